Source: an optimization exercise on an open RTL-to-GDS flow (aim: a short achievable clock period and few clock cycles). Production flows keep margins and buffers that such runs may drop.
At most, simulation tests tie the RTL to the original design; equivalence was not proved.
The runs stand in the order in which they began. Some may have run side by side, so a run need not build on the results above it, and the first need not be the original design.
Some runs may be left out. An edit can pass the tests and still lose a function that they never use.
No functional check of the RTL was part of runs 1 to 3.

### design/flow/config.mk
export PLATFORM = sky130hd
export DESIGN_NAME = JAM
export DESIGN_NICKNAME = JAM
export VERILOG_FILES = /design/flow/design.v
export SDC_FILE = /design/flow/constraint.sdc
export NUM_CORES = 4
export LEC_CHECK = 0
export CAP_MARGIN = 20
export CORE_MARGIN = 2
export CORE_UTILIZATION = 40
export SLEW_MARGIN = 20
### design/flow/constraint.sdc
create_clock -name core_clock -period 5.5 [get_ports {CLK}]
set_input_delay 1.1000 -clock core_clock [delete_from_list [all_inputs] [get_ports {CLK}]]
set_output_delay 1.1000 -clock core_clock [all_outputs]
set_load 0.01 [all_outputs]
### design/flow/design.v
module JAM (
input CLK,
input RST,
output reg [2:0] W,
output reg [2:0] J,
input [6:0] Cost,
output [3:0] MatchCount,
output [9:0] MinCost,
output reg Valid );
reg [2:0] pos;       
reg [2:0] wd, jd;    
reg vd;              
reg last;            
wire lastrd = (W == 3'd7) && (pos == 3'd7);
always @(posedge CLK or posedge RST) begin
  if (RST) begin
    W <= 3'd0; J <= 3'd0; pos <= 3'd0; wd <= 3'd0; jd <= 3'd0; vd <= 1'b0; last <= 1'b0; Valid <= 1'b0;
  end else begin
    pos <= pos + 3'd1;
    if (pos == 3'd7) W <= W + 3'd1; else J <= J + 3'd1;
    wd <= W; jd <= J; vd <= 1'b1;
    last <= lastrd;
    Valid <= last;
  end
end
wire [7:0] jt = 8'd1 << J;    
wire [7:0] jdt = 8'd1 << jd;  
wire [7:0] wdt = vd ? (8'd1 << wd) : 8'd0;
reg [6:0] m_01; wire [3:0] c_01 = 4'd1;
always @(posedge CLK) if (W == 3'd0 && J == 3'd0) m_01 <= Cost;
reg [6:0] m_02; wire [3:0] c_02 = 4'd1;
always @(posedge CLK) if (W == 3'd0 && J == 3'd1) m_02 <= Cost;
reg [6:0] m_04; wire [3:0] c_04 = 4'd1;
always @(posedge CLK) if (W == 3'd0 && J == 3'd2) m_04 <= Cost;
reg [6:0] m_08; wire [3:0] c_08 = 4'd1;
always @(posedge CLK) if (W == 3'd0 && J == 3'd3) m_08 <= Cost;
reg [6:0] m_10; wire [3:0] c_10 = 4'd1;
always @(posedge CLK) if (W == 3'd0 && J == 3'd4) m_10 <= Cost;
reg [6:0] m_20; wire [3:0] c_20 = 4'd1;
always @(posedge CLK) if (W == 3'd0 && J == 3'd5) m_20 <= Cost;
reg [6:0] m_40; wire [3:0] c_40 = 4'd1;
always @(posedge CLK) if (W == 3'd0 && J == 3'd6) m_40 <= Cost;
reg [6:0] m_80; wire [3:0] c_80 = 4'd1;
always @(posedge CLK) if (W == 3'd0 && J == 3'd7) m_80 <= Cost;
reg [7:0] m_03; reg [3:0] c_03;
reg [7:0] dm_03; reg [3:0] dc_03;
wire [6:0] pm_03 = ({7{jt[0]}} & m_02) | ({7{jt[1]}} & m_01);
wire [3:0] pc_03 = ({4{jt[0]}} & c_02) | ({4{jt[1]}} & c_01);
always @(posedge CLK) begin dm_03 <= pm_03 + Cost; dc_03 <= pc_03; end
wire f_03 = wdt[1] & jdt[0];
wire u_03 = wdt[1] & (jdt[1]);
always @(posedge CLK) begin
  if (f_03 || (u_03 && dm_03 < m_03)) begin m_03 <= dm_03; c_03 <= dc_03; end
  else if (u_03 && dm_03 == m_03) c_03 <= c_03 + dc_03;
end
reg [7:0] m_05; reg [3:0] c_05;
reg [7:0] dm_05; reg [3:0] dc_05;
wire [6:0] pm_05 = ({7{jt[0]}} & m_04) | ({7{jt[2]}} & m_01);
wire [3:0] pc_05 = ({4{jt[0]}} & c_04) | ({4{jt[2]}} & c_01);
always @(posedge CLK) begin dm_05 <= pm_05 + Cost; dc_05 <= pc_05; end
wire f_05 = wdt[1] & jdt[0];
wire u_05 = wdt[1] & (jdt[2]);
always @(posedge CLK) begin
  if (f_05 || (u_05 && dm_05 < m_05)) begin m_05 <= dm_05; c_05 <= dc_05; end
  else if (u_05 && dm_05 == m_05) c_05 <= c_05 + dc_05;
end
reg [7:0] m_09; reg [3:0] c_09;
reg [7:0] dm_09; reg [3:0] dc_09;
wire [6:0] pm_09 = ({7{jt[0]}} & m_08) | ({7{jt[3]}} & m_01);
wire [3:0] pc_09 = ({4{jt[0]}} & c_08) | ({4{jt[3]}} & c_01);
always @(posedge CLK) begin dm_09 <= pm_09 + Cost; dc_09 <= pc_09; end
wire f_09 = wdt[1] & jdt[0];
wire u_09 = wdt[1] & (jdt[3]);
always @(posedge CLK) begin
  if (f_09 || (u_09 && dm_09 < m_09)) begin m_09 <= dm_09; c_09 <= dc_09; end
  else if (u_09 && dm_09 == m_09) c_09 <= c_09 + dc_09;
end
reg [7:0] m_11; reg [3:0] c_11;
reg [7:0] dm_11; reg [3:0] dc_11;
wire [6:0] pm_11 = ({7{jt[0]}} & m_10) | ({7{jt[4]}} & m_01);
wire [3:0] pc_11 = ({4{jt[0]}} & c_10) | ({4{jt[4]}} & c_01);
always @(posedge CLK) begin dm_11 <= pm_11 + Cost; dc_11 <= pc_11; end
wire f_11 = wdt[1] & jdt[0];
wire u_11 = wdt[1] & (jdt[4]);
always @(posedge CLK) begin
  if (f_11 || (u_11 && dm_11 < m_11)) begin m_11 <= dm_11; c_11 <= dc_11; end
  else if (u_11 && dm_11 == m_11) c_11 <= c_11 + dc_11;
end
reg [7:0] m_21; reg [3:0] c_21;
reg [7:0] dm_21; reg [3:0] dc_21;
wire [6:0] pm_21 = ({7{jt[0]}} & m_20) | ({7{jt[5]}} & m_01);
wire [3:0] pc_21 = ({4{jt[0]}} & c_20) | ({4{jt[5]}} & c_01);
always @(posedge CLK) begin dm_21 <= pm_21 + Cost; dc_21 <= pc_21; end
wire f_21 = wdt[1] & jdt[0];
wire u_21 = wdt[1] & (jdt[5]);
always @(posedge CLK) begin
  if (f_21 || (u_21 && dm_21 < m_21)) begin m_21 <= dm_21; c_21 <= dc_21; end
  else if (u_21 && dm_21 == m_21) c_21 <= c_21 + dc_21;
end
reg [7:0] m_41; reg [3:0] c_41;
reg [7:0] dm_41; reg [3:0] dc_41;
wire [6:0] pm_41 = ({7{jt[0]}} & m_40) | ({7{jt[6]}} & m_01);
wire [3:0] pc_41 = ({4{jt[0]}} & c_40) | ({4{jt[6]}} & c_01);
always @(posedge CLK) begin dm_41 <= pm_41 + Cost; dc_41 <= pc_41; end
wire f_41 = wdt[1] & jdt[0];
wire u_41 = wdt[1] & (jdt[6]);
always @(posedge CLK) begin
  if (f_41 || (u_41 && dm_41 < m_41)) begin m_41 <= dm_41; c_41 <= dc_41; end
  else if (u_41 && dm_41 == m_41) c_41 <= c_41 + dc_41;
end
reg [7:0] m_81; reg [3:0] c_81;
reg [7:0] dm_81; reg [3:0] dc_81;
wire [6:0] pm_81 = ({7{jt[0]}} & m_80) | ({7{jt[7]}} & m_01);
wire [3:0] pc_81 = ({4{jt[0]}} & c_80) | ({4{jt[7]}} & c_01);
always @(posedge CLK) begin dm_81 <= pm_81 + Cost; dc_81 <= pc_81; end
wire f_81 = wdt[1] & jdt[7];
wire u_81 = wdt[1] & (jdt[0]);
always @(posedge CLK) begin
  if (f_81 || (u_81 && dm_81 < m_81)) begin m_81 <= dm_81; c_81 <= dc_81; end
  else if (u_81 && dm_81 == m_81) c_81 <= c_81 + dc_81;
end
reg [7:0] m_06; reg [3:0] c_06;
reg [7:0] dm_06; reg [3:0] dc_06;
wire [6:0] pm_06 = ({7{jt[1]}} & m_04) | ({7{jt[2]}} & m_02);
wire [3:0] pc_06 = ({4{jt[1]}} & c_04) | ({4{jt[2]}} & c_02);
always @(posedge CLK) begin dm_06 <= pm_06 + Cost; dc_06 <= pc_06; end
wire f_06 = wdt[1] & jdt[1];
wire u_06 = wdt[1] & (jdt[2]);
always @(posedge CLK) begin
  if (f_06 || (u_06 && dm_06 < m_06)) begin m_06 <= dm_06; c_06 <= dc_06; end
  else if (u_06 && dm_06 == m_06) c_06 <= c_06 + dc_06;
end
reg [7:0] m_0a; reg [3:0] c_0a;
reg [7:0] dm_0a; reg [3:0] dc_0a;
wire [6:0] pm_0a = ({7{jt[1]}} & m_08) | ({7{jt[3]}} & m_02);
wire [3:0] pc_0a = ({4{jt[1]}} & c_08) | ({4{jt[3]}} & c_02);
always @(posedge CLK) begin dm_0a <= pm_0a + Cost; dc_0a <= pc_0a; end
wire f_0a = wdt[1] & jdt[1];
wire u_0a = wdt[1] & (jdt[3]);
always @(posedge CLK) begin
  if (f_0a || (u_0a && dm_0a < m_0a)) begin m_0a <= dm_0a; c_0a <= dc_0a; end
  else if (u_0a && dm_0a == m_0a) c_0a <= c_0a + dc_0a;
end
reg [7:0] m_12; reg [3:0] c_12;
reg [7:0] dm_12; reg [3:0] dc_12;
wire [6:0] pm_12 = ({7{jt[1]}} & m_10) | ({7{jt[4]}} & m_02);
wire [3:0] pc_12 = ({4{jt[1]}} & c_10) | ({4{jt[4]}} & c_02);
always @(posedge CLK) begin dm_12 <= pm_12 + Cost; dc_12 <= pc_12; end
wire f_12 = wdt[1] & jdt[1];
wire u_12 = wdt[1] & (jdt[4]);
always @(posedge CLK) begin
  if (f_12 || (u_12 && dm_12 < m_12)) begin m_12 <= dm_12; c_12 <= dc_12; end
  else if (u_12 && dm_12 == m_12) c_12 <= c_12 + dc_12;
end
reg [7:0] m_22; reg [3:0] c_22;
reg [7:0] dm_22; reg [3:0] dc_22;
wire [6:0] pm_22 = ({7{jt[1]}} & m_20) | ({7{jt[5]}} & m_02);
wire [3:0] pc_22 = ({4{jt[1]}} & c_20) | ({4{jt[5]}} & c_02);
always @(posedge CLK) begin dm_22 <= pm_22 + Cost; dc_22 <= pc_22; end
wire f_22 = wdt[1] & jdt[1];
wire u_22 = wdt[1] & (jdt[5]);
always @(posedge CLK) begin
  if (f_22 || (u_22 && dm_22 < m_22)) begin m_22 <= dm_22; c_22 <= dc_22; end
  else if (u_22 && dm_22 == m_22) c_22 <= c_22 + dc_22;
end
reg [7:0] m_42; reg [3:0] c_42;
reg [7:0] dm_42; reg [3:0] dc_42;
wire [6:0] pm_42 = ({7{jt[1]}} & m_40) | ({7{jt[6]}} & m_02);
wire [3:0] pc_42 = ({4{jt[1]}} & c_40) | ({4{jt[6]}} & c_02);
always @(posedge CLK) begin dm_42 <= pm_42 + Cost; dc_42 <= pc_42; end
wire f_42 = wdt[1] & jdt[1];
wire u_42 = wdt[1] & (jdt[6]);
always @(posedge CLK) begin
  if (f_42 || (u_42 && dm_42 < m_42)) begin m_42 <= dm_42; c_42 <= dc_42; end
  else if (u_42 && dm_42 == m_42) c_42 <= c_42 + dc_42;
end
reg [7:0] m_82; reg [3:0] c_82;
reg [7:0] dm_82; reg [3:0] dc_82;
wire [6:0] pm_82 = ({7{jt[1]}} & m_80) | ({7{jt[7]}} & m_02);
wire [3:0] pc_82 = ({4{jt[1]}} & c_80) | ({4{jt[7]}} & c_02);
always @(posedge CLK) begin dm_82 <= pm_82 + Cost; dc_82 <= pc_82; end
wire f_82 = wdt[1] & jdt[7];
wire u_82 = wdt[1] & (jdt[1]);
always @(posedge CLK) begin
  if (f_82 || (u_82 && dm_82 < m_82)) begin m_82 <= dm_82; c_82 <= dc_82; end
  else if (u_82 && dm_82 == m_82) c_82 <= c_82 + dc_82;
end
reg [7:0] m_0c; reg [3:0] c_0c;
reg [7:0] dm_0c; reg [3:0] dc_0c;
wire [6:0] pm_0c = ({7{jt[2]}} & m_08) | ({7{jt[3]}} & m_04);
wire [3:0] pc_0c = ({4{jt[2]}} & c_08) | ({4{jt[3]}} & c_04);
always @(posedge CLK) begin dm_0c <= pm_0c + Cost; dc_0c <= pc_0c; end
wire f_0c = wdt[1] & jdt[2];
wire u_0c = wdt[1] & (jdt[3]);
always @(posedge CLK) begin
  if (f_0c || (u_0c && dm_0c < m_0c)) begin m_0c <= dm_0c; c_0c <= dc_0c; end
  else if (u_0c && dm_0c == m_0c) c_0c <= c_0c + dc_0c;
end
reg [7:0] m_14; reg [3:0] c_14;
reg [7:0] dm_14; reg [3:0] dc_14;
wire [6:0] pm_14 = ({7{jt[2]}} & m_10) | ({7{jt[4]}} & m_04);
wire [3:0] pc_14 = ({4{jt[2]}} & c_10) | ({4{jt[4]}} & c_04);
always @(posedge CLK) begin dm_14 <= pm_14 + Cost; dc_14 <= pc_14; end
wire f_14 = wdt[1] & jdt[2];
wire u_14 = wdt[1] & (jdt[4]);
always @(posedge CLK) begin
  if (f_14 || (u_14 && dm_14 < m_14)) begin m_14 <= dm_14; c_14 <= dc_14; end
  else if (u_14 && dm_14 == m_14) c_14 <= c_14 + dc_14;
end
reg [7:0] m_24; reg [3:0] c_24;
reg [7:0] dm_24; reg [3:0] dc_24;
wire [6:0] pm_24 = ({7{jt[2]}} & m_20) | ({7{jt[5]}} & m_04);
wire [3:0] pc_24 = ({4{jt[2]}} & c_20) | ({4{jt[5]}} & c_04);
always @(posedge CLK) begin dm_24 <= pm_24 + Cost; dc_24 <= pc_24; end
wire f_24 = wdt[1] & jdt[2];
wire u_24 = wdt[1] & (jdt[5]);
always @(posedge CLK) begin
  if (f_24 || (u_24 && dm_24 < m_24)) begin m_24 <= dm_24; c_24 <= dc_24; end
  else if (u_24 && dm_24 == m_24) c_24 <= c_24 + dc_24;
end
reg [7:0] m_44; reg [3:0] c_44;
reg [7:0] dm_44; reg [3:0] dc_44;
wire [6:0] pm_44 = ({7{jt[2]}} & m_40) | ({7{jt[6]}} & m_04);
wire [3:0] pc_44 = ({4{jt[2]}} & c_40) | ({4{jt[6]}} & c_04);
always @(posedge CLK) begin dm_44 <= pm_44 + Cost; dc_44 <= pc_44; end
wire f_44 = wdt[1] & jdt[2];
wire u_44 = wdt[1] & (jdt[6]);
always @(posedge CLK) begin
  if (f_44 || (u_44 && dm_44 < m_44)) begin m_44 <= dm_44; c_44 <= dc_44; end
  else if (u_44 && dm_44 == m_44) c_44 <= c_44 + dc_44;
end
reg [7:0] m_84; reg [3:0] c_84;
reg [7:0] dm_84; reg [3:0] dc_84;
wire [6:0] pm_84 = ({7{jt[2]}} & m_80) | ({7{jt[7]}} & m_04);
wire [3:0] pc_84 = ({4{jt[2]}} & c_80) | ({4{jt[7]}} & c_04);
always @(posedge CLK) begin dm_84 <= pm_84 + Cost; dc_84 <= pc_84; end
wire f_84 = wdt[1] & jdt[7];
wire u_84 = wdt[1] & (jdt[2]);
always @(posedge CLK) begin
  if (f_84 || (u_84 && dm_84 < m_84)) begin m_84 <= dm_84; c_84 <= dc_84; end
  else if (u_84 && dm_84 == m_84) c_84 <= c_84 + dc_84;
end
reg [7:0] m_18; reg [3:0] c_18;
reg [7:0] dm_18; reg [3:0] dc_18;
wire [6:0] pm_18 = ({7{jt[3]}} & m_10) | ({7{jt[4]}} & m_08);
wire [3:0] pc_18 = ({4{jt[3]}} & c_10) | ({4{jt[4]}} & c_08);
always @(posedge CLK) begin dm_18 <= pm_18 + Cost; dc_18 <= pc_18; end
wire f_18 = wdt[1] & jdt[3];
wire u_18 = wdt[1] & (jdt[4]);
always @(posedge CLK) begin
  if (f_18 || (u_18 && dm_18 < m_18)) begin m_18 <= dm_18; c_18 <= dc_18; end
  else if (u_18 && dm_18 == m_18) c_18 <= c_18 + dc_18;
end
reg [7:0] m_28; reg [3:0] c_28;
reg [7:0] dm_28; reg [3:0] dc_28;
wire [6:0] pm_28 = ({7{jt[3]}} & m_20) | ({7{jt[5]}} & m_08);
wire [3:0] pc_28 = ({4{jt[3]}} & c_20) | ({4{jt[5]}} & c_08);
always @(posedge CLK) begin dm_28 <= pm_28 + Cost; dc_28 <= pc_28; end
wire f_28 = wdt[1] & jdt[3];
wire u_28 = wdt[1] & (jdt[5]);
always @(posedge CLK) begin
  if (f_28 || (u_28 && dm_28 < m_28)) begin m_28 <= dm_28; c_28 <= dc_28; end
  else if (u_28 && dm_28 == m_28) c_28 <= c_28 + dc_28;
end
reg [7:0] m_48; reg [3:0] c_48;
reg [7:0] dm_48; reg [3:0] dc_48;
wire [6:0] pm_48 = ({7{jt[3]}} & m_40) | ({7{jt[6]}} & m_08);
wire [3:0] pc_48 = ({4{jt[3]}} & c_40) | ({4{jt[6]}} & c_08);
always @(posedge CLK) begin dm_48 <= pm_48 + Cost; dc_48 <= pc_48; end
wire f_48 = wdt[1] & jdt[3];
wire u_48 = wdt[1] & (jdt[6]);
always @(posedge CLK) begin
  if (f_48 || (u_48 && dm_48 < m_48)) begin m_48 <= dm_48; c_48 <= dc_48; end
  else if (u_48 && dm_48 == m_48) c_48 <= c_48 + dc_48;
end
reg [7:0] m_88; reg [3:0] c_88;
reg [7:0] dm_88; reg [3:0] dc_88;
wire [6:0] pm_88 = ({7{jt[3]}} & m_80) | ({7{jt[7]}} & m_08);
wire [3:0] pc_88 = ({4{jt[3]}} & c_80) | ({4{jt[7]}} & c_08);
always @(posedge CLK) begin dm_88 <= pm_88 + Cost; dc_88 <= pc_88; end
wire f_88 = wdt[1] & jdt[7];
wire u_88 = wdt[1] & (jdt[3]);
always @(posedge CLK) begin
  if (f_88 || (u_88 && dm_88 < m_88)) begin m_88 <= dm_88; c_88 <= dc_88; end
  else if (u_88 && dm_88 == m_88) c_88 <= c_88 + dc_88;
end
reg [7:0] m_30; reg [3:0] c_30;
reg [7:0] dm_30; reg [3:0] dc_30;
wire [6:0] pm_30 = ({7{jt[4]}} & m_20) | ({7{jt[5]}} & m_10);
wire [3:0] pc_30 = ({4{jt[4]}} & c_20) | ({4{jt[5]}} & c_10);
always @(posedge CLK) begin dm_30 <= pm_30 + Cost; dc_30 <= pc_30; end
wire f_30 = wdt[1] & jdt[4];
wire u_30 = wdt[1] & (jdt[5]);
always @(posedge CLK) begin
  if (f_30 || (u_30 && dm_30 < m_30)) begin m_30 <= dm_30; c_30 <= dc_30; end
  else if (u_30 && dm_30 == m_30) c_30 <= c_30 + dc_30;
end
reg [7:0] m_50; reg [3:0] c_50;
reg [7:0] dm_50; reg [3:0] dc_50;
wire [6:0] pm_50 = ({7{jt[4]}} & m_40) | ({7{jt[6]}} & m_10);
wire [3:0] pc_50 = ({4{jt[4]}} & c_40) | ({4{jt[6]}} & c_10);
always @(posedge CLK) begin dm_50 <= pm_50 + Cost; dc_50 <= pc_50; end
wire f_50 = wdt[1] & jdt[4];
wire u_50 = wdt[1] & (jdt[6]);
always @(posedge CLK) begin
  if (f_50 || (u_50 && dm_50 < m_50)) begin m_50 <= dm_50; c_50 <= dc_50; end
  else if (u_50 && dm_50 == m_50) c_50 <= c_50 + dc_50;
end
reg [7:0] m_90; reg [3:0] c_90;
reg [7:0] dm_90; reg [3:0] dc_90;
wire [6:0] pm_90 = ({7{jt[4]}} & m_80) | ({7{jt[7]}} & m_10);
wire [3:0] pc_90 = ({4{jt[4]}} & c_80) | ({4{jt[7]}} & c_10);
always @(posedge CLK) begin dm_90 <= pm_90 + Cost; dc_90 <= pc_90; end
wire f_90 = wdt[1] & jdt[7];
wire u_90 = wdt[1] & (jdt[4]);
always @(posedge CLK) begin
  if (f_90 || (u_90 && dm_90 < m_90)) begin m_90 <= dm_90; c_90 <= dc_90; end
  else if (u_90 && dm_90 == m_90) c_90 <= c_90 + dc_90;
end
reg [7:0] m_60; reg [3:0] c_60;
reg [7:0] dm_60; reg [3:0] dc_60;
wire [6:0] pm_60 = ({7{jt[5]}} & m_40) | ({7{jt[6]}} & m_20);
wire [3:0] pc_60 = ({4{jt[5]}} & c_40) | ({4{jt[6]}} & c_20);
always @(posedge CLK) begin dm_60 <= pm_60 + Cost; dc_60 <= pc_60; end
wire f_60 = wdt[1] & jdt[5];
wire u_60 = wdt[1] & (jdt[6]);
always @(posedge CLK) begin
  if (f_60 || (u_60 && dm_60 < m_60)) begin m_60 <= dm_60; c_60 <= dc_60; end
  else if (u_60 && dm_60 == m_60) c_60 <= c_60 + dc_60;
end
reg [7:0] m_a0; reg [3:0] c_a0;
reg [7:0] dm_a0; reg [3:0] dc_a0;
wire [6:0] pm_a0 = ({7{jt[5]}} & m_80) | ({7{jt[7]}} & m_20);
wire [3:0] pc_a0 = ({4{jt[5]}} & c_80) | ({4{jt[7]}} & c_20);
always @(posedge CLK) begin dm_a0 <= pm_a0 + Cost; dc_a0 <= pc_a0; end
wire f_a0 = wdt[1] & jdt[7];
wire u_a0 = wdt[1] & (jdt[5]);
always @(posedge CLK) begin
  if (f_a0 || (u_a0 && dm_a0 < m_a0)) begin m_a0 <= dm_a0; c_a0 <= dc_a0; end
  else if (u_a0 && dm_a0 == m_a0) c_a0 <= c_a0 + dc_a0;
end
reg [7:0] m_c0; reg [3:0] c_c0;
reg [7:0] dm_c0; reg [3:0] dc_c0;
wire [6:0] pm_c0 = ({7{jt[6]}} & m_80) | ({7{jt[7]}} & m_40);
wire [3:0] pc_c0 = ({4{jt[6]}} & c_80) | ({4{jt[7]}} & c_40);
always @(posedge CLK) begin dm_c0 <= pm_c0 + Cost; dc_c0 <= pc_c0; end
wire f_c0 = wdt[1] & jdt[7];
wire u_c0 = wdt[1] & (jdt[6]);
always @(posedge CLK) begin
  if (f_c0 || (u_c0 && dm_c0 < m_c0)) begin m_c0 <= dm_c0; c_c0 <= dc_c0; end
  else if (u_c0 && dm_c0 == m_c0) c_c0 <= c_c0 + dc_c0;
end
reg [8:0] m_07; reg [3:0] c_07;
reg [8:0] dm_07; reg [3:0] dc_07;
wire [7:0] pm_07 = ({8{jt[0]}} & m_06) | ({8{jt[1]}} & m_05) | ({8{jt[2]}} & m_03);
wire [3:0] pc_07 = ({4{jt[0]}} & c_06) | ({4{jt[1]}} & c_05) | ({4{jt[2]}} & c_03);
always @(posedge CLK) begin dm_07 <= pm_07 + Cost; dc_07 <= pc_07; end
wire f_07 = wdt[2] & jdt[0];
wire u_07 = wdt[2] & (jdt[1] | jdt[2]);
always @(posedge CLK) begin
  if (f_07 || (u_07 && dm_07 < m_07)) begin m_07 <= dm_07; c_07 <= dc_07; end
  else if (u_07 && dm_07 == m_07) c_07 <= c_07 + dc_07;
end
reg [8:0] m_0b; reg [3:0] c_0b;
reg [8:0] dm_0b; reg [3:0] dc_0b;
wire [7:0] pm_0b = ({8{jt[0]}} & m_0a) | ({8{jt[1]}} & m_09) | ({8{jt[3]}} & m_03);
wire [3:0] pc_0b = ({4{jt[0]}} & c_0a) | ({4{jt[1]}} & c_09) | ({4{jt[3]}} & c_03);
always @(posedge CLK) begin dm_0b <= pm_0b + Cost; dc_0b <= pc_0b; end
wire f_0b = wdt[2] & jdt[0];
wire u_0b = wdt[2] & (jdt[1] | jdt[3]);
always @(posedge CLK) begin
  if (f_0b || (u_0b && dm_0b < m_0b)) begin m_0b <= dm_0b; c_0b <= dc_0b; end
  else if (u_0b && dm_0b == m_0b) c_0b <= c_0b + dc_0b;
end
reg [8:0] m_13; reg [3:0] c_13;
reg [8:0] dm_13; reg [3:0] dc_13;
wire [7:0] pm_13 = ({8{jt[0]}} & m_12) | ({8{jt[1]}} & m_11) | ({8{jt[4]}} & m_03);
wire [3:0] pc_13 = ({4{jt[0]}} & c_12) | ({4{jt[1]}} & c_11) | ({4{jt[4]}} & c_03);
always @(posedge CLK) begin dm_13 <= pm_13 + Cost; dc_13 <= pc_13; end
wire f_13 = wdt[2] & jdt[0];
wire u_13 = wdt[2] & (jdt[1] | jdt[4]);
always @(posedge CLK) begin
  if (f_13 || (u_13 && dm_13 < m_13)) begin m_13 <= dm_13; c_13 <= dc_13; end
  else if (u_13 && dm_13 == m_13) c_13 <= c_13 + dc_13;
end
reg [8:0] m_23; reg [3:0] c_23;
reg [8:0] dm_23; reg [3:0] dc_23;
wire [7:0] pm_23 = ({8{jt[0]}} & m_22) | ({8{jt[1]}} & m_21) | ({8{jt[5]}} & m_03);
wire [3:0] pc_23 = ({4{jt[0]}} & c_22) | ({4{jt[1]}} & c_21) | ({4{jt[5]}} & c_03);
always @(posedge CLK) begin dm_23 <= pm_23 + Cost; dc_23 <= pc_23; end
wire f_23 = wdt[2] & jdt[0];
wire u_23 = wdt[2] & (jdt[1] | jdt[5]);
always @(posedge CLK) begin
  if (f_23 || (u_23 && dm_23 < m_23)) begin m_23 <= dm_23; c_23 <= dc_23; end
  else if (u_23 && dm_23 == m_23) c_23 <= c_23 + dc_23;
end
reg [8:0] m_43; reg [3:0] c_43;
reg [8:0] dm_43; reg [3:0] dc_43;
wire [7:0] pm_43 = ({8{jt[0]}} & m_42) | ({8{jt[1]}} & m_41) | ({8{jt[6]}} & m_03);
wire [3:0] pc_43 = ({4{jt[0]}} & c_42) | ({4{jt[1]}} & c_41) | ({4{jt[6]}} & c_03);
always @(posedge CLK) begin dm_43 <= pm_43 + Cost; dc_43 <= pc_43; end
wire f_43 = wdt[2] & jdt[6];
wire u_43 = wdt[2] & (jdt[0] | jdt[1]);
always @(posedge CLK) begin
  if (f_43 || (u_43 && dm_43 < m_43)) begin m_43 <= dm_43; c_43 <= dc_43; end
  else if (u_43 && dm_43 == m_43) c_43 <= c_43 + dc_43;
end
reg [8:0] m_83; reg [3:0] c_83;
reg [8:0] dm_83; reg [3:0] dc_83;
wire [7:0] pm_83 = ({8{jt[0]}} & m_82) | ({8{jt[1]}} & m_81) | ({8{jt[7]}} & m_03);
wire [3:0] pc_83 = ({4{jt[0]}} & c_82) | ({4{jt[1]}} & c_81) | ({4{jt[7]}} & c_03);
always @(posedge CLK) begin dm_83 <= pm_83 + Cost; dc_83 <= pc_83; end
wire f_83 = wdt[2] & jdt[7];
wire u_83 = wdt[2] & (jdt[0] | jdt[1]);
always @(posedge CLK) begin
  if (f_83 || (u_83 && dm_83 < m_83)) begin m_83 <= dm_83; c_83 <= dc_83; end
  else if (u_83 && dm_83 == m_83) c_83 <= c_83 + dc_83;
end
reg [8:0] m_0d; reg [3:0] c_0d;
reg [8:0] dm_0d; reg [3:0] dc_0d;
wire [7:0] pm_0d = ({8{jt[0]}} & m_0c) | ({8{jt[2]}} & m_09) | ({8{jt[3]}} & m_05);
wire [3:0] pc_0d = ({4{jt[0]}} & c_0c) | ({4{jt[2]}} & c_09) | ({4{jt[3]}} & c_05);
always @(posedge CLK) begin dm_0d <= pm_0d + Cost; dc_0d <= pc_0d; end
wire f_0d = wdt[2] & jdt[0];
wire u_0d = wdt[2] & (jdt[2] | jdt[3]);
always @(posedge CLK) begin
  if (f_0d || (u_0d && dm_0d < m_0d)) begin m_0d <= dm_0d; c_0d <= dc_0d; end
  else if (u_0d && dm_0d == m_0d) c_0d <= c_0d + dc_0d;
end
reg [8:0] m_15; reg [3:0] c_15;
reg [8:0] dm_15; reg [3:0] dc_15;
wire [7:0] pm_15 = ({8{jt[0]}} & m_14) | ({8{jt[2]}} & m_11) | ({8{jt[4]}} & m_05);
wire [3:0] pc_15 = ({4{jt[0]}} & c_14) | ({4{jt[2]}} & c_11) | ({4{jt[4]}} & c_05);
always @(posedge CLK) begin dm_15 <= pm_15 + Cost; dc_15 <= pc_15; end
wire f_15 = wdt[2] & jdt[0];
wire u_15 = wdt[2] & (jdt[2] | jdt[4]);
always @(posedge CLK) begin
  if (f_15 || (u_15 && dm_15 < m_15)) begin m_15 <= dm_15; c_15 <= dc_15; end
  else if (u_15 && dm_15 == m_15) c_15 <= c_15 + dc_15;
end
reg [8:0] m_25; reg [3:0] c_25;
reg [8:0] dm_25; reg [3:0] dc_25;
wire [7:0] pm_25 = ({8{jt[0]}} & m_24) | ({8{jt[2]}} & m_21) | ({8{jt[5]}} & m_05);
wire [3:0] pc_25 = ({4{jt[0]}} & c_24) | ({4{jt[2]}} & c_21) | ({4{jt[5]}} & c_05);
always @(posedge CLK) begin dm_25 <= pm_25 + Cost; dc_25 <= pc_25; end
wire f_25 = wdt[2] & jdt[0];
wire u_25 = wdt[2] & (jdt[2] | jdt[5]);
always @(posedge CLK) begin
  if (f_25 || (u_25 && dm_25 < m_25)) begin m_25 <= dm_25; c_25 <= dc_25; end
  else if (u_25 && dm_25 == m_25) c_25 <= c_25 + dc_25;
end
reg [8:0] m_45; reg [3:0] c_45;
reg [8:0] dm_45; reg [3:0] dc_45;
wire [7:0] pm_45 = ({8{jt[0]}} & m_44) | ({8{jt[2]}} & m_41) | ({8{jt[6]}} & m_05);
wire [3:0] pc_45 = ({4{jt[0]}} & c_44) | ({4{jt[2]}} & c_41) | ({4{jt[6]}} & c_05);
always @(posedge CLK) begin dm_45 <= pm_45 + Cost; dc_45 <= pc_45; end
wire f_45 = wdt[2] & jdt[6];
wire u_45 = wdt[2] & (jdt[0] | jdt[2]);
always @(posedge CLK) begin
  if (f_45 || (u_45 && dm_45 < m_45)) begin m_45 <= dm_45; c_45 <= dc_45; end
  else if (u_45 && dm_45 == m_45) c_45 <= c_45 + dc_45;
end
reg [8:0] m_85; reg [3:0] c_85;
reg [8:0] dm_85; reg [3:0] dc_85;
wire [7:0] pm_85 = ({8{jt[0]}} & m_84) | ({8{jt[2]}} & m_81) | ({8{jt[7]}} & m_05);
wire [3:0] pc_85 = ({4{jt[0]}} & c_84) | ({4{jt[2]}} & c_81) | ({4{jt[7]}} & c_05);
always @(posedge CLK) begin dm_85 <= pm_85 + Cost; dc_85 <= pc_85; end
wire f_85 = wdt[2] & jdt[7];
wire u_85 = wdt[2] & (jdt[0] | jdt[2]);
always @(posedge CLK) begin
  if (f_85 || (u_85 && dm_85 < m_85)) begin m_85 <= dm_85; c_85 <= dc_85; end
  else if (u_85 && dm_85 == m_85) c_85 <= c_85 + dc_85;
end
reg [8:0] m_19; reg [3:0] c_19;
reg [8:0] dm_19; reg [3:0] dc_19;
wire [7:0] pm_19 = ({8{jt[0]}} & m_18) | ({8{jt[3]}} & m_11) | ({8{jt[4]}} & m_09);
wire [3:0] pc_19 = ({4{jt[0]}} & c_18) | ({4{jt[3]}} & c_11) | ({4{jt[4]}} & c_09);
always @(posedge CLK) begin dm_19 <= pm_19 + Cost; dc_19 <= pc_19; end
wire f_19 = wdt[2] & jdt[0];
wire u_19 = wdt[2] & (jdt[3] | jdt[4]);
always @(posedge CLK) begin
  if (f_19 || (u_19 && dm_19 < m_19)) begin m_19 <= dm_19; c_19 <= dc_19; end
  else if (u_19 && dm_19 == m_19) c_19 <= c_19 + dc_19;
end
reg [8:0] m_29; reg [3:0] c_29;
reg [8:0] dm_29; reg [3:0] dc_29;
wire [7:0] pm_29 = ({8{jt[0]}} & m_28) | ({8{jt[3]}} & m_21) | ({8{jt[5]}} & m_09);
wire [3:0] pc_29 = ({4{jt[0]}} & c_28) | ({4{jt[3]}} & c_21) | ({4{jt[5]}} & c_09);
always @(posedge CLK) begin dm_29 <= pm_29 + Cost; dc_29 <= pc_29; end
wire f_29 = wdt[2] & jdt[0];
wire u_29 = wdt[2] & (jdt[3] | jdt[5]);
always @(posedge CLK) begin
  if (f_29 || (u_29 && dm_29 < m_29)) begin m_29 <= dm_29; c_29 <= dc_29; end
  else if (u_29 && dm_29 == m_29) c_29 <= c_29 + dc_29;
end
reg [8:0] m_49; reg [3:0] c_49;
reg [8:0] dm_49; reg [3:0] dc_49;
wire [7:0] pm_49 = ({8{jt[0]}} & m_48) | ({8{jt[3]}} & m_41) | ({8{jt[6]}} & m_09);
wire [3:0] pc_49 = ({4{jt[0]}} & c_48) | ({4{jt[3]}} & c_41) | ({4{jt[6]}} & c_09);
always @(posedge CLK) begin dm_49 <= pm_49 + Cost; dc_49 <= pc_49; end
wire f_49 = wdt[2] & jdt[6];
wire u_49 = wdt[2] & (jdt[0] | jdt[3]);
always @(posedge CLK) begin
  if (f_49 || (u_49 && dm_49 < m_49)) begin m_49 <= dm_49; c_49 <= dc_49; end
  else if (u_49 && dm_49 == m_49) c_49 <= c_49 + dc_49;
end
reg [8:0] m_89; reg [3:0] c_89;
reg [8:0] dm_89; reg [3:0] dc_89;
wire [7:0] pm_89 = ({8{jt[0]}} & m_88) | ({8{jt[3]}} & m_81) | ({8{jt[7]}} & m_09);
wire [3:0] pc_89 = ({4{jt[0]}} & c_88) | ({4{jt[3]}} & c_81) | ({4{jt[7]}} & c_09);
always @(posedge CLK) begin dm_89 <= pm_89 + Cost; dc_89 <= pc_89; end
wire f_89 = wdt[2] & jdt[7];
wire u_89 = wdt[2] & (jdt[0] | jdt[3]);
always @(posedge CLK) begin
  if (f_89 || (u_89 && dm_89 < m_89)) begin m_89 <= dm_89; c_89 <= dc_89; end
  else if (u_89 && dm_89 == m_89) c_89 <= c_89 + dc_89;
end
reg [8:0] m_31; reg [3:0] c_31;
reg [8:0] dm_31; reg [3:0] dc_31;
wire [7:0] pm_31 = ({8{jt[0]}} & m_30) | ({8{jt[4]}} & m_21) | ({8{jt[5]}} & m_11);
wire [3:0] pc_31 = ({4{jt[0]}} & c_30) | ({4{jt[4]}} & c_21) | ({4{jt[5]}} & c_11);
always @(posedge CLK) begin dm_31 <= pm_31 + Cost; dc_31 <= pc_31; end
wire f_31 = wdt[2] & jdt[0];
wire u_31 = wdt[2] & (jdt[4] | jdt[5]);
always @(posedge CLK) begin
  if (f_31 || (u_31 && dm_31 < m_31)) begin m_31 <= dm_31; c_31 <= dc_31; end
  else if (u_31 && dm_31 == m_31) c_31 <= c_31 + dc_31;
end
reg [8:0] m_51; reg [3:0] c_51;
reg [8:0] dm_51; reg [3:0] dc_51;
wire [7:0] pm_51 = ({8{jt[0]}} & m_50) | ({8{jt[4]}} & m_41) | ({8{jt[6]}} & m_11);
wire [3:0] pc_51 = ({4{jt[0]}} & c_50) | ({4{jt[4]}} & c_41) | ({4{jt[6]}} & c_11);
always @(posedge CLK) begin dm_51 <= pm_51 + Cost; dc_51 <= pc_51; end
wire f_51 = wdt[2] & jdt[6];
wire u_51 = wdt[2] & (jdt[0] | jdt[4]);
always @(posedge CLK) begin
  if (f_51 || (u_51 && dm_51 < m_51)) begin m_51 <= dm_51; c_51 <= dc_51; end
  else if (u_51 && dm_51 == m_51) c_51 <= c_51 + dc_51;
end
reg [8:0] m_91; reg [3:0] c_91;
reg [8:0] dm_91; reg [3:0] dc_91;
wire [7:0] pm_91 = ({8{jt[0]}} & m_90) | ({8{jt[4]}} & m_81) | ({8{jt[7]}} & m_11);
wire [3:0] pc_91 = ({4{jt[0]}} & c_90) | ({4{jt[4]}} & c_81) | ({4{jt[7]}} & c_11);
always @(posedge CLK) begin dm_91 <= pm_91 + Cost; dc_91 <= pc_91; end
wire f_91 = wdt[2] & jdt[7];
wire u_91 = wdt[2] & (jdt[0] | jdt[4]);
always @(posedge CLK) begin
  if (f_91 || (u_91 && dm_91 < m_91)) begin m_91 <= dm_91; c_91 <= dc_91; end
  else if (u_91 && dm_91 == m_91) c_91 <= c_91 + dc_91;
end
reg [8:0] m_61; reg [3:0] c_61;
reg [8:0] dm_61; reg [3:0] dc_61;
wire [7:0] pm_61 = ({8{jt[0]}} & m_60) | ({8{jt[5]}} & m_41) | ({8{jt[6]}} & m_21);
wire [3:0] pc_61 = ({4{jt[0]}} & c_60) | ({4{jt[5]}} & c_41) | ({4{jt[6]}} & c_21);
always @(posedge CLK) begin dm_61 <= pm_61 + Cost; dc_61 <= pc_61; end
wire f_61 = wdt[2] & jdt[6];
wire u_61 = wdt[2] & (jdt[0] | jdt[5]);
always @(posedge CLK) begin
  if (f_61 || (u_61 && dm_61 < m_61)) begin m_61 <= dm_61; c_61 <= dc_61; end
  else if (u_61 && dm_61 == m_61) c_61 <= c_61 + dc_61;
end
reg [8:0] m_a1; reg [3:0] c_a1;
reg [8:0] dm_a1; reg [3:0] dc_a1;
wire [7:0] pm_a1 = ({8{jt[0]}} & m_a0) | ({8{jt[5]}} & m_81) | ({8{jt[7]}} & m_21);
wire [3:0] pc_a1 = ({4{jt[0]}} & c_a0) | ({4{jt[5]}} & c_81) | ({4{jt[7]}} & c_21);
always @(posedge CLK) begin dm_a1 <= pm_a1 + Cost; dc_a1 <= pc_a1; end
wire f_a1 = wdt[2] & jdt[7];
wire u_a1 = wdt[2] & (jdt[0] | jdt[5]);
always @(posedge CLK) begin
  if (f_a1 || (u_a1 && dm_a1 < m_a1)) begin m_a1 <= dm_a1; c_a1 <= dc_a1; end
  else if (u_a1 && dm_a1 == m_a1) c_a1 <= c_a1 + dc_a1;
end
reg [8:0] m_c1; reg [3:0] c_c1;
reg [8:0] dm_c1; reg [3:0] dc_c1;
wire [7:0] pm_c1 = ({8{jt[0]}} & m_c0) | ({8{jt[6]}} & m_81) | ({8{jt[7]}} & m_41);
wire [3:0] pc_c1 = ({4{jt[0]}} & c_c0) | ({4{jt[6]}} & c_81) | ({4{jt[7]}} & c_41);
always @(posedge CLK) begin dm_c1 <= pm_c1 + Cost; dc_c1 <= pc_c1; end
wire f_c1 = wdt[2] & jdt[6];
wire u_c1 = wdt[2] & (jdt[0] | jdt[7]);
always @(posedge CLK) begin
  if (f_c1 || (u_c1 && dm_c1 < m_c1)) begin m_c1 <= dm_c1; c_c1 <= dc_c1; end
  else if (u_c1 && dm_c1 == m_c1) c_c1 <= c_c1 + dc_c1;
end
reg [8:0] m_0e; reg [3:0] c_0e;
reg [8:0] dm_0e; reg [3:0] dc_0e;
wire [7:0] pm_0e = ({8{jt[1]}} & m_0c) | ({8{jt[2]}} & m_0a) | ({8{jt[3]}} & m_06);
wire [3:0] pc_0e = ({4{jt[1]}} & c_0c) | ({4{jt[2]}} & c_0a) | ({4{jt[3]}} & c_06);
always @(posedge CLK) begin dm_0e <= pm_0e + Cost; dc_0e <= pc_0e; end
wire f_0e = wdt[2] & jdt[1];
wire u_0e = wdt[2] & (jdt[2] | jdt[3]);
always @(posedge CLK) begin
  if (f_0e || (u_0e && dm_0e < m_0e)) begin m_0e <= dm_0e; c_0e <= dc_0e; end
  else if (u_0e && dm_0e == m_0e) c_0e <= c_0e + dc_0e;
end
reg [8:0] m_16; reg [3:0] c_16;
reg [8:0] dm_16; reg [3:0] dc_16;
wire [7:0] pm_16 = ({8{jt[1]}} & m_14) | ({8{jt[2]}} & m_12) | ({8{jt[4]}} & m_06);
wire [3:0] pc_16 = ({4{jt[1]}} & c_14) | ({4{jt[2]}} & c_12) | ({4{jt[4]}} & c_06);
always @(posedge CLK) begin dm_16 <= pm_16 + Cost; dc_16 <= pc_16; end
wire f_16 = wdt[2] & jdt[1];
wire u_16 = wdt[2] & (jdt[2] | jdt[4]);
always @(posedge CLK) begin
  if (f_16 || (u_16 && dm_16 < m_16)) begin m_16 <= dm_16; c_16 <= dc_16; end
  else if (u_16 && dm_16 == m_16) c_16 <= c_16 + dc_16;
end
reg [8:0] m_26; reg [3:0] c_26;
reg [8:0] dm_26; reg [3:0] dc_26;
wire [7:0] pm_26 = ({8{jt[1]}} & m_24) | ({8{jt[2]}} & m_22) | ({8{jt[5]}} & m_06);
wire [3:0] pc_26 = ({4{jt[1]}} & c_24) | ({4{jt[2]}} & c_22) | ({4{jt[5]}} & c_06);
always @(posedge CLK) begin dm_26 <= pm_26 + Cost; dc_26 <= pc_26; end
wire f_26 = wdt[2] & jdt[1];
wire u_26 = wdt[2] & (jdt[2] | jdt[5]);
always @(posedge CLK) begin
  if (f_26 || (u_26 && dm_26 < m_26)) begin m_26 <= dm_26; c_26 <= dc_26; end
  else if (u_26 && dm_26 == m_26) c_26 <= c_26 + dc_26;
end
reg [8:0] m_46; reg [3:0] c_46;
reg [8:0] dm_46; reg [3:0] dc_46;
wire [7:0] pm_46 = ({8{jt[1]}} & m_44) | ({8{jt[2]}} & m_42) | ({8{jt[6]}} & m_06);
wire [3:0] pc_46 = ({4{jt[1]}} & c_44) | ({4{jt[2]}} & c_42) | ({4{jt[6]}} & c_06);
always @(posedge CLK) begin dm_46 <= pm_46 + Cost; dc_46 <= pc_46; end
wire f_46 = wdt[2] & jdt[6];
wire u_46 = wdt[2] & (jdt[1] | jdt[2]);
always @(posedge CLK) begin
  if (f_46 || (u_46 && dm_46 < m_46)) begin m_46 <= dm_46; c_46 <= dc_46; end
  else if (u_46 && dm_46 == m_46) c_46 <= c_46 + dc_46;
end
reg [8:0] m_86; reg [3:0] c_86;
reg [8:0] dm_86; reg [3:0] dc_86;
wire [7:0] pm_86 = ({8{jt[1]}} & m_84) | ({8{jt[2]}} & m_82) | ({8{jt[7]}} & m_06);
wire [3:0] pc_86 = ({4{jt[1]}} & c_84) | ({4{jt[2]}} & c_82) | ({4{jt[7]}} & c_06);
always @(posedge CLK) begin dm_86 <= pm_86 + Cost; dc_86 <= pc_86; end
wire f_86 = wdt[2] & jdt[7];
wire u_86 = wdt[2] & (jdt[1] | jdt[2]);
always @(posedge CLK) begin
  if (f_86 || (u_86 && dm_86 < m_86)) begin m_86 <= dm_86; c_86 <= dc_86; end
  else if (u_86 && dm_86 == m_86) c_86 <= c_86 + dc_86;
end
reg [8:0] m_1a; reg [3:0] c_1a;
reg [8:0] dm_1a; reg [3:0] dc_1a;
wire [7:0] pm_1a = ({8{jt[1]}} & m_18) | ({8{jt[3]}} & m_12) | ({8{jt[4]}} & m_0a);
wire [3:0] pc_1a = ({4{jt[1]}} & c_18) | ({4{jt[3]}} & c_12) | ({4{jt[4]}} & c_0a);
always @(posedge CLK) begin dm_1a <= pm_1a + Cost; dc_1a <= pc_1a; end
wire f_1a = wdt[2] & jdt[1];
wire u_1a = wdt[2] & (jdt[3] | jdt[4]);
always @(posedge CLK) begin
  if (f_1a || (u_1a && dm_1a < m_1a)) begin m_1a <= dm_1a; c_1a <= dc_1a; end
  else if (u_1a && dm_1a == m_1a) c_1a <= c_1a + dc_1a;
end
reg [8:0] m_2a; reg [3:0] c_2a;
reg [8:0] dm_2a; reg [3:0] dc_2a;
wire [7:0] pm_2a = ({8{jt[1]}} & m_28) | ({8{jt[3]}} & m_22) | ({8{jt[5]}} & m_0a);
wire [3:0] pc_2a = ({4{jt[1]}} & c_28) | ({4{jt[3]}} & c_22) | ({4{jt[5]}} & c_0a);
always @(posedge CLK) begin dm_2a <= pm_2a + Cost; dc_2a <= pc_2a; end
wire f_2a = wdt[2] & jdt[1];
wire u_2a = wdt[2] & (jdt[3] | jdt[5]);
always @(posedge CLK) begin
  if (f_2a || (u_2a && dm_2a < m_2a)) begin m_2a <= dm_2a; c_2a <= dc_2a; end
  else if (u_2a && dm_2a == m_2a) c_2a <= c_2a + dc_2a;
end
reg [8:0] m_4a; reg [3:0] c_4a;
reg [8:0] dm_4a; reg [3:0] dc_4a;
wire [7:0] pm_4a = ({8{jt[1]}} & m_48) | ({8{jt[3]}} & m_42) | ({8{jt[6]}} & m_0a);
wire [3:0] pc_4a = ({4{jt[1]}} & c_48) | ({4{jt[3]}} & c_42) | ({4{jt[6]}} & c_0a);
always @(posedge CLK) begin dm_4a <= pm_4a + Cost; dc_4a <= pc_4a; end
wire f_4a = wdt[2] & jdt[6];
wire u_4a = wdt[2] & (jdt[1] | jdt[3]);
always @(posedge CLK) begin
  if (f_4a || (u_4a && dm_4a < m_4a)) begin m_4a <= dm_4a; c_4a <= dc_4a; end
  else if (u_4a && dm_4a == m_4a) c_4a <= c_4a + dc_4a;
end
reg [8:0] m_8a; reg [3:0] c_8a;
reg [8:0] dm_8a; reg [3:0] dc_8a;
wire [7:0] pm_8a = ({8{jt[1]}} & m_88) | ({8{jt[3]}} & m_82) | ({8{jt[7]}} & m_0a);
wire [3:0] pc_8a = ({4{jt[1]}} & c_88) | ({4{jt[3]}} & c_82) | ({4{jt[7]}} & c_0a);
always @(posedge CLK) begin dm_8a <= pm_8a + Cost; dc_8a <= pc_8a; end
wire f_8a = wdt[2] & jdt[7];
wire u_8a = wdt[2] & (jdt[1] | jdt[3]);
always @(posedge CLK) begin
  if (f_8a || (u_8a && dm_8a < m_8a)) begin m_8a <= dm_8a; c_8a <= dc_8a; end
  else if (u_8a && dm_8a == m_8a) c_8a <= c_8a + dc_8a;
end
reg [8:0] m_32; reg [3:0] c_32;
reg [8:0] dm_32; reg [3:0] dc_32;
wire [7:0] pm_32 = ({8{jt[1]}} & m_30) | ({8{jt[4]}} & m_22) | ({8{jt[5]}} & m_12);
wire [3:0] pc_32 = ({4{jt[1]}} & c_30) | ({4{jt[4]}} & c_22) | ({4{jt[5]}} & c_12);
always @(posedge CLK) begin dm_32 <= pm_32 + Cost; dc_32 <= pc_32; end
wire f_32 = wdt[2] & jdt[1];
wire u_32 = wdt[2] & (jdt[4] | jdt[5]);
always @(posedge CLK) begin
  if (f_32 || (u_32 && dm_32 < m_32)) begin m_32 <= dm_32; c_32 <= dc_32; end
  else if (u_32 && dm_32 == m_32) c_32 <= c_32 + dc_32;
end
reg [8:0] m_52; reg [3:0] c_52;
reg [8:0] dm_52; reg [3:0] dc_52;
wire [7:0] pm_52 = ({8{jt[1]}} & m_50) | ({8{jt[4]}} & m_42) | ({8{jt[6]}} & m_12);
wire [3:0] pc_52 = ({4{jt[1]}} & c_50) | ({4{jt[4]}} & c_42) | ({4{jt[6]}} & c_12);
always @(posedge CLK) begin dm_52 <= pm_52 + Cost; dc_52 <= pc_52; end
wire f_52 = wdt[2] & jdt[6];
wire u_52 = wdt[2] & (jdt[1] | jdt[4]);
always @(posedge CLK) begin
  if (f_52 || (u_52 && dm_52 < m_52)) begin m_52 <= dm_52; c_52 <= dc_52; end
  else if (u_52 && dm_52 == m_52) c_52 <= c_52 + dc_52;
end
reg [8:0] m_92; reg [3:0] c_92;
reg [8:0] dm_92; reg [3:0] dc_92;
wire [7:0] pm_92 = ({8{jt[1]}} & m_90) | ({8{jt[4]}} & m_82) | ({8{jt[7]}} & m_12);
wire [3:0] pc_92 = ({4{jt[1]}} & c_90) | ({4{jt[4]}} & c_82) | ({4{jt[7]}} & c_12);
always @(posedge CLK) begin dm_92 <= pm_92 + Cost; dc_92 <= pc_92; end
wire f_92 = wdt[2] & jdt[7];
wire u_92 = wdt[2] & (jdt[1] | jdt[4]);
always @(posedge CLK) begin
  if (f_92 || (u_92 && dm_92 < m_92)) begin m_92 <= dm_92; c_92 <= dc_92; end
  else if (u_92 && dm_92 == m_92) c_92 <= c_92 + dc_92;
end
reg [8:0] m_62; reg [3:0] c_62;
reg [8:0] dm_62; reg [3:0] dc_62;
wire [7:0] pm_62 = ({8{jt[1]}} & m_60) | ({8{jt[5]}} & m_42) | ({8{jt[6]}} & m_22);
wire [3:0] pc_62 = ({4{jt[1]}} & c_60) | ({4{jt[5]}} & c_42) | ({4{jt[6]}} & c_22);
always @(posedge CLK) begin dm_62 <= pm_62 + Cost; dc_62 <= pc_62; end
wire f_62 = wdt[2] & jdt[6];
wire u_62 = wdt[2] & (jdt[1] | jdt[5]);
always @(posedge CLK) begin
  if (f_62 || (u_62 && dm_62 < m_62)) begin m_62 <= dm_62; c_62 <= dc_62; end
  else if (u_62 && dm_62 == m_62) c_62 <= c_62 + dc_62;
end
reg [8:0] m_a2; reg [3:0] c_a2;
reg [8:0] dm_a2; reg [3:0] dc_a2;
wire [7:0] pm_a2 = ({8{jt[1]}} & m_a0) | ({8{jt[5]}} & m_82) | ({8{jt[7]}} & m_22);
wire [3:0] pc_a2 = ({4{jt[1]}} & c_a0) | ({4{jt[5]}} & c_82) | ({4{jt[7]}} & c_22);
always @(posedge CLK) begin dm_a2 <= pm_a2 + Cost; dc_a2 <= pc_a2; end
wire f_a2 = wdt[2] & jdt[7];
wire u_a2 = wdt[2] & (jdt[1] | jdt[5]);
always @(posedge CLK) begin
  if (f_a2 || (u_a2 && dm_a2 < m_a2)) begin m_a2 <= dm_a2; c_a2 <= dc_a2; end
  else if (u_a2 && dm_a2 == m_a2) c_a2 <= c_a2 + dc_a2;
end
reg [8:0] m_c2; reg [3:0] c_c2;
reg [8:0] dm_c2; reg [3:0] dc_c2;
wire [7:0] pm_c2 = ({8{jt[1]}} & m_c0) | ({8{jt[6]}} & m_82) | ({8{jt[7]}} & m_42);
wire [3:0] pc_c2 = ({4{jt[1]}} & c_c0) | ({4{jt[6]}} & c_82) | ({4{jt[7]}} & c_42);
always @(posedge CLK) begin dm_c2 <= pm_c2 + Cost; dc_c2 <= pc_c2; end
wire f_c2 = wdt[2] & jdt[6];
wire u_c2 = wdt[2] & (jdt[1] | jdt[7]);
always @(posedge CLK) begin
  if (f_c2 || (u_c2 && dm_c2 < m_c2)) begin m_c2 <= dm_c2; c_c2 <= dc_c2; end
  else if (u_c2 && dm_c2 == m_c2) c_c2 <= c_c2 + dc_c2;
end
reg [8:0] m_1c; reg [3:0] c_1c;
reg [8:0] dm_1c; reg [3:0] dc_1c;
wire [7:0] pm_1c = ({8{jt[2]}} & m_18) | ({8{jt[3]}} & m_14) | ({8{jt[4]}} & m_0c);
wire [3:0] pc_1c = ({4{jt[2]}} & c_18) | ({4{jt[3]}} & c_14) | ({4{jt[4]}} & c_0c);
always @(posedge CLK) begin dm_1c <= pm_1c + Cost; dc_1c <= pc_1c; end
wire f_1c = wdt[2] & jdt[2];
wire u_1c = wdt[2] & (jdt[3] | jdt[4]);
always @(posedge CLK) begin
  if (f_1c || (u_1c && dm_1c < m_1c)) begin m_1c <= dm_1c; c_1c <= dc_1c; end
  else if (u_1c && dm_1c == m_1c) c_1c <= c_1c + dc_1c;
end
reg [8:0] m_2c; reg [3:0] c_2c;
reg [8:0] dm_2c; reg [3:0] dc_2c;
wire [7:0] pm_2c = ({8{jt[2]}} & m_28) | ({8{jt[3]}} & m_24) | ({8{jt[5]}} & m_0c);
wire [3:0] pc_2c = ({4{jt[2]}} & c_28) | ({4{jt[3]}} & c_24) | ({4{jt[5]}} & c_0c);
always @(posedge CLK) begin dm_2c <= pm_2c + Cost; dc_2c <= pc_2c; end
wire f_2c = wdt[2] & jdt[2];
wire u_2c = wdt[2] & (jdt[3] | jdt[5]);
always @(posedge CLK) begin
  if (f_2c || (u_2c && dm_2c < m_2c)) begin m_2c <= dm_2c; c_2c <= dc_2c; end
  else if (u_2c && dm_2c == m_2c) c_2c <= c_2c + dc_2c;
end
reg [8:0] m_4c; reg [3:0] c_4c;
reg [8:0] dm_4c; reg [3:0] dc_4c;
wire [7:0] pm_4c = ({8{jt[2]}} & m_48) | ({8{jt[3]}} & m_44) | ({8{jt[6]}} & m_0c);
wire [3:0] pc_4c = ({4{jt[2]}} & c_48) | ({4{jt[3]}} & c_44) | ({4{jt[6]}} & c_0c);
always @(posedge CLK) begin dm_4c <= pm_4c + Cost; dc_4c <= pc_4c; end
wire f_4c = wdt[2] & jdt[6];
wire u_4c = wdt[2] & (jdt[2] | jdt[3]);
always @(posedge CLK) begin
  if (f_4c || (u_4c && dm_4c < m_4c)) begin m_4c <= dm_4c; c_4c <= dc_4c; end
  else if (u_4c && dm_4c == m_4c) c_4c <= c_4c + dc_4c;
end
reg [8:0] m_8c; reg [3:0] c_8c;
reg [8:0] dm_8c; reg [3:0] dc_8c;
wire [7:0] pm_8c = ({8{jt[2]}} & m_88) | ({8{jt[3]}} & m_84) | ({8{jt[7]}} & m_0c);
wire [3:0] pc_8c = ({4{jt[2]}} & c_88) | ({4{jt[3]}} & c_84) | ({4{jt[7]}} & c_0c);
always @(posedge CLK) begin dm_8c <= pm_8c + Cost; dc_8c <= pc_8c; end
wire f_8c = wdt[2] & jdt[7];
wire u_8c = wdt[2] & (jdt[2] | jdt[3]);
always @(posedge CLK) begin
  if (f_8c || (u_8c && dm_8c < m_8c)) begin m_8c <= dm_8c; c_8c <= dc_8c; end
  else if (u_8c && dm_8c == m_8c) c_8c <= c_8c + dc_8c;
end
reg [8:0] m_34; reg [3:0] c_34;
reg [8:0] dm_34; reg [3:0] dc_34;
wire [7:0] pm_34 = ({8{jt[2]}} & m_30) | ({8{jt[4]}} & m_24) | ({8{jt[5]}} & m_14);
wire [3:0] pc_34 = ({4{jt[2]}} & c_30) | ({4{jt[4]}} & c_24) | ({4{jt[5]}} & c_14);
always @(posedge CLK) begin dm_34 <= pm_34 + Cost; dc_34 <= pc_34; end
wire f_34 = wdt[2] & jdt[2];
wire u_34 = wdt[2] & (jdt[4] | jdt[5]);
always @(posedge CLK) begin
  if (f_34 || (u_34 && dm_34 < m_34)) begin m_34 <= dm_34; c_34 <= dc_34; end
  else if (u_34 && dm_34 == m_34) c_34 <= c_34 + dc_34;
end
reg [8:0] m_54; reg [3:0] c_54;
reg [8:0] dm_54; reg [3:0] dc_54;
wire [7:0] pm_54 = ({8{jt[2]}} & m_50) | ({8{jt[4]}} & m_44) | ({8{jt[6]}} & m_14);
wire [3:0] pc_54 = ({4{jt[2]}} & c_50) | ({4{jt[4]}} & c_44) | ({4{jt[6]}} & c_14);
always @(posedge CLK) begin dm_54 <= pm_54 + Cost; dc_54 <= pc_54; end
wire f_54 = wdt[2] & jdt[6];
wire u_54 = wdt[2] & (jdt[2] | jdt[4]);
always @(posedge CLK) begin
  if (f_54 || (u_54 && dm_54 < m_54)) begin m_54 <= dm_54; c_54 <= dc_54; end
  else if (u_54 && dm_54 == m_54) c_54 <= c_54 + dc_54;
end
reg [8:0] m_94; reg [3:0] c_94;
reg [8:0] dm_94; reg [3:0] dc_94;
wire [7:0] pm_94 = ({8{jt[2]}} & m_90) | ({8{jt[4]}} & m_84) | ({8{jt[7]}} & m_14);
wire [3:0] pc_94 = ({4{jt[2]}} & c_90) | ({4{jt[4]}} & c_84) | ({4{jt[7]}} & c_14);
always @(posedge CLK) begin dm_94 <= pm_94 + Cost; dc_94 <= pc_94; end
wire f_94 = wdt[2] & jdt[7];
wire u_94 = wdt[2] & (jdt[2] | jdt[4]);
always @(posedge CLK) begin
  if (f_94 || (u_94 && dm_94 < m_94)) begin m_94 <= dm_94; c_94 <= dc_94; end
  else if (u_94 && dm_94 == m_94) c_94 <= c_94 + dc_94;
end
reg [8:0] m_64; reg [3:0] c_64;
reg [8:0] dm_64; reg [3:0] dc_64;
wire [7:0] pm_64 = ({8{jt[2]}} & m_60) | ({8{jt[5]}} & m_44) | ({8{jt[6]}} & m_24);
wire [3:0] pc_64 = ({4{jt[2]}} & c_60) | ({4{jt[5]}} & c_44) | ({4{jt[6]}} & c_24);
always @(posedge CLK) begin dm_64 <= pm_64 + Cost; dc_64 <= pc_64; end
wire f_64 = wdt[2] & jdt[6];
wire u_64 = wdt[2] & (jdt[2] | jdt[5]);
always @(posedge CLK) begin
  if (f_64 || (u_64 && dm_64 < m_64)) begin m_64 <= dm_64; c_64 <= dc_64; end
  else if (u_64 && dm_64 == m_64) c_64 <= c_64 + dc_64;
end
reg [8:0] m_a4; reg [3:0] c_a4;
reg [8:0] dm_a4; reg [3:0] dc_a4;
wire [7:0] pm_a4 = ({8{jt[2]}} & m_a0) | ({8{jt[5]}} & m_84) | ({8{jt[7]}} & m_24);
wire [3:0] pc_a4 = ({4{jt[2]}} & c_a0) | ({4{jt[5]}} & c_84) | ({4{jt[7]}} & c_24);
always @(posedge CLK) begin dm_a4 <= pm_a4 + Cost; dc_a4 <= pc_a4; end
wire f_a4 = wdt[2] & jdt[7];
wire u_a4 = wdt[2] & (jdt[2] | jdt[5]);
always @(posedge CLK) begin
  if (f_a4 || (u_a4 && dm_a4 < m_a4)) begin m_a4 <= dm_a4; c_a4 <= dc_a4; end
  else if (u_a4 && dm_a4 == m_a4) c_a4 <= c_a4 + dc_a4;
end
reg [8:0] m_c4; reg [3:0] c_c4;
reg [8:0] dm_c4; reg [3:0] dc_c4;
wire [7:0] pm_c4 = ({8{jt[2]}} & m_c0) | ({8{jt[6]}} & m_84) | ({8{jt[7]}} & m_44);
wire [3:0] pc_c4 = ({4{jt[2]}} & c_c0) | ({4{jt[6]}} & c_84) | ({4{jt[7]}} & c_44);
always @(posedge CLK) begin dm_c4 <= pm_c4 + Cost; dc_c4 <= pc_c4; end
wire f_c4 = wdt[2] & jdt[6];
wire u_c4 = wdt[2] & (jdt[2] | jdt[7]);
always @(posedge CLK) begin
  if (f_c4 || (u_c4 && dm_c4 < m_c4)) begin m_c4 <= dm_c4; c_c4 <= dc_c4; end
  else if (u_c4 && dm_c4 == m_c4) c_c4 <= c_c4 + dc_c4;
end
reg [8:0] m_38; reg [3:0] c_38;
reg [8:0] dm_38; reg [3:0] dc_38;
wire [7:0] pm_38 = ({8{jt[3]}} & m_30) | ({8{jt[4]}} & m_28) | ({8{jt[5]}} & m_18);
wire [3:0] pc_38 = ({4{jt[3]}} & c_30) | ({4{jt[4]}} & c_28) | ({4{jt[5]}} & c_18);
always @(posedge CLK) begin dm_38 <= pm_38 + Cost; dc_38 <= pc_38; end
wire f_38 = wdt[2] & jdt[3];
wire u_38 = wdt[2] & (jdt[4] | jdt[5]);
always @(posedge CLK) begin
  if (f_38 || (u_38 && dm_38 < m_38)) begin m_38 <= dm_38; c_38 <= dc_38; end
  else if (u_38 && dm_38 == m_38) c_38 <= c_38 + dc_38;
end
reg [8:0] m_58; reg [3:0] c_58;
reg [8:0] dm_58; reg [3:0] dc_58;
wire [7:0] pm_58 = ({8{jt[3]}} & m_50) | ({8{jt[4]}} & m_48) | ({8{jt[6]}} & m_18);
wire [3:0] pc_58 = ({4{jt[3]}} & c_50) | ({4{jt[4]}} & c_48) | ({4{jt[6]}} & c_18);
always @(posedge CLK) begin dm_58 <= pm_58 + Cost; dc_58 <= pc_58; end
wire f_58 = wdt[2] & jdt[6];
wire u_58 = wdt[2] & (jdt[3] | jdt[4]);
always @(posedge CLK) begin
  if (f_58 || (u_58 && dm_58 < m_58)) begin m_58 <= dm_58; c_58 <= dc_58; end
  else if (u_58 && dm_58 == m_58) c_58 <= c_58 + dc_58;
end
reg [8:0] m_98; reg [3:0] c_98;
reg [8:0] dm_98; reg [3:0] dc_98;
wire [7:0] pm_98 = ({8{jt[3]}} & m_90) | ({8{jt[4]}} & m_88) | ({8{jt[7]}} & m_18);
wire [3:0] pc_98 = ({4{jt[3]}} & c_90) | ({4{jt[4]}} & c_88) | ({4{jt[7]}} & c_18);
always @(posedge CLK) begin dm_98 <= pm_98 + Cost; dc_98 <= pc_98; end
wire f_98 = wdt[2] & jdt[7];
wire u_98 = wdt[2] & (jdt[3] | jdt[4]);
always @(posedge CLK) begin
  if (f_98 || (u_98 && dm_98 < m_98)) begin m_98 <= dm_98; c_98 <= dc_98; end
  else if (u_98 && dm_98 == m_98) c_98 <= c_98 + dc_98;
end
reg [8:0] m_68; reg [3:0] c_68;
reg [8:0] dm_68; reg [3:0] dc_68;
wire [7:0] pm_68 = ({8{jt[3]}} & m_60) | ({8{jt[5]}} & m_48) | ({8{jt[6]}} & m_28);
wire [3:0] pc_68 = ({4{jt[3]}} & c_60) | ({4{jt[5]}} & c_48) | ({4{jt[6]}} & c_28);
always @(posedge CLK) begin dm_68 <= pm_68 + Cost; dc_68 <= pc_68; end
wire f_68 = wdt[2] & jdt[6];
wire u_68 = wdt[2] & (jdt[3] | jdt[5]);
always @(posedge CLK) begin
  if (f_68 || (u_68 && dm_68 < m_68)) begin m_68 <= dm_68; c_68 <= dc_68; end
  else if (u_68 && dm_68 == m_68) c_68 <= c_68 + dc_68;
end
reg [8:0] m_a8; reg [3:0] c_a8;
reg [8:0] dm_a8; reg [3:0] dc_a8;
wire [7:0] pm_a8 = ({8{jt[3]}} & m_a0) | ({8{jt[5]}} & m_88) | ({8{jt[7]}} & m_28);
wire [3:0] pc_a8 = ({4{jt[3]}} & c_a0) | ({4{jt[5]}} & c_88) | ({4{jt[7]}} & c_28);
always @(posedge CLK) begin dm_a8 <= pm_a8 + Cost; dc_a8 <= pc_a8; end
wire f_a8 = wdt[2] & jdt[7];
wire u_a8 = wdt[2] & (jdt[3] | jdt[5]);
always @(posedge CLK) begin
  if (f_a8 || (u_a8 && dm_a8 < m_a8)) begin m_a8 <= dm_a8; c_a8 <= dc_a8; end
  else if (u_a8 && dm_a8 == m_a8) c_a8 <= c_a8 + dc_a8;
end
reg [8:0] m_c8; reg [3:0] c_c8;
reg [8:0] dm_c8; reg [3:0] dc_c8;
wire [7:0] pm_c8 = ({8{jt[3]}} & m_c0) | ({8{jt[6]}} & m_88) | ({8{jt[7]}} & m_48);
wire [3:0] pc_c8 = ({4{jt[3]}} & c_c0) | ({4{jt[6]}} & c_88) | ({4{jt[7]}} & c_48);
always @(posedge CLK) begin dm_c8 <= pm_c8 + Cost; dc_c8 <= pc_c8; end
wire f_c8 = wdt[2] & jdt[6];
wire u_c8 = wdt[2] & (jdt[3] | jdt[7]);
always @(posedge CLK) begin
  if (f_c8 || (u_c8 && dm_c8 < m_c8)) begin m_c8 <= dm_c8; c_c8 <= dc_c8; end
  else if (u_c8 && dm_c8 == m_c8) c_c8 <= c_c8 + dc_c8;
end
reg [8:0] m_70; reg [3:0] c_70;
reg [8:0] dm_70; reg [3:0] dc_70;
wire [7:0] pm_70 = ({8{jt[4]}} & m_60) | ({8{jt[5]}} & m_50) | ({8{jt[6]}} & m_30);
wire [3:0] pc_70 = ({4{jt[4]}} & c_60) | ({4{jt[5]}} & c_50) | ({4{jt[6]}} & c_30);
always @(posedge CLK) begin dm_70 <= pm_70 + Cost; dc_70 <= pc_70; end
wire f_70 = wdt[2] & jdt[6];
wire u_70 = wdt[2] & (jdt[4] | jdt[5]);
always @(posedge CLK) begin
  if (f_70 || (u_70 && dm_70 < m_70)) begin m_70 <= dm_70; c_70 <= dc_70; end
  else if (u_70 && dm_70 == m_70) c_70 <= c_70 + dc_70;
end
reg [8:0] m_b0; reg [3:0] c_b0;
reg [8:0] dm_b0; reg [3:0] dc_b0;
wire [7:0] pm_b0 = ({8{jt[4]}} & m_a0) | ({8{jt[5]}} & m_90) | ({8{jt[7]}} & m_30);
wire [3:0] pc_b0 = ({4{jt[4]}} & c_a0) | ({4{jt[5]}} & c_90) | ({4{jt[7]}} & c_30);
always @(posedge CLK) begin dm_b0 <= pm_b0 + Cost; dc_b0 <= pc_b0; end
wire f_b0 = wdt[2] & jdt[7];
wire u_b0 = wdt[2] & (jdt[4] | jdt[5]);
always @(posedge CLK) begin
  if (f_b0 || (u_b0 && dm_b0 < m_b0)) begin m_b0 <= dm_b0; c_b0 <= dc_b0; end
  else if (u_b0 && dm_b0 == m_b0) c_b0 <= c_b0 + dc_b0;
end
reg [8:0] m_d0; reg [3:0] c_d0;
reg [8:0] dm_d0; reg [3:0] dc_d0;
wire [7:0] pm_d0 = ({8{jt[4]}} & m_c0) | ({8{jt[6]}} & m_90) | ({8{jt[7]}} & m_50);
wire [3:0] pc_d0 = ({4{jt[4]}} & c_c0) | ({4{jt[6]}} & c_90) | ({4{jt[7]}} & c_50);
always @(posedge CLK) begin dm_d0 <= pm_d0 + Cost; dc_d0 <= pc_d0; end
wire f_d0 = wdt[2] & jdt[6];
wire u_d0 = wdt[2] & (jdt[4] | jdt[7]);
always @(posedge CLK) begin
  if (f_d0 || (u_d0 && dm_d0 < m_d0)) begin m_d0 <= dm_d0; c_d0 <= dc_d0; end
  else if (u_d0 && dm_d0 == m_d0) c_d0 <= c_d0 + dc_d0;
end
reg [8:0] m_e0; reg [3:0] c_e0;
reg [8:0] dm_e0; reg [3:0] dc_e0;
wire [7:0] pm_e0 = ({8{jt[5]}} & m_c0) | ({8{jt[6]}} & m_a0) | ({8{jt[7]}} & m_60);
wire [3:0] pc_e0 = ({4{jt[5]}} & c_c0) | ({4{jt[6]}} & c_a0) | ({4{jt[7]}} & c_60);
always @(posedge CLK) begin dm_e0 <= pm_e0 + Cost; dc_e0 <= pc_e0; end
wire f_e0 = wdt[2] & jdt[6];
wire u_e0 = wdt[2] & (jdt[5] | jdt[7]);
always @(posedge CLK) begin
  if (f_e0 || (u_e0 && dm_e0 < m_e0)) begin m_e0 <= dm_e0; c_e0 <= dc_e0; end
  else if (u_e0 && dm_e0 == m_e0) c_e0 <= c_e0 + dc_e0;
end
reg [8:0] m_0f; reg [3:0] c_0f;
reg [8:0] dm_0f; reg [3:0] dc_0f;
wire [8:0] pm_0f = ({9{jt[0]}} & m_0e) | ({9{jt[1]}} & m_0d) | ({9{jt[2]}} & m_0b) | ({9{jt[3]}} & m_07);
wire [3:0] pc_0f = ({4{jt[0]}} & c_0e) | ({4{jt[1]}} & c_0d) | ({4{jt[2]}} & c_0b) | ({4{jt[3]}} & c_07);
always @(posedge CLK) begin dm_0f <= pm_0f + Cost; dc_0f <= pc_0f; end
wire f_0f = wdt[3] & jdt[0];
wire u_0f = wdt[3] & (jdt[1] | jdt[2] | jdt[3]);
always @(posedge CLK) begin
  if (f_0f || (u_0f && dm_0f < m_0f)) begin m_0f <= dm_0f; c_0f <= dc_0f; end
  else if (u_0f && dm_0f == m_0f) c_0f <= c_0f + dc_0f;
end
reg [8:0] m_17; reg [3:0] c_17;
reg [8:0] dm_17; reg [3:0] dc_17;
wire [8:0] pm_17 = ({9{jt[0]}} & m_16) | ({9{jt[1]}} & m_15) | ({9{jt[2]}} & m_13) | ({9{jt[4]}} & m_07);
wire [3:0] pc_17 = ({4{jt[0]}} & c_16) | ({4{jt[1]}} & c_15) | ({4{jt[2]}} & c_13) | ({4{jt[4]}} & c_07);
always @(posedge CLK) begin dm_17 <= pm_17 + Cost; dc_17 <= pc_17; end
wire f_17 = wdt[3] & jdt[0];
wire u_17 = wdt[3] & (jdt[1] | jdt[2] | jdt[4]);
always @(posedge CLK) begin
  if (f_17 || (u_17 && dm_17 < m_17)) begin m_17 <= dm_17; c_17 <= dc_17; end
  else if (u_17 && dm_17 == m_17) c_17 <= c_17 + dc_17;
end
reg [8:0] m_27; reg [3:0] c_27;
reg [8:0] dm_27; reg [3:0] dc_27;
wire [8:0] pm_27 = ({9{jt[0]}} & m_26) | ({9{jt[1]}} & m_25) | ({9{jt[2]}} & m_23) | ({9{jt[5]}} & m_07);
wire [3:0] pc_27 = ({4{jt[0]}} & c_26) | ({4{jt[1]}} & c_25) | ({4{jt[2]}} & c_23) | ({4{jt[5]}} & c_07);
always @(posedge CLK) begin dm_27 <= pm_27 + Cost; dc_27 <= pc_27; end
wire f_27 = wdt[3] & jdt[5];
wire u_27 = wdt[3] & (jdt[0] | jdt[1] | jdt[2]);
always @(posedge CLK) begin
  if (f_27 || (u_27 && dm_27 < m_27)) begin m_27 <= dm_27; c_27 <= dc_27; end
  else if (u_27 && dm_27 == m_27) c_27 <= c_27 + dc_27;
end
reg [8:0] m_47; reg [3:0] c_47;
reg [8:0] dm_47; reg [3:0] dc_47;
wire [8:0] pm_47 = ({9{jt[0]}} & m_46) | ({9{jt[1]}} & m_45) | ({9{jt[2]}} & m_43) | ({9{jt[6]}} & m_07);
wire [3:0] pc_47 = ({4{jt[0]}} & c_46) | ({4{jt[1]}} & c_45) | ({4{jt[2]}} & c_43) | ({4{jt[6]}} & c_07);
always @(posedge CLK) begin dm_47 <= pm_47 + Cost; dc_47 <= pc_47; end
wire f_47 = wdt[3] & jdt[6];
wire u_47 = wdt[3] & (jdt[0] | jdt[1] | jdt[2]);
always @(posedge CLK) begin
  if (f_47 || (u_47 && dm_47 < m_47)) begin m_47 <= dm_47; c_47 <= dc_47; end
  else if (u_47 && dm_47 == m_47) c_47 <= c_47 + dc_47;
end
reg [8:0] m_87; reg [3:0] c_87;
reg [8:0] dm_87; reg [3:0] dc_87;
wire [8:0] pm_87 = ({9{jt[0]}} & m_86) | ({9{jt[1]}} & m_85) | ({9{jt[2]}} & m_83) | ({9{jt[7]}} & m_07);
wire [3:0] pc_87 = ({4{jt[0]}} & c_86) | ({4{jt[1]}} & c_85) | ({4{jt[2]}} & c_83) | ({4{jt[7]}} & c_07);
always @(posedge CLK) begin dm_87 <= pm_87 + Cost; dc_87 <= pc_87; end
wire f_87 = wdt[3] & jdt[7];
wire u_87 = wdt[3] & (jdt[0] | jdt[1] | jdt[2]);
always @(posedge CLK) begin
  if (f_87 || (u_87 && dm_87 < m_87)) begin m_87 <= dm_87; c_87 <= dc_87; end
  else if (u_87 && dm_87 == m_87) c_87 <= c_87 + dc_87;
end
reg [8:0] m_1b; reg [3:0] c_1b;
reg [8:0] dm_1b; reg [3:0] dc_1b;
wire [8:0] pm_1b = ({9{jt[0]}} & m_1a) | ({9{jt[1]}} & m_19) | ({9{jt[3]}} & m_13) | ({9{jt[4]}} & m_0b);
wire [3:0] pc_1b = ({4{jt[0]}} & c_1a) | ({4{jt[1]}} & c_19) | ({4{jt[3]}} & c_13) | ({4{jt[4]}} & c_0b);
always @(posedge CLK) begin dm_1b <= pm_1b + Cost; dc_1b <= pc_1b; end
wire f_1b = wdt[3] & jdt[0];
wire u_1b = wdt[3] & (jdt[1] | jdt[3] | jdt[4]);
always @(posedge CLK) begin
  if (f_1b || (u_1b && dm_1b < m_1b)) begin m_1b <= dm_1b; c_1b <= dc_1b; end
  else if (u_1b && dm_1b == m_1b) c_1b <= c_1b + dc_1b;
end
reg [8:0] m_2b; reg [3:0] c_2b;
reg [8:0] dm_2b; reg [3:0] dc_2b;
wire [8:0] pm_2b = ({9{jt[0]}} & m_2a) | ({9{jt[1]}} & m_29) | ({9{jt[3]}} & m_23) | ({9{jt[5]}} & m_0b);
wire [3:0] pc_2b = ({4{jt[0]}} & c_2a) | ({4{jt[1]}} & c_29) | ({4{jt[3]}} & c_23) | ({4{jt[5]}} & c_0b);
always @(posedge CLK) begin dm_2b <= pm_2b + Cost; dc_2b <= pc_2b; end
wire f_2b = wdt[3] & jdt[5];
wire u_2b = wdt[3] & (jdt[0] | jdt[1] | jdt[3]);
always @(posedge CLK) begin
  if (f_2b || (u_2b && dm_2b < m_2b)) begin m_2b <= dm_2b; c_2b <= dc_2b; end
  else if (u_2b && dm_2b == m_2b) c_2b <= c_2b + dc_2b;
end
reg [8:0] m_4b; reg [3:0] c_4b;
reg [8:0] dm_4b; reg [3:0] dc_4b;
wire [8:0] pm_4b = ({9{jt[0]}} & m_4a) | ({9{jt[1]}} & m_49) | ({9{jt[3]}} & m_43) | ({9{jt[6]}} & m_0b);
wire [3:0] pc_4b = ({4{jt[0]}} & c_4a) | ({4{jt[1]}} & c_49) | ({4{jt[3]}} & c_43) | ({4{jt[6]}} & c_0b);
always @(posedge CLK) begin dm_4b <= pm_4b + Cost; dc_4b <= pc_4b; end
wire f_4b = wdt[3] & jdt[6];
wire u_4b = wdt[3] & (jdt[0] | jdt[1] | jdt[3]);
always @(posedge CLK) begin
  if (f_4b || (u_4b && dm_4b < m_4b)) begin m_4b <= dm_4b; c_4b <= dc_4b; end
  else if (u_4b && dm_4b == m_4b) c_4b <= c_4b + dc_4b;
end
reg [8:0] m_8b; reg [3:0] c_8b;
reg [8:0] dm_8b; reg [3:0] dc_8b;
wire [8:0] pm_8b = ({9{jt[0]}} & m_8a) | ({9{jt[1]}} & m_89) | ({9{jt[3]}} & m_83) | ({9{jt[7]}} & m_0b);
wire [3:0] pc_8b = ({4{jt[0]}} & c_8a) | ({4{jt[1]}} & c_89) | ({4{jt[3]}} & c_83) | ({4{jt[7]}} & c_0b);
always @(posedge CLK) begin dm_8b <= pm_8b + Cost; dc_8b <= pc_8b; end
wire f_8b = wdt[3] & jdt[7];
wire u_8b = wdt[3] & (jdt[0] | jdt[1] | jdt[3]);
always @(posedge CLK) begin
  if (f_8b || (u_8b && dm_8b < m_8b)) begin m_8b <= dm_8b; c_8b <= dc_8b; end
  else if (u_8b && dm_8b == m_8b) c_8b <= c_8b + dc_8b;
end
reg [8:0] m_33; reg [3:0] c_33;
reg [8:0] dm_33; reg [3:0] dc_33;
wire [8:0] pm_33 = ({9{jt[0]}} & m_32) | ({9{jt[1]}} & m_31) | ({9{jt[4]}} & m_23) | ({9{jt[5]}} & m_13);
wire [3:0] pc_33 = ({4{jt[0]}} & c_32) | ({4{jt[1]}} & c_31) | ({4{jt[4]}} & c_23) | ({4{jt[5]}} & c_13);
always @(posedge CLK) begin dm_33 <= pm_33 + Cost; dc_33 <= pc_33; end
wire f_33 = wdt[3] & jdt[5];
wire u_33 = wdt[3] & (jdt[0] | jdt[1] | jdt[4]);
always @(posedge CLK) begin
  if (f_33 || (u_33 && dm_33 < m_33)) begin m_33 <= dm_33; c_33 <= dc_33; end
  else if (u_33 && dm_33 == m_33) c_33 <= c_33 + dc_33;
end
reg [8:0] m_53; reg [3:0] c_53;
reg [8:0] dm_53; reg [3:0] dc_53;
wire [8:0] pm_53 = ({9{jt[0]}} & m_52) | ({9{jt[1]}} & m_51) | ({9{jt[4]}} & m_43) | ({9{jt[6]}} & m_13);
wire [3:0] pc_53 = ({4{jt[0]}} & c_52) | ({4{jt[1]}} & c_51) | ({4{jt[4]}} & c_43) | ({4{jt[6]}} & c_13);
always @(posedge CLK) begin dm_53 <= pm_53 + Cost; dc_53 <= pc_53; end
wire f_53 = wdt[3] & jdt[6];
wire u_53 = wdt[3] & (jdt[0] | jdt[1] | jdt[4]);
always @(posedge CLK) begin
  if (f_53 || (u_53 && dm_53 < m_53)) begin m_53 <= dm_53; c_53 <= dc_53; end
  else if (u_53 && dm_53 == m_53) c_53 <= c_53 + dc_53;
end
reg [8:0] m_93; reg [3:0] c_93;
reg [8:0] dm_93; reg [3:0] dc_93;
wire [8:0] pm_93 = ({9{jt[0]}} & m_92) | ({9{jt[1]}} & m_91) | ({9{jt[4]}} & m_83) | ({9{jt[7]}} & m_13);
wire [3:0] pc_93 = ({4{jt[0]}} & c_92) | ({4{jt[1]}} & c_91) | ({4{jt[4]}} & c_83) | ({4{jt[7]}} & c_13);
always @(posedge CLK) begin dm_93 <= pm_93 + Cost; dc_93 <= pc_93; end
wire f_93 = wdt[3] & jdt[7];
wire u_93 = wdt[3] & (jdt[0] | jdt[1] | jdt[4]);
always @(posedge CLK) begin
  if (f_93 || (u_93 && dm_93 < m_93)) begin m_93 <= dm_93; c_93 <= dc_93; end
  else if (u_93 && dm_93 == m_93) c_93 <= c_93 + dc_93;
end
reg [8:0] m_63; reg [3:0] c_63;
reg [8:0] dm_63; reg [3:0] dc_63;
wire [8:0] pm_63 = ({9{jt[0]}} & m_62) | ({9{jt[1]}} & m_61) | ({9{jt[5]}} & m_43) | ({9{jt[6]}} & m_23);
wire [3:0] pc_63 = ({4{jt[0]}} & c_62) | ({4{jt[1]}} & c_61) | ({4{jt[5]}} & c_43) | ({4{jt[6]}} & c_23);
always @(posedge CLK) begin dm_63 <= pm_63 + Cost; dc_63 <= pc_63; end
wire f_63 = wdt[3] & jdt[5];
wire u_63 = wdt[3] & (jdt[0] | jdt[1] | jdt[6]);
always @(posedge CLK) begin
  if (f_63 || (u_63 && dm_63 < m_63)) begin m_63 <= dm_63; c_63 <= dc_63; end
  else if (u_63 && dm_63 == m_63) c_63 <= c_63 + dc_63;
end
reg [8:0] m_a3; reg [3:0] c_a3;
reg [8:0] dm_a3; reg [3:0] dc_a3;
wire [8:0] pm_a3 = ({9{jt[0]}} & m_a2) | ({9{jt[1]}} & m_a1) | ({9{jt[5]}} & m_83) | ({9{jt[7]}} & m_23);
wire [3:0] pc_a3 = ({4{jt[0]}} & c_a2) | ({4{jt[1]}} & c_a1) | ({4{jt[5]}} & c_83) | ({4{jt[7]}} & c_23);
always @(posedge CLK) begin dm_a3 <= pm_a3 + Cost; dc_a3 <= pc_a3; end
wire f_a3 = wdt[3] & jdt[5];
wire u_a3 = wdt[3] & (jdt[0] | jdt[1] | jdt[7]);
always @(posedge CLK) begin
  if (f_a3 || (u_a3 && dm_a3 < m_a3)) begin m_a3 <= dm_a3; c_a3 <= dc_a3; end
  else if (u_a3 && dm_a3 == m_a3) c_a3 <= c_a3 + dc_a3;
end
reg [8:0] m_c3; reg [3:0] c_c3;
reg [8:0] dm_c3; reg [3:0] dc_c3;
wire [8:0] pm_c3 = ({9{jt[0]}} & m_c2) | ({9{jt[1]}} & m_c1) | ({9{jt[6]}} & m_83) | ({9{jt[7]}} & m_43);
wire [3:0] pc_c3 = ({4{jt[0]}} & c_c2) | ({4{jt[1]}} & c_c1) | ({4{jt[6]}} & c_83) | ({4{jt[7]}} & c_43);
always @(posedge CLK) begin dm_c3 <= pm_c3 + Cost; dc_c3 <= pc_c3; end
wire f_c3 = wdt[3] & jdt[6];
wire u_c3 = wdt[3] & (jdt[0] | jdt[1] | jdt[7]);
always @(posedge CLK) begin
  if (f_c3 || (u_c3 && dm_c3 < m_c3)) begin m_c3 <= dm_c3; c_c3 <= dc_c3; end
  else if (u_c3 && dm_c3 == m_c3) c_c3 <= c_c3 + dc_c3;
end
reg [8:0] m_1d; reg [3:0] c_1d;
reg [8:0] dm_1d; reg [3:0] dc_1d;
wire [8:0] pm_1d = ({9{jt[0]}} & m_1c) | ({9{jt[2]}} & m_19) | ({9{jt[3]}} & m_15) | ({9{jt[4]}} & m_0d);
wire [3:0] pc_1d = ({4{jt[0]}} & c_1c) | ({4{jt[2]}} & c_19) | ({4{jt[3]}} & c_15) | ({4{jt[4]}} & c_0d);
always @(posedge CLK) begin dm_1d <= pm_1d + Cost; dc_1d <= pc_1d; end
wire f_1d = wdt[3] & jdt[0];
wire u_1d = wdt[3] & (jdt[2] | jdt[3] | jdt[4]);
always @(posedge CLK) begin
  if (f_1d || (u_1d && dm_1d < m_1d)) begin m_1d <= dm_1d; c_1d <= dc_1d; end
  else if (u_1d && dm_1d == m_1d) c_1d <= c_1d + dc_1d;
end
reg [8:0] m_2d; reg [3:0] c_2d;
reg [8:0] dm_2d; reg [3:0] dc_2d;
wire [8:0] pm_2d = ({9{jt[0]}} & m_2c) | ({9{jt[2]}} & m_29) | ({9{jt[3]}} & m_25) | ({9{jt[5]}} & m_0d);
wire [3:0] pc_2d = ({4{jt[0]}} & c_2c) | ({4{jt[2]}} & c_29) | ({4{jt[3]}} & c_25) | ({4{jt[5]}} & c_0d);
always @(posedge CLK) begin dm_2d <= pm_2d + Cost; dc_2d <= pc_2d; end
wire f_2d = wdt[3] & jdt[5];
wire u_2d = wdt[3] & (jdt[0] | jdt[2] | jdt[3]);
always @(posedge CLK) begin
  if (f_2d || (u_2d && dm_2d < m_2d)) begin m_2d <= dm_2d; c_2d <= dc_2d; end
  else if (u_2d && dm_2d == m_2d) c_2d <= c_2d + dc_2d;
end
reg [8:0] m_4d; reg [3:0] c_4d;
reg [8:0] dm_4d; reg [3:0] dc_4d;
wire [8:0] pm_4d = ({9{jt[0]}} & m_4c) | ({9{jt[2]}} & m_49) | ({9{jt[3]}} & m_45) | ({9{jt[6]}} & m_0d);
wire [3:0] pc_4d = ({4{jt[0]}} & c_4c) | ({4{jt[2]}} & c_49) | ({4{jt[3]}} & c_45) | ({4{jt[6]}} & c_0d);
always @(posedge CLK) begin dm_4d <= pm_4d + Cost; dc_4d <= pc_4d; end
wire f_4d = wdt[3] & jdt[6];
wire u_4d = wdt[3] & (jdt[0] | jdt[2] | jdt[3]);
always @(posedge CLK) begin
  if (f_4d || (u_4d && dm_4d < m_4d)) begin m_4d <= dm_4d; c_4d <= dc_4d; end
  else if (u_4d && dm_4d == m_4d) c_4d <= c_4d + dc_4d;
end
reg [8:0] m_8d; reg [3:0] c_8d;
reg [8:0] dm_8d; reg [3:0] dc_8d;
wire [8:0] pm_8d = ({9{jt[0]}} & m_8c) | ({9{jt[2]}} & m_89) | ({9{jt[3]}} & m_85) | ({9{jt[7]}} & m_0d);
wire [3:0] pc_8d = ({4{jt[0]}} & c_8c) | ({4{jt[2]}} & c_89) | ({4{jt[3]}} & c_85) | ({4{jt[7]}} & c_0d);
always @(posedge CLK) begin dm_8d <= pm_8d + Cost; dc_8d <= pc_8d; end
wire f_8d = wdt[3] & jdt[7];
wire u_8d = wdt[3] & (jdt[0] | jdt[2] | jdt[3]);
always @(posedge CLK) begin
  if (f_8d || (u_8d && dm_8d < m_8d)) begin m_8d <= dm_8d; c_8d <= dc_8d; end
  else if (u_8d && dm_8d == m_8d) c_8d <= c_8d + dc_8d;
end
reg [8:0] m_35; reg [3:0] c_35;
reg [8:0] dm_35; reg [3:0] dc_35;
wire [8:0] pm_35 = ({9{jt[0]}} & m_34) | ({9{jt[2]}} & m_31) | ({9{jt[4]}} & m_25) | ({9{jt[5]}} & m_15);
wire [3:0] pc_35 = ({4{jt[0]}} & c_34) | ({4{jt[2]}} & c_31) | ({4{jt[4]}} & c_25) | ({4{jt[5]}} & c_15);
always @(posedge CLK) begin dm_35 <= pm_35 + Cost; dc_35 <= pc_35; end
wire f_35 = wdt[3] & jdt[5];
wire u_35 = wdt[3] & (jdt[0] | jdt[2] | jdt[4]);
always @(posedge CLK) begin
  if (f_35 || (u_35 && dm_35 < m_35)) begin m_35 <= dm_35; c_35 <= dc_35; end
  else if (u_35 && dm_35 == m_35) c_35 <= c_35 + dc_35;
end
reg [8:0] m_55; reg [3:0] c_55;
reg [8:0] dm_55; reg [3:0] dc_55;
wire [8:0] pm_55 = ({9{jt[0]}} & m_54) | ({9{jt[2]}} & m_51) | ({9{jt[4]}} & m_45) | ({9{jt[6]}} & m_15);
wire [3:0] pc_55 = ({4{jt[0]}} & c_54) | ({4{jt[2]}} & c_51) | ({4{jt[4]}} & c_45) | ({4{jt[6]}} & c_15);
always @(posedge CLK) begin dm_55 <= pm_55 + Cost; dc_55 <= pc_55; end
wire f_55 = wdt[3] & jdt[6];
wire u_55 = wdt[3] & (jdt[0] | jdt[2] | jdt[4]);
always @(posedge CLK) begin
  if (f_55 || (u_55 && dm_55 < m_55)) begin m_55 <= dm_55; c_55 <= dc_55; end
  else if (u_55 && dm_55 == m_55) c_55 <= c_55 + dc_55;
end
reg [8:0] m_95; reg [3:0] c_95;
reg [8:0] dm_95; reg [3:0] dc_95;
wire [8:0] pm_95 = ({9{jt[0]}} & m_94) | ({9{jt[2]}} & m_91) | ({9{jt[4]}} & m_85) | ({9{jt[7]}} & m_15);
wire [3:0] pc_95 = ({4{jt[0]}} & c_94) | ({4{jt[2]}} & c_91) | ({4{jt[4]}} & c_85) | ({4{jt[7]}} & c_15);
always @(posedge CLK) begin dm_95 <= pm_95 + Cost; dc_95 <= pc_95; end
wire f_95 = wdt[3] & jdt[7];
wire u_95 = wdt[3] & (jdt[0] | jdt[2] | jdt[4]);
always @(posedge CLK) begin
  if (f_95 || (u_95 && dm_95 < m_95)) begin m_95 <= dm_95; c_95 <= dc_95; end
  else if (u_95 && dm_95 == m_95) c_95 <= c_95 + dc_95;
end
reg [8:0] m_65; reg [3:0] c_65;
reg [8:0] dm_65; reg [3:0] dc_65;
wire [8:0] pm_65 = ({9{jt[0]}} & m_64) | ({9{jt[2]}} & m_61) | ({9{jt[5]}} & m_45) | ({9{jt[6]}} & m_25);
wire [3:0] pc_65 = ({4{jt[0]}} & c_64) | ({4{jt[2]}} & c_61) | ({4{jt[5]}} & c_45) | ({4{jt[6]}} & c_25);
always @(posedge CLK) begin dm_65 <= pm_65 + Cost; dc_65 <= pc_65; end
wire f_65 = wdt[3] & jdt[5];
wire u_65 = wdt[3] & (jdt[0] | jdt[2] | jdt[6]);
always @(posedge CLK) begin
  if (f_65 || (u_65 && dm_65 < m_65)) begin m_65 <= dm_65; c_65 <= dc_65; end
  else if (u_65 && dm_65 == m_65) c_65 <= c_65 + dc_65;
end
reg [8:0] m_a5; reg [3:0] c_a5;
reg [8:0] dm_a5; reg [3:0] dc_a5;
wire [8:0] pm_a5 = ({9{jt[0]}} & m_a4) | ({9{jt[2]}} & m_a1) | ({9{jt[5]}} & m_85) | ({9{jt[7]}} & m_25);
wire [3:0] pc_a5 = ({4{jt[0]}} & c_a4) | ({4{jt[2]}} & c_a1) | ({4{jt[5]}} & c_85) | ({4{jt[7]}} & c_25);
always @(posedge CLK) begin dm_a5 <= pm_a5 + Cost; dc_a5 <= pc_a5; end
wire f_a5 = wdt[3] & jdt[5];
wire u_a5 = wdt[3] & (jdt[0] | jdt[2] | jdt[7]);
always @(posedge CLK) begin
  if (f_a5 || (u_a5 && dm_a5 < m_a5)) begin m_a5 <= dm_a5; c_a5 <= dc_a5; end
  else if (u_a5 && dm_a5 == m_a5) c_a5 <= c_a5 + dc_a5;
end
reg [8:0] m_c5; reg [3:0] c_c5;
reg [8:0] dm_c5; reg [3:0] dc_c5;
wire [8:0] pm_c5 = ({9{jt[0]}} & m_c4) | ({9{jt[2]}} & m_c1) | ({9{jt[6]}} & m_85) | ({9{jt[7]}} & m_45);
wire [3:0] pc_c5 = ({4{jt[0]}} & c_c4) | ({4{jt[2]}} & c_c1) | ({4{jt[6]}} & c_85) | ({4{jt[7]}} & c_45);
always @(posedge CLK) begin dm_c5 <= pm_c5 + Cost; dc_c5 <= pc_c5; end
wire f_c5 = wdt[3] & jdt[6];
wire u_c5 = wdt[3] & (jdt[0] | jdt[2] | jdt[7]);
always @(posedge CLK) begin
  if (f_c5 || (u_c5 && dm_c5 < m_c5)) begin m_c5 <= dm_c5; c_c5 <= dc_c5; end
  else if (u_c5 && dm_c5 == m_c5) c_c5 <= c_c5 + dc_c5;
end
reg [8:0] m_39; reg [3:0] c_39;
reg [8:0] dm_39; reg [3:0] dc_39;
wire [8:0] pm_39 = ({9{jt[0]}} & m_38) | ({9{jt[3]}} & m_31) | ({9{jt[4]}} & m_29) | ({9{jt[5]}} & m_19);
wire [3:0] pc_39 = ({4{jt[0]}} & c_38) | ({4{jt[3]}} & c_31) | ({4{jt[4]}} & c_29) | ({4{jt[5]}} & c_19);
always @(posedge CLK) begin dm_39 <= pm_39 + Cost; dc_39 <= pc_39; end
wire f_39 = wdt[3] & jdt[5];
wire u_39 = wdt[3] & (jdt[0] | jdt[3] | jdt[4]);
always @(posedge CLK) begin
  if (f_39 || (u_39 && dm_39 < m_39)) begin m_39 <= dm_39; c_39 <= dc_39; end
  else if (u_39 && dm_39 == m_39) c_39 <= c_39 + dc_39;
end
reg [8:0] m_59; reg [3:0] c_59;
reg [8:0] dm_59; reg [3:0] dc_59;
wire [8:0] pm_59 = ({9{jt[0]}} & m_58) | ({9{jt[3]}} & m_51) | ({9{jt[4]}} & m_49) | ({9{jt[6]}} & m_19);
wire [3:0] pc_59 = ({4{jt[0]}} & c_58) | ({4{jt[3]}} & c_51) | ({4{jt[4]}} & c_49) | ({4{jt[6]}} & c_19);
always @(posedge CLK) begin dm_59 <= pm_59 + Cost; dc_59 <= pc_59; end
wire f_59 = wdt[3] & jdt[6];
wire u_59 = wdt[3] & (jdt[0] | jdt[3] | jdt[4]);
always @(posedge CLK) begin
  if (f_59 || (u_59 && dm_59 < m_59)) begin m_59 <= dm_59; c_59 <= dc_59; end
  else if (u_59 && dm_59 == m_59) c_59 <= c_59 + dc_59;
end
reg [8:0] m_99; reg [3:0] c_99;
reg [8:0] dm_99; reg [3:0] dc_99;
wire [8:0] pm_99 = ({9{jt[0]}} & m_98) | ({9{jt[3]}} & m_91) | ({9{jt[4]}} & m_89) | ({9{jt[7]}} & m_19);
wire [3:0] pc_99 = ({4{jt[0]}} & c_98) | ({4{jt[3]}} & c_91) | ({4{jt[4]}} & c_89) | ({4{jt[7]}} & c_19);
always @(posedge CLK) begin dm_99 <= pm_99 + Cost; dc_99 <= pc_99; end
wire f_99 = wdt[3] & jdt[7];
wire u_99 = wdt[3] & (jdt[0] | jdt[3] | jdt[4]);
always @(posedge CLK) begin
  if (f_99 || (u_99 && dm_99 < m_99)) begin m_99 <= dm_99; c_99 <= dc_99; end
  else if (u_99 && dm_99 == m_99) c_99 <= c_99 + dc_99;
end
reg [8:0] m_69; reg [3:0] c_69;
reg [8:0] dm_69; reg [3:0] dc_69;
wire [8:0] pm_69 = ({9{jt[0]}} & m_68) | ({9{jt[3]}} & m_61) | ({9{jt[5]}} & m_49) | ({9{jt[6]}} & m_29);
wire [3:0] pc_69 = ({4{jt[0]}} & c_68) | ({4{jt[3]}} & c_61) | ({4{jt[5]}} & c_49) | ({4{jt[6]}} & c_29);
always @(posedge CLK) begin dm_69 <= pm_69 + Cost; dc_69 <= pc_69; end
wire f_69 = wdt[3] & jdt[5];
wire u_69 = wdt[3] & (jdt[0] | jdt[3] | jdt[6]);
always @(posedge CLK) begin
  if (f_69 || (u_69 && dm_69 < m_69)) begin m_69 <= dm_69; c_69 <= dc_69; end
  else if (u_69 && dm_69 == m_69) c_69 <= c_69 + dc_69;
end
reg [8:0] m_a9; reg [3:0] c_a9;
reg [8:0] dm_a9; reg [3:0] dc_a9;
wire [8:0] pm_a9 = ({9{jt[0]}} & m_a8) | ({9{jt[3]}} & m_a1) | ({9{jt[5]}} & m_89) | ({9{jt[7]}} & m_29);
wire [3:0] pc_a9 = ({4{jt[0]}} & c_a8) | ({4{jt[3]}} & c_a1) | ({4{jt[5]}} & c_89) | ({4{jt[7]}} & c_29);
always @(posedge CLK) begin dm_a9 <= pm_a9 + Cost; dc_a9 <= pc_a9; end
wire f_a9 = wdt[3] & jdt[5];
wire u_a9 = wdt[3] & (jdt[0] | jdt[3] | jdt[7]);
always @(posedge CLK) begin
  if (f_a9 || (u_a9 && dm_a9 < m_a9)) begin m_a9 <= dm_a9; c_a9 <= dc_a9; end
  else if (u_a9 && dm_a9 == m_a9) c_a9 <= c_a9 + dc_a9;
end
reg [8:0] m_c9; reg [3:0] c_c9;
reg [8:0] dm_c9; reg [3:0] dc_c9;
wire [8:0] pm_c9 = ({9{jt[0]}} & m_c8) | ({9{jt[3]}} & m_c1) | ({9{jt[6]}} & m_89) | ({9{jt[7]}} & m_49);
wire [3:0] pc_c9 = ({4{jt[0]}} & c_c8) | ({4{jt[3]}} & c_c1) | ({4{jt[6]}} & c_89) | ({4{jt[7]}} & c_49);
always @(posedge CLK) begin dm_c9 <= pm_c9 + Cost; dc_c9 <= pc_c9; end
wire f_c9 = wdt[3] & jdt[6];
wire u_c9 = wdt[3] & (jdt[0] | jdt[3] | jdt[7]);
always @(posedge CLK) begin
  if (f_c9 || (u_c9 && dm_c9 < m_c9)) begin m_c9 <= dm_c9; c_c9 <= dc_c9; end
  else if (u_c9 && dm_c9 == m_c9) c_c9 <= c_c9 + dc_c9;
end
reg [8:0] m_71; reg [3:0] c_71;
reg [8:0] dm_71; reg [3:0] dc_71;
wire [8:0] pm_71 = ({9{jt[0]}} & m_70) | ({9{jt[4]}} & m_61) | ({9{jt[5]}} & m_51) | ({9{jt[6]}} & m_31);
wire [3:0] pc_71 = ({4{jt[0]}} & c_70) | ({4{jt[4]}} & c_61) | ({4{jt[5]}} & c_51) | ({4{jt[6]}} & c_31);
always @(posedge CLK) begin dm_71 <= pm_71 + Cost; dc_71 <= pc_71; end
wire f_71 = wdt[3] & jdt[5];
wire u_71 = wdt[3] & (jdt[0] | jdt[4] | jdt[6]);
always @(posedge CLK) begin
  if (f_71 || (u_71 && dm_71 < m_71)) begin m_71 <= dm_71; c_71 <= dc_71; end
  else if (u_71 && dm_71 == m_71) c_71 <= c_71 + dc_71;
end
reg [8:0] m_b1; reg [3:0] c_b1;
reg [8:0] dm_b1; reg [3:0] dc_b1;
wire [8:0] pm_b1 = ({9{jt[0]}} & m_b0) | ({9{jt[4]}} & m_a1) | ({9{jt[5]}} & m_91) | ({9{jt[7]}} & m_31);
wire [3:0] pc_b1 = ({4{jt[0]}} & c_b0) | ({4{jt[4]}} & c_a1) | ({4{jt[5]}} & c_91) | ({4{jt[7]}} & c_31);
always @(posedge CLK) begin dm_b1 <= pm_b1 + Cost; dc_b1 <= pc_b1; end
wire f_b1 = wdt[3] & jdt[5];
wire u_b1 = wdt[3] & (jdt[0] | jdt[4] | jdt[7]);
always @(posedge CLK) begin
  if (f_b1 || (u_b1 && dm_b1 < m_b1)) begin m_b1 <= dm_b1; c_b1 <= dc_b1; end
  else if (u_b1 && dm_b1 == m_b1) c_b1 <= c_b1 + dc_b1;
end
reg [8:0] m_d1; reg [3:0] c_d1;
reg [8:0] dm_d1; reg [3:0] dc_d1;
wire [8:0] pm_d1 = ({9{jt[0]}} & m_d0) | ({9{jt[4]}} & m_c1) | ({9{jt[6]}} & m_91) | ({9{jt[7]}} & m_51);
wire [3:0] pc_d1 = ({4{jt[0]}} & c_d0) | ({4{jt[4]}} & c_c1) | ({4{jt[6]}} & c_91) | ({4{jt[7]}} & c_51);
always @(posedge CLK) begin dm_d1 <= pm_d1 + Cost; dc_d1 <= pc_d1; end
wire f_d1 = wdt[3] & jdt[6];
wire u_d1 = wdt[3] & (jdt[0] | jdt[4] | jdt[7]);
always @(posedge CLK) begin
  if (f_d1 || (u_d1 && dm_d1 < m_d1)) begin m_d1 <= dm_d1; c_d1 <= dc_d1; end
  else if (u_d1 && dm_d1 == m_d1) c_d1 <= c_d1 + dc_d1;
end
reg [8:0] m_e1; reg [3:0] c_e1;
reg [8:0] dm_e1; reg [3:0] dc_e1;
wire [8:0] pm_e1 = ({9{jt[0]}} & m_e0) | ({9{jt[5]}} & m_c1) | ({9{jt[6]}} & m_a1) | ({9{jt[7]}} & m_61);
wire [3:0] pc_e1 = ({4{jt[0]}} & c_e0) | ({4{jt[5]}} & c_c1) | ({4{jt[6]}} & c_a1) | ({4{jt[7]}} & c_61);
always @(posedge CLK) begin dm_e1 <= pm_e1 + Cost; dc_e1 <= pc_e1; end
wire f_e1 = wdt[3] & jdt[5];
wire u_e1 = wdt[3] & (jdt[0] | jdt[6] | jdt[7]);
always @(posedge CLK) begin
  if (f_e1 || (u_e1 && dm_e1 < m_e1)) begin m_e1 <= dm_e1; c_e1 <= dc_e1; end
  else if (u_e1 && dm_e1 == m_e1) c_e1 <= c_e1 + dc_e1;
end
reg [8:0] m_1e; reg [3:0] c_1e;
reg [8:0] dm_1e; reg [3:0] dc_1e;
wire [8:0] pm_1e = ({9{jt[1]}} & m_1c) | ({9{jt[2]}} & m_1a) | ({9{jt[3]}} & m_16) | ({9{jt[4]}} & m_0e);
wire [3:0] pc_1e = ({4{jt[1]}} & c_1c) | ({4{jt[2]}} & c_1a) | ({4{jt[3]}} & c_16) | ({4{jt[4]}} & c_0e);
always @(posedge CLK) begin dm_1e <= pm_1e + Cost; dc_1e <= pc_1e; end
wire f_1e = wdt[3] & jdt[1];
wire u_1e = wdt[3] & (jdt[2] | jdt[3] | jdt[4]);
always @(posedge CLK) begin
  if (f_1e || (u_1e && dm_1e < m_1e)) begin m_1e <= dm_1e; c_1e <= dc_1e; end
  else if (u_1e && dm_1e == m_1e) c_1e <= c_1e + dc_1e;
end
reg [8:0] m_2e; reg [3:0] c_2e;
reg [8:0] dm_2e; reg [3:0] dc_2e;
wire [8:0] pm_2e = ({9{jt[1]}} & m_2c) | ({9{jt[2]}} & m_2a) | ({9{jt[3]}} & m_26) | ({9{jt[5]}} & m_0e);
wire [3:0] pc_2e = ({4{jt[1]}} & c_2c) | ({4{jt[2]}} & c_2a) | ({4{jt[3]}} & c_26) | ({4{jt[5]}} & c_0e);
always @(posedge CLK) begin dm_2e <= pm_2e + Cost; dc_2e <= pc_2e; end
wire f_2e = wdt[3] & jdt[5];
wire u_2e = wdt[3] & (jdt[1] | jdt[2] | jdt[3]);
always @(posedge CLK) begin
  if (f_2e || (u_2e && dm_2e < m_2e)) begin m_2e <= dm_2e; c_2e <= dc_2e; end
  else if (u_2e && dm_2e == m_2e) c_2e <= c_2e + dc_2e;
end
reg [8:0] m_4e; reg [3:0] c_4e;
reg [8:0] dm_4e; reg [3:0] dc_4e;
wire [8:0] pm_4e = ({9{jt[1]}} & m_4c) | ({9{jt[2]}} & m_4a) | ({9{jt[3]}} & m_46) | ({9{jt[6]}} & m_0e);
wire [3:0] pc_4e = ({4{jt[1]}} & c_4c) | ({4{jt[2]}} & c_4a) | ({4{jt[3]}} & c_46) | ({4{jt[6]}} & c_0e);
always @(posedge CLK) begin dm_4e <= pm_4e + Cost; dc_4e <= pc_4e; end
wire f_4e = wdt[3] & jdt[6];
wire u_4e = wdt[3] & (jdt[1] | jdt[2] | jdt[3]);
always @(posedge CLK) begin
  if (f_4e || (u_4e && dm_4e < m_4e)) begin m_4e <= dm_4e; c_4e <= dc_4e; end
  else if (u_4e && dm_4e == m_4e) c_4e <= c_4e + dc_4e;
end
reg [8:0] m_8e; reg [3:0] c_8e;
reg [8:0] dm_8e; reg [3:0] dc_8e;
wire [8:0] pm_8e = ({9{jt[1]}} & m_8c) | ({9{jt[2]}} & m_8a) | ({9{jt[3]}} & m_86) | ({9{jt[7]}} & m_0e);
wire [3:0] pc_8e = ({4{jt[1]}} & c_8c) | ({4{jt[2]}} & c_8a) | ({4{jt[3]}} & c_86) | ({4{jt[7]}} & c_0e);
always @(posedge CLK) begin dm_8e <= pm_8e + Cost; dc_8e <= pc_8e; end
wire f_8e = wdt[3] & jdt[7];
wire u_8e = wdt[3] & (jdt[1] | jdt[2] | jdt[3]);
always @(posedge CLK) begin
  if (f_8e || (u_8e && dm_8e < m_8e)) begin m_8e <= dm_8e; c_8e <= dc_8e; end
  else if (u_8e && dm_8e == m_8e) c_8e <= c_8e + dc_8e;
end
reg [8:0] m_36; reg [3:0] c_36;
reg [8:0] dm_36; reg [3:0] dc_36;
wire [8:0] pm_36 = ({9{jt[1]}} & m_34) | ({9{jt[2]}} & m_32) | ({9{jt[4]}} & m_26) | ({9{jt[5]}} & m_16);
wire [3:0] pc_36 = ({4{jt[1]}} & c_34) | ({4{jt[2]}} & c_32) | ({4{jt[4]}} & c_26) | ({4{jt[5]}} & c_16);
always @(posedge CLK) begin dm_36 <= pm_36 + Cost; dc_36 <= pc_36; end
wire f_36 = wdt[3] & jdt[5];
wire u_36 = wdt[3] & (jdt[1] | jdt[2] | jdt[4]);
always @(posedge CLK) begin
  if (f_36 || (u_36 && dm_36 < m_36)) begin m_36 <= dm_36; c_36 <= dc_36; end
  else if (u_36 && dm_36 == m_36) c_36 <= c_36 + dc_36;
end
reg [8:0] m_56; reg [3:0] c_56;
reg [8:0] dm_56; reg [3:0] dc_56;
wire [8:0] pm_56 = ({9{jt[1]}} & m_54) | ({9{jt[2]}} & m_52) | ({9{jt[4]}} & m_46) | ({9{jt[6]}} & m_16);
wire [3:0] pc_56 = ({4{jt[1]}} & c_54) | ({4{jt[2]}} & c_52) | ({4{jt[4]}} & c_46) | ({4{jt[6]}} & c_16);
always @(posedge CLK) begin dm_56 <= pm_56 + Cost; dc_56 <= pc_56; end
wire f_56 = wdt[3] & jdt[6];
wire u_56 = wdt[3] & (jdt[1] | jdt[2] | jdt[4]);
always @(posedge CLK) begin
  if (f_56 || (u_56 && dm_56 < m_56)) begin m_56 <= dm_56; c_56 <= dc_56; end
  else if (u_56 && dm_56 == m_56) c_56 <= c_56 + dc_56;
end
reg [8:0] m_96; reg [3:0] c_96;
reg [8:0] dm_96; reg [3:0] dc_96;
wire [8:0] pm_96 = ({9{jt[1]}} & m_94) | ({9{jt[2]}} & m_92) | ({9{jt[4]}} & m_86) | ({9{jt[7]}} & m_16);
wire [3:0] pc_96 = ({4{jt[1]}} & c_94) | ({4{jt[2]}} & c_92) | ({4{jt[4]}} & c_86) | ({4{jt[7]}} & c_16);
always @(posedge CLK) begin dm_96 <= pm_96 + Cost; dc_96 <= pc_96; end
wire f_96 = wdt[3] & jdt[7];
wire u_96 = wdt[3] & (jdt[1] | jdt[2] | jdt[4]);
always @(posedge CLK) begin
  if (f_96 || (u_96 && dm_96 < m_96)) begin m_96 <= dm_96; c_96 <= dc_96; end
  else if (u_96 && dm_96 == m_96) c_96 <= c_96 + dc_96;
end
reg [8:0] m_66; reg [3:0] c_66;
reg [8:0] dm_66; reg [3:0] dc_66;
wire [8:0] pm_66 = ({9{jt[1]}} & m_64) | ({9{jt[2]}} & m_62) | ({9{jt[5]}} & m_46) | ({9{jt[6]}} & m_26);
wire [3:0] pc_66 = ({4{jt[1]}} & c_64) | ({4{jt[2]}} & c_62) | ({4{jt[5]}} & c_46) | ({4{jt[6]}} & c_26);
always @(posedge CLK) begin dm_66 <= pm_66 + Cost; dc_66 <= pc_66; end
wire f_66 = wdt[3] & jdt[5];
wire u_66 = wdt[3] & (jdt[1] | jdt[2] | jdt[6]);
always @(posedge CLK) begin
  if (f_66 || (u_66 && dm_66 < m_66)) begin m_66 <= dm_66; c_66 <= dc_66; end
  else if (u_66 && dm_66 == m_66) c_66 <= c_66 + dc_66;
end
reg [8:0] m_a6; reg [3:0] c_a6;
reg [8:0] dm_a6; reg [3:0] dc_a6;
wire [8:0] pm_a6 = ({9{jt[1]}} & m_a4) | ({9{jt[2]}} & m_a2) | ({9{jt[5]}} & m_86) | ({9{jt[7]}} & m_26);
wire [3:0] pc_a6 = ({4{jt[1]}} & c_a4) | ({4{jt[2]}} & c_a2) | ({4{jt[5]}} & c_86) | ({4{jt[7]}} & c_26);
always @(posedge CLK) begin dm_a6 <= pm_a6 + Cost; dc_a6 <= pc_a6; end
wire f_a6 = wdt[3] & jdt[5];
wire u_a6 = wdt[3] & (jdt[1] | jdt[2] | jdt[7]);
always @(posedge CLK) begin
  if (f_a6 || (u_a6 && dm_a6 < m_a6)) begin m_a6 <= dm_a6; c_a6 <= dc_a6; end
  else if (u_a6 && dm_a6 == m_a6) c_a6 <= c_a6 + dc_a6;
end
reg [8:0] m_c6; reg [3:0] c_c6;
reg [8:0] dm_c6; reg [3:0] dc_c6;
wire [8:0] pm_c6 = ({9{jt[1]}} & m_c4) | ({9{jt[2]}} & m_c2) | ({9{jt[6]}} & m_86) | ({9{jt[7]}} & m_46);
wire [3:0] pc_c6 = ({4{jt[1]}} & c_c4) | ({4{jt[2]}} & c_c2) | ({4{jt[6]}} & c_86) | ({4{jt[7]}} & c_46);
always @(posedge CLK) begin dm_c6 <= pm_c6 + Cost; dc_c6 <= pc_c6; end
wire f_c6 = wdt[3] & jdt[6];
wire u_c6 = wdt[3] & (jdt[1] | jdt[2] | jdt[7]);
always @(posedge CLK) begin
  if (f_c6 || (u_c6 && dm_c6 < m_c6)) begin m_c6 <= dm_c6; c_c6 <= dc_c6; end
  else if (u_c6 && dm_c6 == m_c6) c_c6 <= c_c6 + dc_c6;
end
reg [8:0] m_3a; reg [3:0] c_3a;
reg [8:0] dm_3a; reg [3:0] dc_3a;
wire [8:0] pm_3a = ({9{jt[1]}} & m_38) | ({9{jt[3]}} & m_32) | ({9{jt[4]}} & m_2a) | ({9{jt[5]}} & m_1a);
wire [3:0] pc_3a = ({4{jt[1]}} & c_38) | ({4{jt[3]}} & c_32) | ({4{jt[4]}} & c_2a) | ({4{jt[5]}} & c_1a);
always @(posedge CLK) begin dm_3a <= pm_3a + Cost; dc_3a <= pc_3a; end
wire f_3a = wdt[3] & jdt[5];
wire u_3a = wdt[3] & (jdt[1] | jdt[3] | jdt[4]);
always @(posedge CLK) begin
  if (f_3a || (u_3a && dm_3a < m_3a)) begin m_3a <= dm_3a; c_3a <= dc_3a; end
  else if (u_3a && dm_3a == m_3a) c_3a <= c_3a + dc_3a;
end
reg [8:0] m_5a; reg [3:0] c_5a;
reg [8:0] dm_5a; reg [3:0] dc_5a;
wire [8:0] pm_5a = ({9{jt[1]}} & m_58) | ({9{jt[3]}} & m_52) | ({9{jt[4]}} & m_4a) | ({9{jt[6]}} & m_1a);
wire [3:0] pc_5a = ({4{jt[1]}} & c_58) | ({4{jt[3]}} & c_52) | ({4{jt[4]}} & c_4a) | ({4{jt[6]}} & c_1a);
always @(posedge CLK) begin dm_5a <= pm_5a + Cost; dc_5a <= pc_5a; end
wire f_5a = wdt[3] & jdt[6];
wire u_5a = wdt[3] & (jdt[1] | jdt[3] | jdt[4]);
always @(posedge CLK) begin
  if (f_5a || (u_5a && dm_5a < m_5a)) begin m_5a <= dm_5a; c_5a <= dc_5a; end
  else if (u_5a && dm_5a == m_5a) c_5a <= c_5a + dc_5a;
end
reg [8:0] m_9a; reg [3:0] c_9a;
reg [8:0] dm_9a; reg [3:0] dc_9a;
wire [8:0] pm_9a = ({9{jt[1]}} & m_98) | ({9{jt[3]}} & m_92) | ({9{jt[4]}} & m_8a) | ({9{jt[7]}} & m_1a);
wire [3:0] pc_9a = ({4{jt[1]}} & c_98) | ({4{jt[3]}} & c_92) | ({4{jt[4]}} & c_8a) | ({4{jt[7]}} & c_1a);
always @(posedge CLK) begin dm_9a <= pm_9a + Cost; dc_9a <= pc_9a; end
wire f_9a = wdt[3] & jdt[7];
wire u_9a = wdt[3] & (jdt[1] | jdt[3] | jdt[4]);
always @(posedge CLK) begin
  if (f_9a || (u_9a && dm_9a < m_9a)) begin m_9a <= dm_9a; c_9a <= dc_9a; end
  else if (u_9a && dm_9a == m_9a) c_9a <= c_9a + dc_9a;
end
reg [8:0] m_6a; reg [3:0] c_6a;
reg [8:0] dm_6a; reg [3:0] dc_6a;
wire [8:0] pm_6a = ({9{jt[1]}} & m_68) | ({9{jt[3]}} & m_62) | ({9{jt[5]}} & m_4a) | ({9{jt[6]}} & m_2a);
wire [3:0] pc_6a = ({4{jt[1]}} & c_68) | ({4{jt[3]}} & c_62) | ({4{jt[5]}} & c_4a) | ({4{jt[6]}} & c_2a);
always @(posedge CLK) begin dm_6a <= pm_6a + Cost; dc_6a <= pc_6a; end
wire f_6a = wdt[3] & jdt[5];
wire u_6a = wdt[3] & (jdt[1] | jdt[3] | jdt[6]);
always @(posedge CLK) begin
  if (f_6a || (u_6a && dm_6a < m_6a)) begin m_6a <= dm_6a; c_6a <= dc_6a; end
  else if (u_6a && dm_6a == m_6a) c_6a <= c_6a + dc_6a;
end
reg [8:0] m_aa; reg [3:0] c_aa;
reg [8:0] dm_aa; reg [3:0] dc_aa;
wire [8:0] pm_aa = ({9{jt[1]}} & m_a8) | ({9{jt[3]}} & m_a2) | ({9{jt[5]}} & m_8a) | ({9{jt[7]}} & m_2a);
wire [3:0] pc_aa = ({4{jt[1]}} & c_a8) | ({4{jt[3]}} & c_a2) | ({4{jt[5]}} & c_8a) | ({4{jt[7]}} & c_2a);
always @(posedge CLK) begin dm_aa <= pm_aa + Cost; dc_aa <= pc_aa; end
wire f_aa = wdt[3] & jdt[5];
wire u_aa = wdt[3] & (jdt[1] | jdt[3] | jdt[7]);
always @(posedge CLK) begin
  if (f_aa || (u_aa && dm_aa < m_aa)) begin m_aa <= dm_aa; c_aa <= dc_aa; end
  else if (u_aa && dm_aa == m_aa) c_aa <= c_aa + dc_aa;
end
reg [8:0] m_ca; reg [3:0] c_ca;
reg [8:0] dm_ca; reg [3:0] dc_ca;
wire [8:0] pm_ca = ({9{jt[1]}} & m_c8) | ({9{jt[3]}} & m_c2) | ({9{jt[6]}} & m_8a) | ({9{jt[7]}} & m_4a);
wire [3:0] pc_ca = ({4{jt[1]}} & c_c8) | ({4{jt[3]}} & c_c2) | ({4{jt[6]}} & c_8a) | ({4{jt[7]}} & c_4a);
always @(posedge CLK) begin dm_ca <= pm_ca + Cost; dc_ca <= pc_ca; end
wire f_ca = wdt[3] & jdt[6];
wire u_ca = wdt[3] & (jdt[1] | jdt[3] | jdt[7]);
always @(posedge CLK) begin
  if (f_ca || (u_ca && dm_ca < m_ca)) begin m_ca <= dm_ca; c_ca <= dc_ca; end
  else if (u_ca && dm_ca == m_ca) c_ca <= c_ca + dc_ca;
end
reg [8:0] m_72; reg [3:0] c_72;
reg [8:0] dm_72; reg [3:0] dc_72;
wire [8:0] pm_72 = ({9{jt[1]}} & m_70) | ({9{jt[4]}} & m_62) | ({9{jt[5]}} & m_52) | ({9{jt[6]}} & m_32);
wire [3:0] pc_72 = ({4{jt[1]}} & c_70) | ({4{jt[4]}} & c_62) | ({4{jt[5]}} & c_52) | ({4{jt[6]}} & c_32);
always @(posedge CLK) begin dm_72 <= pm_72 + Cost; dc_72 <= pc_72; end
wire f_72 = wdt[3] & jdt[5];
wire u_72 = wdt[3] & (jdt[1] | jdt[4] | jdt[6]);
always @(posedge CLK) begin
  if (f_72 || (u_72 && dm_72 < m_72)) begin m_72 <= dm_72; c_72 <= dc_72; end
  else if (u_72 && dm_72 == m_72) c_72 <= c_72 + dc_72;
end
reg [8:0] m_b2; reg [3:0] c_b2;
reg [8:0] dm_b2; reg [3:0] dc_b2;
wire [8:0] pm_b2 = ({9{jt[1]}} & m_b0) | ({9{jt[4]}} & m_a2) | ({9{jt[5]}} & m_92) | ({9{jt[7]}} & m_32);
wire [3:0] pc_b2 = ({4{jt[1]}} & c_b0) | ({4{jt[4]}} & c_a2) | ({4{jt[5]}} & c_92) | ({4{jt[7]}} & c_32);
always @(posedge CLK) begin dm_b2 <= pm_b2 + Cost; dc_b2 <= pc_b2; end
wire f_b2 = wdt[3] & jdt[5];
wire u_b2 = wdt[3] & (jdt[1] | jdt[4] | jdt[7]);
always @(posedge CLK) begin
  if (f_b2 || (u_b2 && dm_b2 < m_b2)) begin m_b2 <= dm_b2; c_b2 <= dc_b2; end
  else if (u_b2 && dm_b2 == m_b2) c_b2 <= c_b2 + dc_b2;
end
reg [8:0] m_d2; reg [3:0] c_d2;
reg [8:0] dm_d2; reg [3:0] dc_d2;
wire [8:0] pm_d2 = ({9{jt[1]}} & m_d0) | ({9{jt[4]}} & m_c2) | ({9{jt[6]}} & m_92) | ({9{jt[7]}} & m_52);
wire [3:0] pc_d2 = ({4{jt[1]}} & c_d0) | ({4{jt[4]}} & c_c2) | ({4{jt[6]}} & c_92) | ({4{jt[7]}} & c_52);
always @(posedge CLK) begin dm_d2 <= pm_d2 + Cost; dc_d2 <= pc_d2; end
wire f_d2 = wdt[3] & jdt[6];
wire u_d2 = wdt[3] & (jdt[1] | jdt[4] | jdt[7]);
always @(posedge CLK) begin
  if (f_d2 || (u_d2 && dm_d2 < m_d2)) begin m_d2 <= dm_d2; c_d2 <= dc_d2; end
  else if (u_d2 && dm_d2 == m_d2) c_d2 <= c_d2 + dc_d2;
end
reg [8:0] m_e2; reg [3:0] c_e2;
reg [8:0] dm_e2; reg [3:0] dc_e2;
wire [8:0] pm_e2 = ({9{jt[1]}} & m_e0) | ({9{jt[5]}} & m_c2) | ({9{jt[6]}} & m_a2) | ({9{jt[7]}} & m_62);
wire [3:0] pc_e2 = ({4{jt[1]}} & c_e0) | ({4{jt[5]}} & c_c2) | ({4{jt[6]}} & c_a2) | ({4{jt[7]}} & c_62);
always @(posedge CLK) begin dm_e2 <= pm_e2 + Cost; dc_e2 <= pc_e2; end
wire f_e2 = wdt[3] & jdt[5];
wire u_e2 = wdt[3] & (jdt[1] | jdt[6] | jdt[7]);
always @(posedge CLK) begin
  if (f_e2 || (u_e2 && dm_e2 < m_e2)) begin m_e2 <= dm_e2; c_e2 <= dc_e2; end
  else if (u_e2 && dm_e2 == m_e2) c_e2 <= c_e2 + dc_e2;
end
reg [8:0] m_3c; reg [3:0] c_3c;
reg [8:0] dm_3c; reg [3:0] dc_3c;
wire [8:0] pm_3c = ({9{jt[2]}} & m_38) | ({9{jt[3]}} & m_34) | ({9{jt[4]}} & m_2c) | ({9{jt[5]}} & m_1c);
wire [3:0] pc_3c = ({4{jt[2]}} & c_38) | ({4{jt[3]}} & c_34) | ({4{jt[4]}} & c_2c) | ({4{jt[5]}} & c_1c);
always @(posedge CLK) begin dm_3c <= pm_3c + Cost; dc_3c <= pc_3c; end
wire f_3c = wdt[3] & jdt[5];
wire u_3c = wdt[3] & (jdt[2] | jdt[3] | jdt[4]);
always @(posedge CLK) begin
  if (f_3c || (u_3c && dm_3c < m_3c)) begin m_3c <= dm_3c; c_3c <= dc_3c; end
  else if (u_3c && dm_3c == m_3c) c_3c <= c_3c + dc_3c;
end
reg [8:0] m_5c; reg [3:0] c_5c;
reg [8:0] dm_5c; reg [3:0] dc_5c;
wire [8:0] pm_5c = ({9{jt[2]}} & m_58) | ({9{jt[3]}} & m_54) | ({9{jt[4]}} & m_4c) | ({9{jt[6]}} & m_1c);
wire [3:0] pc_5c = ({4{jt[2]}} & c_58) | ({4{jt[3]}} & c_54) | ({4{jt[4]}} & c_4c) | ({4{jt[6]}} & c_1c);
always @(posedge CLK) begin dm_5c <= pm_5c + Cost; dc_5c <= pc_5c; end
wire f_5c = wdt[3] & jdt[6];
wire u_5c = wdt[3] & (jdt[2] | jdt[3] | jdt[4]);
always @(posedge CLK) begin
  if (f_5c || (u_5c && dm_5c < m_5c)) begin m_5c <= dm_5c; c_5c <= dc_5c; end
  else if (u_5c && dm_5c == m_5c) c_5c <= c_5c + dc_5c;
end
reg [8:0] m_9c; reg [3:0] c_9c;
reg [8:0] dm_9c; reg [3:0] dc_9c;
wire [8:0] pm_9c = ({9{jt[2]}} & m_98) | ({9{jt[3]}} & m_94) | ({9{jt[4]}} & m_8c) | ({9{jt[7]}} & m_1c);
wire [3:0] pc_9c = ({4{jt[2]}} & c_98) | ({4{jt[3]}} & c_94) | ({4{jt[4]}} & c_8c) | ({4{jt[7]}} & c_1c);
always @(posedge CLK) begin dm_9c <= pm_9c + Cost; dc_9c <= pc_9c; end
wire f_9c = wdt[3] & jdt[7];
wire u_9c = wdt[3] & (jdt[2] | jdt[3] | jdt[4]);
always @(posedge CLK) begin
  if (f_9c || (u_9c && dm_9c < m_9c)) begin m_9c <= dm_9c; c_9c <= dc_9c; end
  else if (u_9c && dm_9c == m_9c) c_9c <= c_9c + dc_9c;
end
reg [8:0] m_6c; reg [3:0] c_6c;
reg [8:0] dm_6c; reg [3:0] dc_6c;
wire [8:0] pm_6c = ({9{jt[2]}} & m_68) | ({9{jt[3]}} & m_64) | ({9{jt[5]}} & m_4c) | ({9{jt[6]}} & m_2c);
wire [3:0] pc_6c = ({4{jt[2]}} & c_68) | ({4{jt[3]}} & c_64) | ({4{jt[5]}} & c_4c) | ({4{jt[6]}} & c_2c);
always @(posedge CLK) begin dm_6c <= pm_6c + Cost; dc_6c <= pc_6c; end
wire f_6c = wdt[3] & jdt[5];
wire u_6c = wdt[3] & (jdt[2] | jdt[3] | jdt[6]);
always @(posedge CLK) begin
  if (f_6c || (u_6c && dm_6c < m_6c)) begin m_6c <= dm_6c; c_6c <= dc_6c; end
  else if (u_6c && dm_6c == m_6c) c_6c <= c_6c + dc_6c;
end
reg [8:0] m_ac; reg [3:0] c_ac;
reg [8:0] dm_ac; reg [3:0] dc_ac;
wire [8:0] pm_ac = ({9{jt[2]}} & m_a8) | ({9{jt[3]}} & m_a4) | ({9{jt[5]}} & m_8c) | ({9{jt[7]}} & m_2c);
wire [3:0] pc_ac = ({4{jt[2]}} & c_a8) | ({4{jt[3]}} & c_a4) | ({4{jt[5]}} & c_8c) | ({4{jt[7]}} & c_2c);
always @(posedge CLK) begin dm_ac <= pm_ac + Cost; dc_ac <= pc_ac; end
wire f_ac = wdt[3] & jdt[5];
wire u_ac = wdt[3] & (jdt[2] | jdt[3] | jdt[7]);
always @(posedge CLK) begin
  if (f_ac || (u_ac && dm_ac < m_ac)) begin m_ac <= dm_ac; c_ac <= dc_ac; end
  else if (u_ac && dm_ac == m_ac) c_ac <= c_ac + dc_ac;
end
reg [8:0] m_cc; reg [3:0] c_cc;
reg [8:0] dm_cc; reg [3:0] dc_cc;
wire [8:0] pm_cc = ({9{jt[2]}} & m_c8) | ({9{jt[3]}} & m_c4) | ({9{jt[6]}} & m_8c) | ({9{jt[7]}} & m_4c);
wire [3:0] pc_cc = ({4{jt[2]}} & c_c8) | ({4{jt[3]}} & c_c4) | ({4{jt[6]}} & c_8c) | ({4{jt[7]}} & c_4c);
always @(posedge CLK) begin dm_cc <= pm_cc + Cost; dc_cc <= pc_cc; end
wire f_cc = wdt[3] & jdt[6];
wire u_cc = wdt[3] & (jdt[2] | jdt[3] | jdt[7]);
always @(posedge CLK) begin
  if (f_cc || (u_cc && dm_cc < m_cc)) begin m_cc <= dm_cc; c_cc <= dc_cc; end
  else if (u_cc && dm_cc == m_cc) c_cc <= c_cc + dc_cc;
end
reg [8:0] m_74; reg [3:0] c_74;
reg [8:0] dm_74; reg [3:0] dc_74;
wire [8:0] pm_74 = ({9{jt[2]}} & m_70) | ({9{jt[4]}} & m_64) | ({9{jt[5]}} & m_54) | ({9{jt[6]}} & m_34);
wire [3:0] pc_74 = ({4{jt[2]}} & c_70) | ({4{jt[4]}} & c_64) | ({4{jt[5]}} & c_54) | ({4{jt[6]}} & c_34);
always @(posedge CLK) begin dm_74 <= pm_74 + Cost; dc_74 <= pc_74; end
wire f_74 = wdt[3] & jdt[5];
wire u_74 = wdt[3] & (jdt[2] | jdt[4] | jdt[6]);
always @(posedge CLK) begin
  if (f_74 || (u_74 && dm_74 < m_74)) begin m_74 <= dm_74; c_74 <= dc_74; end
  else if (u_74 && dm_74 == m_74) c_74 <= c_74 + dc_74;
end
reg [8:0] m_b4; reg [3:0] c_b4;
reg [8:0] dm_b4; reg [3:0] dc_b4;
wire [8:0] pm_b4 = ({9{jt[2]}} & m_b0) | ({9{jt[4]}} & m_a4) | ({9{jt[5]}} & m_94) | ({9{jt[7]}} & m_34);
wire [3:0] pc_b4 = ({4{jt[2]}} & c_b0) | ({4{jt[4]}} & c_a4) | ({4{jt[5]}} & c_94) | ({4{jt[7]}} & c_34);
always @(posedge CLK) begin dm_b4 <= pm_b4 + Cost; dc_b4 <= pc_b4; end
wire f_b4 = wdt[3] & jdt[5];
wire u_b4 = wdt[3] & (jdt[2] | jdt[4] | jdt[7]);
always @(posedge CLK) begin
  if (f_b4 || (u_b4 && dm_b4 < m_b4)) begin m_b4 <= dm_b4; c_b4 <= dc_b4; end
  else if (u_b4 && dm_b4 == m_b4) c_b4 <= c_b4 + dc_b4;
end
reg [8:0] m_d4; reg [3:0] c_d4;
reg [8:0] dm_d4; reg [3:0] dc_d4;
wire [8:0] pm_d4 = ({9{jt[2]}} & m_d0) | ({9{jt[4]}} & m_c4) | ({9{jt[6]}} & m_94) | ({9{jt[7]}} & m_54);
wire [3:0] pc_d4 = ({4{jt[2]}} & c_d0) | ({4{jt[4]}} & c_c4) | ({4{jt[6]}} & c_94) | ({4{jt[7]}} & c_54);
always @(posedge CLK) begin dm_d4 <= pm_d4 + Cost; dc_d4 <= pc_d4; end
wire f_d4 = wdt[3] & jdt[6];
wire u_d4 = wdt[3] & (jdt[2] | jdt[4] | jdt[7]);
always @(posedge CLK) begin
  if (f_d4 || (u_d4 && dm_d4 < m_d4)) begin m_d4 <= dm_d4; c_d4 <= dc_d4; end
  else if (u_d4 && dm_d4 == m_d4) c_d4 <= c_d4 + dc_d4;
end
reg [8:0] m_e4; reg [3:0] c_e4;
reg [8:0] dm_e4; reg [3:0] dc_e4;
wire [8:0] pm_e4 = ({9{jt[2]}} & m_e0) | ({9{jt[5]}} & m_c4) | ({9{jt[6]}} & m_a4) | ({9{jt[7]}} & m_64);
wire [3:0] pc_e4 = ({4{jt[2]}} & c_e0) | ({4{jt[5]}} & c_c4) | ({4{jt[6]}} & c_a4) | ({4{jt[7]}} & c_64);
always @(posedge CLK) begin dm_e4 <= pm_e4 + Cost; dc_e4 <= pc_e4; end
wire f_e4 = wdt[3] & jdt[5];
wire u_e4 = wdt[3] & (jdt[2] | jdt[6] | jdt[7]);
always @(posedge CLK) begin
  if (f_e4 || (u_e4 && dm_e4 < m_e4)) begin m_e4 <= dm_e4; c_e4 <= dc_e4; end
  else if (u_e4 && dm_e4 == m_e4) c_e4 <= c_e4 + dc_e4;
end
reg [8:0] m_78; reg [3:0] c_78;
reg [8:0] dm_78; reg [3:0] dc_78;
wire [8:0] pm_78 = ({9{jt[3]}} & m_70) | ({9{jt[4]}} & m_68) | ({9{jt[5]}} & m_58) | ({9{jt[6]}} & m_38);
wire [3:0] pc_78 = ({4{jt[3]}} & c_70) | ({4{jt[4]}} & c_68) | ({4{jt[5]}} & c_58) | ({4{jt[6]}} & c_38);
always @(posedge CLK) begin dm_78 <= pm_78 + Cost; dc_78 <= pc_78; end
wire f_78 = wdt[3] & jdt[5];
wire u_78 = wdt[3] & (jdt[3] | jdt[4] | jdt[6]);
always @(posedge CLK) begin
  if (f_78 || (u_78 && dm_78 < m_78)) begin m_78 <= dm_78; c_78 <= dc_78; end
  else if (u_78 && dm_78 == m_78) c_78 <= c_78 + dc_78;
end
reg [8:0] m_b8; reg [3:0] c_b8;
reg [8:0] dm_b8; reg [3:0] dc_b8;
wire [8:0] pm_b8 = ({9{jt[3]}} & m_b0) | ({9{jt[4]}} & m_a8) | ({9{jt[5]}} & m_98) | ({9{jt[7]}} & m_38);
wire [3:0] pc_b8 = ({4{jt[3]}} & c_b0) | ({4{jt[4]}} & c_a8) | ({4{jt[5]}} & c_98) | ({4{jt[7]}} & c_38);
always @(posedge CLK) begin dm_b8 <= pm_b8 + Cost; dc_b8 <= pc_b8; end
wire f_b8 = wdt[3] & jdt[5];
wire u_b8 = wdt[3] & (jdt[3] | jdt[4] | jdt[7]);
always @(posedge CLK) begin
  if (f_b8 || (u_b8 && dm_b8 < m_b8)) begin m_b8 <= dm_b8; c_b8 <= dc_b8; end
  else if (u_b8 && dm_b8 == m_b8) c_b8 <= c_b8 + dc_b8;
end
reg [8:0] m_d8; reg [3:0] c_d8;
reg [8:0] dm_d8; reg [3:0] dc_d8;
wire [8:0] pm_d8 = ({9{jt[3]}} & m_d0) | ({9{jt[4]}} & m_c8) | ({9{jt[6]}} & m_98) | ({9{jt[7]}} & m_58);
wire [3:0] pc_d8 = ({4{jt[3]}} & c_d0) | ({4{jt[4]}} & c_c8) | ({4{jt[6]}} & c_98) | ({4{jt[7]}} & c_58);
always @(posedge CLK) begin dm_d8 <= pm_d8 + Cost; dc_d8 <= pc_d8; end
wire f_d8 = wdt[3] & jdt[6];
wire u_d8 = wdt[3] & (jdt[3] | jdt[4] | jdt[7]);
always @(posedge CLK) begin
  if (f_d8 || (u_d8 && dm_d8 < m_d8)) begin m_d8 <= dm_d8; c_d8 <= dc_d8; end
  else if (u_d8 && dm_d8 == m_d8) c_d8 <= c_d8 + dc_d8;
end
reg [8:0] m_e8; reg [3:0] c_e8;
reg [8:0] dm_e8; reg [3:0] dc_e8;
wire [8:0] pm_e8 = ({9{jt[3]}} & m_e0) | ({9{jt[5]}} & m_c8) | ({9{jt[6]}} & m_a8) | ({9{jt[7]}} & m_68);
wire [3:0] pc_e8 = ({4{jt[3]}} & c_e0) | ({4{jt[5]}} & c_c8) | ({4{jt[6]}} & c_a8) | ({4{jt[7]}} & c_68);
always @(posedge CLK) begin dm_e8 <= pm_e8 + Cost; dc_e8 <= pc_e8; end
wire f_e8 = wdt[3] & jdt[5];
wire u_e8 = wdt[3] & (jdt[3] | jdt[6] | jdt[7]);
always @(posedge CLK) begin
  if (f_e8 || (u_e8 && dm_e8 < m_e8)) begin m_e8 <= dm_e8; c_e8 <= dc_e8; end
  else if (u_e8 && dm_e8 == m_e8) c_e8 <= c_e8 + dc_e8;
end
reg [8:0] m_f0; reg [3:0] c_f0;
reg [8:0] dm_f0; reg [3:0] dc_f0;
wire [8:0] pm_f0 = ({9{jt[4]}} & m_e0) | ({9{jt[5]}} & m_d0) | ({9{jt[6]}} & m_b0) | ({9{jt[7]}} & m_70);
wire [3:0] pc_f0 = ({4{jt[4]}} & c_e0) | ({4{jt[5]}} & c_d0) | ({4{jt[6]}} & c_b0) | ({4{jt[7]}} & c_70);
always @(posedge CLK) begin dm_f0 <= pm_f0 + Cost; dc_f0 <= pc_f0; end
wire f_f0 = wdt[3] & jdt[5];
wire u_f0 = wdt[3] & (jdt[4] | jdt[6] | jdt[7]);
always @(posedge CLK) begin
  if (f_f0 || (u_f0 && dm_f0 < m_f0)) begin m_f0 <= dm_f0; c_f0 <= dc_f0; end
  else if (u_f0 && dm_f0 == m_f0) c_f0 <= c_f0 + dc_f0;
end
reg [9:0] m_1f; reg [3:0] c_1f;
reg [9:0] dm_1f; reg [3:0] dc_1f;
wire [8:0] pm_1f = ({9{jt[0]}} & m_1e) | ({9{jt[1]}} & m_1d) | ({9{jt[2]}} & m_1b) | ({9{jt[3]}} & m_17) | ({9{jt[4]}} & m_0f);
wire [3:0] pc_1f = ({4{jt[0]}} & c_1e) | ({4{jt[1]}} & c_1d) | ({4{jt[2]}} & c_1b) | ({4{jt[3]}} & c_17) | ({4{jt[4]}} & c_0f);
always @(posedge CLK) begin dm_1f <= pm_1f + Cost; dc_1f <= pc_1f; end
wire f_1f = wdt[4] & jdt[4];
wire u_1f = wdt[4] & (jdt[0] | jdt[1] | jdt[2] | jdt[3]);
always @(posedge CLK) begin
  if (f_1f || (u_1f && dm_1f < m_1f)) begin m_1f <= dm_1f; c_1f <= dc_1f; end
  else if (u_1f && dm_1f == m_1f) c_1f <= c_1f + dc_1f;
end
reg [9:0] m_2f; reg [3:0] c_2f;
reg [9:0] dm_2f; reg [3:0] dc_2f;
wire [8:0] pm_2f = ({9{jt[0]}} & m_2e) | ({9{jt[1]}} & m_2d) | ({9{jt[2]}} & m_2b) | ({9{jt[3]}} & m_27) | ({9{jt[5]}} & m_0f);
wire [3:0] pc_2f = ({4{jt[0]}} & c_2e) | ({4{jt[1]}} & c_2d) | ({4{jt[2]}} & c_2b) | ({4{jt[3]}} & c_27) | ({4{jt[5]}} & c_0f);
always @(posedge CLK) begin dm_2f <= pm_2f + Cost; dc_2f <= pc_2f; end
wire f_2f = wdt[4] & jdt[5];
wire u_2f = wdt[4] & (jdt[0] | jdt[1] | jdt[2] | jdt[3]);
always @(posedge CLK) begin
  if (f_2f || (u_2f && dm_2f < m_2f)) begin m_2f <= dm_2f; c_2f <= dc_2f; end
  else if (u_2f && dm_2f == m_2f) c_2f <= c_2f + dc_2f;
end
reg [9:0] m_4f; reg [3:0] c_4f;
reg [9:0] dm_4f; reg [3:0] dc_4f;
wire [8:0] pm_4f = ({9{jt[0]}} & m_4e) | ({9{jt[1]}} & m_4d) | ({9{jt[2]}} & m_4b) | ({9{jt[3]}} & m_47) | ({9{jt[6]}} & m_0f);
wire [3:0] pc_4f = ({4{jt[0]}} & c_4e) | ({4{jt[1]}} & c_4d) | ({4{jt[2]}} & c_4b) | ({4{jt[3]}} & c_47) | ({4{jt[6]}} & c_0f);
always @(posedge CLK) begin dm_4f <= pm_4f + Cost; dc_4f <= pc_4f; end
wire f_4f = wdt[4] & jdt[6];
wire u_4f = wdt[4] & (jdt[0] | jdt[1] | jdt[2] | jdt[3]);
always @(posedge CLK) begin
  if (f_4f || (u_4f && dm_4f < m_4f)) begin m_4f <= dm_4f; c_4f <= dc_4f; end
  else if (u_4f && dm_4f == m_4f) c_4f <= c_4f + dc_4f;
end
reg [9:0] m_8f; reg [3:0] c_8f;
reg [9:0] dm_8f; reg [3:0] dc_8f;
wire [8:0] pm_8f = ({9{jt[0]}} & m_8e) | ({9{jt[1]}} & m_8d) | ({9{jt[2]}} & m_8b) | ({9{jt[3]}} & m_87) | ({9{jt[7]}} & m_0f);
wire [3:0] pc_8f = ({4{jt[0]}} & c_8e) | ({4{jt[1]}} & c_8d) | ({4{jt[2]}} & c_8b) | ({4{jt[3]}} & c_87) | ({4{jt[7]}} & c_0f);
always @(posedge CLK) begin dm_8f <= pm_8f + Cost; dc_8f <= pc_8f; end
wire f_8f = wdt[4] & jdt[7];
wire u_8f = wdt[4] & (jdt[0] | jdt[1] | jdt[2] | jdt[3]);
always @(posedge CLK) begin
  if (f_8f || (u_8f && dm_8f < m_8f)) begin m_8f <= dm_8f; c_8f <= dc_8f; end
  else if (u_8f && dm_8f == m_8f) c_8f <= c_8f + dc_8f;
end
reg [9:0] m_37; reg [3:0] c_37;
reg [9:0] dm_37; reg [3:0] dc_37;
wire [8:0] pm_37 = ({9{jt[0]}} & m_36) | ({9{jt[1]}} & m_35) | ({9{jt[2]}} & m_33) | ({9{jt[4]}} & m_27) | ({9{jt[5]}} & m_17);
wire [3:0] pc_37 = ({4{jt[0]}} & c_36) | ({4{jt[1]}} & c_35) | ({4{jt[2]}} & c_33) | ({4{jt[4]}} & c_27) | ({4{jt[5]}} & c_17);
always @(posedge CLK) begin dm_37 <= pm_37 + Cost; dc_37 <= pc_37; end
wire f_37 = wdt[4] & jdt[4];
wire u_37 = wdt[4] & (jdt[0] | jdt[1] | jdt[2] | jdt[5]);
always @(posedge CLK) begin
  if (f_37 || (u_37 && dm_37 < m_37)) begin m_37 <= dm_37; c_37 <= dc_37; end
  else if (u_37 && dm_37 == m_37) c_37 <= c_37 + dc_37;
end
reg [9:0] m_57; reg [3:0] c_57;
reg [9:0] dm_57; reg [3:0] dc_57;
wire [8:0] pm_57 = ({9{jt[0]}} & m_56) | ({9{jt[1]}} & m_55) | ({9{jt[2]}} & m_53) | ({9{jt[4]}} & m_47) | ({9{jt[6]}} & m_17);
wire [3:0] pc_57 = ({4{jt[0]}} & c_56) | ({4{jt[1]}} & c_55) | ({4{jt[2]}} & c_53) | ({4{jt[4]}} & c_47) | ({4{jt[6]}} & c_17);
always @(posedge CLK) begin dm_57 <= pm_57 + Cost; dc_57 <= pc_57; end
wire f_57 = wdt[4] & jdt[4];
wire u_57 = wdt[4] & (jdt[0] | jdt[1] | jdt[2] | jdt[6]);
always @(posedge CLK) begin
  if (f_57 || (u_57 && dm_57 < m_57)) begin m_57 <= dm_57; c_57 <= dc_57; end
  else if (u_57 && dm_57 == m_57) c_57 <= c_57 + dc_57;
end
reg [9:0] m_97; reg [3:0] c_97;
reg [9:0] dm_97; reg [3:0] dc_97;
wire [8:0] pm_97 = ({9{jt[0]}} & m_96) | ({9{jt[1]}} & m_95) | ({9{jt[2]}} & m_93) | ({9{jt[4]}} & m_87) | ({9{jt[7]}} & m_17);
wire [3:0] pc_97 = ({4{jt[0]}} & c_96) | ({4{jt[1]}} & c_95) | ({4{jt[2]}} & c_93) | ({4{jt[4]}} & c_87) | ({4{jt[7]}} & c_17);
always @(posedge CLK) begin dm_97 <= pm_97 + Cost; dc_97 <= pc_97; end
wire f_97 = wdt[4] & jdt[4];
wire u_97 = wdt[4] & (jdt[0] | jdt[1] | jdt[2] | jdt[7]);
always @(posedge CLK) begin
  if (f_97 || (u_97 && dm_97 < m_97)) begin m_97 <= dm_97; c_97 <= dc_97; end
  else if (u_97 && dm_97 == m_97) c_97 <= c_97 + dc_97;
end
reg [9:0] m_67; reg [3:0] c_67;
reg [9:0] dm_67; reg [3:0] dc_67;
wire [8:0] pm_67 = ({9{jt[0]}} & m_66) | ({9{jt[1]}} & m_65) | ({9{jt[2]}} & m_63) | ({9{jt[5]}} & m_47) | ({9{jt[6]}} & m_27);
wire [3:0] pc_67 = ({4{jt[0]}} & c_66) | ({4{jt[1]}} & c_65) | ({4{jt[2]}} & c_63) | ({4{jt[5]}} & c_47) | ({4{jt[6]}} & c_27);
always @(posedge CLK) begin dm_67 <= pm_67 + Cost; dc_67 <= pc_67; end
wire f_67 = wdt[4] & jdt[5];
wire u_67 = wdt[4] & (jdt[0] | jdt[1] | jdt[2] | jdt[6]);
always @(posedge CLK) begin
  if (f_67 || (u_67 && dm_67 < m_67)) begin m_67 <= dm_67; c_67 <= dc_67; end
  else if (u_67 && dm_67 == m_67) c_67 <= c_67 + dc_67;
end
reg [9:0] m_a7; reg [3:0] c_a7;
reg [9:0] dm_a7; reg [3:0] dc_a7;
wire [8:0] pm_a7 = ({9{jt[0]}} & m_a6) | ({9{jt[1]}} & m_a5) | ({9{jt[2]}} & m_a3) | ({9{jt[5]}} & m_87) | ({9{jt[7]}} & m_27);
wire [3:0] pc_a7 = ({4{jt[0]}} & c_a6) | ({4{jt[1]}} & c_a5) | ({4{jt[2]}} & c_a3) | ({4{jt[5]}} & c_87) | ({4{jt[7]}} & c_27);
always @(posedge CLK) begin dm_a7 <= pm_a7 + Cost; dc_a7 <= pc_a7; end
wire f_a7 = wdt[4] & jdt[5];
wire u_a7 = wdt[4] & (jdt[0] | jdt[1] | jdt[2] | jdt[7]);
always @(posedge CLK) begin
  if (f_a7 || (u_a7 && dm_a7 < m_a7)) begin m_a7 <= dm_a7; c_a7 <= dc_a7; end
  else if (u_a7 && dm_a7 == m_a7) c_a7 <= c_a7 + dc_a7;
end
reg [9:0] m_c7; reg [3:0] c_c7;
reg [9:0] dm_c7; reg [3:0] dc_c7;
wire [8:0] pm_c7 = ({9{jt[0]}} & m_c6) | ({9{jt[1]}} & m_c5) | ({9{jt[2]}} & m_c3) | ({9{jt[6]}} & m_87) | ({9{jt[7]}} & m_47);
wire [3:0] pc_c7 = ({4{jt[0]}} & c_c6) | ({4{jt[1]}} & c_c5) | ({4{jt[2]}} & c_c3) | ({4{jt[6]}} & c_87) | ({4{jt[7]}} & c_47);
always @(posedge CLK) begin dm_c7 <= pm_c7 + Cost; dc_c7 <= pc_c7; end
wire f_c7 = wdt[4] & jdt[6];
wire u_c7 = wdt[4] & (jdt[0] | jdt[1] | jdt[2] | jdt[7]);
always @(posedge CLK) begin
  if (f_c7 || (u_c7 && dm_c7 < m_c7)) begin m_c7 <= dm_c7; c_c7 <= dc_c7; end
  else if (u_c7 && dm_c7 == m_c7) c_c7 <= c_c7 + dc_c7;
end
reg [9:0] m_3b; reg [3:0] c_3b;
reg [9:0] dm_3b; reg [3:0] dc_3b;
wire [8:0] pm_3b = ({9{jt[0]}} & m_3a) | ({9{jt[1]}} & m_39) | ({9{jt[3]}} & m_33) | ({9{jt[4]}} & m_2b) | ({9{jt[5]}} & m_1b);
wire [3:0] pc_3b = ({4{jt[0]}} & c_3a) | ({4{jt[1]}} & c_39) | ({4{jt[3]}} & c_33) | ({4{jt[4]}} & c_2b) | ({4{jt[5]}} & c_1b);
always @(posedge CLK) begin dm_3b <= pm_3b + Cost; dc_3b <= pc_3b; end
wire f_3b = wdt[4] & jdt[4];
wire u_3b = wdt[4] & (jdt[0] | jdt[1] | jdt[3] | jdt[5]);
always @(posedge CLK) begin
  if (f_3b || (u_3b && dm_3b < m_3b)) begin m_3b <= dm_3b; c_3b <= dc_3b; end
  else if (u_3b && dm_3b == m_3b) c_3b <= c_3b + dc_3b;
end
reg [9:0] m_5b; reg [3:0] c_5b;
reg [9:0] dm_5b; reg [3:0] dc_5b;
wire [8:0] pm_5b = ({9{jt[0]}} & m_5a) | ({9{jt[1]}} & m_59) | ({9{jt[3]}} & m_53) | ({9{jt[4]}} & m_4b) | ({9{jt[6]}} & m_1b);
wire [3:0] pc_5b = ({4{jt[0]}} & c_5a) | ({4{jt[1]}} & c_59) | ({4{jt[3]}} & c_53) | ({4{jt[4]}} & c_4b) | ({4{jt[6]}} & c_1b);
always @(posedge CLK) begin dm_5b <= pm_5b + Cost; dc_5b <= pc_5b; end
wire f_5b = wdt[4] & jdt[4];
wire u_5b = wdt[4] & (jdt[0] | jdt[1] | jdt[3] | jdt[6]);
always @(posedge CLK) begin
  if (f_5b || (u_5b && dm_5b < m_5b)) begin m_5b <= dm_5b; c_5b <= dc_5b; end
  else if (u_5b && dm_5b == m_5b) c_5b <= c_5b + dc_5b;
end
reg [9:0] m_9b; reg [3:0] c_9b;
reg [9:0] dm_9b; reg [3:0] dc_9b;
wire [8:0] pm_9b = ({9{jt[0]}} & m_9a) | ({9{jt[1]}} & m_99) | ({9{jt[3]}} & m_93) | ({9{jt[4]}} & m_8b) | ({9{jt[7]}} & m_1b);
wire [3:0] pc_9b = ({4{jt[0]}} & c_9a) | ({4{jt[1]}} & c_99) | ({4{jt[3]}} & c_93) | ({4{jt[4]}} & c_8b) | ({4{jt[7]}} & c_1b);
always @(posedge CLK) begin dm_9b <= pm_9b + Cost; dc_9b <= pc_9b; end
wire f_9b = wdt[4] & jdt[4];
wire u_9b = wdt[4] & (jdt[0] | jdt[1] | jdt[3] | jdt[7]);
always @(posedge CLK) begin
  if (f_9b || (u_9b && dm_9b < m_9b)) begin m_9b <= dm_9b; c_9b <= dc_9b; end
  else if (u_9b && dm_9b == m_9b) c_9b <= c_9b + dc_9b;
end
reg [9:0] m_6b; reg [3:0] c_6b;
reg [9:0] dm_6b; reg [3:0] dc_6b;
wire [8:0] pm_6b = ({9{jt[0]}} & m_6a) | ({9{jt[1]}} & m_69) | ({9{jt[3]}} & m_63) | ({9{jt[5]}} & m_4b) | ({9{jt[6]}} & m_2b);
wire [3:0] pc_6b = ({4{jt[0]}} & c_6a) | ({4{jt[1]}} & c_69) | ({4{jt[3]}} & c_63) | ({4{jt[5]}} & c_4b) | ({4{jt[6]}} & c_2b);
always @(posedge CLK) begin dm_6b <= pm_6b + Cost; dc_6b <= pc_6b; end
wire f_6b = wdt[4] & jdt[5];
wire u_6b = wdt[4] & (jdt[0] | jdt[1] | jdt[3] | jdt[6]);
always @(posedge CLK) begin
  if (f_6b || (u_6b && dm_6b < m_6b)) begin m_6b <= dm_6b; c_6b <= dc_6b; end
  else if (u_6b && dm_6b == m_6b) c_6b <= c_6b + dc_6b;
end
reg [9:0] m_ab; reg [3:0] c_ab;
reg [9:0] dm_ab; reg [3:0] dc_ab;
wire [8:0] pm_ab = ({9{jt[0]}} & m_aa) | ({9{jt[1]}} & m_a9) | ({9{jt[3]}} & m_a3) | ({9{jt[5]}} & m_8b) | ({9{jt[7]}} & m_2b);
wire [3:0] pc_ab = ({4{jt[0]}} & c_aa) | ({4{jt[1]}} & c_a9) | ({4{jt[3]}} & c_a3) | ({4{jt[5]}} & c_8b) | ({4{jt[7]}} & c_2b);
always @(posedge CLK) begin dm_ab <= pm_ab + Cost; dc_ab <= pc_ab; end
wire f_ab = wdt[4] & jdt[5];
wire u_ab = wdt[4] & (jdt[0] | jdt[1] | jdt[3] | jdt[7]);
always @(posedge CLK) begin
  if (f_ab || (u_ab && dm_ab < m_ab)) begin m_ab <= dm_ab; c_ab <= dc_ab; end
  else if (u_ab && dm_ab == m_ab) c_ab <= c_ab + dc_ab;
end
reg [9:0] m_cb; reg [3:0] c_cb;
reg [9:0] dm_cb; reg [3:0] dc_cb;
wire [8:0] pm_cb = ({9{jt[0]}} & m_ca) | ({9{jt[1]}} & m_c9) | ({9{jt[3]}} & m_c3) | ({9{jt[6]}} & m_8b) | ({9{jt[7]}} & m_4b);
wire [3:0] pc_cb = ({4{jt[0]}} & c_ca) | ({4{jt[1]}} & c_c9) | ({4{jt[3]}} & c_c3) | ({4{jt[6]}} & c_8b) | ({4{jt[7]}} & c_4b);
always @(posedge CLK) begin dm_cb <= pm_cb + Cost; dc_cb <= pc_cb; end
wire f_cb = wdt[4] & jdt[6];
wire u_cb = wdt[4] & (jdt[0] | jdt[1] | jdt[3] | jdt[7]);
always @(posedge CLK) begin
  if (f_cb || (u_cb && dm_cb < m_cb)) begin m_cb <= dm_cb; c_cb <= dc_cb; end
  else if (u_cb && dm_cb == m_cb) c_cb <= c_cb + dc_cb;
end
reg [9:0] m_73; reg [3:0] c_73;
reg [9:0] dm_73; reg [3:0] dc_73;
wire [8:0] pm_73 = ({9{jt[0]}} & m_72) | ({9{jt[1]}} & m_71) | ({9{jt[4]}} & m_63) | ({9{jt[5]}} & m_53) | ({9{jt[6]}} & m_33);
wire [3:0] pc_73 = ({4{jt[0]}} & c_72) | ({4{jt[1]}} & c_71) | ({4{jt[4]}} & c_63) | ({4{jt[5]}} & c_53) | ({4{jt[6]}} & c_33);
always @(posedge CLK) begin dm_73 <= pm_73 + Cost; dc_73 <= pc_73; end
wire f_73 = wdt[4] & jdt[4];
wire u_73 = wdt[4] & (jdt[0] | jdt[1] | jdt[5] | jdt[6]);
always @(posedge CLK) begin
  if (f_73 || (u_73 && dm_73 < m_73)) begin m_73 <= dm_73; c_73 <= dc_73; end
  else if (u_73 && dm_73 == m_73) c_73 <= c_73 + dc_73;
end
reg [9:0] m_b3; reg [3:0] c_b3;
reg [9:0] dm_b3; reg [3:0] dc_b3;
wire [8:0] pm_b3 = ({9{jt[0]}} & m_b2) | ({9{jt[1]}} & m_b1) | ({9{jt[4]}} & m_a3) | ({9{jt[5]}} & m_93) | ({9{jt[7]}} & m_33);
wire [3:0] pc_b3 = ({4{jt[0]}} & c_b2) | ({4{jt[1]}} & c_b1) | ({4{jt[4]}} & c_a3) | ({4{jt[5]}} & c_93) | ({4{jt[7]}} & c_33);
always @(posedge CLK) begin dm_b3 <= pm_b3 + Cost; dc_b3 <= pc_b3; end
wire f_b3 = wdt[4] & jdt[4];
wire u_b3 = wdt[4] & (jdt[0] | jdt[1] | jdt[5] | jdt[7]);
always @(posedge CLK) begin
  if (f_b3 || (u_b3 && dm_b3 < m_b3)) begin m_b3 <= dm_b3; c_b3 <= dc_b3; end
  else if (u_b3 && dm_b3 == m_b3) c_b3 <= c_b3 + dc_b3;
end
reg [9:0] m_d3; reg [3:0] c_d3;
reg [9:0] dm_d3; reg [3:0] dc_d3;
wire [8:0] pm_d3 = ({9{jt[0]}} & m_d2) | ({9{jt[1]}} & m_d1) | ({9{jt[4]}} & m_c3) | ({9{jt[6]}} & m_93) | ({9{jt[7]}} & m_53);
wire [3:0] pc_d3 = ({4{jt[0]}} & c_d2) | ({4{jt[1]}} & c_d1) | ({4{jt[4]}} & c_c3) | ({4{jt[6]}} & c_93) | ({4{jt[7]}} & c_53);
always @(posedge CLK) begin dm_d3 <= pm_d3 + Cost; dc_d3 <= pc_d3; end
wire f_d3 = wdt[4] & jdt[4];
wire u_d3 = wdt[4] & (jdt[0] | jdt[1] | jdt[6] | jdt[7]);
always @(posedge CLK) begin
  if (f_d3 || (u_d3 && dm_d3 < m_d3)) begin m_d3 <= dm_d3; c_d3 <= dc_d3; end
  else if (u_d3 && dm_d3 == m_d3) c_d3 <= c_d3 + dc_d3;
end
reg [9:0] m_e3; reg [3:0] c_e3;
reg [9:0] dm_e3; reg [3:0] dc_e3;
wire [8:0] pm_e3 = ({9{jt[0]}} & m_e2) | ({9{jt[1]}} & m_e1) | ({9{jt[5]}} & m_c3) | ({9{jt[6]}} & m_a3) | ({9{jt[7]}} & m_63);
wire [3:0] pc_e3 = ({4{jt[0]}} & c_e2) | ({4{jt[1]}} & c_e1) | ({4{jt[5]}} & c_c3) | ({4{jt[6]}} & c_a3) | ({4{jt[7]}} & c_63);
always @(posedge CLK) begin dm_e3 <= pm_e3 + Cost; dc_e3 <= pc_e3; end
wire f_e3 = wdt[4] & jdt[5];
wire u_e3 = wdt[4] & (jdt[0] | jdt[1] | jdt[6] | jdt[7]);
always @(posedge CLK) begin
  if (f_e3 || (u_e3 && dm_e3 < m_e3)) begin m_e3 <= dm_e3; c_e3 <= dc_e3; end
  else if (u_e3 && dm_e3 == m_e3) c_e3 <= c_e3 + dc_e3;
end
reg [9:0] m_3d; reg [3:0] c_3d;
reg [9:0] dm_3d; reg [3:0] dc_3d;
wire [8:0] pm_3d = ({9{jt[0]}} & m_3c) | ({9{jt[2]}} & m_39) | ({9{jt[3]}} & m_35) | ({9{jt[4]}} & m_2d) | ({9{jt[5]}} & m_1d);
wire [3:0] pc_3d = ({4{jt[0]}} & c_3c) | ({4{jt[2]}} & c_39) | ({4{jt[3]}} & c_35) | ({4{jt[4]}} & c_2d) | ({4{jt[5]}} & c_1d);
always @(posedge CLK) begin dm_3d <= pm_3d + Cost; dc_3d <= pc_3d; end
wire f_3d = wdt[4] & jdt[4];
wire u_3d = wdt[4] & (jdt[0] | jdt[2] | jdt[3] | jdt[5]);
always @(posedge CLK) begin
  if (f_3d || (u_3d && dm_3d < m_3d)) begin m_3d <= dm_3d; c_3d <= dc_3d; end
  else if (u_3d && dm_3d == m_3d) c_3d <= c_3d + dc_3d;
end
reg [9:0] m_5d; reg [3:0] c_5d;
reg [9:0] dm_5d; reg [3:0] dc_5d;
wire [8:0] pm_5d = ({9{jt[0]}} & m_5c) | ({9{jt[2]}} & m_59) | ({9{jt[3]}} & m_55) | ({9{jt[4]}} & m_4d) | ({9{jt[6]}} & m_1d);
wire [3:0] pc_5d = ({4{jt[0]}} & c_5c) | ({4{jt[2]}} & c_59) | ({4{jt[3]}} & c_55) | ({4{jt[4]}} & c_4d) | ({4{jt[6]}} & c_1d);
always @(posedge CLK) begin dm_5d <= pm_5d + Cost; dc_5d <= pc_5d; end
wire f_5d = wdt[4] & jdt[4];
wire u_5d = wdt[4] & (jdt[0] | jdt[2] | jdt[3] | jdt[6]);
always @(posedge CLK) begin
  if (f_5d || (u_5d && dm_5d < m_5d)) begin m_5d <= dm_5d; c_5d <= dc_5d; end
  else if (u_5d && dm_5d == m_5d) c_5d <= c_5d + dc_5d;
end
reg [9:0] m_9d; reg [3:0] c_9d;
reg [9:0] dm_9d; reg [3:0] dc_9d;
wire [8:0] pm_9d = ({9{jt[0]}} & m_9c) | ({9{jt[2]}} & m_99) | ({9{jt[3]}} & m_95) | ({9{jt[4]}} & m_8d) | ({9{jt[7]}} & m_1d);
wire [3:0] pc_9d = ({4{jt[0]}} & c_9c) | ({4{jt[2]}} & c_99) | ({4{jt[3]}} & c_95) | ({4{jt[4]}} & c_8d) | ({4{jt[7]}} & c_1d);
always @(posedge CLK) begin dm_9d <= pm_9d + Cost; dc_9d <= pc_9d; end
wire f_9d = wdt[4] & jdt[4];
wire u_9d = wdt[4] & (jdt[0] | jdt[2] | jdt[3] | jdt[7]);
always @(posedge CLK) begin
  if (f_9d || (u_9d && dm_9d < m_9d)) begin m_9d <= dm_9d; c_9d <= dc_9d; end
  else if (u_9d && dm_9d == m_9d) c_9d <= c_9d + dc_9d;
end
reg [9:0] m_6d; reg [3:0] c_6d;
reg [9:0] dm_6d; reg [3:0] dc_6d;
wire [8:0] pm_6d = ({9{jt[0]}} & m_6c) | ({9{jt[2]}} & m_69) | ({9{jt[3]}} & m_65) | ({9{jt[5]}} & m_4d) | ({9{jt[6]}} & m_2d);
wire [3:0] pc_6d = ({4{jt[0]}} & c_6c) | ({4{jt[2]}} & c_69) | ({4{jt[3]}} & c_65) | ({4{jt[5]}} & c_4d) | ({4{jt[6]}} & c_2d);
always @(posedge CLK) begin dm_6d <= pm_6d + Cost; dc_6d <= pc_6d; end
wire f_6d = wdt[4] & jdt[5];
wire u_6d = wdt[4] & (jdt[0] | jdt[2] | jdt[3] | jdt[6]);
always @(posedge CLK) begin
  if (f_6d || (u_6d && dm_6d < m_6d)) begin m_6d <= dm_6d; c_6d <= dc_6d; end
  else if (u_6d && dm_6d == m_6d) c_6d <= c_6d + dc_6d;
end
reg [9:0] m_ad; reg [3:0] c_ad;
reg [9:0] dm_ad; reg [3:0] dc_ad;
wire [8:0] pm_ad = ({9{jt[0]}} & m_ac) | ({9{jt[2]}} & m_a9) | ({9{jt[3]}} & m_a5) | ({9{jt[5]}} & m_8d) | ({9{jt[7]}} & m_2d);
wire [3:0] pc_ad = ({4{jt[0]}} & c_ac) | ({4{jt[2]}} & c_a9) | ({4{jt[3]}} & c_a5) | ({4{jt[5]}} & c_8d) | ({4{jt[7]}} & c_2d);
always @(posedge CLK) begin dm_ad <= pm_ad + Cost; dc_ad <= pc_ad; end
wire f_ad = wdt[4] & jdt[5];
wire u_ad = wdt[4] & (jdt[0] | jdt[2] | jdt[3] | jdt[7]);
always @(posedge CLK) begin
  if (f_ad || (u_ad && dm_ad < m_ad)) begin m_ad <= dm_ad; c_ad <= dc_ad; end
  else if (u_ad && dm_ad == m_ad) c_ad <= c_ad + dc_ad;
end
reg [9:0] m_cd; reg [3:0] c_cd;
reg [9:0] dm_cd; reg [3:0] dc_cd;
wire [8:0] pm_cd = ({9{jt[0]}} & m_cc) | ({9{jt[2]}} & m_c9) | ({9{jt[3]}} & m_c5) | ({9{jt[6]}} & m_8d) | ({9{jt[7]}} & m_4d);
wire [3:0] pc_cd = ({4{jt[0]}} & c_cc) | ({4{jt[2]}} & c_c9) | ({4{jt[3]}} & c_c5) | ({4{jt[6]}} & c_8d) | ({4{jt[7]}} & c_4d);
always @(posedge CLK) begin dm_cd <= pm_cd + Cost; dc_cd <= pc_cd; end
wire f_cd = wdt[4] & jdt[6];
wire u_cd = wdt[4] & (jdt[0] | jdt[2] | jdt[3] | jdt[7]);
always @(posedge CLK) begin
  if (f_cd || (u_cd && dm_cd < m_cd)) begin m_cd <= dm_cd; c_cd <= dc_cd; end
  else if (u_cd && dm_cd == m_cd) c_cd <= c_cd + dc_cd;
end
reg [9:0] m_75; reg [3:0] c_75;
reg [9:0] dm_75; reg [3:0] dc_75;
wire [8:0] pm_75 = ({9{jt[0]}} & m_74) | ({9{jt[2]}} & m_71) | ({9{jt[4]}} & m_65) | ({9{jt[5]}} & m_55) | ({9{jt[6]}} & m_35);
wire [3:0] pc_75 = ({4{jt[0]}} & c_74) | ({4{jt[2]}} & c_71) | ({4{jt[4]}} & c_65) | ({4{jt[5]}} & c_55) | ({4{jt[6]}} & c_35);
always @(posedge CLK) begin dm_75 <= pm_75 + Cost; dc_75 <= pc_75; end
wire f_75 = wdt[4] & jdt[4];
wire u_75 = wdt[4] & (jdt[0] | jdt[2] | jdt[5] | jdt[6]);
always @(posedge CLK) begin
  if (f_75 || (u_75 && dm_75 < m_75)) begin m_75 <= dm_75; c_75 <= dc_75; end
  else if (u_75 && dm_75 == m_75) c_75 <= c_75 + dc_75;
end
reg [9:0] m_b5; reg [3:0] c_b5;
reg [9:0] dm_b5; reg [3:0] dc_b5;
wire [8:0] pm_b5 = ({9{jt[0]}} & m_b4) | ({9{jt[2]}} & m_b1) | ({9{jt[4]}} & m_a5) | ({9{jt[5]}} & m_95) | ({9{jt[7]}} & m_35);
wire [3:0] pc_b5 = ({4{jt[0]}} & c_b4) | ({4{jt[2]}} & c_b1) | ({4{jt[4]}} & c_a5) | ({4{jt[5]}} & c_95) | ({4{jt[7]}} & c_35);
always @(posedge CLK) begin dm_b5 <= pm_b5 + Cost; dc_b5 <= pc_b5; end
wire f_b5 = wdt[4] & jdt[4];
wire u_b5 = wdt[4] & (jdt[0] | jdt[2] | jdt[5] | jdt[7]);
always @(posedge CLK) begin
  if (f_b5 || (u_b5 && dm_b5 < m_b5)) begin m_b5 <= dm_b5; c_b5 <= dc_b5; end
  else if (u_b5 && dm_b5 == m_b5) c_b5 <= c_b5 + dc_b5;
end
reg [9:0] m_d5; reg [3:0] c_d5;
reg [9:0] dm_d5; reg [3:0] dc_d5;
wire [8:0] pm_d5 = ({9{jt[0]}} & m_d4) | ({9{jt[2]}} & m_d1) | ({9{jt[4]}} & m_c5) | ({9{jt[6]}} & m_95) | ({9{jt[7]}} & m_55);
wire [3:0] pc_d5 = ({4{jt[0]}} & c_d4) | ({4{jt[2]}} & c_d1) | ({4{jt[4]}} & c_c5) | ({4{jt[6]}} & c_95) | ({4{jt[7]}} & c_55);
always @(posedge CLK) begin dm_d5 <= pm_d5 + Cost; dc_d5 <= pc_d5; end
wire f_d5 = wdt[4] & jdt[4];
wire u_d5 = wdt[4] & (jdt[0] | jdt[2] | jdt[6] | jdt[7]);
always @(posedge CLK) begin
  if (f_d5 || (u_d5 && dm_d5 < m_d5)) begin m_d5 <= dm_d5; c_d5 <= dc_d5; end
  else if (u_d5 && dm_d5 == m_d5) c_d5 <= c_d5 + dc_d5;
end
reg [9:0] m_e5; reg [3:0] c_e5;
reg [9:0] dm_e5; reg [3:0] dc_e5;
wire [8:0] pm_e5 = ({9{jt[0]}} & m_e4) | ({9{jt[2]}} & m_e1) | ({9{jt[5]}} & m_c5) | ({9{jt[6]}} & m_a5) | ({9{jt[7]}} & m_65);
wire [3:0] pc_e5 = ({4{jt[0]}} & c_e4) | ({4{jt[2]}} & c_e1) | ({4{jt[5]}} & c_c5) | ({4{jt[6]}} & c_a5) | ({4{jt[7]}} & c_65);
always @(posedge CLK) begin dm_e5 <= pm_e5 + Cost; dc_e5 <= pc_e5; end
wire f_e5 = wdt[4] & jdt[5];
wire u_e5 = wdt[4] & (jdt[0] | jdt[2] | jdt[6] | jdt[7]);
always @(posedge CLK) begin
  if (f_e5 || (u_e5 && dm_e5 < m_e5)) begin m_e5 <= dm_e5; c_e5 <= dc_e5; end
  else if (u_e5 && dm_e5 == m_e5) c_e5 <= c_e5 + dc_e5;
end
reg [9:0] m_79; reg [3:0] c_79;
reg [9:0] dm_79; reg [3:0] dc_79;
wire [8:0] pm_79 = ({9{jt[0]}} & m_78) | ({9{jt[3]}} & m_71) | ({9{jt[4]}} & m_69) | ({9{jt[5]}} & m_59) | ({9{jt[6]}} & m_39);
wire [3:0] pc_79 = ({4{jt[0]}} & c_78) | ({4{jt[3]}} & c_71) | ({4{jt[4]}} & c_69) | ({4{jt[5]}} & c_59) | ({4{jt[6]}} & c_39);
always @(posedge CLK) begin dm_79 <= pm_79 + Cost; dc_79 <= pc_79; end
wire f_79 = wdt[4] & jdt[4];
wire u_79 = wdt[4] & (jdt[0] | jdt[3] | jdt[5] | jdt[6]);
always @(posedge CLK) begin
  if (f_79 || (u_79 && dm_79 < m_79)) begin m_79 <= dm_79; c_79 <= dc_79; end
  else if (u_79 && dm_79 == m_79) c_79 <= c_79 + dc_79;
end
reg [9:0] m_b9; reg [3:0] c_b9;
reg [9:0] dm_b9; reg [3:0] dc_b9;
wire [8:0] pm_b9 = ({9{jt[0]}} & m_b8) | ({9{jt[3]}} & m_b1) | ({9{jt[4]}} & m_a9) | ({9{jt[5]}} & m_99) | ({9{jt[7]}} & m_39);
wire [3:0] pc_b9 = ({4{jt[0]}} & c_b8) | ({4{jt[3]}} & c_b1) | ({4{jt[4]}} & c_a9) | ({4{jt[5]}} & c_99) | ({4{jt[7]}} & c_39);
always @(posedge CLK) begin dm_b9 <= pm_b9 + Cost; dc_b9 <= pc_b9; end
wire f_b9 = wdt[4] & jdt[4];
wire u_b9 = wdt[4] & (jdt[0] | jdt[3] | jdt[5] | jdt[7]);
always @(posedge CLK) begin
  if (f_b9 || (u_b9 && dm_b9 < m_b9)) begin m_b9 <= dm_b9; c_b9 <= dc_b9; end
  else if (u_b9 && dm_b9 == m_b9) c_b9 <= c_b9 + dc_b9;
end
reg [9:0] m_d9; reg [3:0] c_d9;
reg [9:0] dm_d9; reg [3:0] dc_d9;
wire [8:0] pm_d9 = ({9{jt[0]}} & m_d8) | ({9{jt[3]}} & m_d1) | ({9{jt[4]}} & m_c9) | ({9{jt[6]}} & m_99) | ({9{jt[7]}} & m_59);
wire [3:0] pc_d9 = ({4{jt[0]}} & c_d8) | ({4{jt[3]}} & c_d1) | ({4{jt[4]}} & c_c9) | ({4{jt[6]}} & c_99) | ({4{jt[7]}} & c_59);
always @(posedge CLK) begin dm_d9 <= pm_d9 + Cost; dc_d9 <= pc_d9; end
wire f_d9 = wdt[4] & jdt[4];
wire u_d9 = wdt[4] & (jdt[0] | jdt[3] | jdt[6] | jdt[7]);
always @(posedge CLK) begin
  if (f_d9 || (u_d9 && dm_d9 < m_d9)) begin m_d9 <= dm_d9; c_d9 <= dc_d9; end
  else if (u_d9 && dm_d9 == m_d9) c_d9 <= c_d9 + dc_d9;
end
reg [9:0] m_e9; reg [3:0] c_e9;
reg [9:0] dm_e9; reg [3:0] dc_e9;
wire [8:0] pm_e9 = ({9{jt[0]}} & m_e8) | ({9{jt[3]}} & m_e1) | ({9{jt[5]}} & m_c9) | ({9{jt[6]}} & m_a9) | ({9{jt[7]}} & m_69);
wire [3:0] pc_e9 = ({4{jt[0]}} & c_e8) | ({4{jt[3]}} & c_e1) | ({4{jt[5]}} & c_c9) | ({4{jt[6]}} & c_a9) | ({4{jt[7]}} & c_69);
always @(posedge CLK) begin dm_e9 <= pm_e9 + Cost; dc_e9 <= pc_e9; end
wire f_e9 = wdt[4] & jdt[5];
wire u_e9 = wdt[4] & (jdt[0] | jdt[3] | jdt[6] | jdt[7]);
always @(posedge CLK) begin
  if (f_e9 || (u_e9 && dm_e9 < m_e9)) begin m_e9 <= dm_e9; c_e9 <= dc_e9; end
  else if (u_e9 && dm_e9 == m_e9) c_e9 <= c_e9 + dc_e9;
end
reg [9:0] m_f1; reg [3:0] c_f1;
reg [9:0] dm_f1; reg [3:0] dc_f1;
wire [8:0] pm_f1 = ({9{jt[0]}} & m_f0) | ({9{jt[4]}} & m_e1) | ({9{jt[5]}} & m_d1) | ({9{jt[6]}} & m_b1) | ({9{jt[7]}} & m_71);
wire [3:0] pc_f1 = ({4{jt[0]}} & c_f0) | ({4{jt[4]}} & c_e1) | ({4{jt[5]}} & c_d1) | ({4{jt[6]}} & c_b1) | ({4{jt[7]}} & c_71);
always @(posedge CLK) begin dm_f1 <= pm_f1 + Cost; dc_f1 <= pc_f1; end
wire f_f1 = wdt[4] & jdt[4];
wire u_f1 = wdt[4] & (jdt[0] | jdt[5] | jdt[6] | jdt[7]);
always @(posedge CLK) begin
  if (f_f1 || (u_f1 && dm_f1 < m_f1)) begin m_f1 <= dm_f1; c_f1 <= dc_f1; end
  else if (u_f1 && dm_f1 == m_f1) c_f1 <= c_f1 + dc_f1;
end
reg [9:0] m_3e; reg [3:0] c_3e;
reg [9:0] dm_3e; reg [3:0] dc_3e;
wire [8:0] pm_3e = ({9{jt[1]}} & m_3c) | ({9{jt[2]}} & m_3a) | ({9{jt[3]}} & m_36) | ({9{jt[4]}} & m_2e) | ({9{jt[5]}} & m_1e);
wire [3:0] pc_3e = ({4{jt[1]}} & c_3c) | ({4{jt[2]}} & c_3a) | ({4{jt[3]}} & c_36) | ({4{jt[4]}} & c_2e) | ({4{jt[5]}} & c_1e);
always @(posedge CLK) begin dm_3e <= pm_3e + Cost; dc_3e <= pc_3e; end
wire f_3e = wdt[4] & jdt[4];
wire u_3e = wdt[4] & (jdt[1] | jdt[2] | jdt[3] | jdt[5]);
always @(posedge CLK) begin
  if (f_3e || (u_3e && dm_3e < m_3e)) begin m_3e <= dm_3e; c_3e <= dc_3e; end
  else if (u_3e && dm_3e == m_3e) c_3e <= c_3e + dc_3e;
end
reg [9:0] m_5e; reg [3:0] c_5e;
reg [9:0] dm_5e; reg [3:0] dc_5e;
wire [8:0] pm_5e = ({9{jt[1]}} & m_5c) | ({9{jt[2]}} & m_5a) | ({9{jt[3]}} & m_56) | ({9{jt[4]}} & m_4e) | ({9{jt[6]}} & m_1e);
wire [3:0] pc_5e = ({4{jt[1]}} & c_5c) | ({4{jt[2]}} & c_5a) | ({4{jt[3]}} & c_56) | ({4{jt[4]}} & c_4e) | ({4{jt[6]}} & c_1e);
always @(posedge CLK) begin dm_5e <= pm_5e + Cost; dc_5e <= pc_5e; end
wire f_5e = wdt[4] & jdt[4];
wire u_5e = wdt[4] & (jdt[1] | jdt[2] | jdt[3] | jdt[6]);
always @(posedge CLK) begin
  if (f_5e || (u_5e && dm_5e < m_5e)) begin m_5e <= dm_5e; c_5e <= dc_5e; end
  else if (u_5e && dm_5e == m_5e) c_5e <= c_5e + dc_5e;
end
reg [9:0] m_9e; reg [3:0] c_9e;
reg [9:0] dm_9e; reg [3:0] dc_9e;
wire [8:0] pm_9e = ({9{jt[1]}} & m_9c) | ({9{jt[2]}} & m_9a) | ({9{jt[3]}} & m_96) | ({9{jt[4]}} & m_8e) | ({9{jt[7]}} & m_1e);
wire [3:0] pc_9e = ({4{jt[1]}} & c_9c) | ({4{jt[2]}} & c_9a) | ({4{jt[3]}} & c_96) | ({4{jt[4]}} & c_8e) | ({4{jt[7]}} & c_1e);
always @(posedge CLK) begin dm_9e <= pm_9e + Cost; dc_9e <= pc_9e; end
wire f_9e = wdt[4] & jdt[4];
wire u_9e = wdt[4] & (jdt[1] | jdt[2] | jdt[3] | jdt[7]);
always @(posedge CLK) begin
  if (f_9e || (u_9e && dm_9e < m_9e)) begin m_9e <= dm_9e; c_9e <= dc_9e; end
  else if (u_9e && dm_9e == m_9e) c_9e <= c_9e + dc_9e;
end
reg [9:0] m_6e; reg [3:0] c_6e;
reg [9:0] dm_6e; reg [3:0] dc_6e;
wire [8:0] pm_6e = ({9{jt[1]}} & m_6c) | ({9{jt[2]}} & m_6a) | ({9{jt[3]}} & m_66) | ({9{jt[5]}} & m_4e) | ({9{jt[6]}} & m_2e);
wire [3:0] pc_6e = ({4{jt[1]}} & c_6c) | ({4{jt[2]}} & c_6a) | ({4{jt[3]}} & c_66) | ({4{jt[5]}} & c_4e) | ({4{jt[6]}} & c_2e);
always @(posedge CLK) begin dm_6e <= pm_6e + Cost; dc_6e <= pc_6e; end
wire f_6e = wdt[4] & jdt[5];
wire u_6e = wdt[4] & (jdt[1] | jdt[2] | jdt[3] | jdt[6]);
always @(posedge CLK) begin
  if (f_6e || (u_6e && dm_6e < m_6e)) begin m_6e <= dm_6e; c_6e <= dc_6e; end
  else if (u_6e && dm_6e == m_6e) c_6e <= c_6e + dc_6e;
end
reg [9:0] m_ae; reg [3:0] c_ae;
reg [9:0] dm_ae; reg [3:0] dc_ae;
wire [8:0] pm_ae = ({9{jt[1]}} & m_ac) | ({9{jt[2]}} & m_aa) | ({9{jt[3]}} & m_a6) | ({9{jt[5]}} & m_8e) | ({9{jt[7]}} & m_2e);
wire [3:0] pc_ae = ({4{jt[1]}} & c_ac) | ({4{jt[2]}} & c_aa) | ({4{jt[3]}} & c_a6) | ({4{jt[5]}} & c_8e) | ({4{jt[7]}} & c_2e);
always @(posedge CLK) begin dm_ae <= pm_ae + Cost; dc_ae <= pc_ae; end
wire f_ae = wdt[4] & jdt[5];
wire u_ae = wdt[4] & (jdt[1] | jdt[2] | jdt[3] | jdt[7]);
always @(posedge CLK) begin
  if (f_ae || (u_ae && dm_ae < m_ae)) begin m_ae <= dm_ae; c_ae <= dc_ae; end
  else if (u_ae && dm_ae == m_ae) c_ae <= c_ae + dc_ae;
end
reg [9:0] m_ce; reg [3:0] c_ce;
reg [9:0] dm_ce; reg [3:0] dc_ce;
wire [8:0] pm_ce = ({9{jt[1]}} & m_cc) | ({9{jt[2]}} & m_ca) | ({9{jt[3]}} & m_c6) | ({9{jt[6]}} & m_8e) | ({9{jt[7]}} & m_4e);
wire [3:0] pc_ce = ({4{jt[1]}} & c_cc) | ({4{jt[2]}} & c_ca) | ({4{jt[3]}} & c_c6) | ({4{jt[6]}} & c_8e) | ({4{jt[7]}} & c_4e);
always @(posedge CLK) begin dm_ce <= pm_ce + Cost; dc_ce <= pc_ce; end
wire f_ce = wdt[4] & jdt[6];
wire u_ce = wdt[4] & (jdt[1] | jdt[2] | jdt[3] | jdt[7]);
always @(posedge CLK) begin
  if (f_ce || (u_ce && dm_ce < m_ce)) begin m_ce <= dm_ce; c_ce <= dc_ce; end
  else if (u_ce && dm_ce == m_ce) c_ce <= c_ce + dc_ce;
end
reg [9:0] m_76; reg [3:0] c_76;
reg [9:0] dm_76; reg [3:0] dc_76;
wire [8:0] pm_76 = ({9{jt[1]}} & m_74) | ({9{jt[2]}} & m_72) | ({9{jt[4]}} & m_66) | ({9{jt[5]}} & m_56) | ({9{jt[6]}} & m_36);
wire [3:0] pc_76 = ({4{jt[1]}} & c_74) | ({4{jt[2]}} & c_72) | ({4{jt[4]}} & c_66) | ({4{jt[5]}} & c_56) | ({4{jt[6]}} & c_36);
always @(posedge CLK) begin dm_76 <= pm_76 + Cost; dc_76 <= pc_76; end
wire f_76 = wdt[4] & jdt[4];
wire u_76 = wdt[4] & (jdt[1] | jdt[2] | jdt[5] | jdt[6]);
always @(posedge CLK) begin
  if (f_76 || (u_76 && dm_76 < m_76)) begin m_76 <= dm_76; c_76 <= dc_76; end
  else if (u_76 && dm_76 == m_76) c_76 <= c_76 + dc_76;
end
reg [9:0] m_b6; reg [3:0] c_b6;
reg [9:0] dm_b6; reg [3:0] dc_b6;
wire [8:0] pm_b6 = ({9{jt[1]}} & m_b4) | ({9{jt[2]}} & m_b2) | ({9{jt[4]}} & m_a6) | ({9{jt[5]}} & m_96) | ({9{jt[7]}} & m_36);
wire [3:0] pc_b6 = ({4{jt[1]}} & c_b4) | ({4{jt[2]}} & c_b2) | ({4{jt[4]}} & c_a6) | ({4{jt[5]}} & c_96) | ({4{jt[7]}} & c_36);
always @(posedge CLK) begin dm_b6 <= pm_b6 + Cost; dc_b6 <= pc_b6; end
wire f_b6 = wdt[4] & jdt[4];
wire u_b6 = wdt[4] & (jdt[1] | jdt[2] | jdt[5] | jdt[7]);
always @(posedge CLK) begin
  if (f_b6 || (u_b6 && dm_b6 < m_b6)) begin m_b6 <= dm_b6; c_b6 <= dc_b6; end
  else if (u_b6 && dm_b6 == m_b6) c_b6 <= c_b6 + dc_b6;
end
reg [9:0] m_d6; reg [3:0] c_d6;
reg [9:0] dm_d6; reg [3:0] dc_d6;
wire [8:0] pm_d6 = ({9{jt[1]}} & m_d4) | ({9{jt[2]}} & m_d2) | ({9{jt[4]}} & m_c6) | ({9{jt[6]}} & m_96) | ({9{jt[7]}} & m_56);
wire [3:0] pc_d6 = ({4{jt[1]}} & c_d4) | ({4{jt[2]}} & c_d2) | ({4{jt[4]}} & c_c6) | ({4{jt[6]}} & c_96) | ({4{jt[7]}} & c_56);
always @(posedge CLK) begin dm_d6 <= pm_d6 + Cost; dc_d6 <= pc_d6; end
wire f_d6 = wdt[4] & jdt[4];
wire u_d6 = wdt[4] & (jdt[1] | jdt[2] | jdt[6] | jdt[7]);
always @(posedge CLK) begin
  if (f_d6 || (u_d6 && dm_d6 < m_d6)) begin m_d6 <= dm_d6; c_d6 <= dc_d6; end
  else if (u_d6 && dm_d6 == m_d6) c_d6 <= c_d6 + dc_d6;
end
reg [9:0] m_e6; reg [3:0] c_e6;
reg [9:0] dm_e6; reg [3:0] dc_e6;
wire [8:0] pm_e6 = ({9{jt[1]}} & m_e4) | ({9{jt[2]}} & m_e2) | ({9{jt[5]}} & m_c6) | ({9{jt[6]}} & m_a6) | ({9{jt[7]}} & m_66);
wire [3:0] pc_e6 = ({4{jt[1]}} & c_e4) | ({4{jt[2]}} & c_e2) | ({4{jt[5]}} & c_c6) | ({4{jt[6]}} & c_a6) | ({4{jt[7]}} & c_66);
always @(posedge CLK) begin dm_e6 <= pm_e6 + Cost; dc_e6 <= pc_e6; end
wire f_e6 = wdt[4] & jdt[5];
wire u_e6 = wdt[4] & (jdt[1] | jdt[2] | jdt[6] | jdt[7]);
always @(posedge CLK) begin
  if (f_e6 || (u_e6 && dm_e6 < m_e6)) begin m_e6 <= dm_e6; c_e6 <= dc_e6; end
  else if (u_e6 && dm_e6 == m_e6) c_e6 <= c_e6 + dc_e6;
end
reg [9:0] m_7a; reg [3:0] c_7a;
reg [9:0] dm_7a; reg [3:0] dc_7a;
wire [8:0] pm_7a = ({9{jt[1]}} & m_78) | ({9{jt[3]}} & m_72) | ({9{jt[4]}} & m_6a) | ({9{jt[5]}} & m_5a) | ({9{jt[6]}} & m_3a);
wire [3:0] pc_7a = ({4{jt[1]}} & c_78) | ({4{jt[3]}} & c_72) | ({4{jt[4]}} & c_6a) | ({4{jt[5]}} & c_5a) | ({4{jt[6]}} & c_3a);
always @(posedge CLK) begin dm_7a <= pm_7a + Cost; dc_7a <= pc_7a; end
wire f_7a = wdt[4] & jdt[4];
wire u_7a = wdt[4] & (jdt[1] | jdt[3] | jdt[5] | jdt[6]);
always @(posedge CLK) begin
  if (f_7a || (u_7a && dm_7a < m_7a)) begin m_7a <= dm_7a; c_7a <= dc_7a; end
  else if (u_7a && dm_7a == m_7a) c_7a <= c_7a + dc_7a;
end
reg [9:0] m_ba; reg [3:0] c_ba;
reg [9:0] dm_ba; reg [3:0] dc_ba;
wire [8:0] pm_ba = ({9{jt[1]}} & m_b8) | ({9{jt[3]}} & m_b2) | ({9{jt[4]}} & m_aa) | ({9{jt[5]}} & m_9a) | ({9{jt[7]}} & m_3a);
wire [3:0] pc_ba = ({4{jt[1]}} & c_b8) | ({4{jt[3]}} & c_b2) | ({4{jt[4]}} & c_aa) | ({4{jt[5]}} & c_9a) | ({4{jt[7]}} & c_3a);
always @(posedge CLK) begin dm_ba <= pm_ba + Cost; dc_ba <= pc_ba; end
wire f_ba = wdt[4] & jdt[4];
wire u_ba = wdt[4] & (jdt[1] | jdt[3] | jdt[5] | jdt[7]);
always @(posedge CLK) begin
  if (f_ba || (u_ba && dm_ba < m_ba)) begin m_ba <= dm_ba; c_ba <= dc_ba; end
  else if (u_ba && dm_ba == m_ba) c_ba <= c_ba + dc_ba;
end
reg [9:0] m_da; reg [3:0] c_da;
reg [9:0] dm_da; reg [3:0] dc_da;
wire [8:0] pm_da = ({9{jt[1]}} & m_d8) | ({9{jt[3]}} & m_d2) | ({9{jt[4]}} & m_ca) | ({9{jt[6]}} & m_9a) | ({9{jt[7]}} & m_5a);
wire [3:0] pc_da = ({4{jt[1]}} & c_d8) | ({4{jt[3]}} & c_d2) | ({4{jt[4]}} & c_ca) | ({4{jt[6]}} & c_9a) | ({4{jt[7]}} & c_5a);
always @(posedge CLK) begin dm_da <= pm_da + Cost; dc_da <= pc_da; end
wire f_da = wdt[4] & jdt[4];
wire u_da = wdt[4] & (jdt[1] | jdt[3] | jdt[6] | jdt[7]);
always @(posedge CLK) begin
  if (f_da || (u_da && dm_da < m_da)) begin m_da <= dm_da; c_da <= dc_da; end
  else if (u_da && dm_da == m_da) c_da <= c_da + dc_da;
end
reg [9:0] m_ea; reg [3:0] c_ea;
reg [9:0] dm_ea; reg [3:0] dc_ea;
wire [8:0] pm_ea = ({9{jt[1]}} & m_e8) | ({9{jt[3]}} & m_e2) | ({9{jt[5]}} & m_ca) | ({9{jt[6]}} & m_aa) | ({9{jt[7]}} & m_6a);
wire [3:0] pc_ea = ({4{jt[1]}} & c_e8) | ({4{jt[3]}} & c_e2) | ({4{jt[5]}} & c_ca) | ({4{jt[6]}} & c_aa) | ({4{jt[7]}} & c_6a);
always @(posedge CLK) begin dm_ea <= pm_ea + Cost; dc_ea <= pc_ea; end
wire f_ea = wdt[4] & jdt[5];
wire u_ea = wdt[4] & (jdt[1] | jdt[3] | jdt[6] | jdt[7]);
always @(posedge CLK) begin
  if (f_ea || (u_ea && dm_ea < m_ea)) begin m_ea <= dm_ea; c_ea <= dc_ea; end
  else if (u_ea && dm_ea == m_ea) c_ea <= c_ea + dc_ea;
end
reg [9:0] m_f2; reg [3:0] c_f2;
reg [9:0] dm_f2; reg [3:0] dc_f2;
wire [8:0] pm_f2 = ({9{jt[1]}} & m_f0) | ({9{jt[4]}} & m_e2) | ({9{jt[5]}} & m_d2) | ({9{jt[6]}} & m_b2) | ({9{jt[7]}} & m_72);
wire [3:0] pc_f2 = ({4{jt[1]}} & c_f0) | ({4{jt[4]}} & c_e2) | ({4{jt[5]}} & c_d2) | ({4{jt[6]}} & c_b2) | ({4{jt[7]}} & c_72);
always @(posedge CLK) begin dm_f2 <= pm_f2 + Cost; dc_f2 <= pc_f2; end
wire f_f2 = wdt[4] & jdt[4];
wire u_f2 = wdt[4] & (jdt[1] | jdt[5] | jdt[6] | jdt[7]);
always @(posedge CLK) begin
  if (f_f2 || (u_f2 && dm_f2 < m_f2)) begin m_f2 <= dm_f2; c_f2 <= dc_f2; end
  else if (u_f2 && dm_f2 == m_f2) c_f2 <= c_f2 + dc_f2;
end
reg [9:0] m_7c; reg [3:0] c_7c;
reg [9:0] dm_7c; reg [3:0] dc_7c;
wire [8:0] pm_7c = ({9{jt[2]}} & m_78) | ({9{jt[3]}} & m_74) | ({9{jt[4]}} & m_6c) | ({9{jt[5]}} & m_5c) | ({9{jt[6]}} & m_3c);
wire [3:0] pc_7c = ({4{jt[2]}} & c_78) | ({4{jt[3]}} & c_74) | ({4{jt[4]}} & c_6c) | ({4{jt[5]}} & c_5c) | ({4{jt[6]}} & c_3c);
always @(posedge CLK) begin dm_7c <= pm_7c + Cost; dc_7c <= pc_7c; end
wire f_7c = wdt[4] & jdt[4];
wire u_7c = wdt[4] & (jdt[2] | jdt[3] | jdt[5] | jdt[6]);
always @(posedge CLK) begin
  if (f_7c || (u_7c && dm_7c < m_7c)) begin m_7c <= dm_7c; c_7c <= dc_7c; end
  else if (u_7c && dm_7c == m_7c) c_7c <= c_7c + dc_7c;
end
reg [9:0] m_bc; reg [3:0] c_bc;
reg [9:0] dm_bc; reg [3:0] dc_bc;
wire [8:0] pm_bc = ({9{jt[2]}} & m_b8) | ({9{jt[3]}} & m_b4) | ({9{jt[4]}} & m_ac) | ({9{jt[5]}} & m_9c) | ({9{jt[7]}} & m_3c);
wire [3:0] pc_bc = ({4{jt[2]}} & c_b8) | ({4{jt[3]}} & c_b4) | ({4{jt[4]}} & c_ac) | ({4{jt[5]}} & c_9c) | ({4{jt[7]}} & c_3c);
always @(posedge CLK) begin dm_bc <= pm_bc + Cost; dc_bc <= pc_bc; end
wire f_bc = wdt[4] & jdt[4];
wire u_bc = wdt[4] & (jdt[2] | jdt[3] | jdt[5] | jdt[7]);
always @(posedge CLK) begin
  if (f_bc || (u_bc && dm_bc < m_bc)) begin m_bc <= dm_bc; c_bc <= dc_bc; end
  else if (u_bc && dm_bc == m_bc) c_bc <= c_bc + dc_bc;
end
reg [9:0] m_dc; reg [3:0] c_dc;
reg [9:0] dm_dc; reg [3:0] dc_dc;
wire [8:0] pm_dc = ({9{jt[2]}} & m_d8) | ({9{jt[3]}} & m_d4) | ({9{jt[4]}} & m_cc) | ({9{jt[6]}} & m_9c) | ({9{jt[7]}} & m_5c);
wire [3:0] pc_dc = ({4{jt[2]}} & c_d8) | ({4{jt[3]}} & c_d4) | ({4{jt[4]}} & c_cc) | ({4{jt[6]}} & c_9c) | ({4{jt[7]}} & c_5c);
always @(posedge CLK) begin dm_dc <= pm_dc + Cost; dc_dc <= pc_dc; end
wire f_dc = wdt[4] & jdt[4];
wire u_dc = wdt[4] & (jdt[2] | jdt[3] | jdt[6] | jdt[7]);
always @(posedge CLK) begin
  if (f_dc || (u_dc && dm_dc < m_dc)) begin m_dc <= dm_dc; c_dc <= dc_dc; end
  else if (u_dc && dm_dc == m_dc) c_dc <= c_dc + dc_dc;
end
reg [9:0] m_ec; reg [3:0] c_ec;
reg [9:0] dm_ec; reg [3:0] dc_ec;
wire [8:0] pm_ec = ({9{jt[2]}} & m_e8) | ({9{jt[3]}} & m_e4) | ({9{jt[5]}} & m_cc) | ({9{jt[6]}} & m_ac) | ({9{jt[7]}} & m_6c);
wire [3:0] pc_ec = ({4{jt[2]}} & c_e8) | ({4{jt[3]}} & c_e4) | ({4{jt[5]}} & c_cc) | ({4{jt[6]}} & c_ac) | ({4{jt[7]}} & c_6c);
always @(posedge CLK) begin dm_ec <= pm_ec + Cost; dc_ec <= pc_ec; end
wire f_ec = wdt[4] & jdt[5];
wire u_ec = wdt[4] & (jdt[2] | jdt[3] | jdt[6] | jdt[7]);
always @(posedge CLK) begin
  if (f_ec || (u_ec && dm_ec < m_ec)) begin m_ec <= dm_ec; c_ec <= dc_ec; end
  else if (u_ec && dm_ec == m_ec) c_ec <= c_ec + dc_ec;
end
reg [9:0] m_f4; reg [3:0] c_f4;
reg [9:0] dm_f4; reg [3:0] dc_f4;
wire [8:0] pm_f4 = ({9{jt[2]}} & m_f0) | ({9{jt[4]}} & m_e4) | ({9{jt[5]}} & m_d4) | ({9{jt[6]}} & m_b4) | ({9{jt[7]}} & m_74);
wire [3:0] pc_f4 = ({4{jt[2]}} & c_f0) | ({4{jt[4]}} & c_e4) | ({4{jt[5]}} & c_d4) | ({4{jt[6]}} & c_b4) | ({4{jt[7]}} & c_74);
always @(posedge CLK) begin dm_f4 <= pm_f4 + Cost; dc_f4 <= pc_f4; end
wire f_f4 = wdt[4] & jdt[4];
wire u_f4 = wdt[4] & (jdt[2] | jdt[5] | jdt[6] | jdt[7]);
always @(posedge CLK) begin
  if (f_f4 || (u_f4 && dm_f4 < m_f4)) begin m_f4 <= dm_f4; c_f4 <= dc_f4; end
  else if (u_f4 && dm_f4 == m_f4) c_f4 <= c_f4 + dc_f4;
end
reg [9:0] m_f8; reg [3:0] c_f8;
reg [9:0] dm_f8; reg [3:0] dc_f8;
wire [8:0] pm_f8 = ({9{jt[3]}} & m_f0) | ({9{jt[4]}} & m_e8) | ({9{jt[5]}} & m_d8) | ({9{jt[6]}} & m_b8) | ({9{jt[7]}} & m_78);
wire [3:0] pc_f8 = ({4{jt[3]}} & c_f0) | ({4{jt[4]}} & c_e8) | ({4{jt[5]}} & c_d8) | ({4{jt[6]}} & c_b8) | ({4{jt[7]}} & c_78);
always @(posedge CLK) begin dm_f8 <= pm_f8 + Cost; dc_f8 <= pc_f8; end
wire f_f8 = wdt[4] & jdt[4];
wire u_f8 = wdt[4] & (jdt[3] | jdt[5] | jdt[6] | jdt[7]);
always @(posedge CLK) begin
  if (f_f8 || (u_f8 && dm_f8 < m_f8)) begin m_f8 <= dm_f8; c_f8 <= dc_f8; end
  else if (u_f8 && dm_f8 == m_f8) c_f8 <= c_f8 + dc_f8;
end
reg [9:0] m_3f; reg [3:0] c_3f;
reg [9:0] dm_3f; reg [3:0] dc_3f;
wire [9:0] pm_3f = ({10{jt[0]}} & m_3e) | ({10{jt[1]}} & m_3d) | ({10{jt[2]}} & m_3b) | ({10{jt[3]}} & m_37) | ({10{jt[4]}} & m_2f) | ({10{jt[5]}} & m_1f);
wire [3:0] pc_3f = ({4{jt[0]}} & c_3e) | ({4{jt[1]}} & c_3d) | ({4{jt[2]}} & c_3b) | ({4{jt[3]}} & c_37) | ({4{jt[4]}} & c_2f) | ({4{jt[5]}} & c_1f);
always @(posedge CLK) begin dm_3f <= pm_3f + Cost; dc_3f <= pc_3f; end
wire f_3f = wdt[5] & jdt[3];
wire u_3f = wdt[5] & (jdt[0] | jdt[1] | jdt[2] | jdt[4] | jdt[5]);
always @(posedge CLK) begin
  if (f_3f || (u_3f && dm_3f < m_3f)) begin m_3f <= dm_3f; c_3f <= dc_3f; end
  else if (u_3f && dm_3f == m_3f) c_3f <= c_3f + dc_3f;
end
reg [9:0] m_5f; reg [3:0] c_5f;
reg [9:0] dm_5f; reg [3:0] dc_5f;
wire [9:0] pm_5f = ({10{jt[0]}} & m_5e) | ({10{jt[1]}} & m_5d) | ({10{jt[2]}} & m_5b) | ({10{jt[3]}} & m_57) | ({10{jt[4]}} & m_4f) | ({10{jt[6]}} & m_1f);
wire [3:0] pc_5f = ({4{jt[0]}} & c_5e) | ({4{jt[1]}} & c_5d) | ({4{jt[2]}} & c_5b) | ({4{jt[3]}} & c_57) | ({4{jt[4]}} & c_4f) | ({4{jt[6]}} & c_1f);
always @(posedge CLK) begin dm_5f <= pm_5f + Cost; dc_5f <= pc_5f; end
wire f_5f = wdt[5] & jdt[3];
wire u_5f = wdt[5] & (jdt[0] | jdt[1] | jdt[2] | jdt[4] | jdt[6]);
always @(posedge CLK) begin
  if (f_5f || (u_5f && dm_5f < m_5f)) begin m_5f <= dm_5f; c_5f <= dc_5f; end
  else if (u_5f && dm_5f == m_5f) c_5f <= c_5f + dc_5f;
end
reg [9:0] m_9f; reg [3:0] c_9f;
reg [9:0] dm_9f; reg [3:0] dc_9f;
wire [9:0] pm_9f = ({10{jt[0]}} & m_9e) | ({10{jt[1]}} & m_9d) | ({10{jt[2]}} & m_9b) | ({10{jt[3]}} & m_97) | ({10{jt[4]}} & m_8f) | ({10{jt[7]}} & m_1f);
wire [3:0] pc_9f = ({4{jt[0]}} & c_9e) | ({4{jt[1]}} & c_9d) | ({4{jt[2]}} & c_9b) | ({4{jt[3]}} & c_97) | ({4{jt[4]}} & c_8f) | ({4{jt[7]}} & c_1f);
always @(posedge CLK) begin dm_9f <= pm_9f + Cost; dc_9f <= pc_9f; end
wire f_9f = wdt[5] & jdt[3];
wire u_9f = wdt[5] & (jdt[0] | jdt[1] | jdt[2] | jdt[4] | jdt[7]);
always @(posedge CLK) begin
  if (f_9f || (u_9f && dm_9f < m_9f)) begin m_9f <= dm_9f; c_9f <= dc_9f; end
  else if (u_9f && dm_9f == m_9f) c_9f <= c_9f + dc_9f;
end
reg [9:0] m_6f; reg [3:0] c_6f;
reg [9:0] dm_6f; reg [3:0] dc_6f;
wire [9:0] pm_6f = ({10{jt[0]}} & m_6e) | ({10{jt[1]}} & m_6d) | ({10{jt[2]}} & m_6b) | ({10{jt[3]}} & m_67) | ({10{jt[5]}} & m_4f) | ({10{jt[6]}} & m_2f);
wire [3:0] pc_6f = ({4{jt[0]}} & c_6e) | ({4{jt[1]}} & c_6d) | ({4{jt[2]}} & c_6b) | ({4{jt[3]}} & c_67) | ({4{jt[5]}} & c_4f) | ({4{jt[6]}} & c_2f);
always @(posedge CLK) begin dm_6f <= pm_6f + Cost; dc_6f <= pc_6f; end
wire f_6f = wdt[5] & jdt[3];
wire u_6f = wdt[5] & (jdt[0] | jdt[1] | jdt[2] | jdt[5] | jdt[6]);
always @(posedge CLK) begin
  if (f_6f || (u_6f && dm_6f < m_6f)) begin m_6f <= dm_6f; c_6f <= dc_6f; end
  else if (u_6f && dm_6f == m_6f) c_6f <= c_6f + dc_6f;
end
reg [9:0] m_af; reg [3:0] c_af;
reg [9:0] dm_af; reg [3:0] dc_af;
wire [9:0] pm_af = ({10{jt[0]}} & m_ae) | ({10{jt[1]}} & m_ad) | ({10{jt[2]}} & m_ab) | ({10{jt[3]}} & m_a7) | ({10{jt[5]}} & m_8f) | ({10{jt[7]}} & m_2f);
wire [3:0] pc_af = ({4{jt[0]}} & c_ae) | ({4{jt[1]}} & c_ad) | ({4{jt[2]}} & c_ab) | ({4{jt[3]}} & c_a7) | ({4{jt[5]}} & c_8f) | ({4{jt[7]}} & c_2f);
always @(posedge CLK) begin dm_af <= pm_af + Cost; dc_af <= pc_af; end
wire f_af = wdt[5] & jdt[3];
wire u_af = wdt[5] & (jdt[0] | jdt[1] | jdt[2] | jdt[5] | jdt[7]);
always @(posedge CLK) begin
  if (f_af || (u_af && dm_af < m_af)) begin m_af <= dm_af; c_af <= dc_af; end
  else if (u_af && dm_af == m_af) c_af <= c_af + dc_af;
end
reg [9:0] m_cf; reg [3:0] c_cf;
reg [9:0] dm_cf; reg [3:0] dc_cf;
wire [9:0] pm_cf = ({10{jt[0]}} & m_ce) | ({10{jt[1]}} & m_cd) | ({10{jt[2]}} & m_cb) | ({10{jt[3]}} & m_c7) | ({10{jt[6]}} & m_8f) | ({10{jt[7]}} & m_4f);
wire [3:0] pc_cf = ({4{jt[0]}} & c_ce) | ({4{jt[1]}} & c_cd) | ({4{jt[2]}} & c_cb) | ({4{jt[3]}} & c_c7) | ({4{jt[6]}} & c_8f) | ({4{jt[7]}} & c_4f);
always @(posedge CLK) begin dm_cf <= pm_cf + Cost; dc_cf <= pc_cf; end
wire f_cf = wdt[5] & jdt[3];
wire u_cf = wdt[5] & (jdt[0] | jdt[1] | jdt[2] | jdt[6] | jdt[7]);
always @(posedge CLK) begin
  if (f_cf || (u_cf && dm_cf < m_cf)) begin m_cf <= dm_cf; c_cf <= dc_cf; end
  else if (u_cf && dm_cf == m_cf) c_cf <= c_cf + dc_cf;
end
reg [9:0] m_77; reg [3:0] c_77;
reg [9:0] dm_77; reg [3:0] dc_77;
wire [9:0] pm_77 = ({10{jt[0]}} & m_76) | ({10{jt[1]}} & m_75) | ({10{jt[2]}} & m_73) | ({10{jt[4]}} & m_67) | ({10{jt[5]}} & m_57) | ({10{jt[6]}} & m_37);
wire [3:0] pc_77 = ({4{jt[0]}} & c_76) | ({4{jt[1]}} & c_75) | ({4{jt[2]}} & c_73) | ({4{jt[4]}} & c_67) | ({4{jt[5]}} & c_57) | ({4{jt[6]}} & c_37);
always @(posedge CLK) begin dm_77 <= pm_77 + Cost; dc_77 <= pc_77; end
wire f_77 = wdt[5] & jdt[4];
wire u_77 = wdt[5] & (jdt[0] | jdt[1] | jdt[2] | jdt[5] | jdt[6]);
always @(posedge CLK) begin
  if (f_77 || (u_77 && dm_77 < m_77)) begin m_77 <= dm_77; c_77 <= dc_77; end
  else if (u_77 && dm_77 == m_77) c_77 <= c_77 + dc_77;
end
reg [9:0] m_b7; reg [3:0] c_b7;
reg [9:0] dm_b7; reg [3:0] dc_b7;
wire [9:0] pm_b7 = ({10{jt[0]}} & m_b6) | ({10{jt[1]}} & m_b5) | ({10{jt[2]}} & m_b3) | ({10{jt[4]}} & m_a7) | ({10{jt[5]}} & m_97) | ({10{jt[7]}} & m_37);
wire [3:0] pc_b7 = ({4{jt[0]}} & c_b6) | ({4{jt[1]}} & c_b5) | ({4{jt[2]}} & c_b3) | ({4{jt[4]}} & c_a7) | ({4{jt[5]}} & c_97) | ({4{jt[7]}} & c_37);
always @(posedge CLK) begin dm_b7 <= pm_b7 + Cost; dc_b7 <= pc_b7; end
wire f_b7 = wdt[5] & jdt[4];
wire u_b7 = wdt[5] & (jdt[0] | jdt[1] | jdt[2] | jdt[5] | jdt[7]);
always @(posedge CLK) begin
  if (f_b7 || (u_b7 && dm_b7 < m_b7)) begin m_b7 <= dm_b7; c_b7 <= dc_b7; end
  else if (u_b7 && dm_b7 == m_b7) c_b7 <= c_b7 + dc_b7;
end
reg [9:0] m_d7; reg [3:0] c_d7;
reg [9:0] dm_d7; reg [3:0] dc_d7;
wire [9:0] pm_d7 = ({10{jt[0]}} & m_d6) | ({10{jt[1]}} & m_d5) | ({10{jt[2]}} & m_d3) | ({10{jt[4]}} & m_c7) | ({10{jt[6]}} & m_97) | ({10{jt[7]}} & m_57);
wire [3:0] pc_d7 = ({4{jt[0]}} & c_d6) | ({4{jt[1]}} & c_d5) | ({4{jt[2]}} & c_d3) | ({4{jt[4]}} & c_c7) | ({4{jt[6]}} & c_97) | ({4{jt[7]}} & c_57);
always @(posedge CLK) begin dm_d7 <= pm_d7 + Cost; dc_d7 <= pc_d7; end
wire f_d7 = wdt[5] & jdt[4];
wire u_d7 = wdt[5] & (jdt[0] | jdt[1] | jdt[2] | jdt[6] | jdt[7]);
always @(posedge CLK) begin
  if (f_d7 || (u_d7 && dm_d7 < m_d7)) begin m_d7 <= dm_d7; c_d7 <= dc_d7; end
  else if (u_d7 && dm_d7 == m_d7) c_d7 <= c_d7 + dc_d7;
end
reg [9:0] m_e7; reg [3:0] c_e7;
reg [9:0] dm_e7; reg [3:0] dc_e7;
wire [9:0] pm_e7 = ({10{jt[0]}} & m_e6) | ({10{jt[1]}} & m_e5) | ({10{jt[2]}} & m_e3) | ({10{jt[5]}} & m_c7) | ({10{jt[6]}} & m_a7) | ({10{jt[7]}} & m_67);
wire [3:0] pc_e7 = ({4{jt[0]}} & c_e6) | ({4{jt[1]}} & c_e5) | ({4{jt[2]}} & c_e3) | ({4{jt[5]}} & c_c7) | ({4{jt[6]}} & c_a7) | ({4{jt[7]}} & c_67);
always @(posedge CLK) begin dm_e7 <= pm_e7 + Cost; dc_e7 <= pc_e7; end
wire f_e7 = wdt[5] & jdt[5];
wire u_e7 = wdt[5] & (jdt[0] | jdt[1] | jdt[2] | jdt[6] | jdt[7]);
always @(posedge CLK) begin
  if (f_e7 || (u_e7 && dm_e7 < m_e7)) begin m_e7 <= dm_e7; c_e7 <= dc_e7; end
  else if (u_e7 && dm_e7 == m_e7) c_e7 <= c_e7 + dc_e7;
end
reg [9:0] m_7b; reg [3:0] c_7b;
reg [9:0] dm_7b; reg [3:0] dc_7b;
wire [9:0] pm_7b = ({10{jt[0]}} & m_7a) | ({10{jt[1]}} & m_79) | ({10{jt[3]}} & m_73) | ({10{jt[4]}} & m_6b) | ({10{jt[5]}} & m_5b) | ({10{jt[6]}} & m_3b);
wire [3:0] pc_7b = ({4{jt[0]}} & c_7a) | ({4{jt[1]}} & c_79) | ({4{jt[3]}} & c_73) | ({4{jt[4]}} & c_6b) | ({4{jt[5]}} & c_5b) | ({4{jt[6]}} & c_3b);
always @(posedge CLK) begin dm_7b <= pm_7b + Cost; dc_7b <= pc_7b; end
wire f_7b = wdt[5] & jdt[3];
wire u_7b = wdt[5] & (jdt[0] | jdt[1] | jdt[4] | jdt[5] | jdt[6]);
always @(posedge CLK) begin
  if (f_7b || (u_7b && dm_7b < m_7b)) begin m_7b <= dm_7b; c_7b <= dc_7b; end
  else if (u_7b && dm_7b == m_7b) c_7b <= c_7b + dc_7b;
end
reg [9:0] m_bb; reg [3:0] c_bb;
reg [9:0] dm_bb; reg [3:0] dc_bb;
wire [9:0] pm_bb = ({10{jt[0]}} & m_ba) | ({10{jt[1]}} & m_b9) | ({10{jt[3]}} & m_b3) | ({10{jt[4]}} & m_ab) | ({10{jt[5]}} & m_9b) | ({10{jt[7]}} & m_3b);
wire [3:0] pc_bb = ({4{jt[0]}} & c_ba) | ({4{jt[1]}} & c_b9) | ({4{jt[3]}} & c_b3) | ({4{jt[4]}} & c_ab) | ({4{jt[5]}} & c_9b) | ({4{jt[7]}} & c_3b);
always @(posedge CLK) begin dm_bb <= pm_bb + Cost; dc_bb <= pc_bb; end
wire f_bb = wdt[5] & jdt[3];
wire u_bb = wdt[5] & (jdt[0] | jdt[1] | jdt[4] | jdt[5] | jdt[7]);
always @(posedge CLK) begin
  if (f_bb || (u_bb && dm_bb < m_bb)) begin m_bb <= dm_bb; c_bb <= dc_bb; end
  else if (u_bb && dm_bb == m_bb) c_bb <= c_bb + dc_bb;
end
reg [9:0] m_db; reg [3:0] c_db;
reg [9:0] dm_db; reg [3:0] dc_db;
wire [9:0] pm_db = ({10{jt[0]}} & m_da) | ({10{jt[1]}} & m_d9) | ({10{jt[3]}} & m_d3) | ({10{jt[4]}} & m_cb) | ({10{jt[6]}} & m_9b) | ({10{jt[7]}} & m_5b);
wire [3:0] pc_db = ({4{jt[0]}} & c_da) | ({4{jt[1]}} & c_d9) | ({4{jt[3]}} & c_d3) | ({4{jt[4]}} & c_cb) | ({4{jt[6]}} & c_9b) | ({4{jt[7]}} & c_5b);
always @(posedge CLK) begin dm_db <= pm_db + Cost; dc_db <= pc_db; end
wire f_db = wdt[5] & jdt[3];
wire u_db = wdt[5] & (jdt[0] | jdt[1] | jdt[4] | jdt[6] | jdt[7]);
always @(posedge CLK) begin
  if (f_db || (u_db && dm_db < m_db)) begin m_db <= dm_db; c_db <= dc_db; end
  else if (u_db && dm_db == m_db) c_db <= c_db + dc_db;
end
reg [9:0] m_eb; reg [3:0] c_eb;
reg [9:0] dm_eb; reg [3:0] dc_eb;
wire [9:0] pm_eb = ({10{jt[0]}} & m_ea) | ({10{jt[1]}} & m_e9) | ({10{jt[3]}} & m_e3) | ({10{jt[5]}} & m_cb) | ({10{jt[6]}} & m_ab) | ({10{jt[7]}} & m_6b);
wire [3:0] pc_eb = ({4{jt[0]}} & c_ea) | ({4{jt[1]}} & c_e9) | ({4{jt[3]}} & c_e3) | ({4{jt[5]}} & c_cb) | ({4{jt[6]}} & c_ab) | ({4{jt[7]}} & c_6b);
always @(posedge CLK) begin dm_eb <= pm_eb + Cost; dc_eb <= pc_eb; end
wire f_eb = wdt[5] & jdt[3];
wire u_eb = wdt[5] & (jdt[0] | jdt[1] | jdt[5] | jdt[6] | jdt[7]);
always @(posedge CLK) begin
  if (f_eb || (u_eb && dm_eb < m_eb)) begin m_eb <= dm_eb; c_eb <= dc_eb; end
  else if (u_eb && dm_eb == m_eb) c_eb <= c_eb + dc_eb;
end
reg [9:0] m_f3; reg [3:0] c_f3;
reg [9:0] dm_f3; reg [3:0] dc_f3;
wire [9:0] pm_f3 = ({10{jt[0]}} & m_f2) | ({10{jt[1]}} & m_f1) | ({10{jt[4]}} & m_e3) | ({10{jt[5]}} & m_d3) | ({10{jt[6]}} & m_b3) | ({10{jt[7]}} & m_73);
wire [3:0] pc_f3 = ({4{jt[0]}} & c_f2) | ({4{jt[1]}} & c_f1) | ({4{jt[4]}} & c_e3) | ({4{jt[5]}} & c_d3) | ({4{jt[6]}} & c_b3) | ({4{jt[7]}} & c_73);
always @(posedge CLK) begin dm_f3 <= pm_f3 + Cost; dc_f3 <= pc_f3; end
wire f_f3 = wdt[5] & jdt[4];
wire u_f3 = wdt[5] & (jdt[0] | jdt[1] | jdt[5] | jdt[6] | jdt[7]);
always @(posedge CLK) begin
  if (f_f3 || (u_f3 && dm_f3 < m_f3)) begin m_f3 <= dm_f3; c_f3 <= dc_f3; end
  else if (u_f3 && dm_f3 == m_f3) c_f3 <= c_f3 + dc_f3;
end
reg [9:0] m_7d; reg [3:0] c_7d;
reg [9:0] dm_7d; reg [3:0] dc_7d;
wire [9:0] pm_7d = ({10{jt[0]}} & m_7c) | ({10{jt[2]}} & m_79) | ({10{jt[3]}} & m_75) | ({10{jt[4]}} & m_6d) | ({10{jt[5]}} & m_5d) | ({10{jt[6]}} & m_3d);
wire [3:0] pc_7d = ({4{jt[0]}} & c_7c) | ({4{jt[2]}} & c_79) | ({4{jt[3]}} & c_75) | ({4{jt[4]}} & c_6d) | ({4{jt[5]}} & c_5d) | ({4{jt[6]}} & c_3d);
always @(posedge CLK) begin dm_7d <= pm_7d + Cost; dc_7d <= pc_7d; end
wire f_7d = wdt[5] & jdt[3];
wire u_7d = wdt[5] & (jdt[0] | jdt[2] | jdt[4] | jdt[5] | jdt[6]);
always @(posedge CLK) begin
  if (f_7d || (u_7d && dm_7d < m_7d)) begin m_7d <= dm_7d; c_7d <= dc_7d; end
  else if (u_7d && dm_7d == m_7d) c_7d <= c_7d + dc_7d;
end
reg [9:0] m_bd; reg [3:0] c_bd;
reg [9:0] dm_bd; reg [3:0] dc_bd;
wire [9:0] pm_bd = ({10{jt[0]}} & m_bc) | ({10{jt[2]}} & m_b9) | ({10{jt[3]}} & m_b5) | ({10{jt[4]}} & m_ad) | ({10{jt[5]}} & m_9d) | ({10{jt[7]}} & m_3d);
wire [3:0] pc_bd = ({4{jt[0]}} & c_bc) | ({4{jt[2]}} & c_b9) | ({4{jt[3]}} & c_b5) | ({4{jt[4]}} & c_ad) | ({4{jt[5]}} & c_9d) | ({4{jt[7]}} & c_3d);
always @(posedge CLK) begin dm_bd <= pm_bd + Cost; dc_bd <= pc_bd; end
wire f_bd = wdt[5] & jdt[3];
wire u_bd = wdt[5] & (jdt[0] | jdt[2] | jdt[4] | jdt[5] | jdt[7]);
always @(posedge CLK) begin
  if (f_bd || (u_bd && dm_bd < m_bd)) begin m_bd <= dm_bd; c_bd <= dc_bd; end
  else if (u_bd && dm_bd == m_bd) c_bd <= c_bd + dc_bd;
end
reg [9:0] m_dd; reg [3:0] c_dd;
reg [9:0] dm_dd; reg [3:0] dc_dd;
wire [9:0] pm_dd = ({10{jt[0]}} & m_dc) | ({10{jt[2]}} & m_d9) | ({10{jt[3]}} & m_d5) | ({10{jt[4]}} & m_cd) | ({10{jt[6]}} & m_9d) | ({10{jt[7]}} & m_5d);
wire [3:0] pc_dd = ({4{jt[0]}} & c_dc) | ({4{jt[2]}} & c_d9) | ({4{jt[3]}} & c_d5) | ({4{jt[4]}} & c_cd) | ({4{jt[6]}} & c_9d) | ({4{jt[7]}} & c_5d);
always @(posedge CLK) begin dm_dd <= pm_dd + Cost; dc_dd <= pc_dd; end
wire f_dd = wdt[5] & jdt[3];
wire u_dd = wdt[5] & (jdt[0] | jdt[2] | jdt[4] | jdt[6] | jdt[7]);
always @(posedge CLK) begin
  if (f_dd || (u_dd && dm_dd < m_dd)) begin m_dd <= dm_dd; c_dd <= dc_dd; end
  else if (u_dd && dm_dd == m_dd) c_dd <= c_dd + dc_dd;
end
reg [9:0] m_ed; reg [3:0] c_ed;
reg [9:0] dm_ed; reg [3:0] dc_ed;
wire [9:0] pm_ed = ({10{jt[0]}} & m_ec) | ({10{jt[2]}} & m_e9) | ({10{jt[3]}} & m_e5) | ({10{jt[5]}} & m_cd) | ({10{jt[6]}} & m_ad) | ({10{jt[7]}} & m_6d);
wire [3:0] pc_ed = ({4{jt[0]}} & c_ec) | ({4{jt[2]}} & c_e9) | ({4{jt[3]}} & c_e5) | ({4{jt[5]}} & c_cd) | ({4{jt[6]}} & c_ad) | ({4{jt[7]}} & c_6d);
always @(posedge CLK) begin dm_ed <= pm_ed + Cost; dc_ed <= pc_ed; end
wire f_ed = wdt[5] & jdt[3];
wire u_ed = wdt[5] & (jdt[0] | jdt[2] | jdt[5] | jdt[6] | jdt[7]);
always @(posedge CLK) begin
  if (f_ed || (u_ed && dm_ed < m_ed)) begin m_ed <= dm_ed; c_ed <= dc_ed; end
  else if (u_ed && dm_ed == m_ed) c_ed <= c_ed + dc_ed;
end
reg [9:0] m_f5; reg [3:0] c_f5;
reg [9:0] dm_f5; reg [3:0] dc_f5;
wire [9:0] pm_f5 = ({10{jt[0]}} & m_f4) | ({10{jt[2]}} & m_f1) | ({10{jt[4]}} & m_e5) | ({10{jt[5]}} & m_d5) | ({10{jt[6]}} & m_b5) | ({10{jt[7]}} & m_75);
wire [3:0] pc_f5 = ({4{jt[0]}} & c_f4) | ({4{jt[2]}} & c_f1) | ({4{jt[4]}} & c_e5) | ({4{jt[5]}} & c_d5) | ({4{jt[6]}} & c_b5) | ({4{jt[7]}} & c_75);
always @(posedge CLK) begin dm_f5 <= pm_f5 + Cost; dc_f5 <= pc_f5; end
wire f_f5 = wdt[5] & jdt[4];
wire u_f5 = wdt[5] & (jdt[0] | jdt[2] | jdt[5] | jdt[6] | jdt[7]);
always @(posedge CLK) begin
  if (f_f5 || (u_f5 && dm_f5 < m_f5)) begin m_f5 <= dm_f5; c_f5 <= dc_f5; end
  else if (u_f5 && dm_f5 == m_f5) c_f5 <= c_f5 + dc_f5;
end
reg [9:0] m_f9; reg [3:0] c_f9;
reg [9:0] dm_f9; reg [3:0] dc_f9;
wire [9:0] pm_f9 = ({10{jt[0]}} & m_f8) | ({10{jt[3]}} & m_f1) | ({10{jt[4]}} & m_e9) | ({10{jt[5]}} & m_d9) | ({10{jt[6]}} & m_b9) | ({10{jt[7]}} & m_79);
wire [3:0] pc_f9 = ({4{jt[0]}} & c_f8) | ({4{jt[3]}} & c_f1) | ({4{jt[4]}} & c_e9) | ({4{jt[5]}} & c_d9) | ({4{jt[6]}} & c_b9) | ({4{jt[7]}} & c_79);
always @(posedge CLK) begin dm_f9 <= pm_f9 + Cost; dc_f9 <= pc_f9; end
wire f_f9 = wdt[5] & jdt[3];
wire u_f9 = wdt[5] & (jdt[0] | jdt[4] | jdt[5] | jdt[6] | jdt[7]);
always @(posedge CLK) begin
  if (f_f9 || (u_f9 && dm_f9 < m_f9)) begin m_f9 <= dm_f9; c_f9 <= dc_f9; end
  else if (u_f9 && dm_f9 == m_f9) c_f9 <= c_f9 + dc_f9;
end
reg [9:0] m_7e; reg [3:0] c_7e;
reg [9:0] dm_7e; reg [3:0] dc_7e;
wire [9:0] pm_7e = ({10{jt[1]}} & m_7c) | ({10{jt[2]}} & m_7a) | ({10{jt[3]}} & m_76) | ({10{jt[4]}} & m_6e) | ({10{jt[5]}} & m_5e) | ({10{jt[6]}} & m_3e);
wire [3:0] pc_7e = ({4{jt[1]}} & c_7c) | ({4{jt[2]}} & c_7a) | ({4{jt[3]}} & c_76) | ({4{jt[4]}} & c_6e) | ({4{jt[5]}} & c_5e) | ({4{jt[6]}} & c_3e);
always @(posedge CLK) begin dm_7e <= pm_7e + Cost; dc_7e <= pc_7e; end
wire f_7e = wdt[5] & jdt[3];
wire u_7e = wdt[5] & (jdt[1] | jdt[2] | jdt[4] | jdt[5] | jdt[6]);
always @(posedge CLK) begin
  if (f_7e || (u_7e && dm_7e < m_7e)) begin m_7e <= dm_7e; c_7e <= dc_7e; end
  else if (u_7e && dm_7e == m_7e) c_7e <= c_7e + dc_7e;
end
reg [9:0] m_be; reg [3:0] c_be;
reg [9:0] dm_be; reg [3:0] dc_be;
wire [9:0] pm_be = ({10{jt[1]}} & m_bc) | ({10{jt[2]}} & m_ba) | ({10{jt[3]}} & m_b6) | ({10{jt[4]}} & m_ae) | ({10{jt[5]}} & m_9e) | ({10{jt[7]}} & m_3e);
wire [3:0] pc_be = ({4{jt[1]}} & c_bc) | ({4{jt[2]}} & c_ba) | ({4{jt[3]}} & c_b6) | ({4{jt[4]}} & c_ae) | ({4{jt[5]}} & c_9e) | ({4{jt[7]}} & c_3e);
always @(posedge CLK) begin dm_be <= pm_be + Cost; dc_be <= pc_be; end
wire f_be = wdt[5] & jdt[3];
wire u_be = wdt[5] & (jdt[1] | jdt[2] | jdt[4] | jdt[5] | jdt[7]);
always @(posedge CLK) begin
  if (f_be || (u_be && dm_be < m_be)) begin m_be <= dm_be; c_be <= dc_be; end
  else if (u_be && dm_be == m_be) c_be <= c_be + dc_be;
end
reg [9:0] m_de; reg [3:0] c_de;
reg [9:0] dm_de; reg [3:0] dc_de;
wire [9:0] pm_de = ({10{jt[1]}} & m_dc) | ({10{jt[2]}} & m_da) | ({10{jt[3]}} & m_d6) | ({10{jt[4]}} & m_ce) | ({10{jt[6]}} & m_9e) | ({10{jt[7]}} & m_5e);
wire [3:0] pc_de = ({4{jt[1]}} & c_dc) | ({4{jt[2]}} & c_da) | ({4{jt[3]}} & c_d6) | ({4{jt[4]}} & c_ce) | ({4{jt[6]}} & c_9e) | ({4{jt[7]}} & c_5e);
always @(posedge CLK) begin dm_de <= pm_de + Cost; dc_de <= pc_de; end
wire f_de = wdt[5] & jdt[3];
wire u_de = wdt[5] & (jdt[1] | jdt[2] | jdt[4] | jdt[6] | jdt[7]);
always @(posedge CLK) begin
  if (f_de || (u_de && dm_de < m_de)) begin m_de <= dm_de; c_de <= dc_de; end
  else if (u_de && dm_de == m_de) c_de <= c_de + dc_de;
end
reg [9:0] m_ee; reg [3:0] c_ee;
reg [9:0] dm_ee; reg [3:0] dc_ee;
wire [9:0] pm_ee = ({10{jt[1]}} & m_ec) | ({10{jt[2]}} & m_ea) | ({10{jt[3]}} & m_e6) | ({10{jt[5]}} & m_ce) | ({10{jt[6]}} & m_ae) | ({10{jt[7]}} & m_6e);
wire [3:0] pc_ee = ({4{jt[1]}} & c_ec) | ({4{jt[2]}} & c_ea) | ({4{jt[3]}} & c_e6) | ({4{jt[5]}} & c_ce) | ({4{jt[6]}} & c_ae) | ({4{jt[7]}} & c_6e);
always @(posedge CLK) begin dm_ee <= pm_ee + Cost; dc_ee <= pc_ee; end
wire f_ee = wdt[5] & jdt[3];
wire u_ee = wdt[5] & (jdt[1] | jdt[2] | jdt[5] | jdt[6] | jdt[7]);
always @(posedge CLK) begin
  if (f_ee || (u_ee && dm_ee < m_ee)) begin m_ee <= dm_ee; c_ee <= dc_ee; end
  else if (u_ee && dm_ee == m_ee) c_ee <= c_ee + dc_ee;
end
reg [9:0] m_f6; reg [3:0] c_f6;
reg [9:0] dm_f6; reg [3:0] dc_f6;
wire [9:0] pm_f6 = ({10{jt[1]}} & m_f4) | ({10{jt[2]}} & m_f2) | ({10{jt[4]}} & m_e6) | ({10{jt[5]}} & m_d6) | ({10{jt[6]}} & m_b6) | ({10{jt[7]}} & m_76);
wire [3:0] pc_f6 = ({4{jt[1]}} & c_f4) | ({4{jt[2]}} & c_f2) | ({4{jt[4]}} & c_e6) | ({4{jt[5]}} & c_d6) | ({4{jt[6]}} & c_b6) | ({4{jt[7]}} & c_76);
always @(posedge CLK) begin dm_f6 <= pm_f6 + Cost; dc_f6 <= pc_f6; end
wire f_f6 = wdt[5] & jdt[4];
wire u_f6 = wdt[5] & (jdt[1] | jdt[2] | jdt[5] | jdt[6] | jdt[7]);
always @(posedge CLK) begin
  if (f_f6 || (u_f6 && dm_f6 < m_f6)) begin m_f6 <= dm_f6; c_f6 <= dc_f6; end
  else if (u_f6 && dm_f6 == m_f6) c_f6 <= c_f6 + dc_f6;
end
reg [9:0] m_fa; reg [3:0] c_fa;
reg [9:0] dm_fa; reg [3:0] dc_fa;
wire [9:0] pm_fa = ({10{jt[1]}} & m_f8) | ({10{jt[3]}} & m_f2) | ({10{jt[4]}} & m_ea) | ({10{jt[5]}} & m_da) | ({10{jt[6]}} & m_ba) | ({10{jt[7]}} & m_7a);
wire [3:0] pc_fa = ({4{jt[1]}} & c_f8) | ({4{jt[3]}} & c_f2) | ({4{jt[4]}} & c_ea) | ({4{jt[5]}} & c_da) | ({4{jt[6]}} & c_ba) | ({4{jt[7]}} & c_7a);
always @(posedge CLK) begin dm_fa <= pm_fa + Cost; dc_fa <= pc_fa; end
wire f_fa = wdt[5] & jdt[3];
wire u_fa = wdt[5] & (jdt[1] | jdt[4] | jdt[5] | jdt[6] | jdt[7]);
always @(posedge CLK) begin
  if (f_fa || (u_fa && dm_fa < m_fa)) begin m_fa <= dm_fa; c_fa <= dc_fa; end
  else if (u_fa && dm_fa == m_fa) c_fa <= c_fa + dc_fa;
end
reg [9:0] m_fc; reg [3:0] c_fc;
reg [9:0] dm_fc; reg [3:0] dc_fc;
wire [9:0] pm_fc = ({10{jt[2]}} & m_f8) | ({10{jt[3]}} & m_f4) | ({10{jt[4]}} & m_ec) | ({10{jt[5]}} & m_dc) | ({10{jt[6]}} & m_bc) | ({10{jt[7]}} & m_7c);
wire [3:0] pc_fc = ({4{jt[2]}} & c_f8) | ({4{jt[3]}} & c_f4) | ({4{jt[4]}} & c_ec) | ({4{jt[5]}} & c_dc) | ({4{jt[6]}} & c_bc) | ({4{jt[7]}} & c_7c);
always @(posedge CLK) begin dm_fc <= pm_fc + Cost; dc_fc <= pc_fc; end
wire f_fc = wdt[5] & jdt[3];
wire u_fc = wdt[5] & (jdt[2] | jdt[4] | jdt[5] | jdt[6] | jdt[7]);
always @(posedge CLK) begin
  if (f_fc || (u_fc && dm_fc < m_fc)) begin m_fc <= dm_fc; c_fc <= dc_fc; end
  else if (u_fc && dm_fc == m_fc) c_fc <= c_fc + dc_fc;
end
reg [9:0] m_7f; reg [3:0] c_7f;
reg [9:0] dm_7f; reg [3:0] dc_7f;
wire [9:0] pm_7f = ({10{jt[0]}} & m_7e) | ({10{jt[1]}} & m_7d) | ({10{jt[2]}} & m_7b) | ({10{jt[3]}} & m_77) | ({10{jt[4]}} & m_6f) | ({10{jt[5]}} & m_5f) | ({10{jt[6]}} & m_3f);
wire [3:0] pc_7f = ({4{jt[0]}} & c_7e) | ({4{jt[1]}} & c_7d) | ({4{jt[2]}} & c_7b) | ({4{jt[3]}} & c_77) | ({4{jt[4]}} & c_6f) | ({4{jt[5]}} & c_5f) | ({4{jt[6]}} & c_3f);
always @(posedge CLK) begin dm_7f <= pm_7f + Cost; dc_7f <= pc_7f; end
wire f_7f = wdt[6] & jdt[2];
wire u_7f = wdt[6] & (jdt[0] | jdt[1] | jdt[3] | jdt[4] | jdt[5] | jdt[6]);
always @(posedge CLK) begin
  if (f_7f || (u_7f && dm_7f < m_7f)) begin m_7f <= dm_7f; c_7f <= dc_7f; end
  else if (u_7f && dm_7f == m_7f) c_7f <= c_7f + dc_7f;
end
reg [9:0] m_bf; reg [3:0] c_bf;
reg [9:0] dm_bf; reg [3:0] dc_bf;
wire [9:0] pm_bf = ({10{jt[0]}} & m_be) | ({10{jt[1]}} & m_bd) | ({10{jt[2]}} & m_bb) | ({10{jt[3]}} & m_b7) | ({10{jt[4]}} & m_af) | ({10{jt[5]}} & m_9f) | ({10{jt[7]}} & m_3f);
wire [3:0] pc_bf = ({4{jt[0]}} & c_be) | ({4{jt[1]}} & c_bd) | ({4{jt[2]}} & c_bb) | ({4{jt[3]}} & c_b7) | ({4{jt[4]}} & c_af) | ({4{jt[5]}} & c_9f) | ({4{jt[7]}} & c_3f);
always @(posedge CLK) begin dm_bf <= pm_bf + Cost; dc_bf <= pc_bf; end
wire f_bf = wdt[6] & jdt[2];
wire u_bf = wdt[6] & (jdt[0] | jdt[1] | jdt[3] | jdt[4] | jdt[5] | jdt[7]);
always @(posedge CLK) begin
  if (f_bf || (u_bf && dm_bf < m_bf)) begin m_bf <= dm_bf; c_bf <= dc_bf; end
  else if (u_bf && dm_bf == m_bf) c_bf <= c_bf + dc_bf;
end
reg [9:0] m_df; reg [3:0] c_df;
reg [9:0] dm_df; reg [3:0] dc_df;
wire [9:0] pm_df = ({10{jt[0]}} & m_de) | ({10{jt[1]}} & m_dd) | ({10{jt[2]}} & m_db) | ({10{jt[3]}} & m_d7) | ({10{jt[4]}} & m_cf) | ({10{jt[6]}} & m_9f) | ({10{jt[7]}} & m_5f);
wire [3:0] pc_df = ({4{jt[0]}} & c_de) | ({4{jt[1]}} & c_dd) | ({4{jt[2]}} & c_db) | ({4{jt[3]}} & c_d7) | ({4{jt[4]}} & c_cf) | ({4{jt[6]}} & c_9f) | ({4{jt[7]}} & c_5f);
always @(posedge CLK) begin dm_df <= pm_df + Cost; dc_df <= pc_df; end
wire f_df = wdt[6] & jdt[2];
wire u_df = wdt[6] & (jdt[0] | jdt[1] | jdt[3] | jdt[4] | jdt[6] | jdt[7]);
always @(posedge CLK) begin
  if (f_df || (u_df && dm_df < m_df)) begin m_df <= dm_df; c_df <= dc_df; end
  else if (u_df && dm_df == m_df) c_df <= c_df + dc_df;
end
reg [9:0] m_ef; reg [3:0] c_ef;
reg [9:0] dm_ef; reg [3:0] dc_ef;
wire [9:0] pm_ef = ({10{jt[0]}} & m_ee) | ({10{jt[1]}} & m_ed) | ({10{jt[2]}} & m_eb) | ({10{jt[3]}} & m_e7) | ({10{jt[5]}} & m_cf) | ({10{jt[6]}} & m_af) | ({10{jt[7]}} & m_6f);
wire [3:0] pc_ef = ({4{jt[0]}} & c_ee) | ({4{jt[1]}} & c_ed) | ({4{jt[2]}} & c_eb) | ({4{jt[3]}} & c_e7) | ({4{jt[5]}} & c_cf) | ({4{jt[6]}} & c_af) | ({4{jt[7]}} & c_6f);
always @(posedge CLK) begin dm_ef <= pm_ef + Cost; dc_ef <= pc_ef; end
wire f_ef = wdt[6] & jdt[2];
wire u_ef = wdt[6] & (jdt[0] | jdt[1] | jdt[3] | jdt[5] | jdt[6] | jdt[7]);
always @(posedge CLK) begin
  if (f_ef || (u_ef && dm_ef < m_ef)) begin m_ef <= dm_ef; c_ef <= dc_ef; end
  else if (u_ef && dm_ef == m_ef) c_ef <= c_ef + dc_ef;
end
reg [9:0] m_f7; reg [3:0] c_f7;
reg [9:0] dm_f7; reg [3:0] dc_f7;
wire [9:0] pm_f7 = ({10{jt[0]}} & m_f6) | ({10{jt[1]}} & m_f5) | ({10{jt[2]}} & m_f3) | ({10{jt[4]}} & m_e7) | ({10{jt[5]}} & m_d7) | ({10{jt[6]}} & m_b7) | ({10{jt[7]}} & m_77);
wire [3:0] pc_f7 = ({4{jt[0]}} & c_f6) | ({4{jt[1]}} & c_f5) | ({4{jt[2]}} & c_f3) | ({4{jt[4]}} & c_e7) | ({4{jt[5]}} & c_d7) | ({4{jt[6]}} & c_b7) | ({4{jt[7]}} & c_77);
always @(posedge CLK) begin dm_f7 <= pm_f7 + Cost; dc_f7 <= pc_f7; end
wire f_f7 = wdt[6] & jdt[2];
wire u_f7 = wdt[6] & (jdt[0] | jdt[1] | jdt[4] | jdt[5] | jdt[6] | jdt[7]);
always @(posedge CLK) begin
  if (f_f7 || (u_f7 && dm_f7 < m_f7)) begin m_f7 <= dm_f7; c_f7 <= dc_f7; end
  else if (u_f7 && dm_f7 == m_f7) c_f7 <= c_f7 + dc_f7;
end
reg [9:0] m_fb; reg [3:0] c_fb;
reg [9:0] dm_fb; reg [3:0] dc_fb;
wire [9:0] pm_fb = ({10{jt[0]}} & m_fa) | ({10{jt[1]}} & m_f9) | ({10{jt[3]}} & m_f3) | ({10{jt[4]}} & m_eb) | ({10{jt[5]}} & m_db) | ({10{jt[6]}} & m_bb) | ({10{jt[7]}} & m_7b);
wire [3:0] pc_fb = ({4{jt[0]}} & c_fa) | ({4{jt[1]}} & c_f9) | ({4{jt[3]}} & c_f3) | ({4{jt[4]}} & c_eb) | ({4{jt[5]}} & c_db) | ({4{jt[6]}} & c_bb) | ({4{jt[7]}} & c_7b);
always @(posedge CLK) begin dm_fb <= pm_fb + Cost; dc_fb <= pc_fb; end
wire f_fb = wdt[6] & jdt[3];
wire u_fb = wdt[6] & (jdt[0] | jdt[1] | jdt[4] | jdt[5] | jdt[6] | jdt[7]);
always @(posedge CLK) begin
  if (f_fb || (u_fb && dm_fb < m_fb)) begin m_fb <= dm_fb; c_fb <= dc_fb; end
  else if (u_fb && dm_fb == m_fb) c_fb <= c_fb + dc_fb;
end
reg [9:0] m_fd; reg [3:0] c_fd;
reg [9:0] dm_fd; reg [3:0] dc_fd;
wire [9:0] pm_fd = ({10{jt[0]}} & m_fc) | ({10{jt[2]}} & m_f9) | ({10{jt[3]}} & m_f5) | ({10{jt[4]}} & m_ed) | ({10{jt[5]}} & m_dd) | ({10{jt[6]}} & m_bd) | ({10{jt[7]}} & m_7d);
wire [3:0] pc_fd = ({4{jt[0]}} & c_fc) | ({4{jt[2]}} & c_f9) | ({4{jt[3]}} & c_f5) | ({4{jt[4]}} & c_ed) | ({4{jt[5]}} & c_dd) | ({4{jt[6]}} & c_bd) | ({4{jt[7]}} & c_7d);
always @(posedge CLK) begin dm_fd <= pm_fd + Cost; dc_fd <= pc_fd; end
wire f_fd = wdt[6] & jdt[2];
wire u_fd = wdt[6] & (jdt[0] | jdt[3] | jdt[4] | jdt[5] | jdt[6] | jdt[7]);
always @(posedge CLK) begin
  if (f_fd || (u_fd && dm_fd < m_fd)) begin m_fd <= dm_fd; c_fd <= dc_fd; end
  else if (u_fd && dm_fd == m_fd) c_fd <= c_fd + dc_fd;
end
reg [9:0] m_fe; reg [3:0] c_fe;
reg [9:0] dm_fe; reg [3:0] dc_fe;
wire [9:0] pm_fe = ({10{jt[1]}} & m_fc) | ({10{jt[2]}} & m_fa) | ({10{jt[3]}} & m_f6) | ({10{jt[4]}} & m_ee) | ({10{jt[5]}} & m_de) | ({10{jt[6]}} & m_be) | ({10{jt[7]}} & m_7e);
wire [3:0] pc_fe = ({4{jt[1]}} & c_fc) | ({4{jt[2]}} & c_fa) | ({4{jt[3]}} & c_f6) | ({4{jt[4]}} & c_ee) | ({4{jt[5]}} & c_de) | ({4{jt[6]}} & c_be) | ({4{jt[7]}} & c_7e);
always @(posedge CLK) begin dm_fe <= pm_fe + Cost; dc_fe <= pc_fe; end
wire f_fe = wdt[6] & jdt[2];
wire u_fe = wdt[6] & (jdt[1] | jdt[3] | jdt[4] | jdt[5] | jdt[6] | jdt[7]);
always @(posedge CLK) begin
  if (f_fe || (u_fe && dm_fe < m_fe)) begin m_fe <= dm_fe; c_fe <= dc_fe; end
  else if (u_fe && dm_fe == m_fe) c_fe <= c_fe + dc_fe;
end
reg [9:0] m_ff; reg [3:0] c_ff;
reg [9:0] dm_ff; reg [3:0] dc_ff;
wire [9:0] pm_ff = ({10{jt[0]}} & m_fe) | ({10{jt[1]}} & m_fd) | ({10{jt[2]}} & m_fb) | ({10{jt[3]}} & m_f7) | ({10{jt[4]}} & m_ef) | ({10{jt[5]}} & m_df) | ({10{jt[6]}} & m_bf) | ({10{jt[7]}} & m_7f);
wire [3:0] pc_ff = ({4{jt[0]}} & c_fe) | ({4{jt[1]}} & c_fd) | ({4{jt[2]}} & c_fb) | ({4{jt[3]}} & c_f7) | ({4{jt[4]}} & c_ef) | ({4{jt[5]}} & c_df) | ({4{jt[6]}} & c_bf) | ({4{jt[7]}} & c_7f);
always @(posedge CLK) begin dm_ff <= pm_ff + Cost; dc_ff <= pc_ff; end
wire f_ff = wdt[7] & jdt[1];
wire u_ff = wdt[7] & (jdt[0] | jdt[2] | jdt[3] | jdt[4] | jdt[5] | jdt[6] | jdt[7]);
always @(posedge CLK) begin
  if (f_ff || (u_ff && dm_ff < m_ff)) begin m_ff <= dm_ff; c_ff <= dc_ff; end
  else if (u_ff && dm_ff == m_ff) c_ff <= c_ff + dc_ff;
end
assign MinCost = m_ff;
assign MatchCount = c_ff;
endmodule
### design/flow/run.sh
#!/bin/bash
# synth_recipe.tcl (not shown) runs the flow's synth.tcl, then flattens the netlist and writes it again
# the make line also repeats each setting of config.mk as NAME=value (left out here)
make -C /OpenROAD-flow-scripts/flow DESIGN_CONFIG=/design/flow/config.mk WORK_HOME=/design/flow/orfs CLKGATE_MAP_FILE= SYNTH_SCRIPT=/design/flow/synth_recipe.tcl finish
==> results of run 1 <==
==> cells in the mapped netlist, types with 110 or more instances <==
cell type  instances
o211ai_1         337
nor3_1           268
a22o_1           196
a211oi_1         138
edfxtp_1        3332
nand4_1          311
nand3_1          433
a221oi_1         110
nor2b_1          593
a22oi_1         1678
a211o_1          217
o41ai_1          128
o221ai_1         549
a21oi_1         1867
ha_1            4741
xnor2_1         1683
xor2_1           659
nor2_1          1441
a222oi_1        1755
mux2_2           460
clkbuf_1        1243
dfxtp_1         3192
o22ai_1          367
nand2b_1         240
buf_1            300
nand2_1         1771
o21a_1           498
buf_2            163
fa_1             470
mux2i_1          366
o21ai_0         2125
a21o_1           866
inv_1           4223
o21bai_1         137
==> through the flow <==
step / util [%] / instances
after floorplan: - / 37900
after global placement: 43.3 / 51300
after CTS: 46.1 / 52800
after detailed placement: 43.4 / 51400
==> cells by family after synthesis <==
logic type,Yosys count
flip-flops,6542
buffers and inverters,5956
multiplexers,850
adder cells (fa/ha/maj),5212
other,1
XOR/XNOR,2344
AND/OR/NAND/NOR,5474
AO/OA/AOI/OAI,11600
==> worst min path at each step <==
| stage | to | slack [ns] | depth (start not counted) |
|---|---|---|---|
| 4_1_cts | Valid$_DFF_PP0_ | 0.36 | 0 |
| 3_5_place_dp | Valid$_DFF_PP0_ | 0.35 | 0 |
| 3_3_place_gp | Valid$_DFF_PP0_ | 0.33 | 0 |
| 2_1_floorplan | Valid$_DFF_PP0_ | 0.33 | 0 |
==> flow_metrics.env, run 1 <==
export IMPL_cts_hold_buf=0
export IMPL_muxShareOfSynthArea_pct=2.31
export IMPL_dpl_cell_area_sq_mm=0.427
export IMPL_yosysTopAreaCell="edfxtp_1"
export IMPL_num_rows=364
export IMPL_yosysSeqAreaShare_pct=41.7
export IMPL_postCtsSetupRepairBufs=0
export IMPL_yosys_area_share_simple_pct=6.49
export IMPL_yosys_warnings=1
export IMPL_synth_cells=37900
export IMPL_synth_xor_area_share_pct=5.21
export IMPL_yosysUniqueCellTypes=111
export IMPL_tool_error="[ERROR GRT-0116] Global routing finished with congestion. Check the congestion regions in the DRC Viewer."
export IMPL_dp_slack_ns=0.582
export IMPL_synth_top_area_share_pct=25.4
export IMPL_numPortBuffers=29
export IMPL_netlist_area_sq_mm=0.395
export IMPL_synth_top_cells_by_area="edfxtp_1 25%, dfxtp_1 16%, ha_1 15%"
export IMPL_die_h_microns=997
export IMPL_cts_resized=0
export IMPL_gp_congestion=1.29
export IMPL_h_tree_depth=6
export IMPL_ys_async_sr_fraction_pct=0.275
export IMPL_grt_max_degree=153
export IMPL_synth_main_ff_cell="edfxtp_1"
export IMPL_start_util_pct=40.1
export IMPL_ys_ff_latch=6542
export IMPL_die_w_microns=997
export IMPL_hpwlAfterDp_microns=2730000
export IMPL_clockBufferDepth=5
export IMPL_cts_buffers=763
export IMPL_synth_edff_count=3332
export IMPL_status="stopped before the end"
export IMPL_synth_top_family_by_area="compound AO/OA/AOI/OAI gates"
export IMPL_io_pins=30
export IMPL_syn_nets=43200
export IMPL_stop_stage="5_1_grt"
export IMPL_synthAdderAreaFrac_pct=17.4
export IMPL_clock_root_buffer="clkbuf_16"
export IMPL_avgSynthCellArea_sq_um=10.4
export IMPL_synth_compound_area_share_pct=21.2
export IMPL_cts_sinks=6542
==> run 2, diff against run 1 <==
==> design/flow/design.v (replaced) <==
module JAM (
input CLK,
input RST,
output reg [2:0] W,
output reg [2:0] J,
input [6:0] Cost,
output [3:0] MatchCount,
output [9:0] MinCost,
output reg Valid );
always @(posedge CLK or posedge RST) begin
  if (RST) begin
    W <= 3'd0; J <= 3'd0; Valid <= 1'b0;
  end else begin
    J <= J + 3'd1;
    if (J == 3'd7) W <= W + 3'd1;
    Valid <= (W == 3'd7) && (J == 3'd7);
  end
end
wire [7:0] row = 8'd1 << W;
wire [7:0] pos = 8'd1 << J;
reg [6:0] vm_01; reg [3:0] vc_01;
reg [6:0] vm_02; reg [3:0] vc_02;
reg [7:0] vm_03; reg [3:0] vc_03;
reg [6:0] vm_04; reg [3:0] vc_04;
reg [7:0] vm_05; reg [3:0] vc_05;
reg [7:0] vm_06; reg [3:0] vc_06;
reg [8:0] vm_07; reg [3:0] vc_07;
reg [6:0] vm_08; reg [3:0] vc_08;
reg [7:0] vm_09; reg [3:0] vc_09;
reg [7:0] vm_0a; reg [3:0] vc_0a;
reg [8:0] vm_0b; reg [3:0] vc_0b;
reg [7:0] vm_0c; reg [3:0] vc_0c;
reg [8:0] vm_0d; reg [3:0] vc_0d;
reg [8:0] vm_0e; reg [3:0] vc_0e;
reg [8:0] vm_0f; reg [3:0] vc_0f;
reg [6:0] vm_10; reg [3:0] vc_10;
reg [7:0] vm_11; reg [3:0] vc_11;
reg [7:0] vm_12; reg [3:0] vc_12;
reg [8:0] vm_13; reg [3:0] vc_13;
reg [7:0] vm_14; reg [3:0] vc_14;
reg [8:0] vm_15; reg [3:0] vc_15;
reg [8:0] vm_16; reg [3:0] vc_16;
reg [8:0] vm_17; reg [3:0] vc_17;
reg [7:0] vm_18; reg [3:0] vc_18;
reg [8:0] vm_19; reg [3:0] vc_19;
reg [8:0] vm_1a; reg [3:0] vc_1a;
reg [8:0] vm_1b; reg [3:0] vc_1b;
reg [8:0] vm_1c; reg [3:0] vc_1c;
reg [8:0] vm_1d; reg [3:0] vc_1d;
reg [8:0] vm_1e; reg [3:0] vc_1e;
reg [9:0] vm_1f; reg [3:0] vc_1f;
reg [6:0] vm_20; reg [3:0] vc_20;
reg [7:0] vm_21; reg [3:0] vc_21;
reg [7:0] vm_22; reg [3:0] vc_22;
reg [8:0] vm_23; reg [3:0] vc_23;
reg [7:0] vm_24; reg [3:0] vc_24;
reg [8:0] vm_25; reg [3:0] vc_25;
reg [8:0] vm_26; reg [3:0] vc_26;
reg [8:0] vm_27; reg [3:0] vc_27;
reg [7:0] vm_28; reg [3:0] vc_28;
reg [8:0] vm_29; reg [3:0] vc_29;
reg [8:0] vm_2a; reg [3:0] vc_2a;
reg [8:0] vm_2b; reg [3:0] vc_2b;
reg [8:0] vm_2c; reg [3:0] vc_2c;
reg [8:0] vm_2d; reg [3:0] vc_2d;
reg [8:0] vm_2e; reg [3:0] vc_2e;
reg [9:0] vm_2f; reg [3:0] vc_2f;
reg [7:0] vm_30; reg [3:0] vc_30;
reg [8:0] vm_31; reg [3:0] vc_31;
reg [8:0] vm_32; reg [3:0] vc_32;
reg [8:0] vm_33; reg [3:0] vc_33;
reg [8:0] vm_34; reg [3:0] vc_34;
reg [8:0] vm_35; reg [3:0] vc_35;
reg [8:0] vm_36; reg [3:0] vc_36;
reg [9:0] vm_37; reg [3:0] vc_37;
reg [8:0] vm_38; reg [3:0] vc_38;
reg [8:0] vm_39; reg [3:0] vc_39;
reg [8:0] vm_3a; reg [3:0] vc_3a;
reg [9:0] vm_3b; reg [3:0] vc_3b;
reg [8:0] vm_3c; reg [3:0] vc_3c;
reg [9:0] vm_3d; reg [3:0] vc_3d;
reg [9:0] vm_3e; reg [3:0] vc_3e;
reg [9:0] vm_3f; reg [3:0] vc_3f;
reg [6:0] vm_40; reg [3:0] vc_40;
reg [7:0] vm_41; reg [3:0] vc_41;
reg [7:0] vm_42; reg [3:0] vc_42;
reg [8:0] vm_43; reg [3:0] vc_43;
reg [7:0] vm_44; reg [3:0] vc_44;
reg [8:0] vm_45; reg [3:0] vc_45;
reg [8:0] vm_46; reg [3:0] vc_46;
reg [8:0] vm_47; reg [3:0] vc_47;
reg [7:0] vm_48; reg [3:0] vc_48;
reg [8:0] vm_49; reg [3:0] vc_49;
reg [8:0] vm_4a; reg [3:0] vc_4a;
reg [8:0] vm_4b; reg [3:0] vc_4b;
reg [8:0] vm_4c; reg [3:0] vc_4c;
reg [8:0] vm_4d; reg [3:0] vc_4d;
reg [8:0] vm_4e; reg [3:0] vc_4e;
reg [9:0] vm_4f; reg [3:0] vc_4f;
reg [7:0] vm_50; reg [3:0] vc_50;
reg [8:0] vm_51; reg [3:0] vc_51;
reg [8:0] vm_52; reg [3:0] vc_52;
reg [8:0] vm_53; reg [3:0] vc_53;
reg [8:0] vm_54; reg [3:0] vc_54;
reg [8:0] vm_55; reg [3:0] vc_55;
reg [8:0] vm_56; reg [3:0] vc_56;
reg [9:0] vm_57; reg [3:0] vc_57;
reg [8:0] vm_58; reg [3:0] vc_58;
reg [8:0] vm_59; reg [3:0] vc_59;
reg [8:0] vm_5a; reg [3:0] vc_5a;
reg [9:0] vm_5b; reg [3:0] vc_5b;
reg [8:0] vm_5c; reg [3:0] vc_5c;
reg [9:0] vm_5d; reg [3:0] vc_5d;
reg [9:0] vm_5e; reg [3:0] vc_5e;
reg [9:0] vm_5f; reg [3:0] vc_5f;
reg [7:0] vm_60; reg [3:0] vc_60;
reg [8:0] vm_61; reg [3:0] vc_61;
reg [8:0] vm_62; reg [3:0] vc_62;
reg [8:0] vm_63; reg [3:0] vc_63;
reg [8:0] vm_64; reg [3:0] vc_64;
reg [8:0] vm_65; reg [3:0] vc_65;
reg [8:0] vm_66; reg [3:0] vc_66;
reg [9:0] vm_67; reg [3:0] vc_67;
reg [8:0] vm_68; reg [3:0] vc_68;
reg [8:0] vm_69; reg [3:0] vc_69;
reg [8:0] vm_6a; reg [3:0] vc_6a;
reg [9:0] vm_6b; reg [3:0] vc_6b;
reg [8:0] vm_6c; reg [3:0] vc_6c;
reg [9:0] vm_6d; reg [3:0] vc_6d;
reg [9:0] vm_6e; reg [3:0] vc_6e;
reg [9:0] vm_6f; reg [3:0] vc_6f;
reg [8:0] vm_70; reg [3:0] vc_70;
reg [8:0] vm_71; reg [3:0] vc_71;
reg [8:0] vm_72; reg [3:0] vc_72;
reg [9:0] vm_73; reg [3:0] vc_73;
reg [8:0] vm_74; reg [3:0] vc_74;
reg [9:0] vm_75; reg [3:0] vc_75;
reg [9:0] vm_76; reg [3:0] vc_76;
reg [9:0] vm_77; reg [3:0] vc_77;
reg [8:0] vm_78; reg [3:0] vc_78;
reg [9:0] vm_79; reg [3:0] vc_79;
reg [9:0] vm_7a; reg [3:0] vc_7a;
reg [9:0] vm_7b; reg [3:0] vc_7b;
reg [9:0] vm_7c; reg [3:0] vc_7c;
reg [9:0] vm_7d; reg [3:0] vc_7d;
reg [9:0] vm_7e; reg [3:0] vc_7e;
reg [9:0] vm_7f; reg [3:0] vc_7f;
reg [6:0] vm_80; reg [3:0] vc_80;
reg [7:0] vm_81; reg [3:0] vc_81;
reg [7:0] vm_82; reg [3:0] vc_82;
reg [8:0] vm_83; reg [3:0] vc_83;
reg [7:0] vm_84; reg [3:0] vc_84;
reg [8:0] vm_85; reg [3:0] vc_85;
reg [8:0] vm_86; reg [3:0] vc_86;
reg [8:0] vm_87; reg [3:0] vc_87;
reg [7:0] vm_88; reg [3:0] vc_88;
reg [8:0] vm_89; reg [3:0] vc_89;
reg [8:0] vm_8a; reg [3:0] vc_8a;
reg [8:0] vm_8b; reg [3:0] vc_8b;
reg [8:0] vm_8c; reg [3:0] vc_8c;
reg [8:0] vm_8d; reg [3:0] vc_8d;
reg [8:0] vm_8e; reg [3:0] vc_8e;
reg [9:0] vm_8f; reg [3:0] vc_8f;
reg [7:0] vm_90; reg [3:0] vc_90;
reg [8:0] vm_91; reg [3:0] vc_91;
reg [8:0] vm_92; reg [3:0] vc_92;
reg [8:0] vm_93; reg [3:0] vc_93;
reg [8:0] vm_94; reg [3:0] vc_94;
reg [8:0] vm_95; reg [3:0] vc_95;
reg [8:0] vm_96; reg [3:0] vc_96;
reg [9:0] vm_97; reg [3:0] vc_97;
reg [8:0] vm_98; reg [3:0] vc_98;
reg [8:0] vm_99; reg [3:0] vc_99;
reg [8:0] vm_9a; reg [3:0] vc_9a;
reg [9:0] vm_9b; reg [3:0] vc_9b;
reg [8:0] vm_9c; reg [3:0] vc_9c;
reg [9:0] vm_9d; reg [3:0] vc_9d;
reg [9:0] vm_9e; reg [3:0] vc_9e;
reg [9:0] vm_9f; reg [3:0] vc_9f;
reg [7:0] vm_a0; reg [3:0] vc_a0;
reg [8:0] vm_a1; reg [3:0] vc_a1;
reg [8:0] vm_a2; reg [3:0] vc_a2;
reg [8:0] vm_a3; reg [3:0] vc_a3;
reg [8:0] vm_a4; reg [3:0] vc_a4;
reg [8:0] vm_a5; reg [3:0] vc_a5;
reg [8:0] vm_a6; reg [3:0] vc_a6;
reg [9:0] vm_a7; reg [3:0] vc_a7;
reg [8:0] vm_a8; reg [3:0] vc_a8;
reg [8:0] vm_a9; reg [3:0] vc_a9;
reg [8:0] vm_aa; reg [3:0] vc_aa;
reg [9:0] vm_ab; reg [3:0] vc_ab;
reg [8:0] vm_ac; reg [3:0] vc_ac;
reg [9:0] vm_ad; reg [3:0] vc_ad;
reg [9:0] vm_ae; reg [3:0] vc_ae;
reg [9:0] vm_af; reg [3:0] vc_af;
reg [8:0] vm_b0; reg [3:0] vc_b0;
reg [8:0] vm_b1; reg [3:0] vc_b1;
reg [8:0] vm_b2; reg [3:0] vc_b2;
reg [9:0] vm_b3; reg [3:0] vc_b3;
reg [8:0] vm_b4; reg [3:0] vc_b4;
reg [9:0] vm_b5; reg [3:0] vc_b5;
reg [9:0] vm_b6; reg [3:0] vc_b6;
reg [9:0] vm_b7; reg [3:0] vc_b7;
reg [8:0] vm_b8; reg [3:0] vc_b8;
reg [9:0] vm_b9; reg [3:0] vc_b9;
reg [9:0] vm_ba; reg [3:0] vc_ba;
reg [9:0] vm_bb; reg [3:0] vc_bb;
reg [9:0] vm_bc; reg [3:0] vc_bc;
reg [9:0] vm_bd; reg [3:0] vc_bd;
reg [9:0] vm_be; reg [3:0] vc_be;
reg [9:0] vm_bf; reg [3:0] vc_bf;
reg [7:0] vm_c0; reg [3:0] vc_c0;
reg [8:0] vm_c1; reg [3:0] vc_c1;
reg [8:0] vm_c2; reg [3:0] vc_c2;
reg [8:0] vm_c3; reg [3:0] vc_c3;
reg [8:0] vm_c4; reg [3:0] vc_c4;
reg [8:0] vm_c5; reg [3:0] vc_c5;
reg [8:0] vm_c6; reg [3:0] vc_c6;
reg [9:0] vm_c7; reg [3:0] vc_c7;
reg [8:0] vm_c8; reg [3:0] vc_c8;
reg [8:0] vm_c9; reg [3:0] vc_c9;
reg [8:0] vm_ca; reg [3:0] vc_ca;
reg [9:0] vm_cb; reg [3:0] vc_cb;
reg [8:0] vm_cc; reg [3:0] vc_cc;
reg [9:0] vm_cd; reg [3:0] vc_cd;
reg [9:0] vm_ce; reg [3:0] vc_ce;
reg [9:0] vm_cf; reg [3:0] vc_cf;
reg [8:0] vm_d0; reg [3:0] vc_d0;
reg [8:0] vm_d1; reg [3:0] vc_d1;
reg [8:0] vm_d2; reg [3:0] vc_d2;
reg [9:0] vm_d3; reg [3:0] vc_d3;
reg [8:0] vm_d4; reg [3:0] vc_d4;
reg [9:0] vm_d5; reg [3:0] vc_d5;
reg [9:0] vm_d6; reg [3:0] vc_d6;
reg [9:0] vm_d7; reg [3:0] vc_d7;
reg [8:0] vm_d8; reg [3:0] vc_d8;
reg [9:0] vm_d9; reg [3:0] vc_d9;
reg [9:0] vm_da; reg [3:0] vc_da;
reg [9:0] vm_db; reg [3:0] vc_db;
reg [9:0] vm_dc; reg [3:0] vc_dc;
reg [9:0] vm_dd; reg [3:0] vc_dd;
reg [9:0] vm_de; reg [3:0] vc_de;
reg [9:0] vm_df; reg [3:0] vc_df;
reg [8:0] vm_e0; reg [3:0] vc_e0;
reg [8:0] vm_e1; reg [3:0] vc_e1;
reg [8:0] vm_e2; reg [3:0] vc_e2;
reg [9:0] vm_e3; reg [3:0] vc_e3;
reg [8:0] vm_e4; reg [3:0] vc_e4;
reg [9:0] vm_e5; reg [3:0] vc_e5;
reg [9:0] vm_e6; reg [3:0] vc_e6;
reg [9:0] vm_e7; reg [3:0] vc_e7;
reg [8:0] vm_e8; reg [3:0] vc_e8;
reg [9:0] vm_e9; reg [3:0] vc_e9;
reg [9:0] vm_ea; reg [3:0] vc_ea;
reg [9:0] vm_eb; reg [3:0] vc_eb;
reg [9:0] vm_ec; reg [3:0] vc_ec;
reg [9:0] vm_ed; reg [3:0] vc_ed;
reg [9:0] vm_ee; reg [3:0] vc_ee;
reg [9:0] vm_ef; reg [3:0] vc_ef;
reg [8:0] vm_f0; reg [3:0] vc_f0;
reg [9:0] vm_f1; reg [3:0] vc_f1;
reg [9:0] vm_f2; reg [3:0] vc_f2;
reg [9:0] vm_f3; reg [3:0] vc_f3;
reg [9:0] vm_f4; reg [3:0] vc_f4;
reg [9:0] vm_f5; reg [3:0] vc_f5;
reg [9:0] vm_f6; reg [3:0] vc_f6;
reg [9:0] vm_f7; reg [3:0] vc_f7;
reg [9:0] vm_f8; reg [3:0] vc_f8;
reg [9:0] vm_f9; reg [3:0] vc_f9;
reg [9:0] vm_fa; reg [3:0] vc_fa;
reg [9:0] vm_fb; reg [3:0] vc_fb;
reg [9:0] vm_fc; reg [3:0] vc_fc;
reg [9:0] vm_fd; reg [3:0] vc_fd;
reg [9:0] vm_fe; reg [3:0] vc_fe;
reg [9:0] vm_ff; reg [3:0] vc_ff;
wire [0:0] vm_00 = 1'b0; wire [3:0] vc_00 = 4'd1;
wire [6:0] s_01 = vm_00 + Cost;
wire e_01 = row[0];
wire f_01 = pos[0] | pos[1] | pos[2] | pos[3] | pos[4] | pos[5] | pos[6] | pos[7];
always @(posedge CLK) begin
  if (e_01 && (f_01 || s_01 < vm_01)) begin vm_80 <= s_01; vc_80 <= vc_00; end
  else if (e_01 && s_01 == vm_01) begin vm_80 <= vm_01; vc_80 <= vc_01 + vc_00; end
  else begin vm_80 <= vm_01; vc_80 <= vc_01; end
end
always @(posedge CLK) begin vm_01 <= vm_02; vc_01 <= vc_02; end
wire [7:0] s_03 = vm_02 + Cost;
wire e_03 = row[1];
wire f_03 = pos[0] | pos[1] | pos[2] | pos[3] | pos[4] | pos[5] | pos[6];
always @(posedge CLK) begin
  if (e_03 && (f_03 || s_03 < vm_03)) begin vm_81 <= s_03; vc_81 <= vc_02; end
  else if (e_03 && s_03 == vm_03) begin vm_81 <= vm_03; vc_81 <= vc_03 + vc_02; end
  else begin vm_81 <= vm_03; vc_81 <= vc_03; end
end
always @(posedge CLK) begin vm_02 <= vm_04; vc_02 <= vc_04; end
wire [7:0] s_05 = vm_04 + Cost;
wire e_05 = row[1];
wire f_05 = pos[0] | pos[1] | pos[2] | pos[3] | pos[4] | pos[5];
always @(posedge CLK) begin
  if (e_05 && (f_05 || s_05 < vm_05)) begin vm_82 <= s_05; vc_82 <= vc_04; end
  else if (e_05 && s_05 == vm_05) begin vm_82 <= vm_05; vc_82 <= vc_05 + vc_04; end
  else begin vm_82 <= vm_05; vc_82 <= vc_05; end
end
always @(posedge CLK) begin vm_03 <= vm_06; vc_03 <= vc_06; end
wire [8:0] s_07 = vm_06 + Cost;
wire e_07 = row[2];
wire f_07 = pos[0] | pos[1] | pos[2] | pos[3] | pos[4] | pos[5];
always @(posedge CLK) begin
  if (e_07 && (f_07 || s_07 < vm_07)) begin vm_83 <= s_07; vc_83 <= vc_06; end
  else if (e_07 && s_07 == vm_07) begin vm_83 <= vm_07; vc_83 <= vc_07 + vc_06; end
  else begin vm_83 <= vm_07; vc_83 <= vc_07; end
end
always @(posedge CLK) begin vm_04 <= vm_08; vc_04 <= vc_08; end
wire [7:0] s_09 = vm_08 + Cost;
wire e_09 = row[1];
wire f_09 = pos[0] | pos[1] | pos[2] | pos[3] | pos[4];
always @(posedge CLK) begin
  if (e_09 && (f_09 || s_09 < vm_09)) begin vm_84 <= s_09; vc_84 <= vc_08; end
  else if (e_09 && s_09 == vm_09) begin vm_84 <= vm_09; vc_84 <= vc_09 + vc_08; end
  else begin vm_84 <= vm_09; vc_84 <= vc_09; end
end
always @(posedge CLK) begin vm_05 <= vm_0a; vc_05 <= vc_0a; end
wire [8:0] s_0b = vm_0a + Cost;
wire e_0b = row[2];
wire f_0b = pos[0] | pos[1] | pos[2] | pos[3] | pos[4];
always @(posedge CLK) begin
  if (e_0b && (f_0b || s_0b < vm_0b)) begin vm_85 <= s_0b; vc_85 <= vc_0a; end
  else if (e_0b && s_0b == vm_0b) begin vm_85 <= vm_0b; vc_85 <= vc_0b + vc_0a; end
  else begin vm_85 <= vm_0b; vc_85 <= vc_0b; end
end
always @(posedge CLK) begin vm_06 <= vm_0c; vc_06 <= vc_0c; end
wire [8:0] s_0d = vm_0c + Cost;
wire e_0d = row[2];
wire f_0d = pos[0] | pos[1] | pos[2] | pos[3] | pos[4];
always @(posedge CLK) begin
  if (e_0d && (f_0d || s_0d < vm_0d)) begin vm_86 <= s_0d; vc_86 <= vc_0c; end
  else if (e_0d && s_0d == vm_0d) begin vm_86 <= vm_0d; vc_86 <= vc_0d + vc_0c; end
  else begin vm_86 <= vm_0d; vc_86 <= vc_0d; end
end
always @(posedge CLK) begin vm_07 <= vm_0e; vc_07 <= vc_0e; end
wire [8:0] s_0f = vm_0e + Cost;
wire e_0f = row[3];
wire f_0f = pos[0] | pos[1] | pos[2] | pos[3] | pos[4];
always @(posedge CLK) begin
  if (e_0f && (f_0f || s_0f < vm_0f)) begin vm_87 <= s_0f; vc_87 <= vc_0e; end
  else if (e_0f && s_0f == vm_0f) begin vm_87 <= vm_0f; vc_87 <= vc_0f + vc_0e; end
  else begin vm_87 <= vm_0f; vc_87 <= vc_0f; end
end
always @(posedge CLK) begin vm_08 <= vm_10; vc_08 <= vc_10; end
wire [7:0] s_11 = vm_10 + Cost;
wire e_11 = row[1];
wire f_11 = pos[0] | pos[1] | pos[2] | pos[3];
always @(posedge CLK) begin
  if (e_11 && (f_11 || s_11 < vm_11)) begin vm_88 <= s_11; vc_88 <= vc_10; end
  else if (e_11 && s_11 == vm_11) begin vm_88 <= vm_11; vc_88 <= vc_11 + vc_10; end
  else begin vm_88 <= vm_11; vc_88 <= vc_11; end
end
always @(posedge CLK) begin vm_09 <= vm_12; vc_09 <= vc_12; end
wire [8:0] s_13 = vm_12 + Cost;
wire e_13 = row[2];
wire f_13 = pos[0] | pos[1] | pos[2] | pos[3];
always @(posedge CLK) begin
  if (e_13 && (f_13 || s_13 < vm_13)) begin vm_89 <= s_13; vc_89 <= vc_12; end
  else if (e_13 && s_13 == vm_13) begin vm_89 <= vm_13; vc_89 <= vc_13 + vc_12; end
  else begin vm_89 <= vm_13; vc_89 <= vc_13; end
end
always @(posedge CLK) begin vm_0a <= vm_14; vc_0a <= vc_14; end
wire [8:0] s_15 = vm_14 + Cost;
wire e_15 = row[2];
wire f_15 = pos[0] | pos[1] | pos[2] | pos[3];
always @(posedge CLK) begin
  if (e_15 && (f_15 || s_15 < vm_15)) begin vm_8a <= s_15; vc_8a <= vc_14; end
  else if (e_15 && s_15 == vm_15) begin vm_8a <= vm_15; vc_8a <= vc_15 + vc_14; end
  else begin vm_8a <= vm_15; vc_8a <= vc_15; end
end
always @(posedge CLK) begin vm_0b <= vm_16; vc_0b <= vc_16; end
wire [8:0] s_17 = vm_16 + Cost;
wire e_17 = row[3];
wire f_17 = pos[0] | pos[1] | pos[2] | pos[3];
always @(posedge CLK) begin
  if (e_17 && (f_17 || s_17 < vm_17)) begin vm_8b <= s_17; vc_8b <= vc_16; end
  else if (e_17 && s_17 == vm_17) begin vm_8b <= vm_17; vc_8b <= vc_17 + vc_16; end
  else begin vm_8b <= vm_17; vc_8b <= vc_17; end
end
always @(posedge CLK) begin vm_0c <= vm_18; vc_0c <= vc_18; end
wire [8:0] s_19 = vm_18 + Cost;
wire e_19 = row[2];
wire f_19 = pos[0] | pos[1] | pos[2] | pos[3];
always @(posedge CLK) begin
  if (e_19 && (f_19 || s_19 < vm_19)) begin vm_8c <= s_19; vc_8c <= vc_18; end
  else if (e_19 && s_19 == vm_19) begin vm_8c <= vm_19; vc_8c <= vc_19 + vc_18; end
  else begin vm_8c <= vm_19; vc_8c <= vc_19; end
end
always @(posedge CLK) begin vm_0d <= vm_1a; vc_0d <= vc_1a; end
wire [8:0] s_1b = vm_1a + Cost;
wire e_1b = row[3];
wire f_1b = pos[0] | pos[1] | pos[2] | pos[3];
always @(posedge CLK) begin
  if (e_1b && (f_1b || s_1b < vm_1b)) begin vm_8d <= s_1b; vc_8d <= vc_1a; end
  else if (e_1b && s_1b == vm_1b) begin vm_8d <= vm_1b; vc_8d <= vc_1b + vc_1a; end
  else begin vm_8d <= vm_1b; vc_8d <= vc_1b; end
end
always @(posedge CLK) begin vm_0e <= vm_1c; vc_0e <= vc_1c; end
wire [8:0] s_1d = vm_1c + Cost;
wire e_1d = row[3];
wire f_1d = pos[0] | pos[1] | pos[2] | pos[3];
always @(posedge CLK) begin
  if (e_1d && (f_1d || s_1d < vm_1d)) begin vm_8e <= s_1d; vc_8e <= vc_1c; end
  else if (e_1d && s_1d == vm_1d) begin vm_8e <= vm_1d; vc_8e <= vc_1d + vc_1c; end
  else begin vm_8e <= vm_1d; vc_8e <= vc_1d; end
end
always @(posedge CLK) begin vm_0f <= vm_1e; vc_0f <= vc_1e; end
wire [9:0] s_1f = vm_1e + Cost;
wire e_1f = row[4];
wire f_1f = pos[0] | pos[1] | pos[2] | pos[3];
always @(posedge CLK) begin
  if (e_1f && (f_1f || s_1f < vm_1f)) begin vm_8f <= s_1f; vc_8f <= vc_1e; end
  else if (e_1f && s_1f == vm_1f) begin vm_8f <= vm_1f; vc_8f <= vc_1f + vc_1e; end
  else begin vm_8f <= vm_1f; vc_8f <= vc_1f; end
end
always @(posedge CLK) begin vm_10 <= vm_20; vc_10 <= vc_20; end
wire [7:0] s_21 = vm_20 + Cost;
wire e_21 = row[1];
wire f_21 = pos[0] | pos[1] | pos[2];
always @(posedge CLK) begin
  if (e_21 && (f_21 || s_21 < vm_21)) begin vm_90 <= s_21; vc_90 <= vc_20; end
  else if (e_21 && s_21 == vm_21) begin vm_90 <= vm_21; vc_90 <= vc_21 + vc_20; end
  else begin vm_90 <= vm_21; vc_90 <= vc_21; end
end
always @(posedge CLK) begin vm_11 <= vm_22; vc_11 <= vc_22; end
wire [8:0] s_23 = vm_22 + Cost;
wire e_23 = row[2];
wire f_23 = pos[0] | pos[1] | pos[2];
always @(posedge CLK) begin
  if (e_23 && (f_23 || s_23 < vm_23)) begin vm_91 <= s_23; vc_91 <= vc_22; end
  else if (e_23 && s_23 == vm_23) begin vm_91 <= vm_23; vc_91 <= vc_23 + vc_22; end
  else begin vm_91 <= vm_23; vc_91 <= vc_23; end
end
always @(posedge CLK) begin vm_12 <= vm_24; vc_12 <= vc_24; end
wire [8:0] s_25 = vm_24 + Cost;
wire e_25 = row[2];
wire f_25 = pos[0] | pos[1] | pos[2];
always @(posedge CLK) begin
  if (e_25 && (f_25 || s_25 < vm_25)) begin vm_92 <= s_25; vc_92 <= vc_24; end
  else if (e_25 && s_25 == vm_25) begin vm_92 <= vm_25; vc_92 <= vc_25 + vc_24; end
  else begin vm_92 <= vm_25; vc_92 <= vc_25; end
end
always @(posedge CLK) begin vm_13 <= vm_26; vc_13 <= vc_26; end
wire [8:0] s_27 = vm_26 + Cost;
wire e_27 = row[3];
wire f_27 = pos[0] | pos[1] | pos[2];
always @(posedge CLK) begin
  if (e_27 && (f_27 || s_27 < vm_27)) begin vm_93 <= s_27; vc_93 <= vc_26; end
  else if (e_27 && s_27 == vm_27) begin vm_93 <= vm_27; vc_93 <= vc_27 + vc_26; end
  else begin vm_93 <= vm_27; vc_93 <= vc_27; end
end
always @(posedge CLK) begin vm_14 <= vm_28; vc_14 <= vc_28; end
wire [8:0] s_29 = vm_28 + Cost;
wire e_29 = row[2];
wire f_29 = pos[0] | pos[1] | pos[2];
always @(posedge CLK) begin
  if (e_29 && (f_29 || s_29 < vm_29)) begin vm_94 <= s_29; vc_94 <= vc_28; end
  else if (e_29 && s_29 == vm_29) begin vm_94 <= vm_29; vc_94 <= vc_29 + vc_28; end
  else begin vm_94 <= vm_29; vc_94 <= vc_29; end
end
always @(posedge CLK) begin vm_15 <= vm_2a; vc_15 <= vc_2a; end
wire [8:0] s_2b = vm_2a + Cost;
wire e_2b = row[3];
wire f_2b = pos[0] | pos[1] | pos[2];
always @(posedge CLK) begin
  if (e_2b && (f_2b || s_2b < vm_2b)) begin vm_95 <= s_2b; vc_95 <= vc_2a; end
  else if (e_2b && s_2b == vm_2b) begin vm_95 <= vm_2b; vc_95 <= vc_2b + vc_2a; end
  else begin vm_95 <= vm_2b; vc_95 <= vc_2b; end
end
always @(posedge CLK) begin vm_16 <= vm_2c; vc_16 <= vc_2c; end
wire [8:0] s_2d = vm_2c + Cost;
wire e_2d = row[3];
wire f_2d = pos[0] | pos[1] | pos[2];
always @(posedge CLK) begin
  if (e_2d && (f_2d || s_2d < vm_2d)) begin vm_96 <= s_2d; vc_96 <= vc_2c; end
  else if (e_2d && s_2d == vm_2d) begin vm_96 <= vm_2d; vc_96 <= vc_2d + vc_2c; end
  else begin vm_96 <= vm_2d; vc_96 <= vc_2d; end
end
always @(posedge CLK) begin vm_17 <= vm_2e; vc_17 <= vc_2e; end
wire [9:0] s_2f = vm_2e + Cost;
wire e_2f = row[4];
wire f_2f = pos[0] | pos[1] | pos[2];
always @(posedge CLK) begin
  if (e_2f && (f_2f || s_2f < vm_2f)) begin vm_97 <= s_2f; vc_97 <= vc_2e; end
  else if (e_2f && s_2f == vm_2f) begin vm_97 <= vm_2f; vc_97 <= vc_2f + vc_2e; end
  else begin vm_97 <= vm_2f; vc_97 <= vc_2f; end
end
always @(posedge CLK) begin vm_18 <= vm_30; vc_18 <= vc_30; end
wire [8:0] s_31 = vm_30 + Cost;
wire e_31 = row[2];
wire f_31 = pos[0] | pos[1] | pos[2];
always @(posedge CLK) begin
  if (e_31 && (f_31 || s_31 < vm_31)) begin vm_98 <= s_31; vc_98 <= vc_30; end
  else if (e_31 && s_31 == vm_31) begin vm_98 <= vm_31; vc_98 <= vc_31 + vc_30; end
  else begin vm_98 <= vm_31; vc_98 <= vc_31; end
end
always @(posedge CLK) begin vm_19 <= vm_32; vc_19 <= vc_32; end
wire [8:0] s_33 = vm_32 + Cost;
wire e_33 = row[3];
wire f_33 = pos[0] | pos[1] | pos[2];
always @(posedge CLK) begin
  if (e_33 && (f_33 || s_33 < vm_33)) begin vm_99 <= s_33; vc_99 <= vc_32; end
  else if (e_33 && s_33 == vm_33) begin vm_99 <= vm_33; vc_99 <= vc_33 + vc_32; end
  else begin vm_99 <= vm_33; vc_99 <= vc_33; end
end
always @(posedge CLK) begin vm_1a <= vm_34; vc_1a <= vc_34; end
wire [8:0] s_35 = vm_34 + Cost;
wire e_35 = row[3];
wire f_35 = pos[0] | pos[1] | pos[2];
always @(posedge CLK) begin
  if (e_35 && (f_35 || s_35 < vm_35)) begin vm_9a <= s_35; vc_9a <= vc_34; end
  else if (e_35 && s_35 == vm_35) begin vm_9a <= vm_35; vc_9a <= vc_35 + vc_34; end
  else begin vm_9a <= vm_35; vc_9a <= vc_35; end
end
always @(posedge CLK) begin vm_1b <= vm_36; vc_1b <= vc_36; end
wire [9:0] s_37 = vm_36 + Cost;
wire e_37 = row[4];
wire f_37 = pos[0] | pos[1] | pos[2];
always @(posedge CLK) begin
  if (e_37 && (f_37 || s_37 < vm_37)) begin vm_9b <= s_37; vc_9b <= vc_36; end
  else if (e_37 && s_37 == vm_37) begin vm_9b <= vm_37; vc_9b <= vc_37 + vc_36; end
  else begin vm_9b <= vm_37; vc_9b <= vc_37; end
end
always @(posedge CLK) begin vm_1c <= vm_38; vc_1c <= vc_38; end
wire [8:0] s_39 = vm_38 + Cost;
wire e_39 = row[3];
wire f_39 = pos[0] | pos[1] | pos[2];
always @(posedge CLK) begin
  if (e_39 && (f_39 || s_39 < vm_39)) begin vm_9c <= s_39; vc_9c <= vc_38; end
  else if (e_39 && s_39 == vm_39) begin vm_9c <= vm_39; vc_9c <= vc_39 + vc_38; end
  else begin vm_9c <= vm_39; vc_9c <= vc_39; end
end
always @(posedge CLK) begin vm_1d <= vm_3a; vc_1d <= vc_3a; end
wire [9:0] s_3b = vm_3a + Cost;
wire e_3b = row[4];
wire f_3b = pos[0] | pos[1] | pos[2];
always @(posedge CLK) begin
  if (e_3b && (f_3b || s_3b < vm_3b)) begin vm_9d <= s_3b; vc_9d <= vc_3a; end
  else if (e_3b && s_3b == vm_3b) begin vm_9d <= vm_3b; vc_9d <= vc_3b + vc_3a; end
  else begin vm_9d <= vm_3b; vc_9d <= vc_3b; end
end
always @(posedge CLK) begin vm_1e <= vm_3c; vc_1e <= vc_3c; end
wire [9:0] s_3d = vm_3c + Cost;
wire e_3d = row[4];
wire f_3d = pos[0] | pos[1] | pos[2];
always @(posedge CLK) begin
  if (e_3d && (f_3d || s_3d < vm_3d)) begin vm_9e <= s_3d; vc_9e <= vc_3c; end
  else if (e_3d && s_3d == vm_3d) begin vm_9e <= vm_3d; vc_9e <= vc_3d + vc_3c; end
  else begin vm_9e <= vm_3d; vc_9e <= vc_3d; end
end
always @(posedge CLK) begin vm_1f <= vm_3e; vc_1f <= vc_3e; end
wire [9:0] s_3f = vm_3e + Cost;
wire e_3f = row[5];
wire f_3f = pos[0] | pos[1] | pos[2];
always @(posedge CLK) begin
  if (e_3f && (f_3f || s_3f < vm_3f)) begin vm_9f <= s_3f; vc_9f <= vc_3e; end
  else if (e_3f && s_3f == vm_3f) begin vm_9f <= vm_3f; vc_9f <= vc_3f + vc_3e; end
  else begin vm_9f <= vm_3f; vc_9f <= vc_3f; end
end
always @(posedge CLK) begin vm_20 <= vm_40; vc_20 <= vc_40; end
wire [7:0] s_41 = vm_40 + Cost;
wire e_41 = row[1];
wire f_41 = pos[0] | pos[1];
always @(posedge CLK) begin
  if (e_41 && (f_41 || s_41 < vm_41)) begin vm_a0 <= s_41; vc_a0 <= vc_40; end
  else if (e_41 && s_41 == vm_41) begin vm_a0 <= vm_41; vc_a0 <= vc_41 + vc_40; end
  else begin vm_a0 <= vm_41; vc_a0 <= vc_41; end
end
always @(posedge CLK) begin vm_21 <= vm_42; vc_21 <= vc_42; end
wire [8:0] s_43 = vm_42 + Cost;
wire e_43 = row[2];
wire f_43 = pos[0] | pos[1];
always @(posedge CLK) begin
  if (e_43 && (f_43 || s_43 < vm_43)) begin vm_a1 <= s_43; vc_a1 <= vc_42; end
  else if (e_43 && s_43 == vm_43) begin vm_a1 <= vm_43; vc_a1 <= vc_43 + vc_42; end
  else begin vm_a1 <= vm_43; vc_a1 <= vc_43; end
end
always @(posedge CLK) begin vm_22 <= vm_44; vc_22 <= vc_44; end
wire [8:0] s_45 = vm_44 + Cost;
wire e_45 = row[2];
wire f_45 = pos[0] | pos[1];
always @(posedge CLK) begin
  if (e_45 && (f_45 || s_45 < vm_45)) begin vm_a2 <= s_45; vc_a2 <= vc_44; end
  else if (e_45 && s_45 == vm_45) begin vm_a2 <= vm_45; vc_a2 <= vc_45 + vc_44; end
  else begin vm_a2 <= vm_45; vc_a2 <= vc_45; end
end
always @(posedge CLK) begin vm_23 <= vm_46; vc_23 <= vc_46; end
wire [8:0] s_47 = vm_46 + Cost;
wire e_47 = row[3];
wire f_47 = pos[0] | pos[1];
always @(posedge CLK) begin
  if (e_47 && (f_47 || s_47 < vm_47)) begin vm_a3 <= s_47; vc_a3 <= vc_46; end
  else if (e_47 && s_47 == vm_47) begin vm_a3 <= vm_47; vc_a3 <= vc_47 + vc_46; end
  else begin vm_a3 <= vm_47; vc_a3 <= vc_47; end
end
always @(posedge CLK) begin vm_24 <= vm_48; vc_24 <= vc_48; end
wire [8:0] s_49 = vm_48 + Cost;
wire e_49 = row[2];
wire f_49 = pos[0] | pos[1];
always @(posedge CLK) begin
  if (e_49 && (f_49 || s_49 < vm_49)) begin vm_a4 <= s_49; vc_a4 <= vc_48; end
  else if (e_49 && s_49 == vm_49) begin vm_a4 <= vm_49; vc_a4 <= vc_49 + vc_48; end
  else begin vm_a4 <= vm_49; vc_a4 <= vc_49; end
end
always @(posedge CLK) begin vm_25 <= vm_4a; vc_25 <= vc_4a; end
wire [8:0] s_4b = vm_4a + Cost;
wire e_4b = row[3];
wire f_4b = pos[0] | pos[1];
always @(posedge CLK) begin
  if (e_4b && (f_4b || s_4b < vm_4b)) begin vm_a5 <= s_4b; vc_a5 <= vc_4a; end
  else if (e_4b && s_4b == vm_4b) begin vm_a5 <= vm_4b; vc_a5 <= vc_4b + vc_4a; end
  else begin vm_a5 <= vm_4b; vc_a5 <= vc_4b; end
end
always @(posedge CLK) begin vm_26 <= vm_4c; vc_26 <= vc_4c; end
wire [8:0] s_4d = vm_4c + Cost;
wire e_4d = row[3];
wire f_4d = pos[0] | pos[1];
always @(posedge CLK) begin
  if (e_4d && (f_4d || s_4d < vm_4d)) begin vm_a6 <= s_4d; vc_a6 <= vc_4c; end
  else if (e_4d && s_4d == vm_4d) begin vm_a6 <= vm_4d; vc_a6 <= vc_4d + vc_4c; end
  else begin vm_a6 <= vm_4d; vc_a6 <= vc_4d; end
end
always @(posedge CLK) begin vm_27 <= vm_4e; vc_27 <= vc_4e; end
wire [9:0] s_4f = vm_4e + Cost;
wire e_4f = row[4];
wire f_4f = pos[0] | pos[1];
always @(posedge CLK) begin
  if (e_4f && (f_4f || s_4f < vm_4f)) begin vm_a7 <= s_4f; vc_a7 <= vc_4e; end
  else if (e_4f && s_4f == vm_4f) begin vm_a7 <= vm_4f; vc_a7 <= vc_4f + vc_4e; end
  else begin vm_a7 <= vm_4f; vc_a7 <= vc_4f; end
end
always @(posedge CLK) begin vm_28 <= vm_50; vc_28 <= vc_50; end
wire [8:0] s_51 = vm_50 + Cost;
wire e_51 = row[2];
wire f_51 = pos[0] | pos[1];
always @(posedge CLK) begin
  if (e_51 && (f_51 || s_51 < vm_51)) begin vm_a8 <= s_51; vc_a8 <= vc_50; end
  else if (e_51 && s_51 == vm_51) begin vm_a8 <= vm_51; vc_a8 <= vc_51 + vc_50; end
  else begin vm_a8 <= vm_51; vc_a8 <= vc_51; end
end
always @(posedge CLK) begin vm_29 <= vm_52; vc_29 <= vc_52; end
wire [8:0] s_53 = vm_52 + Cost;
wire e_53 = row[3];
wire f_53 = pos[0] | pos[1];
always @(posedge CLK) begin
  if (e_53 && (f_53 || s_53 < vm_53)) begin vm_a9 <= s_53; vc_a9 <= vc_52; end
  else if (e_53 && s_53 == vm_53) begin vm_a9 <= vm_53; vc_a9 <= vc_53 + vc_52; end
  else begin vm_a9 <= vm_53; vc_a9 <= vc_53; end
end
always @(posedge CLK) begin vm_2a <= vm_54; vc_2a <= vc_54; end
wire [8:0] s_55 = vm_54 + Cost;
wire e_55 = row[3];
wire f_55 = pos[0] | pos[1];
always @(posedge CLK) begin
  if (e_55 && (f_55 || s_55 < vm_55)) begin vm_aa <= s_55; vc_aa <= vc_54; end
  else if (e_55 && s_55 == vm_55) begin vm_aa <= vm_55; vc_aa <= vc_55 + vc_54; end
  else begin vm_aa <= vm_55; vc_aa <= vc_55; end
end
always @(posedge CLK) begin vm_2b <= vm_56; vc_2b <= vc_56; end
wire [9:0] s_57 = vm_56 + Cost;
wire e_57 = row[4];
wire f_57 = pos[0] | pos[1];
always @(posedge CLK) begin
  if (e_57 && (f_57 || s_57 < vm_57)) begin vm_ab <= s_57; vc_ab <= vc_56; end
  else if (e_57 && s_57 == vm_57) begin vm_ab <= vm_57; vc_ab <= vc_57 + vc_56; end
  else begin vm_ab <= vm_57; vc_ab <= vc_57; end
end
always @(posedge CLK) begin vm_2c <= vm_58; vc_2c <= vc_58; end
wire [8:0] s_59 = vm_58 + Cost;
wire e_59 = row[3];
wire f_59 = pos[0] | pos[1];
always @(posedge CLK) begin
  if (e_59 && (f_59 || s_59 < vm_59)) begin vm_ac <= s_59; vc_ac <= vc_58; end
  else if (e_59 && s_59 == vm_59) begin vm_ac <= vm_59; vc_ac <= vc_59 + vc_58; end
  else begin vm_ac <= vm_59; vc_ac <= vc_59; end
end
always @(posedge CLK) begin vm_2d <= vm_5a; vc_2d <= vc_5a; end
wire [9:0] s_5b = vm_5a + Cost;
wire e_5b = row[4];
wire f_5b = pos[0] | pos[1];
always @(posedge CLK) begin
  if (e_5b && (f_5b || s_5b < vm_5b)) begin vm_ad <= s_5b; vc_ad <= vc_5a; end
  else if (e_5b && s_5b == vm_5b) begin vm_ad <= vm_5b; vc_ad <= vc_5b + vc_5a; end
  else begin vm_ad <= vm_5b; vc_ad <= vc_5b; end
end
always @(posedge CLK) begin vm_2e <= vm_5c; vc_2e <= vc_5c; end
wire [9:0] s_5d = vm_5c + Cost;
wire e_5d = row[4];
wire f_5d = pos[0] | pos[1];
always @(posedge CLK) begin
  if (e_5d && (f_5d || s_5d < vm_5d)) begin vm_ae <= s_5d; vc_ae <= vc_5c; end
  else if (e_5d && s_5d == vm_5d) begin vm_ae <= vm_5d; vc_ae <= vc_5d + vc_5c; end
  else begin vm_ae <= vm_5d; vc_ae <= vc_5d; end
end
always @(posedge CLK) begin vm_2f <= vm_5e; vc_2f <= vc_5e; end
wire [9:0] s_5f = vm_5e + Cost;
wire e_5f = row[5];
wire f_5f = pos[0] | pos[1];
always @(posedge CLK) begin
  if (e_5f && (f_5f || s_5f < vm_5f)) begin vm_af <= s_5f; vc_af <= vc_5e; end
  else if (e_5f && s_5f == vm_5f) begin vm_af <= vm_5f; vc_af <= vc_5f + vc_5e; end
  else begin vm_af <= vm_5f; vc_af <= vc_5f; end
end
always @(posedge CLK) begin vm_30 <= vm_60; vc_30 <= vc_60; end
wire [8:0] s_61 = vm_60 + Cost;
wire e_61 = row[2];
wire f_61 = pos[0] | pos[1];
always @(posedge CLK) begin
  if (e_61 && (f_61 || s_61 < vm_61)) begin vm_b0 <= s_61; vc_b0 <= vc_60; end
  else if (e_61 && s_61 == vm_61) begin vm_b0 <= vm_61; vc_b0 <= vc_61 + vc_60; end
  else begin vm_b0 <= vm_61; vc_b0 <= vc_61; end
end
always @(posedge CLK) begin vm_31 <= vm_62; vc_31 <= vc_62; end
wire [8:0] s_63 = vm_62 + Cost;
wire e_63 = row[3];
wire f_63 = pos[0] | pos[1];
always @(posedge CLK) begin
  if (e_63 && (f_63 || s_63 < vm_63)) begin vm_b1 <= s_63; vc_b1 <= vc_62; end
  else if (e_63 && s_63 == vm_63) begin vm_b1 <= vm_63; vc_b1 <= vc_63 + vc_62; end
  else begin vm_b1 <= vm_63; vc_b1 <= vc_63; end
end
always @(posedge CLK) begin vm_32 <= vm_64; vc_32 <= vc_64; end
wire [8:0] s_65 = vm_64 + Cost;
wire e_65 = row[3];
wire f_65 = pos[0] | pos[1];
always @(posedge CLK) begin
  if (e_65 && (f_65 || s_65 < vm_65)) begin vm_b2 <= s_65; vc_b2 <= vc_64; end
  else if (e_65 && s_65 == vm_65) begin vm_b2 <= vm_65; vc_b2 <= vc_65 + vc_64; end
  else begin vm_b2 <= vm_65; vc_b2 <= vc_65; end
end
always @(posedge CLK) begin vm_33 <= vm_66; vc_33 <= vc_66; end
wire [9:0] s_67 = vm_66 + Cost;
wire e_67 = row[4];
wire f_67 = pos[0] | pos[1];
always @(posedge CLK) begin
  if (e_67 && (f_67 || s_67 < vm_67)) begin vm_b3 <= s_67; vc_b3 <= vc_66; end
  else if (e_67 && s_67 == vm_67) begin vm_b3 <= vm_67; vc_b3 <= vc_67 + vc_66; end
  else begin vm_b3 <= vm_67; vc_b3 <= vc_67; end
end
always @(posedge CLK) begin vm_34 <= vm_68; vc_34 <= vc_68; end
wire [8:0] s_69 = vm_68 + Cost;
wire e_69 = row[3];
wire f_69 = pos[0] | pos[1];
always @(posedge CLK) begin
  if (e_69 && (f_69 || s_69 < vm_69)) begin vm_b4 <= s_69; vc_b4 <= vc_68; end
  else if (e_69 && s_69 == vm_69) begin vm_b4 <= vm_69; vc_b4 <= vc_69 + vc_68; end
  else begin vm_b4 <= vm_69; vc_b4 <= vc_69; end
end
always @(posedge CLK) begin vm_35 <= vm_6a; vc_35 <= vc_6a; end
wire [9:0] s_6b = vm_6a + Cost;
wire e_6b = row[4];
wire f_6b = pos[0] | pos[1];
always @(posedge CLK) begin
  if (e_6b && (f_6b || s_6b < vm_6b)) begin vm_b5 <= s_6b; vc_b5 <= vc_6a; end
  else if (e_6b && s_6b == vm_6b) begin vm_b5 <= vm_6b; vc_b5 <= vc_6b + vc_6a; end
  else begin vm_b5 <= vm_6b; vc_b5 <= vc_6b; end
end
always @(posedge CLK) begin vm_36 <= vm_6c; vc_36 <= vc_6c; end
wire [9:0] s_6d = vm_6c + Cost;
wire e_6d = row[4];
wire f_6d = pos[0] | pos[1];
always @(posedge CLK) begin
  if (e_6d && (f_6d || s_6d < vm_6d)) begin vm_b6 <= s_6d; vc_b6 <= vc_6c; end
  else if (e_6d && s_6d == vm_6d) begin vm_b6 <= vm_6d; vc_b6 <= vc_6d + vc_6c; end
  else begin vm_b6 <= vm_6d; vc_b6 <= vc_6d; end
end
always @(posedge CLK) begin vm_37 <= vm_6e; vc_37 <= vc_6e; end
wire [9:0] s_6f = vm_6e + Cost;
wire e_6f = row[5];
wire f_6f = pos[0] | pos[1];
always @(posedge CLK) begin
  if (e_6f && (f_6f || s_6f < vm_6f)) begin vm_b7 <= s_6f; vc_b7 <= vc_6e; end
  else if (e_6f && s_6f == vm_6f) begin vm_b7 <= vm_6f; vc_b7 <= vc_6f + vc_6e; end
  else begin vm_b7 <= vm_6f; vc_b7 <= vc_6f; end
end
always @(posedge CLK) begin vm_38 <= vm_70; vc_38 <= vc_70; end
wire [8:0] s_71 = vm_70 + Cost;
wire e_71 = row[3];
wire f_71 = pos[0] | pos[1];
always @(posedge CLK) begin
  if (e_71 && (f_71 || s_71 < vm_71)) begin vm_b8 <= s_71; vc_b8 <= vc_70; end
  else if (e_71 && s_71 == vm_71) begin vm_b8 <= vm_71; vc_b8 <= vc_71 + vc_70; end
  else begin vm_b8 <= vm_71; vc_b8 <= vc_71; end
end
always @(posedge CLK) begin vm_39 <= vm_72; vc_39 <= vc_72; end
wire [9:0] s_73 = vm_72 + Cost;
wire e_73 = row[4];
wire f_73 = pos[0] | pos[1];
always @(posedge CLK) begin
  if (e_73 && (f_73 || s_73 < vm_73)) begin vm_b9 <= s_73; vc_b9 <= vc_72; end
  else if (e_73 && s_73 == vm_73) begin vm_b9 <= vm_73; vc_b9 <= vc_73 + vc_72; end
  else begin vm_b9 <= vm_73; vc_b9 <= vc_73; end
end
always @(posedge CLK) begin vm_3a <= vm_74; vc_3a <= vc_74; end
wire [9:0] s_75 = vm_74 + Cost;
wire e_75 = row[4];
wire f_75 = pos[0] | pos[1];
always @(posedge CLK) begin
  if (e_75 && (f_75 || s_75 < vm_75)) begin vm_ba <= s_75; vc_ba <= vc_74; end
  else if (e_75 && s_75 == vm_75) begin vm_ba <= vm_75; vc_ba <= vc_75 + vc_74; end
  else begin vm_ba <= vm_75; vc_ba <= vc_75; end
end
always @(posedge CLK) begin vm_3b <= vm_76; vc_3b <= vc_76; end
wire [9:0] s_77 = vm_76 + Cost;
wire e_77 = row[5];
wire f_77 = pos[0] | pos[1];
always @(posedge CLK) begin
  if (e_77 && (f_77 || s_77 < vm_77)) begin vm_bb <= s_77; vc_bb <= vc_76; end
  else if (e_77 && s_77 == vm_77) begin vm_bb <= vm_77; vc_bb <= vc_77 + vc_76; end
  else begin vm_bb <= vm_77; vc_bb <= vc_77; end
end
always @(posedge CLK) begin vm_3c <= vm_78; vc_3c <= vc_78; end
wire [9:0] s_79 = vm_78 + Cost;
wire e_79 = row[4];
wire f_79 = pos[0] | pos[1];
always @(posedge CLK) begin
  if (e_79 && (f_79 || s_79 < vm_79)) begin vm_bc <= s_79; vc_bc <= vc_78; end
  else if (e_79 && s_79 == vm_79) begin vm_bc <= vm_79; vc_bc <= vc_79 + vc_78; end
  else begin vm_bc <= vm_79; vc_bc <= vc_79; end
end
always @(posedge CLK) begin vm_3d <= vm_7a; vc_3d <= vc_7a; end
wire [9:0] s_7b = vm_7a + Cost;
wire e_7b = row[5];
wire f_7b = pos[0] | pos[1];
always @(posedge CLK) begin
  if (e_7b && (f_7b || s_7b < vm_7b)) begin vm_bd <= s_7b; vc_bd <= vc_7a; end
  else if (e_7b && s_7b == vm_7b) begin vm_bd <= vm_7b; vc_bd <= vc_7b + vc_7a; end
  else begin vm_bd <= vm_7b; vc_bd <= vc_7b; end
end
always @(posedge CLK) begin vm_3e <= vm_7c; vc_3e <= vc_7c; end
wire [9:0] s_7d = vm_7c + Cost;
wire e_7d = row[5];
wire f_7d = pos[0] | pos[1];
always @(posedge CLK) begin
  if (e_7d && (f_7d || s_7d < vm_7d)) begin vm_be <= s_7d; vc_be <= vc_7c; end
  else if (e_7d && s_7d == vm_7d) begin vm_be <= vm_7d; vc_be <= vc_7d + vc_7c; end
  else begin vm_be <= vm_7d; vc_be <= vc_7d; end
end
always @(posedge CLK) begin vm_3f <= vm_7e; vc_3f <= vc_7e; end
wire [9:0] s_7f = vm_7e + Cost;
wire e_7f = row[6];
wire f_7f = pos[0] | pos[1];
always @(posedge CLK) begin
  if (e_7f && (f_7f || s_7f < vm_7f)) begin vm_bf <= s_7f; vc_bf <= vc_7e; end
  else if (e_7f && s_7f == vm_7f) begin vm_bf <= vm_7f; vc_bf <= vc_7f + vc_7e; end
  else begin vm_bf <= vm_7f; vc_bf <= vc_7f; end
end
always @(posedge CLK) begin vm_40 <= vm_80; vc_40 <= vc_80; end
wire [7:0] s_81 = vm_80 + Cost;
wire e_81 = row[1];
wire f_81 = pos[0];
always @(posedge CLK) begin
  if (e_81 && (f_81 || s_81 < vm_81)) begin vm_c0 <= s_81; vc_c0 <= vc_80; end
  else if (e_81 && s_81 == vm_81) begin vm_c0 <= vm_81; vc_c0 <= vc_81 + vc_80; end
  else begin vm_c0 <= vm_81; vc_c0 <= vc_81; end
end
always @(posedge CLK) begin vm_41 <= vm_82; vc_41 <= vc_82; end
wire [8:0] s_83 = vm_82 + Cost;
wire e_83 = row[2];
wire f_83 = pos[0];
always @(posedge CLK) begin
  if (e_83 && (f_83 || s_83 < vm_83)) begin vm_c1 <= s_83; vc_c1 <= vc_82; end
  else if (e_83 && s_83 == vm_83) begin vm_c1 <= vm_83; vc_c1 <= vc_83 + vc_82; end
  else begin vm_c1 <= vm_83; vc_c1 <= vc_83; end
end
always @(posedge CLK) begin vm_42 <= vm_84; vc_42 <= vc_84; end
wire [8:0] s_85 = vm_84 + Cost;
wire e_85 = row[2];
wire f_85 = pos[0];
always @(posedge CLK) begin
  if (e_85 && (f_85 || s_85 < vm_85)) begin vm_c2 <= s_85; vc_c2 <= vc_84; end
  else if (e_85 && s_85 == vm_85) begin vm_c2 <= vm_85; vc_c2 <= vc_85 + vc_84; end
  else begin vm_c2 <= vm_85; vc_c2 <= vc_85; end
end
always @(posedge CLK) begin vm_43 <= vm_86; vc_43 <= vc_86; end
wire [8:0] s_87 = vm_86 + Cost;
wire e_87 = row[3];
wire f_87 = pos[0];
always @(posedge CLK) begin
  if (e_87 && (f_87 || s_87 < vm_87)) begin vm_c3 <= s_87; vc_c3 <= vc_86; end
  else if (e_87 && s_87 == vm_87) begin vm_c3 <= vm_87; vc_c3 <= vc_87 + vc_86; end
  else begin vm_c3 <= vm_87; vc_c3 <= vc_87; end
end
always @(posedge CLK) begin vm_44 <= vm_88; vc_44 <= vc_88; end
wire [8:0] s_89 = vm_88 + Cost;
wire e_89 = row[2];
wire f_89 = pos[0];
always @(posedge CLK) begin
  if (e_89 && (f_89 || s_89 < vm_89)) begin vm_c4 <= s_89; vc_c4 <= vc_88; end
  else if (e_89 && s_89 == vm_89) begin vm_c4 <= vm_89; vc_c4 <= vc_89 + vc_88; end
  else begin vm_c4 <= vm_89; vc_c4 <= vc_89; end
end
always @(posedge CLK) begin vm_45 <= vm_8a; vc_45 <= vc_8a; end
wire [8:0] s_8b = vm_8a + Cost;
wire e_8b = row[3];
wire f_8b = pos[0];
always @(posedge CLK) begin
  if (e_8b && (f_8b || s_8b < vm_8b)) begin vm_c5 <= s_8b; vc_c5 <= vc_8a; end
  else if (e_8b && s_8b == vm_8b) begin vm_c5 <= vm_8b; vc_c5 <= vc_8b + vc_8a; end
  else begin vm_c5 <= vm_8b; vc_c5 <= vc_8b; end
end
always @(posedge CLK) begin vm_46 <= vm_8c; vc_46 <= vc_8c; end
wire [8:0] s_8d = vm_8c + Cost;
wire e_8d = row[3];
wire f_8d = pos[0];
always @(posedge CLK) begin
  if (e_8d && (f_8d || s_8d < vm_8d)) begin vm_c6 <= s_8d; vc_c6 <= vc_8c; end
  else if (e_8d && s_8d == vm_8d) begin vm_c6 <= vm_8d; vc_c6 <= vc_8d + vc_8c; end
  else begin vm_c6 <= vm_8d; vc_c6 <= vc_8d; end
end
always @(posedge CLK) begin vm_47 <= vm_8e; vc_47 <= vc_8e; end
wire [9:0] s_8f = vm_8e + Cost;
wire e_8f = row[4];
wire f_8f = pos[0];
always @(posedge CLK) begin
  if (e_8f && (f_8f || s_8f < vm_8f)) begin vm_c7 <= s_8f; vc_c7 <= vc_8e; end
  else if (e_8f && s_8f == vm_8f) begin vm_c7 <= vm_8f; vc_c7 <= vc_8f + vc_8e; end
  else begin vm_c7 <= vm_8f; vc_c7 <= vc_8f; end
end
always @(posedge CLK) begin vm_48 <= vm_90; vc_48 <= vc_90; end
wire [8:0] s_91 = vm_90 + Cost;
wire e_91 = row[2];
wire f_91 = pos[0];
always @(posedge CLK) begin
  if (e_91 && (f_91 || s_91 < vm_91)) begin vm_c8 <= s_91; vc_c8 <= vc_90; end
  else if (e_91 && s_91 == vm_91) begin vm_c8 <= vm_91; vc_c8 <= vc_91 + vc_90; end
  else begin vm_c8 <= vm_91; vc_c8 <= vc_91; end
end
always @(posedge CLK) begin vm_49 <= vm_92; vc_49 <= vc_92; end
wire [8:0] s_93 = vm_92 + Cost;
wire e_93 = row[3];
wire f_93 = pos[0];
always @(posedge CLK) begin
  if (e_93 && (f_93 || s_93 < vm_93)) begin vm_c9 <= s_93; vc_c9 <= vc_92; end
  else if (e_93 && s_93 == vm_93) begin vm_c9 <= vm_93; vc_c9 <= vc_93 + vc_92; end
  else begin vm_c9 <= vm_93; vc_c9 <= vc_93; end
end
always @(posedge CLK) begin vm_4a <= vm_94; vc_4a <= vc_94; end
wire [8:0] s_95 = vm_94 + Cost;
wire e_95 = row[3];
wire f_95 = pos[0];
always @(posedge CLK) begin
  if (e_95 && (f_95 || s_95 < vm_95)) begin vm_ca <= s_95; vc_ca <= vc_94; end
  else if (e_95 && s_95 == vm_95) begin vm_ca <= vm_95; vc_ca <= vc_95 + vc_94; end
  else begin vm_ca <= vm_95; vc_ca <= vc_95; end
end
always @(posedge CLK) begin vm_4b <= vm_96; vc_4b <= vc_96; end
wire [9:0] s_97 = vm_96 + Cost;
wire e_97 = row[4];
wire f_97 = pos[0];
always @(posedge CLK) begin
  if (e_97 && (f_97 || s_97 < vm_97)) begin vm_cb <= s_97; vc_cb <= vc_96; end
  else if (e_97 && s_97 == vm_97) begin vm_cb <= vm_97; vc_cb <= vc_97 + vc_96; end
  else begin vm_cb <= vm_97; vc_cb <= vc_97; end
end
always @(posedge CLK) begin vm_4c <= vm_98; vc_4c <= vc_98; end
wire [8:0] s_99 = vm_98 + Cost;
wire e_99 = row[3];
wire f_99 = pos[0];
always @(posedge CLK) begin
  if (e_99 && (f_99 || s_99 < vm_99)) begin vm_cc <= s_99; vc_cc <= vc_98; end
  else if (e_99 && s_99 == vm_99) begin vm_cc <= vm_99; vc_cc <= vc_99 + vc_98; end
  else begin vm_cc <= vm_99; vc_cc <= vc_99; end
end
always @(posedge CLK) begin vm_4d <= vm_9a; vc_4d <= vc_9a; end
wire [9:0] s_9b = vm_9a + Cost;
wire e_9b = row[4];
wire f_9b = pos[0];
always @(posedge CLK) begin
  if (e_9b && (f_9b || s_9b < vm_9b)) begin vm_cd <= s_9b; vc_cd <= vc_9a; end
  else if (e_9b && s_9b == vm_9b) begin vm_cd <= vm_9b; vc_cd <= vc_9b + vc_9a; end
  else begin vm_cd <= vm_9b; vc_cd <= vc_9b; end
end
always @(posedge CLK) begin vm_4e <= vm_9c; vc_4e <= vc_9c; end
wire [9:0] s_9d = vm_9c + Cost;
wire e_9d = row[4];
wire f_9d = pos[0];
always @(posedge CLK) begin
  if (e_9d && (f_9d || s_9d < vm_9d)) begin vm_ce <= s_9d; vc_ce <= vc_9c; end
  else if (e_9d && s_9d == vm_9d) begin vm_ce <= vm_9d; vc_ce <= vc_9d + vc_9c; end
  else begin vm_ce <= vm_9d; vc_ce <= vc_9d; end
end
always @(posedge CLK) begin vm_4f <= vm_9e; vc_4f <= vc_9e; end
wire [9:0] s_9f = vm_9e + Cost;
wire e_9f = row[5];
wire f_9f = pos[0];
always @(posedge CLK) begin
  if (e_9f && (f_9f || s_9f < vm_9f)) begin vm_cf <= s_9f; vc_cf <= vc_9e; end
  else if (e_9f && s_9f == vm_9f) begin vm_cf <= vm_9f; vc_cf <= vc_9f + vc_9e; end
  else begin vm_cf <= vm_9f; vc_cf <= vc_9f; end
end
always @(posedge CLK) begin vm_50 <= vm_a0; vc_50 <= vc_a0; end
wire [8:0] s_a1 = vm_a0 + Cost;
wire e_a1 = row[2];
wire f_a1 = pos[0];
always @(posedge CLK) begin
  if (e_a1 && (f_a1 || s_a1 < vm_a1)) begin vm_d0 <= s_a1; vc_d0 <= vc_a0; end
  else if (e_a1 && s_a1 == vm_a1) begin vm_d0 <= vm_a1; vc_d0 <= vc_a1 + vc_a0; end
  else begin vm_d0 <= vm_a1; vc_d0 <= vc_a1; end
end
always @(posedge CLK) begin vm_51 <= vm_a2; vc_51 <= vc_a2; end
wire [8:0] s_a3 = vm_a2 + Cost;
wire e_a3 = row[3];
wire f_a3 = pos[0];
always @(posedge CLK) begin
  if (e_a3 && (f_a3 || s_a3 < vm_a3)) begin vm_d1 <= s_a3; vc_d1 <= vc_a2; end
  else if (e_a3 && s_a3 == vm_a3) begin vm_d1 <= vm_a3; vc_d1 <= vc_a3 + vc_a2; end
  else begin vm_d1 <= vm_a3; vc_d1 <= vc_a3; end
end
always @(posedge CLK) begin vm_52 <= vm_a4; vc_52 <= vc_a4; end
wire [8:0] s_a5 = vm_a4 + Cost;
wire e_a5 = row[3];
wire f_a5 = pos[0];
always @(posedge CLK) begin
  if (e_a5 && (f_a5 || s_a5 < vm_a5)) begin vm_d2 <= s_a5; vc_d2 <= vc_a4; end
  else if (e_a5 && s_a5 == vm_a5) begin vm_d2 <= vm_a5; vc_d2 <= vc_a5 + vc_a4; end
  else begin vm_d2 <= vm_a5; vc_d2 <= vc_a5; end
end
always @(posedge CLK) begin vm_53 <= vm_a6; vc_53 <= vc_a6; end
wire [9:0] s_a7 = vm_a6 + Cost;
wire e_a7 = row[4];
wire f_a7 = pos[0];
always @(posedge CLK) begin
  if (e_a7 && (f_a7 || s_a7 < vm_a7)) begin vm_d3 <= s_a7; vc_d3 <= vc_a6; end
  else if (e_a7 && s_a7 == vm_a7) begin vm_d3 <= vm_a7; vc_d3 <= vc_a7 + vc_a6; end
  else begin vm_d3 <= vm_a7; vc_d3 <= vc_a7; end
end
always @(posedge CLK) begin vm_54 <= vm_a8; vc_54 <= vc_a8; end
wire [8:0] s_a9 = vm_a8 + Cost;
wire e_a9 = row[3];
wire f_a9 = pos[0];
always @(posedge CLK) begin
  if (e_a9 && (f_a9 || s_a9 < vm_a9)) begin vm_d4 <= s_a9; vc_d4 <= vc_a8; end
  else if (e_a9 && s_a9 == vm_a9) begin vm_d4 <= vm_a9; vc_d4 <= vc_a9 + vc_a8; end
  else begin vm_d4 <= vm_a9; vc_d4 <= vc_a9; end
end
always @(posedge CLK) begin vm_55 <= vm_aa; vc_55 <= vc_aa; end
wire [9:0] s_ab = vm_aa + Cost;
wire e_ab = row[4];
wire f_ab = pos[0];
always @(posedge CLK) begin
  if (e_ab && (f_ab || s_ab < vm_ab)) begin vm_d5 <= s_ab; vc_d5 <= vc_aa; end
  else if (e_ab && s_ab == vm_ab) begin vm_d5 <= vm_ab; vc_d5 <= vc_ab + vc_aa; end
  else begin vm_d5 <= vm_ab; vc_d5 <= vc_ab; end
end
always @(posedge CLK) begin vm_56 <= vm_ac; vc_56 <= vc_ac; end
wire [9:0] s_ad = vm_ac + Cost;
wire e_ad = row[4];
wire f_ad = pos[0];
always @(posedge CLK) begin
  if (e_ad && (f_ad || s_ad < vm_ad)) begin vm_d6 <= s_ad; vc_d6 <= vc_ac; end
  else if (e_ad && s_ad == vm_ad) begin vm_d6 <= vm_ad; vc_d6 <= vc_ad + vc_ac; end
  else begin vm_d6 <= vm_ad; vc_d6 <= vc_ad; end
end
always @(posedge CLK) begin vm_57 <= vm_ae; vc_57 <= vc_ae; end
wire [9:0] s_af = vm_ae + Cost;
wire e_af = row[5];
wire f_af = pos[0];
always @(posedge CLK) begin
  if (e_af && (f_af || s_af < vm_af)) begin vm_d7 <= s_af; vc_d7 <= vc_ae; end
  else if (e_af && s_af == vm_af) begin vm_d7 <= vm_af; vc_d7 <= vc_af + vc_ae; end
  else begin vm_d7 <= vm_af; vc_d7 <= vc_af; end
end
always @(posedge CLK) begin vm_58 <= vm_b0; vc_58 <= vc_b0; end
wire [8:0] s_b1 = vm_b0 + Cost;
wire e_b1 = row[3];
wire f_b1 = pos[0];
always @(posedge CLK) begin
  if (e_b1 && (f_b1 || s_b1 < vm_b1)) begin vm_d8 <= s_b1; vc_d8 <= vc_b0; end
  else if (e_b1 && s_b1 == vm_b1) begin vm_d8 <= vm_b1; vc_d8 <= vc_b1 + vc_b0; end
  else begin vm_d8 <= vm_b1; vc_d8 <= vc_b1; end
end
always @(posedge CLK) begin vm_59 <= vm_b2; vc_59 <= vc_b2; end
wire [9:0] s_b3 = vm_b2 + Cost;
wire e_b3 = row[4];
wire f_b3 = pos[0];
always @(posedge CLK) begin
  if (e_b3 && (f_b3 || s_b3 < vm_b3)) begin vm_d9 <= s_b3; vc_d9 <= vc_b2; end
  else if (e_b3 && s_b3 == vm_b3) begin vm_d9 <= vm_b3; vc_d9 <= vc_b3 + vc_b2; end
  else begin vm_d9 <= vm_b3; vc_d9 <= vc_b3; end
end
always @(posedge CLK) begin vm_5a <= vm_b4; vc_5a <= vc_b4; end
wire [9:0] s_b5 = vm_b4 + Cost;
wire e_b5 = row[4];
wire f_b5 = pos[0];
always @(posedge CLK) begin
  if (e_b5 && (f_b5 || s_b5 < vm_b5)) begin vm_da <= s_b5; vc_da <= vc_b4; end
  else if (e_b5 && s_b5 == vm_b5) begin vm_da <= vm_b5; vc_da <= vc_b5 + vc_b4; end
  else begin vm_da <= vm_b5; vc_da <= vc_b5; end
end
always @(posedge CLK) begin vm_5b <= vm_b6; vc_5b <= vc_b6; end
wire [9:0] s_b7 = vm_b6 + Cost;
wire e_b7 = row[5];
wire f_b7 = pos[0];
always @(posedge CLK) begin
  if (e_b7 && (f_b7 || s_b7 < vm_b7)) begin vm_db <= s_b7; vc_db <= vc_b6; end
  else if (e_b7 && s_b7 == vm_b7) begin vm_db <= vm_b7; vc_db <= vc_b7 + vc_b6; end
  else begin vm_db <= vm_b7; vc_db <= vc_b7; end
end
always @(posedge CLK) begin vm_5c <= vm_b8; vc_5c <= vc_b8; end
wire [9:0] s_b9 = vm_b8 + Cost;
wire e_b9 = row[4];
wire f_b9 = pos[0];
always @(posedge CLK) begin
  if (e_b9 && (f_b9 || s_b9 < vm_b9)) begin vm_dc <= s_b9; vc_dc <= vc_b8; end
  else if (e_b9 && s_b9 == vm_b9) begin vm_dc <= vm_b9; vc_dc <= vc_b9 + vc_b8; end
  else begin vm_dc <= vm_b9; vc_dc <= vc_b9; end
end
always @(posedge CLK) begin vm_5d <= vm_ba; vc_5d <= vc_ba; end
wire [9:0] s_bb = vm_ba + Cost;
wire e_bb = row[5];
wire f_bb = pos[0];
always @(posedge CLK) begin
  if (e_bb && (f_bb || s_bb < vm_bb)) begin vm_dd <= s_bb; vc_dd <= vc_ba; end
  else if (e_bb && s_bb == vm_bb) begin vm_dd <= vm_bb; vc_dd <= vc_bb + vc_ba; end
  else begin vm_dd <= vm_bb; vc_dd <= vc_bb; end
end
always @(posedge CLK) begin vm_5e <= vm_bc; vc_5e <= vc_bc; end
wire [9:0] s_bd = vm_bc + Cost;
wire e_bd = row[5];
wire f_bd = pos[0];
always @(posedge CLK) begin
  if (e_bd && (f_bd || s_bd < vm_bd)) begin vm_de <= s_bd; vc_de <= vc_bc; end
  else if (e_bd && s_bd == vm_bd) begin vm_de <= vm_bd; vc_de <= vc_bd + vc_bc; end
  else begin vm_de <= vm_bd; vc_de <= vc_bd; end
end
always @(posedge CLK) begin vm_5f <= vm_be; vc_5f <= vc_be; end
wire [9:0] s_bf = vm_be + Cost;
wire e_bf = row[6];
wire f_bf = pos[0];
always @(posedge CLK) begin
  if (e_bf && (f_bf || s_bf < vm_bf)) begin vm_df <= s_bf; vc_df <= vc_be; end
  else if (e_bf && s_bf == vm_bf) begin vm_df <= vm_bf; vc_df <= vc_bf + vc_be; end
  else begin vm_df <= vm_bf; vc_df <= vc_bf; end
end
always @(posedge CLK) begin vm_60 <= vm_c0; vc_60 <= vc_c0; end
wire [8:0] s_c1 = vm_c0 + Cost;
wire e_c1 = row[2];
wire f_c1 = pos[0];
always @(posedge CLK) begin
  if (e_c1 && (f_c1 || s_c1 < vm_c1)) begin vm_e0 <= s_c1; vc_e0 <= vc_c0; end
  else if (e_c1 && s_c1 == vm_c1) begin vm_e0 <= vm_c1; vc_e0 <= vc_c1 + vc_c0; end
  else begin vm_e0 <= vm_c1; vc_e0 <= vc_c1; end
end
always @(posedge CLK) begin vm_61 <= vm_c2; vc_61 <= vc_c2; end
wire [8:0] s_c3 = vm_c2 + Cost;
wire e_c3 = row[3];
wire f_c3 = pos[0];
always @(posedge CLK) begin
  if (e_c3 && (f_c3 || s_c3 < vm_c3)) begin vm_e1 <= s_c3; vc_e1 <= vc_c2; end
  else if (e_c3 && s_c3 == vm_c3) begin vm_e1 <= vm_c3; vc_e1 <= vc_c3 + vc_c2; end
  else begin vm_e1 <= vm_c3; vc_e1 <= vc_c3; end
end
always @(posedge CLK) begin vm_62 <= vm_c4; vc_62 <= vc_c4; end
wire [8:0] s_c5 = vm_c4 + Cost;
wire e_c5 = row[3];
wire f_c5 = pos[0];
always @(posedge CLK) begin
  if (e_c5 && (f_c5 || s_c5 < vm_c5)) begin vm_e2 <= s_c5; vc_e2 <= vc_c4; end
  else if (e_c5 && s_c5 == vm_c5) begin vm_e2 <= vm_c5; vc_e2 <= vc_c5 + vc_c4; end
  else begin vm_e2 <= vm_c5; vc_e2 <= vc_c5; end
end
always @(posedge CLK) begin vm_63 <= vm_c6; vc_63 <= vc_c6; end
wire [9:0] s_c7 = vm_c6 + Cost;
wire e_c7 = row[4];
wire f_c7 = pos[0];
always @(posedge CLK) begin
  if (e_c7 && (f_c7 || s_c7 < vm_c7)) begin vm_e3 <= s_c7; vc_e3 <= vc_c6; end
  else if (e_c7 && s_c7 == vm_c7) begin vm_e3 <= vm_c7; vc_e3 <= vc_c7 + vc_c6; end
  else begin vm_e3 <= vm_c7; vc_e3 <= vc_c7; end
end
always @(posedge CLK) begin vm_64 <= vm_c8; vc_64 <= vc_c8; end
wire [8:0] s_c9 = vm_c8 + Cost;
wire e_c9 = row[3];
wire f_c9 = pos[0];
always @(posedge CLK) begin
  if (e_c9 && (f_c9 || s_c9 < vm_c9)) begin vm_e4 <= s_c9; vc_e4 <= vc_c8; end
  else if (e_c9 && s_c9 == vm_c9) begin vm_e4 <= vm_c9; vc_e4 <= vc_c9 + vc_c8; end
  else begin vm_e4 <= vm_c9; vc_e4 <= vc_c9; end
end
always @(posedge CLK) begin vm_65 <= vm_ca; vc_65 <= vc_ca; end
wire [9:0] s_cb = vm_ca + Cost;
wire e_cb = row[4];
wire f_cb = pos[0];
always @(posedge CLK) begin
  if (e_cb && (f_cb || s_cb < vm_cb)) begin vm_e5 <= s_cb; vc_e5 <= vc_ca; end
  else if (e_cb && s_cb == vm_cb) begin vm_e5 <= vm_cb; vc_e5 <= vc_cb + vc_ca; end
  else begin vm_e5 <= vm_cb; vc_e5 <= vc_cb; end
end
always @(posedge CLK) begin vm_66 <= vm_cc; vc_66 <= vc_cc; end
wire [9:0] s_cd = vm_cc + Cost;
wire e_cd = row[4];
wire f_cd = pos[0];
always @(posedge CLK) begin
  if (e_cd && (f_cd || s_cd < vm_cd)) begin vm_e6 <= s_cd; vc_e6 <= vc_cc; end
  else if (e_cd && s_cd == vm_cd) begin vm_e6 <= vm_cd; vc_e6 <= vc_cd + vc_cc; end
  else begin vm_e6 <= vm_cd; vc_e6 <= vc_cd; end
end
always @(posedge CLK) begin vm_67 <= vm_ce; vc_67 <= vc_ce; end
wire [9:0] s_cf = vm_ce + Cost;
wire e_cf = row[5];
wire f_cf = pos[0];
always @(posedge CLK) begin
  if (e_cf && (f_cf || s_cf < vm_cf)) begin vm_e7 <= s_cf; vc_e7 <= vc_ce; end
  else if (e_cf && s_cf == vm_cf) begin vm_e7 <= vm_cf; vc_e7 <= vc_cf + vc_ce; end
  else begin vm_e7 <= vm_cf; vc_e7 <= vc_cf; end
end
always @(posedge CLK) begin vm_68 <= vm_d0; vc_68 <= vc_d0; end
wire [8:0] s_d1 = vm_d0 + Cost;
wire e_d1 = row[3];
wire f_d1 = pos[0];
always @(posedge CLK) begin
  if (e_d1 && (f_d1 || s_d1 < vm_d1)) begin vm_e8 <= s_d1; vc_e8 <= vc_d0; end
  else if (e_d1 && s_d1 == vm_d1) begin vm_e8 <= vm_d1; vc_e8 <= vc_d1 + vc_d0; end
  else begin vm_e8 <= vm_d1; vc_e8 <= vc_d1; end
end
always @(posedge CLK) begin vm_69 <= vm_d2; vc_69 <= vc_d2; end
wire [9:0] s_d3 = vm_d2 + Cost;
wire e_d3 = row[4];
wire f_d3 = pos[0];
always @(posedge CLK) begin
  if (e_d3 && (f_d3 || s_d3 < vm_d3)) begin vm_e9 <= s_d3; vc_e9 <= vc_d2; end
  else if (e_d3 && s_d3 == vm_d3) begin vm_e9 <= vm_d3; vc_e9 <= vc_d3 + vc_d2; end
  else begin vm_e9 <= vm_d3; vc_e9 <= vc_d3; end
end
always @(posedge CLK) begin vm_6a <= vm_d4; vc_6a <= vc_d4; end
wire [9:0] s_d5 = vm_d4 + Cost;
wire e_d5 = row[4];
wire f_d5 = pos[0];
always @(posedge CLK) begin
  if (e_d5 && (f_d5 || s_d5 < vm_d5)) begin vm_ea <= s_d5; vc_ea <= vc_d4; end
  else if (e_d5 && s_d5 == vm_d5) begin vm_ea <= vm_d5; vc_ea <= vc_d5 + vc_d4; end
  else begin vm_ea <= vm_d5; vc_ea <= vc_d5; end
end
always @(posedge CLK) begin vm_6b <= vm_d6; vc_6b <= vc_d6; end
wire [9:0] s_d7 = vm_d6 + Cost;
wire e_d7 = row[5];
wire f_d7 = pos[0];
always @(posedge CLK) begin
  if (e_d7 && (f_d7 || s_d7 < vm_d7)) begin vm_eb <= s_d7; vc_eb <= vc_d6; end
  else if (e_d7 && s_d7 == vm_d7) begin vm_eb <= vm_d7; vc_eb <= vc_d7 + vc_d6; end
  else begin vm_eb <= vm_d7; vc_eb <= vc_d7; end
end
always @(posedge CLK) begin vm_6c <= vm_d8; vc_6c <= vc_d8; end
wire [9:0] s_d9 = vm_d8 + Cost;
wire e_d9 = row[4];
wire f_d9 = pos[0];
always @(posedge CLK) begin
  if (e_d9 && (f_d9 || s_d9 < vm_d9)) begin vm_ec <= s_d9; vc_ec <= vc_d8; end
  else if (e_d9 && s_d9 == vm_d9) begin vm_ec <= vm_d9; vc_ec <= vc_d9 + vc_d8; end
  else begin vm_ec <= vm_d9; vc_ec <= vc_d9; end
end
always @(posedge CLK) begin vm_6d <= vm_da; vc_6d <= vc_da; end
wire [9:0] s_db = vm_da + Cost;
wire e_db = row[5];
wire f_db = pos[0];
always @(posedge CLK) begin
  if (e_db && (f_db || s_db < vm_db)) begin vm_ed <= s_db; vc_ed <= vc_da; end
  else if (e_db && s_db == vm_db) begin vm_ed <= vm_db; vc_ed <= vc_db + vc_da; end
  else begin vm_ed <= vm_db; vc_ed <= vc_db; end
end
always @(posedge CLK) begin vm_6e <= vm_dc; vc_6e <= vc_dc; end
wire [9:0] s_dd = vm_dc + Cost;
wire e_dd = row[5];
wire f_dd = pos[0];
always @(posedge CLK) begin
  if (e_dd && (f_dd || s_dd < vm_dd)) begin vm_ee <= s_dd; vc_ee <= vc_dc; end
  else if (e_dd && s_dd == vm_dd) begin vm_ee <= vm_dd; vc_ee <= vc_dd + vc_dc; end
  else begin vm_ee <= vm_dd; vc_ee <= vc_dd; end
end
always @(posedge CLK) begin vm_6f <= vm_de; vc_6f <= vc_de; end
wire [9:0] s_df = vm_de + Cost;
wire e_df = row[6];
wire f_df = pos[0];
always @(posedge CLK) begin
  if (e_df && (f_df || s_df < vm_df)) begin vm_ef <= s_df; vc_ef <= vc_de; end
  else if (e_df && s_df == vm_df) begin vm_ef <= vm_df; vc_ef <= vc_df + vc_de; end
  else begin vm_ef <= vm_df; vc_ef <= vc_df; end
end
always @(posedge CLK) begin vm_70 <= vm_e0; vc_70 <= vc_e0; end
wire [8:0] s_e1 = vm_e0 + Cost;
wire e_e1 = row[3];
wire f_e1 = pos[0];
always @(posedge CLK) begin
  if (e_e1 && (f_e1 || s_e1 < vm_e1)) begin vm_f0 <= s_e1; vc_f0 <= vc_e0; end
  else if (e_e1 && s_e1 == vm_e1) begin vm_f0 <= vm_e1; vc_f0 <= vc_e1 + vc_e0; end
  else begin vm_f0 <= vm_e1; vc_f0 <= vc_e1; end
end
always @(posedge CLK) begin vm_71 <= vm_e2; vc_71 <= vc_e2; end
wire [9:0] s_e3 = vm_e2 + Cost;
wire e_e3 = row[4];
wire f_e3 = pos[0];
always @(posedge CLK) begin
  if (e_e3 && (f_e3 || s_e3 < vm_e3)) begin vm_f1 <= s_e3; vc_f1 <= vc_e2; end
  else if (e_e3 && s_e3 == vm_e3) begin vm_f1 <= vm_e3; vc_f1 <= vc_e3 + vc_e2; end
  else begin vm_f1 <= vm_e3; vc_f1 <= vc_e3; end
end
always @(posedge CLK) begin vm_72 <= vm_e4; vc_72 <= vc_e4; end
wire [9:0] s_e5 = vm_e4 + Cost;
wire e_e5 = row[4];
wire f_e5 = pos[0];
always @(posedge CLK) begin
  if (e_e5 && (f_e5 || s_e5 < vm_e5)) begin vm_f2 <= s_e5; vc_f2 <= vc_e4; end
  else if (e_e5 && s_e5 == vm_e5) begin vm_f2 <= vm_e5; vc_f2 <= vc_e5 + vc_e4; end
  else begin vm_f2 <= vm_e5; vc_f2 <= vc_e5; end
end
always @(posedge CLK) begin vm_73 <= vm_e6; vc_73 <= vc_e6; end
wire [9:0] s_e7 = vm_e6 + Cost;
wire e_e7 = row[5];
wire f_e7 = pos[0];
always @(posedge CLK) begin
  if (e_e7 && (f_e7 || s_e7 < vm_e7)) begin vm_f3 <= s_e7; vc_f3 <= vc_e6; end
  else if (e_e7 && s_e7 == vm_e7) begin vm_f3 <= vm_e7; vc_f3 <= vc_e7 + vc_e6; end
  else begin vm_f3 <= vm_e7; vc_f3 <= vc_e7; end
end
always @(posedge CLK) begin vm_74 <= vm_e8; vc_74 <= vc_e8; end
wire [9:0] s_e9 = vm_e8 + Cost;
wire e_e9 = row[4];
wire f_e9 = pos[0];
always @(posedge CLK) begin
  if (e_e9 && (f_e9 || s_e9 < vm_e9)) begin vm_f4 <= s_e9; vc_f4 <= vc_e8; end
  else if (e_e9 && s_e9 == vm_e9) begin vm_f4 <= vm_e9; vc_f4 <= vc_e9 + vc_e8; end
  else begin vm_f4 <= vm_e9; vc_f4 <= vc_e9; end
end
always @(posedge CLK) begin vm_75 <= vm_ea; vc_75 <= vc_ea; end
wire [9:0] s_eb = vm_ea + Cost;
wire e_eb = row[5];
wire f_eb = pos[0];
always @(posedge CLK) begin
  if (e_eb && (f_eb || s_eb < vm_eb)) begin vm_f5 <= s_eb; vc_f5 <= vc_ea; end
  else if (e_eb && s_eb == vm_eb) begin vm_f5 <= vm_eb; vc_f5 <= vc_eb + vc_ea; end
  else begin vm_f5 <= vm_eb; vc_f5 <= vc_eb; end
end
always @(posedge CLK) begin vm_76 <= vm_ec; vc_76 <= vc_ec; end
wire [9:0] s_ed = vm_ec + Cost;
wire e_ed = row[5];
wire f_ed = pos[0];
always @(posedge CLK) begin
  if (e_ed && (f_ed || s_ed < vm_ed)) begin vm_f6 <= s_ed; vc_f6 <= vc_ec; end
  else if (e_ed && s_ed == vm_ed) begin vm_f6 <= vm_ed; vc_f6 <= vc_ed + vc_ec; end
  else begin vm_f6 <= vm_ed; vc_f6 <= vc_ed; end
end
always @(posedge CLK) begin vm_77 <= vm_ee; vc_77 <= vc_ee; end
wire [9:0] s_ef = vm_ee + Cost;
wire e_ef = row[6];
wire f_ef = pos[0];
always @(posedge CLK) begin
  if (e_ef && (f_ef || s_ef < vm_ef)) begin vm_f7 <= s_ef; vc_f7 <= vc_ee; end
  else if (e_ef && s_ef == vm_ef) begin vm_f7 <= vm_ef; vc_f7 <= vc_ef + vc_ee; end
  else begin vm_f7 <= vm_ef; vc_f7 <= vc_ef; end
end
always @(posedge CLK) begin vm_78 <= vm_f0; vc_78 <= vc_f0; end
wire [9:0] s_f1 = vm_f0 + Cost;
wire e_f1 = row[4];
wire f_f1 = pos[0];
always @(posedge CLK) begin
  if (e_f1 && (f_f1 || s_f1 < vm_f1)) begin vm_f8 <= s_f1; vc_f8 <= vc_f0; end
  else if (e_f1 && s_f1 == vm_f1) begin vm_f8 <= vm_f1; vc_f8 <= vc_f1 + vc_f0; end
  else begin vm_f8 <= vm_f1; vc_f8 <= vc_f1; end
end
always @(posedge CLK) begin vm_79 <= vm_f2; vc_79 <= vc_f2; end
wire [9:0] s_f3 = vm_f2 + Cost;
wire e_f3 = row[5];
wire f_f3 = pos[0];
always @(posedge CLK) begin
  if (e_f3 && (f_f3 || s_f3 < vm_f3)) begin vm_f9 <= s_f3; vc_f9 <= vc_f2; end
  else if (e_f3 && s_f3 == vm_f3) begin vm_f9 <= vm_f3; vc_f9 <= vc_f3 + vc_f2; end
  else begin vm_f9 <= vm_f3; vc_f9 <= vc_f3; end
end
always @(posedge CLK) begin vm_7a <= vm_f4; vc_7a <= vc_f4; end
wire [9:0] s_f5 = vm_f4 + Cost;
wire e_f5 = row[5];
wire f_f5 = pos[0];
always @(posedge CLK) begin
  if (e_f5 && (f_f5 || s_f5 < vm_f5)) begin vm_fa <= s_f5; vc_fa <= vc_f4; end
  else if (e_f5 && s_f5 == vm_f5) begin vm_fa <= vm_f5; vc_fa <= vc_f5 + vc_f4; end
  else begin vm_fa <= vm_f5; vc_fa <= vc_f5; end
end
always @(posedge CLK) begin vm_7b <= vm_f6; vc_7b <= vc_f6; end
wire [9:0] s_f7 = vm_f6 + Cost;
wire e_f7 = row[6];
wire f_f7 = pos[0];
always @(posedge CLK) begin
  if (e_f7 && (f_f7 || s_f7 < vm_f7)) begin vm_fb <= s_f7; vc_fb <= vc_f6; end
  else if (e_f7 && s_f7 == vm_f7) begin vm_fb <= vm_f7; vc_fb <= vc_f7 + vc_f6; end
  else begin vm_fb <= vm_f7; vc_fb <= vc_f7; end
end
always @(posedge CLK) begin vm_7c <= vm_f8; vc_7c <= vc_f8; end
wire [9:0] s_f9 = vm_f8 + Cost;
wire e_f9 = row[5];
wire f_f9 = pos[0];
always @(posedge CLK) begin
  if (e_f9 && (f_f9 || s_f9 < vm_f9)) begin vm_fc <= s_f9; vc_fc <= vc_f8; end
  else if (e_f9 && s_f9 == vm_f9) begin vm_fc <= vm_f9; vc_fc <= vc_f9 + vc_f8; end
  else begin vm_fc <= vm_f9; vc_fc <= vc_f9; end
end
always @(posedge CLK) begin vm_7d <= vm_fa; vc_7d <= vc_fa; end
wire [9:0] s_fb = vm_fa + Cost;
wire e_fb = row[6];
wire f_fb = pos[0];
always @(posedge CLK) begin
  if (e_fb && (f_fb || s_fb < vm_fb)) begin vm_fd <= s_fb; vc_fd <= vc_fa; end
  else if (e_fb && s_fb == vm_fb) begin vm_fd <= vm_fb; vc_fd <= vc_fb + vc_fa; end
  else begin vm_fd <= vm_fb; vc_fd <= vc_fb; end
end
always @(posedge CLK) begin vm_7e <= vm_fc; vc_7e <= vc_fc; end
wire [9:0] s_fd = vm_fc + Cost;
wire e_fd = row[6];
wire f_fd = pos[0];
always @(posedge CLK) begin
  if (e_fd && (f_fd || s_fd < vm_fd)) begin vm_fe <= s_fd; vc_fe <= vc_fc; end
  else if (e_fd && s_fd == vm_fd) begin vm_fe <= vm_fd; vc_fe <= vc_fd + vc_fc; end
  else begin vm_fe <= vm_fd; vc_fe <= vc_fd; end
end
always @(posedge CLK) begin vm_7f <= vm_fe; vc_7f <= vc_fe; end
wire [9:0] s_ff = vm_fe + Cost;
wire e_ff = row[7];
wire f_ff = pos[0];
always @(posedge CLK) begin
  if (e_ff && (f_ff || s_ff < vm_ff)) begin vm_ff <= s_ff; vc_ff <= vc_fe; end
  else if (e_ff && s_ff == vm_ff) begin vm_ff <= vm_ff; vc_ff <= vc_ff + vc_fe; end
  else begin vm_ff <= vm_ff; vc_ff <= vc_ff; end
end
assign MinCost = vm_ff;
assign MatchCount = vc_ff;
endmodule
==> run 2 against run 1 <==
Effect of this change:
- now clean on timing, DRC and antenna
- area after synthesis fell by 55%
- synthesized cell count fell by 51%
==> flow_metrics.env, run 2 <==
export IMPL_cts_resized=0
export IMPL_final_max_slew_violation_count=0
export IMPL_cts_tree="built"
export IMPL_clk_pin_slew_ns=0.06
export IMPL_endpoint_kind="register"
export IMPL_synth_top_cells_by_area="dfxtp_1 38%, ha_1 18%, mux2_2 4.8%"
export IMPL_io_pins=30
export IMPL_cts_sinks=3371
export IMPL_synth_edff_count=14
export IMPL_clockBufferDepth=4
export IMPL_area_growth_pct=13.5
export IMPL_synth_cells=18500
export IMPL_hpwlAfterDp_microns=518000
export IMPL_gp_congestion=0.980
export IMPL_cp_max_fo=4
export IMPL_grt_pass1_wl_microns=892000
export IMPL_r2r_start="vm_fe[0]$_DFF_P_"
export IMPL_drt_iter0_drc=13000
export IMPL_cts_hold_buf=0
export IMPL_muxShareOfSynthArea_pct=6.16
export IMPL_clock_root_buffer="clkbuf_16"
export IMPL_ys_ff_latch=3371
export IMPL_drive_gt1_share_pct=10.4
export IMPL_finalSetupViolCount=0
export IMPL_postCtsSetupRepairBufs=0
export IMPL_syn_nets=21300
export IMPL_hp_start="vm_d6[3]$_DFF_P_"
export IMPL_drc=0
export IMPL_wl_per_cell_microns=25.2
export IMPL_firstDrtPassIters=8
export IMPL_h_tree_depth=5
export IMPL_max_freq_ghz=0.212
export IMPL_dpl_cell_area_sq_mm=0.187
export IMPL_netlist_area_sq_mm=0.176
export IMPL_drv_cap=0
export IMPL_critPathLaunch="vm_fe[0]$_DFF_P_"
export IMPL_final_common_cell="dfxtp_1"
export IMPL_core_area_sq_mm=0.438
export IMPL_crit_required_ns=6.09
export IMPL_dp_cells=24600
export IMPL_yosysSeqAreaShare_pct=38.4
export IMPL_grt_max_degree=49
export IMPL_fin_area_sq_mm=0.200
export IMPL_rsz0062_at_grt="no"
export IMPL_fin_nets=21800
export IMPL_clock_skew_ns=0.0744
export IMPL_clk_latency_ns=1.02
export IMPL_status="timing/DRC/antenna clean"
export IMPL_final_cell_mix="3,350 x dfxtp_1, 2,489 x ha_1, 1,992 x inv_1"
export IMPL_crit_type="reg -> reg"
export IMPL_yosys_warnings=1
export IMPL_synth_main_ff_cell="dfxtp_1"
export IMPL_vias_per_cell=5.47
export IMPL_grt_pass1_vias=128000
export IMPL_die_w_microns=668
export IMPL_relSlewSlack_pct=18.1
export IMPL_arrival_ns=5.30
export IMPL_yosysMostFrequentCell="dfxtp_1"
export IMPL_synth_top_area_share_pct=38.1
export IMPL_ys_async_sr_fraction_pct=0.208
export IMPL_synth_xor_area_share_pct=4.19
export IMPL_yosysTopAreaCell="dfxtp_1"
export IMPL_ant_nets=0
export IMPL_layout_setup_ws_ns=0.790
export IMPL_finalHoldViolations=0
export IMPL_num_rows=243
export IMPL_critPathLaunchType="register"
export IMPL_antenna_found_initial=82
export IMPL_synth_compound_area_share_pct=14.8
export IMPL_start_util_pct=40.2
export IMPL_worstMarginPinSlew_ns=1.23
export IMPL_min_path_type="reg -> reg"
export IMPL_die_area_sq_mm=0.446
export IMPL_dp_slack_ns=0.0106
export IMPL_wirelength_microns=637000
export IMPL_numPortBuffers=29
export IMPL_yosys_area_share_simple_pct=10.9
export IMPL_synthAdderAreaFrac_pct=20.6
export IMPL_period_share_pct=85.6
export IMPL_route_vias_total=138000
export IMPL_synth_common_cells="3,350 x dfxtp_1, 2,490 x ha_1, 1,992 x inv_1"
export IMPL_synth_top_family_by_area="adder cells"
export IMPL_cts_buffers=366
export IMPL_grt_total_usage_pct=27.7
export IMPL_period_needed_ns=4.71
export IMPL_yosysUniqueCellTypes=84
export IMPL_grt_overflow_total=0
export IMPL_avgSynthCellArea_sq_um=9.51
export IMPL_die_h_microns=668
export IMPL_instances_no_fill=25300
-- run 2: changes by cell type after synthesis, sizes merged, moves of 484 or more --
cell / before / now
edfxtp: 3332 / 14
o21ai: 2270 / 1123
clkbuf: 1245 / 191
nand2: 1783 / 1253
inv: 4225 / 1993
xnor2: 1684 / 522
o221ai: 549 / 0
a21o: 866 / 382
a222oi: 1755 / 0
a21oi: 1873 / 1258
a22oi: 1678 / 14
ha: 4741 / 2490
-- run 2: stage by stage --
| step | hold WS, ns | TNS, ns | util [%] |
|---|---|---|---|
| after global routing | 0.352 | 0 | 45.6 |
| final | 0.352 | 0 | 45.6 |
| after global placement | 0.339 | -0.354 | 42.6 |
| after floorplan | 0.331 | 0 | - |
| after detailed placement | 0.341 | 0 | 42.6 |
| after CTS | 0.352 | 0 | 45.6 |
-- run 2: logic make-up (layout without fill, tap and decap cells) --
family                   after synthesis  in the layout
flip-flops                          3371           3371
multiplexers                         991            991
AND/OR/NAND/NOR                     4134           4134
other                                  0             45
buffers and inverters               2301           3159
AO/OA/AOI/OAI                       4144           4144
XOR/XNOR                             844            844
adder cells (fa/ha/maj)             2744           2744
-- run 2: final cells by class --
class                   count  area (sq um)
clock buffers             462         10100
flip-flops and latches   3371         67700
repair buffers            492          4330
fillers                 41600        238000
well taps                5880          7360
diodes                     45           113
inverters                1993          7480
clock inverters           212          2890
multi-input cells       12900        100000
-- run 2: path summary, 6_finish.rpt --
path | endpoint | slack (ns) | depth (start not counted)
max reg2reg | vc_ff[3]$_DFFE_PP_ | 0.79 | 14
max | vc_ff[3]$_DFFE_PP_ | 0.79 | 14
min | vm_6b[3]$_DFF_P_ | 0.35 | 0
min in group asynchronous | Valid$_DFF_PP0_ | 0.73 | 2
max in group asynchronous | W[2]$_DFFE_PP0P_ | 4.38 | 2
min reg2reg | vm_6b[3]$_DFF_P_ | 0.35 | 0
-- run 2: routing by layer --
| metal | wire [microns] | vias to the layer above | track usage, % |
|---|---|---|---|
| li1 | - | 66200 | - |
| met1 | 282000 | 66300 | 37.9 |
| met2 | 273000 | 4799 | 42.4 |
| met3 | 46100 | 1131 | 4.03 |
| met4 | 36500 | 14 | 13.7 |
| met5 | 91 | - | 0 |
-- run 2: worst max-delay path: stages (launching register included) --
cell       delay [ns]
dfxtp_1          0.75
ha_1             0.43
inv_1            0.09
fa_1             0.40
nor2b_1          0.12
o21ai_0          0.10
a21boi_0         0.26
o21a_1           0.20
mux2i_1          0.20
o2111ai_1        0.24
ha_1             0.38
nand3_1          0.09
nor3_1           0.27
nand3_1          0.11
a21boi_0         0.67
Power of run 2 is not shown: the default activity estimate is doubtful for this run.
==> run 3: too many edits to list; what changed since run 2 <==
design/flow/design.v: 1430 -> 21117 lines; modules unchanged: 0
  JAM: edited, 1430 -> 21117 lines, shown in part
==> module JAM, changes in run 3, first 49 of 21762 lines <==
@@ -7,17 +7,24 @@
 output [3:0] MatchCount,
 output [9:0] MinCost,
 output reg Valid );
-always @(posedge CLK or posedge RST) begin
+reg [7:0] rw, le;
+reg [63:0] ef;  
+wire [2:0] nW = (J == 3'd7) ? W + 3'd1 : W;
+wire [2:0] nJ = J + 3'd1;
+integer q, w;
+always @(posedge CLK) begin
   if (RST) begin
-    W <= 3'd0; J <= 3'd0; Valid <= 1'b0;
+    W <= 3'd0; J <= 3'd0; Valid <= 1'b0; rw <= 8'd1; le <= 8'hff;
+    for (w = 0; w < 8; w = w + 1) for (q = 0; q < 8; q = q + 1) ef[8*w+q] <= (w == 0);
   end else begin
-    J <= J + 3'd1;
-    if (J == 3'd7) W <= W + 3'd1;
+    J <= nJ; W <= nW;
     Valid <= (W == 3'd7) && (J == 3'd7);
+    rw <= 8'd1 << nW;
+    for (q = 0; q < 8; q = q + 1) le[q] <= (nJ <= q);
+    for (w = 0; w < 8; w = w + 1) for (q = 0; q < 8; q = q + 1) ef[8*w+q] <= (nW == w) && (nJ <= q);
   end
 end
-wire [7:0] row = 8'd1 << W;
-wire [7:0] pos = 8'd1 << J;
+wire [6:0] nc = ~Cost;
 reg [6:0] vm_01; reg [3:0] vc_01;
 reg [6:0] vm_02; reg [3:0] vc_02;
 reg [7:0] vm_03; reg [3:0] vc_03;
@@ -274,1156 +281,20836 @@
 reg [9:0] vm_fe; reg [3:0] vc_fe;
 reg [9:0] vm_ff; reg [3:0] vc_ff;
 wire [0:0] vm_00 = 1'b0; wire [3:0] vc_00 = 4'd1;
-wire [6:0] s_01 = vm_00 + Cost;
-wire e_01 = row[0];
-wire f_01 = pos[0] | pos[1] | pos[2] | pos[3] | pos[4] | pos[5] | pos[6] | pos[7];
+wire e_u01 = rw[0];
+wire ef_u01 = ef[7];
 always @(posedge CLK) begin
-  if (e_01 && (f_01 || s_01 < vm_01)) begin vm_80 <= s_01; vc_80 <= vc_00; end
-  else if (e_01 && s_01 == vm_01) begin vm_80 <= vm_01; vc_80 <= vc_01 + vc_00; end
+  if (ef_u01) begin vm_80 <= Cost; vc_80 <= 4'd1; end
   else begin vm_80 <= vm_01; vc_80 <= vc_01; end
 end
 always @(posedge CLK) begin vm_01 <= vm_02; vc_01 <= vc_02; end
-wire [7:0] s_03 = vm_02 + Cost;
-wire e_03 = row[1];
--- a/design/flow/config.mk
+++ b/design/flow/config.mk
@@ -8,4 +8,6 @@
 export CAP_MARGIN = 20
 export CORE_MARGIN = 2
 export CORE_UTILIZATION = 40
+export SETUP_SLACK_MARGIN = 2.5
 export SLEW_MARGIN = 20
+export TNS_END_PERCENT = 5
==> run 3 against run 2 <==
Effect of this change:
- still clean
- flip-flop and latch count increased by 36
- clock skew is 0.021 ns higher
- die area increased by 25%
- first-iteration DRC count rose by 20%
- area after synthesis up 26%
- synthesized cell count is 24% higher
- count of clock-buffer cells in the layout rose by 11
- critical endpoint is now vc_c2[1]$_DFF_P_
- highest routed layer unchanged
==> flow_metrics.env, run 3 <==
export IMPL_ys_async_sr_fraction_pct=0
export IMPL_cp_top_family="buffers and inverters"
export IMPL_yosysTopAreaCell="dfxtp_1"
export IMPL_finalSetupTns_ns=0
export IMPL_status="timing/DRC/antenna clean"
export IMPL_crit_slowest_cell="fa_1"
export IMPL_cp_common_cell="buf_16"
export IMPL_relSlewSlack_pct=23.5
export IMPL_grt_max_degree=55
export IMPL_clock_skew_ns=0.0950
export IMPL_yosysMostFrequentCell="ha_1"
export IMPL_hpwlAfterDp_microns=693000
export IMPL_netlist_area_sq_mm=0.221
export IMPL_synth_top_area_share_pct=30.7
export IMPL_multi_input_area_sq_mm=0.145
export IMPL_top_register="ef"
export IMPL_grt_pass1_wl_microns=1210000
export IMPL_rsz0062_at_grt="yes"
export IMPL_synth_top_cells_by_area="dfxtp_1 31%, ha_1 20%, fa_1 10%"
export IMPL_cp_max_fo=6
export IMPL_clockBufferDepth=4
export IMPL_yosysSeqAreaShare_pct=30.9
export IMPL_synth_edff_count=14
export IMPL_io_pins=30
export IMPL_cts_buffers=376
export IMPL_avgSynthCellArea_sq_um=9.60
export IMPL_min_path_type="reg -> reg"
export IMPL_wirelength_microns=875000
export IMPL_grt_overflow_total=0
export IMPL_grt_pass1_vias=165000
export IMPL_cts_tree="built"
export IMPL_clk_latency_ns=1.07
export IMPL_synth_common_cells="3,488 x ha_1, 3,393 x dfxtp_1, 2,785 x inv_1"
export IMPL_endpoint_kind="register"
export IMPL_crit_required_ns=6.44
export IMPL_clk_pin_slew_ns=0.06
export IMPL_h_tree_depth=5
export IMPL_drc=0
export IMPL_ant_nets=0
export IMPL_period_share_pct=66.5
export IMPL_start_util_pct=40.1
export IMPL_num_rows=273
export IMPL_vias_per_cell=5.41
export IMPL_arrival_ns=4.60
export IMPL_cts_sinks=3407
export IMPL_drv_cap=0
export IMPL_critPathBufInv=7
export IMPL_core_area_sq_mm=0.552
export IMPL_crit_type="in -> reg"
export IMPL_antenna_found_initial=110
export IMPL_numPortBuffers=29
export IMPL_largest_register_ffs=29
export IMPL_firstDrtPassIters=6
export IMPL_yosysUniqueCellTypes=98
export IMPL_route_vias_total=172000
export IMPL_die_w_microns=748
export IMPL_slowest_delay_ns=0.59
export IMPL_finalHoldViolations=0
export IMPL_final_max_slew_violation_count=0
export IMPL_gp_congestion=0.984
export IMPL_grt_total_usage_pct=30.1
export IMPL_fillers=51800
export IMPL_yosys_warnings=1
export IMPL_synth_cells=23100
export IMPL_cp_cell_sequence="buf_16 > clkinvlp_4 > buf_12 > buf_12 > buf_16 > buf_16 > fa_1 > ha_4 > nor2b_4 > o31a_1 > o41ai_4 > xor2_1 > a2111oi_4 > buf_4 > mux2i_1 > mux2_2"
export IMPL_area_growth_pct=16.3
export IMPL_period_needed_ns=3.66
export IMPL_critPathLaunchType="primary input"
export IMPL_die_area_sq_mm=0.559
export IMPL_drt_iter0_drc=15500
export IMPL_final_cell_mix="3,437 x ha_1, 3,321 x dfxtp_1, 2,776 x inv_1"
export IMPL_ys_ff_latch=3407
export IMPL_fin_nets=28800
export IMPL_syn_nets=27700
export IMPL_max_freq_ghz=0.273
export IMPL_worstMarginPinSlew_ns=1.14
export IMPL_final_common_cell="ha_1"
export IMPL_finalSetupViolCount=0
export IMPL_die_h_microns=748
export IMPL_layout_area_seq_sq_mm=0.0685
export IMPL_drive_gt1_share_pct=10.8
export IMPL_synth_main_ff_cell="dfxtp_1"
export IMPL_wl_per_cell_microns=27.5
export IMPL_clock_root_buffer="clkbuf_16"
## run 3: cell count changes after synthesis, sizes merged, moves of 278 or more
cell	previous run	this run
mux2	754	319
inv	1993	2785
xnor2	522	800
fa	254	1143
xor2	322	852
ha	2490	3488
o21ai	1123	1441
## run 3: final timing paths
kind | slack, ns | from | end | cells past startpoint
worst max-delay path | 1.84 | Cost[1] | vc_c2[1]$_DFF_P_ | 16
worst min-delay path | 0.34 | vm_fe[6]$_DFF_P_ | vm_7f[6]$_DFF_P_ | 0
worst max register to register | 1.92 | J[0]$_SDFF_PP0_ | ef[35]$_SDFF_PP0_ | 5
worst min register to register | 0.34 | vm_fe[6]$_DFF_P_ | vm_7f[6]$_DFF_P_ | 0
## run 3: worst register-to-register path, delay by kind of cell (launching register included)
kind	cells	cell delay, ns
DFF	1	0.47
and+or+nand+nor	2	1.36
muxes	1	0.88
adders and majority gates	2	0.65
## run 3: layout make-up
cell class,instances,area share [%]
diodes,61,0.0593
clock buffers,473,4.03
clock inverters,219,1.26
inverters,2785,4.10
multi-input cells,16600,56.3
flip-flops and latches,3407,26.6
well taps,7287,3.54
repair buffers,1029,4.04
repair inverters,7,0.0364
## run 3: per-stage QoR
step / hold WS, ns / area (sq um) / cells / setup slack [ns] / util (%)
finish: 0.344 / 257000 / 31800 / 1.84 / 46.6
global route: 0.356 / 257000 / 31800 / 1.81 / 46.6
CTS: 0.338 / 254000 / 31600 / 1.97 / 46.0
detailed placement: 0.362 / 236000 / 30600 / 0.430 / 42.7
global placement: 0.360 / 236000 / 30600 / 0.513 / 42.7
floorplan: 0.350 / 222000 / 23100 / -8.08 / -
## run 3: per-layer routing
layer  GRT usage, %  wire (microns)
met4           18.7           66200
met2           46.7          377000
met3           4.51           60500
met1           39.5          371000
met5              0             170
## run 3: repair_timing
item,CTS,global route
resized for setup,456,407
endpoints found under the setup margin,1749,1747
pin swaps,149,189
endpoints found under the hold margin,0,0
hold buffers,0,0
cloned,33,25
buffers inserted,227,147
## run 3: cells by family after synthesis
logic type | synth area share, %
mux | 3.47
flops | 30.9
fa+ha+maj | 30.1
compound gates | 13.1
buf+inv | 5.31
xor+xnor | 6.54
simple gates | 10.6
Power of run 3 is not shown: the default activity estimate is doubtful for this run.
## Run 4: large edit since run 3, in outline
design/flow/design.v: 21117 -> 1526 lines; modules unchanged: 0
  JAM: edited, 21117 -> 1526 lines, shown in part
==> module JAM, changes in run 4, first 52 of 22495 lines <==
@@ -7,21110 +7,1519 @@
 output [3:0] MatchCount,
 output [9:0] MinCost,
 output reg Valid );
-reg [7:0] rw, le;
-reg [63:0] ef;  
-wire [2:0] nW = (J == 3'd7) ? W + 3'd1 : W;
-wire [2:0] nJ = J + 3'd1;
+reg [2:0] pos;
+reg [7:0] rw, rw2;
+reg [63:0] ef, ef2;
+reg last;
+wire [2:0] nW = (pos == 3'd7) ? W + 3'd1 : W;
+wire [2:0] nP = pos + 3'd1;
 integer q, w;
 always @(posedge CLK) begin
   if (RST) begin
-    W <= 3'd0; J <= 3'd0; Valid <= 1'b0; rw <= 8'd1; le <= 8'hff;
+    W <= 3'd0; J <= 3'd0; pos <= 3'd0; last <= 1'b0; Valid <= 1'b0;
+    rw <= 8'd1; rw2 <= 8'd0; ef2 <= 64'd0;
     for (w = 0; w < 8; w = w + 1) for (q = 0; q < 8; q = q + 1) ef[8*w+q] <= (w == 0);
   end else begin
-    J <= nJ; W <= nW;
-    Valid <= (W == 3'd7) && (J == 3'd7);
+    pos <= nP; W <= nW;
+    if (pos != 3'd7) J <= J + 3'd1;
+    last <= (W == 3'd7) && (pos == 3'd7);
+    Valid <= last;
     rw <= 8'd1 << nW;
-    for (q = 0; q < 8; q = q + 1) le[q] <= (nJ <= q);
-    for (w = 0; w < 8; w = w + 1) for (q = 0; q < 8; q = q + 1) ef[8*w+q] <= (nW == w) && (nJ <= q);
+    for (w = 0; w < 8; w = w + 1) for (q = 0; q < 8; q = q + 1) ef[8*w+q] <= (nW == w) && (nP <= q);
+    rw2 <= rw; ef2 <= ef;
   end
 end
-wire [6:0] nc = ~Cost;
-reg [6:0] vm_01; reg [3:0] vc_01;
-reg [6:0] vm_02; reg [3:0] vc_02;
-reg [7:0] vm_03; reg [3:0] vc_03;
-reg [6:0] vm_04; reg [3:0] vc_04;
-reg [7:0] vm_05; reg [3:0] vc_05;
-reg [7:0] vm_06; reg [3:0] vc_06;
-reg [8:0] vm_07; reg [3:0] vc_07;
-reg [6:0] vm_08; reg [3:0] vc_08;
-reg [7:0] vm_09; reg [3:0] vc_09;
-reg [7:0] vm_0a; reg [3:0] vc_0a;
-reg [8:0] vm_0b; reg [3:0] vc_0b;
-reg [7:0] vm_0c; reg [3:0] vc_0c;
-reg [8:0] vm_0d; reg [3:0] vc_0d;
-reg [8:0] vm_0e; reg [3:0] vc_0e;
+reg [9:0] vm_01; reg [3:0] vc_01;
+reg [9:0] vm_02; reg [3:0] vc_02;
removed: design/flow/run.sh
==> design/flow/flow/run.sh (new file) <==
#!/bin/bash
# The standard layout, except that the resizer may swap a cell for any cell of the same
# function (not only one with the same footprint). ORFS writes each step's log under orfs/logs/;
# make's own output goes to make.log here.
set -euo pipefail
bash standard.sh MATCH_CELL_FOOTPRINT=0 finish > make.log 2>&1
==> design/flow/standard.sh (new file) <==
#!/bin/bash
# synth_recipe.tcl (not shown) runs the flow's synth.tcl, then flattens the netlist and writes it again
# the make line also repeats each setting of config.mk as NAME=value (left out here)
make -C /OpenROAD-flow-scripts/flow DESIGN_CONFIG=/design/flow/config.mk WORK_HOME=/design/flow/orfs CLKGATE_MAP_FILE= SYNTH_SCRIPT=/design/flow/synth_recipe.tcl "${@:-finish}"
==> design/flow/config.mk (replaced) <==
export PLATFORM = sky130hd
export DESIGN_NAME = JAM
export DESIGN_NICKNAME = JAM
export VERILOG_FILES = /design/flow/design.v
export SDC_FILE = /design/flow/constraint.sdc
export NUM_CORES = 4
export LEC_CHECK = 0
export CAP_MARGIN = 35
export CORE_MARGIN = 2
export CORE_UTILIZATION = 40
export SETUP_SLACK_MARGIN = 3.0
export SLEW_MARGIN = 20
export TNS_END_PERCENT = 5
==> run 4 against run 3 <==
Effect of this change:
- sequential share of layout area up 10 points
- final cell count down 30%
- worst hold slack worse by 0.029 ns
- register-to-register slack better by 0.75 ns
- count of clock-buffer cells in the layout up 33
- still clean on timing, DRC and antenna
- routed wire length down 24%
- first-iteration DRC count down 13%
==> flow_metrics.env, run 4 <==
export IMPL_crit_slowest_cell="buf_4"
export IMPL_hpwlAfterDp_microns=534000
export IMPL_cp_top_family="compound AO/OA/AOI/OAI gates"
export IMPL_worstMarginPinSlew_ns=1.10
export IMPL_drt_iter0_drc=13600
export IMPL_start_util_pct=40.2
export IMPL_critPathLaunchType="register"
export IMPL_grt_pass1_vias=112000
export IMPL_endpoint_kind="register"
export IMPL_grt_max_degree=69
export IMPL_min_path_type="reg -> reg"
export IMPL_firstDrtPassIters=6
export IMPL_fin_area_sq_mm=0.187
export IMPL_cp_cell_sequence="buf_4 > a41o_1 > o21ai_0"
export IMPL_crit_required_ns=6.24
export IMPL_cp_max_fo=25
export IMPL_vias_per_cell=5.53
export IMPL_yosysTopAreaCell="dfxtp_1"
export IMPL_synth_main_ff_cell="dfxtp_1"
export IMPL_ys_ff_latch=3431
export IMPL_layout_area_seq_sq_mm=0.0689
export IMPL_synth_xor_area_share_pct=3.75
export IMPL_io_pins=30
export IMPL_synthAdderAreaFrac_pct=18.1
export IMPL_clk_latency_ns=1.05
export IMPL_yosysSeqAreaShare_pct=42.8
export IMPL_synth_edff_count=14
export IMPL_slowest_delay_ns=0.74
export IMPL_ys_async_sr_fraction_pct=0
export IMPL_final_common_cell="dfxtp_1"
export IMPL_final_max_slew_violation_count=0
export IMPL_muxShareOfSynthArea_pct=8.55
export IMPL_final_cell_mix="3,372 x dfxtp_1, 1,957 x ha_1, 1,557 x inv_1"
export IMPL_clk_pin_slew_ns=0.06
export IMPL_drive_gt1_share_pct=14.8
export IMPL_period_share_pct=51.5
export IMPL_relSlewSlack_pct=26.1
export IMPL_multi_input_area_sq_mm=0.0874
export IMPL_clockBufferDepth=4
export IMPL_netlist_area_sq_mm=0.161
export IMPL_yosys_warnings=1
export IMPL_finalHoldViolations=0
export IMPL_grt_total_usage_pct=31.7
export IMPL_fin_nets=18700
export IMPL_wirelength_microns=669000
export IMPL_wl_per_cell_microns=30.1
export IMPL_crit_type="reg -> reg"
export IMPL_clock_root_buffer="clkbuf_16"
export IMPL_cts_buffers=369
export IMPL_syn_nets=18100
export IMPL_grt_overflow_total=0
export IMPL_core_area_sq_mm=0.400
export IMPL_hold_slack_ns=0.315
export IMPL_synth_top_area_share_pct=42.5
export IMPL_synth_top_family_by_area="adder cells"
export IMPL_numPortBuffers=29
export IMPL_instances_no_fill=22200
export IMPL_die_w_microns=638
export IMPL_synth_common_cells="3,417 x dfxtp_1, 2,009 x ha_1, 1,565 x inv_1"
export IMPL_rsz0062_at_grt="yes"
export IMPL_h_tree_depth=5
export IMPL_die_area_sq_mm=0.407
export IMPL_dpl_cell_area_sq_mm=0.169
export IMPL_antenna_found_initial=171
export IMPL_synth_cells=15900
export IMPL_clock_skew_ns=0.0756
export IMPL_critPathBufInv=1
export IMPL_status="timing/DRC/antenna clean"
export IMPL_area_growth_pct=16.2
export IMPL_avgSynthCellArea_sq_um=10.1
export IMPL_drc=0
export IMPL_period_needed_ns=2.83
export IMPL_synth_top_cells_by_area="dfxtp_1 43%, ha_1 16%, mux2_2 6.3%"
export IMPL_cts_sinks=3431
export IMPL_num_rows=232
export IMPL_fillers=37000
export IMPL_yosysMostFrequentCell="dfxtp_1"
export IMPL_finalSetupViolCount=0
export IMPL_cts_tree="built"
export IMPL_reg_top3="ef2: 29 flops, ef: 29 flops"
export IMPL_route_vias_total=123000
export IMPL_rrSetupSlack_ns=2.67
export IMPL_yosys_area_share_simple_pct=11.1
export IMPL_ant_nets=0
export IMPL_drv_cap=0
export IMPL_die_h_microns=638
export IMPL_synth_compound_area_share_pct=11.3
export IMPL_max_freq_ghz=0.353
export IMPL_gp_congestion=1.04
export IMPL_arrival_ns=3.57
export IMPL_yosysUniqueCellTypes=82
export IMPL_grt_pass1_wl_microns=892000
export IMPL_dp_cells=21100
export IMPL_finalSetupTns_ns=0
==> run 4: changes by cell type after synthesis, sizes merged, moves of 545 or more <==
cell,delta
nand2,-545
inv,-1220
xor2,-717
ha,-1479
fa,-942
mux2,+587
==> run 4: cell families after synthesis <==
| logic type | count (synthesis) |
|---|---|
| and+or+nand+nor | 3513 |
| muxes | 1261 |
| xor gates and xnor gates | 689 |
| adders and majority gates | 2210 |
| buffers and inverters | 1824 |
| DFF | 3431 |
| AOI/OAI and AO/OA | 2944 |
==> run 4: final timing paths <==
| kind | start | depth (start not counted) | endpoint |
|---|---|---|---|
| setup / recovery | ef2[24]$_SDFF_PP0_ | 3 | vm_3c[7]$_DFF_P_ |
| hold / removal | vc_0b[1]$_DFF_P_ | 0 | vc_85[1]$_DFF_P_ |
| setup reg to reg | ef2[24]$_SDFF_PP0_ | 3 | vm_3c[7]$_DFF_P_ |
| hold reg to reg | vc_0b[1]$_DFF_P_ | 0 | vc_85[1]$_DFF_P_ |
==> run 4: repair_timing <==
action | 4_1_cts | 5_1_grt
hold buffers | 0 | 0
setup endpoints to repair | 1217 | 1152
resized for setup | 319 | 144
cloned | 11 | 1
pin swaps | 85 | 47
setup buffers | 119 | 49
==> run 4: layout make-up <==
type,instances,area share (%)
multi-input cells,10600,46.8
diodes,206,0.276
well taps,5265,3.52
repair buffers,451,2.58
clock buffers,506,5.66
inverters,1565,3.14
clock inverters,172,1.21
flip-flops and latches,3431,36.9
==> run 4: stage by stage <==
step / worst slack [ns] / utilization, %
2_1_floorplan: 2.56 / -
3_3_place_gp: 1.43 / 42.1
3_5_place_dp: 1.42 / 42.4
4_1_cts: 2.72 / 46.3
5_1_grt: 2.67 / 46.7
6_report: 2.67 / 46.7
==> run 4: metal layers <==
layer / GRT usage (%) / wire length, microns
met4: 24.1 / 58000
met2: 45.2 / 270000
met1: 41.4 / 275000
met3: 7.46 / 65100
met5: 0 / 319
Testbench counts for the RTL of run 4, summed over its fixed seeds: cycles 1,560.
Power of run 4 is not shown: the default activity estimate is doubtful for this run.
==> run 5, diff against run 4 <==
==> design/flow/run.sh (new file) <==
#!/bin/bash
# synth_recipe.tcl (not shown) runs the flow's synth.tcl, then flattens the netlist and writes it again
# the make line also repeats each setting of config.mk as NAME=value (left out here)
make -C /OpenROAD-flow-scripts/flow DESIGN_CONFIG=/design/flow/config.mk WORK_HOME=/design/flow/orfs CLKGATE_MAP_FILE= SYNTH_SCRIPT=/design/flow/synth_recipe.tcl finish
removed: design/flow/flow/run.sh
removed: design/flow/standard.sh
==> run 5 against run 4 <==
Effect of this change:
- routed wire length barely moved
- area after synthesis did not move
- first-iteration DRC count rose by 0.49%
- count of clock-buffer cells in the layout fell by 27
- synthesized cell count did not move
- critical path type unchanged
- non-clock buffer count rose by 35
==> flow_metrics.env, run 5 <==
export IMPL_status="timing/DRC/antenna clean"
export IMPL_r2r_start="rw2[5]$_SDFF_PP0_"
export IMPL_endpoint_kind="register"
export IMPL_synth_cells=15900
export IMPL_drt_iter0_drc=13600
export IMPL_yosysTopAreaCell="dfxtp_1"
export IMPL_die_area_sq_mm=0.407
export IMPL_final_cell_mix="3,354 x dfxtp_1, 1,964 x ha_1, 1,557 x inv_1"
export IMPL_period_needed_ns=2.84
export IMPL_cp_cell_sequence="nor2b_4 > and4_1 > and4_1 > o21ai_0 > o211a_1"
export IMPL_hp_start="vc_c6[3]$_DFF_P_"
export IMPL_ys_ff_latch=3431
export IMPL_rsz0062_at_grt="yes"
export IMPL_max_freq_ghz=0.352
export IMPL_finalSetupViolCount=0
export IMPL_h_tree_depth=5
export IMPL_cts_buffers=370
export IMPL_synth_edff_count=14
export IMPL_ys_async_sr_fraction_pct=0
export IMPL_arrival_ns=3.74
export IMPL_drc=0
export IMPL_fin_area_sq_mm=0.188
export IMPL_crit_slowest_cell="nor2b_4"
export IMPL_antenna_found_initial=106
export IMPL_critPathBufInv=0
export IMPL_period_share_pct=51.6
export IMPL_drive_gt1_share_pct=15.1
export IMPL_core_area_sq_mm=0.400
export IMPL_yosys_warnings=1
export IMPL_yosysUniqueCellTypes=82
export IMPL_yosysSeqAreaShare_pct=42.8
export IMPL_hpwlAfterDp_microns=532000
export IMPL_clock_root_buffer="clkbuf_16"
export IMPL_slowest_delay_ns=0.90
export IMPL_area_growth_pct=16.5
export IMPL_fillers=36900
export IMPL_clk_pin_slew_ns=0.06
export IMPL_reg_top3="ef2: 29 flops, ef: 29 flops"
export IMPL_io_pins=30
export IMPL_grt_total_usage_pct=31.7
export IMPL_crit_required_ns=6.40
export IMPL_ant_nets=0
export IMPL_vias_per_cell=5.56
export IMPL_cp_common_cell="and4_1"
export IMPL_final_max_slew_violation_count=0
export IMPL_gp_congestion=1.07
export IMPL_critPathLaunchType="register"
export IMPL_die_h_microns=638
export IMPL_dpl_cell_area_sq_mm=0.169
export IMPL_grt_overflow_total=0
export IMPL_cp_max_fo=12
export IMPL_critPathLaunch="rw2[5]$_SDFF_PP0_"
export IMPL_start_util_pct=40.2
export IMPL_worstMarginPinSlew_ns=1.08
export IMPL_finalSetupTns_ns=0
export IMPL_syn_nets=18100
export IMPL_cts_sinks=3431
export IMPL_drv_cap=0
export IMPL_layout_area_seq_sq_mm=0.0689
export IMPL_synth_common_cells="3,417 x dfxtp_1, 2,009 x ha_1, 1,565 x inv_1"
export IMPL_route_vias_total=123000
export IMPL_cp_top_family="simple AND/OR/NAND/NOR gates"
export IMPL_clockBufferDepth=4
export IMPL_numPortBuffers=29
export IMPL_yosysMostFrequentCell="dfxtp_1"
export IMPL_avgSynthCellArea_sq_um=10.1
export IMPL_crit_type="reg -> reg"
export IMPL_grt_pass1_wl_microns=893000
export IMPL_grt_pass1_vias=113000
export IMPL_multi_input_area_sq_mm=0.0873
export IMPL_die_w_microns=638
export IMPL_synth_main_ff_cell="dfxtp_1"
export IMPL_wirelength_microns=669000
export IMPL_fin_nets=18700
export IMPL_finalHoldViolations=0
export IMPL_clk_latency_ns=1.03
export IMPL_min_path_type="reg -> reg"
export IMPL_relSlewSlack_pct=27.7
export IMPL_grt_max_degree=63
export IMPL_cts_tree="built"
export IMPL_synth_top_cells_by_area="dfxtp_1 43%, ha_1 16%, mux2_2 6.3%"
export IMPL_wl_per_cell_microns=30.2
export IMPL_netlist_area_sq_mm=0.161
export IMPL_cts_hold_buf=0
export IMPL_synth_top_area_share_pct=42.5
export IMPL_num_rows=232
export IMPL_clock_skew_ns=0.0666
export IMPL_final_common_cell="dfxtp_1"
export IMPL_firstDrtPassIters=7
[run 5: final timing paths]
kind	to	slack, ns	cells past startpoint
setup / recovery	vc_05[3]$_DFF_P_	2.66	5
setup reg to reg	vc_05[3]$_DFF_P_	2.66	5
hold reg to reg	cc_94[3]$_DFF_P_	0.31	0
hold / removal	cc_94[3]$_DFF_P_	0.31	0
[run 5: kinds of logic after synthesis]
group | synth area share [%]
multiplexers | 8.55
adder cells (fa/ha/maj) | 18.1
AND/OR/NAND/NOR | 11.1
flip-flops | 42.8
XOR/XNOR | 3.75
buffers and inverters | 4.34
AO/OA/AOI/OAI | 11.3
[run 5: area by class of cell]
class	count	share of cell area [%]
well taps	5265	3.51
flip-flops and latches	3431	36.8
inverters	1565	3.14
repair buffers	486	2.75
clock inverters	198	1.54
clock buffers	479	5.55
diodes	133	0.177
multi-input cells	10600	46.6
[run 5: routing by layer]
layer  vias to the layer above  wire (microns)  track usage (%)
met5                         -             393                0
met1                     59300          269000             40.8
met3                      1422           67700             7.64
met4                        14           63700             25.5
met2                      5851          268000             45.0
li1                      56700               -                -
[run 5: timing repair]
action	in CTS	in global routing
buffers inserted	145	52
cloned	14	5
pin swaps	118	34
endpoints found under the setup margin	1366	1169
resized for setup	391	115
[run 5: worst register-to-register path, stage by stage (launching register included)]
cell and delay [ns]:
dfxtp_4 0.67, nor2b_4 0.92, and4_1 0.68, and4_1 0.26
o21ai_0 0.07, o211a_1 0.15
[run 5: metrics by stage]
step | std cells | util [%] | setup slack (ns) | hold WS, ns
2_1_floorplan | 15900 | - | 2.56 | 0.310
3_3_place_gp | 21100 | 42.1 | 1.27 | 0.310
3_5_place_dp | 21100 | 42.4 | 1.54 | 0.312
4_1_cts | 22000 | 46.5 | 2.74 | 0.303
5_1_grt | 22100 | 46.8 | 2.69 | 0.308
6_report | 22200 | 46.9 | 2.66 | 0.312
Power of run 5 is not shown: the default activity estimate is doubtful for this run.
==> run 6, diff against run 5 <==
--- a/design/flow/design.v
+++ b/design/flow/design.v
@@ -8,8 +8,8 @@
 output [9:0] MinCost,
 output reg Valid );
 reg [2:0] pos;
-reg [7:0] rw, rw2;
-reg [63:0] ef, ef2;
+reg [7:0] rw;
+reg [63:0] ef;
 reg last;
 wire [2:0] nW = (pos == 3'd7) ? W + 3'd1 : W;
 wire [2:0] nP = pos + 3'd1;
@@ -17,7 +17,7 @@
 always @(posedge CLK) begin
   if (RST) begin
     W <= 3'd0; J <= 3'd0; pos <= 3'd0; last <= 1'b0; Valid <= 1'b0;
-    rw <= 8'd1; rw2 <= 8'd0; ef2 <= 64'd0;
+    rw <= 8'd1;
     for (w = 0; w < 8; w = w + 1) for (q = 0; q < 8; q = q + 1) ef[8*w+q] <= (w == 0);
   end else begin
     pos <= nP; W <= nW;
@@ -26,7 +26,6 @@
     Valid <= last;
     rw <= 8'd1 << nW;
     for (w = 0; w < 8; w = w + 1) for (q = 0; q < 8; q = q + 1) ef[8*w+q] <= (nW == w) && (nP <= q);
-    rw2 <= rw; ef2 <= ef;
   end
 end
 reg [9:0] vm_01; reg [3:0] vc_01;
@@ -197,8 +196,8 @@
 always @(posedge CLK) cc_80 <= rw[0] ? 4'd1 : vc_05;
 wire lt_80 = cd_80 < vm_80;
 wire eq_80 = cd_80 == vm_80;
-wire tk_80 = (ef2[7] | ef2[48]) | ((rw2[0] | rw2[6]) & lt_80);
-wire ac_80 = (rw2[0] | rw2[6]) & ~(ef2[7] | ef2[48]) & eq_80;
+wire tk_80 = fl_ef2 | (fl_en0 & lt_80);
+wire ac_80 = fl_ac1 & eq_80;
 wire [3:0] pc_80 = cc_80;
 always @(posedge CLK) begin
   vm_40 <= tk_80 ? cd_80 : vm_80;
@@ -209,8 +208,8 @@
 always @(posedge CLK) cc_01 <= vc_06;
 wire lt_01 = cd_01 < vm_01;
 wire eq_01 = cd_01 == vm_01;
-wire tk_01 = ef2[49] | (rw2[6] & lt_01);
-wire ac_01 = rw2[6] & ~ef2[49] & eq_01;
+wire tk_01 = fl_ef5 | (fl_en3 & lt_01);
+wire ac_01 = fl_ac4 & eq_01;
 wire [3:0] pc_01 = cc_01;
 always @(posedge CLK) begin
   vm_80 <= tk_01 ? cd_01 : vm_01;
@@ -221,8 +220,8 @@
 always @(posedge CLK) cc_81 <= vc_0b;
 wire lt_81 = cd_81 < vm_81;
 wire eq_81 = cd_81 == vm_81;
-wire tk_81 = ef2[40] | (rw2[5] & lt_81);
-wire ac_81 = rw2[5] & ~ef2[40] & eq_81;
+wire tk_81 = fl_ef8 | (fl_en6 & lt_81);
+wire ac_81 = fl_ac7 & eq_81;
 wire [3:0] pc_81 = cc_81;
 always @(posedge CLK) begin
   vm_c0 <= tk_81 ? cd_81 : vm_81;
@@ -234,8 +233,8 @@
 always @(posedge CLK) cc_82 <= vc_0d;
 wire lt_82 = cd_82 < vm_82;
 wire eq_82 = cd_82 == vm_82;
-wire tk_82 = ef2[41] | (rw2[5] & lt_82);
-wire ac_82 = rw2[5] & ~ef2[41] & eq_82;
+wire tk_82 = fl_ef10 | (fl_en6 & lt_82);
+wire ac_82 = fl_ac9 & eq_82;
 wire [3:0] pc_82 = cc_82;
 always @(posedge CLK) begin
   vm_41 <= tk_82 ? cd_82 : vm_82;
@@ -246,8 +245,8 @@
 always @(posedge CLK) cc_03 <= vc_0e;
 wire lt_03 = cd_03 < vm_03;
 wire eq_03 = cd_03 == vm_03;
-wire tk_03 = ef2[42] | (rw2[5] & lt_03);
-wire ac_03 = rw2[5] & ~ef2[42] & eq_03;
+wire tk_03 = fl_ef12 | (fl_en6 & lt_03);
+wire ac_03 = fl_ac11 & eq_03;
 wire [3:0] pc_03 = cc_03;
 always @(posedge CLK) begin
   vm_81 <= tk_03 ? cd_03 : vm_03;
@@ -258,8 +257,8 @@
 always @(posedge CLK) cc_83 <= vc_e8;
 wire lt_83 = cd_83 < vm_83;
 wire eq_83 = cd_83 == vm_83;
-wire tk_83 = ef2[32] | (rw2[4] & lt_83);
-wire ac_83 = rw2[4] & ~ef2[32] & eq_83;
+wire tk_83 = fl_ef15 | (fl_en13 & lt_83);
+wire ac_83 = fl_ac14 & eq_83;
 wire [3:0] pc_83 = cc_83;
 always @(posedge CLK) begin
   vm_c1 <= tk_83 ? cd_83 : vm_83;
@@ -270,8 +269,8 @@
 always @(posedge CLK) cc_04 <= vc_0c;
 wire lt_04 = cd_04 < vm_04;
 wire eq_04 = cd_04 == vm_04;
-wire tk_04 = ef2[48] | (rw2[6] & lt_04);
-wire ac_04 = rw2[6] & ~ef2[48] & eq_04;
+wire tk_04 = fl_ef17 | (fl_en3 & lt_04);
+wire ac_04 = fl_ac16 & eq_04;
 wire [3:0] pc_04 = cc_04;
 always @(posedge CLK) begin
   vm_02 <= tk_04 ? cd_04 : vm_04;
@@ -284,8 +283,8 @@
 always @(posedge CLK) cc_85 <= vc_e4;
 wire lt_85 = cd_85 < vm_85;
 wire eq_85 = cd_85 == vm_85;
-wire tk_85 = ef2[33] | (rw2[4] & lt_85);
-wire ac_85 = rw2[4] & ~ef2[33] & eq_85;
+wire tk_85 = fl_ef19 | (fl_en13 & lt_85);
+wire ac_85 = fl_ac18 & eq_85;
 wire [3:0] pc_85 = cc_85;
 always @(posedge CLK) begin
   vm_c2 <= tk_85 ? cd_85 : vm_85;
@@ -297,8 +296,8 @@
 always @(posedge CLK) cc_86 <= vc_e2;
 wire lt_86 = cd_86 < vm_86;
 wire eq_86 = cd_86 == vm_86;
-wire tk_86 = ef2[34] | (rw2[4] & lt_86);
-wire ac_86 = rw2[4] & ~ef2[34] & eq_86;
+wire tk_86 = fl_ef21 | (fl_en13 & lt_86);
+wire ac_86 = fl_ac20 & eq_86;
 wire [3:0] pc_86 = cc_86;
 always @(posedge CLK) begin
   vm_43 <= tk_86 ? cd_86 : vm_86;
@@ -309,8 +308,8 @@
 always @(posedge CLK) cc_07 <= vc_e1;
 wire lt_07 = cd_07 < vm_07;
 wire eq_07 = cd_07 == vm_07;
-wire tk_07 = ef2[35] | (rw2[4] & lt_07);
-wire ac_07 = rw2[4] & ~ef2[35] & eq_07;
+wire tk_07 = fl_ef23 | (fl_en13 & lt_07);
+wire ac_07 = fl_ac22 & eq_07;
 wire [3:0] pc_07 = cc_07;
 always @(posedge CLK) begin
   vm_83 <= tk_07 ? cd_07 : vm_07;
@@ -322,8 +321,8 @@
 always @(posedge CLK) cc_08 <= vc_14;
 wire lt_08 = cd_08 < vm_08;
 wire eq_08 = cd_08 == vm_08;
-wire tk_08 = ef2[48] | (rw2[6] & lt_08);
-wire ac_08 = rw2[6] & ~ef2[48] & eq_08;
+wire tk_08 = fl_ef17 | (fl_en3 & lt_08);
+wire ac_08 = fl_ac16 & eq_08;
 wire [3:0] pc_08 = cc_08;
 always @(posedge CLK) begin
   vm_04 <= tk_08 ? cd_08 : vm_08;
@@ -334,8 +333,8 @@
 always @(posedge CLK) cc_88 <= vc_19;
 wire lt_88 = cd_88 < vm_88;
 wire eq_88 = cd_88 == vm_88;
-wire tk_88 = ef2[40] | (rw2[5] & lt_88);
-wire ac_88 = rw2[5] & ~ef2[40] & eq_88;
+wire tk_88 = fl_ef8 | (fl_en6 & lt_88);
+wire ac_88 = fl_ac7 & eq_88;
 wire [3:0] pc_88 = cc_88;
 always @(posedge CLK) begin
   vm_44 <= tk_88 ? cd_88 : vm_88;
@@ -346,8 +345,8 @@
 always @(posedge CLK) cc_09 <= vc_1a;
 wire lt_09 = cd_09 < vm_09;
 wire eq_09 = cd_09 == vm_09;
-wire tk_09 = ef2[40] | (rw2[5] & lt_09);
-wire ac_09 = rw2[5] & ~ef2[40] & eq_09;
+wire tk_09 = fl_ef8 | (fl_en6 & lt_09);
+wire ac_09 = fl_ac7 & eq_09;
 wire [3:0] pc_09 = cc_09;
 always @(posedge CLK) begin
   vm_84 <= tk_09 ? cd_09 : vm_09;
@@ -359,8 +358,8 @@
 always @(posedge CLK) cc_0a <= vc_1c;
 wire lt_0a = cd_0a < vm_0a;
 wire eq_0a = cd_0a == vm_0a;
-wire tk_0a = ef2[41] | (rw2[5] & lt_0a);
-wire ac_0a = rw2[5] & ~ef2[41] & eq_0a;
+wire tk_0a = fl_ef10 | (fl_en6 & lt_0a);
+wire ac_0a = fl_ac9 & eq_0a;
 wire [3:0] pc_0a = cc_0a;
 always @(posedge CLK) begin
   vm_05 <= tk_0a ? cd_0a : vm_0a;
@@ -381,8 +380,8 @@
 always @(posedge CLK) cc_10 <= vc_24;
 wire lt_10 = cd_10 < vm_10;
 wire eq_10 = cd_10 == vm_10;
-wire tk_10 = ef2[48] | (rw2[6] & lt_10);
-wire ac_10 = rw2[6] & ~ef2[48] & eq_10;
+wire tk_10 = fl_ef17 | (fl_en3 & lt_10);
+wire ac_10 = fl_ac16 & eq_10;
 wire [3:0] pc_10 = cc_10;
 always @(posedge CLK) begin
   vm_08 <= tk_10 ? cd_10 : vm_10;
@@ -393,8 +392,8 @@
 always @(posedge CLK) cc_90 <= vc_29;
 wire lt_90 = cd_90 < vm_90;
 wire eq_90 = cd_90 == vm_90;
-wire tk_90 = ef2[40] | (rw2[5] & lt_90);
-wire ac_90 = rw2[5] & ~ef2[40] & eq_90;
+wire tk_90 = fl_ef8 | (fl_en6 & lt_90);
+wire ac_90 = fl_ac7 & eq_90;
 wire [3:0] pc_90 = cc_90;
 always @(posedge CLK) begin
   vm_48 <= tk_90 ? cd_90 : vm_90;
@@ -405,8 +404,8 @@
 always @(posedge CLK) cc_11 <= vc_2a;
 wire lt_11 = cd_11 < vm_11;
 wire eq_11 = cd_11 == vm_11;
-wire tk_11 = ef2[40] | (rw2[5] & lt_11);
-wire ac_11 = rw2[5] & ~ef2[40] & eq_11;
+wire tk_11 = fl_ef8 | (fl_en6 & lt_11);
+wire ac_11 = fl_ac7 & eq_11;
 wire [3:0] pc_11 = cc_11;
 always @(posedge CLK) begin
   vm_88 <= tk_11 ? cd_11 : vm_11;
@@ -417,8 +416,8 @@
 always @(posedge CLK) cc_91 <= vc_cc;
 wire lt_91 = cd_91 < vm_91;
 wire eq_91 = cd_91 == vm_91;
-wire tk_91 = ef2[32] | (rw2[4] & lt_91);
-wire ac_91 = rw2[4] & ~ef2[32] & eq_91;
+wire tk_91 = fl_ef15 | (fl_en13 & lt_91);
+wire ac_91 = fl_ac14 & eq_91;
 wire [3:0] pc_91 = cc_91;
 always @(posedge CLK) begin
   vm_c8 <= tk_91 ? cd_91 : vm_91;
@@ -429,8 +428,8 @@
 always @(posedge CLK) cc_12 <= vc_2c;
 wire lt_12 = cd_12 < vm_12;
 wire eq_12 = cd_12 == vm_12;
-wire tk_12 = ef2[41] | (rw2[5] & lt_12);
-wire ac_12 = rw2[5] & ~ef2[41] & eq_12;
+wire tk_12 = fl_ef10 | (fl_en6 & lt_12);
+wire ac_12 = fl_ac9 & eq_12;
 wire [3:0] pc_12 = cc_12;
 always @(posedge CLK) begin
   vm_09 <= tk_12 ? cd_12 : vm_12;
@@ -441,8 +440,8 @@
 always @(posedge CLK) cc_92 <= vc_ca;
 wire lt_92 = cd_92 < vm_92;
 wire eq_92 = cd_92 == vm_92;
-wire tk_92 = ef2[32] | (rw2[4] & lt_92);
-wire ac_92 = rw2[4] & ~ef2[32] & eq_92;
+wire tk_92 = fl_ef15 | (fl_en13 & lt_92);
+wire ac_92 = fl_ac14 & eq_92;
 wire [3:0] pc_92 = cc_92;
 always @(posedge CLK) begin
   vm_49 <= tk_92 ? cd_92 : vm_92;
@@ -453,8 +452,8 @@
 always @(posedge CLK) cc_13 <= vc_c9;
 wire lt_13 = cd_13 < vm_13;
 wire eq_13 = cd_13 == vm_13;
-wire tk_13 = ef2[32] | (rw2[4] & lt_13);
-wire ac_13 = rw2[4] & ~ef2[32] & eq_13;
+wire tk_13 = fl_ef15 | (fl_en13 & lt_13);
+wire ac_13 = fl_ac14 & eq_13;
 wire [3:0] pc_13 = cc_13;
 always @(posedge CLK) begin
   vm_89 <= tk_13 ? cd_13 : vm_13;
@@ -465,8 +464,8 @@
 always @(posedge CLK) cc_93 <= vc_07;
 wire lt_93 = cd_93 < vm_93;
 wire eq_93 = cd_93 == vm_93;
-wire tk_93 = ef2[26] | (rw2[3] & lt_93);
-wire ac_93 = rw2[3] & ~ef2[26] & eq_93;
+wire tk_93 = fl_ef26 | (fl_en24 & lt_93);
+wire ac_93 = fl_ac25 & eq_93;
 wire [3:0] pc_93 = cc_93;
 always @(posedge CLK) begin
   vm_c9 <= tk_93 ? cd_93 : vm_93;
@@ -478,8 +477,8 @@
 always @(posedge CLK) cc_94 <= vc_c6;
 wire lt_94 = cd_94 < vm_94;
 wire eq_94 = cd_94 == vm_94;
-wire tk_94 = ef2[33] | (rw2[4] & lt_94);
-wire ac_94 = rw2[4] & ~ef2[33] & eq_94;
+wire tk_94 = fl_ef19 | (fl_en13 & lt_94);
+wire ac_94 = fl_ac18 & eq_94;
 wire [3:0] pc_94 = cc_94;
 always @(posedge CLK) begin
   vm_4a <= tk_94 ? cd_94 : vm_94;
@@ -490,8 +489,8 @@
 always @(posedge CLK) cc_15 <= vc_c5;
 wire lt_15 = cd_15 < vm_15;
 wire eq_15 = cd_15 == vm_15;
-wire tk_15 = ef2[33] | (rw2[4] & lt_15);
-wire ac_15 = rw2[4] & ~ef2[33] & eq_15;
+wire tk_15 = fl_ef19 | (fl_en13 & lt_15);
+wire ac_15 = fl_ac18 & eq_15;
 wire [3:0] pc_15 = cc_15;
 always @(posedge CLK) begin
   vm_8a <= tk_15 ? cd_15 : vm_15;
@@ -502,8 +501,8 @@
 always @(posedge CLK) cc_95 <= vc_0b;
 wire lt_95 = cd_95 < vm_95;
 wire eq_95 = cd_95 == vm_95;
-wire tk_95 = ef2[25] | (rw2[3] & lt_95);
-wire ac_95 = rw2[3] & ~ef2[25] & eq_95;
+wire tk_95 = fl_ef28 | (fl_en24 & lt_95);
+wire ac_95 = fl_ac27 & eq_95;
 wire [3:0] pc_95 = cc_95;
 always @(posedge CLK) begin
   vm_ca <= tk_95 ? cd_95 : vm_95;
@@ -514,8 +513,8 @@
 always @(posedge CLK) cc_16 <= vc_c3;
 wire lt_16 = cd_16 < vm_16;
 wire eq_16 = cd_16 == vm_16;
-wire tk_16 = ef2[34] | (rw2[4] & lt_16);
-wire ac_16 = rw2[4] & ~ef2[34] & eq_16;
+wire tk_16 = fl_ef21 | (fl_en13 & lt_16);
+wire ac_16 = fl_ac20 & eq_16;
 wire [3:0] pc_16 = cc_16;
 always @(posedge CLK) begin
   vm_0b <= tk_16 ? cd_16 : vm_16;
@@ -526,8 +525,8 @@
 always @(posedge CLK) cc_96 <= vc_0d;
 wire lt_96 = cd_96 < vm_96;
 wire eq_96 = cd_96 == vm_96;
-wire tk_96 = ef2[25] | (rw2[3] & lt_96);
-wire ac_96 = rw2[3] & ~ef2[25] & eq_96;
+wire tk_96 = fl_ef28 | (fl_en24 & lt_96);
+wire ac_96 = fl_ac27 & eq_96;
 wire [3:0] pc_96 = cc_96;
 always @(posedge CLK) begin
   vm_4b <= tk_96 ? cd_96 : vm_96;
@@ -538,8 +537,8 @@
 always @(posedge CLK) cc_17 <= vc_0e;
 wire lt_17 = cd_17 < vm_17;
 wire eq_17 = cd_17 == vm_17;
-wire tk_17 = ef2[25] | (rw2[3] & lt_17);
-wire ac_17 = rw2[3] & ~ef2[25] & eq_17;
+wire tk_17 = fl_ef28 | (fl_en24 & lt_17);
+wire ac_17 = fl_ac27 & eq_17;
 wire [3:0] pc_17 = cc_17;
 always @(posedge CLK) begin
   vm_8b <= tk_17 ? cd_17 : vm_17;
@@ -550,8 +549,8 @@
 always @(posedge CLK) cc_18 <= vc_38;
 wire lt_18 = cd_18 < vm_18;
 wire eq_18 = cd_18 == vm_18;
-wire tk_18 = ef2[40] | (rw2[5] & lt_18);
-wire ac_18 = rw2[5] & ~ef2[40] & eq_18;
+wire tk_18 = fl_ef8 | (fl_en6 & lt_18);
+wire ac_18 = fl_ac7 & eq_18;
 wire [3:0] pc_18 = cc_18;
 always @(posedge CLK) begin
   vm_0c <= tk_18 ? cd_18 : vm_18;
@@ -564,8 +563,8 @@
 always @(posedge CLK) cc_99 <= vc_13;
 wire lt_99 = cd_99 < vm_99;
 wire eq_99 = cd_99 == vm_99;
-wire tk_99 = ef2[24] | (rw2[3] & lt_99);
-wire ac_99 = rw2[3] & ~ef2[24] & eq_99;
+wire tk_99 = fl_ef30 | (fl_en24 & lt_99);
+wire ac_99 = fl_ac29 & eq_99;
 wire [3:0] pc_99 = cc_99;
 always @(posedge CLK) begin
   vm_cc <= tk_99 ? cd_99 : vm_99;
@@ -577,8 +576,8 @@
 always @(posedge CLK) cc_9a <= vc_15;
 wire lt_9a = cd_9a < vm_9a;
 wire eq_9a = cd_9a == vm_9a;
-wire tk_9a = ef2[24] | (rw2[3] & lt_9a);
-wire ac_9a = rw2[3] & ~ef2[24] & eq_9a;
+wire tk_9a = fl_ef30 | (fl_en24 & lt_9a);
+wire ac_9a = fl_ac29 & eq_9a;
 wire [3:0] pc_9a = cc_9a;
 always @(posedge CLK) begin
   vm_4d <= tk_9a ? cd_9a : vm_9a;
@@ -589,8 +588,8 @@
 always @(posedge CLK) cc_1b <= vc_16;
 wire lt_1b = cd_1b < vm_1b;
 wire eq_1b = cd_1b == vm_1b;
-wire tk_1b = ef2[24] | (rw2[3] & lt_1b);
-wire ac_1b = rw2[3] & ~ef2[24] & eq_1b;
+wire tk_1b = fl_ef30 | (fl_en24 & lt_1b);
+wire ac_1b = fl_ac29 & eq_1b;
 wire [3:0] pc_1b = cc_1b;
 always @(posedge CLK) begin
   vm_8d <= tk_1b ? cd_1b : vm_1b;
@@ -602,8 +601,8 @@
 always @(posedge CLK) cc_9c <= vc_19;
 wire lt_9c = cd_9c < vm_9c;
 wire eq_9c = cd_9c == vm_9c;
-wire tk_9c = ef2[24] | (rw2[3] & lt_9c);
-wire ac_9c = rw2[3] & ~ef2[24] & eq_9c;
+wire tk_9c = fl_ef30 | (fl_en24 & lt_9c);
+wire ac_9c = fl_ac29 & eq_9c;
 wire [3:0] pc_9c = cc_9c;
 always @(posedge CLK) begin
   vm_4e <= tk_9c ? cd_9c : vm_9c;
@@ -614,8 +613,8 @@
 always @(posedge CLK) cc_1d <= vc_1a;
 wire lt_1d = cd_1d < vm_1d;
 wire eq_1d = cd_1d == vm_1d;
-wire tk_1d = ef2[24] | (rw2[3] & lt_1d);
-wire ac_1d = rw2[3] & ~ef2[24] & eq_1d;
+wire tk_1d = fl_ef30 | (fl_en24 & lt_1d);
+wire ac_1d = fl_ac29 & eq_1d;
 wire [3:0] pc_1d = cc_1d;
 always @(posedge CLK) begin
   vm_8e <= tk_1d ? cd_1d : vm_1d;
@@ -626,8 +625,8 @@
 always @(posedge CLK) cc_1e <= vc_1c;
 wire lt_1e = cd_1e < vm_1e;
 wire eq_1e = cd_1e == vm_1e;
-wire tk_1e = ef2[24] | (rw2[3] & lt_1e);
-wire ac_1e = rw2[3] & ~ef2[24] & eq_1e;
+wire tk_1e = fl_ef30 | (fl_en24 & lt_1e);
+wire ac_1e = fl_ac29 & eq_1e;
 wire [3:0] pc_1e = cc_1e;
 always @(posedge CLK) begin
   vm_0f <= tk_1e ? cd_1e : vm_1e;
@@ -638,8 +637,8 @@
 always @(posedge CLK) cc_20 <= vc_44;
 wire lt_20 = cd_20 < vm_20;
 wire eq_20 = cd_20 == vm_20;
-wire tk_20 = ef2[48] | (rw2[6] & lt_20);
-wire ac_20 = rw2[6] & ~ef2[48] & eq_20;
+wire tk_20 = fl_ef17 | (fl_en3 & lt_20);
+wire ac_20 = fl_ac16 & eq_20;
 wire [3:0] pc_20 = cc_20;
 always @(posedge CLK) begin
   vm_10 <= tk_20 ? cd_20 : vm_20;
@@ -650,8 +649,8 @@
 always @(posedge CLK) cc_a0 <= vc_49;
 wire lt_a0 = cd_a0 < vm_a0;
 wire eq_a0 = cd_a0 == vm_a0;
-wire tk_a0 = ef2[40] | (rw2[5] & lt_a0);
-wire ac_a0 = rw2[5] & ~ef2[40] & eq_a0;
+wire tk_a0 = fl_ef8 | (fl_en6 & lt_a0);
+wire ac_a0 = fl_ac7 & eq_a0;
 wire [3:0] pc_a0 = cc_a0;
 always @(posedge CLK) begin
   vm_50 <= tk_a0 ? cd_a0 : vm_a0;
@@ -662,8 +661,8 @@
 always @(posedge CLK) cc_21 <= vc_4a;
 wire lt_21 = cd_21 < vm_21;
 wire eq_21 = cd_21 == vm_21;
-wire tk_21 = ef2[40] | (rw2[5] & lt_21);
-wire ac_21 = rw2[5] & ~ef2[40] & eq_21;
+wire tk_21 = fl_ef8 | (fl_en6 & lt_21);
+wire ac_21 = fl_ac7 & eq_21;
 wire [3:0] pc_21 = cc_21;
 always @(posedge CLK) begin
   vm_90 <= tk_21 ? cd_21 : vm_21;
@@ -674,8 +673,8 @@
 always @(posedge CLK) cc_a1 <= rw[2] ? vc_03 : vc_ac;
 wire lt_a1 = cd_a1 < vm_a1;
 wire eq_a1 = cd_a1 == vm_a1;
-wire tk_a1 = (ef2[20] | ef2[32]) | ((rw2[2] | rw2[4]) & lt_a1);
-wire ac_a1 = (rw2[2] | rw2[4]) & ~(ef2[20] | ef2[32]) & eq_a1;
+wire tk_a1 = fl_ef33 | (fl_en31 & lt_a1);
+wire ac_a1 = fl_ac32 & eq_a1;
 wire [3:0] pc_a1 = cc_a1;
 always @(posedge CLK) begin
   vm_d0 <= tk_a1 ? cd_a1 : vm_a1;
@@ -686,8 +685,8 @@
 always @(posedge CLK) cc_22 <= vc_4c;
 wire lt_22 = cd_22 < vm_22;
 wire eq_22 = cd_22 == vm_22;
-wire tk_22 = ef2[41] | (rw2[5] & lt_22);
-wire ac_22 = rw2[5] & ~ef2[41] & eq_22;
+wire tk_22 = fl_ef10 | (fl_en6 & lt_22);
+wire ac_22 = fl_ac9 & eq_22;
 wire [3:0] pc_22 = cc_22;
 always @(posedge CLK) begin
   vm_11 <= tk_22 ? cd_22 : vm_22;
@@ -698,8 +697,8 @@
 always @(posedge CLK) cc_a2 <= rw[2] ? vc_05 : vc_aa;
 wire lt_a2 = cd_a2 < vm_a2;
 wire eq_a2 = cd_a2 == vm_a2;
-wire tk_a2 = (ef2[19] | ef2[32]) | ((rw2[2] | rw2[4]) & lt_a2);
-wire ac_a2 = (rw2[2] | rw2[4]) & ~(ef2[19] | ef2[32]) & eq_a2;
+wire tk_a2 = fl_ef35 | (fl_en31 & lt_a2);
+wire ac_a2 = fl_ac34 & eq_a2;
 wire [3:0] pc_a2 = cc_a2;
 always @(posedge CLK) begin
   vm_51 <= tk_a2 ? cd_a2 : vm_a2;
@@ -710,8 +709,8 @@
 always @(posedge CLK) cc_23 <= rw[2] ? vc_06 : vc_a9;
 wire lt_23 = cd_23 < vm_23;
 wire eq_23 = cd_23 == vm_23;
-wire tk_23 = (ef2[19] | ef2[32]) | ((rw2[2] | rw2[4]) & lt_23);
-wire ac_23 = (rw2[2] | rw2[4]) & ~(ef2[19] | ef2[32]) & eq_23;
+wire tk_23 = fl_ef35 | (fl_en31 & lt_23);
+wire ac_23 = fl_ac34 & eq_23;
 wire [3:0] pc_23 = cc_23;
 always @(posedge CLK) begin
   vm_91 <= tk_23 ? cd_23 : vm_23;
@@ -724,8 +723,8 @@
 always @(posedge CLK) cc_a4 <= rw[2] ? vc_09 : vc_a6;
 wire lt_a4 = cd_a4 < vm_a4;
 wire eq_a4 = cd_a4 == vm_a4;
-wire tk_a4 = (ef2[18] | ef2[33]) | ((rw2[2] | rw2[4]) & lt_a4);
-wire ac_a4 = (rw2[2] | rw2[4]) & ~(ef2[18] | ef2[33]) & eq_a4;
+wire tk_a4 = fl_ef37 | (fl_en31 & lt_a4);
+wire ac_a4 = fl_ac36 & eq_a4;
 wire [3:0] pc_a4 = cc_a4;
 always @(posedge CLK) begin
   vm_52 <= tk_a4 ? cd_a4 : vm_a4;
@@ -736,8 +735,8 @@
 always @(posedge CLK) cc_25 <= rw[2] ? vc_0a : vc_a5;
 wire lt_25 = cd_25 < vm_25;
 wire eq_25 = cd_25 == vm_25;
-wire tk_25 = (ef2[18] | ef2[33]) | ((rw2[2] | rw2[4]) & lt_25);
-wire ac_25 = (rw2[2] | rw2[4]) & ~(ef2[18] | ef2[33]) & eq_25;
+wire tk_25 = fl_ef37 | (fl_en31 & lt_25);
+wire ac_25 = fl_ac36 & eq_25;
 wire [3:0] pc_25 = cc_25;
 always @(posedge CLK) begin
   vm_92 <= tk_25 ? cd_25 : vm_25;
@@ -749,8 +748,8 @@
 always @(posedge CLK) cc_26 <= rw[2] ? vc_0c : vc_a3;
 wire lt_26 = cd_26 < vm_26;
 wire eq_26 = cd_26 == vm_26;
-wire tk_26 = (ef2[18] | ef2[34]) | ((rw2[2] | rw2[4]) & lt_26);
-wire ac_26 = (rw2[2] | rw2[4]) & ~(ef2[18] | ef2[34]) & eq_26;
+wire tk_26 = fl_ef39 | (fl_en31 & lt_26);
+wire ac_26 = fl_ac38 & eq_26;
 wire [3:0] pc_26 = cc_26;
 always @(posedge CLK) begin
   vm_13 <= tk_26 ? cd_26 : vm_26;
@@ -763,8 +762,8 @@
 always @(posedge CLK) cc_28 <= vc_58;
 wire lt_28 = cd_28 < vm_28;
 wire eq_28 = cd_28 == vm_28;
-wire tk_28 = ef2[40] | (rw2[5] & lt_28);
-wire ac_28 = rw2[5] & ~ef2[40] & eq_28;
+wire tk_28 = fl_ef8 | (fl_en6 & lt_28);
+wire ac_28 = fl_ac7 & eq_28;
 wire [3:0] pc_28 = cc_28;
 always @(posedge CLK) begin
   vm_14 <= tk_28 ? cd_28 : vm_28;
@@ -775,8 +774,8 @@
 always @(posedge CLK) cc_a8 <= vc_11;
 wire lt_a8 = cd_a8 < vm_a8;
 wire eq_a8 = cd_a8 == vm_a8;
-wire tk_a8 = ef2[17] | (rw2[2] & lt_a8);
-wire ac_a8 = rw2[2] & ~ef2[17] & eq_a8;
+wire tk_a8 = fl_ef42 | (fl_en40 & lt_a8);
+wire ac_a8 = fl_ac41 & eq_a8;
 wire [3:0] pc_a8 = cc_a8;
 always @(posedge CLK) begin
   vm_54 <= tk_a8 ? cd_a8 : vm_a8;
@@ -787,8 +786,8 @@
 always @(posedge CLK) cc_29 <= vc_12;
 wire lt_29 = cd_29 < vm_29;
 wire eq_29 = cd_29 == vm_29;
-wire tk_29 = ef2[17] | (rw2[2] & lt_29);
-wire ac_29 = rw2[2] & ~ef2[17] & eq_29;
+wire tk_29 = fl_ef42 | (fl_en40 & lt_29);
+wire ac_29 = fl_ac41 & eq_29;
 wire [3:0] pc_29 = cc_29;
 always @(posedge CLK) begin
   vm_94 <= tk_29 ? cd_29 : vm_29;
@@ -800,8 +799,8 @@
 always @(posedge CLK) cc_2a <= vc_14;
 wire lt_2a = cd_2a < vm_2a;
 wire eq_2a = cd_2a == vm_2a;
-wire tk_2a = ef2[17] | (rw2[2] & lt_2a);
-wire ac_2a = rw2[2] & ~ef2[17] & eq_2a;
+wire tk_2a = fl_ef42 | (fl_en40 & lt_2a);
+wire ac_2a = fl_ac41 & eq_2a;
 wire [3:0] pc_2a = cc_2a;
 always @(posedge CLK) begin
   vm_15 <= tk_2a ? cd_2a : vm_2a;
@@ -814,8 +813,8 @@
 always @(posedge CLK) cc_2c <= vc_18;
 wire lt_2c = cd_2c < vm_2c;
 wire eq_2c = cd_2c == vm_2c;
-wire tk_2c = ef2[17] | (rw2[2] & lt_2c);
-wire ac_2c = rw2[2] & ~ef2[17] & eq_2c;
+wire tk_2c = fl_ef42 | (fl_en40 & lt_2c);
+wire ac_2c = fl_ac41 & eq_2c;
 wire [3:0] pc_2c = cc_2c;
 always @(posedge CLK) begin
   vm_16 <= tk_2c ? cd_2c : vm_2c;
@@ -829,8 +828,8 @@
 always @(posedge CLK) cc_30 <= vc_68;
 wire lt_30 = cd_30 < vm_30;
 wire eq_30 = cd_30 == vm_30;
-wire tk_30 = ef2[40] | (rw2[5] & lt_30);
-wire ac_30 = rw2[5] & ~ef2[40] & eq_30;
+wire tk_30 = fl_ef8 | (fl_en6 & lt_30);
+wire ac_30 = fl_ac7 & eq_30;
 wire [3:0] pc_30 = cc_30;
 always @(posedge CLK) begin
   vm_18 <= tk_30 ? cd_30 : vm_30;
@@ -841,8 +840,8 @@
 always @(posedge CLK) cc_b0 <= rw[2] ? vc_21 : vc_8e;
 wire lt_b0 = cd_b0 < vm_b0;
 wire eq_b0 = cd_b0 == vm_b0;
-wire tk_b0 = (ef2[16] | ef2[32]) | ((rw2[2] | rw2[4]) & lt_b0);
-wire ac_b0 = (rw2[2] | rw2[4]) & ~(ef2[16] | ef2[32]) & eq_b0;
+wire tk_b0 = fl_ef44 | (fl_en31 & lt_b0);
+wire ac_b0 = fl_ac43 & eq_b0;
 wire [3:0] pc_b0 = cc_b0;
 always @(posedge CLK) begin
   vm_58 <= tk_b0 ? cd_b0 : vm_b0;
@@ -853,8 +852,8 @@
 always @(posedge CLK) cc_31 <= rw[2] ? vc_22 : vc_8d;
 wire lt_31 = cd_31 < vm_31;
 wire eq_31 = cd_31 == vm_31;
-wire tk_31 = (ef2[16] | ef2[32]) | ((rw2[2] | rw2[4]) & lt_31);
-wire ac_31 = (rw2[2] | rw2[4]) & ~(ef2[16] | ef2[32]) & eq_31;
+wire tk_31 = fl_ef44 | (fl_en31 & lt_31);
+wire ac_31 = fl_ac43 & eq_31;
 wire [3:0] pc_31 = cc_31;
 always @(posedge CLK) begin
   vm_98 <= tk_31 ? cd_31 : vm_31;
@@ -865,8 +864,8 @@
 always @(posedge CLK) cc_b1 <= vc_43;
 wire lt_b1 = cd_b1 < vm_b1;
 wire eq_b1 = cd_b1 == vm_b1;
-wire tk_b1 = ef2[27] | (rw2[3] & lt_b1);
-wire ac_b1 = rw2[3] & ~ef2[27] & eq_b1;
+wire tk_b1 = fl_ef46 | (fl_en24 & lt_b1);
+wire ac_b1 = fl_ac45 & eq_b1;
 wire [3:0] pc_b1 = cc_b1;
 always @(posedge CLK) begin
   vm_d8 <= tk_b1 ? cd_b1 : vm_b1;
@@ -877,8 +876,8 @@
 always @(posedge CLK) cc_32 <= rw[2] ? vc_24 : vc_8b;
 wire lt_32 = cd_32 < vm_32;
 wire eq_32 = cd_32 == vm_32;
-wire tk_32 = (ef2[16] | ef2[32]) | ((rw2[2] | rw2[4]) & lt_32);
-wire ac_32 = (rw2[2] | rw2[4]) & ~(ef2[16] | ef2[32]) & eq_32;
+wire tk_32 = fl_ef44 | (fl_en31 & lt_32);
+wire ac_32 = fl_ac43 & eq_32;
 wire [3:0] pc_32 = cc_32;
 always @(posedge CLK) begin
   vm_19 <= tk_32 ? cd_32 : vm_32;
@@ -889,8 +888,8 @@
 always @(posedge CLK) cc_b2 <= vc_45;
 wire lt_b2 = cd_b2 < vm_b2;
 wire eq_b2 = cd_b2 == vm_b2;
-wire tk_b2 = ef2[26] | (rw2[3] & lt_b2);
-wire ac_b2 = rw2[3] & ~ef2[26] & eq_b2;
+wire tk_b2 = fl_ef26 | (fl_en24 & lt_b2);
+wire ac_b2 = fl_ac25 & eq_b2;
 wire [3:0] pc_b2 = cc_b2;
 always @(posedge CLK) begin
   vm_59 <= tk_b2 ? cd_b2 : vm_b2;
@@ -901,8 +900,8 @@
 always @(posedge CLK) cc_33 <= vc_46;
 wire lt_33 = cd_33 < vm_33;
 wire eq_33 = cd_33 == vm_33;
-wire tk_33 = ef2[26] | (rw2[3] & lt_33);
-wire ac_33 = rw2[3] & ~ef2[26] & eq_33;
+wire tk_33 = fl_ef26 | (fl_en24 & lt_33);
+wire ac_33 = fl_ac25 & eq_33;
 wire [3:0] pc_33 = cc_33;
 always @(posedge CLK) begin
   vm_99 <= tk_33 ? cd_33 : vm_33;
@@ -913,8 +912,8 @@
 always @(posedge CLK) cc_34 <= rw[2] ? vc_28 : vc_87;
 wire lt_34 = cd_34 < vm_34;
 wire eq_34 = cd_34 == vm_34;
-wire tk_34 = (ef2[16] | ef2[33]) | ((rw2[2] | rw2[4]) & lt_34);
-wire ac_34 = (rw2[2] | rw2[4]) & ~(ef2[16] | ef2[33]) & eq_34;
+wire tk_34 = fl_ef48 | (fl_en31 & lt_34);
+wire ac_34 = fl_ac47 & eq_34;
 wire [3:0] pc_34 = cc_34;
 always @(posedge CLK) begin
   vm_1a <= tk_34 ? cd_34 : vm_34;
@@ -925,8 +924,8 @@
 always @(posedge CLK) cc_b4 <= vc_49;
 wire lt_b4 = cd_b4 < vm_b4;
 wire eq_b4 = cd_b4 == vm_b4;
-wire tk_b4 = ef2[25] | (rw2[3] & lt_b4);
-wire ac_b4 = rw2[3] & ~ef2[25] & eq_b4;
+wire tk_b4 = fl_ef28 | (fl_en24 & lt_b4);
+wire ac_b4 = fl_ac27 & eq_b4;
 wire [3:0] pc_b4 = cc_b4;
 always @(posedge CLK) begin
   vm_5a <= tk_b4 ? cd_b4 : vm_b4;
@@ -937,8 +936,8 @@
 always @(posedge CLK) cc_35 <= vc_4a;
 wire lt_35 = cd_35 < vm_35;
 wire eq_35 = cd_35 == vm_35;
-wire tk_35 = ef2[25] | (rw2[3] & lt_35);
-wire ac_35 = rw2[3] & ~ef2[25] & eq_35;
+wire tk_35 = fl_ef28 | (fl_en24 & lt_35);
+wire ac_35 = fl_ac27 & eq_35;
 wire [3:0] pc_35 = cc_35;
 always @(posedge CLK) begin
   vm_9a <= tk_35 ? cd_35 : vm_35;
@@ -949,8 +948,8 @@
 always @(posedge CLK) cc_36 <= vc_4c;
 wire lt_36 = cd_36 < vm_36;
 wire eq_36 = cd_36 == vm_36;
-wire tk_36 = ef2[25] | (rw2[3] & lt_36);
-wire ac_36 = rw2[3] & ~ef2[25] & eq_36;
+wire tk_36 = fl_ef28 | (fl_en24 & lt_36);
+wire ac_36 = fl_ac27 & eq_36;
 wire [3:0] pc_36 = cc_36;
 always @(posedge CLK) begin
   vm_1b <= tk_36 ? cd_36 : vm_36;
@@ -961,8 +960,8 @@
 always @(posedge CLK) cc_38 <= vc_30;
 wire lt_38 = cd_38 < vm_38;
 wire eq_38 = cd_38 == vm_38;
-wire tk_38 = ef2[16] | (rw2[2] & lt_38);
-wire ac_38 = rw2[2] & ~ef2[16] & eq_38;
+wire tk_38 = fl_ef50 | (fl_en40 & lt_38);
+wire ac_38 = fl_ac49 & eq_38;
 wire [3:0] pc_38 = cc_38;
 always @(posedge CLK) begin
   vm_1c <= tk_38 ? cd_38 : vm_38;
@@ -973,8 +972,8 @@
 always @(posedge CLK) cc_b8 <= vc_51;
 wire lt_b8 = cd_b8 < vm_b8;
 wire eq_b8 = cd_b8 == vm_b8;
-wire tk_b8 = ef2[24] | (rw2[3] & lt_b8);
-wire ac_b8 = rw2[3] & ~ef2[24] & eq_b8;
+wire tk_b8 = fl_ef30 | (fl_en24 & lt_b8);
+wire ac_b8 = fl_ac29 & eq_b8;
 wire [3:0] pc_b8 = cc_b8;
 always @(posedge CLK) begin
   vm_5c <= tk_b8 ? cd_b8 : vm_b8;
@@ -985,8 +984,8 @@
 always @(posedge CLK) cc_39 <= vc_52;
 wire lt_39 = cd_39 < vm_39;
 wire eq_39 = cd_39 == vm_39;
-wire tk_39 = ef2[24] | (rw2[3] & lt_39);
-wire ac_39 = rw2[3] & ~ef2[24] & eq_39;
+wire tk_39 = fl_ef30 | (fl_en24 & lt_39);
+wire ac_39 = fl_ac29 & eq_39;
 wire [3:0] pc_39 = cc_39;
 always @(posedge CLK) begin
   vm_9c <= tk_39 ? cd_39 : vm_39;
@@ -997,8 +996,8 @@
 always @(posedge CLK) cc_3a <= vc_54;
 wire lt_3a = cd_3a < vm_3a;
 wire eq_3a = cd_3a == vm_3a;
-wire tk_3a = ef2[24] | (rw2[3] & lt_3a);
-wire ac_3a = rw2[3] & ~ef2[24] & eq_3a;
+wire tk_3a = fl_ef30 | (fl_en24 & lt_3a);
+wire ac_3a = fl_ac29 & eq_3a;
 wire [3:0] pc_3a = cc_3a;
 always @(posedge CLK) begin
   vm_1d <= tk_3a ? cd_3a : vm_3a;
@@ -1009,8 +1008,8 @@
 always @(posedge CLK) cc_3c <= vc_58;
 wire lt_3c = cd_3c < vm_3c;
 wire eq_3c = cd_3c == vm_3c;
-wire tk_3c = ef2[24] | (rw2[3] & lt_3c);
-wire ac_3c = rw2[3] & ~ef2[24] & eq_3c;
+wire tk_3c = fl_ef30 | (fl_en24 & lt_3c);
+wire ac_3c = fl_ac29 & eq_3c;
 wire [3:0] pc_3c = cc_3c;
 always @(posedge CLK) begin
   vm_1e <= tk_3c ? cd_3c : vm_3c;
@@ -1021,8 +1020,8 @@
 always @(posedge CLK) cc_40 <= vc_84;
 wire lt_40 = cd_40 < vm_40;
 wire eq_40 = cd_40 == vm_40;
-wire tk_40 = ef2[48] | (rw2[6] & lt_40);
-wire ac_40 = rw2[6] & ~ef2[48] & eq_40;
+wire tk_40 = fl_ef17 | (fl_en3 & lt_40);
+wire ac_40 = fl_ac16 & eq_40;
 wire [3:0] pc_40 = cc_40;
 always @(posedge CLK) begin
   vm_20 <= tk_40 ? cd_40 : vm_40;
@@ -1033,8 +1032,8 @@
 always @(posedge CLK) cc_c0 <= rw[1] ? vc_01 : vc_89;
 wire lt_c0 = cd_c0 < vm_c0;
 wire eq_c0 = cd_c0 == vm_c0;
-wire tk_c0 = (ef2[14] | ef2[40]) | ((rw2[1] | rw2[5]) & lt_c0);
-wire ac_c0 = (rw2[1] | rw2[5]) & ~(ef2[14] | ef2[40]) & eq_c0;
+wire tk_c0 = fl_ef53 | (fl_en51 & lt_c0);
+wire ac_c0 = fl_ac52 & eq_c0;
 wire [3:0] pc_c0 = cc_c0;
 always @(posedge CLK) begin
   vm_60 <= tk_c0 ? cd_c0 : vm_c0;
@@ -1045,8 +1044,8 @@
 always @(posedge CLK) cc_41 <= rw[1] ? vc_02 : vc_8a;
 wire lt_41 = cd_41 < vm_41;
 wire eq_41 = cd_41 == vm_41;
-wire tk_41 = (ef2[13] | ef2[40]) | ((rw2[1] | rw2[5]) & lt_41);
-wire ac_41 = (rw2[1] | rw2[5]) & ~(ef2[13] | ef2[40]) & eq_41;
+wire tk_41 = fl_ef55 | (fl_en51 & lt_41);
+wire ac_41 = fl_ac54 & eq_41;
 wire [3:0] pc_41 = cc_41;
 always @(posedge CLK) begin
   vm_a0 <= tk_41 ? cd_41 : vm_41;
@@ -1057,8 +1056,8 @@
 always @(posedge CLK) cc_c1 <= vc_6c;
 wire lt_c1 = cd_c1 < vm_c1;
 wire eq_c1 = cd_c1 == vm_c1;
-wire tk_c1 = ef2[32] | (rw2[4] & lt_c1);
-wire ac_c1 = rw2[4] & ~ef2[32] & eq_c1;
+wire tk_c1 = fl_ef15 | (fl_en13 & lt_c1);
+wire ac_c1 = fl_ac14 & eq_c1;
 wire [3:0] pc_c1 = cc_c1;
 always @(posedge CLK) begin
   vm_e0 <= tk_c1 ? cd_c1 : vm_c1;
@@ -1069,8 +1068,8 @@
 always @(posedge CLK) cc_42 <= rw[1] ? vc_04 : vc_8c;
 wire lt_42 = cd_42 < vm_42;
 wire eq_42 = cd_42 == vm_42;
-wire tk_42 = (ef2[12] | ef2[41]) | ((rw2[1] | rw2[5]) & lt_42);
-wire ac_42 = (rw2[1] | rw2[5]) & ~(ef2[12] | ef2[41]) & eq_42;
+wire tk_42 = fl_ef57 | (fl_en51 & lt_42);
+wire ac_42 = fl_ac56 & eq_42;
 wire [3:0] pc_42 = cc_42;
 always @(posedge CLK) begin
   vm_21 <= tk_42 ? cd_42 : vm_42;
@@ -1081,8 +1080,8 @@
 always @(posedge CLK) cc_c2 <= vc_6a;
 wire lt_c2 = cd_c2 < vm_c2;
 wire eq_c2 = cd_c2 == vm_c2;
-wire tk_c2 = ef2[32] | (rw2[4] & lt_c2);
-wire ac_c2 = rw2[4] & ~ef2[32] & eq_c2;
+wire tk_c2 = fl_ef15 | (fl_en13 & lt_c2);
+wire ac_c2 = fl_ac14 & eq_c2;
 wire [3:0] pc_c2 = cc_c2;
 always @(posedge CLK) begin
   vm_61 <= tk_c2 ? cd_c2 : vm_c2;
@@ -1093,8 +1092,8 @@
 always @(posedge CLK) cc_43 <= vc_69;
 wire lt_43 = cd_43 < vm_43;
 wire eq_43 = cd_43 == vm_43;
-wire tk_43 = ef2[32] | (rw2[4] & lt_43);
-wire ac_43 = rw2[4] & ~ef2[32] & eq_43;
+wire tk_43 = fl_ef15 | (fl_en13 & lt_43);
+wire ac_43 = fl_ac14 & eq_43;
 wire [3:0] pc_43 = cc_43;
 always @(posedge CLK) begin
   vm_a1 <= tk_43 ? cd_43 : vm_43;
@@ -1106,8 +1105,8 @@
 always @(posedge CLK) cc_44 <= vc_08;
 wire lt_44 = cd_44 < vm_44;
 wire eq_44 = cd_44 == vm_44;
-wire tk_44 = ef2[11] | (rw2[1] & lt_44);
-wire ac_44 = rw2[1] & ~ef2[11] & eq_44;
+wire tk_44 = fl_ef60 | (fl_en58 & lt_44);
+wire ac_44 = fl_ac59 & eq_44;
 wire [3:0] pc_44 = cc_44;
 always @(posedge CLK) begin
   vm_22 <= tk_44 ? cd_44 : vm_44;
@@ -1118,8 +1117,8 @@
 always @(posedge CLK) cc_c4 <= vc_66;
 wire lt_c4 = cd_c4 < vm_c4;
 wire eq_c4 = cd_c4 == vm_c4;
-wire tk_c4 = ef2[33] | (rw2[4] & lt_c4);
-wire ac_c4 = rw2[4] & ~ef2[33] & eq_c4;
+wire tk_c4 = fl_ef19 | (fl_en13 & lt_c4);
+wire ac_c4 = fl_ac18 & eq_c4;
 wire [3:0] pc_c4 = cc_c4;
 always @(posedge CLK) begin
   vm_62 <= tk_c4 ? cd_c4 : vm_c4;
@@ -1130,8 +1129,8 @@
 always @(posedge CLK) cc_45 <= vc_65;
 wire lt_45 = cd_45 < vm_45;
 wire eq_45 = cd_45 == vm_45;
-wire tk_45 = ef2[33] | (rw2[4] & lt_45);
-wire ac_45 = rw2[4] & ~ef2[33] & eq_45;
+wire tk_45 = fl_ef19 | (fl_en13 & lt_45);
+wire ac_45 = fl_ac18 & eq_45;
 wire [3:0] pc_45 = cc_45;
 always @(posedge CLK) begin
   vm_a2 <= tk_45 ? cd_45 : vm_45;
@@ -1143,8 +1142,8 @@
 always @(posedge CLK) cc_46 <= vc_63;
 wire lt_46 = cd_46 < vm_46;
 wire eq_46 = cd_46 == vm_46;
-wire tk_46 = ef2[34] | (rw2[4] & lt_46);
-wire ac_46 = rw2[4] & ~ef2[34] & eq_46;
+wire tk_46 = fl_ef21 | (fl_en13 & lt_46);
+wire ac_46 = fl_ac20 & eq_46;
 wire [3:0] pc_46 = cc_46;
 always @(posedge CLK) begin
   vm_23 <= tk_46 ? cd_46 : vm_46;
@@ -1157,8 +1156,8 @@
 always @(posedge CLK) cc_48 <= rw[1] ? vc_10 : vc_98;
 wire lt_48 = cd_48 < vm_48;
 wire eq_48 = cd_48 == vm_48;
-wire tk_48 = (ef2[10] | ef2[40]) | ((rw2[1] | rw2[5]) & lt_48);
-wire ac_48 = (rw2[1] | rw2[5]) & ~(ef2[10] | ef2[40]) & eq_48;
+wire tk_48 = fl_ef62 | (fl_en51 & lt_48);
+wire ac_48 = fl_ac61 & eq_48;
 wire [3:0] pc_48 = cc_48;
 always @(posedge CLK) begin
   vm_24 <= tk_48 ? cd_48 : vm_48;
@@ -1179,8 +1178,8 @@
 always @(posedge CLK) cc_50 <= rw[1] ? vc_20 : vc_a8;
 wire lt_50 = cd_50 < vm_50;
 wire eq_50 = cd_50 == vm_50;
-wire tk_50 = (ef2[9] | ef2[40]) | ((rw2[1] | rw2[5]) & lt_50);
-wire ac_50 = (rw2[1] | rw2[5]) & ~(ef2[9] | ef2[40]) & eq_50;
+wire tk_50 = fl_ef64 | (fl_en51 & lt_50);
+wire ac_50 = fl_ac63 & eq_50;
 wire [3:0] pc_50 = cc_50;
 always @(posedge CLK) begin
   vm_28 <= tk_50 ? cd_50 : vm_50;
@@ -1191,8 +1190,8 @@
 always @(posedge CLK) cc_d0 <= vc_4e;
 wire lt_d0 = cd_d0 < vm_d0;
 wire eq_d0 = cd_d0 == vm_d0;
-wire tk_d0 = ef2[32] | (rw2[4] & lt_d0);
-wire ac_d0 = rw2[4] & ~ef2[32] & eq_d0;
+wire tk_d0 = fl_ef15 | (fl_en13 & lt_d0);
+wire ac_d0 = fl_ac14 & eq_d0;
 wire [3:0] pc_d0 = cc_d0;
 always @(posedge CLK) begin
   vm_68 <= tk_d0 ? cd_d0 : vm_d0;
@@ -1203,8 +1202,8 @@
 always @(posedge CLK) cc_51 <= vc_4d;
 wire lt_51 = cd_51 < vm_51;
 wire eq_51 = cd_51 == vm_51;
-wire tk_51 = ef2[32] | (rw2[4] & lt_51);
-wire ac_51 = rw2[4] & ~ef2[32] & eq_51;
+wire tk_51 = fl_ef15 | (fl_en13 & lt_51);
+wire ac_51 = fl_ac14 & eq_51;
 wire [3:0] pc_51 = cc_51;
 always @(posedge CLK) begin
   vm_a8 <= tk_51 ? cd_51 : vm_51;
@@ -1215,8 +1214,8 @@
 always @(posedge CLK) cc_d1 <= vc_83;
 wire lt_d1 = cd_d1 < vm_d1;
 wire eq_d1 = cd_d1 == vm_d1;
-wire tk_d1 = ef2[27] | (rw2[3] & lt_d1);
-wire ac_d1 = rw2[3] & ~ef2[27] & eq_d1;
+wire tk_d1 = fl_ef46 | (fl_en24 & lt_d1);
+wire ac_d1 = fl_ac45 & eq_d1;
 wire [3:0] pc_d1 = cc_d1;
 always @(posedge CLK) begin
   vm_e8 <= tk_d1 ? cd_d1 : vm_d1;
@@ -1227,8 +1226,8 @@
 always @(posedge CLK) cc_52 <= vc_4b;
 wire lt_52 = cd_52 < vm_52;
 wire eq_52 = cd_52 == vm_52;
-wire tk_52 = ef2[32] | (rw2[4] & lt_52);
-wire ac_52 = rw2[4] & ~ef2[32] & eq_52;
+wire tk_52 = fl_ef15 | (fl_en13 & lt_52);
+wire ac_52 = fl_ac14 & eq_52;
 wire [3:0] pc_52 = cc_52;
 always @(posedge CLK) begin
   vm_29 <= tk_52 ? cd_52 : vm_52;
@@ -1239,8 +1238,8 @@
 always @(posedge CLK) cc_d2 <= vc_85;
 wire lt_d2 = cd_d2 < vm_d2;
 wire eq_d2 = cd_d2 == vm_d2;
-wire tk_d2 = ef2[26] | (rw2[3] & lt_d2);
-wire ac_d2 = rw2[3] & ~ef2[26] & eq_d2;
+wire tk_d2 = fl_ef26 | (fl_en24 & lt_d2);
+wire ac_d2 = fl_ac25 & eq_d2;
 wire [3:0] pc_d2 = cc_d2;
 always @(posedge CLK) begin
   vm_69 <= tk_d2 ? cd_d2 : vm_d2;
@@ -1251,8 +1250,8 @@
 always @(posedge CLK) cc_53 <= vc_86;
 wire lt_53 = cd_53 < vm_53;
 wire eq_53 = cd_53 == vm_53;
-wire tk_53 = ef2[26] | (rw2[3] & lt_53);
-wire ac_53 = rw2[3] & ~ef2[26] & eq_53;
+wire tk_53 = fl_ef26 | (fl_en24 & lt_53);
+wire ac_53 = fl_ac25 & eq_53;
 wire [3:0] pc_53 = cc_53;
 always @(posedge CLK) begin
   vm_a9 <= tk_53 ? cd_53 : vm_53;
@@ -1263,8 +1262,8 @@
 always @(posedge CLK) cc_54 <= vc_47;
 wire lt_54 = cd_54 < vm_54;
 wire eq_54 = cd_54 == vm_54;
-wire tk_54 = ef2[33] | (rw2[4] & lt_54);
-wire ac_54 = rw2[4] & ~ef2[33] & eq_54;
+wire tk_54 = fl_ef19 | (fl_en13 & lt_54);
+wire ac_54 = fl_ac18 & eq_54;
 wire [3:0] pc_54 = cc_54;
 always @(posedge CLK) begin
   vm_2a <= tk_54 ? cd_54 : vm_54;
@@ -1275,8 +1274,8 @@
 always @(posedge CLK) cc_d4 <= vc_89;
 wire lt_d4 = cd_d4 < vm_d4;
 wire eq_d4 = cd_d4 == vm_d4;
-wire tk_d4 = ef2[25] | (rw2[3] & lt_d4);
-wire ac_d4 = rw2[3] & ~ef2[25] & eq_d4;
+wire tk_d4 = fl_ef28 | (fl_en24 & lt_d4);
+wire ac_d4 = fl_ac27 & eq_d4;
 wire [3:0] pc_d4 = cc_d4;
 always @(posedge CLK) begin
   vm_6a <= tk_d4 ? cd_d4 : vm_d4;
@@ -1287,8 +1286,8 @@
 always @(posedge CLK) cc_55 <= vc_8a;
 wire lt_55 = cd_55 < vm_55;
 wire eq_55 = cd_55 == vm_55;
-wire tk_55 = ef2[25] | (rw2[3] & lt_55);
-wire ac_55 = rw2[3] & ~ef2[25] & eq_55;
+wire tk_55 = fl_ef28 | (fl_en24 & lt_55);
+wire ac_55 = fl_ac27 & eq_55;
 wire [3:0] pc_55 = cc_55;
 always @(posedge CLK) begin
   vm_aa <= tk_55 ? cd_55 : vm_55;
@@ -1299,8 +1298,8 @@
 always @(posedge CLK) cc_56 <= vc_8c;
 wire lt_56 = cd_56 < vm_56;
 wire eq_56 = cd_56 == vm_56;
-wire tk_56 = ef2[25] | (rw2[3] & lt_56);
-wire ac_56 = rw2[3] & ~ef2[25] & eq_56;
+wire tk_56 = fl_ef28 | (fl_en24 & lt_56);
+wire ac_56 = fl_ac27 & eq_56;
 wire [3:0] pc_56 = cc_56;
 always @(posedge CLK) begin
   vm_2b <= tk_56 ? cd_56 : vm_56;
@@ -1312,8 +1311,8 @@
 always @(posedge CLK) cc_d8 <= vc_91;
 wire lt_d8 = cd_d8 < vm_d8;
 wire eq_d8 = cd_d8 == vm_d8;
-wire tk_d8 = ef2[24] | (rw2[3] & lt_d8);
-wire ac_d8 = rw2[3] & ~ef2[24] & eq_d8;
+wire tk_d8 = fl_ef30 | (fl_en24 & lt_d8);
+wire ac_d8 = fl_ac29 & eq_d8;
 wire [3:0] pc_d8 = cc_d8;
 always @(posedge CLK) begin
   vm_6c <= tk_d8 ? cd_d8 : vm_d8;
@@ -1324,8 +1323,8 @@
 always @(posedge CLK) cc_59 <= vc_92;
 wire lt_59 = cd_59 < vm_59;
 wire eq_59 = cd_59 == vm_59;
-wire tk_59 = ef2[24] | (rw2[3] & lt_59);
-wire ac_59 = rw2[3] & ~ef2[24] & eq_59;
+wire tk_59 = fl_ef30 | (fl_en24 & lt_59);
+wire ac_59 = fl_ac29 & eq_59;
 wire [3:0] pc_59 = cc_59;
 always @(posedge CLK) begin
   vm_ac <= tk_59 ? cd_59 : vm_59;
@@ -1336,8 +1335,8 @@
 always @(posedge CLK) cc_5a <= vc_94;
 wire lt_5a = cd_5a < vm_5a;
 wire eq_5a = cd_5a == vm_5a;
-wire tk_5a = ef2[24] | (rw2[3] & lt_5a);
-wire ac_5a = rw2[3] & ~ef2[24] & eq_5a;
+wire tk_5a = fl_ef30 | (fl_en24 & lt_5a);
+wire ac_5a = fl_ac29 & eq_5a;
 wire [3:0] pc_5a = cc_5a;
 always @(posedge CLK) begin
   vm_2d <= tk_5a ? cd_5a : vm_5a;
@@ -1348,8 +1347,8 @@
 always @(posedge CLK) cc_5c <= vc_98;
 wire lt_5c = cd_5c < vm_5c;
 wire eq_5c = cd_5c == vm_5c;
-wire tk_5c = ef2[24] | (rw2[3] & lt_5c);
-wire ac_5c = rw2[3] & ~ef2[24] & eq_5c;
+wire tk_5c = fl_ef30 | (fl_en24 & lt_5c);
+wire ac_5c = fl_ac29 & eq_5c;
 wire [3:0] pc_5c = cc_5c;
 always @(posedge CLK) begin
   vm_2e <= tk_5c ? cd_5c : vm_5c;
@@ -1360,8 +1359,8 @@
 always @(posedge CLK) cc_60 <= rw[1] ? vc_40 : vc_c8;
 wire lt_60 = cd_60 < vm_60;
 wire eq_60 = cd_60 == vm_60;
-wire tk_60 = (ef2[8] | ef2[40]) | ((rw2[1] | rw2[5]) & lt_60);
-wire ac_60 = (rw2[1] | rw2[5]) & ~(ef2[8] | ef2[40]) & eq_60;
+wire tk_60 = fl_ef66 | (fl_en51 & lt_60);
+wire ac_60 = fl_ac65 & eq_60;
 wire [3:0] pc_60 = cc_60;
 always @(posedge CLK) begin
   vm_30 <= tk_60 ? cd_60 : vm_60;
@@ -1372,8 +1371,8 @@
 always @(posedge CLK) cc_e0 <= rw[2] ? vc_81 : vc_2e;
 wire lt_e0 = cd_e0 < vm_e0;
 wire eq_e0 = cd_e0 == vm_e0;
-wire tk_e0 = (ef2[21] | ef2[32]) | ((rw2[2] | rw2[4]) & lt_e0);
-wire ac_e0 = (rw2[2] | rw2[4]) & ~(ef2[21] | ef2[32]) & eq_e0;
+wire tk_e0 = fl_ef68 | (fl_en31 & lt_e0);
+wire ac_e0 = fl_ac67 & eq_e0;
 wire [3:0] pc_e0 = cc_e0;
 always @(posedge CLK) begin
   vm_70 <= tk_e0 ? cd_e0 : vm_e0;
@@ -1384,8 +1383,8 @@
 always @(posedge CLK) cc_61 <= rw[2] ? vc_82 : vc_2d;
 wire lt_61 = cd_61 < vm_61;
 wire eq_61 = cd_61 == vm_61;
-wire tk_61 = (ef2[20] | ef2[32]) | ((rw2[2] | rw2[4]) & lt_61);
-wire ac_61 = (rw2[2] | rw2[4]) & ~(ef2[20] | ef2[32]) & eq_61;
+wire tk_61 = fl_ef33 | (fl_en31 & lt_61);
+wire ac_61 = fl_ac32 & eq_61;
 wire [3:0] pc_61 = cc_61;
 always @(posedge CLK) begin
   vm_b0 <= tk_61 ? cd_61 : vm_61;
@@ -1397,8 +1396,8 @@
 always @(posedge CLK) cc_62 <= rw[2] ? vc_84 : vc_2b;
 wire lt_62 = cd_62 < vm_62;
 wire eq_62 = cd_62 == vm_62;
-wire tk_62 = (ef2[19] | ef2[32]) | ((rw2[2] | rw2[4]) & lt_62);
-wire ac_62 = (rw2[2] | rw2[4]) & ~(ef2[19] | ef2[32]) & eq_62;
+wire tk_62 = fl_ef35 | (fl_en31 & lt_62);
+wire ac_62 = fl_ac34 & eq_62;
 wire [3:0] pc_62 = cc_62;
 always @(posedge CLK) begin
   vm_31 <= tk_62 ? cd_62 : vm_62;
@@ -1411,8 +1410,8 @@
 always @(posedge CLK) cc_64 <= rw[2] ? vc_88 : vc_27;
 wire lt_64 = cd_64 < vm_64;
 wire eq_64 = cd_64 == vm_64;
-wire tk_64 = (ef2[18] | ef2[33]) | ((rw2[2] | rw2[4]) & lt_64);
-wire ac_64 = (rw2[2] | rw2[4]) & ~(ef2[18] | ef2[33]) & eq_64;
+wire tk_64 = fl_ef37 | (fl_en31 & lt_64);
+wire ac_64 = fl_ac36 & eq_64;
 wire [3:0] pc_64 = cc_64;
 always @(posedge CLK) begin
   vm_32 <= tk_64 ? cd_64 : vm_64;
@@ -1426,8 +1425,8 @@
 always @(posedge CLK) cc_68 <= vc_90;
 wire lt_68 = cd_68 < vm_68;
 wire eq_68 = cd_68 == vm_68;
-wire tk_68 = ef2[17] | (rw2[2] & lt_68);
-wire ac_68 = rw2[2] & ~ef2[17] & eq_68;
+wire tk_68 = fl_ef42 | (fl_en40 & lt_68);
+wire ac_68 = fl_ac41 & eq_68;
 wire [3:0] pc_68 = cc_68;
 always @(posedge CLK) begin
   vm_34 <= tk_68 ? cd_68 : vm_68;
@@ -1442,8 +1441,8 @@
 always @(posedge CLK) cc_70 <= rw[2] ? vc_a0 : vc_0f;
 wire lt_70 = cd_70 < vm_70;
 wire eq_70 = cd_70 == vm_70;
-wire tk_70 = (ef2[16] | ef2[32]) | ((rw2[2] | rw2[4]) & lt_70);
-wire ac_70 = (rw2[2] | rw2[4]) & ~(ef2[16] | ef2[32]) & eq_70;
+wire tk_70 = fl_ef44 | (fl_en31 & lt_70);
+wire ac_70 = fl_ac43 & eq_70;
 wire [3:0] pc_70 = cc_70;
 always @(posedge CLK) begin
   vm_38 <= tk_70 ? cd_70 : vm_70;
@@ -1454,8 +1453,8 @@
 always @(posedge CLK) cc_f0 <= vc_c1;
 wire lt_f0 = cd_f0 < vm_f0;
 wire eq_f0 = cd_f0 == vm_f0;
-wire tk_f0 = ef2[28] | (rw2[3] & lt_f0);
-wire ac_f0 = rw2[3] & ~ef2[28] & eq_f0;
+wire tk_f0 = fl_ef70 | (fl_en24 & lt_f0);
+wire ac_f0 = fl_ac69 & eq_f0;
 wire [3:0] pc_f0 = cc_f0;
 always @(posedge CLK) begin
   vm_78 <= tk_f0 ? cd_f0 : vm_f0;
@@ -1466,8 +1465,8 @@
 always @(posedge CLK) cc_71 <= vc_c2;
 wire lt_71 = cd_71 < vm_71;
 wire eq_71 = cd_71 == vm_71;
-wire tk_71 = ef2[27] | (rw2[3] & lt_71);
-wire ac_71 = rw2[3] & ~ef2[27] & eq_71;
+wire tk_71 = fl_ef46 | (fl_en24 & lt_71);
+wire ac_71 = fl_ac45 & eq_71;
 wire [3:0] pc_71 = cc_71;
 always @(posedge CLK) begin
   vm_b8 <= tk_71 ? cd_71 : vm_71;
@@ -1478,8 +1477,8 @@
 always @(posedge CLK) cc_72 <= vc_c4;
 wire lt_72 = cd_72 < vm_72;
 wire eq_72 = cd_72 == vm_72;
-wire tk_72 = ef2[26] | (rw2[3] & lt_72);
-wire ac_72 = rw2[3] & ~ef2[26] & eq_72;
+wire tk_72 = fl_ef26 | (fl_en24 & lt_72);
+wire ac_72 = fl_ac25 & eq_72;
 wire [3:0] pc_72 = cc_72;
 always @(posedge CLK) begin
   vm_39 <= tk_72 ? cd_72 : vm_72;
@@ -1490,8 +1489,8 @@
 always @(posedge CLK) cc_74 <= vc_c8;
 wire lt_74 = cd_74 < vm_74;
 wire eq_74 = cd_74 == vm_74;
-wire tk_74 = ef2[25] | (rw2[3] & lt_74);
-wire ac_74 = rw2[3] & ~ef2[25] & eq_74;
+wire tk_74 = fl_ef28 | (fl_en24 & lt_74);
+wire ac_74 = fl_ac27 & eq_74;
 wire [3:0] pc_74 = cc_74;
 always @(posedge CLK) begin
   vm_3a <= tk_74 ? cd_74 : vm_74;
@@ -1502,8 +1501,8 @@
 always @(posedge CLK) cc_78 <= vc_d0;
 wire lt_78 = cd_78 < vm_78;
 wire eq_78 = cd_78 == vm_78;
-wire tk_78 = ef2[24] | (rw2[3] & lt_78);
-wire ac_78 = rw2[3] & ~ef2[24] & eq_78;
+wire tk_78 = fl_ef30 | (fl_en24 & lt_78);
+wire ac_78 = fl_ac29 & eq_78;
 wire [3:0] pc_78 = cc_78;
 always @(posedge CLK) begin
   vm_3c <= tk_78 ? cd_78 : vm_78;
@@ -1514,13 +1513,240 @@
 always @(posedge CLK) cc_ff <= vc_02;
 wire lt_ff = cd_ff < vm_ff;
 wire eq_ff = cd_ff == vm_ff;
-wire tk_ff = ef2[56] | (rw2[7] & lt_ff);
-wire ac_ff = rw2[7] & ~ef2[56] & eq_ff;
+wire tk_ff = fl_ef73 | (fl_en71 & lt_ff);
+wire ac_ff = fl_ac72 & eq_ff;
 wire [3:0] pc_ff = cc_ff;
 always @(posedge CLK) begin
   vm_ff <= tk_ff ? cd_ff : vm_ff;
   vc_ff <= tk_ff ? pc_ff : ac_ff ? vc_ff + pc_ff : vc_ff;
 end
+reg fl_en0;
+reg fl_ac1;
+reg fl_ef2;
+reg fl_en3;
+reg fl_ac4;
+reg fl_ef5;
+reg fl_en6;
+reg fl_ac7;
+reg fl_ef8;
+reg fl_ac9;
+reg fl_ef10;
+reg fl_ac11;
+reg fl_ef12;
+reg fl_en13;
+reg fl_ac14;
+reg fl_ef15;
+reg fl_ac16;
+reg fl_ef17;
+reg fl_ac18;
+reg fl_ef19;
+reg fl_ac20;
+reg fl_ef21;
+reg fl_ac22;
+reg fl_ef23;
+reg fl_en24;
+reg fl_ac25;
+reg fl_ef26;
+reg fl_ac27;
+reg fl_ef28;
+reg fl_ac29;
+reg fl_ef30;
+reg fl_en31;
+reg fl_ac32;
+reg fl_ef33;
+reg fl_ac34;
+reg fl_ef35;
+reg fl_ac36;
+reg fl_ef37;
+reg fl_ac38;
+reg fl_ef39;
+reg fl_en40;
+reg fl_ac41;
+reg fl_ef42;
+reg fl_ac43;
+reg fl_ef44;
+reg fl_ac45;
+reg fl_ef46;
+reg fl_ac47;
+reg fl_ef48;
+reg fl_ac49;
+reg fl_ef50;
+reg fl_en51;
+reg fl_ac52;
+reg fl_ef53;
+reg fl_ac54;
+reg fl_ef55;
+reg fl_ac56;
+reg fl_ef57;
+reg fl_en58;
+reg fl_ac59;
+reg fl_ef60;
+reg fl_ac61;
+reg fl_ef62;
+reg fl_ac63;
+reg fl_ef64;
+reg fl_ac65;
+reg fl_ef66;
+reg fl_ac67;
+reg fl_ef68;
+reg fl_ac69;
+reg fl_ef70;
+reg fl_en71;
+reg fl_ac72;
+reg fl_ef73;
+always @(posedge CLK) begin
+  if (RST) begin
+    fl_en0 <= 1'b0;
+    fl_ac1 <= 1'b0;
+    fl_ef2 <= 1'b0;
+    fl_en3 <= 1'b0;
+    fl_ac4 <= 1'b0;
+    fl_ef5 <= 1'b0;
+    fl_en6 <= 1'b0;
+    fl_ac7 <= 1'b0;
+    fl_ef8 <= 1'b0;
+    fl_ac9 <= 1'b0;
+    fl_ef10 <= 1'b0;
+    fl_ac11 <= 1'b0;
+    fl_ef12 <= 1'b0;
+    fl_en13 <= 1'b0;
+    fl_ac14 <= 1'b0;
+    fl_ef15 <= 1'b0;
+    fl_ac16 <= 1'b0;
+    fl_ef17 <= 1'b0;
+    fl_ac18 <= 1'b0;
+    fl_ef19 <= 1'b0;
+    fl_ac20 <= 1'b0;
+    fl_ef21 <= 1'b0;
+    fl_ac22 <= 1'b0;
+    fl_ef23 <= 1'b0;
+    fl_en24 <= 1'b0;
+    fl_ac25 <= 1'b0;
+    fl_ef26 <= 1'b0;
+    fl_ac27 <= 1'b0;
+    fl_ef28 <= 1'b0;
+    fl_ac29 <= 1'b0;
+    fl_ef30 <= 1'b0;
+    fl_en31 <= 1'b0;
+    fl_ac32 <= 1'b0;
+    fl_ef33 <= 1'b0;
+    fl_ac34 <= 1'b0;
+    fl_ef35 <= 1'b0;
+    fl_ac36 <= 1'b0;
+    fl_ef37 <= 1'b0;
+    fl_ac38 <= 1'b0;
+    fl_ef39 <= 1'b0;
+    fl_en40 <= 1'b0;
+    fl_ac41 <= 1'b0;
+    fl_ef42 <= 1'b0;
+    fl_ac43 <= 1'b0;
+    fl_ef44 <= 1'b0;
+    fl_ac45 <= 1'b0;
+    fl_ef46 <= 1'b0;
+    fl_ac47 <= 1'b0;
+    fl_ef48 <= 1'b0;
+    fl_ac49 <= 1'b0;
+    fl_ef50 <= 1'b0;
+    fl_en51 <= 1'b0;
+    fl_ac52 <= 1'b0;
+    fl_ef53 <= 1'b0;
+    fl_ac54 <= 1'b0;
+    fl_ef55 <= 1'b0;
+    fl_ac56 <= 1'b0;
+    fl_ef57 <= 1'b0;
+    fl_en58 <= 1'b0;
+    fl_ac59 <= 1'b0;
+    fl_ef60 <= 1'b0;
+    fl_ac61 <= 1'b0;
+    fl_ef62 <= 1'b0;
+    fl_ac63 <= 1'b0;
+    fl_ef64 <= 1'b0;
+    fl_ac65 <= 1'b0;
+    fl_ef66 <= 1'b0;
+    fl_ac67 <= 1'b0;
+    fl_ef68 <= 1'b0;
+    fl_ac69 <= 1'b0;
+    fl_ef70 <= 1'b0;
+    fl_en71 <= 1'b0;
+    fl_ac72 <= 1'b0;
+    fl_ef73 <= 1'b0;
+  end else begin
+    fl_en0 <= (rw[0] | rw[6]);
+    fl_ac1 <= (rw[0] | rw[6]) & ~(ef[7] | ef[48]);
+    fl_ef2 <= (ef[7] | ef[48]);
+    fl_en3 <= rw[6];
+    fl_ac4 <= rw[6] & ~ef[49];
+    fl_ef5 <= ef[49];
+    fl_en6 <= rw[5];
+    fl_ac7 <= rw[5] & ~ef[40];
+    fl_ef8 <= ef[40];
+    fl_ac9 <= rw[5] & ~ef[41];
+    fl_ef10 <= ef[41];
+    fl_ac11 <= rw[5] & ~ef[42];
+    fl_ef12 <= ef[42];
+    fl_en13 <= rw[4];
+    fl_ac14 <= rw[4] & ~ef[32];
+    fl_ef15 <= ef[32];
+    fl_ac16 <= rw[6] & ~ef[48];
+    fl_ef17 <= ef[48];
+    fl_ac18 <= rw[4] & ~ef[33];
+    fl_ef19 <= ef[33];
+    fl_ac20 <= rw[4] & ~ef[34];
+    fl_ef21 <= ef[34];
+    fl_ac22 <= rw[4] & ~ef[35];
+    fl_ef23 <= ef[35];
+    fl_en24 <= rw[3];
+    fl_ac25 <= rw[3] & ~ef[26];
+    fl_ef26 <= ef[26];
+    fl_ac27 <= rw[3] & ~ef[25];
+    fl_ef28 <= ef[25];
+    fl_ac29 <= rw[3] & ~ef[24];
+    fl_ef30 <= ef[24];
+    fl_en31 <= (rw[2] | rw[4]);
+    fl_ac32 <= (rw[2] | rw[4]) & ~(ef[20] | ef[32]);
+    fl_ef33 <= (ef[20] | ef[32]);
+    fl_ac34 <= (rw[2] | rw[4]) & ~(ef[19] | ef[32]);
+    fl_ef35 <= (ef[19] | ef[32]);
+    fl_ac36 <= (rw[2] | rw[4]) & ~(ef[18] | ef[33]);
+    fl_ef37 <= (ef[18] | ef[33]);
+    fl_ac38 <= (rw[2] | rw[4]) & ~(ef[18] | ef[34]);
+    fl_ef39 <= (ef[18] | ef[34]);
+    fl_en40 <= rw[2];
+    fl_ac41 <= rw[2] & ~ef[17];
+    fl_ef42 <= ef[17];
+    fl_ac43 <= (rw[2] | rw[4]) & ~(ef[16] | ef[32]);
+    fl_ef44 <= (ef[16] | ef[32]);
+    fl_ac45 <= rw[3] & ~ef[27];
+    fl_ef46 <= ef[27];
+    fl_ac47 <= (rw[2] | rw[4]) & ~(ef[16] | ef[33]);
+    fl_ef48 <= (ef[16] | ef[33]);
+    fl_ac49 <= rw[2] & ~ef[16];
+    fl_ef50 <= ef[16];
+    fl_en51 <= (rw[1] | rw[5]);
+    fl_ac52 <= (rw[1] | rw[5]) & ~(ef[14] | ef[40]);
+    fl_ef53 <= (ef[14] | ef[40]);
+    fl_ac54 <= (rw[1] | rw[5]) & ~(ef[13] | ef[40]);
+    fl_ef55 <= (ef[13] | ef[40]);
+    fl_ac56 <= (rw[1] | rw[5]) & ~(ef[12] | ef[41]);
+    fl_ef57 <= (ef[12] | ef[41]);
+    fl_en58 <= rw[1];
+    fl_ac59 <= rw[1] & ~ef[11];
+    fl_ef60 <= ef[11];
+    fl_ac61 <= (rw[1] | rw[5]) & ~(ef[10] | ef[40]);
+    fl_ef62 <= (ef[10] | ef[40]);
+    fl_ac63 <= (rw[1] | rw[5]) & ~(ef[9] | ef[40]);
+    fl_ef64 <= (ef[9] | ef[40]);
+    fl_ac65 <= (rw[1] | rw[5]) & ~(ef[8] | ef[40]);
+    fl_ef66 <= (ef[8] | ef[40]);
+    fl_ac67 <= (rw[2] | rw[4]) & ~(ef[21] | ef[32]);
+    fl_ef68 <= (ef[21] | ef[32]);
+    fl_ac69 <= rw[3] & ~ef[28];
+    fl_ef70 <= ef[28];
+    fl_en71 <= rw[7];
+    fl_ac72 <= rw[7] & ~ef[56];
+    fl_ef73 <= ef[56];
+  end
+end
 assign MinCost = vm_ff;
 assign MatchCount = vc_ff;
 endmodule
==> run 6 against run 5 <==
Effect of this change:
- still clean
- cell area about the same
- global-route usage increased by 0.69 points
- maximum frequency decreased by 1.8%
- flip-flop and latch count increased by 37
- register-to-register slack got worse by 0.05 ns
- critical endpoint is now cd_61[9]$_DFF_P_
- highest routed layer unchanged
==> flow_metrics.env, run 6 <==
export IMPL_drt_iter0_drc=14400
export IMPL_grt_total_usage_pct=32.4
export IMPL_fin_util_pct=46.6
export IMPL_die_area_sq_mm=0.410
export IMPL_grt_pass1_vias=113000
export IMPL_crit_type="reg -> reg"
export IMPL_grt_overflow_total=0
export IMPL_finalSetupTns_ns=0
export IMPL_fin_area_sq_mm=0.188
export IMPL_final_max_slew_violation_count=0
export IMPL_syn_nets=18200
export IMPL_cts_sinks=3468
export IMPL_synth_common_cells="3,454 x dfxtp_1, 2,009 x ha_1, 1,588 x inv_1"
export IMPL_dpl_cell_area_sq_mm=0.170
export IMPL_clock_root_buffer="clkbuf_16"
export IMPL_area_growth_pct=15.9
export IMPL_drv_cap=0
export IMPL_wl_per_cell_microns=30.8
export IMPL_core_area_sq_mm=0.403
export IMPL_cts_tree="built"
export IMPL_clock_skew_ns=0.0718
export IMPL_die_w_microns=640
export IMPL_yosysMostFrequentCell="dfxtp_1"
export IMPL_synth_edff_count=14
export IMPL_period_share_pct=52.6
export IMPL_grt_use_met3_pct=6.70
export IMPL_top_register="ef"
export IMPL_cts_hold_buf=0
export IMPL_numPortBuffers=29
export IMPL_clockBufferDepth=4
export IMPL_clk_pin_slew_ns=0.06
export IMPL_gp_congestion=1.06
export IMPL_yosysSeqAreaShare_pct=43.0
export IMPL_route_vias_total=124000
export IMPL_arrival_ns=3.75
export IMPL_fin_nets=18700
export IMPL_max_freq_ghz=0.346
export IMPL_ys_async_sr_fraction_pct=0
export IMPL_vias_per_cell=5.56
export IMPL_drc=0
export IMPL_num_rows=233
export IMPL_met1_usage_pct=42.9
export IMPL_final_cell_mix="3,397 x dfxtp_1, 1,951 x ha_1, 1,579 x inv_1"
export IMPL_grtUsageMet2_pct=45.6
export IMPL_yosysUniqueCellTypes=83
export IMPL_critPathLaunchType="register"
export IMPL_cp_max_fo=8
export IMPL_worstHoldPathCells=0
export IMPL_finalSetupViolCount=0
export IMPL_busiest_layer="met2"
export IMPL_hpwlAfterDp_microns=548000
export IMPL_start_util_pct=40.2
export IMPL_endpoint_kind="register"
export IMPL_synth_cells=15900
export IMPL_avgSynthCellArea_sq_um=10.2
export IMPL_final_common_cell="dfxtp_1"
export IMPL_min_path_type="reg -> reg"
export IMPL_finalHoldViolations=0
export IMPL_grt_max_degree=54
export IMPL_crit_required_ns=6.36
export IMPL_synth_top_area_share_pct=42.7
export IMPL_period_needed_ns=2.89
export IMPL_synth_top_cells_by_area="dfxtp_1 43%, ha_1 16%, mux2_2 6.3%"
export IMPL_h_tree_depth=5
export IMPL_ff2ff_path_depth=13
export IMPL_die_h_microns=640
export IMPL_drive_gt1_share_pct=14.3
export IMPL_ys_ff_latch=3468
export IMPL_worstMarginPinSlew_ns=1.03
export IMPL_cts_buffers=375
export IMPL_layout_setup_ws_ns=2.61
export IMPL_relSlewSlack_pct=30.9
export IMPL_io_pins=30
export IMPL_antenna_found_initial=141
export IMPL_largest_register_ffs=29
export IMPL_yosysTopAreaCell="dfxtp_1"
export IMPL_yosys_warnings=1
export IMPL_synth_main_ff_cell="dfxtp_1"
export IMPL_netlist_area_sq_mm=0.162
export IMPL_ant_nets=0
export IMPL_grt_pass1_wl_microns=909000
export IMPL_wirelength_microns=686000
export IMPL_clk_latency_ns=1.02
export IMPL_rsz0062_at_grt="yes"
export IMPL_dp_slack_ns=1.53
export IMPL_firstDrtPassIters=6
export IMPL_status="timing/DRC/antenna clean"
run 6: cell types whose count changed in the layout (fill, tap and decap cells not counted), sizes merged, moves of 21 or more:
cell | before | now
and4 | 91 | 66
nor3 | 248 | 282
buf | 454 | 394
dfxtp | 3417 | 3454
diode | 133 | 112
nand2 | 907 | 886
a211oi | 71 | 50
nor4 | 73 | 42
nand3 | 147 | 215
nor2b | 401 | 374
run 6: cells by family (layout without fill, tap and decap cells):
logic type               Yosys count  after routing  share of synthesized area, %
flip-flops                      3468           3468                          43.0
AND/OR/NAND/NOR                 3530           3530                          10.9
XOR/XNOR                         688            688                          3.72
AO/OA/AOI/OAI                   2924           2926                          11.3
buffers and inverters           1837           2698                          4.45
other                              0            112                             0
adder cells (fa/ha/maj)         2210           2210                          18.0
multiplexers                    1277           1277                          8.59
run 6: timing repair:
action / in CTS / in global routing
cloned: 15 / 8
pin swaps: 65 / 69
resized for setup: 273 / 188
endpoints found under the setup margin: 1059 / 1215
buffers inserted: 101 / 68
run 6: critical path, cell delays in order, from the launching register on:
cell and delay [ns]:
dfxtp_4 0.38, buf_12 0.13, buf_12 0.15, buf_12 0.17, buf_16 0.19, buf_12 0.13, buf_4 0.11, mux2_2 0.32
ha_1 0.31, o21ai_0 0.15, nor2_2 0.21, o41ai_4 0.12, o311ai_2 0.26, nand2_1 0.08
run 6: per-stage QoR:
stage | cells | hold slack [ns]
after floorplan | 15900 | 0.310
after global placement | 21200 | 0.310
after detailed placement | 21300 | 0.312
after CTS | 22100 | 0.312
after global routing | 22200 | 0.327
final | 22300 | 0.318
run 6: area by class of cell:
type | instances | area (sq um)
Antenna cell | 112 | 280
Inverter | 1588 | 5960
Timing Repair Buffer | 431 | 4810
Tap cell | 5405 | 6760
Sequential cell | 3468 | 69700
Clock buffer | 496 | 10600
Fill cell | 37500 | 215000
Clock inverter | 183 | 2460
Multi-Input combinational cell | 10600 | 87000
run 6: final timing paths:
check | from | to | slack, ns
min | vc_c6[2]$_DFF_P_ | cc_94[2]$_DFF_P_ | 0.32
min reg2reg | vc_c6[2]$_DFF_P_ | cc_94[2]$_DFF_P_ | 0.32
max | rw[2]$_SDFF_PP0_ | cd_61[9]$_DFF_P_ | 2.61
max reg2reg | rw[2]$_SDFF_PP0_ | cd_61[9]$_DFF_P_ | 2.61
run 6: layer usage:
| metal | share of wire [%] | vias to the layer above |
|---|---|---|
| met5 | 0.037 | - |
| met4 | 9.3 | 32 |
| met3 | 9.9 | 1443 |
| met2 | 40 | 6000 |
| met1 | 41 | 59800 |
| li1 | - | 56800 |
Testbench counts for the RTL of run 6, summed over its fixed seeds: cycles 1,560.
Power of run 6 is not shown: the default activity estimate is doubtful for this run.
==> run 7, diff against run 6 <==
==> design/flow/design.v: back to that of run 4 <==
==> design/flow/flow/run.sh (new file) <==
#!/bin/bash
# The standard layout, except that the resizer may swap a cell for any cell of the same
# function (not only one with the same footprint). ORFS writes each step's log under orfs/logs/;
# make's own output goes to make.log here.
set -euo pipefail
bash standard.sh MATCH_CELL_FOOTPRINT=0 finish > make.log 2>&1
==> design/flow/standard.sh (new file) <==
#!/bin/bash
# synth_recipe.tcl (not shown) runs the flow's synth.tcl, then flattens the netlist and writes it again
# the make line also repeats each setting of config.mk as NAME=value (left out here)
make -C /OpenROAD-flow-scripts/flow DESIGN_CONFIG=/design/flow/config.mk WORK_HOME=/design/flow/orfs CLKGATE_MAP_FILE= SYNTH_SCRIPT=/design/flow/synth_recipe.tcl "${@:-finish}"
--- a/design/flow/config.mk
+++ b/design/flow/config.mk
@@ -7,7 +7,7 @@
 export LEC_CHECK = 0
 export CAP_MARGIN = 35
 export CORE_MARGIN = 2
-export CORE_UTILIZATION = 40
+export CORE_UTILIZATION = 50
 export SETUP_SLACK_MARGIN = 3.0
 export SLEW_MARGIN = 20
 export TNS_END_PERCENT = 5
removed: design/flow/run.sh
==> run 7 against run 6 <==
Effect of this change:
- non-clock buffer count increased by 73
- setup slack lost 0.085 ns
- sequential share of layout area decreased by 0.26 points
- highest routed layer unchanged
- still clean on timing, DRC and antenna
- count of clock-buffer cells in the layout is 1 higher
- maximum frequency shrank 2.9%
==> flow_metrics.env, run 7 <==
export IMPL_status="timing/DRC/antenna clean"
export IMPL_clk_latency_ns=1.01
export IMPL_relSlewSlack_pct=21.9
export IMPL_netlist_area_sq_mm=0.161
export IMPL_period_share_pct=54.1
export IMPL_wl_per_cell_microns=31.9
export IMPL_finalSetupTns_ns=0
export IMPL_area_growth_pct=16.1
export IMPL_synth_edff_count=14
export IMPL_arrival_ns=3.74
export IMPL_final_common_cell="dfxtp_1"
export IMPL_die_area_sq_mm=0.326
export IMPL_yosysSeqAreaShare_pct=42.8
export IMPL_finalSetupViolCount=0
export IMPL_firstDrtPassIters=7
export IMPL_worstMarginPinSlew_ns=1.16
export IMPL_period_needed_ns=2.98
export IMPL_final_cell_mix="3,370 x dfxtp_1, 1,953 x ha_1, 1,555 x inv_1"
export IMPL_yosysUniqueCellTypes=82
export IMPL_clk_pin_slew_ns=0.06
export IMPL_cts_hold_buf=0
export IMPL_slowest_delay_ns=0.93
export IMPL_die_h_microns=571
export IMPL_ys_ff_latch=3431
export IMPL_avgSynthCellArea_sq_um=10.1
export IMPL_wirelength_microns=678000
export IMPL_drt_iter0_drc=14500
export IMPL_start_util_pct=50.2
export IMPL_clockBufferDepth=4
export IMPL_cts_buffers=367
export IMPL_clock_skew_ns=0.0617
export IMPL_hpwlAfterDp_microns=530000
export IMPL_yosysMostFrequentCell="dfxtp_1"
export IMPL_grt_overflow_total=0
export IMPL_crit_required_ns=6.26
export IMPL_fin_nets=18700
export IMPL_rsz0062_at_grt="yes"
export IMPL_grt_total_usage_pct=39.7
export IMPL_critPathLaunchType="register"
export IMPL_fillers=27600
export IMPL_numPortBuffers=29
export IMPL_drive_gt1_share_pct=15.4
export IMPL_synth_cells=15900
export IMPL_grt_pass1_wl_microns=888000
export IMPL_ant_nets=0
export IMPL_reg_top3="ef2: 29 flops, ef: 29 flops"
export IMPL_endpoint_kind="register"
export IMPL_vias_per_cell=5.82
export IMPL_min_path_type="reg -> reg"
export IMPL_cts_tree="built"
export IMPL_crit_type="reg -> reg"
export IMPL_layout_area_seq_sq_mm=0.0689
export IMPL_core_area_sq_mm=0.321
export IMPL_cp_max_fo=26
export IMPL_num_rows=208
export IMPL_die_w_microns=571
export IMPL_synth_common_cells="3,417 x dfxtp_1, 2,009 x ha_1, 1,565 x inv_1"
export IMPL_drc=0
export IMPL_antenna_found_initial=139
export IMPL_ys_async_sr_fraction_pct=0
export IMPL_synth_top_cells_by_area="dfxtp_1 43%, ha_1 16%, mux2_2 6.3%"
export IMPL_clock_root_buffer="clkbuf_16"
export IMPL_max_freq_ghz=0.336
export IMPL_gp_congestion=1.05
export IMPL_route_vias_total=124000
export IMPL_drv_cap=0
export IMPL_multi_input_area_sq_mm=0.0877
export IMPL_grt_pass1_vias=111000
export IMPL_synth_top_area_share_pct=42.5
export IMPL_grt_max_degree=59
export IMPL_yosysTopAreaCell="dfxtp_1"
export IMPL_crit_slowest_cell="nor2_1"
export IMPL_cp_cell_sequence="ha_1 > and4_1 > o211ai_1 > a41o_2 > nor2_1"
export IMPL_io_pins=30
export IMPL_finalHoldViolations=0
export IMPL_synth_main_ff_cell="dfxtp_1"
export IMPL_cts_sinks=3431
export IMPL_yosys_warnings=1
export IMPL_syn_nets=18100
export IMPL_h_tree_depth=5
export IMPL_final_max_slew_violation_count=0
==> run 7: cell types whose count changed after synthesis, moves of 24 or more <==
cell      change
clkbuf_1    +100
buf_2        -77
nand3_1      -68
a31oi_2      +40
dfxtp_1      -37
nor4_2       +37
a31oi_4      -34
buf_4        -28
nor2b_1      +27
nor3_2       -26
and4_1       +25
or4b_1       -24
or4b_2       +24
==> run 7: cell type report <==
| type | count | share of cell area (%) |
|---|---|---|
| Sequential cell | 3431 | 36.9 |
| Timing Repair Buffer | 504 | 2.95 |
| Clock inverter | 176 | 1.35 |
| Antenna cell | 142 | 0.190 |
| Clock buffer | 497 | 5.63 |
| Inverter | 1565 | 3.15 |
| Multi-Input combinational cell | 10600 | 47.0 |
| Tap cell | 4305 | 2.88 |
==> run 7: cells by family after synthesis <==
group | Yosys count | synth area share (%)
compound gates | 2944 | 11.3
xor+xnor | 689 | 3.75
fa+ha+maj | 2210 | 18.1
buf+inv | 1824 | 4.34
flops | 3431 | 42.8
mux | 1261 | 8.55
simple gates | 3513 | 11.1
==> run 7: path summary, 6_finish.rpt <==
kind / start / end / slack (ns) / cells past startpoint
min reg2reg: vc_47[3]$_DFF_P_ / vc_a3[3]$_DFF_P_ / 0.31 / 0
min: vc_47[3]$_DFF_P_ / vc_a3[3]$_DFF_P_ / 0.31 / 0
max: cd_08[4]$_DFF_P_ / vm_15[9]$_SDFF_PP0_ / 2.52 / 5
max reg2reg: cd_08[4]$_DFF_P_ / vm_15[9]$_SDFF_PP0_ / 2.52 / 5
==> run 7: repair_timing <==
action | CTS | global route
pin swaps | 24 | 127
endpoints found under the setup margin | 1351 | 1323
buffers inserted | 67 | 161
gates cloned | 8 | 19
endpoints found under the hold margin | 0 | 0
gates resized for setup | 186 | 362
==> run 7: through the flow <==
| step | hold slack (ns) | worst slack [ns] | utilization [%] | cell area (sq um) | instances |
|---|---|---|---|---|---|
| after detailed placement | 0.312 | 1.46 | 52.4 | 168000 | 20200 |
| after global routing | 0.317 | 2.56 | 58.2 | 187000 | 21200 |
| after global placement | 0.310 | 1.48 | 52.2 | 167000 | 20100 |
| after CTS | 0.301 | 2.73 | 57.0 | 183000 | 20900 |
| after floorplan | 0.310 | 2.56 | - | 161000 | 15900 |
| final | 0.310 | 2.52 | 58.3 | 187000 | 21200 |
==> run 7: critical path: cells and delay by family, from the launching register on <==
kind            cells  cell delay (ns)
compound gates      2             0.55
fa+ha+maj           1             0.24
flops               1             0.80
simple gates        2             1.15
==> run 7: routing by layer <==
metal / GRT usage, % / vias to the layer above / routed length [microns]
li1: - / 56700 / -
met1: 53.1 / 59200 / 277000
met5: 0 / - / 142
met3: 8.86 / 1481 / 70000
met2: 55.6 / 6122 / 270000
met4: 29.8 / 22 / 61400
Testbench counts for the RTL of run 7, summed over its fixed seeds: cycles 1,560.
Power of run 7 is not shown: the default activity estimate is doubtful for this run.
==> run 8, diff against run 7 <==
==> design/flow/run.sh (new file) <==
#!/bin/bash
# synth_recipe.tcl (not shown) runs the flow's synth.tcl, then flattens the netlist and writes it again
# the make line also repeats each setting of config.mk as NAME=value (left out here)
make -C /OpenROAD-flow-scripts/flow DESIGN_CONFIG=/design/flow/config.mk WORK_HOME=/design/flow/orfs CLKGATE_MAP_FILE= SYNTH_SCRIPT=/design/flow/synth_recipe.tcl finish
--- a/design/flow/config.mk
+++ b/design/flow/config.mk
@@ -7,7 +7,7 @@
 export LEC_CHECK = 0
 export CAP_MARGIN = 35
 export CORE_MARGIN = 2
-export CORE_UTILIZATION = 50
-export SETUP_SLACK_MARGIN = 3.0
+export CORE_UTILIZATION = 40
+export SETUP_SLACK_MARGIN = 3.3
 export SLEW_MARGIN = 20
 export TNS_END_PERCENT = 5
removed: design/flow/flow/run.sh
removed: design/flow/standard.sh
==> run 8 against run 7 <==
Effect of this change:
- cell area is 0.55% higher
- clock skew is 0.0014 ns higher
- critical path type unchanged
- largest cell class unchanged
- first-iteration DRC count is 3.1% higher
- critical endpoint is now cd_62[9]$_DFF_P_
- core utilization is 11 points lower
- final cell count is 4.4% higher
- routed wire length is 0.54% lower
==> flow_metrics.env, run 8 <==
export IMPL_layout_setup_ws_ns=2.63
export IMPL_final_max_slew_violation_count=0
export IMPL_crit_type="reg -> reg"
export IMPL_area_growth_pct=16.7
export IMPL_firstDrtPassIters=9
export IMPL_drive_gt1_share_pct=15.6
export IMPL_yosysSeqAreaShare_pct=42.8
export IMPL_wl_per_cell_microns=30.4
export IMPL_max_freq_ghz=0.348
export IMPL_numPortBuffers=29
export IMPL_drt_iter0_drc=14900
export IMPL_drc=0
export IMPL_grt_max_degree=45
export IMPL_rsz0062_at_grt="yes"
export IMPL_synth_top_area_share_pct=42.5
export IMPL_cp_max_fo=14
export IMPL_antenna_found_initial=154
export IMPL_drv_cap=0
export IMPL_h_tree_depth=5
export IMPL_clock_skew_ns=0.0632
export IMPL_synth_top_cells_by_area="dfxtp_1 43%, ha_1 16%, mux2_2 6.3%"
export IMPL_clk_pin_slew_ns=0.07
export IMPL_critPathLaunchType="register"
export IMPL_arrival_ns=3.81
export IMPL_route_vias_total=124000
export IMPL_period_share_pct=52.2
export IMPL_num_rows=232
export IMPL_period_needed_ns=2.87
export IMPL_yosysMostFrequentCell="dfxtp_1"
export IMPL_crit_required_ns=6.44
export IMPL_cts_buffers=370
export IMPL_synth_main_ff_cell="dfxtp_1"
export IMPL_status="timing/DRC/antenna clean"
export IMPL_netlist_area_sq_mm=0.161
export IMPL_core_area_sq_mm=0.400
export IMPL_clk_latency_ns=1.01
export IMPL_die_area_sq_mm=0.407
export IMPL_synth_edff_count=14
export IMPL_clockBufferDepth=4
export IMPL_die_h_microns=638
export IMPL_ys_async_sr_fraction_pct=0
export IMPL_finalSetupViolCount=0
export IMPL_gp_congestion=1.06
export IMPL_final_common_cell="dfxtp_1"
export IMPL_fin_nets=18700
export IMPL_wirelength_microns=675000
export IMPL_synth_common_cells="3,417 x dfxtp_1, 2,009 x ha_1, 1,565 x inv_1"
export IMPL_grt_pass1_vias=112000
export IMPL_synth_cells=15900
export IMPL_ant_nets=0
export IMPL_cts_tree="built"
export IMPL_yosys_warnings=1
export IMPL_syn_nets=18100
export IMPL_cts_sinks=3431
export IMPL_start_util_pct=40.2
export IMPL_grt_total_usage_pct=31.4
export IMPL_avgSynthCellArea_sq_um=10.1
export IMPL_final_cell_mix="3,294 x dfxtp_1, 1,966 x ha_1, 1,538 x inv_1"
export IMPL_endpoint_kind="register"
export IMPL_dp_slack_ns=1.49
export IMPL_grt_overflow_total=0
export IMPL_die_w_microns=638
export IMPL_worstMarginPinSlew_ns=1.09
export IMPL_hpwlAfterDp_microns=531000
export IMPL_finalHoldViolations=0
export IMPL_ys_ff_latch=3431
export IMPL_yosysUniqueCellTypes=82
export IMPL_min_path_type="reg -> reg"
export IMPL_finalSetupTns_ns=0
export IMPL_vias_per_cell=5.59
export IMPL_reg_top3="ef2: 29 flops, ef: 29 flops"
export IMPL_io_pins=30
export IMPL_yosysTopAreaCell="dfxtp_1"
export IMPL_clock_root_buffer="clkbuf_16"
export IMPL_grt_pass1_wl_microns=886000
export IMPL_relSlewSlack_pct=27.4
-- run 8: cell counts after synthesis --
Identical to the previous run, type by type.
-- run 8: cell type report --
type	instances	area, sq um
tap	5265	6590
clock inverter	172	2430
timing repair buffer	514	5650
multi-input combinational	10600	87300
inverter	1565	5910
antenna	106	265
sequential	3431	69100
fill	36800	212000
clock buffer	510	10600
-- run 8: worst max-delay path: stages, from the launching register on --
cell     delay [ns]
dfxtp_4        0.40
buf_16         0.20
buf_16         0.20
mux2_2         0.38
ha_1           0.34
o21ai_0        0.09
nor2_1         0.30
o41ai_4        0.13
or4b_2         0.65
nand3_1        0.08
-- run 8: final timing paths --
| kind | from | to | slack [ns] | depth (start not counted) |
|---|---|---|---|---|
| setup / recovery | rw[2]$_SDFF_PP0_ | cd_62[9]$_DFF_P_ | 2.63 | 9 |
| hold / removal | vc_4a[0]$_DFF_P_ | cc_21[0]$_DFF_P_ | 0.30 | 0 |
| setup reg to reg | rw[2]$_SDFF_PP0_ | cd_62[9]$_DFF_P_ | 2.63 | 9 |
| hold reg to reg | vc_4a[0]$_DFF_P_ | cc_21[0]$_DFF_P_ | 0.30 | 0 |
-- run 8: logic make-up after synthesis --
kind of cell / share of synthesized area, %
buf+inv: 4.34
simple gates: 11.1
xor+xnor: 3.75
compound gates: 11.3
flops: 42.8
mux: 8.55
fa+ha+maj: 18.1
-- run 8: metal layers --
layer | global-route usage, % | routed length, microns | share of wire (%) | vias to the layer above
met4 | 22.5 | 59700 | 8.8 | 18
met2 | 45.4 | 272000 | 40 | 6181
met1 | 41.7 | 272000 | 40 | 59700
met3 | 6.23 | 70200 | 10 | 1422
met5 | 0 | 124 | 0.018 | -
li1 | - | - | - | 56700
-- run 8: repair_timing --
item	CTS	global route
endpoints found under the setup margin	1949	1837
cloned	10	21
setup buffers	109	127
pin swaps	29	71
hold buffers	0	0
resized for setup	323	350
-- run 8: metrics by stage --
step / hold WS [ns] / cell area [sq um] / util (%) / std cells
4_1_cts: 0.306 / 185000 / 46.2 / 21900
3_5_place_dp: 0.312 / 169000 / 42.3 / 21100
2_1_floorplan: 0.310 / 161000 / - / 15900
6_report: 0.296 / 188000 / 47.0 / 22200
3_3_place_gp: 0.310 / 169000 / 42.1 / 21000
5_1_grt: 0.317 / 188000 / 46.9 / 22100
Power of run 8 is not shown: the default activity estimate is doubtful for this run.

[port drivers added, routing unchanged]
The flow's constraints put no driver on any port. The routed layouts listed below were extracted and timed again, unchanged, in two steps. Step 1 assumes that a clkbuf_16 drives the clock port and a buf_2 every other input. Step 2 times the ports against the registers' clock, not the clock port: input delays grow and output delays shrink by t, the midpoint of the rising clock arrivals with the driver on. Three values: ideal ports, drivers, drivers and shift; two values: the first two.
| run | t (ns) | slack for setup (ns) | worst hold slack (ns) | worst data-port slew with drivers (ns) | cell pins on the clock port's net |
|---|---|---|---|---|---|
| run 2 | 1.111 | 0.790 / 0.790 / -0.144 | 0.352 / 0.352 / 0.352 | 0.07 | 1 |
| run 3 | 1.143 | 1.843 / 1.875 / 0.732 | 0.344 / 0.344 / 0.344 | 0.08 | 1 |
| run 4 | 1.121 | 2.670 / 2.600 / 1.479 | 0.315 / 0.315 / 0.315 | 0.42 | 1 |
| run 5 | 1.090 | 2.660 / 2.615 / 1.526 | 0.312 / 0.280 / 0.312 | 0.35 | 1 |
| run 6 | 1.111 | 2.607 / 2.561 / 1.523 | 0.318 / 0.318 / 0.318 | 0.46 | 1 |
| run 7 | 1.090 | 2.522 / 2.522 / 1.554 | 0.310 / 0.310 / 0.310 | 0.51 | 1 |
| run 8 | 1.089 | 2.627 / 2.527 / 1.438 | 0.296 / 0.296 / 0.296 | 0.59 | 1 |
Met with ideal ports but missed after step 2: setup timing in run 2. For run 4, which loses most, drivers alone change the setup slack by -0.070 ns; drivers and shift together by -1.191 ns.
